From an optimization exercise on the open Yosys and OpenROAD flow, aimed at small area; shortcuts taken in it are not production practice. At most, simulation tests tie the RTL to the original design; equivalence was not proved. The runs stand in the order in which they began. Some may have run side by side, so a run need not build on the results above it, and the first need not be the original design. Some runs may be left out. An edit can pass the tests and still lose a function that they never use. No functional check of the RTL was part of runs 5 to 9, 12, 14 to 16 and 21. The flow treats the clock pin as an ideal source, which a real chip does not have. Power is estimated from default activity; no workload was simulated.

==> flow/design.v <==
`timescale 1ns / 1ps
module mfe_led7seg_74hc595_controller (
    clk,
    rst,
    dat,
    vld,
    rdy,
    sclk,
    rclk,
    dio
    );
function integer clogb2;
   input [31:0] value;
   integer 	i;
   begin
      clogb2 = 0;
      for(i = 0; 2**i < value; i = i + 1)
	clogb2 = i + 1;
   end
endfunction
parameter   DIG_NUM       = 8;                           
parameter   SEG_NUM       = 8;                           
localparam  DAT_WIDTH_RAW = DIG_NUM + SEG_NUM;
localparam  DAT_WIDTH     = 2**clogb2(DAT_WIDTH_RAW);    
parameter   DIV_WIDTH     = 8;                           
input                     clk;
input                     rst;
input [DAT_WIDTH - 1 : 0] dat;
input                     vld;
output                    rdy;
output                    sclk;
output                    rclk;
output                    dio;
reg [DAT_WIDTH - 1 : 0] dat_reg;
reg                     start;
reg [DIV_WIDTH - 1:0]   div_cnt;
reg                     sclk_reg;
wire                    sclk_enb;
localparam CNT_WIDTH = clogb2(DAT_WIDTH);
reg [CNT_WIDTH - 1 : 0] cnt;
reg                     rclk_enb;
wire                    stop;
assign stop = rclk & (div_cnt == 0);
localparam MISS_BIT = DAT_WIDTH - DAT_WIDTH_RAW;
always @(posedge clk) begin
    if (rst) begin
        dat_reg <= {DAT_WIDTH{1'b0}};
    end
    else if (vld) begin
        dat_reg <= {dat[DAT_WIDTH_RAW - 1 -: DAT_WIDTH>>1],
                    {MISS_BIT{1'b0}}, dat[0 +: ((DAT_WIDTH>>1) - MISS_BIT)]};
    end
    else if (sclk_enb) begin
        dat_reg <= dat_reg << 1;
    end
end
always @(posedge clk) begin
    if (rst) begin
        start <= 1'b0;
    end
    else if (vld) begin
        start <= 1'b1;
    end
    else if (stop) begin
        start <= 1'b0;
    end
end
assign rdy = ~start;
assign dio = dat_reg[DAT_WIDTH - 1];
always @(posedge clk) begin
    if (rst) begin
        div_cnt <= {DIV_WIDTH{1'b0}};
    end
    else begin
        div_cnt <= div_cnt + 1'b1;
    end
end
assign sclk_enb = (div_cnt == 'd1) & sclk_reg;
always @(posedge clk) begin
    if (rst) begin
        sclk_reg <= 1'b0;
    end
    else if (start) begin
        if (div_cnt == 0) sclk_reg <= ~sclk_reg;
    end
end
assign sclk = sclk_reg & start;
always @(posedge clk) begin
    if (rst) begin
        cnt <= {CNT_WIDTH{1'b0}};
    end
    else if (start & sclk_enb) begin
        cnt <= cnt + 1'b1;
    end
end
always @(posedge clk) begin
    if (rst) begin
        rclk_enb <= 1'b0;
    end
    else if (vld) begin
        rclk_enb <= 1'b0;
    end
    else if (sclk_enb) begin
        rclk_enb <= 1'b1;
    end
end
assign rclk = (cnt == 'd0) & ~sclk & rclk_enb;
endmodule
`timescale 1ns / 1ps
module mfe_led7seg_74hc595_controller_wrapper (
    clk,
    rst,
    dat,
    vld,
    sclk,
    rclk,
    dio
    );
parameter   DIG_NUM       = 8;                       
parameter   SEG_NUM       = 8;                       
localparam  CHA_WIDTH     = DIG_NUM + SEG_NUM;       
localparam  DAT_WIDTH     = SEG_NUM * DIG_NUM;       
parameter   DIV_WIDTH     = 8;                       
function integer clogb2;
   input [31:0] value;
   integer 	i;
   begin
      clogb2 = 0;
      for(i = 0; 2**i < value; i = i + 1)
	clogb2 = i + 1;
   end
endfunction
input                     clk;
input                     rst;
input [DAT_WIDTH - 1 : 0] dat;
input                     vld;
output                    sclk;
output                    rclk;
output                    dio;
reg  [DAT_WIDTH - 1 : 0] dat_reg;
wire [CHA_WIDTH - 1 : 0] char_pos [DIG_NUM - 1 : 0];
always @(posedge clk) begin
    if (rst) begin
        dat_reg <= {DAT_WIDTH{1'b0}};
    end
    else if (vld) begin
        dat_reg <= dat;
    end
end
genvar i;
generate
    for (i = 0; i < DIG_NUM; i = i + 1) begin
        assign char_pos[i] = dat_reg[SEG_NUM * (i + 1) - 1 : SEG_NUM * i];
    end
endgenerate
localparam CNT_WIDTH = clogb2(DIG_NUM);
reg [CHA_WIDTH - 1 : 0] char;
reg [CNT_WIDTH - 1 : 0] cnt;
reg [  DIG_NUM - 1 : 0] pos;
wire                    char_vld;
wire                    ready;
assign char_vld = ready;
always @(posedge clk) begin
    if (rst) cnt <= 0;
    else if (char_vld) begin
        cnt <= cnt + 1'b1; 
    end
end
always @(posedge clk) begin
    if (rst) begin
        pos  <= {{{DIG_NUM - 1}{1'b0}}, 1'b1};
    end
    else if (char_vld) begin
        pos  <= {pos[DIG_NUM - 2 : 0], pos[DIG_NUM - 1]};
    end
end
always @(posedge clk) begin
    if (rst) begin
        char <= {CHA_WIDTH{1'b0}};
    end
    else begin
        char <= {char_pos[cnt], pos};
    end
end
mfe_led7seg_74hc595_controller
    #(
    .DIG_NUM    (DIG_NUM),
    .SEG_NUM    (SEG_NUM),
    .DIV_WIDTH  (DIV_WIDTH)
    )
led7seg_74hc595_ctrl
    (
    .clk        (clk),
    .rst        (rst),
    .dat        (char),
    .vld        (char_vld),
    .rdy        (ready),
    .sclk       (sclk),
    .rclk       (rclk),
    .dio        (dio)
    );
endmodule
==> flow/run.sh <==
#!/bin/bash
# synth_recipe.tcl (not shown) runs the flow's synth.tcl, then flattens the netlist and writes it again
# the make line also repeats each setting of config.mk as NAME=value (left out here)
make -C /OpenROAD-flow-scripts/flow DESIGN_CONFIG=/design/flow/config.mk WORK_HOME=/design/flow/orfs CLKGATE_MAP_FILE= SYNTH_SCRIPT=/design/flow/synth_recipe.tcl finish
==> flow/config.mk <==
export PLATFORM = sky130hd
export DESIGN_NAME = mfe_led7seg_74hc595_controller_wrapper
export DESIGN_NICKNAME = mfe_led7seg_74hc595_controller_wrapper
export VERILOG_FILES = /design/flow/design.v
export SDC_FILE = /design/flow/constraint.sdc
export NUM_CORES = 4
export LEC_CHECK = 0
export CAP_MARGIN = 20
export CORE_MARGIN = 2
export CORE_UTILIZATION = 40
export SLEW_MARGIN = 20
==> flow/constraint.sdc <==
create_clock -name core_clock -period 5.0 [get_ports {clk}]
set_input_delay 1.0000 -clock core_clock [delete_from_list [all_inputs] [get_ports {clk}]]
set_output_delay 1.0000 -clock core_clock [all_outputs]
set_load 0.01 [all_outputs]
==> results of run 1 <==
## metal layers
metal / global-route usage / up-vias
met3: 0.0591 / 18
met1: 0.234 / 1866
met4: 0.0685 / 0
met5: 0 / -
met2: 0.274 / 90
li1: - / 1995
## cell usage after synthesis (3+ instances only)
cell type	number
sky130_fd_sc_hd__a21oi_1	9
sky130_fd_sc_hd__o31ai_1	3
sky130_fd_sc_hd__nor2b_1	12
sky130_fd_sc_hd__buf_1	5
sky130_fd_sc_hd__a22o_1	7
sky130_fd_sc_hd__nand4_1	20
sky130_fd_sc_hd__nand3_1	19
sky130_fd_sc_hd__nor3_1	9
sky130_fd_sc_hd__buf_2	8
sky130_fd_sc_hd__nand2_1	26
sky130_fd_sc_hd__clkbuf_1	30
sky130_fd_sc_hd__or3_1	3
sky130_fd_sc_hd__inv_1	9
sky130_fd_sc_hd__xor2_1	3
sky130_fd_sc_hd__mux2_2	15
sky130_fd_sc_hd__mux2i_1	72
sky130_fd_sc_hd__dfxtp_1	122
sky130_fd_sc_hd__and3b_1	16
sky130_fd_sc_hd__o21ai_1	6
sky130_fd_sc_hd__a311oi_1	7
sky130_fd_sc_hd__ha_1	11
sky130_fd_sc_hd__o21ai_0	12
sky130_fd_sc_hd__nor2_1	82
sky130_fd_sc_hd__buf_6	3
sky130_fd_sc_hd__a221oi_1	8
## kinds of logic after synthesis
group | Yosys count | synth area share
flip-flops | 122 | 0.471
AO/OA/AOI/OAI | 59 | 0.0797
AND/OR/NAND/NOR | 201 | 0.195
buffers and inverters | 55 | 0.0461
multiplexers | 88 | 0.174
adder cells (fa/ha/maj) | 11 | 0.0266
XOR/XNOR | 4 | 0.00676
## cell usage in the layout, fill, tap and decap left out, types with 2 or more instances in the layout
cell type                         count
sky130_fd_sc_hd__nand3_1             19
sky130_fd_sc_hd__inv_1                9
sky130_fd_sc_hd__clkinv_2             3
sky130_fd_sc_hd__a22o_1               7
sky130_fd_sc_hd__nor2_1              82
sky130_fd_sc_hd__mux2i_1             72
sky130_fd_sc_hd__and3b_1             16
sky130_fd_sc_hd__a21oi_1              9
sky130_fd_sc_hd__dfxtp_1            122
sky130_fd_sc_hd__nand4_1             20
sky130_fd_sc_hd__bufinv_16            4
sky130_fd_sc_hd__buf_4                7
sky130_fd_sc_hd__or4_1                2
sky130_fd_sc_hd__clkdlybuf4s50_1     67
sky130_fd_sc_hd__xor2_1               3
sky130_fd_sc_hd__nor2b_1             12
sky130_fd_sc_hd__nand2_1             26
sky130_fd_sc_hd__a221oi_1             8
sky130_fd_sc_hd__mux2_2              15
sky130_fd_sc_hd__clkbuf_16           17
sky130_fd_sc_hd__clkbuf_8             6
sky130_fd_sc_hd__ha_1                11
sky130_fd_sc_hd__or3_1                3
sky130_fd_sc_hd__o21ai_0             12
sky130_fd_sc_hd__nor3_1               9
sky130_fd_sc_hd__a311oi_1             7
sky130_fd_sc_hd__o21ai_1              6
sky130_fd_sc_hd__o31ai_1              3
## through the flow
step	utilization	instance area, µm²	hold WS (ns)
6_report	0.521	6570	0.423
5_1_grt	0.521	6570	0.448
4_1_cts	0.521	6570	0.428
3_5_place_dp	0.469	5920	0.415
3_3_place_gp	0.469	5920	0.414
2_1_floorplan	-	5180	0.402
## critical path: stages, from the launching register on
cell and delay (ns):
sky130_fd_sc_hd__dfxtp_1 0.29, sky130_fd_sc_hd__buf_4 0.24, sky130_fd_sc_hd__nand2_1 0.14, sky130_fd_sc_hd__inv_1 0.10
sky130_fd_sc_hd__nor4_1 0.39, sky130_fd_sc_hd__clkdlybuf4s50_1 0.62
## area by class of cell
type | instances | area share
Timing Repair Buffer | 74 | 0.110
Tap cell | 172 | 0.0327
Clock buffer | 24 | 0.0779
Clock inverter | 7 | 0.0206
Multi-Input combinational cell | 363 | 0.382
Inverter | 9 | 0.00514
Sequential cell | 122 | 0.372
## where the power goes
part           total [mW]  switching, mW  internal (mW)
Sequential           1.06         0.0293           1.03
Combinational       0.231          0.113          0.119
Clock                1.32          0.411          0.907
## final timing paths
| kind | start | endpoint | slack (ns) |
|---|---|---|---|
| setup / recovery | led7seg_74hc595_ctrl.start | rclk | 1.81 |
| hold / removal | char[6] | led7seg_74hc595_ctrl.dat_reg[6] | 0.42 |
| hold reg to reg | char[6] | led7seg_74hc595_ctrl.dat_reg[6] | 0.42 |
| setup reg to reg | cnt[0] | char[13] | 2.60 |
==> PnR_summary.wiki, run 1 <==
{| class="wikitable"
! Metric !! Value
|-
| Result of the run || complete, no violations
|-
| Cts repair resizes || 0
|-
| Post-synthesis sequential area ratio || 0.471
|-
| Hold Buf Count CTS || 0
|-
| Row Count || 41
|-
| Initial antenna violation count || 0
|-
| Gpl congestion || ~0.75
|-
| Mapped Nets || between 600 and 700
|-
| Post-route non-filler standard cell count || 771
|-
| Final worst path period share || 0.639
|-
| Number of violations of the max-capacitance limit || 0
|-
| WP data arrival || about 2.2 ns
|-
| Total track usage || 0.179
|-
| Vias in the first global route || about 4000
|-
| Number of detailed-routing iterations run before antenna repair || 4
|-
| Unrepaired setup endpoints after global routing || false
|-
| Filler cells || around 1200
|-
| Crit Path Max Fanout || 36
|-
| Number of diodes || 0
|-
| Ys flop type || sky130_fd_sc_hd__dfxtp_1
|-
| Timing-limited maximum frequency || approximately 310 MHz
|-
| Wire length of the first global-routing pass || about 20000 µm
|-
| Mapped Avg Cell Area || ~9.6 µm²
|-
| Slew Limit Fails || 0
|-
| Nets@finish || around 670
|-
| Die boundary width || roughly 120 µm
|-
| Worst slack at placement || ~2.2 ns
|-
| Leak Pwr || ~2.8 nW
|-
| Total number of vias || about 4000
|-
| DRT met1 WL || ~5600 µm
|-
| Hold/Removal Path Class || register to register
|-
| Worst ir drop on vdd || approximately 0.28 mV
|-
| Required time at the worst-slack endpoint || ~4.0 ns
|-
| Largest buffer count on any clock path || 2
|-
| Total wirelength of the detailed-routed design || ~12000 µm
|-
| Vias per cell || 5.15
|-
| Clk sink count || approximately 120
|-
| Full die area || about 14000 µm²
|-
| Final setup slack of the worst path || between 1.5 and 2 ns
|-
| Setup Fix Bufs, Post-CTS || 0
|-
| Kind of launch point of the worst setup path || register
|-
| Synth cell types || 45
|-
| Final setup vio count || 0
|-
| Least-Margin Pin Slew || 1.07 ns
|-
| Hold violation total from the final report || 0
|-
| Register Area || ~2400 µm²
|-
| Wire length on met3 || about 580 µm
|-
| Number of flip-flops under the largest register name || 64
|-
| Yosys synthesis warning count || 2
|-
| Max transition margin || 0.289
|-
| Number of DRC violations after detailed-routing iteration 0 || approximately 310
|-
| Synth Cell Area || 5180 µm²
|-
| Final min period || between 3 and 4 ns
|-
| Y dimension of the die || around 120 µm
|-
| Grt ovf || 0
|-
| Total power consumption of the routed design || approximately 2.6 mW
|-
| Cell area power density || 397 nW/µm²
|-
| Floorplan core area || between 10000 and 15000 µm²
|-
| Fraction of final layout cells with drive strength greater than 1 || 0.0968
|-
| Final worst clock skew || ~0.0070 ns
|-
| Count of flip-flops with a built-in enable after synthesis || 0
|-
| Initial core utilization || 0.410
|-
| Highest metal layer with signal wires || met4
|-
| Setup TNS || 0 ns
|-
| Clock tree root buffer cell || sky130_fd_sc_hd__clkbuf_16
|-
| Remaining design rule violation count || 0
|-
| Wire length per cell after detailed routing || 15.2 µm
|-
| Met2 Wirelength || 5430 µm
|-
| Count of mapped cells out of synthesis || 540
|-
| Worst R2R Path Depth || 5
|-
| Pin count of the biggest net entering global routing || 85
|-
| TritonCTS clock tree || yes
|-
| Depth of the worst hold-timing path || 2
|-
| Synthesized flop and latch total || approximately 120
|-
| Largest cells by area after synthesis || sky130_fd_sc_hd__dfxtp_1 (47%), sky130_fd_sc_hd__mux2i_1 (14%), sky130_fd_sc_hd__nor2_1 (5.9%)
|-
| Worst Setup Path Type || register to output pin
|-
| Input/output buffers || between 60 and 70
|-
| Layout overhead on the synthesized area || 26.9%
|-
| CTS buffer count || 17
|-
| Half-perimeter wire length after placement || between 7000 and 8000 µm
|-
| Async set-or-reset flop fraction in the synthesized netlist || 0
|-
| Number of top-level design ports || 70
|-
| H-tree depth || 4
|-
| Source-to-sink clock delay at the later pin of the worst-skew pair || 0.42 ns
|-
| Library cell with the largest summed area after synthesis || sky130_fd_sc_hd__dfxtp_1
|-
| Proportion of netlist area held by the largest area contributor || 0.471
|-
| Post-route ant nets || 0
|-
| Area of the multi-input gates || 2510 µm²
|-
| Clock-pin slew of the registers on the worst-case setup and hold paths || ~0.05 ns
|-
| Cell count after placement || 740
|-
| Element type at the critical path end || output pin
|}
==> run 2: changes to the inputs <==
==> flow/design.v (replaced) <==
module mfe_led7seg_74hc595_controller (
    clk,
    rst,
    seg,
    dig,
    sclk,
    rclk,
    dio
    );
input           clk;
input           rst;
input  [7 : 0]  seg;      
output [2 : 0]  dig;      
output          sclk;
output          rclk;
output          dio;
reg  [7 : 0] div;
reg  [5 : 0] slot;
reg          first;       
reg  [2 : 0] dig;
reg  [7 : 0] seg_reg;     
wire div0 = (div == 8'd0);
wire div1 = (div == 8'd1);
wire last = (slot == 6'd33);
always @(posedge clk) begin
    if (rst) begin
        div <= 8'd0;
    end
    else begin
        div <= div + 1'b1;
    end
end
always @(posedge clk) begin
    if (rst) begin
        slot <= 6'd0;
    end
    else if (div0) begin
        slot <= last ? 6'd0 : slot + 1'b1;
    end
end
always @(posedge clk) begin
    if (rst) begin
        first <= 1'b1;
    end
    else if (div0 & last) begin
        first <= 1'b0;
    end
end
always @(posedge clk) begin
    if (rst) begin
        dig <= 3'd0;
    end
    else if (div0 & (slot == 6'd32)) begin
        dig <= dig + 1'b1;
    end
end
always @(posedge clk) begin
    if (rst) begin
        seg_reg <= 8'd0;
    end
    else if (div0 & last) begin
        seg_reg <= seg;
    end
end
assign sclk = ((slot[0] == 1'b0) & (slot != 6'd0) & (slot <= 6'd32))
            | ((slot == 6'd0) & ~first & ~div1);
assign rclk = last | ((slot == 6'd0) & div1 & ~first);
wire [5 : 0] bslot = div1 ? slot - 1'b1 : slot;
wire [3 : 0] k     = bslot[4 : 1];
wire [2 : 0] b     = ~k[2 : 0];
wire         pbit  = ~first & (dig == b);
assign dio = ~bslot[5] & (k[3] ? pbit : seg_reg[b]);
endmodule
module mfe_led7seg_74hc595_controller_wrapper (
    clk,
    rst,
    dat,
    vld,
    sclk,
    rclk,
    dio
    );
input           clk;
input           rst;
input  [63 : 0] dat;
input           vld;
output          sclk;
output          rclk;
output          dio;
reg  [63 : 0] dat_reg;
always @(posedge clk) begin
    if (rst) begin
        dat_reg <= 64'd0;
    end
    else if (vld) begin
        dat_reg <= dat;
    end
end
wire [2 : 0] dig;
wire [7 : 0] seg = dat_reg[8 * dig +: 8];
mfe_led7seg_74hc595_controller led7seg_74hc595_ctrl (
    .clk  (clk),
    .rst  (rst),
    .seg  (seg),
    .dig  (dig),
    .sclk (sclk),
    .rclk (rclk),
    .dio  (dio)
    );
endmodule
==> PnR_summary.wiki, run 2 <==
{| class="wikitable"
! Metric !! Value
|-
| Result of the run || complete, no violations
|-
| Largest cells by area after synthesis || sky130_fd_sc_hd__dfxtp_1 (44%), sky130_fd_sc_hd__mux2i_1 (16%), sky130_fd_sc_hd__mux4_2 (8.7%)
|-
| TritonCTS clock tree || yes
|-
| Clock-pin slew of the registers on the worst-case setup and hold paths || 0.09 ns (+0.04 ns)
|-
| Number of flip-flops under the largest register name || 64 (unchanged)
|-
| WP data arrival || 3.14 ns (+0.95 ns)
|-
| Wire length per cell after detailed routing || 14.8 µm (-3.0%)
|-
| Mapped Avg Cell Area || 9.97 µm² (+4.0%)
|-
| Total number of vias || 3067 (-23%)
|-
| Initial antenna violation count || 0 (unchanged)
|-
| Clk network pwr share || 0.342 (-0.164)
|-
| Reg power frac || 0.502 (+0.097)
|-
| Row Count || 37 (-9.8%)
|-
| Element type at the critical path end || output pin
|-
| Largest incremental delay on the critical path || 0.54 ns (-0.08 ns)
|-
| Count of flip-flops with a built-in enable after synthesis || 0 (unchanged)
|-
| Final min period || 4.14 ns (+0.950 ns)
|-
| Hold Buf Count CTS || 0 (unchanged)
|-
| Critical path buffer and inverter count || 1 (-2)
|-
| Wire length of the first global-routing pass || 15000 µm (-24%)
|-
| Largest buffer count on any clock path || 2 (unchanged)
|-
| Post-route ant nets || 0 (unchanged)
|-
| Final non-filler cell area || 5100 µm² (-22%)
|-
| Reg2Reg Setup Slack || 2.50 ns (-0.10 ns)
|-
| Full die area || 11200 µm² (-19%)
|-
| Clock tree root buffer cell || sky130_fd_sc_hd__clkbuf_8
|-
| Worst R2R Path Depth || 5 (unchanged)
|-
| Fraction of final layout cells with drive strength greater than 1 || 0.0930 (-0.00380)
|-
| Worst ir drop on vdd || 0.167 mV (-41%)
|-
| Number of diodes || 0 (unchanged)
|-
| Initial core utilization || 0.406 (-0.00408)
|-
| Most frequent cells after synthesis || sky130_fd_sc_hd__nor2_1 (93), sky130_fd_sc_hd__dfxtp_1 (90), sky130_fd_sc_hd__mux2i_1 (66)
|-
| Post-synthesis sequential area ratio || 0.435 (-0.0362)
|-
| Layout overhead on the synthesized area || 23.2%
|-
| Crit Path Max Fanout || 8 (-78%)
|-
| Unrepaired setup endpoints after global routing || false
|-
| Final worst clock skew || 0.00807 ns (+0.00103 ns)
|-
| Total track usage || 0.168 (-0.0114)
|-
| Cts repair resizes || 0 (unchanged)
|-
| Source-to-sink clock delay at the later pin of the worst-skew pair || 0.34 ns (-0.08 ns)
|-
| Slew Limit Fails || 0 (unchanged)
|-
| Yosys synthesis warning count || 2 (unchanged)
|-
| Power Internal || 1.16 mW (-43%)
|-
| R2R Path End || led7seg_74hc595_ctrl.slot[2]
|-
| Worst hold path endpoint || dat_reg[45]
|-
| Timing-limited maximum frequency || 241 MHz (-23%)
|-
| Count of mapped cells out of synthesis || 415 (-23%)
|-
| Kind of launch point of the worst setup path || register
|-
| Register Area || 1800 µm² (-26%)
|-
| Grt ovf || 0 (unchanged)
|-
| Most common library cell in the layout ignoring fill and taps || sky130_fd_sc_hd__nor2_1
|-
| Half-perimeter wire length after placement || 6170 µm (-20%)
|-
| Depth of the worst hold-timing path || 2 (unchanged)
|-
| Hold/Removal Path Class || register to register
|-
| Final setup vio count || 0 (unchanged)
|-
| Library cell with the largest summed area after synthesis || sky130_fd_sc_hd__dfxtp_1
|-
| Filler cells || 975 (-18%)
|-
| Setup TNS || 0 ns (unchanged)
|-
| Critical R2R Launch || led7seg_74hc595_ctrl.div[2]
|-
| Max transition margin || 0.286 (-0.00370)
|-
| Cell family with most CP delay || compound AO/OA/AOI/OAI gates
|-
| Top library cells by usage in the layout, fill and taps aside || sky130_fd_sc_hd__nor2_1 (93), sky130_fd_sc_hd__dfxtp_1 (90), sky130_fd_sc_hd__clkdlybuf4s50_1 (67), sky130_fd_sc_hd__mux2i_1 (66), sky130_fd_sc_hd__nand2_1 (24)
|-
| Gpl congestion || 0.861 (+15%)
|-
| Cell with the most instances after synthesis || sky130_fd_sc_hd__nor2_1
|-
| Number of detailed-routing iterations run before antenna repair || 4 (unchanged)
|-
| Clk sink count || 90 (-26%)
|-
| Leak Pwr || 2.07 nW (-26%)
|-
| Total wirelength of the detailed-routed design || 9000 µm (-23%)
|-
| Mapped Nets || 490 (-21%)
|-
| Synth Cell Area || 4140 µm² (-20%)
|-
| Area post-placement || 4890 µm² (-17%)
|-
| Y dimension of the die || 106 µm (-10%)
|-
| Logic gate share of total power || 0.155 (+0.066)
|-
| Net switching power || 0.384 mW (-31%)
|-
| H-tree depth || 3 (-1)
|-
| Vias per cell || 5.04 (-2.2%)
|-
| Cells along the critical path || ha_1 -> nor3b_2 -> nand4_1 -> xnor2_1 -> o211ai_1 -> a2111oi_0 -> a211o_1 -> clkdlybuf4s50_1
|-
| Number of top-level design ports || 70 (unchanged)
|-
| Vias in the first global route || 3145 (-20%)
|-
| CTS buffer count || 9 (-8)
|-
| Cell with the biggest individual delay on the critical path || sky130_fd_sc_hd__clkdlybuf4s50_1
|-
| Nets@finish || 544 (-18%)
|-
| Required time at the worst-slack endpoint || 4.00 ns (about the same)
|-
| Input/output buffers || 69 (unchanged)
|-
| Area of the multi-input gates || 2180 µm² (-13%)
|-
| Synthesized flop and latch total || 90 (-26%)
|-
| Ys flop type || sky130_fd_sc_hd__dfxtp_1
|-
| Synth cell types || 44 (-2.2%)
|-
| Setup Fix Bufs, Post-CTS || 0 (unchanged)
|-
| Least-Margin Pin Slew || 1.07 ns (+0.00555 ns)
|-
| Hold violation total from the final report || 0 (unchanged)
|-
| Remaining design rule violation count || 0 (unchanged)
|-
| Die boundary width || 106 µm (-10%)
|-
| Floorplan core area || 10200 µm² (-19%)
|-
| Proportion of netlist area held by the largest area contributor || 0.435 (-0.0362)
|-
| Startpoint of the most critical hold path || dat_reg[45]
|-
| Startpoint of the worst setup timing path || led7seg_74hc595_ctrl.div[0]
|-
| Number of DRC violations after detailed-routing iteration 0 || 128 (-58%)
|-
| Sw Share || 0.248 (+0.0363)
|-
| Cell area power density || 303 nW/µm² (-24%)
|-
| Total stage count of the critical path || 8 (+3)
|-
| Async set-or-reset flop fraction in the synthesized netlist || 0 (unchanged)
|-
| Pin count of the biggest net entering global routing || 85 (unchanged)
|-
| Worst Setup Path Type || register to output pin
|-
| Number of violations of the max-capacitance limit || 0 (unchanged)
|-
| Final worst path period share || 0.829 (+0.190)
|}
-- run 2: cell types whose count changed after synthesis, sizes merged, moves of 8 or more --
| cell | before | now |
|---|---|---|
| mux2 | 16 | 0 |
| clkbuf | 30 | 15 |
| and3b | 16 | 0 |
| xnor2 | 1 | 9 |
| nand3 | 19 | 8 |
| nand4 | 20 | 9 |
| nor2 | 82 | 93 |
| o21ai | 18 | 1 |
| mux4 | 0 | 16 |
| dfxtp | 122 | 90 |
| nor2b | 12 | 2 |
-- run 2: logic make-up (layout without fill, tap and decap cells) --
| group | Yosys count | in the layout | share of synthesized area |
|---|---|---|---|
| simple gates | 155 | 155 | 0.171 |
| flops | 90 | 90 | 0.435 |
| mux | 82 | 82 | 0.247 |
| buf+inv | 38 | 96 | 0.0384 |
| compound gates | 23 | 23 | 0.0444 |
| xor+xnor | 19 | 19 | 0.0402 |
| fa+ha+maj | 8 | 8 | 0.0242 |
-- run 2: how the worst max path moves through the flow --
| stage | end | slack (ns) |
|---|---|---|
| after CTS | dio | 0.90 |
| after global placement | dio | 1.37 |
| after floorplan | dio | 1.96 |
| after global routing | dio | 0.70 |
| final | dio | 0.86 |
| after detailed placement | dio | 1.28 |
-- run 2: metrics by stage --
| step | instances | hold WS, ns | power (mW) | setup WS (ns) | util |
|---|---|---|---|---|---|
| 6_report | 609 | 0.494 | 1.55 | 0.856 | 0.500 |
| 4_1_cts | 609 | 0.498 | 1.56 | 0.902 | 0.500 |
| 2_1_floorplan | 415 | 0.441 | 0.939 | 1.96 | - |
| 3_3_place_gp | 594 | 0.461 | 1.03 | 1.37 | 0.480 |
| 3_5_place_dp | 594 | 0.478 | 1.03 | 1.28 | 0.480 |
| 5_1_grt | 609 | 0.511 | 1.61 | 0.699 | 0.500 |
-- run 2: final cells by class --
type | count | share of cell area
clock buffer | 10 | 0.0250
clock inverter | 5 | 0.0157
inverter | 9 | 0.00663
multi-input combinational | 287 | 0.427
sequential | 90 | 0.353
tap | 136 | 0.0334
timing repair buffer | 72 | 0.138
-- run 2: worst reg2reg max path, cell delays in order, from the launching register on --
cell	delay [ns]
sky130_fd_sc_hd__dfxtp_1	0.38
sky130_fd_sc_hd__nor4_4	0.55
sky130_fd_sc_hd__and3_1	0.42
sky130_fd_sc_hd__and4_1	0.66
sky130_fd_sc_hd__or2_1	0.31
sky130_fd_sc_hd__nor2_1	0.08
-- run 2: layer usage --
layer	vias to the layer above	GRT usage	routed length, µm
li1	1544	-	-
met1	1457	0.218	4260
met2	51	0.278	4290
met3	15	0.0334	327
met4	0	0.0564	123
met5	-	0	0
-- run 2: power groups by stage --
| stage | Sequential, mW | Clock [mW] | Combinational [mW] |
|---|---|---|---|
| 5_1_grt | 0.782 | 0.570 | 0.262 |
| 6_report | 0.777 | 0.530 | 0.240 |
| 2_1_floorplan | 0.785 | 0 | 0.153 |
| 3_5_place_dp | 0.793 | 0 | 0.240 |
| 3_3_place_gp | 0.791 | 0 | 0.236 |
| 4_1_cts | 0.777 | 0.540 | 0.241 |
==> run 3: changes to the inputs <==
==> flow/flow/run.sh (new file) <==
#!/bin/bash
# Standard ORFS layout, with the port buffers made from the smallest buffer
# cell instead of the one buffer_ports picks by default.
set -euo pipefail
export BUFFER_PORTS_ARGS="-buffer_cell sky130_fd_sc_hd__buf_1"
bash standard.sh > standard.log 2>&1
==> flow/standard.sh (new file) <==
#!/bin/bash
# synth_recipe.tcl (not shown) runs the flow's synth.tcl, then flattens the netlist and writes it again
# the make line also repeats each setting of config.mk as NAME=value (left out here)
make -C /OpenROAD-flow-scripts/flow DESIGN_CONFIG=/design/flow/config.mk WORK_HOME=/design/flow/orfs CLKGATE_MAP_FILE= SYNTH_SCRIPT=/design/flow/synth_recipe.tcl "${@:-finish}"
removed: flow/run.sh
==> PnR_summary.wiki, run 3 <==
{| class="wikitable"
! Metric !! Value
|-
| Wire length of the first global-routing pass || 14800 µm (-1.1%)
|-
| Startpoint of the most critical hold path || led7seg_74hc595_ctrl.div[0]
|-
| Slew Limit Fails || 0 (unchanged)
|-
| Largest buffer count on any clock path || 2 (unchanged)
|-
| Leak Pwr || 1.88 nW (-9.2%)
|-
| Remaining design rule violation count || 0 (unchanged)
|-
| Number of diodes || 0 (unchanged)
|-
| Total track usage || 0.166 (-0.00166)
|-
| Fraction of final layout cells with drive strength greater than 1 || 0.0930 (unchanged)
|-
| Setup TNS || 0 ns (unchanged)
|-
| Required time at the worst-slack endpoint || 4.00 ns (about the same)
|-
| Number of flip-flops under the largest register name || 64 (unchanged)
|-
| Cell area power density || 320 nW/µm² (+5.3%)
|-
| Synth Cell Area || 4140 µm² (unchanged)
|-
| Setup Fix Bufs, Post-CTS || 0 (unchanged)
|-
| Y dimension of the die || 106 µm (unchanged)
|-
| Result of the run || complete, no violations
|-
| Gpl congestion || 0.869 (+0.93%)
|-
| Final setup vio count || 0 (unchanged)
|-
| Vias in the first global route || 3069 (-2.4%)
|-
| Max transition margin || 0.264 (-0.0214)
|-
| Unrepaired setup endpoints after global routing || false
|-
| Proportion of netlist area held by the largest area contributor || 0.435 (unchanged)
|-
| Total wirelength of the detailed-routed design || 8780 µm (-2.4%)
|-
| Full die area || 11200 µm² (unchanged)
|-
| Vias per cell || 5.05 (+0.29%)
|-
| TritonCTS clock tree || yes
|-
| Largest cells by area after synthesis || sky130_fd_sc_hd__dfxtp_1 (44%), sky130_fd_sc_hd__mux2i_1 (16%), sky130_fd_sc_hd__mux4_2 (8.7%)
|-
| Crit Path Max Fanout || 7 (-1)
|-
| Mapped Avg Cell Area || 9.97 µm² (unchanged)
|-
| Initial core utilization || 0.406 (unchanged)
|-
| Count of flip-flops with a built-in enable after synthesis || 0 (unchanged)
|-
| Timing-limited maximum frequency || 265 MHz (+9.7%)
|-
| Register Area || 1800 µm² (unchanged)
|-
| Clock-pin slew of the registers on the worst-case setup and hold paths || 0.09 ns (about the same)
|-
| Yosys synthesis warning count || 2 (unchanged)
|-
| Hold violation total from the final report || 0 (unchanged)
|-
| H-tree depth || 3 (unchanged)
|-
| Kind of launch point of the worst setup path || register
|-
| Number of top-level design ports || 70 (unchanged)
|-
| Element type at the critical path end || output pin
|-
| Cts repair resizes || 0 (unchanged)
|-
| Input/output buffers || 69 (unchanged)
|-
| Synth cell types || 44 (unchanged)
|-
| Source-to-sink clock delay at the later pin of the worst-skew pair || 0.36 ns (+0.02 ns)
|-
| Library cell with the largest summed area after synthesis || sky130_fd_sc_hd__dfxtp_1
|-
| Final worst hold slack || 0.483 ns (-0.0106 ns)
|-
| Die boundary width || 106 µm (unchanged)
|-
| Total number of vias || 3076 (+0.29%)
|-
| Clock tree root buffer cell || sky130_fd_sc_hd__clkbuf_8
|-
| Number of DRC violations after detailed-routing iteration 0 || 86 (-33%)
|-
| Nets@finish || 543 (-0.18%)
|-
| Synthesized flop and latch total || 90 (unchanged)
|-
| CTS buffer count || 9 (unchanged)
|-
| Area of the multi-input gates || 2180 µm² (unchanged)
|-
| Cell with the biggest individual delay on the critical path || sky130_fd_sc_hd__dfxtp_1
|-
| Final worst clock skew || 0.0111 ns (+0.00306 ns)
|-
| Least-Margin Pin Slew || 1.10 ns (+0.0322 ns)
|-
| Final min period || 3.78 ns (-0.366 ns)
|-
| Worst Setup Path Type || register to output pin
|-
| Hold Buf Count CTS || 0 (unchanged)
|-
| Top library cells by usage in the layout, fill and taps aside || sky130_fd_sc_hd__nor2_1 (93), sky130_fd_sc_hd__dfxtp_1 (90), sky130_fd_sc_hd__buf_1 (67), sky130_fd_sc_hd__mux2i_1 (66), sky130_fd_sc_hd__nand2_1 (24)
|-
| Ys flop type || sky130_fd_sc_hd__dfxtp_1
|-
| Row Count || 37 (unchanged)
|-
| Post-synthesis sequential area ratio || 0.435 (unchanged)
|-
| Pin count of the biggest net entering global routing || 70 (-18%)
|-
| Clk sink count || 90 (unchanged)
|-
| Async set-or-reset flop fraction in the synthesized netlist || 0 (unchanged)
|-
| Half-perimeter wire length after placement || 6150 µm (-0.45%)
|-
| Most frequent cells after synthesis || sky130_fd_sc_hd__nor2_1 (93), sky130_fd_sc_hd__dfxtp_1 (90), sky130_fd_sc_hd__mux2i_1 (66)
|-
| Cells along the critical path || inv_1 -> ha_1 -> nand4_2 -> and2_4 -> a2111o_1 -> and4b_1 -> a211o_1 -> buf_1
|-
| Filler cells || 1029 (+5.5%)
|-
| Post-route ant nets || 0 (unchanged)
|-
| Initial antenna violation count || 0 (unchanged)
|-
| Critical R2R Launch || led7seg_74hc595_ctrl.div[2]
|-
| Floorplan core area || 10200 µm² (unchanged)
|-
| Wire length per cell after detailed routing || 14.4 µm (-2.4%)
|-
| Number of detailed-routing iterations run before antenna repair || 4 (unchanged)
|-
| Number of violations of the max-capacitance limit || 0 (unchanged)
|-
| Startpoint of the worst setup timing path || led7seg_74hc595_ctrl.slot[1]
|-
| Cell with the most instances after synthesis || sky130_fd_sc_hd__nor2_1
|-
| Worst ir drop on vdd || 0.145 mV (-13%)
|-
| Layout overhead on the synthesized area || 12.8%
|-
| Mapped Nets || 490 (unchanged)
|-
| Largest incremental delay on the critical path || 0.47 ns (-0.07 ns)
|-
| WP data arrival || 2.78 ns (-0.36 ns)
|-
| Final worst path period share || 0.755 (-0.0732)
|-
| Grt ovf || 0 (unchanged)
|-
| Hold/Removal Path Class || register to register
|-
| Most common library cell in the layout ignoring fill and taps || sky130_fd_sc_hd__nor2_1
|-
| Count of mapped cells out of synthesis || 415 (unchanged)
|}
[run 3: changes by cell type in the layout (fill, tap and decap cells not counted)]
cell                              delta
sky130_fd_sc_hd__buf_1              +67
sky130_fd_sc_hd__buf_2               -1
sky130_fd_sc_hd__buf_4               -1
sky130_fd_sc_hd__bufinv_16           -1
sky130_fd_sc_hd__clkbuf_2            +1
sky130_fd_sc_hd__clkbuf_8            +1
sky130_fd_sc_hd__clkdlybuf4s50_1    -67
sky130_fd_sc_hd__clkinv_2            -1
sky130_fd_sc_hd__clkinv_4            +1
sky130_fd_sc_hd__inv_6               +1
[run 3: power breakdown]
| part | total, mW | leakage, nW | internal [mW] | switching, mW |
|---|---|---|---|---|
| registers | 0.777 | 0.739 | 0.752 | 0.0245 |
| logic | 0.202 | 1.04 | 0.0942 | 0.108 |
| clock network | 0.512 | 0.0962 | 0.248 | 0.264 |
[run 3: cell type report]
type,instances,share of cell area
clock buffers,11,0.0303
well taps,136,0.0365
multi-input cells,287,0.467
clock inverters,5,0.0134
inverters,9,0.00724
repair buffers,71,0.0598
flip-flops and latches,90,0.386
[run 3: final timing paths]
check        depth (start not counted)  slack [ns]                      endpoint
max                                  8        1.22                           dio
min                                  1        0.48   led7seg_74hc595_ctrl.div[0]
min reg2reg                          1        0.48   led7seg_74hc595_ctrl.div[0]
max reg2reg                          5        2.51  led7seg_74hc595_ctrl.slot[3]
[run 3: critical path: cells and delay by family (launching register included)]
kind	cells	cell delay, ns
buf+inv	2	0.31
fa+ha+maj	1	0.41
simple gates	3	0.59
compound gates	2	0.65
flops	1	0.47
[run 3: cell families after synthesis]
logic type      count (synthesis)  share of synthesized area
simple gates                  155                      0.171
fa+ha+maj                       8                     0.0242
mux                            82                      0.247
buf+inv                        38                     0.0384
xor+xnor                       19                     0.0402
compound gates                 23                     0.0444
flops                          90                      0.435
[run 3: metrics by stage]
step / util / power [mW] / worst slack [ns] / instance area, µm² / instances
2_1_floorplan: - / 0.939 / 1.96 / 4140 / 415
3_3_place_gp: 0.438 / 0.988 / 1.70 / 4460 / 593
3_5_place_dp: 0.438 / 0.997 / 1.63 / 4460 / 593
4_1_cts: 0.458 / 1.51 / 1.24 / 4670 / 609
5_1_grt: 0.458 / 1.57 / 0.982 / 4670 / 609
6_report: 0.458 / 1.49 / 1.22 / 4670 / 609
[run 3: metal layers]
layer | GRT usage | part of all wire
met4 | 0.0479 | 0.011
met2 | 0.271 | 0.47
met1 | 0.217 | 0.48
met5 | 0 | 0
met3 | 0.0421 | 0.042
==> run 4: changes to the inputs <==
==> flow/design.v (replaced) <==
module mfe_led7seg_74hc595_controller (
    clk,
    rst,
    seg,
    sel,
    sclk,
    rclk,
    dio
    );
input           clk;
input           rst;
input  [7 : 0]  seg;      
output [7 : 0]  sel;      
output          sclk;
output          rclk;
output          dio;
reg  [7 : 0] div;
reg  [5 : 0] slot;
reg          first;       
reg  [2 : 0] dig;
reg  [7 : 0] seg_reg;     
wire div0 = (div == 8'd0);
wire div1 = (div == 8'd1);
wire s32  = slot[5] & ~slot[0];
wire s33  = slot[5] &  slot[0];
always @(posedge clk) begin
    if (rst) begin
        div <= 8'd0;
    end
    else begin
        div <= div + 1'b1;
    end
end
always @(posedge clk) begin
    if (rst) begin
        slot <= 6'd0;
    end
    else if (div1) begin
        slot <= s33 ? 6'd0 : slot + 1'b1;
    end
end
always @(posedge clk) begin
    if (rst) begin
        first <= 1'b1;
    end
    else if (div0 & s33) begin
        first <= 1'b0;
    end
end
always @(posedge clk) begin
    if (rst) begin
        dig <= 3'd0;
    end
    else if (div1 & s32) begin
        dig <= dig + 1'b1;
    end
end
always @(posedge clk) begin
    if (rst) begin
        seg_reg <= 8'd0;
    end
    else if (div0 & s33) begin
        seg_reg <= seg;
    end
end
assign sel = 8'd1 << dig;
assign sclk = div1 ? (slot[0] & ~slot[5])
                   : (~slot[0] & (slot[5] | (slot[4 : 1] != 4'd0) | ~first));
assign rclk = slot[5] & (div1 | slot[0]);
wire [2 : 0] b    = ~slot[3 : 1];
wire         pbit = ~first & (dig == b);
assign dio = ~slot[5] & (slot[4] ? pbit : seg_reg[b]);
endmodule
module mfe_led7seg_74hc595_controller_wrapper (
    clk,
    rst,
    dat,
    vld,
    sclk,
    rclk,
    dio
    );
input           clk;
input           rst;
input  [63 : 0] dat;
input           vld;
output          sclk;
output          rclk;
output          dio;
wire [63 : 0] dat_reg;
mfe_led7seg_74hc595_store store (
    .clk  (clk),
    .ld   (vld & ~rst),
    .hd   (~vld & ~rst),
    .dat  (dat),
    .q    (dat_reg)
    );
wire [7 : 0] sel;     
reg  [7 : 0] seg;
integer      i;
always @(*) begin
    seg = 8'd0;
    for (i = 0; i < 8; i = i + 1) begin
        seg = seg | ({8{sel[i]}} & dat_reg[8 * i +: 8]);
    end
end
mfe_led7seg_74hc595_controller led7seg_74hc595_ctrl (
    .clk  (clk),
    .rst  (rst),
    .seg  (seg),
    .sel  (sel),
    .sclk (sclk),
    .rclk (rclk),
    .dio  (dio)
    );
endmodule
module mfe_led7seg_74hc595_store (
    clk,
    ld,
    hd,
    dat,
    q
    );
input             clk;
input             ld;
input             hd;
input  [63 : 0]   dat;
output [63 : 0]   q;
reg    [63 : 0]   q;
always @(posedge clk) begin
    q <= ({64{ld}} & dat) | ({64{hd}} & q);
end
endmodule
--- a/flow/config.mk
+++ b/flow/config.mk
@@ -10,2 +10,3 @@
 export CORE_UTILIZATION = 40
 export SLEW_MARGIN = 20
+export SYNTH_HIERARCHICAL = 1
==> PnR_summary.wiki, run 4 <==
{| class="wikitable"
! Metric !! Value
|-
| Result of the run || complete, no violations
|-
| Cell area power density || 325 nW/µm² (+1.8%)
|-
| Final min period || 3.05 ns (-0.726 ns)
|-
| Depth of the worst hold-timing path || 2 (+1)
|-
| Y dimension of the die || 103 µm (-2.2%)
|-
| Unrepaired setup endpoints after global routing || false
|-
| CTS buffer count || 9 (unchanged)
|-
| Largest incremental delay on the critical path || 0.48 ns (about the same)
|-
| Post-route ant nets || 0 (unchanged)
|-
| Worst R2R Path Depth || 3 (-2)
|-
| Synthesized flop and latch total || 90 (unchanged)
|-
| Critical R2R Launch || led7seg_74hc595_ctrl.div[4]
|-
| Async set-or-reset flop fraction in the synthesized netlist || 0 (unchanged)
|-
| Library cell with the largest summed area after synthesis || sky130_fd_sc_hd__dfxtp_1
|-
| TritonCTS clock tree || yes
|-
| Cell with the biggest individual delay on the critical path || sky130_fd_sc_hd__or3b_2
|-
| Pin count of the biggest net entering global routing || 46 (-34%)
|-
| Worst hold path endpoint || led7seg_74hc595_ctrl.seg_reg[2]
|-
| Most frequent cells after synthesis || sky130_fd_sc_hd__dfxtp_1 (90), sky130_fd_sc_hd__a22o_1 (61), sky130_fd_sc_hd__a22oi_1 (29)
|-
| Wire length per cell after detailed routing || 16.0 µm (+11%)
|-
| Least-Margin Pin Slew || 1.00 ns (-0.104 ns)
|-
| Number of DRC violations after detailed-routing iteration 0 || 104 (+21%)
|-
| Count of mapped cells out of synthesis || 361 (-13%)
|-
| Wire length of the first global-routing pass || 14000 µm (-5.5%)
|-
| Element type at the critical path end || output pin
|-
| Clock-pin slew of the registers on the worst-case setup and hold paths || 0.09 ns (about the same)
|-
| Vias in the first global route || 2719 (-11%)
|-
| Top library cells by usage in the layout, fill and taps aside || sky130_fd_sc_hd__dfxtp_1 (90), sky130_fd_sc_hd__buf_1 (69), sky130_fd_sc_hd__a22o_1 (61), sky130_fd_sc_hd__a22oi_1 (29), sky130_fd_sc_hd__nand2b_1 (18)
|-
| Reg2Reg Setup Slack || 2.94 ns (+0.43 ns)
|-
| Yosys synthesis warning count || 9 (+7)
|-
| Nets@finish || 487 (-10%)
|-
| R2R Path End || led7seg_74hc595_ctrl.seg_reg[6]
|-
| Clk sink count || 90 (unchanged)
|-
| Layout overhead on the synthesized area || 8.52%
|-
| Mapped Avg Cell Area || 10.9 µm² (+9.7%)
|-
| Final worst clock skew || 0.0150 ns (+0.00385 ns)
|-
| Worst ir drop on vdd || 0.158 mV (+9.1%)
|-
| Synth Cell Area || 3950 µm² (-4.6%)
|-
| Number of flip-flops under the largest register name || 64 (unchanged)
|-
| Setup TNS || 0 ns (unchanged)
|-
| Simple-gate share of the synthesized area || 0.121 (-0.0498)
|-
| Source-to-sink clock delay at the later pin of the worst-skew pair || 0.36 ns (about the same)
|-
| Arithmetic-cell share of the synthesized area counting full adders, half adders and majority gates || 0.0317 (+0.00749)
|-
| Die boundary width || 103 µm (-2.2%)
|-
| Compound-gate portion of the synthesized area || 0.247 (+0.203)
|-
| Kind of launch point of the worst setup path || register
|-
| Full die area || 10700 µm² (-4.4%)
|-
| Final worst hold slack || 0.479 ns (-0.00408 ns)
|-
| Row Count || 36 (-2.7%)
|-
| Remaining design rule violation count || 0 (unchanged)
|-
| Number of diodes || 0 (unchanged)
|-
| Post-synthesis share of cell area spent on xor and xnor gates || 0.0133 (-0.0269)
|-
| Cell with the most instances after synthesis || sky130_fd_sc_hd__dfxtp_1
|-
| Number of violations of the max-capacitance limit || 0 (unchanged)
|-
| Number of top-level design ports || 70 (unchanged)
|-
| Worst Setup Path Type || register to output pin
|-
| Post-synthesis mux area share || 0.0371 (-0.210)
|-
| Cts repair resizes || 0 (unchanged)
|-
| Hold/Removal Path Class || register to register
|-
| H-tree depth || 3 (unchanged)
|-
| Vias per cell || 5.27 (+4.4%)
|-
| Final worst path period share || 0.610 (-0.145)
|-
| Number of detailed-routing iterations run before antenna repair || 4 (unchanged)
|-
| Half-perimeter wire length after placement || 6280 µm (+2.2%)
|-
| Post-synthesis sequential area ratio || 0.456 (+0.0208)
|-
| Largest cells by area after synthesis || sky130_fd_sc_hd__dfxtp_1 (46%), sky130_fd_sc_hd__a22o_1 (14%), sky130_fd_sc_hd__buf_6 (7.4%)
|-
| Gpl congestion || 0.747 (-14%)
|-
| Count of flip-flops with a built-in enable after synthesis || 0 (unchanged)
|-
| Fraction of final layout cells with drive strength greater than 1 || 0.0819 (-0.0111)
|-
| Cells along the critical path || ha_1 -> or3b_2 -> o21ai_0 -> and2_1 -> buf_1
|-
| Synth cell types || 43 (-2.3%)
|-
| Initial antenna violation count || 0 (unchanged)
|-
| Final setup vio count || 0 (unchanged)
|-
| WP data arrival || 2.05 ns (-0.73 ns)
|-
| Setup Fix Bufs, Post-CTS || 0 (unchanged)
|-
| Total track usage || 0.171 (+0.00558)
|-
| Initial core utilization || 0.408 (+0.00149)
|-
| Startpoint of the most critical hold path || led7seg_74hc595_ctrl.seg_reg[2]
|-
| Grt ovf || 0 (unchanged)
|-
| Filler cells || 956 (-7.1%)
|-
| Max transition margin || 0.332 (+0.0679)
|-
| Proportion of netlist area held by the largest area contributor || 0.456 (+0.0208)
|-
| Total wirelength of the detailed-routed design || 8740 µm (-0.48%)
|-
| Crit Path Max Fanout || 7 (unchanged)
|-
| Hold violation total from the final report || 0 (unchanged)
|-
| Clock tree root buffer cell || sky130_fd_sc_hd__clkbuf_8
|-
| Largest buffer count on any clock path || 2 (unchanged)
|-
| Dominant combinational cell family by area after synthesis || compound AO/OA/AOI/OAI gates
|-
| Ys flop type || sky130_fd_sc_hd__dfxtp_1
|-
| Floorplan core area || 9680 µm² (-4.9%)
|-
| Most common library cell in the layout ignoring fill and taps || sky130_fd_sc_hd__dfxtp_1
|-
| Timing-limited maximum frequency || 328 MHz (+24%)
|-
| Input/output buffers || 69 (unchanged)
|-
| Required time at the worst-slack endpoint || 4.00 ns (about the same)
|-
| Slew Limit Fails || 0 (unchanged)
|-
| Hold Buf Count CTS || 0 (unchanged)
|-
| Leak Pwr || 1.54 nW (-18%)
|-
| Mapped Nets || 438 (-11%)
|-
| Total number of vias || 2890 (-6.0%)
|}
==> run 4: changes by cell type after synthesis, moves of 7 or more <==
| cell | previous run | this run |
|---|---|---|
| sky130_fd_sc_hd__a22oi_1 | 0 | 29 |
| sky130_fd_sc_hd__o21ai_0 | 1 | 8 |
| sky130_fd_sc_hd__nand2_1 | 24 | 3 |
| sky130_fd_sc_hd__buf_1 | 8 | 0 |
| sky130_fd_sc_hd__clkbuf_1 | 15 | 2 |
| sky130_fd_sc_hd__nor2_1 | 93 | 9 |
| sky130_fd_sc_hd__mux2i_1 | 66 | 9 |
| sky130_fd_sc_hd__a311oi_1 | 9 | 0 |
| sky130_fd_sc_hd__nand2b_1 | 1 | 18 |
| sky130_fd_sc_hd__buf_6 | 1 | 26 |
| sky130_fd_sc_hd__xnor2_1 | 9 | 1 |
| sky130_fd_sc_hd__mux4_2 | 16 | 1 |
| sky130_fd_sc_hd__a22o_1 | 0 | 61 |
==> run 4: layout make-up <==
cell class	instances	area, µm²	area share
inverters	9	33.8	0.00788
well taps	133	166	0.0388
clock inverters	7	85.1	0.0198
repair buffers	72	282	0.0657
clock buffers	9	124	0.0289
flip-flops and latches	90	1800	0.420
multi-input cells	228	1790	0.419
==> run 4: routing by layer <==
| layer | track usage | vias up | wire [µm] |
|---|---|---|---|
| li1 | - | 1462 | - |
| met1 | 0.239 | 1365 | 4320 |
| met2 | 0.267 | 55 | 4000 |
| met3 | 0.0397 | 8 | 334 |
| met4 | 0.0476 | 0 | 84 |
| met5 | 0 | - | 0 |
==> run 4: how the worst max path moves through the flow <==
stage | start | to | slack [ns] | cells past startpoint
6_report | led7seg_74hc595_ctrl.div[0] | rclk | 1.95 | 5
5_1_grt | led7seg_74hc595_ctrl.div[0] | rclk | 1.81 | 5
4_1_cts | led7seg_74hc595_ctrl.div[0] | rclk | 1.93 | 5
3_5_place_dp | rst | store.q[34] | 2.24 | 5
3_3_place_gp | rst | store.q[1] | 2.28 | 5
2_1_floorplan | led7seg_74hc595_ctrl.div[0] | rclk | 2.55 | 4
==> run 4: kinds of logic after synthesis <==
group / count (synthesis)
compound gates: 122
flops: 90
simple gates: 77
buf+inv: 43
mux: 13
fa+ha+maj: 10
xor+xnor: 6
==> run 4: critical path: cells and delay by family, from the launching register on <==
family | cells | cell delay (ns)
simple gates | 2 | 0.64
buf+inv | 1 | 0.15
flops | 1 | 0.45
compound gates | 1 | 0.21
fa+ha+maj | 1 | 0.25
==> run 4: power by group <==
| part | internal (mW) | switching, mW |
|---|---|---|
| clock | 0.242 | 0.279 |
| sequential | 0.750 | 0.0224 |
| combinational | 0.0513 | 0.0506 |
| total | 1.04 | 0.352 |
==> run 4: Yosys stat by module (local to each module, per instance) <==
module / cells inside / area (µm²) / times used / flip-flops and latches
mfe_led7seg_74hc595_controller_wrapper: 50 / 389 / 1 / 0
mfe_led7seg_74hc595_controller: 169 / 1560 / 1 / 26
mfe_led7seg_74hc595_store: 142 / 2000 / 1 / 64
==> run 4: through the flow <==
stage	cells	util	setup WS, ns	instance area [µm²]	power, mW
after global routing	548	0.443	1.81	4290	1.45
after CTS	548	0.443	1.93	4290	1.41
after floorplan	361	-	2.55	3950	0.863
after global placement	532	0.421	2.28	4080	0.889
final	548	0.443	1.95	4290	1.39
after detailed placement	532	0.421	2.24	4080	0.891
==> run 5: changes to the inputs <==
--- a/flow/design.v
+++ b/flow/design.v
@@ -16,12 +16,8 @@
 output          dio;
 reg  [7 : 0] div;
-reg  [5 : 0] slot;
-reg          first;       
-reg  [2 : 0] dig;
-reg  [7 : 0] seg_reg;     
-wire div0 = (div == 8'd0);
-wire div1 = (div == 8'd1);
-wire s32  = slot[5] & ~slot[0];
-wire s33  = slot[5] &  slot[0];
+wire         z61  = ~|div[6 : 1];
+wire         z    = z61 & ~div[0];
+wire         div0 = z & ~div[7];
+wire         div1 = z61 & div[0] & ~div[7];
 always @(posedge clk) begin
     if (rst) begin
@@ -29,7 +25,20 @@
     end
     else begin
-        div <= div + 1'b1;
+        div <= {div[6 : 0], div[7] ^ div[5] ^ div[4] ^ div[3] ^ z};
     end
 end
+reg  [5 : 0] slot;
+reg          first;       
+reg  [2 : 0] dig;
+reg  [7 : 0] seg_reg;     
+wire s32  = slot[5] & ~slot[0];
+wire s33  = slot[5] &  slot[0];
+wire [5 : 0] tgl;
+assign tgl[0] = 1'b1;
+assign tgl[1] = slot[0] & ~slot[5];
+assign tgl[2] = slot[0] & slot[1];
+assign tgl[3] = tgl[2] & slot[2];
+assign tgl[4] = tgl[3] & slot[3];
+assign tgl[5] = (tgl[4] & slot[4]) | s33;
 always @(posedge clk) begin
     if (rst) begin
@@ -37,5 +46,5 @@
     end
     else if (div1) begin
-        slot <= s33 ? 6'd0 : slot + 1'b1;
+        slot <= slot ^ tgl;
     end
 end
==> PnR_summary.wiki, run 5 <==
{| class="wikitable"
! Metric !! Value
|-
| Result of the run || complete, no violations
|-
| Post-synthesis sequential area ratio || 0.489 (+0.0333)
|-
| Proportion of netlist area held by the largest area contributor || 0.489 (+0.0333)
|-
| Vias in the first global route || 2617 (-3.8%)
|-
| Timing-limited maximum frequency || 356 MHz (+8.5%)
|-
| Final setup slack of the worst path || 2.19 ns (+0.239 ns)
|-
| Most common library cell in the layout ignoring fill and taps || sky130_fd_sc_hd__dfxtp_1
|-
| Final min period || 2.81 ns (-0.239 ns)
|-
| Post-synthesis mux area share || 0.0364 (-0.000691)
|-
| Max transition margin || 0.460 (+0.128)
|-
| Kind of launch point of the worst setup path || register
|-
| H-tree depth || 3 (unchanged)
|-
| Async set-or-reset flop fraction in the synthesized netlist || 0 (unchanged)
|-
| Critical R2R Launch || led7seg_74hc595_ctrl.dig[0]
|-
| Input/output buffers || 69 (unchanged)
|-
| Worst Setup Path Type || register to output pin
|-
| Nets@finish || 456 (-6.4%)
|-
| Worst ir drop on vdd || 0.157 mV (-0.18%)
|-
| Reg2Reg Setup Slack || 3.11 ns (+0.17 ns)
|-
| Yosys synthesis warning count || 9 (unchanged)
|-
| Cell area power density || 357 nW/µm² (+9.8%)
|-
| Hold violation total from the final report || 0 (unchanged)
|-
| Library cell with the largest summed area after synthesis || sky130_fd_sc_hd__dfxtp_1
|-
| Largest cells by area after synthesis || sky130_fd_sc_hd__dfxtp_1 (49%), sky130_fd_sc_hd__a22o_1 (15%), sky130_fd_sc_hd__a22oi_1 (5.9%)
|-
| Arithmetic-cell share of the synthesized area counting full adders, half adders and majority gates || 0.0306 (-0.00108)
|-
| Half-perimeter wire length after placement || 5620 µm (-11%)
|-
| Slew Limit Fails || 0 (unchanged)
|-
| Source-to-sink clock delay at the later pin of the worst-skew pair || 0.36 ns (about the same)
|-
| Startpoint of the most critical hold path || store.q[12]
|-
| TritonCTS clock tree || yes
|-
| Number of top-level design ports || 70 (unchanged)
|-
| Gpl congestion || 0.773 (+3.4%)
|-
| Largest buffer count on any clock path || 2 (unchanged)
|-
| Compound-gate portion of the synthesized area || 0.240 (-0.00741)
|-
| Least-Margin Pin Slew || 0.808 ns (-0.192 ns)
|-
| Count of flip-flops with a built-in enable after synthesis || 0 (unchanged)
|-
| WP data arrival || 1.81 ns (-0.24 ns)
|-
| Clock tree root buffer cell || sky130_fd_sc_hd__clkbuf_8
|-
| Y dimension of the die || 99.9 µm (-3.3%)
|-
| Crit Path Max Fanout || 7 (unchanged)
|-
| Initial antenna violation count || 0 (unchanged)
|-
| Floorplan core area || 9060 µm² (-6.4%)
|-
| Final non-filler cell area || 4090 µm² (-4.7%)
|-
| Synth Cell Area || 3680 µm² (-6.8%)
|-
| Mapped Avg Cell Area || 11.3 µm² (+3.5%)
|-
| Area post-placement || 3860 µm² (-5.3%)
|-
| Setup TNS || 0 ns (unchanged)
|-
| Top library cells by usage in the layout, fill and taps aside || sky130_fd_sc_hd__dfxtp_1 (90), sky130_fd_sc_hd__buf_1 (69), sky130_fd_sc_hd__a22o_1 (61), sky130_fd_sc_hd__a22oi_1 (29), sky130_fd_sc_hd__nor2_1 (15)
|-
| Worst slack at placement || 2.47 ns (+0.229 ns)
|-
| Total number of vias || 2680 (-7.3%)
|-
| Most frequent cells after synthesis || sky130_fd_sc_hd__dfxtp_1 (90), sky130_fd_sc_hd__a22o_1 (61), sky130_fd_sc_hd__a22oi_1 (29)
|-
| Initial core utilization || 0.406 (-0.00181)
|-
| Remaining design rule violation count || 0 (unchanged)
|-
| R2R Path End || led7seg_74hc595_ctrl.seg_reg[4]
|-
| Element type at the critical path end || output pin
|-
| Post-route ant nets || 0 (unchanged)
|-
| Number of violations of the max-capacitance limit || 0 (unchanged)
|-
| Number of diodes || 0 (unchanged)
|-
| Pin count of the biggest net entering global routing || 65 (+41%)
|-
| Hold/Removal Path Class || register to register
|-
| Post-synthesis share of cell area spent on xor and xnor gates || 0.0238 (+0.0105)
|-
| Synth cell types || 36 (-16%)
|-
| Worst hold path endpoint || store.q[12]
|-
| CTS buffer count || 9 (unchanged)
|-
| Layout overhead on the synthesized area || 11.0%
|-
| Final worst clock skew || 0.00800 ns (-0.00698 ns)
|-
| Row Count || 35 (-2.8%)
|-
| Worst R2R Path Depth || 7 (+4)
|-
| Final worst path period share || 0.562 (-0.0478)
|-
| Final setup vio count || 0 (unchanged)
|-
| Wire length of the first global-routing pass || 13100 µm (-6.6%)
|-
| Simple-gate share of the synthesized area || 0.105 (-0.0156)
|-
| Cts repair resizes || 0 (unchanged)
|-
| Synthesized flop and latch total || 90 (unchanged)
|-
| Unrepaired setup endpoints after global routing || false
|-
| Ys flop type || sky130_fd_sc_hd__dfxtp_1
|-
| Dominant combinational cell family by area after synthesis || compound AO/OA/AOI/OAI gates
|-
| Cell with the most instances after synthesis || sky130_fd_sc_hd__dfxtp_1
|-
| Number of detailed-routing iterations run before antenna repair || 4 (unchanged)
|-
| Number of DRC violations after detailed-routing iteration 0 || 120 (+15%)
|-
| Depth of the worst hold-timing path || 1 (-1)
|-
| Total track usage || 0.168 (-0.00315)
|-
| Leak Pwr || 1.59 nW (+3.1%)
|-
| Clock-pin slew of the registers on the worst-case setup and hold paths || 0.09 ns (about the same)
|-
| Setup Fix Bufs, Post-CTS || 0 (unchanged)
|-
| Total wirelength of the detailed-routed design || 8040 µm (-8.0%)
|-
| Vias per cell || 5.40 (+2.5%)
|-
| Count of mapped cells out of synthesis || 325 (-10%)
|-
| Mapped Nets || 401 (-8.4%)
|-
| Number of flip-flops under the largest register name || 64 (unchanged)
|-
| Hold Buf Count CTS || 0 (unchanged)
|-
| Required time at the worst-slack endpoint || 4.00 ns (about the same)
|-
| Wire length per cell after detailed routing || 16.2 µm (+1.6%)
|-
| Grt ovf || 0 (unchanged)
|-
| Full die area || 9990 µm² (-6.6%)
|-
| Fraction of final layout cells with drive strength greater than 1 || 0.0883 (+0.00638)
|-
| Die boundary width || 99.9 µm (-3.3%)
|-
| Clk sink count || 90 (unchanged)
|}
## run 5: worst max path at each step
stage | startpoint | endpoint | slack, ns | depth (start not counted)
floorplan | led7seg_74hc595_ctrl.slot[3] | dio | 2.69 | 4
global placement | rst | store.q[3] | 2.48 | 5
detailed placement | rst | store.q[29] | 2.47 | 5
CTS | led7seg_74hc595_ctrl.slot[3] | dio | 2.12 | 4
global route | led7seg_74hc595_ctrl.slot[3] | dio | 2.03 | 4
finish | led7seg_74hc595_ctrl.slot[3] | dio | 2.19 | 4
## run 5: cell type report
| class | count | area [µm²] |
|---|---|---|
| Clock buffer | 9 | 124 |
| Multi-Input combinational cell | 203 | 1620 |
| Inverter | 3 | 11.3 |
| Fill cell | 886 | 4980 |
| Sequential cell | 90 | 1800 |
| Clock inverter | 7 | 101 |
| Tap cell | 111 | 139 |
| Timing Repair Buffer | 73 | 289 |
## run 5: worst max-delay path, cell delays in order (launching register included)
cell,delay [ns]
sky130_fd_sc_hd__dfxtp_1,0.51
sky130_fd_sc_hd__mux2_2,0.37
sky130_fd_sc_hd__o311ai_0,0.28
sky130_fd_sc_hd__o21ai_0,0.15
sky130_fd_sc_hd__buf_1,0.14
## run 5: kinds of logic (layout without fill, tap and decap cells)
kind of cell / after synthesis / after routing
xor gates and xnor gates: 10 / 10
muxes: 12 / 12
and+or+nand+nor: 65 / 65
AOI/OAI and AO/OA: 107 / 107
DFF: 90 / 90
adders and majority gates: 9 / 9
buffers and inverters: 32 / 92
## run 5: per-stage QoR
step	power (mW)	cells	hold slack (ns)	utilization
global placement	0.921	480	0.455	0.426
detailed placement	0.923	480	0.456	0.426
finish	1.46	496	0.477	0.451
global route	1.53	496	0.497	0.451
CTS	1.48	496	0.482	0.451
floorplan	0.889	325	0.440	-
## run 5: Yosys stat by module, one instance, submodules excluded
module / cells inside / cell area [µm²] / times used / flip-flops and latches
mfe_led7seg_74hc595_store: 142 / 2000 / 1 / 64
mfe_led7seg_74hc595_controller_wrapper: 50 / 389 / 1 / 0
mfe_led7seg_74hc595_controller: 133 / 1290 / 1 / 26
## run 5: report_power, final
group	switching [mW]	internal (mW)	total, mW
combinational	0.0610	0.0635	0.124
sequential	0.0274	0.754	0.782
clock	0.268	0.287	0.554
total	0.356	1.10	1.46
## run 5: routing by layer
layer  GRT usage  vias to the layer above  share of wire
met1       0.241                     1274           0.50
met4      0.0558                        0          0.012
li1            -                     1323              -
met3      0.0501                        6          0.053
met5           0                        -              0
met2       0.242                       77           0.44
==> run 6: changes to the inputs <==
==> flow/flow/run.sh (replaced) <==
#!/bin/bash
# Standard ORFS layout, with the port buffers made from the smallest buffer
# cell, and a clock tree of a few leaf clusters without dummy loads.
set -euo pipefail
export BUFFER_PORTS_ARGS="-buffer_cell sky130_fd_sc_hd__buf_1"
export CTS_ARGS="-sink_clustering_enable -repair_clock_nets -dont_use_dummy_load -buf_list sky130_fd_sc_hd__clkbuf_8 -sink_clustering_size 30 -sink_clustering_max_diameter 200"
bash standard.sh > standard.log 2>&1
==> PnR_summary.wiki, run 6 <==
{| class="wikitable"
! Metric !! Value
|-
| Result of the run || complete, no violations
|-
| Remaining design rule violation count || 0 (unchanged)
|-
| Full die area || 9990 µm² (unchanged)
|-
| Mapped Nets || 401 (unchanged)
|-
| Hold violation total from the final report || 0 (unchanged)
|-
| Clk network pwr share || 0.297 (-0.082)
|-
| Layout overhead on the synthesized area || 8.26%
|-
| Final min period || 2.79 ns (-0.0274 ns)
|-
| Clock tree root buffer cell || sky130_fd_sc_hd__clkbuf_8
|-
| Unrepaired setup endpoints after global routing || false
|-
| Mapped Avg Cell Area || 11.3 µm² (unchanged)
|-
| Total track usage || 0.166 (-0.00260)
|-
| Vias per cell || 5.42 (+0.22%)
|-
| Crit Path Max Fanout || 7 (unchanged)
|-
| Y dimension of the die || 99.9 µm (unchanged)
|-
| Kind of launch point of the worst setup path || register
|-
| Final worst hold slack || 0.477 ns (-0.0000150 ns)
|-
| Total wirelength of the detailed-routed design || 7940 µm (-1.3%)
|-
| Synth Cell Area || 3680 µm² (unchanged)
|-
| Pin count of the biggest net entering global routing || 65 (unchanged)
|-
| Vias in the first global route || 2573 (-1.7%)
|-
| Initial core utilization || 0.406 (unchanged)
|-
| Grt ovf || 0 (unchanged)
|-
| Startpoint of the most critical hold path || store.q[12]
|-
| Critical R2R Launch || led7seg_74hc595_ctrl.dig[0]
|-
| Async set-or-reset flop fraction in the synthesized netlist || 0 (unchanged)
|-
| Setup TNS || 0 ns (unchanged)
|-
| Number of detailed-routing iterations run before antenna repair || 4 (unchanged)
|-
| Count of mapped cells out of synthesis || 325 (unchanged)
|-
| Number of diodes || 0 (unchanged)
|-
| Leak Pwr || 1.54 nW (-3.0%)
|-
| Logic gate share of total power || 0.096 (+0.011)
|-
| Final worst clock skew || 0.0301 ns (+0.0221 ns)
|-
| Timing-limited maximum frequency || 359 MHz (+0.98%)
|-
| Fraction of final layout cells with drive strength greater than 1 || 0.0714 (-0.0169)
|-
| Cell area power density || 323 nW/µm² (-9.6%)
|-
| Most frequent cells after synthesis || sky130_fd_sc_hd__dfxtp_1 (90), sky130_fd_sc_hd__a22o_1 (61), sky130_fd_sc_hd__a22oi_1 (29)
|-
| Setup Fix Bufs, Post-CTS || 0 (unchanged)
|-
| Synth cell types || 36 (unchanged)
|-
| Number of flip-flops under the largest register name || 64 (unchanged)
|-
| Total number of vias || 2648 (-1.2%)
|-
| Wire length per cell after detailed routing || 16.2 µm (+0.12%)
|-
| Proportion of netlist area held by the largest area contributor || 0.489 (unchanged)
|-
| Number of violations of the max-capacitance limit || 0 (unchanged)
|-
| Die boundary width || 99.9 µm (unchanged)
|-
| Gpl congestion || 0.773 (unchanged)
|-
| WP data arrival || 1.79 ns (-0.02 ns)
|-
| Nets@finish || 456 (unchanged)
|-
| Post-route ant nets || 0 (unchanged)
|-
| Count of flip-flops with a built-in enable after synthesis || 0 (unchanged)
|-
| Half-perimeter wire length after placement || 5620 µm (unchanged)
|-
| Number of top-level design ports || 70 (unchanged)
|-
| Row Count || 35 (unchanged)
|-
| TritonCTS clock tree || yes
|-
| Element type at the critical path end || output pin
|-
| Hold Buf Count CTS || 0 (unchanged)
|-
| Wire length of the first global-routing pass || 12900 µm (-1.5%)
|-
| Reg power frac || 0.607 (+0.072)
|-
| H-tree depth || 3 (unchanged)
|-
| Clock-pin slew of the registers on the worst-case setup and hold paths || 0.08 ns (about the same)
|-
| Final setup vio count || 0 (unchanged)
|-
| Worst ir drop on vdd || 0.148 mV (-5.7%)
|-
| Max transition margin || 0.463 (+0.00206)
|-
| Least-Margin Pin Slew || 0.804 ns (-0.00308 ns)
|-
| Net switching power || 0.308 mW (-13%)
|-
| Ys flop type || sky130_fd_sc_hd__dfxtp_1
|-
| Power Internal || 0.980 mW (-11%)
|-
| Initial antenna violation count || 0 (unchanged)
|-
| Source-to-sink clock delay at the later pin of the worst-skew pair || 0.36 ns (about the same)
|-
| Startpoint of the worst setup timing path || led7seg_74hc595_ctrl.slot[3]
|-
| Floorplan core area || 9060 µm² (unchanged)
|-
| Most common library cell in the layout ignoring fill and taps || sky130_fd_sc_hd__dfxtp_1
|-
| Top library cells by usage in the layout, fill and taps aside || sky130_fd_sc_hd__dfxtp_1 (90), sky130_fd_sc_hd__buf_1 (69), sky130_fd_sc_hd__a22o_1 (61), sky130_fd_sc_hd__a22oi_1 (29), sky130_fd_sc_hd__nor2_1 (15)
|-
| Largest buffer count on any clock path || 2 (unchanged)
|-
| Required time at the worst-slack endpoint || 4.00 ns (about the same)
|-
| Library cell with the largest summed area after synthesis || sky130_fd_sc_hd__dfxtp_1
|-
| CTS buffer count || 9 (unchanged)
|-
| Post-synthesis sequential area ratio || 0.489 (unchanged)
|-
| Largest cells by area after synthesis || sky130_fd_sc_hd__dfxtp_1 (49%), sky130_fd_sc_hd__a22o_1 (15%), sky130_fd_sc_hd__a22oi_1 (5.9%)
|-
| Clk sink count || 90 (unchanged)
|-
| Cell with the most instances after synthesis || sky130_fd_sc_hd__dfxtp_1
|-
| Slew Limit Fails || 0 (unchanged)
|-
| Number of DRC violations after detailed-routing iteration 0 || 133 (+11%)
|-
| Final worst path period share || 0.557 (-0.00548)
|-
| Sw Share || 0.239 (-0.00428)
|-
| Filler cells || 892 (+0.68%)
|-
| Worst Setup Path Type || register to output pin
|-
| Yosys synthesis warning count || 9 (unchanged)
|-
| Cts repair resizes || 0 (unchanged)
|-
| Input/output buffers || 69 (unchanged)
|-
| Synthesized flop and latch total || 90 (unchanged)
|-
| Hold/Removal Path Class || register to register
|}
==> run 6: cell count changes in the layout (fill, tap and decap cells not counted) <==
cell,delta
sky130_fd_sc_hd__clkinv_4,-1
sky130_fd_sc_hd__bufinv_16,-2
sky130_fd_sc_hd__clkinvlp_4,-1
sky130_fd_sc_hd__inv_6,-1
sky130_fd_sc_hd__inv_8,-1
sky130_fd_sc_hd__clkinv_2,-1
==> run 6: cells by family (layout without fill, tap and decap cells) <==
family                     after synthesis  in the layout  share of synthesized area
AOI/OAI and AO/OA                      107            107                      0.240
DFF                                     90             90                      0.489
and+or+nand+nor                         65             65                      0.105
buffers and inverters                   32             85                     0.0744
muxes                                   12             12                     0.0364
xor gates and xnor gates                10             10                     0.0238
adders and majority gates                9              9                     0.0306
==> run 6: metrics by stage <==
stage	worst slack [ns]	cell area, µm²	utilization	power (mW)	cells
6_report	2.21	3990	0.440	1.29	489
2_1_floorplan	2.69	3680	-	0.889	325
3_3_place_gp	2.48	3860	0.426	0.921	480
4_1_cts	2.16	3990	0.440	1.30	489
3_5_place_dp	2.47	3860	0.426	0.923	480
5_1_grt	2.07	3990	0.440	1.35	489
==> run 6: power by group through the flow <==
| stage | Clock (mW) | Combinational, mW | Sequential [mW] |
|---|---|---|---|
| after floorplan | 0 | 0.101 | 0.788 |
| after global placement | 0 | 0.123 | 0.798 |
| after detailed placement | 0 | 0.125 | 0.798 |
| after CTS | 0.396 | 0.126 | 0.782 |
| after global routing | 0.428 | 0.138 | 0.787 |
| final | 0.382 | 0.124 | 0.782 |
==> run 6: worst max-delay path, cell delays in order, from the launching register on <==
cell and delay, ns:
sky130_fd_sc_hd__dfxtp_1 0.50, sky130_fd_sc_hd__mux2_2 0.37, sky130_fd_sc_hd__o311ai_0 0.28, sky130_fd_sc_hd__o21ai_0 0.15
sky130_fd_sc_hd__buf_1 0.14
==> run 6: layout make-up <==
cell class | count | area [µm²] | area share
Clock buffer | 9 | 124 | 0.0311
Inverter | 3 | 11.3 | 0.00283
Multi-Input combinational cell | 203 | 1620 | 0.407
Sequential cell | 90 | 1800 | 0.452
Tap cell | 111 | 139 | 0.0349
Timing Repair Buffer | 73 | 289 | 0.0725
==> run 6: worst paths after layout <==
kind	to	slack (ns)	cells past startpoint
min reg2reg	store.q[12]	0.48	1
max	dio	2.21	4
max reg2reg	led7seg_74hc595_ctrl.seg_reg[2]	3.11	7
min	store.q[12]	0.48	1
==> run 6: metal layers <==
metal / wire (µm) / track usage / vias up
li1: - / - / 1317
met1: 4000 / 0.242 / 1257
met2: 3380 / 0.236 / 69
met3: 468 / 0.0501 / 5
met4: 82 / 0.0474 / 0
met5: 0 / 0 / -
==> run 6: Yosys stat by module (local to each module, per instance) <==
module,flops+latches,cells inside
mfe_led7seg_74hc595_store,64,142
mfe_led7seg_74hc595_controller,26,133
mfe_led7seg_74hc595_controller_wrapper,0,50
==> run 7: changes to the inputs <==
==> flow/flow/run.sh (replaced) <==
#!/bin/bash
# Standard ORFS layout, with the port buffers made from the smallest buffer
# cell, and a clock tree of a few leaf clusters without dummy loads.
set -euo pipefail
export BUFFER_PORTS_ARGS="-buffer_cell sky130_fd_sc_hd__buf_1"
export CTS_ARGS="-sink_clustering_enable -repair_clock_nets -dont_use_dummy_load -buf_list sky130_fd_sc_hd__clkbuf_16 -sink_clustering_size 50 -sink_clustering_max_diameter 200"
bash standard.sh > standard.log 2>&1
==> PnR_summary.wiki, run 7 <==
{| class="wikitable"
! Metric !! Value
|-
| Vias in the first global route || 2574 (+0.039%)
|-
| Final worst clock skew || 0.0200 ns (-0.0101 ns)
|-
| Final worst path period share || 0.553 (-0.00355)
|-
| Top library cells by usage in the layout, fill and taps aside || sky130_fd_sc_hd__dfxtp_1 (90), sky130_fd_sc_hd__buf_1 (69), sky130_fd_sc_hd__a22o_1 (61), sky130_fd_sc_hd__a22oi_1 (29), sky130_fd_sc_hd__nor2_1 (15)
|-
| Hold/Removal Path Class || register to register
|-
| Clock tree root buffer cell || sky130_fd_sc_hd__clkbuf_16
|-
| Unrepaired setup endpoints after global routing || false
|-
| Grt ovf || 0 (unchanged)
|-
| Setup Fix Bufs, Post-CTS || 0 (unchanged)
|-
| Cells along the critical path || mux2_2 -> o311ai_0 -> o21ai_0 -> buf_1
|-
| Timing-limited maximum frequency || 361 MHz (+0.64%)
|-
| Least-Margin Pin Slew || 0.817 ns (+0.0122 ns)
|-
| Critical R2R Launch || led7seg_74hc595_ctrl.dig[0]
|-
| Row Count || 35 (unchanged)
|-
| Yosys synthesis warning count || 9 (unchanged)
|-
| Nets@finish || 456 (unchanged)
|-
| Cell area power density || 358 nW/µm² (+11%)
|-
| TritonCTS clock tree || yes
|-
| Register Area || 1800 µm² (unchanged)
|-
| Startpoint of the most critical hold path || store.q[40]
|-
| Clk sink count || 90 (unchanged)
|-
| Worst slack at placement || 2.47 ns (unchanged)
|-
| Total wirelength of the detailed-routed design || 7980 µm (+0.58%)
|-
| Logic gate share of total power || 0.085 (-0.011)
|-
| Vias per cell || 5.39 (-0.42%)
|-
| WP data arrival || 1.77 ns (-0.02 ns)
|-
| Total power consumption of the routed design || 1.46 mW (+14%)
|-
| Async set-or-reset flop fraction in the synthesized netlist || 0 (unchanged)
|-
| Largest cells by area after synthesis || sky130_fd_sc_hd__dfxtp_1 (49%), sky130_fd_sc_hd__a22o_1 (15%), sky130_fd_sc_hd__a22oi_1 (5.9%)
|-
| H-tree depth || 3 (unchanged)
|-
| Filler cells || 874 (-2.0%)
|-
| Wire length of the first global-routing pass || 12900 µm (+0.48%)
|-
| R2R Path End || led7seg_74hc595_ctrl.seg_reg[2]
|-
| Proportion of netlist area held by the largest area contributor || 0.489 (unchanged)
|-
| Number of flip-flops under the largest register name || 64 (unchanged)
|-
| Net switching power || 0.329 mW (+6.7%)
|-
| Half-perimeter wire length after placement || 5620 µm (unchanged)
|-
| Total track usage || 0.166 (+0.000221)
|-
| Floorplan core area || 9060 µm² (unchanged)
|-
| Post-synthesis sequential area ratio || 0.489 (unchanged)
|-
| Sw Share || 0.225 (-0.0148)
|-
| Number of violations of the max-capacitance limit || 0 (unchanged)
|-
| Setup TNS || 0 ns (unchanged)
|-
| Final min period || 2.77 ns (-0.0177 ns)
|-
| Fraction of the core area covered by cells at the end of the flow || 0.451 (+0.0112)
|-
| Leak Pwr || 1.59 nW (+3.0%)
|-
| Clk network pwr share || 0.381 (+0.084)
|-
| Total number of vias || 2637 (-0.42%)
|-
| Most common library cell in the layout ignoring fill and taps || sky130_fd_sc_hd__dfxtp_1
|-
| Layout overhead on the synthesized area || 11.0%
|-
| Cell count after placement || 480 (unchanged)
|-
| Result of the run || complete, no violations
|-
| Element type at the critical path end || output pin
|-
| Final worst hold slack || 0.473 ns (-0.00422 ns)
|-
| Wire length per cell after detailed routing || 16.3 µm (+0.58%)
|-
| Cell with the biggest individual delay on the critical path || sky130_fd_sc_hd__dfxtp_1
|-
| Pin count of the biggest net entering global routing || 65 (unchanged)
|-
| Library cell with the largest summed area after synthesis || sky130_fd_sc_hd__dfxtp_1
|-
| Count of flip-flops with a built-in enable after synthesis || 0 (unchanged)
|-
| Synthesized flop and latch total || 90 (unchanged)
|-
| Most frequent cells after synthesis || sky130_fd_sc_hd__dfxtp_1 (90), sky130_fd_sc_hd__a22o_1 (61), sky130_fd_sc_hd__a22oi_1 (29)
|-
| Kind of launch point of the worst setup path || register
|-
| Mapped Nets || 401 (unchanged)
|-
| Gpl congestion || 0.773 (unchanged)
|-
| Crit Path Max Fanout || 7 (unchanged)
|-
| Synth Cell Area || 3680 µm² (unchanged)
|-
| Ys flop type || sky130_fd_sc_hd__dfxtp_1
|-
| Worst ir drop on vdd || 0.194 mV (+30%)
|-
| Post-route ant nets || 0 (unchanged)
|-
| Largest buffer count on any clock path || 2 (unchanged)
|-
| Mapped Avg Cell Area || 11.3 µm² (unchanged)
|-
| Die boundary width || 99.9 µm (unchanged)
|-
| Number of detailed-routing iterations run before antenna repair || 4 (unchanged)
|-
| Initial core utilization || 0.406 (unchanged)
|-
| Number of DRC violations after detailed-routing iteration 0 || 112 (-16%)
|-
| Reg2Reg Setup Slack || 3.12 ns (about the same)
|-
| Synth cell types || 36 (unchanged)
|-
| Power Internal || 1.14 mW (+16%)
|-
| Full die area || 9990 µm² (unchanged)
|-
| Clock-pin slew of the registers on the worst-case setup and hold paths || 0.07 ns (about the same)
|-
| Hold violation total from the final report || 0 (unchanged)
|-
| Fraction of final layout cells with drive strength greater than 1 || 0.0714 (unchanged)
|-
| Number of diodes || 0 (unchanged)
|-
| Slew Limit Fails || 0 (unchanged)
|-
| Cts repair resizes || 0 (unchanged)
|-
| Worst R2R Path Depth || 7 (unchanged)
|-
| Count of mapped cells out of synthesis || 325 (unchanged)
|-
| CTS buffer count || 9 (unchanged)
|-
| Source-to-sink clock delay at the later pin of the worst-skew pair || 0.34 ns (-0.02 ns)
|-
| Worst hold path endpoint || store.q[40]
|-
| Cell family with most CP delay || flip-flops
|-
| Hold Buf Count CTS || 0 (unchanged)
|-
| Depth of the worst hold-timing path || 1 (unchanged)
|-
| Final setup vio count || 0 (unchanged)
|-
| Input/output buffers || 69 (unchanged)
|-
| Area of the multi-input gates || 1620 µm² (unchanged)
|-
| Area post-placement || 3860 µm² (unchanged)
|-
| Max transition margin || 0.454 (-0.00812)
|-
| Largest incremental delay on the critical path || 0.50 ns (about the same)
|-
| Final setup slack of the worst path || 2.23 ns (+0.0177 ns)
|-
| Required time at the worst-slack endpoint || 4.00 ns (about the same)
|-
| Remaining design rule violation count || 0 (unchanged)
|-
| Y dimension of the die || 99.9 µm (unchanged)
|-
| Critical path buffer and inverter count || 1 (unchanged)
|-
| Number of top-level design ports || 70 (unchanged)
|-
| Post-route non-filler standard cell count || 489 (unchanged)
|-
| Final non-filler cell area || 4090 µm² (+2.5%)
|-
| Initial antenna violation count || 0 (unchanged)
|-
| Cell with the most instances after synthesis || sky130_fd_sc_hd__dfxtp_1
|-
| Worst Setup Path Type || register to output pin
|-
| Reg power frac || 0.534 (-0.073)
|}
[run 7: cell counts after synthesis]
Identical to the previous run, type by type.
[run 7: cell type report]
cell class	count	area share
Multi-Input combinational cell	203	0.397
Tap cell	111	0.0340
Sequential cell	90	0.441
Clock buffer	9	0.0551
Inverter	3	0.00276
Timing Repair Buffer	73	0.0707
[run 7: worst register-to-register path, cell delays in order (launching register included)]
cell and delay [ns]:
sky130_fd_sc_hd__dfxtp_1 0.35, sky130_fd_sc_hd__inv_1 0.13, sky130_fd_sc_hd__ha_1 0.17, sky130_fd_sc_hd__nor2b_1 0.56
sky130_fd_sc_hd__a22oi_1 0.27, sky130_fd_sc_hd__nand4_1 0.16, sky130_fd_sc_hd__mux2i_1 0.08, sky130_fd_sc_hd__nor2_1 0.09
[run 7: per-module statistics from Yosys (local to each module, per instance)]
| module | area [µm²] | times used |
|---|---|---|
| mfe_led7seg_74hc595_store | 2000 | 1 |
| mfe_led7seg_74hc595_controller_wrapper | 389 | 1 |
| mfe_led7seg_74hc595_controller | 1290 | 1 |
[run 7: layer usage]
layer / track usage / wire (µm)
met1: 0.240 / 4160
met5: 0 / 0
met4: 0.0537 / 110
met2: 0.241 / 3360
met3: 0.0439 / 349
[run 7: power by group through the flow]
stage / clock network (mW) / registers [mW] / logic (mW)
finish: 0.558 / 0.783 / 0.124
global route: 0.602 / 0.787 / 0.138
CTS: 0.571 / 0.783 / 0.126
detailed placement: 0 / 0.798 / 0.125
global placement: 0 / 0.798 / 0.123
floorplan: 0 / 0.788 / 0.101
[run 7: cells by family (layout without fill, tap and decap cells)]
group | after synthesis | count (layout) | share of synthesized area
muxes | 12 | 12 | 0.0364
xor gates and xnor gates | 10 | 10 | 0.0238
buffers and inverters | 32 | 85 | 0.0744
AOI/OAI and AO/OA | 107 | 107 | 0.240
and+or+nand+nor | 65 | 65 | 0.105
adders and majority gates | 9 | 9 | 0.0306
DFF | 90 | 90 | 0.489
[run 7: how the worst max path moves through the flow]
stage,start,to,slack [ns],depth (start not counted)
2_1_floorplan,led7seg_74hc595_ctrl.slot[3],dio,2.69,4
4_1_cts,led7seg_74hc595_ctrl.slot[3],dio,2.18,4
6_report,led7seg_74hc595_ctrl.slot[3],dio,2.23,4
3_5_place_dp,rst,store.q[29],2.47,5
5_1_grt,led7seg_74hc595_ctrl.slot[3],dio,2.10,4
3_3_place_gp,rst,store.q[3],2.48,5
==> run 8: changes to the inputs <==
==> flow/flow/run.sh (replaced) <==
#!/bin/bash
# Standard ORFS layout, with the port buffers made from the smallest buffer
# cell, and a clock tree of a few leaf clusters without dummy loads.
set -euo pipefail
export BUFFER_PORTS_ARGS="-buffer_cell sky130_fd_sc_hd__buf_1"
export CTS_ARGS="-repair_clock_nets -dont_use_dummy_load -buf_list sky130_fd_sc_hd__clkbuf_8"
bash standard.sh > standard.log 2>&1
==> PnR_summary.wiki, run 8 <==
{| class="wikitable"
! Metric !! Value
|-
| Result of the run || complete, no violations
|-
| Initial core utilization || 0.406 (unchanged)
|-
| Library cell with the largest summed area after synthesis || sky130_fd_sc_hd__dfxtp_1
|-
| Final worst path period share || 0.557 (+0.00355)
|-
| Worst ir drop on vdd || 0.148 mV (-23%)
|-
| Number of DRC violations after detailed-routing iteration 0 || 133 (+19%)
|-
| Number of detailed-routing iterations run before antenna repair || 4 (unchanged)
|-
| Async set-or-reset flop fraction in the synthesized netlist || 0 (unchanged)
|-
| Source-to-sink clock delay at the later pin of the worst-skew pair || 0.36 ns (+0.02 ns)
|-
| Final non-filler cell area || 3990 µm² (-2.5%)
|-
| Total power consumption of the routed design || 1.29 mW (-12%)
|-
| Least-Margin Pin Slew || 0.804 ns (-0.0122 ns)
|-
| Post-route ant nets || 0 (unchanged)
|-
| Largest incremental delay on the critical path || 0.50 ns (about the same)
|-
| Number of top-level design ports || 70 (unchanged)
|-
| Count of flip-flops with a built-in enable after synthesis || 0 (unchanged)
|-
| Cell with the most instances after synthesis || sky130_fd_sc_hd__dfxtp_1
|-
| Y dimension of the die || 99.9 µm (unchanged)
|-
| Hold violation total from the final report || 0 (unchanged)
|-
| Total number of vias || 2648 (+0.42%)
|-
| Element type at the critical path end || output pin
|-
| Number of violations of the max-capacitance limit || 0 (unchanged)
|-
| Kind of launch point of the worst setup path || register
|-
| Floorplan core area || 9060 µm² (unchanged)
|-
| Cell area power density || 323 nW/µm² (-9.8%)
|-
| Worst hold path endpoint || store.q[12]
|-
| Total wirelength of the detailed-routed design || 7940 µm (-0.58%)
|-
| Synthesized flop and latch total || 90 (unchanged)
|-
| Hold/Removal Path Class || register to register
|-
| Clk sink count || 90 (unchanged)
|-
| Synth Cell Area || 3680 µm² (unchanged)
|-
| Full die area || 9990 µm² (unchanged)
|-
| WP data arrival || 1.79 ns (+0.02 ns)
|-
| Vias per cell || 5.42 (+0.42%)
|-
| Total track usage || 0.166 (-0.000221)
|-
| Fraction of the core area covered by cells at the end of the flow || 0.440 (-0.0112)
|-
| Wire length per cell after detailed routing || 16.2 µm (-0.58%)
|-
| Area post-placement || 3860 µm² (unchanged)
|-
| Setup Fix Bufs, Post-CTS || 0 (unchanged)
|-
| Area of the multi-input gates || 1620 µm² (unchanged)
|-
| Worst Setup Path Type || register to output pin
|-
| TritonCTS clock tree || yes
|-
| H-tree depth || 3 (unchanged)
|-
| Yosys synthesis warning count || 9 (unchanged)
|-
| Cell with the biggest individual delay on the critical path || sky130_fd_sc_hd__dfxtp_1
|-
| Proportion of netlist area held by the largest area contributor || 0.489 (unchanged)
|-
| Final setup vio count || 0 (unchanged)
|-
| Largest buffer count on any clock path || 2 (unchanged)
|-
| Final worst hold slack || 0.477 ns (+0.00422 ns)
|-
| Count of mapped cells out of synthesis || 325 (unchanged)
|-
| Setup TNS || 0 ns (unchanged)
|-
| Grt ovf || 0 (unchanged)
|-
| Slew Limit Fails || 0 (unchanged)
|-
| Die boundary width || 99.9 µm (unchanged)
|-
| Clock-pin slew of the registers on the worst-case setup and hold paths || 0.08 ns (about the same)
|-
| Synth cell types || 36 (unchanged)
|-
| Mapped Avg Cell Area || 11.3 µm² (unchanged)
|-
| Fraction of final layout cells with drive strength greater than 1 || 0.0714 (unchanged)
|-
| Post-synthesis sequential area ratio || 0.489 (unchanged)
|-
| Nets@finish || 456 (unchanged)
|-
| Vias in the first global route || 2573 (-0.039%)
|-
| Startpoint of the most critical hold path || store.q[12]
|-
| Required time at the worst-slack endpoint || 4.00 ns (about the same)
|-
| Ys flop type || sky130_fd_sc_hd__dfxtp_1
|-
| Crit Path Max Fanout || 7 (unchanged)
|-
| Cts repair resizes || 0 (unchanged)
|-
| Remaining design rule violation count || 0 (unchanged)
|-
| Initial antenna violation count || 0 (unchanged)
|-
| Most common library cell in the layout ignoring fill and taps || sky130_fd_sc_hd__dfxtp_1
|-
| Worst slack at placement || 2.47 ns (unchanged)
|-
| R2R Path End || led7seg_74hc595_ctrl.seg_reg[2]
|-
| Cells along the critical path || mux2_2 -> o311ai_0 -> o21ai_0 -> buf_1
|-
| Row Count || 35 (unchanged)
|-
| Final setup slack of the worst path || 2.21 ns (-0.0177 ns)
|-
| Worst R2R Path Depth || 7 (unchanged)
|-
| Gpl congestion || 0.773 (unchanged)
|-
| Max transition margin || 0.463 (+0.00812)
|-
| Most frequent cells after synthesis || sky130_fd_sc_hd__dfxtp_1 (90), sky130_fd_sc_hd__a22o_1 (61), sky130_fd_sc_hd__a22oi_1 (29)
|-
| Timing-limited maximum frequency || 359 MHz (-0.64%)
|-
| Layout overhead on the synthesized area || 8.26%
|-
| Reg2Reg Setup Slack || 3.11 ns (about the same)
|-
| Depth of the worst hold-timing path || 1 (unchanged)
|-
| CTS buffer count || 9 (unchanged)
|-
| Number of diodes || 0 (unchanged)
|-
| Half-perimeter wire length after placement || 5620 µm (unchanged)
|-
| Cell count after placement || 480 (unchanged)
|-
| Number of flip-flops under the largest register name || 64 (unchanged)
|-
| Leak Pwr || 1.54 nW (-2.9%)
|-
| Pin count of the biggest net entering global routing || 65 (unchanged)
|-
| Unrepaired setup endpoints after global routing || false
|-
| Filler cells || 892 (+2.1%)
|-
| Input/output buffers || 69 (unchanged)
|-
| Wire length of the first global-routing pass || 12900 µm (-0.48%)
|-
| Post-route non-filler standard cell count || 489 (unchanged)
|-
| Final min period || 2.79 ns (+0.0177 ns)
|-
| Hold Buf Count CTS || 0 (unchanged)
|-
| Mapped Nets || 401 (unchanged)
|-
| Register Area || 1800 µm² (unchanged)
|-
| Top library cells by usage in the layout, fill and taps aside || sky130_fd_sc_hd__dfxtp_1 (90), sky130_fd_sc_hd__buf_1 (69), sky130_fd_sc_hd__a22o_1 (61), sky130_fd_sc_hd__a22oi_1 (29), sky130_fd_sc_hd__nor2_1 (15)
|-
| Largest cells by area after synthesis || sky130_fd_sc_hd__dfxtp_1 (49%), sky130_fd_sc_hd__a22o_1 (15%), sky130_fd_sc_hd__a22oi_1 (5.9%)
|-
| Critical R2R Launch || led7seg_74hc595_ctrl.dig[0]
|-
| Clock tree root buffer cell || sky130_fd_sc_hd__clkbuf_8
|-
| Final worst clock skew || 0.0301 ns (+0.0101 ns)
|-
| Startpoint of the worst setup timing path || led7seg_74hc595_ctrl.slot[3]
|}
## run 8: changes by cell type in the layout (fill, tap and decap cells not counted)
cell / change
sky130_fd_sc_hd__clkbuf_16: -9
sky130_fd_sc_hd__clkbuf_8: +9
## run 8: worst max path at each step
stage / end
after floorplan: dio
after CTS: dio
after detailed placement: store.q[29]
after global placement: store.q[3]
after global routing: dio
final: dio
## run 8: cell families (layout without fill, tap and decap cells)
group                      count (synthesis)  after routing  synth area share
DFF                                       90             90             0.489
buffers and inverters                     32             85            0.0744
adders and majority gates                  9              9            0.0306
and+or+nand+nor                           65             65             0.105
xor gates and xnor gates                  10             10            0.0238
muxes                                     12             12            0.0364
AOI/OAI and AO/OA                        107            107             0.240
## run 8: routing by layer
layer	track usage	share of wire	vias to the layer above	wire, µm
li1	-	-	1317	-
met3	0.0501	0.059	5	468
met4	0.0474	0.010	0	82
met1	0.242	0.50	1257	4000
met2	0.236	0.43	69	3380
met5	0	0	-	0
## run 8: power by group
group	internal [mW]	switching [mW]	total, mW	leakage (nW)
registers	0.755	0.0271	0.782	0.738
logic	0.0635	0.0606	0.124	0.739
clock network	0.162	0.221	0.382	0.0647
total	0.980	0.308	1.29	1.54
## run 8: worst max-delay path, delay by kind of cell, from the launching register on
family	cells	cell delay, ns
buf+inv	1	0.14
mux	1	0.37
compound gates	2	0.43
flops	1	0.50
## run 8: cell type report
cell class	instances	area share
flip-flops and latches	90	0.452
multi-input cells	203	0.407
repair buffers	73	0.0725
well taps	111	0.0349
clock buffers	9	0.0311
inverters	3	0.00283
## run 8: modules after synthesis (local to each module, per instance)
module                                  area (µm²)  cells inside  flip-flops and latches  times used
mfe_led7seg_74hc595_controller                1290           133                      26           1
mfe_led7seg_74hc595_controller_wrapper         389            50                       0           1
mfe_led7seg_74hc595_store                     2000           142                      64           1
==> run 9: changes to the inputs <==
==> flow/flow/run.sh (replaced) <==
#!/bin/bash
# Standard ORFS layout, with the port buffers made from the smallest buffer
# cell, and a clock tree of a few leaf clusters without dummy loads.
set -euo pipefail
export BUFFER_PORTS_ARGS="-buffer_cell sky130_fd_sc_hd__buf_1"
export CTS_ARGS="-sink_clustering_enable -sink_clustering_levels 1 -repair_clock_nets -dont_use_dummy_load -buf_list sky130_fd_sc_hd__clkbuf_8 -sink_clustering_size 30 -sink_clustering_max_diameter 300"
bash standard.sh > standard.log 2>&1
==> PnR_summary.wiki, run 9 <==
{| class="wikitable"
! Metric !! Value
|-
| Hold/Removal Path Class || register to register
|-
| Arithmetic-cell share of the synthesized area counting full adders, half adders and majority gates || 0.0306 (unchanged)
|-
| Hold violation total from the final report || 0 (unchanged)
|-
| Pin count of the biggest net entering global routing || 65 (unchanged)
|-
| Element type at the critical path end || output pin
|-
| Kind of launch point of the worst setup path || register
|-
| Number of flip-flops under the largest register name || 64 (unchanged)
|-
| Number of detailed-routing iterations run before antenna repair || 4 (unchanged)
|-
| Cell area power density || 323 nW/µm² (unchanged)
|-
| Crit Path Max Fanout || 7 (unchanged)
|-
| Mapped Nets || 401 (unchanged)
|-
| Grt ovf || 0 (unchanged)
|-
| Total number of vias || 2648 (unchanged)
|-
| Die boundary width || 99.9 µm (unchanged)
|-
| Unrepaired setup endpoints after global routing || false
|-
| Gpl congestion || 0.773 (unchanged)
|-
| Setup Fix Bufs, Post-CTS || 0 (unchanged)
|-
| Post-synthesis mux area share || 0.0364 (unchanged)
|-
| Fraction of final layout cells with drive strength greater than 1 || 0.0714 (unchanged)
|-
| Clock-pin slew of the registers on the worst-case setup and hold paths || 0.08 ns (about the same)
|-
| WP data arrival || 1.79 ns (about the same)
|-
| Filler cells || 892 (unchanged)
|-
| Ys flop type || sky130_fd_sc_hd__dfxtp_1
|-
| Least-Margin Pin Slew || 0.804 ns (unchanged)
|-
| Worst Setup EP || dio
|-
| Compound-gate portion of the synthesized area || 0.240 (unchanged)
|-
| Count of flip-flops with a built-in enable after synthesis || 0 (unchanged)
|-
| Number of DRC violations after detailed-routing iteration 0 || 133 (unchanged)
|-
| Worst R2R Path Depth || 7 (unchanged)
|-
| Most frequent cells after synthesis || sky130_fd_sc_hd__dfxtp_1 (90), sky130_fd_sc_hd__a22o_1 (61), sky130_fd_sc_hd__a22oi_1 (29)
|-
| TritonCTS clock tree || yes
|-
| Vias in the first global route || 2573 (unchanged)
|-
| Total wirelength of the detailed-routed design || 7940 µm (unchanged)
|-
| Count of mapped cells out of synthesis || 325 (unchanged)
|-
| Max transition margin || 0.463 (unchanged)
|-
| Vias per cell || 5.42 (unchanged)
|-
| Total track usage || 0.166 (unchanged)
|-
| Cts repair resizes || 0 (unchanged)
|-
| Worst ir drop on vdd || 0.148 mV (unchanged)
|-
| Source-to-sink clock delay at the later pin of the worst-skew pair || 0.36 ns (about the same)
|-
| Final setup vio count || 0 (unchanged)
|-
| Layout overhead on the synthesized area || 8.26% (unchanged)
|-
| Fraction of the core area covered by cells at the end of the flow || 0.440 (unchanged)
|-
| Slew Limit Fails || 0 (unchanged)
|-
| Clock tree root buffer cell || sky130_fd_sc_hd__clkbuf_8
|-
| Yosys synthesis warning count || 9 (unchanged)
|-
| Async set-or-reset flop fraction in the synthesized netlist || 0 (unchanged)
|-
| CTS buffer count || 9 (unchanged)
|-
| Y dimension of the die || 99.9 µm (unchanged)
|-
| Final worst path period share || 0.557 (unchanged)
|-
| Hold Buf Count CTS || 0 (unchanged)
|-
| Dominant combinational cell family by area after synthesis || compound AO/OA/AOI/OAI gates
|-
| Leak Pwr || 1.54 nW (unchanged)
|-
| Total power consumption of the routed design || 1.29 mW (unchanged)
|-
| Simple-gate share of the synthesized area || 0.105 (unchanged)
|-
| Nets@finish || 456 (unchanged)
|-
| Half-perimeter wire length after placement || 5620 µm (unchanged)
|-
| Final worst clock skew || 0.0301 ns (unchanged)
|-
| Post-synthesis sequential area ratio || 0.489 (unchanged)
|-
| Required time at the worst-slack endpoint || 4.00 ns (about the same)
|-
| Synth Cell Area || 3680 µm² (unchanged)
|-
| Synth cell types || 36 (unchanged)
|-
| Largest buffer count on any clock path || 2 (unchanged)
|-
| Synthesized flop and latch total || 90 (unchanged)
|-
| Full die area || 9990 µm² (unchanged)
|-
| Row Count || 35 (unchanged)
|-
| Register Area || 1800 µm² (unchanged)
|-
| Input/output buffers || 69 (unchanged)
|-
| Proportion of netlist area held by the largest area contributor || 0.489 (unchanged)
|-
| Startpoint of the worst setup timing path || led7seg_74hc595_ctrl.slot[3]
|-
| Post-route ant nets || 0 (unchanged)
|-
| Number of top-level design ports || 70 (unchanged)
|-
| Floorplan core area || 9060 µm² (unchanged)
|-
| Library cell with the largest summed area after synthesis || sky130_fd_sc_hd__dfxtp_1
|-
| Most common library cell in the layout ignoring fill and taps || sky130_fd_sc_hd__dfxtp_1
|-
| Final min period || 2.79 ns (unchanged)
|-
| Worst Setup Path Type || register to output pin
|-
| Wire length of the first global-routing pass || 12900 µm (unchanged)
|-
| Area of the multi-input gates || 1620 µm² (unchanged)
|-
| H-tree depth || 3 (unchanged)
|-
| Initial antenna violation count || 0 (unchanged)
|-
| Top library cells by usage in the layout, fill and taps aside || sky130_fd_sc_hd__dfxtp_1 (90), sky130_fd_sc_hd__buf_1 (69), sky130_fd_sc_hd__a22o_1 (61), sky130_fd_sc_hd__a22oi_1 (29), sky130_fd_sc_hd__nor2_1 (15)
|-
| Cell with the most instances after synthesis || sky130_fd_sc_hd__dfxtp_1
|-
| Post-synthesis share of cell area spent on xor and xnor gates || 0.0238 (unchanged)
|-
| Critical R2R Launch || led7seg_74hc595_ctrl.dig[0]
|-
| R2R Path End || led7seg_74hc595_ctrl.seg_reg[2]
|-
| Clk sink count || 90 (unchanged)
|-
| Largest cells by area after synthesis || sky130_fd_sc_hd__dfxtp_1 (49%), sky130_fd_sc_hd__a22o_1 (15%), sky130_fd_sc_hd__a22oi_1 (5.9%)
|-
| Number of violations of the max-capacitance limit || 0 (unchanged)
|-
| Initial core utilization || 0.406 (unchanged)
|-
| Timing-limited maximum frequency || 359 MHz (unchanged)
|-
| Result of the run || complete, no violations
|-
| Setup TNS || 0 ns (unchanged)
|-
| Wire length per cell after detailed routing || 16.2 µm (unchanged)
|-
| Mapped Avg Cell Area || 11.3 µm² (unchanged)
|-
| Remaining design rule violation count || 0 (unchanged)
|-
| Reg2Reg Setup Slack || 3.11 ns (about the same)
|-
| Number of diodes || 0 (unchanged)
|}
-- run 9: cell counts in the layout (fill, tap and decap cells not counted) --
No cell type changed its count.
-- run 9: metrics by stage --
stage,instance area (µm²),std cells,worst slack (ns),hold WS (ns)
after floorplan,3680,325,2.69,0.440
after global placement,3860,480,2.48,0.455
after detailed placement,3860,480,2.47,0.456
after CTS,3990,489,2.16,0.478
after global routing,3990,489,2.07,0.496
final,3990,489,2.21,0.477
-- run 9: routing by layer --
metal	global-route usage	share of wire	vias up
met5	0	0	-
met3	0.0501	0.059	5
met2	0.236	0.43	69
li1	-	-	1317
met4	0.0474	0.010	0
met1	0.242	0.50	1257
-- run 9: layout make-up --
cell class                      instances  area share
Multi-Input combinational cell        203       0.407
Inverter                                3     0.00283
Timing Repair Buffer                   73      0.0725
Clock buffer                            9      0.0311
Tap cell                              111      0.0349
Sequential cell                        90       0.452
-- run 9: worst max-delay path: stages (launching register included) --
cell and delay, ns:
sky130_fd_sc_hd__dfxtp_1 0.50, sky130_fd_sc_hd__mux2_2 0.37, sky130_fd_sc_hd__o311ai_0 0.28, sky130_fd_sc_hd__o21ai_0 0.15, sky130_fd_sc_hd__buf_1 0.14
-- run 9: per-module statistics from Yosys (local to each module, per instance) --
module                                  flip-flops and latches  cell area [µm²]
mfe_led7seg_74hc595_controller                              26             1290
mfe_led7seg_74hc595_controller_wrapper                       0              389
mfe_led7seg_74hc595_store                                   64             2000
-- run 9: cell families after synthesis --
logic type,count (synthesis)
xor+xnor,10
compound gates,107
simple gates,65
buf+inv,32
fa+ha+maj,9
mux,12
flops,90
-- run 9: worst min path at each step --
| stage | start | endpoint | slack [ns] | depth (start not counted) |
|---|---|---|---|---|
| 2_1_floorplan | store.q[22] | store.q[22] | 0.44 | 1 |
| 3_3_place_gp | store.q[9] | store.q[9] | 0.45 | 1 |
| 3_5_place_dp | store.q[47] | store.q[47] | 0.46 | 1 |
| 4_1_cts | store.q[8] | store.q[8] | 0.48 | 1 |
| 5_1_grt | store.q[21] | store.q[21] | 0.50 | 1 |
| 6_report | store.q[12] | store.q[12] | 0.48 | 1 |
-- run 9: power by group --
part,internal (mW),total (mW),switching (mW)
combinational,0.0635,0.124,0.0606
sequential,0.755,0.782,0.0271
clock,0.162,0.382,0.221
==> run 10: changes to the inputs <==
--- a/flow/design.v
+++ b/flow/design.v
@@ -2,6 +2,5 @@
     clk,
     rst,
-    seg,
-    sel,
+    dat,
     sclk,
     rclk,
@@ -10,6 +9,5 @@
 input           clk;
 input           rst;
-input  [7 : 0]  seg;      
-output [7 : 0]  sel;      
+input  [63 : 0] dat;      
 output          sclk;
 output          rclk;
@@ -31,5 +29,4 @@
 reg          first;       
 reg  [2 : 0] dig;
-reg  [7 : 0] seg_reg;     
 wire s32  = slot[5] & ~slot[0];
 wire s33  = slot[5] &  slot[0];
@@ -49,4 +46,5 @@
     end
 end
+wire cap = div0 & s33 & ~rst;
 always @(posedge clk) begin
     if (rst) begin
@@ -65,13 +63,12 @@
     end
 end
-always @(posedge clk) begin
-    if (rst) begin
-        seg_reg <= 8'd0;
-    end
-    else if (div0 & s33) begin
-        seg_reg <= seg;
-    end
-end
-assign sel = 8'd1 << dig;
+wire [7 : 0] seg_reg;
+mfe_led7seg_74hc595_snap snap (
+    .clk  (clk),
+    .sel  ({8{cap}} & (8'd1 << dig)),
+    .hd   (~cap & ~rst),
+    .dat  (dat),
+    .q    (seg_reg)
+    );
 assign sclk = div1 ? (slot[0] & ~slot[5])
                    : (~slot[0] & (slot[5] | (slot[4 : 1] != 4'd0) | ~first));
@@ -98,25 +95,15 @@
 output          dio;
 wire [63 : 0] dat_reg;
-mfe_led7seg_74hc595_store store (
+mfe_led7seg_74hc595_store #(.W(64)) store (
     .clk  (clk),
     .ld   (vld & ~rst),
     .hd   (~vld & ~rst),
-    .dat  (dat),
+    .d    (dat),
     .q    (dat_reg)
     );
-wire [7 : 0] sel;     
-reg  [7 : 0] seg;
-integer      i;
-always @(*) begin
-    seg = 8'd0;
-    for (i = 0; i < 8; i = i + 1) begin
-        seg = seg | ({8{sel[i]}} & dat_reg[8 * i +: 8]);
-    end
-end
 mfe_led7seg_74hc595_controller led7seg_74hc595_ctrl (
     .clk  (clk),
     .rst  (rst),
-    .seg  (seg),
-    .sel  (sel),
+    .dat  (dat_reg),
     .sclk (sclk),
     .rclk (rclk),
@@ -124,7 +111,26 @@
     );
 endmodule
-module mfe_led7seg_74hc595_store (
+module mfe_led7seg_74hc595_store #(
+    parameter W = 64
+    ) (
     clk,
     ld,
+    hd,
+    d,
+    q
+    );
+input             clk;
+input             ld;
+input             hd;
+input  [W - 1 : 0] d;
+output [W - 1 : 0] q;
+reg    [W - 1 : 0] q;
+always @(posedge clk) begin
+    q <= ({W{ld}} & d) | ({W{hd}} & q);
+end
+endmodule
+module mfe_led7seg_74hc595_snap (
+    clk,
+    sel,
     hd,
     dat,
@@ -132,11 +138,57 @@
     );
 input             clk;
-input             ld;
+input  [7 : 0]    sel;
 input             hd;
 input  [63 : 0]   dat;
-output [63 : 0]   q;
-reg    [63 : 0]   q;
+output [7 : 0]    q;
+reg    [7 : 0]    q;
+wire   [7 : 0]    t0;
+wire   [7 : 0]    t1;
+wire   [7 : 0]    t2;
+wire   [7 : 0]    nxt;
+genvar i;
+generate
+    for (i = 0; i < 8; i = i + 1) begin : bit_g
+        mfe_led7seg_74hc595_aoi222 g0 (
+            .a1 (sel[0]), .a2 (dat[i]),
+            .b1 (sel[1]), .b2 (dat[8 + i]),
+            .c1 (sel[2]), .c2 (dat[16 + i]),
+            .y  (t0[i])
+            );
+        mfe_led7seg_74hc595_aoi222 g1 (
+            .a1 (sel[3]), .a2 (dat[24 + i]),
+            .b1 (sel[4]), .b2 (dat[32 + i]),
+            .c1 (sel[5]), .c2 (dat[40 + i]),
+            .y  (t1[i])
+            );
+        mfe_led7seg_74hc595_aoi222 g2 (
+            .a1 (sel[6]), .a2 (dat[48 + i]),
+            .b1 (sel[7]), .b2 (dat[56 + i]),
+            .c1 (hd),     .c2 (q[i]),
+            .y  (t2[i])
+            );
+        assign nxt[i] = ~(t0[i] & t1[i] & t2[i]);
+    end
+endgenerate
 always @(posedge clk) begin
-    q <= ({64{ld}} & dat) | ({64{hd}} & q);
+    q <= nxt;
 end
 endmodule
+module mfe_led7seg_74hc595_aoi222 (
+    a1,
+    a2,
+    b1,
+    b2,
+    c1,
+    c2,
+    y
+    );
+input  a1;
+input  a2;
+input  b1;
+input  b2;
+input  c1;
+input  c2;
+output y;
+assign y = ~((a1 & a2) | (b1 & b2) | (c1 & c2));
+endmodule
==> flow/flow/run.sh (replaced) <==
#!/bin/bash
# Standard ORFS layout, with the port buffers made from the smallest buffer
# cell, and a clock tree of a few leaf clusters without dummy loads.
set -euo pipefail
export BUFFER_PORTS_ARGS="-buffer_cell sky130_fd_sc_hd__buf_1"
export CTS_ARGS="-sink_clustering_enable -repair_clock_nets -dont_use_dummy_load -buf_list sky130_fd_sc_hd__clkbuf_8 -sink_clustering_size 30 -sink_clustering_max_diameter 200"
bash standard.sh > standard.log 2>&1
==> PnR_summary.wiki, run 10 <==
{| class="wikitable"
! Metric !! Value
|-
| Total power consumption of the routed design || 1.28 mW (-0.71%)
|-
| Gpl congestion || 0.790 (+2.3%)
|-
| Largest cells by area after synthesis || sky130_fd_sc_hd__dfxtp_1 (52%), sky130_fd_sc_hd__a22o_1 (15%), sky130_fd_sc_hd__a222oi_1 (6.9%)
|-
| Critical R2R Launch || led7seg_74hc595_ctrl.div[2]
|-
| Crit Path Max Fanout || 6 (-1)
|-
| Async set-or-reset flop fraction in the synthesized netlist || 0 (unchanged)
|-
| Clock tree root buffer cell || sky130_fd_sc_hd__clkbuf_8
|-
| Final worst clock skew || 0.0148 ns (-0.0153 ns)
|-
| Hold Buf Count CTS || 0 (unchanged)
|-
| Synth cell types || 38 (+5.6%)
|-
| Nets@finish || 430 (-5.7%)
|-
| Final setup vio count || 0 (unchanged)
|-
| Filler cells || 849 (-4.8%)
|-
| Worst Setup EP || dio
|-
| Setup Fix Bufs, Post-CTS || 0 (unchanged)
|-
| Post-route ant nets || 0 (unchanged)
|-
| Number of diodes || 0 (unchanged)
|-
| Reg2Reg Setup Slack || 2.78 ns (-0.33 ns)
|-
| H-tree depth || 3 (unchanged)
|-
| Grt ovf || 0 (unchanged)
|-
| Fraction of final layout cells with drive strength greater than 1 || 0.0682 (-0.00325)
|-
| Hold/Removal Path Class || register to register
|-
| Input/output buffers || 69 (unchanged)
|-
| Die boundary width || 97.5 µm (-2.4%)
|-
| Cts repair resizes || 0 (unchanged)
|-
| Row Count || 34 (-2.9%)
|-
| Number of violations of the max-capacitance limit || 0 (unchanged)
|-
| Final min period || 3.05 ns (+0.268 ns)
|-
| Slew Limit Fails || 0 (unchanged)
|-
| WP data arrival || 2.05 ns (+0.26 ns)
|-
| Wire length of the first global-routing pass || 13200 µm (+2.4%)
|-
| Full die area || 9510 µm² (-4.8%)
|-
| Pin count of the biggest net entering global routing || 37 (-43%)
|-
| TritonCTS clock tree || yes
|-
| Highest metal layer with signal wires || met4
|-
| Largest buffer count on any clock path || 2 (unchanged)
|-
| Unrepaired setup endpoints after global routing || false
|-
| Leak Pwr || 1.47 nW (-4.8%)
|-
| Worst Setup Path Type || register to output pin
|-
| Vias in the first global route || 2472 (-3.9%)
|-
| Most common library cell in the layout ignoring fill and taps || sky130_fd_sc_hd__dfxtp_1
|-
| R2R Path End || led7seg_74hc595_ctrl.snap.q[2]
|-
| Floorplan core area || 8590 µm² (-5.2%)
|-
| Vias per cell || 5.70 (+5.3%)
|-
| Library cell with the largest summed area after synthesis || sky130_fd_sc_hd__dfxtp_1
|-
| Setup TNS || 0 ns (unchanged)
|-
| Clock-pin slew of the registers on the worst-case setup and hold paths || 0.07 ns (about the same)
|-
| Number of DRC violations after detailed-routing iteration 0 || 173 (+30%)
|-
| Initial core utilization || 0.407 (+0.00103)
|-
| Clk sink count || 90 (unchanged)
|-
| Half-perimeter wire length after placement || 5700 µm (+1.5%)
|-
| Number of top-level design ports || 70 (unchanged)
|-
| Yosys synthesis warning count || 9 (unchanged)
|-
| Met2 Wirelength || 3750 µm (+11%)
|-
| Area post-placement || 3750 µm² (-3.0%)
|-
| Post-synthesis sequential area ratio || 0.515 (+0.0256)
|-
| Worst ir drop on vdd || 0.172 mV (+16%)
|-
| Least-Margin Pin Slew || 0.799 ns (-0.00564 ns)
|-
| Source-to-sink clock delay at the later pin of the worst-skew pair || 0.35 ns (about the same)
|-
| Element type at the critical path end || output pin
|-
| Initial antenna violation count || 0 (unchanged)
|-
| Top library cells by usage in the layout, fill and taps aside || sky130_fd_sc_hd__dfxtp_1 (90), sky130_fd_sc_hd__buf_1 (69), sky130_fd_sc_hd__a22o_1 (61), sky130_fd_sc_hd__a222oi_1 (24), sky130_fd_sc_hd__nand3_1 (12)
|-
| Result of the run || complete, no violations
|-
| Number of detailed-routing iterations run before antenna repair || 5 (+1)
|-
| Worst R2R Path Depth || 6 (-1)
|-
| Wire length on met3 || 344 µm (-26%)
|-
| Ys flop type || sky130_fd_sc_hd__dfxtp_1
|-
| Kind of launch point of the worst setup path || register
|-
| Count of flip-flops with a built-in enable after synthesis || 0 (unchanged)
|-
| Number of flip-flops under the largest register name || 64 (unchanged)
|-
| Synth Cell Area || 3500 µm² (-5.0%)
|-
| Total track usage || 0.173 (+0.00711)
|-
| Proportion of netlist area held by the largest area contributor || 0.515 (+0.0256)
|-
| CTS buffer count || 9 (unchanged)
|-
| Mapped Avg Cell Area || 12.1 µm² (+6.9%)
|-
| Y dimension of the die || 97.5 µm (-2.4%)
|-
| Synthesized flop and latch total || 90 (unchanged)
|-
| DRT met1 WL || 3880 µm (-3.1%)
|-
| Hold violation total from the final report || 0 (unchanged)
|-
| Max transition margin || 0.466 (+0.00363)
|-
| Mapped Nets || 365 (-9.0%)
|-
| Final non-filler cell area || 3870 µm² (-2.9%)
|-
| Timing-limited maximum frequency || 328 MHz (-8.8%)
|-
| Total wirelength of the detailed-routed design || 8040 µm (+1.3%)
|-
| Remaining design rule violation count || 0 (unchanged)
|-
| Most frequent cells after synthesis || sky130_fd_sc_hd__dfxtp_1 (90), sky130_fd_sc_hd__a22o_1 (61), sky130_fd_sc_hd__a222oi_1 (24)
|-
| Required time at the worst-slack endpoint || 4.00 ns (about the same)
|-
| Startpoint of the worst setup timing path || led7seg_74hc595_ctrl.slot[1]
|-
| Final worst path period share || 0.611 (+0.0535)
|-
| Cell area power density || 330 nW/µm² (+2.2%)
|-
| Wire length per cell after detailed routing || 17.5 µm (+7.6%)
|-
| Layout overhead on the synthesized area || 10.6%
|-
| Total number of vias || 2623 (-0.94%)
|-
| Cell with the most instances after synthesis || sky130_fd_sc_hd__dfxtp_1
|-
| Depth of the worst hold-timing path || 1 (unchanged)
|-
| Count of mapped cells out of synthesis || 289 (-11%)
|}
-- run 10: metal layers --
layer | track usage | vias up
met4 | 0.0481 | 0
li1 | - | 1274
met5 | 0 | -
met1 | 0.247 | 1275
met2 | 0.259 | 68
met3 | 0.0446 | 6
-- run 10: layout make-up --
cell class / count / area [µm²] / area share
Inverter: 4 / 15.0 / 0.00388
Sequential cell: 90 / 1800 / 0.466
Multi-Input combinational cell: 177 / 1510 / 0.391
Tap cell: 108 / 135 / 0.0349
Clock buffer: 9 / 124 / 0.0320
Timing Repair Buffer: 72 / 282 / 0.0727
-- run 10: cells by family (layout without fill, tap and decap cells) --
| group | after synthesis | in the layout | share of synthesized area |
|---|---|---|---|
| flip-flops | 90 | 90 | 0.515 |
| buffers and inverters | 22 | 85 | 0.0561 |
| AO/OA/AOI/OAI | 97 | 97 | 0.245 |
| XOR/XNOR | 10 | 10 | 0.0250 |
| multiplexers | 5 | 5 | 0.0240 |
| adder cells (fa/ha/maj) | 9 | 9 | 0.0322 |
| AND/OR/NAND/NOR | 56 | 56 | 0.102 |
-- run 10: modules after synthesis, one instance, submodules excluded, excerpt --
module,times used,cells
mfe_led7seg_74hc595_aoi222,24,1
mfe_led7seg_74hc595_controller,1,105
mfe_led7seg_74hc595_controller_wrapper,1,2
mfe_led7seg_74hc595_snap,1,16
-- run 10: how the worst min path moves through the flow --
stage / from / to / slack (ns)
5_1_grt: store.q[29] / store.q[29] / 0.49
3_3_place_gp: store.q[25] / store.q[25] / 0.45
2_1_floorplan: store.q[24] / store.q[24] / 0.44
4_1_cts: store.q[6] / store.q[6] / 0.48
3_5_place_dp: store.q[44] / store.q[44] / 0.46
6_report: store.q[6] / store.q[6] / 0.47
-- run 10: critical path, cell delays in order (launching register included) --
cell and delay [ns]:
sky130_fd_sc_hd__dfxtp_1 0.51, sky130_fd_sc_hd__mux4_1 0.59, sky130_fd_sc_hd__mux2_2 0.28, sky130_fd_sc_hd__o21ai_1 0.17
sky130_fd_sc_hd__nor2_1 0.06, sky130_fd_sc_hd__buf_1 0.13
-- run 10: through the flow --
stage,utilization,hold WS (ns),setup slack [ns],instances
finish,0.450,0.470,1.95,460
global route,0.450,0.488,1.84,460
global placement,0.436,0.451,2.31,451
floorplan,-,0.438,2.62,289
detailed placement,0.436,0.457,2.30,451
CTS,0.450,0.476,1.93,460
-- run 10: power breakdown --
group	internal, mW	switching (mW)
combinational	0.0578	0.0578
sequential	0.755	0.0297
clock	0.161	0.217
total	0.974	0.305
==> run 11: changes to the inputs <==
--- a/flow/flow/run.sh
+++ b/flow/flow/run.sh
@@ -4,4 +4,5 @@
 set -euo pipefail
 export BUFFER_PORTS_ARGS="-buffer_cell sky130_fd_sc_hd__buf_1"
+export RECOVER_POWER=100
 export CTS_ARGS="-sink_clustering_enable -repair_clock_nets -dont_use_dummy_load -buf_list sky130_fd_sc_hd__clkbuf_8 -sink_clustering_size 30 -sink_clustering_max_diameter 200"
 bash standard.sh > standard.log 2>&1
==> PnR_summary.wiki, run 11 <==
{| class="wikitable"
! Metric !! Value
|-
| CTS buffer count || 9 (unchanged)
|-
| Full die area || 9510 µm² (unchanged)
|-
| Y dimension of the die || 97.5 µm (unchanged)
|-
| Total wirelength of the detailed-routed design || 8060 µm (+0.31%)
|-
| Final setup slack of the worst path || 1.39 ns (-0.553 ns)
|-
| Die boundary width || 97.5 µm (unchanged)
|-
| Hold violation total from the final report || 0 (unchanged)
|-
| Ys flop type || sky130_fd_sc_hd__dfxtp_1
|-
| Clock tree root buffer cell || sky130_fd_sc_hd__clkbuf_8
|-
| Cell count after placement || 451 (unchanged)
|-
| Gpl congestion || 0.790 (unchanged)
|-
| Number of DRC violations after detailed-routing iteration 0 || 168 (-2.9%)
|-
| Initial core utilization || 0.407 (unchanged)
|-
| Vias in the first global route || 2472 (unchanged)
|-
| Wire length per cell after detailed routing || 17.5 µm (+0.31%)
|-
| Cell with the most instances after synthesis || sky130_fd_sc_hd__dfxtp_1
|-
| Grt ovf || 0 (unchanged)
|-
| Worst Setup Path Type || register to output pin
|-
| Layout overhead on the synthesized area || 9.91%
|-
| Final min period || 3.61 ns (+0.553 ns)
|-
| Largest buffer count on any clock path || 2 (unchanged)
|-
| Worst ir drop on vdd || 0.172 mV (about the same)
|-
| Source-to-sink clock delay at the later pin of the worst-skew pair || 0.35 ns (about the same)
|-
| Mapped Avg Cell Area || 12.1 µm² (unchanged)
|-
| Mapped Nets || 365 (unchanged)
|-
| Final worst path period share || 0.721 (+0.111)
|-
| Vias per cell || 5.72 (+0.27%)
|-
| Proportion of netlist area held by the largest area contributor || 0.515 (unchanged)
|-
| Number of violations of the max-capacitance limit || 0 (unchanged)
|-
| Most frequent cells after synthesis || sky130_fd_sc_hd__dfxtp_1 (90), sky130_fd_sc_hd__a22o_1 (61), sky130_fd_sc_hd__a222oi_1 (24)
|-
| Nets@finish || 430 (unchanged)
|-
| Hold Buf Count CTS || 0 (unchanged)
|-
| Row Count || 34 (unchanged)
|-
| Fraction of the core area covered by cells at the end of the flow || 0.447 (-0.00291)
|-
| H-tree depth || 3 (unchanged)
|-
| Cts repair resizes || 0 (unchanged)
|-
| Final setup vio count || 0 (unchanged)
|-
| Synthesized flop and latch total || 90 (unchanged)
|-
| WP data arrival || 2.61 ns (+0.56 ns)
|-
| Library cell with the largest summed area after synthesis || sky130_fd_sc_hd__dfxtp_1
|-
| Number of flip-flops under the largest register name || 64 (unchanged)
|-
| Post-route non-filler standard cell count || 460 (unchanged)
|-
| Synth cell types || 38 (unchanged)
|-
| Element type at the critical path end || output pin
|-
| Number of detailed-routing iterations run before antenna repair || 5 (unchanged)
|-
| Unrepaired setup endpoints after global routing || false
|-
| Setup TNS || 0 ns (unchanged)
|-
| Leak Pwr || 1.45 nW (-0.98%)
|-
| Crit Path Max Fanout || 9 (+3)
|-
| Count of flip-flops with a built-in enable after synthesis || 0 (unchanged)
|-
| Synth Cell Area || 3500 µm² (unchanged)
|-
| Largest cells by area after synthesis || sky130_fd_sc_hd__dfxtp_1 (52%), sky130_fd_sc_hd__a22o_1 (15%), sky130_fd_sc_hd__a222oi_1 (6.9%)
|-
| Floorplan core area || 8590 µm² (unchanged)
|-
| Cell area power density || 332 nW/µm² (+0.40%)
|-
| Async set-or-reset flop fraction in the synthesized netlist || 0 (unchanged)
|-
| Top library cells by usage in the layout, fill and taps aside || sky130_fd_sc_hd__dfxtp_1 (90), sky130_fd_sc_hd__buf_1 (69), sky130_fd_sc_hd__a22o_1 (61), sky130_fd_sc_hd__a222oi_1 (24), sky130_fd_sc_hd__nand3_1 (12)
|-
| Final worst clock skew || 0.0150 ns (+0.000137 ns)
|-
| Initial antenna violation count || 0 (unchanged)
|-
| Number of diodes || 0 (unchanged)
|-
| Count of mapped cells out of synthesis || 289 (unchanged)
|-
| Wire length of the first global-routing pass || 13200 µm (unchanged)
|-
| Filler cells || 851 (+0.24%)
|-
| Slew Limit Fails || 0 (unchanged)
|-
| Required time at the worst-slack endpoint || 4.00 ns (about the same)
|-
| Most common library cell in the layout ignoring fill and taps || sky130_fd_sc_hd__dfxtp_1
|-
| Number of top-level design ports || 70 (unchanged)
|-
| Max transition margin || 0.125 (-0.341)
|-
| Worst slack at placement || 2.30 ns (unchanged)
|-
| Input/output buffers || 69 (unchanged)
|-
| Remaining design rule violation count || 0 (unchanged)
|-
| Yosys synthesis warning count || 9 (unchanged)
|-
| Total track usage || 0.173 (unchanged)
|-
| Fraction of final layout cells with drive strength greater than 1 || 0.0568 (-0.0114)
|-
| Clock-pin slew of the registers on the worst-case setup and hold paths || 0.08 ns (about the same)
|-
| Least-Margin Pin Slew || 1.30 ns (+0.502 ns)
|-
| Result of the run || complete, no violations
|-
| Post-synthesis sequential area ratio || 0.515 (unchanged)
|-
| Pin count of the biggest net entering global routing || 37 (unchanged)
|-
| Total number of vias || 2630 (+0.27%)
|-
| Setup Fix Bufs, Post-CTS || 0 (unchanged)
|-
| Kind of launch point of the worst setup path || register
|-
| Half-perimeter wire length after placement || 5700 µm (unchanged)
|-
| Timing-limited maximum frequency || 277 MHz (-15%)
|-
| Final worst hold slack || 0.454 ns (-0.0160 ns)
|-
| Hold/Removal Path Class || register to register
|-
| Clk sink count || 90 (unchanged)
|-
| Post-route ant nets || 0 (unchanged)
|-
| TritonCTS clock tree || yes
|}
[run 11: critical path, cell delays in order (launching register included)]
cell and delay, ns:
sky130_fd_sc_hd__dfxtp_1 0.31, sky130_fd_sc_hd__nor4_1 1.08, sky130_fd_sc_hd__nand2_1 0.44, sky130_fd_sc_hd__a21boi_0 0.28, sky130_fd_sc_hd__buf_1 0.17
[run 11: metal layers]
metal  wire [µm]  track usage
met5           0            0
met4          49       0.0481
met3         366       0.0446
met2        3770        0.259
met1        3880        0.247
[run 11: power breakdown]
part / internal (mW) / total (mW) / switching (mW) / leakage [nW]
clock: 0.161 / 0.379 / 0.218 / 0.0647
sequential: 0.755 / 0.784 / 0.0289 / 0.738
combinational: 0.0552 / 0.113 / 0.0575 / 0.650
total: 0.971 / 1.28 / 0.304 / 1.45
[run 11: modules after synthesis, one instance, submodules excluded, excerpt]
module	cells inside	times used	flip-flops and latches	cell area, µm²
mfe_led7seg_74hc595_aoi222	1	24	0	10.0
mfe_led7seg_74hc595_controller	105	1	18	1040
mfe_led7seg_74hc595_controller_wrapper	2	1	0	12.5
mfe_led7seg_74hc595_snap	16	1	8	200
[run 11: kinds of logic (layout without fill, tap and decap cells)]
family          count (synthesis)  count (layout)  share of synthesized area
compound gates                 97              97                      0.245
flops                          90              90                      0.515
simple gates                   56              56                      0.102
buf+inv                        22              85                     0.0561
xor+xnor                       10              10                     0.0250
fa+ha+maj                       9               9                     0.0322
mux                             5               5                     0.0240
[run 11: worst paths after layout]
check,startpoint,endpoint,slack [ns],depth (start not counted)
worst max register to register,led7seg_74hc595_ctrl.div[2],led7seg_74hc595_ctrl.snap.q[2],1.84,6
worst min-delay path,led7seg_74hc595_ctrl.div[2],led7seg_74hc595_ctrl.div[3],0.45,1
worst min register to register,led7seg_74hc595_ctrl.div[2],led7seg_74hc595_ctrl.div[3],0.45,1
worst max-delay path,led7seg_74hc595_ctrl.div[2],rclk,1.39,4
[run 11: area by class of cell]
cell class / instances / area, µm² / share of cell area
flip-flops and latches: 90 / 1800 / 0.469
multi-input cells: 177 / 1500 / 0.389
repair buffers: 72 / 274 / 0.0713
well taps: 108 / 135 / 0.0351
clock buffers: 9 / 124 / 0.0322
inverters: 4 / 15.0 / 0.00390
[run 11: per-stage QoR]
step / area (µm²) / total power, mW
floorplan: 3500 / 0.881
global placement: 3750 / 0.915
detailed placement: 3750 / 0.917
CTS: 3870 / 1.29
global route: 3840 / 1.34
finish: 3840 / 1.28
==> run 12: changes to the inputs <==
--- a/flow/design.v
+++ b/flow/design.v
@@ -13,43 +13,140 @@
 output          rclk;
 output          dio;
-reg  [7 : 0] div;
-wire         z61  = ~|div[6 : 1];
-wire         z    = z61 & ~div[0];
-wire         div0 = z & ~div[7];
-wire         div1 = z61 & div[0] & ~div[7];
+wire         div0;        
+wire         div1;        
+wire [5 : 0] slot;
+wire         first;       
+wire [2 : 0] dig;         
+wire [7 : 0] sel;         
+wire         hd;          
+wire [7 : 0] seg_reg;     
+mfe_led7seg_74hc595_div div (
+    .clk  (clk),
+    .rst  (rst),
+    .div0 (div0),
+    .div1 (div1)
+    );
+mfe_led7seg_74hc595_slot slot_cnt (
+    .clk  (clk),
+    .rst  (rst),
+    .en   (div1),
+    .slot (slot)
+    );
+mfe_led7seg_74hc595_digit digit (
+    .clk   (clk),
+    .rst   (rst),
+    .div0  (div0),
+    .div1  (div1),
+    .s5    (slot[5]),
+    .s0    (slot[0]),
+    .first (first),
+    .dig   (dig),
+    .sel   (sel),
+    .hd    (hd)
+    );
+mfe_led7seg_74hc595_snap snap (
+    .clk  (clk),
+    .sel  (sel),
+    .hd   (hd),
+    .dat  (dat),
+    .q    (seg_reg)
+    );
+mfe_led7seg_74hc595_out out (
+    .div1  (div1),
+    .slot  (slot),
+    .first (first),
+    .dig   (dig),
+    .seg   (seg_reg),
+    .sclk  (sclk),
+    .rclk  (rclk),
+    .dio   (dio)
+    );
+endmodule
+module mfe_led7seg_74hc595_div (
+    clk,
+    rst,
+    div0,
+    div1
+    );
+input        clk;
+input        rst;
+output       div0;
+output       div1;
+reg  [7 : 0] q;
+wire         z61 = ~|q[6 : 1];
+wire         z   = z61 & ~q[0];
+assign div0 = z & ~q[7];
+assign div1 = z61 & q[0] & ~q[7];
 always @(posedge clk) begin
     if (rst) begin
-        div <= 8'd0;
+        q <= 8'd0;
     end
     else begin
-        div <= {div[6 : 0], div[7] ^ div[5] ^ div[4] ^ div[3] ^ z};
-    end
-end
+        q <= {q[6 : 0], q[7] ^ q[5] ^ q[4] ^ q[3] ^ z};
+    end
+end
+endmodule
+module mfe_led7seg_74hc595_slot (
+    clk,
+    rst,
+    en,
+    slot
+    );
+input        clk;
+input        rst;
+input        en;
+output [5 : 0] slot;
 reg  [5 : 0] slot;
-reg          first;       
-reg  [2 : 0] dig;
-wire s32  = slot[5] & ~slot[0];
-wire s33  = slot[5] &  slot[0];
 wire [5 : 0] tgl;
-assign tgl[0] = 1'b1;
-assign tgl[1] = slot[0] & ~slot[5];
-assign tgl[2] = slot[0] & slot[1];
+wire         a = en & slot[0];
+assign tgl[0] = en;
+assign tgl[1] = a & ~slot[5];
+assign tgl[2] = a & slot[1];
 assign tgl[3] = tgl[2] & slot[2];
 assign tgl[4] = tgl[3] & slot[3];
-assign tgl[5] = (tgl[4] & slot[4]) | s33;
+assign tgl[5] = (tgl[4] & slot[4]) | (a & slot[5]);
 always @(posedge clk) begin
     if (rst) begin
         slot <= 6'd0;
     end
-    else if (div1) begin
+    else begin
         slot <= slot ^ tgl;
     end
 end
-wire cap = div0 & s33 & ~rst;
+endmodule
+module mfe_led7seg_74hc595_digit (
+    clk,
+    rst,
+    div0,
+    div1,
+    s5,
+    s0,
+    first,
+    dig,
+    sel,
+    hd
+    );
+input          clk;
+input          rst;
+input          div0;
+input          div1;
+input          s5;
+input          s0;
+output         first;
+output [2 : 0] dig;
+output [7 : 0] sel;
+output         hd;
+reg            first;
+reg    [2 : 0] dig;
+wire           end0 = div0 & s5 & s0;
+wire           cap  = end0 & ~rst;
+wire           inc  = div1 & s5 & ~s0;
+assign sel = {8{cap}} & (8'd1 << dig);
+assign hd  = ~end0 & ~rst;
 always @(posedge clk) begin
     if (rst) begin
         first <= 1'b1;
     end
-    else if (div0 & s33) begin
+    else if (end0) begin
         first <= 1'b0;
     end
@@ -59,22 +156,33 @@
         dig <= 3'd0;
     end
-    else if (div1 & s32) begin
+    else if (inc) begin
         dig <= dig + 1'b1;
     end
 end
-wire [7 : 0] seg_reg;
-mfe_led7seg_74hc595_snap snap (
-    .clk  (clk),
-    .sel  ({8{cap}} & (8'd1 << dig)),
-    .hd   (~cap & ~rst),
-    .dat  (dat),
-    .q    (seg_reg)
-    );
+endmodule
+module mfe_led7seg_74hc595_out (
+    div1,
+    slot,
+    first,
+    dig,
+    seg,
+    sclk,
+    rclk,
+    dio
+    );
+input          div1;
+input  [5 : 0] slot;
+input          first;
+input  [2 : 0] dig;
+input  [7 : 0] seg;
+output         sclk;
+output         rclk;
+output         dio;
+wire   [2 : 0] b    = ~slot[3 : 1];
+wire           pbit = ~first & (dig == b);
 assign sclk = div1 ? (slot[0] & ~slot[5])
                    : (~slot[0] & (slot[5] | (slot[4 : 1] != 4'd0) | ~first));
 assign rclk = slot[5] & (div1 | slot[0]);
-wire [2 : 0] b    = ~slot[3 : 1];
-wire         pbit = ~first & (dig == b);
-assign dio = ~slot[5] & (slot[4] ? pbit : seg_reg[b]);
+assign dio  = ~slot[5] & (slot[4] ? pbit : seg[b]);
 endmodule
 module mfe_led7seg_74hc595_controller_wrapper (
==> PnR_summary.wiki, run 12 <==
{| class="wikitable"
! Metric !! Value
|-
| SO Faults || capacitance limit, slew limit
|-
| Element type at the critical path end || register
|-
| Required time at the worst-slack endpoint || 5.27 ns (+1.27 ns)
|-
| Floorplan core area || 8680 µm² (+0.99%)
|-
| Initial antenna violation count || 0 (unchanged)
|-
| Y dimension of the die || 98.2 µm (+0.67%)
|-
| Hold Buf Count CTS || 0 (unchanged)
|-
| Cell with the most instances after synthesis || sky130_fd_sc_hd__dfxtp_1
|-
| Result of the run || failed layout checks
|-
| Half-perimeter wire length after placement || 5880 µm (+3.1%)
|-
| Mapped Avg Cell Area || 12.1 µm² (-0.33%)
|-
| Full die area || 9640 µm² (+1.3%)
|-
| Final worst path period share || 0.675 (-0.0459)
|-
| Initial core utilization || 0.409 (+0.00163)
|-
| Die boundary width || 98.2 µm (+0.67%)
|-
| Fraction of final layout cells with drive strength greater than 1 || 0.0557 (-0.00111)
|-
| Unrepaired setup endpoints after global routing || false
|-
| Synth cell types || 44 (+16%)
|-
| Max transition margin || -0.222 (-0.347)
|-
| Clk sink count || 90 (unchanged)
|-
| Kind of launch point of the worst setup path || input port
|-
| Fraction of the core area covered by cells at the end of the flow || 0.450 (+0.00225)
|-
| Ys flop type || sky130_fd_sc_hd__dfxtp_1
|-
| Number of flip-flops under the largest register name || 64 (unchanged)
|-
| Startpoint of the worst setup timing path || rst
|-
| Crit Path Max Fanout || 38 (+29)
|-
| H-tree depth || 3 (unchanged)
|-
| Leak Pwr || 1.48 nW (+1.5%)
|-
| Async set-or-reset flop fraction in the synthesized netlist || 0 (unchanged)
|-
| Setup Fix Bufs, Post-CTS || 0 (unchanged)
|-
| DRT met1 WL || 3690 µm (-4.8%)
|-
| Mapped Nets || 371 (+1.6%)
|-
| Highest metal layer with signal wires || met4
|-
| Timing-limited maximum frequency || 296 MHz (+6.8%)
|-
| Source-to-sink clock delay at the later pin of the worst-skew pair || 0.35 ns (about the same)
|-
| Largest buffer count on any clock path || 2 (unchanged)
|-
| Number of violations of the max-capacitance limit || 1 (+1)
|-
| Wire length per cell after detailed routing || 17.2 µm (-1.6%)
|-
| Clock-pin slew of the registers on the worst-case setup and hold paths || 0.09 ns (about the same)
|-
| Yosys synthesis warning count || 11 (+2)
|-
| Total wirelength of the detailed-routed design || 8050 µm (about the same)
|-
| Slew Limit Fails || 28 (+28)
|-
| Wire length on met3 || 395 µm (+7.9%)
|-
| Count of mapped cells out of synthesis || 294 (+1.7%)
|-
| Count of flip-flops with a built-in enable after synthesis || 0 (unchanged)
|-
| Met2 Wirelength || 3820 µm (+1.2%)
|-
| CTS buffer count || 9 (unchanged)
|-
| Largest cells by area after synthesis || sky130_fd_sc_hd__dfxtp_1 (51%), sky130_fd_sc_hd__a22o_1 (15%), sky130_fd_sc_hd__a222oi_1 (6.8%)
|-
| Vias per cell || 5.64 (-1.3%)
|-
| Number of DRC violations after detailed-routing iteration 0 || 186 (+11%)
|-
| Wire length of the first global-routing pass || 13100 µm (-0.31%)
|-
| Gpl congestion || 0.754 (-4.6%)
|-
| Setup TNS || 0 ns (unchanged)
|-
| Most frequent cells after synthesis || sky130_fd_sc_hd__dfxtp_1 (90), sky130_fd_sc_hd__a22o_1 (61), sky130_fd_sc_hd__a222oi_1 (24)
|-
| Worst Setup Path Type || input port to register
|-
| Pin count of the biggest net entering global routing || 39 (+5.4%)
|-
| Row Count || 34 (unchanged)
|-
| Layout overhead on the synthesized area || 10.0%
|-
| Hold/Removal Path Class || register to register
|-
| Total track usage || 0.172 (-0.000909)
|-
| Vias in the first global route || 2603 (+5.3%)
|-
| Critical R2R Launch || led7seg_74hc595_ctrl.div.q[4]
|-
| Most common library cell in the layout ignoring fill and taps || sky130_fd_sc_hd__dfxtp_1
|-
| Total number of vias || 2635 (+0.19%)
|-
| Number of detailed-routing iterations run before antenna repair || 5 (unchanged)
|-
| Post-route ant nets || 0 (unchanged)
|-
| Cts repair resizes || 0 (unchanged)
|-
| Synth Cell Area || 3550 µm² (+1.4%)
|-
| WP data arrival || 3.65 ns (+1.04 ns)
|-
| Least-Margin Pin Slew || 1.83 ns (+0.529 ns)
|-
| Final setup vio count || 0 (unchanged)
|-
| Filler cells || 854 (+0.35%)
|-
| Library cell with the largest summed area after synthesis || sky130_fd_sc_hd__dfxtp_1
|-
| Input/output buffers || 69 (unchanged)
|-
| Clock tree root buffer cell || sky130_fd_sc_hd__clkbuf_8
|-
| TritonCTS clock tree || yes
|-
| Hold violation total from the final report || 0 (unchanged)
|-
| Grt ovf || 0 (unchanged)
|-
| Nets@finish || 438 (+1.9%)
|-
| Area of the multi-input gates || 1550 µm² (+3.6%)
|-
| Cell area power density || 322 nW/µm² (-2.9%)
|-
| Startpoint of the most critical hold path || led7seg_74hc595_ctrl.div.q[6]
|-
| Proportion of netlist area held by the largest area contributor || 0.508 (-0.00708)
|-
| Number of top-level design ports || 70 (unchanged)
|-
| Register Area || 1800 µm² (unchanged)
|-
| Final min period || 3.38 ns (-0.229 ns)
|-
| Number of diodes || 0 (unchanged)
|-
| Worst ir drop on vdd || 0.169 mV (-1.7%)
|-
| Synthesized flop and latch total || 90 (unchanged)
|-
| Final worst clock skew || 0.0272 ns (+0.0123 ns)
|-
| Post-synthesis sequential area ratio || 0.508 (-0.00708)
|-
| Remaining design rule violation count || 0 (unchanged)
|-
| Top library cells by usage in the layout, fill and taps aside || sky130_fd_sc_hd__dfxtp_1 (90), sky130_fd_sc_hd__buf_1 (68), sky130_fd_sc_hd__a22o_1 (61), sky130_fd_sc_hd__a222oi_1 (24), sky130_fd_sc_hd__nor2b_1 (11)
|}
[run 12: power by group]
part | internal, mW | leakage (nW) | switching, mW
combinational | 0.0491 | 0.672 | 0.0492
clock | 0.161 | 0.0647 | 0.216
sequential | 0.753 | 0.738 | 0.0290
total | 0.964 | 1.48 | 0.294
[run 12: cell type report]
type	instances	share of cell area
Clock buffer	9	0.0317
Inverter	4	0.00385
Multi-Input combinational cell	184	0.397
Sequential cell	90	0.462
Tap cell	108	0.0346
Timing Repair Buffer	72	0.0712
[run 12: worst paths after layout]
check,cells past startpoint,endpoint,slack [ns]
setup / recovery,4,store.q[4],1.62
hold / removal,1,led7seg_74hc595_ctrl.div.q[7],0.44
setup reg to reg,7,led7seg_74hc595_ctrl.snap.q[3],2.21
hold reg to reg,1,led7seg_74hc595_ctrl.div.q[7],0.44
[run 12: worst max-delay path, cell delays in order]
cell and delay (ns):
sky130_fd_sc_hd__clkbuf_1 0.36, sky130_fd_sc_hd__nor2b_1 1.50, sky130_fd_sc_hd__buf_4 0.55, sky130_fd_sc_hd__a22o_1 0.20
[run 12: kinds of logic (layout without fill, tap and decap cells)]
logic type,Yosys count,in the layout,synth area share
buffers and inverters,20,85,0.0511
XOR/XNOR,4,4,0.00988
AND/OR/NAND/NOR,65,65,0.115
adder cells (fa/ha/maj),10,10,0.0353
AO/OA/AOI/OAI,97,97,0.246
multiplexers,8,8,0.0349
flip-flops,90,90,0.508
[run 12: stage by stage]
stage | worst slack [ns] | instances | hold WS (ns) | power (mW) | area [µm²]
floorplan | 2.59 | 294 | 0.438 | 0.863 | 3550
global placement | 1.82 | 458 | 0.451 | 0.900 | 3800
detailed placement | 1.74 | 458 | 0.457 | 0.900 | 3800
CTS | 1.99 | 467 | 0.450 | 1.27 | 3930
global route | 1.33 | 467 | 0.461 | 1.32 | 3900
finish | 1.62 | 467 | 0.444 | 1.26 | 3900
[run 12: per-module statistics from Yosys, one instance, submodules excluded, a selection]
module | cell area [µm²] | cells inside
mfe_led7seg_74hc595_digit | 362 | 42
mfe_led7seg_74hc595_aoi222 | 10.0 | 1
mfe_led7seg_74hc595_snap | 200 | 16
mfe_led7seg_74hc595_slot | 254 | 22
mfe_led7seg_74hc595_div | 327 | 32
mfe_led7seg_74hc595_out | 144 | 14
mfe_led7seg_74hc595_controller_wrapper | 17.5 | 2
[run 12: per-layer routing]
metal | global-route usage | vias up
li1 | - | 1303
met1 | 0.233 | 1249
met2 | 0.266 | 72
met3 | 0.0494 | 11
met4 | 0.0548 | 0
met5 | 0 | -
==> run 13: changes to the inputs <==
==> flow/design.v: back to that of run 10 <==
--- a/flow/config.mk
+++ b/flow/config.mk
@@ -8,5 +8,6 @@
 export CAP_MARGIN = 20
 export CORE_MARGIN = 2
-export CORE_UTILIZATION = 40
+export CORE_UTILIZATION = 65
+export PLACE_DENSITY = 0.75
 export SLEW_MARGIN = 20
 export SYNTH_HIERARCHICAL = 1
==> PnR_summary.wiki, run 13 <==
{| class="wikitable"
! Metric !! Value
|-
| Number of violations of the max-capacitance limit || 0 (-1)
|-
| Slew Limit Fails || 0 (-100%)
|-
| Max transition margin || 0.197 (+0.420)
|-
| TritonCTS clock tree || yes
|-
| Setup Fix Bufs, Post-CTS || 0 (unchanged)
|-
| Post-route ant nets || 0 (unchanged)
|-
| Synth Cell Area || 3500 µm² (-1.4%)
|-
| Largest incremental delay on the critical path || 1.00 ns (-0.50 ns)
|-
| Row Count || 26 (-24%)
|-
| Total wirelength of the detailed-routed design || 7270 µm (-9.7%)
|-
| Count of flip-flops with a built-in enable after synthesis || 0 (unchanged)
|-
| Grt ovf || 0 (unchanged)
|-
| Post-synthesis sequential area ratio || 0.515 (+0.00708)
|-
| Mapped Avg Cell Area || 12.1 µm² (+0.33%)
|-
| Final min period || 3.56 ns (+0.187 ns)
|-
| Floorplan core area || 5140 µm² (-41%)
|-
| Proportion of netlist area held by the largest area contributor || 0.515 (+0.00708)
|-
| Largest buffer count on any clock path || 2 (unchanged)
|-
| Source-to-sink clock delay at the later pin of the worst-skew pair || 0.35 ns (about the same)
|-
| Final setup slack of the worst path || 1.44 ns (-0.187 ns)
|-
| Input/output buffers || 69 (unchanged)
|-
| Cells along the critical path || nor4_1 -> nand2_1 -> a21boi_0 -> buf_1
|-
| Synth cell types || 38 (-14%)
|-
| Final worst clock skew || 0.0168 ns (-0.0104 ns)
|-
| Critical path buffer and inverter count || 1 (-1)
|-
| Most frequent cells after synthesis || sky130_fd_sc_hd__dfxtp_1 (90), sky130_fd_sc_hd__a22o_1 (61), sky130_fd_sc_hd__a222oi_1 (24)
|-
| Number of detailed-routing iterations run before antenna repair || 5 (unchanged)
|-
| Clock-pin slew of the registers on the worst-case setup and hold paths || 0.07 ns (-0.02 ns)
|-
| Clock tree root buffer cell || sky130_fd_sc_hd__clkbuf_8
|-
| Least-Margin Pin Slew || 1.19 ns (-0.637 ns)
|-
| Fraction of final layout cells with drive strength greater than 1 || 0.0595 (+0.00378)
|-
| Die boundary width || 77.4 µm (-21%)
|-
| Number of top-level design ports || 70 (unchanged)
|-
| Initial antenna violation count || 0 (unchanged)
|-
| Largest cells by area after synthesis || sky130_fd_sc_hd__dfxtp_1 (52%), sky130_fd_sc_hd__a22o_1 (15%), sky130_fd_sc_hd__a222oi_1 (6.9%)
|-
| Clk sink count || 90 (unchanged)
|-
| Wire length of the first global-routing pass || 12200 µm (-7.0%)
|-
| Synthesized flop and latch total || 90 (unchanged)
|-
| Ys flop type || sky130_fd_sc_hd__dfxtp_1
|-
| Worst R2R Path Depth || 6 (-1)
|-
| Most common library cell in the layout ignoring fill and taps || sky130_fd_sc_hd__dfxtp_1
|-
| Cell area power density || 332 nW/µm² (+2.9%)
|-
| Worst Setup Path Type || register to output pin
|-
| Total stage count of the critical path || 4 (unchanged)
|-
| R2R Path End || led7seg_74hc595_ctrl.snap.q[4]
|-
| Total track usage || 0.258 (+0.0859)
|-
| Vias per cell || 6.26 (+11%)
|-
| Hold Buf Count CTS || 0 (unchanged)
|-
| Remaining design rule violation count || 0 (unchanged)
|-
| Crit Path Max Fanout || 9 (-76%)
|-
| Vias in the first global route || 2458 (-5.6%)
|-
| Cell with the most instances after synthesis || sky130_fd_sc_hd__dfxtp_1
|-
| Leak Pwr || 1.46 nW (-0.80%)
|-
| Layout overhead on the synthesized area || 9.12%
|-
| H-tree depth || 3 (unchanged)
|-
| Total number of vias || 2650 (+0.57%)
|-
| Reg2Reg Setup Slack || 2.17 ns (-0.04 ns)
|-
| Mapped Nets || 365 (-1.6%)
|-
| Hold/Removal Path Class || register to register
|-
| Hold violation total from the final report || 0 (unchanged)
|-
| Cts repair resizes || 0 (unchanged)
|-
| Count of mapped cells out of synthesis || 289 (-1.7%)
|-
| Result of the run || complete, no violations
|-
| Worst Setup EP || rclk
|-
| Number of flip-flops under the largest register name || 64 (unchanged)
|-
| Top library cells by usage in the layout, fill and taps aside || sky130_fd_sc_hd__dfxtp_1 (90), sky130_fd_sc_hd__buf_1 (69), sky130_fd_sc_hd__a22o_1 (61), sky130_fd_sc_hd__a222oi_1 (24), sky130_fd_sc_hd__nand3_1 (12)
|-
| Worst ir drop on vdd || 0.276 mV (+63%)
|-
| Y dimension of the die || 77.4 µm (-21%)
|-
| Initial core utilization || 0.681 (+0.272)
|-
| Cell with the biggest individual delay on the critical path || sky130_fd_sc_hd__nor4_1
|-
| Yosys synthesis warning count || 9 (-2)
|-
| WP data arrival || 2.56 ns (-1.09 ns)
|-
| Final setup vio count || 0 (unchanged)
|-
| Timing-limited maximum frequency || 281 MHz (-5.2%)
|-
| Unrepaired setup endpoints after global routing || false
|-
| Number of diodes || 0 (unchanged)
|-
| Critical R2R Launch || led7seg_74hc595_ctrl.div[2]
|-
| Library cell with the largest summed area after synthesis || sky130_fd_sc_hd__dfxtp_1
|-
| Element type at the critical path end || output pin
|-
| Required time at the worst-slack endpoint || 4.00 ns (-1.27 ns)
|-
| Number of DRC violations after detailed-routing iteration 0 || 286 (+54%)
|-
| Startpoint of the worst setup timing path || led7seg_74hc595_ctrl.div[2]
|-
| Worst slack at placement || 2.25 ns (+0.502 ns)
|-
| Half-perimeter wire length after placement || 5120 µm (-13%)
|-
| Full die area || 5980 µm² (-38%)
|-
| Setup TNS || 0 ns (unchanged)
|-
| Nets@finish || 431 (-1.6%)
|-
| Wire length per cell after detailed routing || 17.2 µm (-0.32%)
|-
| Async set-or-reset flop fraction in the synthesized netlist || 0 (unchanged)
|-
| Final worst path period share || 0.713 (+0.0374)
|-
| Cell family with most CP delay || simple AND/OR/NAND/NOR gates
|-
| Pin count of the biggest net entering global routing || 54 (+38%)
|-
| Gpl congestion || 0.808 (+7.2%)
|-
| CTS buffer count || 9 (unchanged)
|-
| Kind of launch point of the worst setup path || register
|}
==> run 13: changes by cell type after synthesis, sizes merged, moves of 3 or more <==
cell    before  now
a21oi        1    4
and2b        4    0
and3         2    6
nand2b       5    0
xnor2        3    9
==> run 13: modules after synthesis (local to each module, per instance), a selection <==
| module | cell area [µm²] | cells |
|---|---|---|
| mfe_led7seg_74hc595_aoi222 | 10.0 | 1 |
| mfe_led7seg_74hc595_controller | 1040 | 105 |
| mfe_led7seg_74hc595_controller_wrapper | 12.5 | 2 |
| mfe_led7seg_74hc595_snap | 200 | 16 |
==> run 13: metrics by stage <==
step / hold WS, ns / util / area (µm²) / std cells / total power, mW
after floorplan: 0.438 / - / 3500 / 289 / 0.881
after global placement: 0.452 / 0.720 / 3700 / 413 / 0.910
after detailed placement: 0.456 / 0.720 / 3700 / 413 / 0.913
after CTS: 0.476 / 0.744 / 3820 / 422 / 1.27
after global routing: 0.475 / 0.743 / 3820 / 423 / 1.32
final: 0.468 / 0.743 / 3820 / 423 / 1.27
==> run 13: worst min path at each step <==
stage	depth (start not counted)	startpoint	end	slack (ns)
final	1	led7seg_74hc595_ctrl.div[1]	led7seg_74hc595_ctrl.div[2]	0.47
after global routing	1	led7seg_74hc595_ctrl.div[1]	led7seg_74hc595_ctrl.div[2]	0.47
after CTS	1	store.q[15]	store.q[15]	0.48
after detailed placement	1	store.q[12]	store.q[12]	0.46
after global placement	1	store.q[17]	store.q[17]	0.45
after floorplan	1	store.q[24]	store.q[24]	0.44
==> run 13: layout make-up <==
| cell class | count | area, µm² |
|---|---|---|
| clock buffers | 9 | 124 |
| fillers | 396 | 1320 |
| flip-flops and latches | 90 | 1800 |
| well taps | 70 | 87.6 |
| inverters | 4 | 15.0 |
| repair buffers | 73 | 294 |
| multi-input cells | 177 | 1500 |
==> run 13: worst register-to-register path, stage by stage (launching register included) <==
cell	delay, ns
sky130_fd_sc_hd__dfxtp_1	0.31
sky130_fd_sc_hd__nor4_1	1.00
sky130_fd_sc_hd__nand4b_1	0.31
sky130_fd_sc_hd__nor2_1	0.39
sky130_fd_sc_hd__and3_1	0.40
sky130_fd_sc_hd__a222oi_1	0.24
sky130_fd_sc_hd__nand3_1	0.12
==> run 13: logic make-up after synthesis <==
| group | count (synthesis) | share of synthesized area |
|---|---|---|
| multiplexers | 5 | 0.0240 |
| adder cells (fa/ha/maj) | 9 | 0.0322 |
| XOR/XNOR | 10 | 0.0250 |
| flip-flops | 90 | 0.515 |
| AND/OR/NAND/NOR | 56 | 0.102 |
| AO/OA/AOI/OAI | 97 | 0.245 |
| buffers and inverters | 22 | 0.0561 |
==> run 13: power breakdown <==
part	switching [mW]	total [mW]	leakage (nW)	internal [mW]
Sequential	0.0283	0.783	0.738	0.755
Combinational	0.0565	0.113	0.660	0.0568
Clock	0.208	0.369	0.0647	0.161
Total	0.293	1.27	1.46	0.973
==> run 13: layer usage <==
layer | share of wire | vias to the layer above | track usage
li1 | - | 1269 | -
met3 | 0.058 | 7 | 0.0709
met2 | 0.45 | 99 | 0.376
met4 | 0.0083 | 0 | 0.0625
met5 | 0 | - | 0
met1 | 0.49 | 1275 | 0.382
==> run 14: changes to the inputs <==
--- a/flow/design.v
+++ b/flow/design.v
@@ -13,68 +13,180 @@
 output          rclk;
 output          dio;
-reg  [7 : 0] div;
-wire         z61  = ~|div[6 : 1];
-wire         z    = z61 & ~div[0];
-wire         div0 = z & ~div[7];
-wire         div1 = z61 & div[0] & ~div[7];
+reg  [7 : 0] div;         
+reg  [5 : 0] slot;        
+reg          first;       
+reg  [2 : 0] dig;         
+wire [7 : 0] seg_reg;     
+wire [7 : 0] div_d;
+wire [5 : 0] slot_d;
+wire         first_d;
+wire [2 : 0] dig_d;
 always @(posedge clk) begin
-    if (rst) begin
-        div <= 8'd0;
+    div   <= div_d;
+    slot  <= slot_d;
+    first <= first_d;
+    dig   <= dig_d;
+end
+wire n64, n31, z61n, div0, div1, z, x75, x43, x, xn;
+mfe_led7seg_74hc595_g_nor3  u_n64  (.a(div[6]), .b(div[5]), .c(div[4]), .y(n64));
+mfe_led7seg_74hc595_g_nor3  u_n31  (.a(div[3]), .b(div[2]), .c(div[1]), .y(n31));
+mfe_led7seg_74hc595_g_nand2 u_z61n (.a(n64), .b(n31), .y(z61n));
+mfe_led7seg_74hc595_g_nor3  u_div0 (.a(z61n), .b(div[0]), .c(div[7]), .y(div0));
+mfe_led7seg_74hc595_g_nor2n u_div1 (.a(z61n), .b(div[7]), .c(div[0]), .y(div1));
+mfe_led7seg_74hc595_g_nor2  u_z    (.a(z61n), .b(div[0]), .y(z));
+mfe_led7seg_74hc595_g_xor2  u_x75  (.a(div[7]), .b(div[5]), .y(x75));
+mfe_led7seg_74hc595_g_xor2  u_x43  (.a(div[4]), .b(div[3]), .y(x43));
+mfe_led7seg_74hc595_g_xor2  u_x    (.a(x75), .b(x43), .y(x));
+mfe_led7seg_74hc595_g_xnor2 u_xn   (.a(x), .b(z), .y(xn));
+mfe_led7seg_74hc595_g_nor2  u_d0   (.a(rst), .b(xn), .y(div_d[0]));
+genvar i;
+generate
+    for (i = 1; i < 8; i = i + 1) begin : div_g
+        mfe_led7seg_74hc595_g_andn u_d (.a(rst), .b(div[i - 1]), .y(div_d[i]));
     end
-    else begin
-        div <= {div[6 : 0], div[7] ^ div[5] ^ div[4] ^ div[3] ^ z};
+endgenerate
+wire [5 : 0] tgl;
+wire         a;
+assign tgl[0] = div1;
+mfe_led7seg_74hc595_g_and2 u_a  (.a(div1), .b(slot[0]), .y(a));
+mfe_led7seg_74hc595_g_andn u_t1 (.a(slot[5]), .b(a), .y(tgl[1]));
+mfe_led7seg_74hc595_g_and2 u_t2 (.a(a), .b(slot[1]), .y(tgl[2]));
+mfe_led7seg_74hc595_g_and2 u_t3 (.a(tgl[2]), .b(slot[2]), .y(tgl[3]));
+mfe_led7seg_74hc595_g_and2 u_t4 (.a(tgl[3]), .b(slot[3]), .y(tgl[4]));
+mfe_led7seg_74hc595_g_a22o u_t5 (.a1(tgl[4]), .a2(slot[4]), .b1(a), .b2(slot[5]), .y(tgl[5]));
+generate
+    for (i = 0; i < 6; i = i + 1) begin : slot_g
+        mfe_led7seg_74hc595_g_tbit u_s (.rst(rst), .q(slot[i]), .t(tgl[i]), .y(slot_d[i]));
     end
-end
-reg  [5 : 0] slot;
-reg          first;       
-reg  [2 : 0] dig;
-wire s32  = slot[5] & ~slot[0];
-wire s33  = slot[5] &  slot[0];
-wire [5 : 0] tgl;
-assign tgl[0] = 1'b1;
-assign tgl[1] = slot[0] & ~slot[5];
-assign tgl[2] = slot[0] & slot[1];
-assign tgl[3] = tgl[2] & slot[2];
-assign tgl[4] = tgl[3] & slot[3];
-assign tgl[5] = (tgl[4] & slot[4]) | s33;
-always @(posedge clk) begin
-    if (rst) begin
-        slot <= 6'd0;
-    end
-    else if (div1) begin
-        slot <= slot ^ tgl;
-    end
-end
-wire cap = div0 & s33 & ~rst;
-always @(posedge clk) begin
-    if (rst) begin
-        first <= 1'b1;
-    end
-    else if (div0 & s33) begin
-        first <= 1'b0;
-    end
-end
-always @(posedge clk) begin
-    if (rst) begin
-        dig <= 3'd0;
-    end
-    else if (div1 & s32) begin
-        dig <= dig + 1'b1;
-    end
-end
-wire [7 : 0] seg_reg;
+endgenerate
+wire inc, i1, i2, end0n, hd, cap, c0, c1;
+wire [7 : 0] sel;
+mfe_led7seg_74hc595_g_and3n u_inc (.a(slot[0]), .b(div1), .c(slot[5]), .y(inc));
+mfe_led7seg_74hc595_g_and2  u_i1  (.a(inc), .b(dig[0]), .y(i1));
+mfe_led7seg_74hc595_g_and2  u_i2  (.a(i1), .b(dig[1]), .y(i2));
+mfe_led7seg_74hc595_g_tbit  u_g0  (.rst(rst), .q(dig[0]), .t(inc), .y(dig_d[0]));
+mfe_led7seg_74hc595_g_tbit  u_g1  (.rst(rst), .q(dig[1]), .t(i1), .y(dig_d[1]));
+mfe_led7seg_74hc595_g_tbit  u_g2  (.rst(rst), .q(dig[2]), .t(i2), .y(dig_d[2]));
+mfe_led7seg_74hc595_g_nand3 u_end (.a(div0), .b(slot[5]), .c(slot[0]), .y(end0n));
+mfe_led7seg_74hc595_g_a21o  u_f   (.a1(first), .a2(end0n), .b1(rst), .y(first_d));
+mfe_led7seg_74hc595_g_andn  u_hd  (.a(rst), .b(end0n), .y(hd));
+mfe_led7seg_74hc595_g_nor2  u_cap (.a(rst), .b(end0n), .y(cap));
+mfe_led7seg_74hc595_g_andn  u_c0  (.a(dig[2]), .b(cap), .y(c0));
+mfe_led7seg_74hc595_g_and2  u_c1  (.a(dig[2]), .b(cap), .y(c1));
+mfe_led7seg_74hc595_g_nor2n u_s0  (.a(dig[1]), .b(dig[0]), .c(c0), .y(sel[0]));
+mfe_led7seg_74hc595_g_and3n u_s1  (.a(dig[1]), .b(c0), .c(dig[0]), .y(sel[1]));
+mfe_led7seg_74hc595_g_and3n u_s2  (.a(dig[0]), .b(c0), .c(dig[1]), .y(sel[2]));
+mfe_led7seg_74hc595_g_and3  u_s3  (.a(c0), .b(dig[1]), .c(dig[0]), .y(sel[3]));
+mfe_led7seg_74hc595_g_nor2n u_s4  (.a(dig[1]), .b(dig[0]), .c(c1), .y(sel[4]));
+mfe_led7seg_74hc595_g_and3n u_s5  (.a(dig[1]), .b(c1), .c(dig[0]), .y(sel[5]));
+mfe_led7seg_74hc595_g_and3n u_s6  (.a(dig[0]), .b(c1), .c(dig[1]), .y(sel[6]));
+mfe_led7seg_74hc595_g_and3  u_s7  (.a(c1), .b(dig[1]), .c(dig[0]), .y(sel[7]));
 mfe_led7seg_74hc595_snap snap (
     .clk  (clk),
-    .sel  ({8{cap}} & (8'd1 << dig)),
-    .hd   (~cap & ~rst),
+    .sel  (sel),
+    .hd   (hd),
     .dat  (dat),
     .q    (seg_reg)
     );
-assign sclk = div1 ? (slot[0] & ~slot[5])
-                   : (~slot[0] & (slot[5] | (slot[4 : 1] != 4'd0) | ~first));
-assign rclk = slot[5] & (div1 | slot[0]);
-wire [2 : 0] b    = ~slot[3 : 1];
-wire         pbit = ~first & (dig == b);
-assign dio = ~slot[5] & (slot[4] ? pbit : seg_reg[b]);
+wire v, nz, w, u, m_hi, m_lo, m_s, e0, e1, e2, pbit, ms;
+mfe_led7seg_74hc595_g_o21a  u_rclk (.a1(div1), .a2(slot[0]), .b1(slot[5]), .y(rclk));
+mfe_led7seg_74hc595_g_andn  u_v    (.a(slot[5]), .b(slot[0]), .y(v));
+mfe_led7seg_74hc595_g_or4   u_nz   (.a(slot[4]), .b(slot[3]), .c(slot[2]), .d(slot[1]), .y(nz));
+mfe_led7seg_74hc595_g_or3n  u_w    (.a(slot[5]), .b(nz), .c(first), .y(w));
+mfe_led7seg_74hc595_g_andn  u_u    (.a(slot[0]), .b(w), .y(u));
+mfe_led7seg_74hc595_g_mux2  u_sclk (.a0(u), .a1(v), .s(div1), .y(sclk));
+mfe_led7seg_74hc595_g_mux4  u_mhi  (.a0(seg_reg[7]), .a1(seg_reg[6]), .a2(seg_reg[5]), .a3(seg_reg[4]),
+                                    .s0(slot[1]), .s1(slot[2]), .y(m_hi));
+mfe_led7seg_74hc595_g_mux4  u_mlo  (.a0(seg_reg[3]), .a1(seg_reg[2]), .a2(seg_reg[1]), .a3(seg_reg[0]),
+                                    .s0(slot[1]), .s1(slot[2]), .y(m_lo));
+mfe_led7seg_74hc595_g_mux2  u_ms   (.a0(m_hi), .a1(m_lo), .s(slot[3]), .y(m_s));
+mfe_led7seg_74hc595_g_xor2  u_e0   (.a(dig[0]), .b(slot[1]), .y(e0));
+mfe_led7seg_74hc595_g_xor2  u_e1   (.a(dig[1]), .b(slot[2]), .y(e1));
+mfe_led7seg_74hc595_g_xor2  u_e2   (.a(dig[2]), .b(slot[3]), .y(e2));
+mfe_led7seg_74hc595_g_and4n u_pbit (.a(first), .b(e0), .c(e1), .d(e2), .y(pbit));
+mfe_led7seg_74hc595_g_andn  u_mss  (.a(slot[5]), .b(m_s), .y(ms));
+mfe_led7seg_74hc595_g_mux2  u_dio  (.a0(ms), .a1(pbit), .s(slot[4]), .y(dio));
+endmodule
+module mfe_led7seg_74hc595_g_nor2 (a, b, y);
+input a, b; output y;
+assign y = ~(a | b);
+endmodule
+module mfe_led7seg_74hc595_g_nor3 (a, b, c, y);
+input a, b, c; output y;
+assign y = ~(a | b | c);
+endmodule
+module mfe_led7seg_74hc595_g_nor2n (a, b, c, y);
+input a, b, c; output y;
+assign y = ~(a | b) & c;
+endmodule
+module mfe_led7seg_74hc595_g_nand2 (a, b, y);
+input a, b; output y;
+assign y = ~(a & b);
+endmodule
+module mfe_led7seg_74hc595_g_nand3 (a, b, c, y);
+input a, b, c; output y;
+assign y = ~(a & b & c);
+endmodule
+module mfe_led7seg_74hc595_g_and2 (a, b, y);
+input a, b; output y;
+assign y = a & b;
+endmodule
+module mfe_led7seg_74hc595_g_and3 (a, b, c, y);
+input a, b, c; output y;
+assign y = a & b & c;
+endmodule
+module mfe_led7seg_74hc595_g_andn (a, b, y);
+input a, b; output y;
+assign y = ~a & b;
+endmodule
+module mfe_led7seg_74hc595_g_and3n (a, b, c, y);
+input a, b, c; output y;
+assign y = ~a & b & c;
+endmodule
+module mfe_led7seg_74hc595_g_and4n (a, b, c, d, y);
+input a, b, c, d; output y;
+assign y = ~a & b & c & d;
+endmodule
+module mfe_led7seg_74hc595_g_or4 (a, b, c, d, y);
+input a, b, c, d; output y;
+assign y = a | b | c | d;
+endmodule
+module mfe_led7seg_74hc595_g_or3n (a, b, c, y);
+input a, b, c; output y;
+assign y = a | b | ~c;
+endmodule
+module mfe_led7seg_74hc595_g_xor2 (a, b, y);
+input a, b; output y;
+assign y = a ^ b;
+endmodule
+module mfe_led7seg_74hc595_g_xnor2 (a, b, y);
+input a, b; output y;
+assign y = ~(a ^ b);
+endmodule
+module mfe_led7seg_74hc595_g_a21o (a1, a2, b1, y);
+input a1, a2, b1; output y;
+assign y = (a1 & a2) | b1;
+endmodule
+module mfe_led7seg_74hc595_g_o21a (a1, a2, b1, y);
+input a1, a2, b1; output y;
+assign y = (a1 | a2) & b1;
+endmodule
+module mfe_led7seg_74hc595_g_a22o (a1, a2, b1, b2, y);
+input a1, a2, b1, b2; output y;
+assign y = (a1 & a2) | (b1 & b2);
+endmodule
+module mfe_led7seg_74hc595_g_mux2 (a0, a1, s, y);
+input a0, a1, s; output y;
+assign y = s ? a1 : a0;
+endmodule
+module mfe_led7seg_74hc595_g_mux4 (a0, a1, a2, a3, s0, s1, y);
+input a0, a1, a2, a3, s0, s1; output y;
+assign y = s1 ? (s0 ? a3 : a2) : (s0 ? a1 : a0);
+endmodule
+module mfe_led7seg_74hc595_g_tbit (rst, q, t, y);
+input rst, q, t; output y;
+wire xn;
+mfe_led7seg_74hc595_g_xnor2 u_xn (.a(q), .b(t), .y(xn));
+mfe_led7seg_74hc595_g_nor2  u_y  (.a(rst), .b(xn), .y(y));
 endmodule
 module mfe_led7seg_74hc595_controller_wrapper (
--- a/flow/config.mk
+++ b/flow/config.mk
@@ -8,6 +8,5 @@
 export CAP_MARGIN = 20
 export CORE_MARGIN = 2
-export CORE_UTILIZATION = 65
-export PLACE_DENSITY = 0.75
+export CORE_UTILIZATION = 40
 export SLEW_MARGIN = 20
 export SYNTH_HIERARCHICAL = 1
==> PnR_summary.wiki, run 14 <==
{| class="wikitable"
! Metric !! Value
|-
| Highest metal layer with signal wires || met4
|-
| Final worst clock skew || 0.0166 ns (-0.000188 ns)
|-
| Fraction of final layout cells with drive strength greater than 1 || 0.102 (+0.0428)
|-
| WP data arrival || 3.95 ns (+1.39 ns)
|-
| Wire length on met3 || 402 µm (-4.5%)
|-
| Library cell with the largest summed area after synthesis || sky130_fd_sc_hd__dfxtp_1
|-
| Row Count || 34 (+31%)
|-
| Wire length of the first global-routing pass || 12600 µm (+3.3%)
|-
| DRT met1 WL || 3510 µm (-0.88%)
|-
| Cts repair resizes || 0 (unchanged)
|-
| Gpl congestion || 0.776 (-3.9%)
|-
| Input/output buffers || 69 (unchanged)
|-
| Mapped Avg Cell Area || 12.7 µm² (+4.8%)
|-
| Number of diodes || 0 (unchanged)
|-
| Max transition margin || -0.131 (-0.329)
|-
| Number of DRC violations after detailed-routing iteration 0 || 207 (-28%)
|-
| Startpoint of the worst setup timing path || rst
|-
| Number of violations of the max-capacitance limit || 2 (+2)
|-
| Count of flip-flops with a built-in enable after synthesis || 0 (unchanged)
|-
| Hold Buf Count CTS || 0 (unchanged)
|-
| Largest incremental delay on the critical path || 1.18 ns (+0.18 ns)
|-
| Layout overhead on the synthesized area || 10.2%
|-
| Clock-pin slew of the registers on the worst-case setup and hold paths || 0.08 ns (about the same)
|-
| Initial core utilization || 0.408 (-0.273)
|-
| Half-perimeter wire length after placement || 5570 µm (+8.7%)
|-
| Post-route ant nets || 0 (unchanged)
|-
| Full die area || 9520 µm² (+59%)
|-
| Worst ir drop on vdd || 0.187 mV (-32%)
|-
| Yosys synthesis warning count || 9 (unchanged)
|-
| Setup Fix Bufs, Post-CTS || 0 (unchanged)
|-
| Vias per cell || 5.59 (-11%)
|-
| Synthesized flop and latch total || 90 (unchanged)
|-
| Grt ovf || 0 (unchanged)
|-
| Largest buffer count on any clock path || 2 (unchanged)
|-
| Total number of vias || 2517 (-5.0%)
|-
| Cell area power density || 331 nW/µm² (about the same)
|-
| Number of detailed-routing iterations run before antenna repair || 6 (+1)
|-
| Post-synthesis sequential area ratio || 0.514 (-0.000552)
|-
| Crit Path Max Fanout || 34 (+25)
|-
| Kind of launch point of the worst setup path || input port
|-
| Required time at the worst-slack endpoint || 5.28 ns (+1.28 ns)
|-
| Met2 Wirelength || 3610 µm (+11%)
|-
| Y dimension of the die || 97.6 µm (+26%)
|-
| Hold/Removal Path Class || register to register
|-
| Floorplan core area || 8590 µm² (+67%)
|-
| Total track usage || 0.167 (-0.0906)
|-
| Async set-or-reset flop fraction in the synthesized netlist || 0 (unchanged)
|-
| Vias in the first global route || 2518 (+2.4%)
|-
| Synth Cell Area || 3500 µm² (+0.11%)
|-
| Most common library cell in the layout ignoring fill and taps || sky130_fd_sc_hd__dfxtp_1
|-
| Slew Limit Fails || 58 (+58)
|-
| SO Faults || capacitance limit, slew limit
|-
| CTS buffer count || 9 (unchanged)
|-
| Startpoint of the most critical hold path || led7seg_74hc595_ctrl.div[6]
|-
| Critical R2R Launch || led7seg_74hc595_ctrl.div[5]
|-
| Top library cells by usage in the layout, fill and taps aside || sky130_fd_sc_hd__dfxtp_1 (90), sky130_fd_sc_hd__buf_1 (68), sky130_fd_sc_hd__a22o_1 (62), sky130_fd_sc_hd__a222oi_1 (24), sky130_fd_sc_hd__nor2b_4 (13)
|-
| Cell with the most instances after synthesis || sky130_fd_sc_hd__dfxtp_1
|-
| Wire length per cell after detailed routing || 17.1 µm (-0.42%)
|-
| Unrepaired setup endpoints after global routing || false
|-
| Total power consumption of the routed design || 1.28 mW (+1.1%)
|-
| Total wirelength of the detailed-routed design || 7700 µm (+5.9%)
|-
| Worst Setup Path Type || input port to register
|-
| Die boundary width || 97.6 µm (+26%)
|-
| Number of flip-flops under the largest register name || 64 (unchanged)
|-
| Final setup vio count || 0 (unchanged)
|-
| Final min period || 3.68 ns (+0.114 ns)
|-
| Clock tree root buffer cell || sky130_fd_sc_hd__clkbuf_8
|-
| Most frequent cells after synthesis || sky130_fd_sc_hd__dfxtp_1 (90), sky130_fd_sc_hd__a22o_1 (62), sky130_fd_sc_hd__a222oi_1 (24)
|-
| Clk sink count || 90 (unchanged)
|-
| Result of the run || failed layout checks
|-
| H-tree depth || 3 (unchanged)
|-
| Mapped Nets || 343 (-6.0%)
|-
| Cells along the critical path || clkbuf_1 -> nor2b_4 -> clkbuf_1 -> a22o_1
|-
| Leak Pwr || 1.48 nW (+0.88%)
|-
| Nets@finish || 411 (-4.6%)
|-
| Remaining design rule violation count || 0 (unchanged)
|-
| Pin count of the biggest net entering global routing || 35 (-35%)
|-
| Largest cells by area after synthesis || sky130_fd_sc_hd__dfxtp_1 (51%), sky130_fd_sc_hd__a22o_1 (16%), sky130_fd_sc_hd__a222oi_1 (6.9%)
|-
| Number of top-level design ports || 70 (unchanged)
|-
| Setup TNS || 0 ns (unchanged)
|-
| Count of mapped cells out of synthesis || 276 (-4.5%)
|-
| Timing-limited maximum frequency || 272 MHz (-3.1%)
|-
| Least-Margin Pin Slew || 1.70 ns (+0.504 ns)
|-
| TritonCTS clock tree || yes
|-
| Ys flop type || sky130_fd_sc_hd__dfxtp_1
|-
| Source-to-sink clock delay at the later pin of the worst-skew pair || 0.35 ns (about the same)
|-
| Final worst path period share || 0.735 (+0.0228)
|-
| Cell with the biggest individual delay on the critical path || sky130_fd_sc_hd__clkbuf_1
|-
| Proportion of netlist area held by the largest area contributor || 0.514 (-0.000552)
|-
| Element type at the critical path end || register
|-
| Most repeated library cell on the critical path || sky130_fd_sc_hd__clkbuf_1
|-
| Hold violation total from the final report || 0 (unchanged)
|-
| Synth cell types || 23 (-39%)
|-
| Initial antenna violation count || 0 (unchanged)
|}
==> run 14: worst paths after layout <==
| check | to | slack (ns) | cells after the start |
|---|---|---|---|
| hold / removal | led7seg_74hc595_ctrl.div[7] | 0.47 | 1 |
| setup / recovery | store.q[10] | 1.32 | 4 |
| setup reg to reg | led7seg_74hc595_ctrl.slot[5] | 2.52 | 10 |
| hold reg to reg | led7seg_74hc595_ctrl.div[7] | 0.47 | 1 |
==> run 14: logic make-up (layout without fill, tap and decap cells) <==
logic type | after synthesis | count (layout) | synth area share
muxes | 5 | 5 | 0.0257
DFF | 90 | 90 | 0.514
and+or+nand+nor | 60 | 60 | 0.138
buffers and inverters | 14 | 80 | 0.0450
xor gates and xnor gates | 16 | 16 | 0.0400
AOI/OAI and AO/OA | 91 | 91 | 0.237
==> run 14: metrics by stage <==
step	util	setup WS, ns	hold slack, ns	instance area, µm²	cells
3_3_place_gp	0.438	2.07	0.451	3760	441
6_report	0.449	1.32	0.474	3860	450
2_1_floorplan	-	2.39	0.436	3500	276
4_1_cts	0.452	1.78	0.477	3890	450
3_5_place_dp	0.438	2.05	0.458	3760	441
5_1_grt	0.449	1.11	0.490	3860	450
==> run 14: modules after synthesis, one instance, submodules excluded, excerpt <==
module	times used	flops+latches
mfe_led7seg_74hc595_g_a22o	1	0
mfe_led7seg_74hc595_g_and4n	1	0
mfe_led7seg_74hc595_g_nand2	1	0
mfe_led7seg_74hc595_g_nor3	3	0
mfe_led7seg_74hc595_g_o21a	1	0
mfe_led7seg_74hc595_g_or3n	1	0
==> run 14: cell type report <==
type / count / area, µm²
fillers: 849 / 4730
flip-flops and latches: 90 / 1800
multi-input cells: 172 / 1530
repair buffers: 71 / 270
well taps: 108 / 135
clock buffers: 9 / 124
==> run 14: critical path, delay by kind of cell <==
kind / cells / cell delay (ns)
and+or+nand+nor: 1 / 0.82
AOI/OAI and AO/OA: 1 / 0.32
buffers and inverters: 2 / 1.80
==> run 14: metal layers <==
metal  up-vias  track usage
met4         0       0.0716
met5         -            0
met1      1205        0.213
li1       1225            -
met2        72        0.266
met3        15       0.0468
==> run 14: power breakdown <==
part,switching (mW),internal [mW]
Clock,0.219,0.161
Sequential,0.0297,0.755
Combinational,0.0516,0.0631
Total,0.300,0.979
==> run 15: changes to the inputs <==
--- a/flow/flow/run.sh
+++ b/flow/flow/run.sh
@@ -4,5 +4,4 @@
 set -euo pipefail
 export BUFFER_PORTS_ARGS="-buffer_cell sky130_fd_sc_hd__buf_1"
-export RECOVER_POWER=100
 export CTS_ARGS="-sink_clustering_enable -repair_clock_nets -dont_use_dummy_load -buf_list sky130_fd_sc_hd__clkbuf_8 -sink_clustering_size 30 -sink_clustering_max_diameter 200"
 bash standard.sh > standard.log 2>&1
==> PnR_summary.wiki, run 15 <==
{| class="wikitable"
! Metric !! Value
|-
| Count of mapped cells out of synthesis || 276 (unchanged)
|-
| Number of top-level design ports || 70 (unchanged)
|-
| Final worst path period share || 0.637 (-0.0989)
|-
| Kind of launch point of the worst setup path || register
|-
| Cells along the critical path || mux4_2 -> mux2_4 -> nor2b_4 -> mux2_4 -> buf_1
|-
| Most frequent cells after synthesis || sky130_fd_sc_hd__dfxtp_1 (90), sky130_fd_sc_hd__a22o_1 (62), sky130_fd_sc_hd__a222oi_1 (24)
|-
| Pin count of the biggest net entering global routing || 35 (unchanged)
|-
| Proportion of netlist area held by the largest area contributor || 0.514 (unchanged)
|-
| Required time at the worst-slack endpoint || 4.00 ns (-1.28 ns)
|-
| Grt ovf || 0 (unchanged)
|-
| Hold violation total from the final report || 0 (unchanged)
|-
| Register Area || 1800 µm² (unchanged)
|-
| Cts repair resizes || 0 (unchanged)
|-
| Fraction of final layout cells with drive strength greater than 1 || 0.120 (+0.0175)
|-
| Worst Setup Path Type || register to output pin
|-
| Layout overhead on the synthesized area || 11.0%
|-
| Mapped Nets || 343 (unchanged)
|-
| Full die area || 9520 µm² (unchanged)
|-
| Most repeated library cell on the critical path || sky130_fd_sc_hd__mux2_4
|-
| TritonCTS clock tree || yes
|-
| Filler cells || 846 (-0.35%)
|-
| Final min period || 3.18 ns (-0.495 ns)
|-
| Count of flip-flops with a built-in enable after synthesis || 0 (unchanged)
|-
| Clock-pin slew of the registers on the worst-case setup and hold paths || 0.09 ns (about the same)
|-
| Area post-placement || 3760 µm² (unchanged)
|-
| Hold Buf Count CTS || 0 (unchanged)
|-
| Row Count || 34 (unchanged)
|-
| Vias in the first global route || 2518 (unchanged)
|-
| Most common library cell in the layout ignoring fill and taps || sky130_fd_sc_hd__dfxtp_1
|-
| Cell with the biggest individual delay on the critical path || sky130_fd_sc_hd__mux4_2
|-
| Gpl congestion || 0.776 (unchanged)
|-
| Initial core utilization || 0.408 (unchanged)
|-
| Result of the run || complete, no violations
|-
| Unrepaired setup endpoints after global routing || false
|-
| Element type at the critical path end || output pin
|-
| Max transition margin || 0.475 (+0.607)
|-
| Library cell with the largest summed area after synthesis || sky130_fd_sc_hd__dfxtp_1
|-
| Die boundary width || 97.6 µm (unchanged)
|-
| Final setup slack of the worst path || 1.82 ns (+0.495 ns)
|-
| Post-route ant nets || 0 (unchanged)
|-
| Source-to-sink clock delay at the later pin of the worst-skew pair || 0.35 ns (about the same)
|-
| Initial antenna violation count || 0 (unchanged)
|-
| Worst hold path endpoint || store.q[33]
|-
| Yosys synthesis warning count || 9 (unchanged)
|-
| Number of detailed-routing iterations run before antenna repair || 6 (unchanged)
|-
| Number of violations of the max-capacitance limit || 0 (-2)
|-
| Wire length of the first global-routing pass || 12600 µm (unchanged)
|-
| Setup Fix Bufs, Post-CTS || 0 (unchanged)
|-
| Hold/Removal Path Class || register to register
|-
| Final non-filler cell area || 3890 µm² (+0.68%)
|-
| Setup TNS || 0 ns (unchanged)
|-
| Startpoint of the worst setup timing path || led7seg_74hc595_ctrl.slot[1]
|-
| Input/output buffers || 69 (unchanged)
|-
| Vias per cell || 5.60 (+0.20%)
|-
| Timing-limited maximum frequency || 314 MHz (+16%)
|-
| WP data arrival || 2.18 ns (-1.77 ns)
|-
| Clock tree root buffer cell || sky130_fd_sc_hd__clkbuf_8
|-
| Crit Path Max Fanout || 6 (-82%)
|-
| Post-route non-filler standard cell count || 450 (unchanged)
|-
| Floorplan core area || 8590 µm² (unchanged)
|-
| Worst slack at placement || 2.05 ns (unchanged)
|-
| H-tree depth || 3 (unchanged)
|-
| Least-Margin Pin Slew || 0.787 ns (-0.910 ns)
|-
| Number of flip-flops under the largest register name || 64 (unchanged)
|-
| Synth Cell Area || 3500 µm² (unchanged)
|-
| Number of diodes || 0 (unchanged)
|-
| Total track usage || 0.167 (unchanged)
|-
| Startpoint of the most critical hold path || store.q[33]
|-
| Clk sink count || 90 (unchanged)
|-
| Async set-or-reset flop fraction in the synthesized netlist || 0 (unchanged)
|-
| Cell with the most instances after synthesis || sky130_fd_sc_hd__dfxtp_1
|-
| R2R Path End || led7seg_74hc595_ctrl.slot[5]
|-
| Y dimension of the die || 97.6 µm (unchanged)
|-
| Worst ir drop on vdd || 0.187 mV (about the same)
|-
| Final worst clock skew || 0.0172 ns (+0.000548 ns)
|-
| Worst R2R Path Depth || 10 (unchanged)
|-
| Reg2Reg Setup Slack || 2.81 ns (+0.29 ns)
|-
| Total number of vias || 2522 (+0.20%)
|-
| Largest cells by area after synthesis || sky130_fd_sc_hd__dfxtp_1 (51%), sky130_fd_sc_hd__a22o_1 (16%), sky130_fd_sc_hd__a222oi_1 (6.9%)
|-
| Synth cell types || 23 (unchanged)
|-
| Half-perimeter wire length after placement || 5570 µm (unchanged)
|-
| Largest incremental delay on the critical path || 0.54 ns (-0.64 ns)
|-
| Wire length per cell after detailed routing || 17.2 µm (+0.61%)
|-
| Final setup vio count || 0 (unchanged)
|-
| Slew Limit Fails || 0 (-100%)
|-
| Total wirelength of the detailed-routed design || 7750 µm (+0.61%)
|-
| Cell count after placement || 441 (unchanged)
|-
| Largest buffer count on any clock path || 2 (unchanged)
|-
| Area of the multi-input gates || 1550 µm² (+1.4%)
|-
| Top library cells by usage in the layout, fill and taps aside || sky130_fd_sc_hd__dfxtp_1 (90), sky130_fd_sc_hd__buf_1 (68), sky130_fd_sc_hd__a22o_1 (62), sky130_fd_sc_hd__a222oi_1 (24), sky130_fd_sc_hd__nor2b_4 (14)
|-
| Nets@finish || 411 (unchanged)
|-
| Critical R2R Launch || led7seg_74hc595_ctrl.div[5]
|-
| Mapped Avg Cell Area || 12.7 µm² (unchanged)
|-
| Ys flop type || sky130_fd_sc_hd__dfxtp_1
|-
| Post-synthesis sequential area ratio || 0.514 (unchanged)
|-
| CTS buffer count || 9 (unchanged)
|-
| Remaining design rule violation count || 0 (unchanged)
|-
| Synthesized flop and latch total || 90 (unchanged)
|-
| Leak Pwr || 1.49 nW (+0.91%)
|-
| Number of DRC violations after detailed-routing iteration 0 || 215 (+3.9%)
|-
| Cell area power density || 330 nW/µm² (-0.40%)
|-
| Depth of the worst hold-timing path || 1 (unchanged)
|}
run 15: kinds of logic (layout without fill, tap and decap cells):
family	Yosys count	count (layout)	share of synthesized area
AOI/OAI and AO/OA	91	91	0.237
DFF	90	90	0.514
and+or+nand+nor	60	60	0.138
xor gates and xnor gates	16	16	0.0400
buffers and inverters	14	80	0.0450
muxes	5	5	0.0257
run 15: Yosys stat by module, one instance, submodules excluded, a selection:
module	cells	flip-flops and latches	copies in the design	area, µm²
mfe_led7seg_74hc595_g_and3	1	0	2	6.26
mfe_led7seg_74hc595_controller	18	18	1	360
mfe_led7seg_74hc595_g_xor2	1	0	6	8.76
mfe_led7seg_74hc595_controller_wrapper	2	0	1	17.5
mfe_led7seg_74hc595_g_nand3	1	0	1	5.00
mfe_led7seg_74hc595_g_nor2n	1	0	3	12.5
mfe_led7seg_74hc595_g_mux4	1	0	2	22.5
mfe_led7seg_74hc595_g_a22o	1	0	1	8.76
mfe_led7seg_74hc595_g_a21o	1	0	1	7.51
mfe_led7seg_74hc595_g_nor2	1	0	12	3.75
run 15: worst max-delay path by stage:
stage | depth (start not counted) | to | slack [ns]
after detailed placement | 6 | led7seg_74hc595_ctrl.snap.q[4] | 2.05
final | 5 | dio | 1.82
after CTS | 5 | dio | 1.78
after floorplan | 4 | dio | 2.39
after global placement | 6 | led7seg_74hc595_ctrl.snap.q[4] | 2.07
after global routing | 5 | dio | 1.70
run 15: critical path, delay by kind of cell, from the launching register on:
family	cells	cell delay (ns)
buffers and inverters	1	0.13
muxes	3	1.09
and+or+nand+nor	1	0.12
DFF	1	0.49
run 15: final cells by class:
cell class                      count  area share
Multi-Input combinational cell    172       0.399
Timing Repair Buffer               71      0.0708
Tap cell                          108      0.0348
Sequential cell                    90       0.464
Clock buffer                        9      0.0319
run 15: metrics by stage:
step | power [mW] | hold WS [ns] | utilization
after floorplan | 0.882 | 0.436 | -
after global placement | 0.919 | 0.451 | 0.438
after detailed placement | 0.920 | 0.458 | 0.438
after CTS | 1.30 | 0.477 | 0.452
after global routing | 1.34 | 0.490 | 0.452
final | 1.28 | 0.476 | 0.452
run 15: report_power, final:
group / internal [mW] / total [mW] / switching [mW]
Sequential: 0.755 / 0.786 / 0.0311
Combinational: 0.0646 / 0.116 / 0.0518
Clock: 0.161 / 0.380 / 0.219
run 15: routing by layer:
metal	vias to the layer above	GRT usage	part of all wire
met3	15	0.0468	0.058
met2	87	0.266	0.47
met4	0	0.0716	0.023
met1	1196	0.213	0.45
met5	-	0	0
li1	1224	-	-
==> run 16: changes to the inputs <==
--- a/flow/design.v
+++ b/flow/design.v
@@ -28,20 +28,23 @@
     dig   <= dig_d;
 end
-wire n64, n31, z61n, div0, div1, z, x75, x43, x, xn;
-mfe_led7seg_74hc595_g_nor3  u_n64  (.a(div[6]), .b(div[5]), .c(div[4]), .y(n64));
-mfe_led7seg_74hc595_g_nor3  u_n31  (.a(div[3]), .b(div[2]), .c(div[1]), .y(n31));
-mfe_led7seg_74hc595_g_nand2 u_z61n (.a(n64), .b(n31), .y(z61n));
-mfe_led7seg_74hc595_g_nor3  u_div0 (.a(z61n), .b(div[0]), .c(div[7]), .y(div0));
-mfe_led7seg_74hc595_g_nor2n u_div1 (.a(z61n), .b(div[7]), .c(div[0]), .y(div1));
-mfe_led7seg_74hc595_g_nor2  u_z    (.a(z61n), .b(div[0]), .y(z));
+genvar i;
+wire o7, o3, h7, h3, div0, div1, o6, n5, z, x75, x43, x, xz;
+mfe_led7seg_74hc595_g_or4   u_o7   (.a(div[7]), .b(div[6]), .c(div[5]), .d(div[4]), .y(o7));
+mfe_led7seg_74hc595_g_or4   u_o3   (.a(div[3]), .b(div[2]), .c(div[1]), .d(div[0]), .y(o3));
+mfe_led7seg_74hc595_g_nor2  u_div0 (.a(o7), .b(o3), .y(div0));
+mfe_led7seg_74hc595_g_nand4 u_h7   (.a(div[7]), .b(div[6]), .c(div[5]), .d(div[4]), .y(h7));
+mfe_led7seg_74hc595_g_nand4 u_h3   (.a(div[3]), .b(div[2]), .c(div[1]), .d(div[0]), .y(h3));
+mfe_led7seg_74hc595_g_nor2  u_div1 (.a(h7), .b(h3), .y(div1));
+mfe_led7seg_74hc595_g_or4   u_o6   (.a(div[6]), .b(div[4]), .c(div[2]), .d(div[0]), .y(o6));
+mfe_led7seg_74hc595_g_nand3 u_n5   (.a(div[5]), .b(div[3]), .c(div[1]), .y(n5));
+mfe_led7seg_74hc595_g_nor2  u_z    (.a(o6), .b(n5), .y(z));
 mfe_led7seg_74hc595_g_xor2  u_x75  (.a(div[7]), .b(div[5]), .y(x75));
 mfe_led7seg_74hc595_g_xor2  u_x43  (.a(div[4]), .b(div[3]), .y(x43));
 mfe_led7seg_74hc595_g_xor2  u_x    (.a(x75), .b(x43), .y(x));
-mfe_led7seg_74hc595_g_xnor2 u_xn   (.a(x), .b(z), .y(xn));
-mfe_led7seg_74hc595_g_nor2  u_d0   (.a(rst), .b(xn), .y(div_d[0]));
-genvar i;
+mfe_led7seg_74hc595_g_xor2  u_xz   (.a(x), .b(z), .y(xz));
+mfe_led7seg_74hc595_g_nor2  u_d0   (.a(rst), .b(xz), .y(div_d[0]));
 generate
     for (i = 1; i < 8; i = i + 1) begin : div_g
-        mfe_led7seg_74hc595_g_andn u_d (.a(rst), .b(div[i - 1]), .y(div_d[i]));
+        mfe_led7seg_74hc595_g_nor2 u_d (.a(rst), .b(div[i - 1]), .y(div_d[i]));
     end
 endgenerate
@@ -49,10 +52,10 @@
 wire         a;
 assign tgl[0] = div1;
-mfe_led7seg_74hc595_g_and2 u_a  (.a(div1), .b(slot[0]), .y(a));
-mfe_led7seg_74hc595_g_andn u_t1 (.a(slot[5]), .b(a), .y(tgl[1]));
-mfe_led7seg_74hc595_g_and2 u_t2 (.a(a), .b(slot[1]), .y(tgl[2]));
-mfe_led7seg_74hc595_g_and2 u_t3 (.a(tgl[2]), .b(slot[2]), .y(tgl[3]));
-mfe_led7seg_74hc595_g_and2 u_t4 (.a(tgl[3]), .b(slot[3]), .y(tgl[4]));
-mfe_led7seg_74hc595_g_a22o u_t5 (.a1(tgl[4]), .a2(slot[4]), .b1(a), .b2(slot[5]), .y(tgl[5]));
+mfe_led7seg_74hc595_g_and2  u_a  (.a(div1), .b(slot[0]), .y(a));
+mfe_led7seg_74hc595_g_and3n u_t1 (.a(slot[5]), .b(div1), .c(slot[0]), .y(tgl[1]));
+mfe_led7seg_74hc595_g_and2  u_t2 (.a(a), .b(slot[1]), .y(tgl[2]));
+mfe_led7seg_74hc595_g_and2  u_t3 (.a(tgl[2]), .b(slot[2]), .y(tgl[3]));
+mfe_led7seg_74hc595_g_and2  u_t4 (.a(tgl[3]), .b(slot[3]), .y(tgl[4]));
+mfe_led7seg_74hc595_g_a22o  u_t5 (.a1(tgl[4]), .a2(slot[4]), .b1(a), .b2(slot[5]), .y(tgl[5]));
 generate
     for (i = 0; i < 6; i = i + 1) begin : slot_g
@@ -60,5 +63,5 @@
     end
 endgenerate
-wire inc, i1, i2, end0n, hd, cap, c0, c1;
+wire inc, i1, i2, end0, end0n, hd, cap, capn, c0, c0n, c1, c1n, g00n;
 wire [7 : 0] sel;
 mfe_led7seg_74hc595_g_and3n u_inc (.a(slot[0]), .b(div1), .c(slot[5]), .y(inc));
@@ -68,18 +71,23 @@
 mfe_led7seg_74hc595_g_tbit  u_g1  (.rst(rst), .q(dig[1]), .t(i1), .y(dig_d[1]));
 mfe_led7seg_74hc595_g_tbit  u_g2  (.rst(rst), .q(dig[2]), .t(i2), .y(dig_d[2]));
-mfe_led7seg_74hc595_g_nand3 u_end (.a(div0), .b(slot[5]), .c(slot[0]), .y(end0n));
-mfe_led7seg_74hc595_g_a21o  u_f   (.a1(first), .a2(end0n), .b1(rst), .y(first_d));
-mfe_led7seg_74hc595_g_andn  u_hd  (.a(rst), .b(end0n), .y(hd));
-mfe_led7seg_74hc595_g_nor2  u_cap (.a(rst), .b(end0n), .y(cap));
-mfe_led7seg_74hc595_g_andn  u_c0  (.a(dig[2]), .b(cap), .y(c0));
-mfe_led7seg_74hc595_g_and2  u_c1  (.a(dig[2]), .b(cap), .y(c1));
-mfe_led7seg_74hc595_g_nor2n u_s0  (.a(dig[1]), .b(dig[0]), .c(c0), .y(sel[0]));
-mfe_led7seg_74hc595_g_and3n u_s1  (.a(dig[1]), .b(c0), .c(dig[0]), .y(sel[1]));
-mfe_led7seg_74hc595_g_and3n u_s2  (.a(dig[0]), .b(c0), .c(dig[1]), .y(sel[2]));
-mfe_led7seg_74hc595_g_and3  u_s3  (.a(c0), .b(dig[1]), .c(dig[0]), .y(sel[3]));
-mfe_led7seg_74hc595_g_nor2n u_s4  (.a(dig[1]), .b(dig[0]), .c(c1), .y(sel[4]));
-mfe_led7seg_74hc595_g_and3n u_s5  (.a(dig[1]), .b(c1), .c(dig[0]), .y(sel[5]));
-mfe_led7seg_74hc595_g_and3n u_s6  (.a(dig[0]), .b(c1), .c(dig[1]), .y(sel[6]));
-mfe_led7seg_74hc595_g_and3  u_s7  (.a(c1), .b(dig[1]), .c(dig[0]), .y(sel[7]));
+mfe_led7seg_74hc595_g_and3  u_end  (.a(div0), .b(slot[5]), .c(slot[0]), .y(end0));
+mfe_led7seg_74hc595_g_nand3 u_endn (.a(div0), .b(slot[5]), .c(slot[0]), .y(end0n));
+mfe_led7seg_74hc595_g_a21o  u_f    (.a1(first), .a2(end0n), .b1(rst), .y(first_d));
+mfe_led7seg_74hc595_g_nor2  u_hd   (.a(rst), .b(end0), .y(hd));
+mfe_led7seg_74hc595_g_nor2  u_cap  (.a(rst), .b(end0n), .y(cap));
+mfe_led7seg_74hc595_g_or2   u_capn (.a(rst), .b(end0n), .y(capn));
+mfe_led7seg_74hc595_g_nor2  u_c0   (.a(dig[2]), .b(capn), .y(c0));
+mfe_led7seg_74hc595_g_or2   u_c0n  (.a(dig[2]), .b(capn), .y(c0n));
+mfe_led7seg_74hc595_g_and2  u_c1   (.a(dig[2]), .b(cap), .y(c1));
+mfe_led7seg_74hc595_g_nand2 u_c1n  (.a(dig[2]), .b(cap), .y(c1n));
+mfe_led7seg_74hc595_g_or2   u_g00n (.a(dig[1]), .b(dig[0]), .y(g00n));
+mfe_led7seg_74hc595_g_nor2  u_s0   (.a(g00n), .b(c0n), .y(sel[0]));
+mfe_led7seg_74hc595_g_and3n u_s1   (.a(dig[1]), .b(c0), .c(dig[0]), .y(sel[1]));
+mfe_led7seg_74hc595_g_and3n u_s2   (.a(dig[0]), .b(c0), .c(dig[1]), .y(sel[2]));
+mfe_led7seg_74hc595_g_and3  u_s3   (.a(c0), .b(dig[1]), .c(dig[0]), .y(sel[3]));
+mfe_led7seg_74hc595_g_nor2  u_s4   (.a(g00n), .b(c1n), .y(sel[4]));
+mfe_led7seg_74hc595_g_and3n u_s5   (.a(dig[1]), .b(c1), .c(dig[0]), .y(sel[5]));
+mfe_led7seg_74hc595_g_and3n u_s6   (.a(dig[0]), .b(c1), .c(dig[1]), .y(sel[6]));
+mfe_led7seg_74hc595_g_and3  u_s7   (.a(c1), .b(dig[1]), .c(dig[0]), .y(sel[7]));
 mfe_led7seg_74hc595_snap snap (
     .clk  (clk),
@@ -89,22 +97,26 @@
     .q    (seg_reg)
     );
-wire v, nz, w, u, m_hi, m_lo, m_s, e0, e1, e2, pbit, ms;
+wire nz, w, n01, m_hi, m_lo, e0, e1, e2, pbit, m, s5n;
 mfe_led7seg_74hc595_g_o21a  u_rclk (.a1(div1), .a2(slot[0]), .b1(slot[5]), .y(rclk));
-mfe_led7seg_74hc595_g_andn  u_v    (.a(slot[5]), .b(slot[0]), .y(v));
 mfe_led7seg_74hc595_g_or4   u_nz   (.a(slot[4]), .b(slot[3]), .c(slot[2]), .d(slot[1]), .y(nz));
 mfe_led7seg_74hc595_g_or3n  u_w    (.a(slot[5]), .b(nz), .c(first), .y(w));
-mfe_led7seg_74hc595_g_andn  u_u    (.a(slot[0]), .b(w), .y(u));
-mfe_led7seg_74hc595_g_mux2  u_sclk (.a0(u), .a1(v), .s(div1), .y(sclk));
+mfe_led7seg_74hc595_g_nor2  u_n01  (.a(div1), .b(slot[0]), .y(n01));
+mfe_led7seg_74hc595_g_a21o  u_sclk (.a1(n01), .a2(w), .b1(tgl[1]), .y(sclk));
 mfe_led7seg_74hc595_g_mux4  u_mhi  (.a0(seg_reg[7]), .a1(seg_reg[6]), .a2(seg_reg[5]), .a3(seg_reg[4]),
                                     .s0(slot[1]), .s1(slot[2]), .y(m_hi));
 mfe_led7seg_74hc595_g_mux4  u_mlo  (.a0(seg_reg[3]), .a1(seg_reg[2]), .a2(seg_reg[1]), .a3(seg_reg[0]),
                                     .s0(slot[1]), .s1(slot[2]), .y(m_lo));
-mfe_led7seg_74hc595_g_mux2  u_ms   (.a0(m_hi), .a1(m_lo), .s(slot[3]), .y(m_s));
 mfe_led7seg_74hc595_g_xor2  u_e0   (.a(dig[0]), .b(slot[1]), .y(e0));
 mfe_led7seg_74hc595_g_xor2  u_e1   (.a(dig[1]), .b(slot[2]), .y(e1));
 mfe_led7seg_74hc595_g_xor2  u_e2   (.a(dig[2]), .b(slot[3]), .y(e2));
 mfe_led7seg_74hc595_g_and4n u_pbit (.a(first), .b(e0), .c(e1), .d(e2), .y(pbit));
-mfe_led7seg_74hc595_g_andn  u_mss  (.a(slot[5]), .b(m_s), .y(ms));
-mfe_led7seg_74hc595_g_mux2  u_dio  (.a0(ms), .a1(pbit), .s(slot[4]), .y(dio));
+mfe_led7seg_74hc595_g_mux4  u_m    (.a0(m_hi), .a1(m_lo), .a2(pbit), .a3(pbit),
+                                    .s0(slot[3]), .s1(slot[4]), .y(m));
+mfe_led7seg_74hc595_g_inv   u_s5n  (.a(slot[5]), .y(s5n));
+mfe_led7seg_74hc595_g_and2  u_dio  (.a(m), .b(s5n), .y(dio));
+endmodule
+module mfe_led7seg_74hc595_g_inv (a, y);
+input a; output y;
+assign y = ~a;
 endmodule
 module mfe_led7seg_74hc595_g_nor2 (a, b, y);
@@ -112,12 +124,4 @@
 assign y = ~(a | b);
 endmodule
-module mfe_led7seg_74hc595_g_nor3 (a, b, c, y);
-input a, b, c; output y;
-assign y = ~(a | b | c);
-endmodule
-module mfe_led7seg_74hc595_g_nor2n (a, b, c, y);
-input a, b, c; output y;
-assign y = ~(a | b) & c;
-endmodule
 module mfe_led7seg_74hc595_g_nand2 (a, b, y);
 input a, b; output y;
@@ -128,4 +132,8 @@
 assign y = ~(a & b & c);
 endmodule
+module mfe_led7seg_74hc595_g_nand4 (a, b, c, d, y);
+input a, b, c, d; output y;
+assign y = ~(a & b & c & d);
+endmodule
 module mfe_led7seg_74hc595_g_and2 (a, b, y);
 input a, b; output y;
@@ -136,8 +144,4 @@
 assign y = a & b & c;
 endmodule
-module mfe_led7seg_74hc595_g_andn (a, b, y);
-input a, b; output y;
-assign y = ~a & b;
-endmodule
 module mfe_led7seg_74hc595_g_and3n (a, b, c, y);
 input a, b, c; output y;
@@ -148,4 +152,8 @@
 assign y = ~a & b & c & d;
 endmodule
+module mfe_led7seg_74hc595_g_or2 (a, b, y);
+input a, b; output y;
+assign y = a | b;
+endmodule
 module mfe_led7seg_74hc595_g_or4 (a, b, c, d, y);
 input a, b, c, d; output y;
@@ -176,8 +184,4 @@
 assign y = (a1 & a2) | (b1 & b2);
 endmodule
-module mfe_led7seg_74hc595_g_mux2 (a0, a1, s, y);
-input a0, a1, s; output y;
-assign y = s ? a1 : a0;
-endmodule
 module mfe_led7seg_74hc595_g_mux4 (a0, a1, a2, a3, s0, s1, y);
 input a0, a1, a2, a3, s0, s1; output y;
@@ -207,8 +211,11 @@
 output          dio;
 wire [63 : 0] dat_reg;
+wire          vld_n = ~vld;
+wire          ld    = ~(rst | vld_n);
+wire          hd    = ~(rst | vld);
 mfe_led7seg_74hc595_store #(.W(64)) store (
     .clk  (clk),
-    .ld   (vld & ~rst),
-    .hd   (~vld & ~rst),
+    .ld   (ld),
+    .hd   (hd),
     .d    (dat),
     .q    (dat_reg)
==> PnR_summary.wiki, run 16 <==
{| class="wikitable"
! Metric !! Value
|-
| Result of the run || complete, no violations
|-
| Wire length on met3 || 456 µm (+1.6%)
|-
| Crit Path Max Fanout || 6 (unchanged)
|-
| Cell area power density || 328 nW/µm² (-0.62%)
|-
| Highest metal layer with signal wires || met4
|-
| Final worst clock skew || 0.0214 ns (+0.00419 ns)
|-
| Half-perimeter wire length after placement || 5530 µm (-0.77%)
|-
| Total track usage || 0.175 (+0.00769)
|-
| Gpl congestion || 0.785 (+1.1%)
|-
| Post-route ant nets || 0 (unchanged)
|-
| Library cell with the largest summed area after synthesis || sky130_fd_sc_hd__dfxtp_1
|-
| Layout overhead on the synthesized area || 11.4%
|-
| Worst ir drop on vdd || 0.150 mV (-20%)
|-
| Unrepaired setup endpoints after global routing || false
|-
| Clock-pin slew of the registers on the worst-case setup and hold paths || 0.09 ns (about the same)
|-
| Most common library cell in the layout ignoring fill and taps || sky130_fd_sc_hd__dfxtp_1
|-
| Setup Fix Bufs, Post-CTS || 0 (unchanged)
|-
| Vias per cell || 5.55 (-0.90%)
|-
| Mapped Avg Cell Area || 11.9 µm² (-6.0%)
|-
| Remaining design rule violation count || 0 (unchanged)
|-
| Number of violations of the max-capacitance limit || 0 (unchanged)
|-
| Clk sink count || 90 (unchanged)
|-
| Timing-limited maximum frequency || 320 MHz (+1.8%)
|-
| Met2 Wirelength || 3490 µm (-4.6%)
|-
| Cell with the biggest individual delay on the critical path || sky130_fd_sc_hd__mux4_2
|-
| Mapped Nets || 350 (+2.0%)
|-
| Count of mapped cells out of synthesis || 283 (+2.5%)
|-
| Element type at the critical path end || output pin
|-
| Hold/Removal Path Class || register to register
|-
| Register Area || 1800 µm² (unchanged)
|-
| Initial antenna violation count || 0 (unchanged)
|-
| Yosys synthesis warning count || 9 (unchanged)
|-
| Largest buffer count on any clock path || 2 (unchanged)
|-
| Final worst path period share || 0.625 (-0.0111)
|-
| Final min period || 3.13 ns (-0.0554 ns)
|-
| Row Count || 33 (-2.9%)
|-
| Largest incremental delay on the critical path || 0.55 ns (about the same)
|-
| Worst Setup Path Type || register to output pin
|-
| H-tree depth || 3 (unchanged)
|-
| Area post-placement || 3640 µm² (-3.3%)
|-
| Final setup slack of the worst path || 1.87 ns (+0.0554 ns)
|-
| Total wirelength of the detailed-routed design || 7810 µm (+0.74%)
|-
| Vias in the first global route || 2428 (-3.6%)
|-
| Synth Cell Area || 3380 µm² (-3.6%)
|-
| Worst slack at placement || 2.24 ns (+0.196 ns)
|-
| Filler cells || 780 (-7.8%)
|-
| Largest cells by area after synthesis || sky130_fd_sc_hd__dfxtp_1 (53%), sky130_fd_sc_hd__a22o_1 (16%), sky130_fd_sc_hd__a222oi_1 (7.1%)
|-
| Nets@finish || 419 (+1.9%)
|-
| Initial core utilization || 0.411 (+0.00345)
|-
| Y dimension of the die || 95.9 µm (-1.7%)
|-
| Input/output buffers || 69 (unchanged)
|-
| Required time at the worst-slack endpoint || 4.00 ns (about the same)
|-
| Clock tree root buffer cell || sky130_fd_sc_hd__clkbuf_8
|-
| Kind of launch point of the worst setup path || register
|-
| Number of top-level design ports || 70 (unchanged)
|-
| Source-to-sink clock delay at the later pin of the worst-skew pair || 0.34 ns (about the same)
|-
| Full die area || 9190 µm² (-3.4%)
|-
| Slew Limit Fails || 0 (unchanged)
|-
| Async set-or-reset flop fraction in the synthesized netlist || 0 (unchanged)
|-
| Most repeated library cell on the critical path || sky130_fd_sc_hd__mux4_2
|-
| Floorplan core area || 8220 µm² (-4.4%)
|-
| Least-Margin Pin Slew || 0.676 ns (-0.110 ns)
|-
| Hold violation total from the final report || 0 (unchanged)
|-
| Fraction of final layout cells with drive strength greater than 1 || 0.0571 (-0.0627)
|-
| Area of the multi-input gates || 1420 µm² (-8.3%)
|-
| Reg2Reg Setup Slack || 2.43 ns (-0.38 ns)
|-
| Top library cells by usage in the layout, fill and taps aside || sky130_fd_sc_hd__dfxtp_1 (90), sky130_fd_sc_hd__buf_1 (69), sky130_fd_sc_hd__a22o_1 (62), sky130_fd_sc_hd__nor2_1 (26), sky130_fd_sc_hd__a222oi_1 (24)
|-
| Synthesized flop and latch total || 90 (unchanged)
|-
| Cts repair resizes || 0 (unchanged)
|-
| Number of diodes || 0 (unchanged)
|-
| WP data arrival || 2.13 ns (-0.05 ns)
|-
| Final worst hold slack || 0.458 ns (-0.0187 ns)
|-
| Wire length of the first global-routing pass || 12200 µm (-3.4%)
|-
| Grt ovf || 0 (unchanged)
|-
| Ys flop type || sky130_fd_sc_hd__dfxtp_1
|-
| Number of DRC violations after detailed-routing iteration 0 || 205 (-4.7%)
|-
| Pin count of the biggest net entering global routing || 39 (+11%)
|-
| Number of flip-flops under the largest register name || 64 (unchanged)
|-
| Total number of vias || 2527 (+0.20%)
|-
| Cell with the most instances after synthesis || sky130_fd_sc_hd__dfxtp_1
|-
| Post-synthesis sequential area ratio || 0.534 (+0.0191)
|-
| Wire length per cell after detailed routing || 17.2 µm (-0.37%)
|-
| Total power consumption of the routed design || 1.23 mW (-3.8%)
|-
| Leak Pwr || 1.45 nW (-2.6%)
|-
| Synth cell types || 23 (unchanged)
|-
| Cells along the critical path || mux4_2 -> mux4_2 -> and2_1 -> buf_1
|-
| Most frequent cells after synthesis || sky130_fd_sc_hd__dfxtp_1 (90), sky130_fd_sc_hd__a22o_1 (62), sky130_fd_sc_hd__nor2_1 (27)
|-
| DRT met1 WL || 3800 µm (+9.8%)
|-
| Setup TNS || 0 ns (unchanged)
|-
| Number of detailed-routing iterations run before antenna repair || 5 (-1)
|-
| Hold Buf Count CTS || 0 (unchanged)
|-
| TritonCTS clock tree || yes
|-
| Die boundary width || 95.9 µm (-1.7%)
|-
| Final setup vio count || 0 (unchanged)
|-
| Proportion of netlist area held by the largest area contributor || 0.534 (+0.0191)
|-
| Final non-filler cell area || 3760 µm² (-3.2%)
|-
| CTS buffer count || 9 (unchanged)
|-
| Count of flip-flops with a built-in enable after synthesis || 0 (unchanged)
|-
| Max transition margin || 0.547 (+0.0720)
|}
## run 16: cell count changes in the layout (fill, tap and decap cells not counted), moves of 2 or more
cell                      previous run  this run
sky130_fd_sc_hd__nor2b_4            14         1
sky130_fd_sc_hd__nor2_1             12        26
sky130_fd_sc_hd__nand4_1             0         2
sky130_fd_sc_hd__mux2_4              3         0
sky130_fd_sc_hd__nor3b_2             3         0
sky130_fd_sc_hd__or2_1               0         3
sky130_fd_sc_hd__nor3_2              3         0
sky130_fd_sc_hd__or4_1               1         4
## run 16: path summary, 6_finish.rpt
path                                      from  cells after the start                              to
hold reg to reg    led7seg_74hc595_ctrl.div[2]                      1     led7seg_74hc595_ctrl.div[3]
setup reg to reg   led7seg_74hc595_ctrl.div[3]                      8  led7seg_74hc595_ctrl.snap.q[2]
setup / recovery  led7seg_74hc595_ctrl.slot[1]                      4                             dio
hold / removal     led7seg_74hc595_ctrl.div[2]                      1     led7seg_74hc595_ctrl.div[3]
## run 16: worst max-delay path, delay by kind of cell, from the launching register on
| family | cells | cell delay, ns |
|---|---|---|
| buffers and inverters | 1 | 0.12 |
| DFF | 1 | 0.48 |
| muxes | 2 | 1.02 |
| and+or+nand+nor | 1 | 0.17 |
## run 16: report_power, final
group          total, mW  switching (mW)  internal, mW
Sequential         0.778          0.0245         0.754
Combinational     0.0838          0.0412        0.0426
Clock              0.372           0.211         0.161
Total               1.23           0.277         0.958
## run 16: area by class of cell
cell class / count / share of cell area
timing repair buffer: 72 / 0.0748
multi-input combinational: 178 / 0.378
clock buffer: 9 / 0.0329
sequential: 90 / 0.479
tap: 105 / 0.0349
inverter: 1 / 0.000997
## run 16: per-module statistics from Yosys (local to each module, per instance), a selection
module	cells inside	area [µm²]	times used
mfe_led7seg_74hc595_g_nand2	1	3.75	1
mfe_led7seg_74hc595_g_a22o	1	8.76	1
mfe_led7seg_74hc595_g_or4	1	7.51	4
mfe_led7seg_74hc595_snap	16	200	1
mfe_led7seg_74hc595_g_a21o	1	7.51	2
mfe_led7seg_74hc595_g_nand4	1	6.26	2
mfe_led7seg_74hc595_g_and4n	1	10.0	1
mfe_led7seg_74hc595_g_mux4	1	22.5	3
mfe_led7seg_74hc595_g_and3n	1	8.76	6
mfe_led7seg_74hc595_g_xnor2	1	8.76	9
## run 16: cell families after synthesis
| family | share of synthesized area |
|---|---|
| buffers and inverters | 0.0478 |
| DFF | 0.534 |
| AOI/OAI and AO/OA | 0.247 |
| muxes | 0.0200 |
| xor gates and xnor gates | 0.0415 |
| and+or+nand+nor | 0.110 |
## run 16: per-stage QoR
step | util | std cells
floorplan | - | 283
global placement | 0.443 | 446
detailed placement | 0.443 | 446
CTS | 0.458 | 455
global route | 0.458 | 455
finish | 0.458 | 455
## run 16: per-layer routing
metal | GRT usage | vias up
met5 | 0 | -
met4 | 0.0476 | 0
met3 | 0.0501 | 7
met2 | 0.266 | 72
met1 | 0.244 | 1197
li1 | - | 1251
==> run 17: changes to the inputs <==
--- a/flow/design.v
+++ b/flow/design.v
@@ -211,7 +211,10 @@
 output          dio;
 wire [63 : 0] dat_reg;
-wire          vld_n = ~vld;
-wire          ld    = ~(rst | vld_n);
-wire          hd    = ~(rst | vld);
+wire          vld_n;
+wire          ld;
+wire          hd;
+mfe_led7seg_74hc595_g_inv  u_vld_n (.a(vld), .y(vld_n));
+mfe_led7seg_74hc595_g_nor2 u_ld    (.a(rst), .b(vld_n), .y(ld));
+mfe_led7seg_74hc595_g_nor2 u_hd    (.a(rst), .b(vld), .y(hd));
 mfe_led7seg_74hc595_store #(.W(64)) store (
     .clk  (clk),
@@ -245,6 +248,13 @@
 output [W - 1 : 0] q;
 reg    [W - 1 : 0] q;
+wire   [W - 1 : 0] nxt;
+genvar i;
+generate
+    for (i = 0; i < W; i = i + 1) begin : bit_g
+        mfe_led7seg_74hc595_g_a22o u_n (.a1(ld), .a2(d[i]), .b1(hd), .b2(q[i]), .y(nxt[i]));
+    end
+endgenerate
 always @(posedge clk) begin
-    q <= ({W{ld}} & d) | ({W{hd}} & q);
+    q <= nxt;
 end
 endmodule
==> PnR_summary.wiki, run 17 <==
{| class="wikitable"
! Metric !! Value
|-
| Leak Pwr || 1.45 nW (about the same)
|-
| Synth cell types || 20 (-13%)
|-
| Number of detailed-routing iterations run before antenna repair || 4 (-1)
|-
| Worst Setup Path Type || register to output pin
|-
| Nets@finish || 420 (+0.24%)
|-
| Total number of vias || 2559 (+1.3%)
|-
| Result of the run || complete, no violations
|-
| Filler cells || 751 (-3.7%)
|-
| Initial antenna violation count || 0 (unchanged)
|-
| Proportion of netlist area held by the largest area contributor || 0.561 (+0.0279)
|-
| Post-route ant nets || 0 (unchanged)
|-
| Pin count of the biggest net entering global routing || 35 (-10%)
|-
| Number of flip-flops under the largest register name || 64 (unchanged)
|-
| Post-route non-filler standard cell count || 453 (-0.44%)
|-
| Grt ovf || 0 (unchanged)
|-
| CTS buffer count || 9 (unchanged)
|-
| Cell with the most instances after synthesis || sky130_fd_sc_hd__dfxtp_1
|-
| Count of flip-flops with a built-in enable after synthesis || 0 (unchanged)
|-
| Final setup slack of the worst path || 1.89 ns (+0.0150 ns)
|-
| Hold/Removal Path Class || register to register
|-
| Slew Limit Fails || 0 (unchanged)
|-
| Area post-placement || 3630 µm² (-0.17%)
|-
| Critical path buffer and inverter count || 1 (unchanged)
|-
| WP data arrival || 2.11 ns (-0.02 ns)
|-
| Top library cells by usage in the layout, fill and taps aside || sky130_fd_sc_hd__dfxtp_1 (90), sky130_fd_sc_hd__buf_1 (69), sky130_fd_sc_hd__a22o_1 (65), sky130_fd_sc_hd__nor2_1 (26), sky130_fd_sc_hd__a222oi_1 (24)
|-
| Startpoint of the most critical hold path || led7seg_74hc595_ctrl.div[6]
|-
| Reg2Reg Setup Slack || 2.40 ns (-0.03 ns)
|-
| Final worst path period share || 0.622 (-0.00299)
|-
| Largest incremental delay on the critical path || 0.55 ns (about the same)
|-
| Total track usage || 0.182 (+0.00704)
|-
| Mapped Nets || 337 (-3.7%)
|-
| Yosys synthesis warning count || 9 (unchanged)
|-
| Worst slack at placement || 2.24 ns (-0.00424 ns)
|-
| Depth of the worst hold-timing path || 1 (unchanged)
|-
| Mapped Avg Cell Area || 11.9 µm² (-0.39%)
|-
| Unrepaired setup endpoints after global routing || false
|-
| Cell area power density || 330 nW/µm² (+0.49%)
|-
| Half-perimeter wire length after placement || 5140 µm (-7.0%)
|-
| Count of mapped cells out of synthesis || 270 (-4.6%)
|-
| Cell with the biggest individual delay on the critical path || sky130_fd_sc_hd__mux4_2
|-
| Wire length per cell after detailed routing || 16.7 µm (-2.7%)
|-
| Largest cells by area after synthesis || sky130_fd_sc_hd__dfxtp_1 (56%), sky130_fd_sc_hd__a22o_1 (18%), sky130_fd_sc_hd__a222oi_1 (7.5%)
|-
| Number of diodes || 0 (unchanged)
|-
| Vias in the first global route || 2392 (-1.5%)
|-
| Total wirelength of the detailed-routed design || 7570 µm (-3.1%)
|-
| Vias per cell || 5.65 (+1.7%)
|-
| Setup TNS || 0 ns (unchanged)
|-
| Crit Path Max Fanout || 6 (unchanged)
|-
| Most common library cell in the layout ignoring fill and taps || sky130_fd_sc_hd__dfxtp_1
|-
| Worst ir drop on vdd || 0.174 mV (+16%)
|-
| Final setup vio count || 0 (unchanged)
|-
| Hold Buf Count CTS || 0 (unchanged)
|-
| Y dimension of the die || 93.6 µm (-2.4%)
|-
| Setup Fix Bufs, Post-CTS || 0 (unchanged)
|-
| Number of top-level design ports || 70 (unchanged)
|-
| Critical R2R Launch || led7seg_74hc595_ctrl.div[3]
|-
| Final worst hold slack || 0.450 ns (-0.00786 ns)
|-
| Final worst clock skew || 0.0161 ns (-0.00524 ns)
|-
| Synthesized flop and latch total || 90 (unchanged)
|-
| Floorplan core area || 7770 µm² (-5.5%)
|-
| Fraction of final layout cells with drive strength greater than 1 || 0.0484 (-0.00871)
|-
| Full die area || 8760 µm² (-4.8%)
|-
| Gpl congestion || 0.761 (-3.0%)
|-
| Source-to-sink clock delay at the later pin of the worst-skew pair || 0.35 ns (about the same)
|-
| Number of violations of the max-capacitance limit || 0 (unchanged)
|-
| Clk sink count || 90 (unchanged)
|-
| Final min period || 3.11 ns (-0.0150 ns)
|-
| Max transition margin || 0.492 (-0.0553)
|-
| Final non-filler cell area || 3760 µm² (-0.17%)
|-
| Wire length of the first global-routing pass || 12200 µm (-0.17%)
|-
| Input/output buffers || 69 (unchanged)
|-
| Cell family with most CP delay || multiplexers
|-
| Die boundary width || 93.6 µm (-2.4%)
|-
| Async set-or-reset flop fraction in the synthesized netlist || 0 (unchanged)
|-
| Cells along the critical path || mux4_2 -> mux4_2 -> and2_1 -> buf_1
|-
| Initial core utilization || 0.413 (+0.00218)
|-
| Worst R2R Path Depth || 8 (unchanged)
|-
| Post-synthesis sequential area ratio || 0.561 (+0.0279)
|-
| Synth Cell Area || 3210 µm² (-5.0%)
|-
| Kind of launch point of the worst setup path || register
|-
| Fraction of the core area covered by cells at the end of the flow || 0.484 (+0.0257)
|-
| Element type at the critical path end || output pin
|-
| Layout overhead on the synthesized area || 17.1%
|-
| Largest buffer count on any clock path || 2 (unchanged)
|-
| R2R Path End || led7seg_74hc595_ctrl.snap.q[0]
|-
| H-tree depth || 3 (unchanged)
|-
| Worst hold path endpoint || led7seg_74hc595_ctrl.div[7]
|-
| Cell count after placement || 444 (-0.45%)
|-
| Hold violation total from the final report || 0 (unchanged)
|-
| Number of DRC violations after detailed-routing iteration 0 || 247 (+20%)
|-
| Least-Margin Pin Slew || 0.760 ns (+0.0836 ns)
|-
| Row Count || 32 (-3.0%)
|-
| TritonCTS clock tree || yes
|-
| Total power consumption of the routed design || 1.24 mW (+0.32%)
|-
| Timing-limited maximum frequency || 321 MHz (+0.48%)
|-
| Cts repair resizes || 0 (unchanged)
|-
| Most frequent cells after synthesis || sky130_fd_sc_hd__dfxtp_1 (90), sky130_fd_sc_hd__a22o_1 (65), sky130_fd_sc_hd__nor2_1 (28)
|-
| Remaining design rule violation count || 0 (unchanged)
|-
| Ys flop type || sky130_fd_sc_hd__dfxtp_1
|-
| Library cell with the largest summed area after synthesis || sky130_fd_sc_hd__dfxtp_1
|-
| Required time at the worst-slack endpoint || 4.00 ns (about the same)
|-
| Clock-pin slew of the registers on the worst-case setup and hold paths || 0.07 ns (-0.02 ns)
|-
| Most repeated library cell on the critical path || sky130_fd_sc_hd__mux4_2
|-
| Clock tree root buffer cell || sky130_fd_sc_hd__clkbuf_8
|}
-- run 17: metal layers --
metal  up-vias  share of wire  global-route usage
met2        63           0.46               0.269
li1       1258              -                   -
met1      1226           0.48               0.260
met5         -              0                   0
met3        12          0.046              0.0379
met4         0          0.017              0.0725
-- run 17: cell families (layout without fill, tap and decap cells) --
logic type      after synthesis  in the layout  share of synthesized area
xor+xnor                     16             16                     0.0437
buf+inv                       2             83                    0.00234
compound gates               92             92                      0.259
flops                        90             90                      0.561
mux                           3              3                     0.0211
simple gates                 67             67                      0.112
-- run 17: worst max path at each step --
stage | startpoint | endpoint | slack (ns) | cells past startpoint
after detailed placement | led7seg_74hc595_ctrl.slot[1] | dio | 2.24 | 4
after global placement | led7seg_74hc595_ctrl.slot[1] | dio | 2.29 | 4
after CTS | led7seg_74hc595_ctrl.slot[1] | dio | 1.86 | 4
final | led7seg_74hc595_ctrl.slot[1] | dio | 1.89 | 4
after global routing | led7seg_74hc595_ctrl.slot[1] | dio | 1.76 | 4
after floorplan | vld | store.q[0] | 1.56 | 3
-- run 17: where the power goes --
group | internal, mW | switching, mW | total (mW)
Sequential | 0.754 | 0.0235 | 0.777
Combinational | 0.0426 | 0.0406 | 0.0833
Clock | 0.161 | 0.217 | 0.378
Total | 0.958 | 0.281 | 1.24
-- run 17: final cells by class --
type | instances | area, µm² | area share
multi-input combinational | 178 | 1420 | 0.377
timing repair buffer | 72 | 282 | 0.0749
clock buffer | 9 | 124 | 0.0330
sequential | 90 | 1800 | 0.480
inverter | 2 | 7.51 | 0.00200
tap | 102 | 128 | 0.0340
-- run 17: worst register-to-register path, cell delays in order, from the launching register on --
cell and delay (ns):
sky130_fd_sc_hd__dfxtp_1 0.36, sky130_fd_sc_hd__or4_1 0.52, sky130_fd_sc_hd__nor2_1 0.15, sky130_fd_sc_hd__nand3_1 0.14
sky130_fd_sc_hd__or2_1 0.27, sky130_fd_sc_hd__or2_1 0.22, sky130_fd_sc_hd__nor2_1 0.50, sky130_fd_sc_hd__a222oi_1 0.26
sky130_fd_sc_hd__nand3_1 0.13
-- run 17: per-module statistics from Yosys (local to each module, per instance), a selection --
module	flops+latches	cells inside	cell area, µm²	times used
mfe_led7seg_74hc595_g_nor2	0	1	3.75	28
mfe_led7seg_74hc595_g_xor2	0	1	8.76	7
mfe_led7seg_74hc595_aoi222	0	1	10.0	24
mfe_led7seg_74hc595_g_nand4	0	1	6.26	2
mfe_led7seg_74hc595_g_mux4	0	1	22.5	3
mfe_led7seg_74hc595_g_a22o	0	1	8.76	65
mfe_led7seg_74hc595_g_a21o	0	1	7.51	2
mfe_led7seg_74hc595_g_and4n	0	1	10.0	1
mfe_led7seg_74hc595_g_or3n	0	1	8.76	1
mfe_led7seg_74hc595_g_o21a	0	1	7.51	1
mfe_led7seg_74hc595_g_and3n	0	1	8.76	6
mfe_led7seg_74hc595_g_nand2	0	1	3.75	1
==> run 18: changes to the inputs <==
==> flow/flow/run.sh (replaced) <==
#!/bin/bash
# Standard ORFS layout with three changes:
#  - the port buffers are made from the smallest buffer cell;
#  - the clock tree is built by flow/cts_tree.tcl before CTS runs (one root
#    buffer on the clock port driving six leaf buffers, each driving the
#    registers nearest to it), and CTS leaves it alone;
#  - no dummy loads on the clock tree.
set -euo pipefail
export BUFFER_PORTS_ARGS="-buffer_cell sky130_fd_sc_hd__buf_1"
export PRE_CTS_TCL="$PWD/flow/cts_tree.tcl"
export CTS_ARGS="-sink_clustering_enable -repair_clock_nets -dont_use_dummy_load -buf_list sky130_fd_sc_hd__clkbuf_8"
bash standard.sh > standard.log 2>&1
==> flow/flow/cts_tree.tcl (new file) <==
# Clock tree made by hand, run before clock_tree_synthesis (PRE_CTS_TCL).
# The registers are split into groups by position (k-means on their
# locations, with a cap on group size); each group is driven by a leaf clock
# buffer placed at its centre, and the leaves are driven by one root buffer
# on the clock port. TritonCTS is then told to leave these nets alone.
proc mfe_clock_tree { nleaf leaf_cell root_cell } {
  set block [ord::get_db_block]
  set db [ord::get_db]
  set clk_net [$block findNet clk]
  set sinks {}
  foreach it [$clk_net getITerms] {
    set inst [$it getInst]
    if { [[$inst getMaster] isSequential] } {
      set box [$inst getBBox]
      set x [expr {([$box xMin] + [$box xMax]) / 2}]
      set y [expr {([$box yMin] + [$box yMax]) / 2}]
      lappend sinks [list $x $y $it]
    }
  }
  set n [llength $sinks]
  # initial centres: spread along a snake over the bounding box
  set sorted [lsort -integer -index 0 $sinks]
  set cx {}
  set cy {}
  for {set g 0} {$g < $nleaf} {incr g} {
    set s [lindex $sorted [expr {int(($g + 0.5) * $n / $nleaf)}]]
    lappend cx [lindex $s 0]
    lappend cy [lindex $s 1]
  }
  set cap [expr {int(ceil(double($n) / $nleaf)) + 1}]
  for {set iter 0} {$iter < 40} {incr iter} {
    set pairs {}
    set i 0
    foreach s $sinks {
      for {set g 0} {$g < $nleaf} {incr g} {
        set dx [expr {[lindex $s 0] - [lindex $cx $g]}]
        set dy [expr {[lindex $s 1] - [lindex $cy $g]}]
        lappend pairs [list [expr {$dx * $dx + $dy * $dy}] $i $g]
      }
      incr i
    }
    set pairs [lsort -integer -index 0 $pairs]
    set assign [lrepeat $n -1]
    set count [lrepeat $nleaf 0]
    foreach p $pairs {
      lassign $p d i g
      if { [lindex $assign $i] >= 0 || [lindex $count $g] >= $cap } { continue }
      lset assign $i $g
      lset count $g [expr {[lindex $count $g] + 1}]
    }
    set sx [lrepeat $nleaf 0]
    set sy [lrepeat $nleaf 0]
    set i 0
    foreach s $sinks {
      set g [lindex $assign $i]
      lset sx $g [expr {[lindex $sx $g] + [lindex $s 0]}]
      lset sy $g [expr {[lindex $sy $g] + [lindex $s 1]}]
      incr i
    }
    for {set g 0} {$g < $nleaf} {incr g} {
      set c [lindex $count $g]
      if { $c > 0 } {
        lset cx $g [expr {[lindex $sx $g] / $c}]
        lset cy $g [expr {[lindex $sy $g] / $c}]
      }
    }
  }
  # root buffer on the clock port, at the centre of the leaves
  set root_net [odb::dbNet_create $block "clknet_mfe_root"]
  $root_net setSigType CLOCK
  set root [odb::dbInst_create $block [$db findMaster $root_cell] "clkbuf_mfe_root"]
  [$root findITerm A] connect $clk_net
  [$root findITerm X] connect $root_net
  set rx 0
  set ry 0
  set nets [list clk clknet_mfe_root]
  for {set g 0} {$g < $nleaf} {incr g} {
    set net [odb::dbNet_create $block "clknet_mfe_$g"]
    $net setSigType CLOCK
    lappend nets "clknet_mfe_$g"
    set buf [odb::dbInst_create $block [$db findMaster $leaf_cell] "clkbuf_mfe_$g"]
    [$buf findITerm A] connect $root_net
    [$buf findITerm X] connect $net
    set i 0
    foreach s $sinks {
      if { [lindex $assign $i] == $g } {
        set it [lindex $s 2]
        $it disconnect
        $it connect $net
      }
      incr i
    }
    $buf setLocation [lindex $cx $g] [lindex $cy $g]
    $buf setPlacementStatus PLACED
    incr rx [lindex $cx $g]
    incr ry [lindex $cy $g]
    puts "clkbuf_mfe_$g drives [lindex $count $g] registers"
  }
  $root setLocation [expr {$rx / $nleaf}] [expr {$ry / $nleaf}]
  $root setPlacementStatus PLACED
  set_cts_config -skip_nets $nets
}

# Six leaf buffers of about 15 registers each, under one small root buffer
mfe_clock_tree 6 sky130_fd_sc_hd__clkbuf_8 sky130_fd_sc_hd__clkbuf_2
set_propagated_clock [all_clocks]
==> PnR_summary.wiki, run 18 <==
{| class="wikitable"
! Metric !! Value
|-
| Library cell with the largest summed area after synthesis || sky130_fd_sc_hd__dfxtp_1
|-
| Pin count of the biggest net entering global routing || 35 (unchanged)
|-
| Synth cell types || 20 (unchanged)
|-
| Area post-placement || 3630 µm² (unchanged)
|-
| Reg2Reg Setup Slack || 2.42 ns (+0.02 ns)
|-
| Total track usage || 0.170 (-0.0121)
|-
| Wire length of the first global-routing pass || 12100 µm (-0.57%)
|-
| Full die area || 8760 µm² (unchanged)
|-
| WP data arrival || 2.28 ns (+0.17 ns)
|-
| Total power consumption of the routed design || 1.18 mW (-4.7%)
|-
| Final worst path period share || 0.655 (+0.0328)
|-
| Number of violations of the max-capacitance limit || 0 (unchanged)
|-
| Vias in the first global route || 2365 (-1.1%)
|-
| Number of detailed-routing iterations run before antenna repair || 5 (+1)
|-
| Worst ir drop on vdd || 0.167 mV (-3.6%)
|-
| Unrepaired setup endpoints after global routing || false
|-
| Hold/Removal Path Class || register to register
|-
| Largest cells by area after synthesis || sky130_fd_sc_hd__dfxtp_1 (56%), sky130_fd_sc_hd__a22o_1 (18%), sky130_fd_sc_hd__a222oi_1 (7.5%)
|-
| Initial core utilization || 0.413 (unchanged)
|-
| Final non-filler cell area || 3720 µm² (-0.97%)
|-
| Max transition margin || 0.501 (+0.00856)
|-
| Async set-or-reset flop fraction in the synthesized netlist || 0 (unchanged)
|-
| Input/output buffers || 69 (unchanged)
|-
| Worst slack at placement || 2.24 ns (unchanged)
|-
| Final min period || 3.28 ns (+0.164 ns)
|-
| Kind of launch point of the worst setup path || register
|-
| Total wirelength of the detailed-routed design || 7530 µm (-0.44%)
|-
| Critical R2R Launch || led7seg_74hc595_ctrl.div[3]
|-
| Final setup vio count || 0 (unchanged)
|-
| Remaining design rule violation count || 0 (unchanged)
|-
| Final worst clock skew || 0.0103 ns (-0.00582 ns)
|-
| Startpoint of the worst setup timing path || led7seg_74hc595_ctrl.slot[1]
|-
| Number of top-level design ports || 70 (unchanged)
|-
| Setup Fix Bufs, Post-CTS || 0 (unchanged)
|-
| Gpl congestion || 0.761 (unchanged)
|-
| Element type at the critical path end || output pin
|-
| Most frequent cells after synthesis || sky130_fd_sc_hd__dfxtp_1 (90), sky130_fd_sc_hd__a22o_1 (65), sky130_fd_sc_hd__nor2_1 (28)
|-
| Area of the multi-input gates || 1420 µm² (unchanged)
|-
| Floorplan core area || 7770 µm² (unchanged)
|-
| Number of DRC violations after detailed-routing iteration 0 || 203 (-18%)
|-
| Result of the run || complete, no violations
|-
| Most common library cell in the layout ignoring fill and taps || sky130_fd_sc_hd__dfxtp_1
|-
| Proportion of netlist area held by the largest area contributor || 0.561 (unchanged)
|-
| Cell area power density || 317 nW/µm² (-3.8%)
|-
| Layout overhead on the synthesized area || 15.9%
|-
| Least-Margin Pin Slew || 0.747 ns (-0.0128 ns)
|-
| Number of flip-flops under the largest register name || 64 (unchanged)
|-
| Hold Buf Count CTS || 0 (unchanged)
|-
| Cell count after placement || 444 (unchanged)
|-
| Top library cells by usage in the layout, fill and taps aside || sky130_fd_sc_hd__dfxtp_1 (90), sky130_fd_sc_hd__buf_1 (69), sky130_fd_sc_hd__a22o_1 (65), sky130_fd_sc_hd__nor2_1 (26), sky130_fd_sc_hd__a222oi_1 (24)
|-
| Post-synthesis sequential area ratio || 0.561 (unchanged)
|-
| Total number of vias || 2490 (-2.7%)
|-
| Timing-limited maximum frequency || 305 MHz (-5.0%)
|-
| Initial antenna violation count || 0 (unchanged)
|-
| Worst R2R Path Depth || 8 (unchanged)
|-
| Final setup slack of the worst path || 1.72 ns (-0.164 ns)
|-
| Yosys synthesis warning count || 9 (unchanged)
|-
| Mapped Avg Cell Area || 11.9 µm² (unchanged)
|-
| Row Count || 32 (unchanged)
|-
| Source-to-sink clock delay at the later pin of the worst-skew pair || 0.50 ns (+0.15 ns)
|-
| Ys flop type || sky130_fd_sc_hd__dfxtp_1
|-
| Filler cells || 743 (-1.1%)
|-
| Count of flip-flops with a built-in enable after synthesis || 0 (unchanged)
|-
| Register Area || 1800 µm² (unchanged)
|-
| Die boundary width || 93.6 µm (unchanged)
|-
| Worst Setup Path Type || register to output pin
|-
| Synthesized flop and latch total || 90 (unchanged)
|-
| Final worst hold slack || 0.453 ns (+0.00337 ns)
|-
| Worst Setup EP || dio
|-
| Mapped Nets || 337 (unchanged)
|-
| Nets@finish || 418 (-0.48%)
|-
| Grt ovf || 0 (unchanged)
|-
| Half-perimeter wire length after placement || 5140 µm (unchanged)
|-
| Slew Limit Fails || 0 (unchanged)
|-
| Clock-pin slew of the registers on the worst-case setup and hold paths || 0.10 ns (+0.03 ns)
|-
| Setup TNS || 0 ns (unchanged)
|-
| Synth Cell Area || 3210 µm² (unchanged)
|-
| Required time at the worst-slack endpoint || 4.00 ns (about the same)
|-
| Fraction of final layout cells with drive strength greater than 1 || 0.0430 (-0.00545)
|-
| Number of diodes || 0 (unchanged)
|-
| Leak Pwr || 1.43 nW (-1.2%)
|-
| Cell with the most instances after synthesis || sky130_fd_sc_hd__dfxtp_1
|-
| Post-route non-filler standard cell count || 451 (-0.44%)
|-
| Post-route ant nets || 0 (unchanged)
|-
| Vias per cell || 5.52 (-2.3%)
|-
| Hold violation total from the final report || 0 (unchanged)
|-
| Count of mapped cells out of synthesis || 270 (unchanged)
|-
| Crit Path Max Fanout || 6 (unchanged)
|-
| Cts repair resizes || 0 (unchanged)
|-
| Y dimension of the die || 93.6 µm (unchanged)
|-
| Fraction of the core area covered by cells at the end of the flow || 0.479 (-0.00467)
|-
| Wire length per cell after detailed routing || 16.7 µm (about the same)
|-
| R2R Path End || led7seg_74hc595_ctrl.snap.q[0]
|}
[run 18: changes by cell type in the layout (fill, tap and decap cells not counted), sizes merged]
cell and change:
clkbuf -2
[run 18: critical path: stages (launching register included)]
cell                      delay (ns)
sky130_fd_sc_hd__dfxtp_1        0.48
sky130_fd_sc_hd__mux4_2         0.55
sky130_fd_sc_hd__mux4_2         0.47
sky130_fd_sc_hd__and2_1         0.17
sky130_fd_sc_hd__buf_1          0.12
[run 18: cells by family (layout without fill, tap and decap cells)]
kind of cell / after synthesis / in the layout / synth area share
flops: 90 / 90 / 0.561
buf+inv: 2 / 81 / 0.00234
simple gates: 67 / 67 / 0.112
mux: 3 / 3 / 0.0211
compound gates: 92 / 92 / 0.259
xor+xnor: 16 / 16 / 0.0437
[run 18: per-layer routing]
metal	wire length (µm)	track usage	part of all wire	vias up
li1	-	-	-	1255
met1	3640	0.258	0.48	1168
met2	3430	0.267	0.46	58
met3	353	0.0193	0.047	9
met4	108	0.0242	0.014	0
met5	0	0	0	-
[run 18: modules after synthesis, one instance, submodules excluded, a selection]
module                       area (µm²)  flops+latches
mfe_led7seg_74hc595_g_a21o         7.51              0
mfe_led7seg_74hc595_g_a22o         8.76              0
mfe_led7seg_74hc595_g_and3         6.26              0
mfe_led7seg_74hc595_g_and3n        8.76              0
mfe_led7seg_74hc595_g_mux4         22.5              0
mfe_led7seg_74hc595_g_nand3        5.00              0
mfe_led7seg_74hc595_g_o21a         7.51              0
mfe_led7seg_74hc595_g_or2          6.26              0
mfe_led7seg_74hc595_g_or3n         8.76              0
mfe_led7seg_74hc595_g_or4          7.51              0
mfe_led7seg_74hc595_snap            200              8
[run 18: report_power, final]
part	internal, mW	switching [mW]	leakage [nW]
Combinational	0.0426	0.0406	0.645
Sequential	0.753	0.0237	0.740
Clock	0.111	0.208	0.0473
Total	0.907	0.273	1.43
[run 18: how the worst min path moves through the flow]
stage | start | endpoint | slack (ns) | depth (start not counted)
floorplan | led7seg_74hc595_ctrl.div[2] | led7seg_74hc595_ctrl.div[3] | 0.41 | 1
global placement | led7seg_74hc595_ctrl.div[2] | led7seg_74hc595_ctrl.div[3] | 0.42 | 1
detailed placement | led7seg_74hc595_ctrl.div[2] | led7seg_74hc595_ctrl.div[3] | 0.43 | 1
CTS | led7seg_74hc595_ctrl.div[2] | led7seg_74hc595_ctrl.div[3] | 0.46 | 1
global route | led7seg_74hc595_ctrl.div[6] | led7seg_74hc595_ctrl.div[7] | 0.49 | 1
finish | led7seg_74hc595_ctrl.div[6] | led7seg_74hc595_ctrl.div[7] | 0.45 | 1
[run 18: layout make-up]
cell class / count / share of cell area
Buffer: 7 / 0.0235
Multi-Input combinational cell: 178 / 0.380
Inverter: 2 / 0.00202
Timing Repair Buffer: 72 / 0.0757
Tap cell: 102 / 0.0343
Sequential cell: 90 / 0.484
==> run 19: changes to the inputs <==
--- a/flow/flow/cts_tree.tcl
+++ b/flow/flow/cts_tree.tcl
@@ -102,5 +102,5 @@
 }
 
-# Six leaf buffers of about 15 registers each, under one small root buffer
-mfe_clock_tree 6 sky130_fd_sc_hd__clkbuf_8 sky130_fd_sc_hd__clkbuf_2
+# Five leaf buffers of about 18 registers each, under one small root buffer
+mfe_clock_tree 5 sky130_fd_sc_hd__clkbuf_8 sky130_fd_sc_hd__clkbuf_2
 set_propagated_clock [all_clocks]
==> PnR_summary.wiki, run 19 <==
{| class="wikitable"
! Metric !! Value
|-
| Total number of vias || 2507 (+0.68%)
|-
| Timing-limited maximum frequency || 306 MHz (+0.23%)
|-
| Die boundary width || 93.6 µm (unchanged)
|-
| Worst Setup Path Type || register to output pin
|-
| Hold/Removal Path Class || register to register
|-
| Vias per cell || 5.57 (+0.91%)
|-
| Most common library cell in the layout ignoring fill and taps || sky130_fd_sc_hd__dfxtp_1
|-
| Kind of launch point of the worst setup path || register
|-
| Fraction of final layout cells with drive strength greater than 1 || 0.0402 (-0.00275)
|-
| Final setup slack of the worst path || 1.73 ns (+0.00749 ns)
|-
| Dominant combinational cell family by area after synthesis || compound AO/OA/AOI/OAI gates
|-
| Y dimension of the die || 93.6 µm (unchanged)
|-
| Startpoint of the worst setup timing path || led7seg_74hc595_ctrl.slot[1]
|-
| Hold Buf Count CTS || 0 (unchanged)
|-
| Post-synthesis share of cell area spent on xor and xnor gates || 0.0437 (unchanged)
|-
| Grt ovf || 0 (unchanged)
|-
| Number of DRC violations after detailed-routing iteration 0 || 207 (+2.0%)
|-
| Fraction of the core area covered by cells at the end of the flow || 0.477 (-0.00177)
|-
| Number of flip-flops under the largest register name || 64 (unchanged)
|-
| Filler cells || 747 (+0.54%)
|-
| Unrepaired setup endpoints after global routing || false
|-
| Number of diodes || 0 (unchanged)
|-
| Simple-gate share of the synthesized area || 0.112 (unchanged)
|-
| Half-perimeter wire length after placement || 5140 µm (unchanged)
|-
| Post-synthesis mux area share || 0.0211 (unchanged)
|-
| Final min period || 3.27 ns (-0.00749 ns)
|-
| Max transition margin || 0.501 (+0.000551)
|-
| Setup TNS || 0 ns (unchanged)
|-
| Wire length per cell after detailed routing || 16.8 µm (+0.58%)
|-
| Yosys synthesis warning count || 9 (unchanged)
|-
| Initial core utilization || 0.413 (unchanged)
|-
| Result of the run || complete, no violations
|-
| Number of violations of the max-capacitance limit || 0 (unchanged)
|-
| Remaining design rule violation count || 0 (unchanged)
|-
| Worst ir drop on vdd || 0.176 mV (+5.3%)
|-
| Setup Fix Bufs, Post-CTS || 0 (unchanged)
|-
| Pin count of the biggest net entering global routing || 35 (unchanged)
|-
| Floorplan core area || 7770 µm² (unchanged)
|-
| Cell area power density || 312 nW/µm² (-1.5%)
|-
| Crit Path Max Fanout || 6 (unchanged)
|-
| Largest cells by area after synthesis || sky130_fd_sc_hd__dfxtp_1 (56%), sky130_fd_sc_hd__a22o_1 (18%), sky130_fd_sc_hd__a222oi_1 (7.5%)
|-
| Leak Pwr || 1.43 nW (-0.50%)
|-
| Total track usage || 0.170 (+0.000512)
|-
| Gpl congestion || 0.761 (unchanged)
|-
| Mapped Avg Cell Area || 11.9 µm² (unchanged)
|-
| Worst Setup EP || dio
|-
| Critical R2R Launch || led7seg_74hc595_ctrl.div[3]
|-
| Input/output buffers || 69 (unchanged)
|-
| Final worst hold slack || 0.456 ns (+0.00334 ns)
|-
| Worst slack at placement || 2.24 ns (unchanged)
|-
| Top library cells by usage in the layout, fill and taps aside || sky130_fd_sc_hd__dfxtp_1 (90), sky130_fd_sc_hd__buf_1 (69), sky130_fd_sc_hd__a22o_1 (65), sky130_fd_sc_hd__nor2_1 (26), sky130_fd_sc_hd__a222oi_1 (24)
|-
| Ys flop type || sky130_fd_sc_hd__dfxtp_1
|-
| Reg2Reg Setup Slack || 2.41 ns (about the same)
|-
| Synth Cell Area || 3210 µm² (unchanged)
|-
| Least-Margin Pin Slew || 0.746 ns (-0.000824 ns)
|-
| Synth cell types || 20 (unchanged)
|-
| Hold violation total from the final report || 0 (unchanged)
|-
| Slew Limit Fails || 0 (unchanged)
|-
| Compound-gate portion of the synthesized area || 0.259 (unchanged)
|-
| Final setup vio count || 0 (unchanged)
|-
| Worst R2R Path Depth || 8 (unchanged)
|-
| Clock-pin slew of the registers on the worst-case setup and hold paths || 0.11 ns (about the same)
|-
| Required time at the worst-slack endpoint || 4.00 ns (about the same)
|-
| Post-synthesis sequential area ratio || 0.561 (unchanged)
|-
| Post-route ant nets || 0 (unchanged)
|-
| Final worst path period share || 0.654 (-0.00150)
|-
| Number of top-level design ports || 70 (unchanged)
|-
| Synthesized flop and latch total || 90 (unchanged)
|-
| Proportion of netlist area held by the largest area contributor || 0.561 (unchanged)
|-
| Async set-or-reset flop fraction in the synthesized netlist || 0 (unchanged)
|-
| Layout overhead on the synthesized area || 15.5%
|-
| Vias in the first global route || 2356 (-0.38%)
|-
| Library cell with the largest summed area after synthesis || sky130_fd_sc_hd__dfxtp_1
|-
| WP data arrival || 2.27 ns (about the same)
|-
| Total wirelength of the detailed-routed design || 7560 µm (+0.36%)
|-
| Initial antenna violation count || 0 (unchanged)
|-
| Arithmetic-cell share of the synthesized area counting full adders, half adders and majority gates || 0 (unchanged)
|-
| Mapped Nets || 337 (unchanged)
|-
| Most frequent cells after synthesis || sky130_fd_sc_hd__dfxtp_1 (90), sky130_fd_sc_hd__a22o_1 (65), sky130_fd_sc_hd__nor2_1 (28)
|-
| Row Count || 32 (unchanged)
|-
| Final worst clock skew || 0.0115 ns (+0.00121 ns)
|-
| Cts repair resizes || 0 (unchanged)
|-
| Full die area || 8760 µm² (unchanged)
|-
| Count of mapped cells out of synthesis || 270 (unchanged)
|-
| Element type at the critical path end || output pin
|-
| Number of detailed-routing iterations run before antenna repair || 6 (+1)
|-
| Wire length of the first global-routing pass || 12200 µm (+0.34%)
|-
| R2R Path End || led7seg_74hc595_ctrl.snap.q[6]
|-
| Source-to-sink clock delay at the later pin of the worst-skew pair || 0.48 ns (-0.02 ns)
|-
| Nets@finish || 417 (-0.24%)
|-
| Count of flip-flops with a built-in enable after synthesis || 0 (unchanged)
|-
| Cell with the most instances after synthesis || sky130_fd_sc_hd__dfxtp_1
|}
## run 19: per-layer routing
metal	track usage	wire (µm)
met5	0	0
met4	0.0181	98
met3	0.0201	408
met2	0.268	3480
met1	0.260	3570
## run 19: layout make-up
type,count,area [µm²],area share
timing repair buffer,72,282,0.0759
sequential,90,1800,0.486
multi-input combinational,178,1420,0.382
buffer,6,73.8,0.0199
inverter,2,7.51,0.00202
tap,102,128,0.0344
## run 19: worst max-delay path: stages (launching register included)
cell and delay, ns:
sky130_fd_sc_hd__dfxtp_1 0.49, sky130_fd_sc_hd__mux4_2 0.55, sky130_fd_sc_hd__mux4_2 0.47, sky130_fd_sc_hd__and2_1 0.17
sky130_fd_sc_hd__buf_1 0.12
## run 19: cell families (layout without fill, tap and decap cells)
group | count (synthesis) | in the layout
AOI/OAI and AO/OA | 92 | 92
DFF | 90 | 90
and+or+nand+nor | 67 | 67
xor gates and xnor gates | 16 | 16
muxes | 3 | 3
buffers and inverters | 2 | 80
## run 19: stage by stage
step / power (mW) / cells / area [µm²]
6_report: 1.16 / 450 / 3710
5_1_grt: 1.22 / 450 / 3710
2_1_floorplan: 0.834 / 270 / 3210
3_3_place_gp: 0.876 / 444 / 3630
4_1_cts: 1.17 / 450 / 3710
3_5_place_dp: 0.877 / 444 / 3630
## run 19: how the worst min path moves through the flow
stage	from	to	slack, ns	cells past startpoint
floorplan	led7seg_74hc595_ctrl.div[2]	led7seg_74hc595_ctrl.div[3]	0.41	1
global placement	led7seg_74hc595_ctrl.div[2]	led7seg_74hc595_ctrl.div[3]	0.42	1
detailed placement	led7seg_74hc595_ctrl.div[2]	led7seg_74hc595_ctrl.div[3]	0.43	1
CTS	led7seg_74hc595_ctrl.div[2]	led7seg_74hc595_ctrl.div[3]	0.46	1
global route	led7seg_74hc595_ctrl.div[6]	led7seg_74hc595_ctrl.div[7]	0.49	1
finish	led7seg_74hc595_ctrl.div[2]	led7seg_74hc595_ctrl.div[3]	0.46	1
## run 19: modules after synthesis, one instance, submodules excluded, a selection
| module | copies in the design | area, µm² | flops+latches |
|---|---|---|---|
| mfe_led7seg_74hc595_controller | 1 | 360 | 18 |
| mfe_led7seg_74hc595_snap | 1 | 200 | 8 |
| mfe_led7seg_74hc595_g_mux4 | 3 | 22.5 | 0 |
| mfe_led7seg_74hc595_g_and4n | 1 | 10.0 | 0 |
| mfe_led7seg_74hc595_g_xnor2 | 9 | 8.76 | 0 |
| mfe_led7seg_74hc595_g_xor2 | 7 | 8.76 | 0 |
| mfe_led7seg_74hc595_g_or3n | 1 | 8.76 | 0 |
| mfe_led7seg_74hc595_g_o21a | 1 | 7.51 | 0 |
| mfe_led7seg_74hc595_g_and3 | 3 | 6.26 | 0 |
| mfe_led7seg_74hc595_g_nand4 | 2 | 6.26 | 0 |
| mfe_led7seg_74hc595_g_nand3 | 2 | 5.00 | 0 |
| mfe_led7seg_74hc595_g_nor2 | 28 | 3.75 | 0 |
| mfe_led7seg_74hc595_g_nand2 | 1 | 3.75 | 0 |
| mfe_led7seg_74hc595_g_inv | 2 | 3.75 | 0 |
## run 19: power by group
part	switching, mW	total (mW)	internal, mW
sequential	0.0236	0.777	0.754
combinational	0.0407	0.0834	0.0426
clock	0.203	0.298	0.0944
==> run 20: changes to the inputs <==
--- a/flow/flow/run.sh
+++ b/flow/flow/run.sh
@@ -3,5 +3,5 @@
 #  - the port buffers are made from the smallest buffer cell;
 #  - the clock tree is built by flow/cts_tree.tcl before CTS runs (one root
-#    buffer on the clock port driving six leaf buffers, each driving the
+#    buffer on the clock port driving five leaf buffers, each driving the
 #    registers nearest to it), and CTS leaves it alone;
 #  - no dummy loads on the clock tree.
==> PnR_summary.wiki, run 20 <==
{| class="wikitable"
! Metric !! Value
|-
| Result of the run || complete, no violations
|-
| Clk network pwr share || 0.257 (about the same)
|-
| Gpl congestion || 0.761 (unchanged)
|-
| Vias per cell || 5.57 (unchanged)
|-
| Worst Setup Path Type || register to output pin
|-
| Total power consumption of the routed design || 1.16 mW (unchanged)
|-
| Die boundary width || 93.6 µm (unchanged)
|-
| Wire length of the first global-routing pass || 12200 µm (unchanged)
|-
| Floorplan core area || 7770 µm² (unchanged)
|-
| Half-perimeter wire length after placement || 5140 µm (unchanged)
|-
| Final non-filler cell area || 3710 µm² (unchanged)
|-
| Worst slack at placement || 2.24 ns (unchanged)
|-
| Layout overhead on the synthesized area || 15.5% (unchanged)
|-
| Logic gate share of total power || 0.072 (about the same)
|-
| Final setup vio count || 0 (unchanged)
|-
| Synth Cell Area || 3210 µm² (unchanged)
|-
| Kind of launch point of the worst setup path || register
|-
| Count of flip-flops with a built-in enable after synthesis || 0 (unchanged)
|-
| Wire length per cell after detailed routing || 16.8 µm (unchanged)
|-
| Vias in the first global route || 2356 (unchanged)
|-
| Sw Share || 0.231 (unchanged)
|-
| Final setup slack of the worst path || 1.73 ns (unchanged)
|-
| Ys flop type || sky130_fd_sc_hd__dfxtp_1
|-
| Proportion of netlist area held by the largest area contributor || 0.561 (unchanged)
|-
| Post-route ant nets || 0 (unchanged)
|-
| Reg power frac || 0.671 (about the same)
|-
| Final worst hold slack || 0.456 ns (unchanged)
|-
| R2R Path End || led7seg_74hc595_ctrl.snap.q[6]
|-
| Initial antenna violation count || 0 (unchanged)
|-
| Top library cells by usage in the layout, fill and taps aside || sky130_fd_sc_hd__dfxtp_1 (90), sky130_fd_sc_hd__buf_1 (69), sky130_fd_sc_hd__a22o_1 (65), sky130_fd_sc_hd__nor2_1 (26), sky130_fd_sc_hd__a222oi_1 (24)
|-
| Required time at the worst-slack endpoint || 4.00 ns (about the same)
|-
| Clock-pin slew of the registers on the worst-case setup and hold paths || 0.11 ns (about the same)
|-
| Full die area || 8760 µm² (unchanged)
|-
| Cell with the most instances after synthesis || sky130_fd_sc_hd__dfxtp_1
|-
| Setup TNS || 0 ns (unchanged)
|-
| Yosys synthesis warning count || 9 (unchanged)
|-
| Timing-limited maximum frequency || 306 MHz (unchanged)
|-
| Input/output buffers || 69 (unchanged)
|-
| Y dimension of the die || 93.6 µm (unchanged)
|-
| Source-to-sink clock delay at the later pin of the worst-skew pair || 0.48 ns (about the same)
|-
| Total track usage || 0.170 (unchanged)
|-
| Number of diodes || 0 (unchanged)
|-
| Max transition margin || 0.501 (unchanged)
|-
| Number of violations of the max-capacitance limit || 0 (unchanged)
|-
| Fraction of final layout cells with drive strength greater than 1 || 0.0402 (unchanged)
|-
| Area post-placement || 3630 µm² (unchanged)
|-
| Mapped Avg Cell Area || 11.9 µm² (unchanged)
|-
| Element type at the critical path end || output pin
|-
| Least-Margin Pin Slew || 0.746 ns (unchanged)
|-
| Mapped Nets || 337 (unchanged)
|-
| Largest cells by area after synthesis || sky130_fd_sc_hd__dfxtp_1 (56%), sky130_fd_sc_hd__a22o_1 (18%), sky130_fd_sc_hd__a222oi_1 (7.5%)
|-
| Total number of vias || 2507 (unchanged)
|-
| Reg2Reg Setup Slack || 2.41 ns (about the same)
|-
| Setup Fix Bufs, Post-CTS || 0 (unchanged)
|-
| Synthesized flop and latch total || 90 (unchanged)
|-
| Hold/Removal Path Class || register to register
|-
| Leak Pwr || 1.43 nW (unchanged)
|-
| Worst ir drop on vdd || 0.176 mV (unchanged)
|-
| Cell area power density || 312 nW/µm² (unchanged)
|-
| Startpoint of the worst setup timing path || led7seg_74hc595_ctrl.slot[1]
|-
| Final worst clock skew || 0.0115 ns (unchanged)
|-
| Slew Limit Fails || 0 (unchanged)
|-
| Initial core utilization || 0.413 (unchanged)
|-
| Net switching power || 0.268 mW (unchanged)
|-
| Row Count || 32 (unchanged)
|-
| Nets@finish || 417 (unchanged)
|-
| Total wirelength of the detailed-routed design || 7560 µm (unchanged)
|-
| Library cell with the largest summed area after synthesis || sky130_fd_sc_hd__dfxtp_1
|-
| Synth cell types || 20 (unchanged)
|-
| Post-synthesis sequential area ratio || 0.561 (unchanged)
|-
| Number of detailed-routing iterations run before antenna repair || 6 (unchanged)
|-
| Post-route non-filler standard cell count || 450 (unchanged)
|-
| Critical R2R Launch || led7seg_74hc595_ctrl.div[3]
|-
| WP data arrival || 2.27 ns (about the same)
|-
| Most common library cell in the layout ignoring fill and taps || sky130_fd_sc_hd__dfxtp_1
|-
| Unrepaired setup endpoints after global routing || false
|-
| Grt ovf || 0 (unchanged)
|-
| Worst Setup EP || dio
|-
| Remaining design rule violation count || 0 (unchanged)
|-
| Hold violation total from the final report || 0 (unchanged)
|-
| Hold Buf Count CTS || 0 (unchanged)
|-
| Number of flip-flops under the largest register name || 64 (unchanged)
|-
| Number of top-level design ports || 70 (unchanged)
|-
| Power Internal || 0.891 mW (unchanged)
|-
| Cts repair resizes || 0 (unchanged)
|-
| Cell count after placement || 444 (unchanged)
|-
| Fraction of the core area covered by cells at the end of the flow || 0.477 (unchanged)
|-
| Crit Path Max Fanout || 6 (unchanged)
|-
| Count of mapped cells out of synthesis || 270 (unchanged)
|-
| Async set-or-reset flop fraction in the synthesized netlist || 0 (unchanged)
|-
| Number of DRC violations after detailed-routing iteration 0 || 207 (unchanged)
|-
| Final worst path period share || 0.654 (unchanged)
|-
| Pin count of the biggest net entering global routing || 35 (unchanged)
|-
| Worst R2R Path Depth || 8 (unchanged)
|-
| Final min period || 3.27 ns (unchanged)
|-
| Most frequent cells after synthesis || sky130_fd_sc_hd__dfxtp_1 (90), sky130_fd_sc_hd__a22o_1 (65), sky130_fd_sc_hd__nor2_1 (28)
|}
==> run 20: kinds of logic after synthesis <==
family / Yosys count / share of synthesized area
buffers and inverters: 2 / 0.00234
AO/OA/AOI/OAI: 92 / 0.259
multiplexers: 3 / 0.0211
XOR/XNOR: 16 / 0.0437
flip-flops: 90 / 0.561
AND/OR/NAND/NOR: 67 / 0.112
==> run 20: how the worst min path moves through the flow <==
stage / from / endpoint / slack, ns / depth (start not counted)
after floorplan: led7seg_74hc595_ctrl.div[2] / led7seg_74hc595_ctrl.div[3] / 0.41 / 1
after global placement: led7seg_74hc595_ctrl.div[2] / led7seg_74hc595_ctrl.div[3] / 0.42 / 1
after detailed placement: led7seg_74hc595_ctrl.div[2] / led7seg_74hc595_ctrl.div[3] / 0.43 / 1
after CTS: led7seg_74hc595_ctrl.div[2] / led7seg_74hc595_ctrl.div[3] / 0.46 / 1
after global routing: led7seg_74hc595_ctrl.div[6] / led7seg_74hc595_ctrl.div[7] / 0.49 / 1
final: led7seg_74hc595_ctrl.div[2] / led7seg_74hc595_ctrl.div[3] / 0.46 / 1
==> run 20: critical path, cell delays in order, from the launching register on <==
cell and delay (ns):
sky130_fd_sc_hd__dfxtp_1 0.49, sky130_fd_sc_hd__mux4_2 0.55, sky130_fd_sc_hd__mux4_2 0.47, sky130_fd_sc_hd__and2_1 0.17
sky130_fd_sc_hd__buf_1 0.12
==> run 20: layer usage <==
| layer | vias to the layer above | wire, µm | track usage |
|---|---|---|---|
| met5 | - | 0 | 0 |
| met4 | 0 | 98 | 0.0181 |
| met3 | 8 | 408 | 0.0201 |
| met2 | 69 | 3480 | 0.268 |
| met1 | 1178 | 3570 | 0.260 |
| li1 | 1252 | - | - |
==> run 20: power groups by stage <==
| stage | clock network [mW] | logic (mW) | registers [mW] |
|---|---|---|---|
| floorplan | 0 | 0.0486 | 0.786 |
| global placement | 0 | 0.0823 | 0.793 |
| detailed placement | 0 | 0.0836 | 0.793 |
| CTS | 0.311 | 0.0839 | 0.777 |
| global route | 0.341 | 0.0929 | 0.782 |
| finish | 0.298 | 0.0834 | 0.777 |
==> run 20: per-module statistics from Yosys (local to each module, per instance), a selection <==
| module | cells | times used |
|---|---|---|
| mfe_led7seg_74hc595_g_and2 | 1 | 8 |
| mfe_led7seg_74hc595_g_and3 | 1 | 3 |
| mfe_led7seg_74hc595_g_nand4 | 1 | 2 |
| mfe_led7seg_74hc595_g_and3n | 1 | 6 |
| mfe_led7seg_74hc595_g_xnor2 | 1 | 9 |
| mfe_led7seg_74hc595_g_a21o | 1 | 2 |
| mfe_led7seg_74hc595_aoi222 | 1 | 24 |
==> run 20: layout make-up <==
cell class                 count  area [µm²]
multi-input combinational    178        1420
inverter                       2        7.51
buffer                         6        73.8
sequential                    90        1800
timing repair buffer          72         282
tap                          102         128
fill                         747        4060
==> run 21: changes to the inputs <==
--- a/flow/design.v
+++ b/flow/design.v
@@ -212,16 +212,21 @@
 wire [63 : 0] dat_reg;
 wire          vld_n;
-wire          ld;
-wire          hd;
-mfe_led7seg_74hc595_g_inv  u_vld_n (.a(vld), .y(vld_n));
-mfe_led7seg_74hc595_g_nor2 u_ld    (.a(rst), .b(vld_n), .y(ld));
-mfe_led7seg_74hc595_g_nor2 u_hd    (.a(rst), .b(vld), .y(hd));
-mfe_led7seg_74hc595_store #(.W(64)) store (
-    .clk  (clk),
-    .ld   (ld),
-    .hd   (hd),
-    .d    (dat),
-    .q    (dat_reg)
-    );
+mfe_led7seg_74hc595_g_inv u_vld_n (.a(vld), .y(vld_n));
+genvar i;
+generate
+    for (i = 0; i < 4; i = i + 1) begin : quarter_g
+        wire ld;
+        wire hd;
+        mfe_led7seg_74hc595_g_nor2 u_ld (.a(rst), .b(vld_n), .y(ld));
+        mfe_led7seg_74hc595_g_nor2 u_hd (.a(rst), .b(vld), .y(hd));
+        mfe_led7seg_74hc595_store #(.W(16)) store (
+            .clk  (clk),
+            .ld   (ld),
+            .hd   (hd),
+            .d    (dat[16 * i +: 16]),
+            .q    (dat_reg[16 * i +: 16])
+            );
+    end
+endgenerate
 mfe_led7seg_74hc595_controller led7seg_74hc595_ctrl (
     .clk  (clk),
@@ -234,5 +239,5 @@
 endmodule
 module mfe_led7seg_74hc595_store #(
-    parameter W = 64
+    parameter W = 16
     ) (
     clk,
==> PnR_summary.wiki, run 21 <==
{| class="wikitable"
! Metric !! Value
|-
| Result of the run || complete, no violations
|-
| Worst Setup Path Type || register to output pin
|-
| Setup TNS || 0 ns (unchanged)
|-
| Cts repair resizes || 0 (unchanged)
|-
| Unrepaired setup endpoints after global routing || false
|-
| Ys flop type || sky130_fd_sc_hd__dfxtp_1
|-
| Vias in the first global route || 2438 (+3.5%)
|-
| Async set-or-reset flop fraction in the synthesized netlist || 0 (unchanged)
|-
| Final worst path period share || 0.653 (about the same)
|-
| Hold violation total from the final report || 0 (unchanged)
|-
| Synth Cell Area || 3230 µm² (+0.70%)
|-
| Global Route met1 Usage || 0.265 (+0.00523)
|-
| Initial antenna violation count || 0 (unchanged)
|-
| Clock-pin slew of the registers on the worst-case setup and hold paths || 0.11 ns (about the same)
|-
| Kind of launch point of the worst setup path || register
|-
| Proportion of netlist area held by the largest area contributor || 0.557 (-0.00391)
|-
| Half-perimeter wire length after placement || 5620 µm (+9.3%)
|-
| Yosys synthesis warning count || 9 (unchanged)
|-
| Post-synthesis sequential area ratio || 0.557 (-0.00391)
|-
| Total wirelength of the detailed-routed design || 8080 µm (+6.9%)
|-
| Number of diodes || 0 (unchanged)
|-
| Input/output buffers || 69 (unchanged)
|-
| Vias per cell || 5.67 (+1.8%)
|-
| Cell with the most instances after synthesis || sky130_fd_sc_hd__dfxtp_1
|-
| Floorplan core area || 7770 µm² (unchanged)
|-
| Mapped Nets || 343 (+1.8%)
|-
| Remaining design rule violation count || 0 (unchanged)
|-
| Met2 routing resource usage after global routing || 0.289 (+0.0207)
|-
| Number of top-level design ports || 70 (unchanged)
|-
| Wire length per cell after detailed routing || 17.8 µm (+6.0%)
|-
| Least-Margin Pin Slew || 0.773 ns (+0.0270 ns)
|-
| Count of flip-flops with a built-in enable after synthesis || 0 (unchanged)
|-
| Initial core utilization || 0.416 (+0.00290)
|-
| Source-to-sink clock delay at the later pin of the worst-skew pair || 0.48 ns (about the same)
|-
| Gpl congestion || 0.799 (+4.9%)
|-
| Number of violations of the max-capacitance limit || 0 (unchanged)
|-
| WP data arrival || 2.27 ns (about the same)
|-
| Slew Limit Fails || 0 (unchanged)
|-
| Total number of vias || 2574 (+2.7%)
|-
| Required time at the worst-slack endpoint || 4.00 ns (about the same)
|-
| Full die area || 8810 µm² (+0.67%)
|-
| Timing-limited maximum frequency || 306 MHz (about the same)
|-
| Number of flip-flops under the largest register name || 64 (unchanged)
|-
| Y dimension of the die || 93.9 µm (+0.34%)
|-
| Worst ir drop on vdd || 0.158 mV (-10%)
|-
| Met3 track demand over resource in global routing || 0.0257 (+0.00554)
|-
| Final worst clock skew || 0.00474 ns (-0.00678 ns)
|-
| Most common library cell in the layout ignoring fill and taps || sky130_fd_sc_hd__dfxtp_1
|-
| Post-route ant nets || 0 (unchanged)
|-
| Count of mapped cells out of synthesis || 276 (+2.2%)
|-
| Pin count of the biggest net entering global routing || 30 (-14%)
|-
| Row Count || 32 (unchanged)
|-
| Total track usage || 0.180 (+0.00980)
|-
| Fraction of final layout cells with drive strength greater than 1 || 0.0511 (+0.0109)
|-
| Mapped Avg Cell Area || 11.7 µm² (-1.5%)
|-
| Synthesized flop and latch total || 90 (unchanged)
|-
| Library cell with the largest summed area after synthesis || sky130_fd_sc_hd__dfxtp_1
|-
| Die boundary width || 93.9 µm (+0.34%)
|-
| Synth cell types || 20 (unchanged)
|-
| Fraction of the core area covered by cells at the end of the flow || 0.479 (+0.00161)
|-
| Final min period || 3.27 ns (-0.00292 ns)
|-
| Setup Fix Bufs, Post-CTS || 0 (unchanged)
|-
| Hold Buf Count CTS || 0 (unchanged)
|-
| Wire length of the first global-routing pass || 13000 µm (+6.8%)
|-
| Cell area power density || 314 nW/µm² (+0.48%)
|-
| Final setup vio count || 0 (unchanged)
|-
| Layout overhead on the synthesized area || 15.1%
|-
| Most crowded layer after global routing || met2
|-
| Hold/Removal Path Class || register to register
|-
| Filler cells || 781 (+4.6%)
|-
| Element type at the critical path end || output pin
|-
| Nets@finish || 421 (+0.96%)
|-
| Grt ovf || 0 (unchanged)
|-
| Number of DRC violations after detailed-routing iteration 0 || 206 (-0.48%)
|-
| Crit Path Max Fanout || 6 (unchanged)
|-
| Most frequent cells after synthesis || sky130_fd_sc_hd__dfxtp_1 (90), sky130_fd_sc_hd__a22o_1 (65), sky130_fd_sc_hd__nor2_1 (34)
|-
| Leak Pwr || 1.42 nW (about the same)
|-
| Max transition margin || 0.484 (-0.0173)
|-
| Largest cells by area after synthesis || sky130_fd_sc_hd__dfxtp_1 (56%), sky130_fd_sc_hd__a22o_1 (18%), sky130_fd_sc_hd__a222oi_1 (7.4%)
|-
| Number of detailed-routing iterations run before antenna repair || 4 (-2)
|-
| Top library cells by usage in the layout, fill and taps aside || sky130_fd_sc_hd__dfxtp_1 (90), sky130_fd_sc_hd__buf_1 (69), sky130_fd_sc_hd__a22o_1 (65), sky130_fd_sc_hd__nor2_1 (26), sky130_fd_sc_hd__a222oi_1 (24)
|}
[run 21: changes by cell type after synthesis]
cell | previous run | this run
sky130_fd_sc_hd__nor2_1 | 28 | 34
[run 21: modules after synthesis, one instance, submodules excluded, a selection]
module	flip-flops and latches	area, µm²	cells
mfe_led7seg_74hc595_g_inv	0	3.75	1
mfe_led7seg_74hc595_g_and4n	0	10.0	1
mfe_led7seg_74hc595_g_nand4	0	6.26	1
mfe_led7seg_74hc595_g_and3n	0	8.76	1
mfe_led7seg_74hc595_g_or2	0	6.26	1
mfe_led7seg_74hc595_controller	18	360	18
mfe_led7seg_74hc595_g_o21a	0	7.51	1
mfe_led7seg_74hc595_g_mux4	0	22.5	1
mfe_led7seg_74hc595_g_a22o	0	8.76	1
mfe_led7seg_74hc595_g_xor2	0	8.76	1
mfe_led7seg_74hc595_g_and3	0	6.26	1
[run 21: worst paths after layout]
check | end | cells past startpoint | slack [ns] | from
worst max-delay path | dio | 4 | 1.73 | led7seg_74hc595_ctrl.slot[1]
worst min-delay path | led7seg_74hc595_ctrl.div[3] | 1 | 0.47 | led7seg_74hc595_ctrl.div[2]
worst max register to register | led7seg_74hc595_ctrl.snap.q[2] | 8 | 2.41 | led7seg_74hc595_ctrl.div[3]
worst min register to register | led7seg_74hc595_ctrl.div[3] | 1 | 0.47 | led7seg_74hc595_ctrl.div[2]
[run 21: worst max-delay path, cell delays in order, from the launching register on]
cell,delay [ns]
sky130_fd_sc_hd__dfxtp_1,0.49
sky130_fd_sc_hd__mux4_2,0.55
sky130_fd_sc_hd__mux4_2,0.45
sky130_fd_sc_hd__and2_1,0.16
sky130_fd_sc_hd__buf_1,0.12
[run 21: cell type report]
| class | count | area [µm²] | share of cell area |
|---|---|---|---|
| plain buffers | 6 | 73.8 | 0.0198 |
| inverters | 2 | 7.51 | 0.00202 |
| repair buffers | 70 | 267 | 0.0716 |
| flip-flops and latches | 90 | 1800 | 0.484 |
| multi-input cells | 184 | 1440 | 0.388 |
| well taps | 102 | 128 | 0.0343 |
[run 21: metrics by stage]
stage	power (mW)	setup slack (ns)	area, µm²	cells	hold slack, ns
3_3_place_gp	0.878	2.29	3630	448	0.431
3_5_place_dp	0.879	2.24	3630	448	0.442
6_report	1.17	1.73	3720	454	0.467
2_1_floorplan	0.835	2.43	3230	276	0.414
5_1_grt	1.22	1.61	3720	454	0.492
4_1_cts	1.18	1.68	3700	454	0.467
[run 21: power breakdown]
group	switching, mW	total (mW)	internal, mW
clock	0.209	0.304	0.0946
combinational	0.0433	0.0857	0.0424
sequential	0.0248	0.778	0.754
total	0.277	1.17	0.891
[run 21: cells by family after synthesis]
family          synth area share
flops                      0.557
mux                       0.0209
compound gates             0.257
buf+inv                  0.00232
simple gates               0.118
xor+xnor                  0.0434
[run 21: routing by layer]
layer | wire, µm | part of all wire
met1 | 3760 | 0.47
met2 | 3760 | 0.47
met3 | 441 | 0.055
met4 | 115 | 0.014
met5 | 0 | 0
==> run 22: changes to the inputs <==
--- a/flow/design.v
+++ b/flow/design.v
@@ -63,5 +63,5 @@
     end
 endgenerate
-wire inc, i1, i2, end0, end0n, hd, cap, capn, c0, c0n, c1, c1n, g00n;
+wire inc, i1, i2, end0, end0n, lo, sh, hs, hd, cap, capn, c0, c0n, c1, c1n, g00n;
 wire [7 : 0] sel;
 mfe_led7seg_74hc595_g_and3n u_inc (.a(slot[0]), .b(div1), .c(slot[5]), .y(inc));
@@ -74,5 +74,8 @@
 mfe_led7seg_74hc595_g_nand3 u_endn (.a(div0), .b(slot[5]), .c(slot[0]), .y(end0n));
 mfe_led7seg_74hc595_g_a21o  u_f    (.a1(first), .a2(end0n), .b1(rst), .y(first_d));
-mfe_led7seg_74hc595_g_nor2  u_hd   (.a(rst), .b(end0), .y(hd));
+mfe_led7seg_74hc595_g_nor2  u_lo   (.a(slot[4]), .b(slot[5]), .y(lo));
+mfe_led7seg_74hc595_g_and3n u_sh   (.a(rst), .b(a), .c(lo), .y(sh));
+mfe_led7seg_74hc595_g_or2   u_hs   (.a(end0), .b(sh), .y(hs));
+mfe_led7seg_74hc595_g_nor2  u_hd   (.a(rst), .b(hs), .y(hd));
 mfe_led7seg_74hc595_g_nor2  u_cap  (.a(rst), .b(end0n), .y(cap));
 mfe_led7seg_74hc595_g_or2   u_capn (.a(rst), .b(end0n), .y(capn));
@@ -93,9 +96,10 @@
     .clk  (clk),
     .sel  (sel),
+    .sh   (sh),
     .hd   (hd),
     .dat  (dat),
     .q    (seg_reg)
     );
-wire nz, w, n01, m_hi, m_lo, e0, e1, e2, pbit, m, s5n;
+wire nz, w, n01, e0, e1, e2, pbit;
 mfe_led7seg_74hc595_g_o21a  u_rclk (.a1(div1), .a2(slot[0]), .b1(slot[5]), .y(rclk));
 mfe_led7seg_74hc595_g_or4   u_nz   (.a(slot[4]), .b(slot[3]), .c(slot[2]), .d(slot[1]), .y(nz));
@@ -103,16 +107,9 @@
 mfe_led7seg_74hc595_g_nor2  u_n01  (.a(div1), .b(slot[0]), .y(n01));
 mfe_led7seg_74hc595_g_a21o  u_sclk (.a1(n01), .a2(w), .b1(tgl[1]), .y(sclk));
-mfe_led7seg_74hc595_g_mux4  u_mhi  (.a0(seg_reg[7]), .a1(seg_reg[6]), .a2(seg_reg[5]), .a3(seg_reg[4]),
-                                    .s0(slot[1]), .s1(slot[2]), .y(m_hi));
-mfe_led7seg_74hc595_g_mux4  u_mlo  (.a0(seg_reg[3]), .a1(seg_reg[2]), .a2(seg_reg[1]), .a3(seg_reg[0]),
-                                    .s0(slot[1]), .s1(slot[2]), .y(m_lo));
 mfe_led7seg_74hc595_g_xor2  u_e0   (.a(dig[0]), .b(slot[1]), .y(e0));
 mfe_led7seg_74hc595_g_xor2  u_e1   (.a(dig[1]), .b(slot[2]), .y(e1));
 mfe_led7seg_74hc595_g_xor2  u_e2   (.a(dig[2]), .b(slot[3]), .y(e2));
 mfe_led7seg_74hc595_g_and4n u_pbit (.a(first), .b(e0), .c(e1), .d(e2), .y(pbit));
-mfe_led7seg_74hc595_g_mux4  u_m    (.a0(m_hi), .a1(m_lo), .a2(pbit), .a3(pbit),
-                                    .s0(slot[3]), .s1(slot[4]), .y(m));
-mfe_led7seg_74hc595_g_inv   u_s5n  (.a(slot[5]), .y(s5n));
-mfe_led7seg_74hc595_g_and2  u_dio  (.a(m), .b(s5n), .y(dio));
+mfe_led7seg_74hc595_g_a22o  u_dio  (.a1(slot[4]), .a2(pbit), .b1(lo), .b2(seg_reg[7]), .y(dio));
 endmodule
 module mfe_led7seg_74hc595_g_inv (a, y);
@@ -212,21 +209,16 @@
 wire [63 : 0] dat_reg;
 wire          vld_n;
-mfe_led7seg_74hc595_g_inv u_vld_n (.a(vld), .y(vld_n));
-genvar i;
-generate
-    for (i = 0; i < 4; i = i + 1) begin : quarter_g
-        wire ld;
-        wire hd;
-        mfe_led7seg_74hc595_g_nor2 u_ld (.a(rst), .b(vld_n), .y(ld));
-        mfe_led7seg_74hc595_g_nor2 u_hd (.a(rst), .b(vld), .y(hd));
-        mfe_led7seg_74hc595_store #(.W(16)) store (
-            .clk  (clk),
-            .ld   (ld),
-            .hd   (hd),
-            .d    (dat[16 * i +: 16]),
-            .q    (dat_reg[16 * i +: 16])
-            );
-    end
-endgenerate
+wire          ld;
+wire          hd;
+mfe_led7seg_74hc595_g_inv  u_vld_n (.a(vld), .y(vld_n));
+mfe_led7seg_74hc595_g_nor2 u_ld    (.a(rst), .b(vld_n), .y(ld));
+mfe_led7seg_74hc595_g_nor2 u_hd    (.a(rst), .b(vld), .y(hd));
+mfe_led7seg_74hc595_store #(.W(64)) store (
+    .clk  (clk),
+    .ld   (ld),
+    .hd   (hd),
+    .d    (dat),
+    .q    (dat_reg)
+    );
 mfe_led7seg_74hc595_controller led7seg_74hc595_ctrl (
     .clk  (clk),
@@ -239,5 +231,5 @@
 endmodule
 module mfe_led7seg_74hc595_store #(
-    parameter W = 16
+    parameter W = 64
     ) (
     clk,
@@ -267,4 +259,5 @@
     clk,
     sel,
+    sh,
     hd,
     dat,
@@ -273,4 +266,5 @@
 input             clk;
 input  [7 : 0]    sel;
+input             sh;
 input             hd;
 input  [63 : 0]   dat;
@@ -280,4 +274,5 @@
 wire   [7 : 0]    t1;
 wire   [7 : 0]    t2;
+wire   [7 : 0]    t3;
 wire   [7 : 0]    nxt;
 genvar i;
@@ -296,11 +291,24 @@
             .y  (t1[i])
             );
-        mfe_led7seg_74hc595_aoi222 g2 (
-            .a1 (sel[6]), .a2 (dat[48 + i]),
-            .b1 (sel[7]), .b2 (dat[56 + i]),
-            .c1 (hd),     .c2 (q[i]),
-            .y  (t2[i])
-            );
-        assign nxt[i] = ~(t0[i] & t1[i] & t2[i]);
+        if (i == 0) begin : lsb_g
+            mfe_led7seg_74hc595_aoi222 g2 (
+                .a1 (sel[6]), .a2 (dat[48 + i]),
+                .b1 (sel[7]), .b2 (dat[56 + i]),
+                .c1 (hd),     .c2 (q[i]),
+                .y  (t2[i])
+                );
+            assign t3[i] = 1'b1;
+            mfe_led7seg_74hc595_g_nand3 g4 (.a(t0[i]), .b(t1[i]), .c(t2[i]), .y(nxt[i]));
+        end
+        else begin : up_g
+            mfe_led7seg_74hc595_aoi222 g2 (
+                .a1 (sel[6]), .a2 (dat[48 + i]),
+                .b1 (sel[7]), .b2 (dat[56 + i]),
+                .c1 (sh),     .c2 (q[i - 1]),
+                .y  (t2[i])
+                );
+            mfe_led7seg_74hc595_g_nand2 g3 (.a(hd), .b(q[i]), .y(t3[i]));
+            mfe_led7seg_74hc595_g_nand4 g4 (.a(t0[i]), .b(t1[i]), .c(t2[i]), .d(t3[i]), .y(nxt[i]));
+        end
     end
 endgenerate
==> PnR_summary.wiki, run 22 <==
{| class="wikitable"
! Metric !! Value
|-
| Count of flip-flops with a built-in enable after synthesis || 0 (unchanged)
|-
| Simple-gate share of the synthesized area || 0.128 (+0.00923)
|-
| Filler cells || 755 (-3.3%)
|-
| Slew Limit Fails || 0 (unchanged)
|-
| Mapped Avg Cell Area || 11.6 µm² (-1.2%)
|-
| Proportion of netlist area held by the largest area contributor || 0.564 (+0.00655)
|-
| Cell count after placement || 450 (+0.45%)
|-
| Vias in the first global route || 2408 (-1.2%)
|-
| Wire length per cell after detailed routing || 16.7 µm (-6.4%)
|-
| Final worst path period share || 0.613 (-0.0403)
|-
| Unrepaired setup endpoints after global routing || false
|-
| Kind of launch point of the worst setup path || register
|-
| Nets@finish || 423 (+0.48%)
|-
| Leak Pwr || 1.42 nW (-0.53%)
|-
| Worst Setup Path Type || register to output pin
|-
| Number of top-level design ports || 70 (unchanged)
|-
| Area of the multi-input gates || 1400 µm² (-2.7%)
|-
| Fraction of final layout cells with drive strength greater than 1 || 0.0311 (-0.0201)
|-
| Dominant combinational cell family by area after synthesis || compound AO/OA/AOI/OAI gates
|-
| Cts repair resizes || 0 (unchanged)
|-
| Register Area || 1800 µm² (unchanged)
|-
| Startpoint of the worst setup timing path || led7seg_74hc595_ctrl.slot[3]
|-
| Hold violation total from the final report || 0 (unchanged)
|-
| Result of the run || complete, no violations
|-
| Initial antenna violation count || 0 (unchanged)
|-
| Final worst clock skew || 0.0180 ns (+0.0133 ns)
|-
| Pin count of the biggest net entering global routing || 42 (+40%)
|-
| Async set-or-reset flop fraction in the synthesized netlist || 0 (unchanged)
|-
| Net switching power || 0.277 mW (-0.11%)
|-
| Hold/Removal Path Class || register to register
|-
| Power Internal || 0.891 mW (about the same)
|-
| Wire length of the first global-routing pass || 12400 µm (-4.4%)
|-
| Ys flop type || sky130_fd_sc_hd__dfxtp_1
|-
| WP data arrival || 2.06 ns (-0.21 ns)
|-
| Crit Path Max Fanout || 4 (-2)
|-
| Post-route ant nets || 0 (unchanged)
|-
| Most frequent cells after synthesis || sky130_fd_sc_hd__dfxtp_1 (90), sky130_fd_sc_hd__a22o_1 (66), sky130_fd_sc_hd__nor2_1 (29)
|-
| Y dimension of the die || 93.4 µm (-0.55%)
|-
| Input/output buffers || 69 (unchanged)
|-
| Total wirelength of the detailed-routed design || 7600 µm (-6.0%)
|-
| Cell area power density || 316 nW/µm² (+0.76%)
|-
| Die boundary width || 93.4 µm (-0.55%)
|-
| Synth cell types || 19 (-5.0%)
|-
| Reg power frac || 0.667 (about the same)
|-
| Grt ovf || 0 (unchanged)
|-
| Synth Cell Area || 3190 µm² (-1.2%)
|-
| Number of DRC violations after detailed-routing iteration 0 || 177 (-14%)
|-
| Synthesized flop and latch total || 90 (unchanged)
|-
| Vias per cell || 5.61 (-1.1%)
|-
| Half-perimeter wire length after placement || 5330 µm (-5.2%)
|-
| Post-synthesis sequential area ratio || 0.564 (+0.00655)
|-
| Required time at the worst-slack endpoint || 4.00 ns (about the same)
|-
| Logic gate share of total power || 0.072 (about the same)
|-
| Clock-pin slew of the registers on the worst-case setup and hold paths || 0.12 ns (about the same)
|-
| Number of detailed-routing iterations run before antenna repair || 5 (+1)
|-
| Hold Buf Count CTS || 0 (unchanged)
|-
| Initial core utilization || 0.413 (-0.00270)
|-
| Number of flip-flops under the largest register name || 64 (unchanged)
|-
| Critical R2R Launch || led7seg_74hc595_ctrl.div[3]
|-
| Compound-gate portion of the synthesized area || 0.263 (+0.00577)
|-
| Arithmetic-cell share of the synthesized area counting full adders, half adders and majority gates || 0 (unchanged)
|-
| Largest cells by area after synthesis || sky130_fd_sc_hd__dfxtp_1 (56%), sky130_fd_sc_hd__a22o_1 (18%), sky130_fd_sc_hd__a222oi_1 (7.5%)
|-
| Setup Fix Bufs, Post-CTS || 0 (unchanged)
|-
| Total track usage || 0.172 (-0.00858)
|-
| Most common library cell in the layout ignoring fill and taps || sky130_fd_sc_hd__dfxtp_1
|-
| Layout overhead on the synthesized area || 15.6%
|-
| Least-Margin Pin Slew || 0.905 ns (+0.131 ns)
|-
| Number of diodes || 0 (unchanged)
|-
| Gpl congestion || 0.761 (-4.7%)
|-
| Post-synthesis share of cell area spent on xor and xnor gates || 0.0439 (+0.000510)
|-
| Library cell with the largest summed area after synthesis || sky130_fd_sc_hd__dfxtp_1
|-
| Number of violations of the max-capacitance limit || 0 (unchanged)
|-
| Full die area || 8720 µm² (-1.1%)
|-
| Yosys synthesis warning count || 9 (unchanged)
|-
| Cell with the most instances after synthesis || sky130_fd_sc_hd__dfxtp_1
|-
| Top library cells by usage in the layout, fill and taps aside || sky130_fd_sc_hd__dfxtp_1 (90), sky130_fd_sc_hd__buf_1 (69), sky130_fd_sc_hd__a22o_1 (66), sky130_fd_sc_hd__nor2_1 (27), sky130_fd_sc_hd__a222oi_1 (24)
|-
| Total number of vias || 2557 (-0.66%)
|-
| Worst ir drop on vdd || 0.142 mV (-11%)
|-
| Floorplan core area || 7730 µm² (-0.52%)
|-
| Final setup vio count || 0 (unchanged)
|-
| Final min period || 3.06 ns (-0.201 ns)
|-
| Remaining design rule violation count || 0 (unchanged)
|-
| Row Count || 32 (unchanged)
|-
| Startpoint of the most critical hold path || led7seg_74hc595_ctrl.div[1]
|-
| Max transition margin || 0.396 (-0.0884)
|-
| Element type at the critical path end || output pin
|-
| Source-to-sink clock delay at the later pin of the worst-skew pair || 0.49 ns (about the same)
|-
| Timing-limited maximum frequency || 326 MHz (+6.6%)
|-
| Post-synthesis mux area share || 0 (-0.0209)
|-
| Count of mapped cells out of synthesis || 276 (unchanged)
|-
| Mapped Nets || 343 (unchanged)
|-
| Sw Share || 0.237 (-0.000276)
|-
| Clk network pwr share || 0.262 (+0.002)
|-
| Post-route non-filler standard cell count || 456 (+0.44%)
|-
| Setup TNS || 0 ns (unchanged)
|}
==> run 22: worst paths after layout <==
check	to	slack, ns	depth (start not counted)
max	sclk	1.94	4
min	led7seg_74hc595_ctrl.div[2]	0.47	1
max reg2reg	led7seg_74hc595_ctrl.snap.q[2]	2.50	8
min reg2reg	led7seg_74hc595_ctrl.div[2]	0.47	1
==> run 22: layer usage <==
metal | global-route usage | vias to the layer above | part of all wire | wire, µm
met5 | 0 | - | 0 | 0
met4 | 0.0184 | 0 | 0.013 | 97
li1 | - | 1270 | - | -
met3 | 0.0193 | 8 | 0.063 | 475
met1 | 0.276 | 1201 | 0.51 | 3880
met2 | 0.254 | 78 | 0.41 | 3150
==> run 22: through the flow <==
stage | area, µm² | worst slack, ns | power (mW) | hold WS [ns] | utilization
finish | 3690 | 1.94 | 1.17 | 0.471 | 0.478
global route | 3690 | 1.86 | 1.22 | 0.501 | 0.478
CTS | 3690 | 1.91 | 1.18 | 0.478 | 0.478
detailed placement | 3620 | 2.28 | 0.879 | 0.442 | 0.468
global placement | 3620 | 2.28 | 0.876 | 0.436 | 0.468
floorplan | 3190 | 1.56 | 0.835 | 0.414 | -
==> run 22: logic make-up after synthesis <==
logic type	Yosys count
flops	90
buf+inv	1
xor+xnor	16
simple gates	76
compound gates	93
==> run 22: per-module statistics from Yosys (local to each module, per instance), a selection <==
module	flops+latches	area (µm²)	cells
mfe_led7seg_74hc595_g_a22o	0	8.76	1
mfe_led7seg_74hc595_g_nand4	0	6.26	1
mfe_led7seg_74hc595_g_and3n	0	8.76	1
mfe_led7seg_74hc595_g_nor2	0	3.75	1
mfe_led7seg_74hc595_snap	8	160	8
mfe_led7seg_74hc595_aoi222	0	10.0	1
mfe_led7seg_74hc595_g_xnor2	0	8.76	1
mfe_led7seg_74hc595_g_a21o	0	7.51	1
mfe_led7seg_74hc595_g_nand3	0	5.00	1
mfe_led7seg_74hc595_controller	18	360	18
mfe_led7seg_74hc595_g_nand2	0	3.75	1
==> run 22: final cells by class <==
type	instances	share of cell area
buffer	6	0.0200
inverter	1	0.00102
multi-input combinational	185	0.380
sequential	90	0.488
tap	102	0.0346
timing repair buffer	72	0.0762
==> run 22: power by group through the flow <==
| stage | logic, mW | clock network, mW | registers [mW] |
|---|---|---|---|
| after global routing | 0.0944 | 0.341 | 0.784 |
| after CTS | 0.0852 | 0.313 | 0.779 |
| after global placement | 0.0824 | 0 | 0.794 |
| final | 0.0838 | 0.305 | 0.779 |
| after detailed placement | 0.0847 | 0 | 0.794 |
| after floorplan | 0.0487 | 0 | 0.786 |
==> run 22: critical path, cell delays in order (launching register included) <==
cell and delay (ns):
sky130_fd_sc_hd__dfxtp_1 0.37, sky130_fd_sc_hd__or4_1 0.53, sky130_fd_sc_hd__or3b_1 0.39, sky130_fd_sc_hd__a21o_1 0.16, sky130_fd_sc_hd__buf_1 0.12
==> run 23: changes to the inputs <==
--- a/flow/config.mk
+++ b/flow/config.mk
@@ -6,7 +6,7 @@
 export NUM_CORES = 4
 export LEC_CHECK = 0
-export CAP_MARGIN = 20
+export CAP_MARGIN = 5
 export CORE_MARGIN = 2
 export CORE_UTILIZATION = 40
-export SLEW_MARGIN = 20
+export SLEW_MARGIN = 5
 export SYNTH_HIERARCHICAL = 1
==> PnR_summary.wiki, run 23 <==
{| class="wikitable"
! Metric !! Value
|-
| Number of diodes || 0 (unchanged)
|-
| R2R Path End || led7seg_74hc595_ctrl.snap.q[2]
|-
| Reg2Reg Setup Slack || 2.50 ns (about the same)
|-
| Layout overhead on the synthesized area || 15.6% (unchanged)
|-
| Most common library cell in the layout ignoring fill and taps || sky130_fd_sc_hd__dfxtp_1
|-
| Source-to-sink clock delay at the later pin of the worst-skew pair || 0.49 ns (about the same)
|-
| Floorplan core area || 7730 µm² (unchanged)
|-
| Total power consumption of the routed design || 1.17 mW (unchanged)
|-
| Post-synthesis sequential area ratio || 0.564 (unchanged)
|-
| Depth of the worst hold-timing path || 1 (unchanged)
|-
| Setup TNS || 0 ns (unchanged)
|-
| Wire length of the first global-routing pass || 12400 µm (unchanged)
|-
| Post-route ant nets || 0 (unchanged)
|-
| Worst ir drop on vdd || 0.142 mV (unchanged)
|-
| Final min period || 3.06 ns (unchanged)
|-
| Largest cells by area after synthesis || sky130_fd_sc_hd__dfxtp_1 (56%), sky130_fd_sc_hd__a22o_1 (18%), sky130_fd_sc_hd__a222oi_1 (7.5%)
|-
| Critical R2R Launch || led7seg_74hc595_ctrl.div[3]
|-
| Startpoint of the most critical hold path || led7seg_74hc595_ctrl.div[1]
|-
| Synth Cell Area || 3190 µm² (unchanged)
|-
| Least-Margin Pin Slew || 0.905 ns (unchanged)
|-
| Setup Fix Bufs, Post-CTS || 0 (unchanged)
|-
| Gpl congestion || 0.761 (unchanged)
|-
| Most frequent cells after synthesis || sky130_fd_sc_hd__dfxtp_1 (90), sky130_fd_sc_hd__a22o_1 (66), sky130_fd_sc_hd__nor2_1 (29)
|-
| Required time at the worst-slack endpoint || 4.00 ns (about the same)
|-
| Unrepaired setup endpoints after global routing || false
|-
| Total track usage || 0.172 (unchanged)
|-
| Hold Buf Count CTS || 0 (unchanged)
|-
| Final worst path period share || 0.613 (unchanged)
|-
| Total number of vias || 2557 (unchanged)
|-
| Leak Pwr || 1.42 nW (unchanged)
|-
| Worst hold path endpoint || led7seg_74hc595_ctrl.div[2]
|-
| Nets@finish || 423 (unchanged)
|-
| Y dimension of the die || 93.4 µm (unchanged)
|-
| Slew Limit Fails || 0 (unchanged)
|-
| Synthesized flop and latch total || 90 (unchanged)
|-
| Hold/Removal Path Class || register to register
|-
| Number of top-level design ports || 70 (unchanged)
|-
| Final setup vio count || 0 (unchanged)
|-
| Remaining design rule violation count || 0 (unchanged)
|-
| Worst Setup Path Type || register to output pin
|-
| Clock-pin slew of the registers on the worst-case setup and hold paths || 0.12 ns (about the same)
|-
| Initial antenna violation count || 0 (unchanged)
|-
| Grt ovf || 0 (unchanged)
|-
| Worst R2R Path Depth || 8 (unchanged)
|-
| Row Count || 32 (unchanged)
|-
| Vias per cell || 5.61 (unchanged)
|-
| Yosys synthesis warning count || 9 (unchanged)
|-
| Fraction of final layout cells with drive strength greater than 1 || 0.0311 (unchanged)
|-
| Wire length per cell after detailed routing || 16.7 µm (unchanged)
|-
| Number of detailed-routing iterations run before antenna repair || 5 (unchanged)
|-
| Kind of launch point of the worst setup path || register
|-
| Number of violations of the max-capacitance limit || 0 (unchanged)
|-
| Mapped Nets || 343 (unchanged)
|-
| Input/output buffers || 69 (unchanged)
|-
| Element type at the critical path end || output pin
|-
| Async set-or-reset flop fraction in the synthesized netlist || 0 (unchanged)
|-
| Total wirelength of the detailed-routed design || 7600 µm (unchanged)
|-
| Full die area || 8720 µm² (unchanged)
|-
| Max transition margin || 0.396 (unchanged)
|-
| Proportion of netlist area held by the largest area contributor || 0.564 (unchanged)
|-
| Timing-limited maximum frequency || 326 MHz (unchanged)
|-
| Final worst clock skew || 0.0180 ns (unchanged)
|-
| Ys flop type || sky130_fd_sc_hd__dfxtp_1
|-
| Cell with the most instances after synthesis || sky130_fd_sc_hd__dfxtp_1
|-
| Number of flip-flops under the largest register name || 64 (unchanged)
|-
| Synth cell types || 19 (unchanged)
|-
| Result of the run || complete, no violations
|-
| Crit Path Max Fanout || 4 (unchanged)
|-
| Initial core utilization || 0.413 (unchanged)
|-
| WP data arrival || 2.06 ns (about the same)
|-
| Hold violation total from the final report || 0 (unchanged)
|-
| Vias in the first global route || 2408 (unchanged)
|-
| Number of DRC violations after detailed-routing iteration 0 || 177 (unchanged)
|-
| Half-perimeter wire length after placement || 5330 µm (unchanged)
|-
| Die boundary width || 93.4 µm (unchanged)
|-
| Mapped Avg Cell Area || 11.6 µm² (unchanged)
|-
| Cts repair resizes || 0 (unchanged)
|-
| Count of mapped cells out of synthesis || 276 (unchanged)
|-
| Pin count of the biggest net entering global routing || 42 (unchanged)
|-
| Count of flip-flops with a built-in enable after synthesis || 0 (unchanged)
|-
| Library cell with the largest summed area after synthesis || sky130_fd_sc_hd__dfxtp_1
|-
| Top library cells by usage in the layout, fill and taps aside || sky130_fd_sc_hd__dfxtp_1 (90), sky130_fd_sc_hd__buf_1 (69), sky130_fd_sc_hd__a22o_1 (66), sky130_fd_sc_hd__nor2_1 (27), sky130_fd_sc_hd__a222oi_1 (24)
|-
| Filler cells || 755 (unchanged)
|-
| Cell area power density || 316 nW/µm² (unchanged)
|}
[run 23: cell counts after synthesis]
No cell type changed its count.
[run 23: modules after synthesis, one instance, submodules excluded, a selection]
module | area [µm²] | cells inside | flops+latches | times used
mfe_led7seg_74hc595_g_or3n | 8.76 | 1 | 0 | 1
mfe_led7seg_74hc595_g_and3n | 8.76 | 1 | 0 | 7
mfe_led7seg_74hc595_g_inv | 3.75 | 1 | 0 | 1
mfe_led7seg_74hc595_g_or4 | 7.51 | 1 | 0 | 4
mfe_led7seg_74hc595_g_a22o | 8.76 | 1 | 0 | 66
mfe_led7seg_74hc595_snap | 160 | 8 | 8 | 1
mfe_led7seg_74hc595_aoi222 | 10.0 | 1 | 0 | 24
mfe_led7seg_74hc595_g_a21o | 7.51 | 1 | 0 | 2
mfe_led7seg_74hc595_g_and4n | 10.0 | 1 | 0 | 1
mfe_led7seg_74hc595_g_o21a | 7.51 | 1 | 0 | 1
mfe_led7seg_74hc595_g_nand2 | 3.75 | 1 | 0 | 8
mfe_led7seg_74hc595_g_nor2 | 3.75 | 1 | 0 | 29
mfe_led7seg_74hc595_g_xnor2 | 8.76 | 1 | 0 | 9
mfe_led7seg_74hc595_g_and3 | 6.26 | 1 | 0 | 3
[run 23: metal layers]
metal,vias up,share of wire,global-route usage
met5,-,0,0
met4,0,0.013,0.0184
li1,1270,-,-
met1,1201,0.51,0.276
met2,78,0.41,0.254
met3,8,0.063,0.0193
[run 23: final cells by class]
type	instances	area, µm²	area share
Timing Repair Buffer	72	282	0.0762
Sequential cell	90	1800	0.488
Buffer	6	73.8	0.0200
Inverter	1	3.75	0.00102
Multi-Input combinational cell	185	1400	0.380
Tap cell	102	128	0.0346
[run 23: worst max-delay path by stage]
| stage | start | end | cells after the start | slack (ns) |
|---|---|---|---|---|
| after detailed placement | rst | led7seg_74hc595_ctrl.snap.q[0] | 7 | 2.28 |
| after global routing | led7seg_74hc595_ctrl.slot[3] | sclk | 4 | 1.86 |
| after CTS | led7seg_74hc595_ctrl.slot[3] | sclk | 4 | 1.91 |
| after global placement | rst | led7seg_74hc595_ctrl.snap.q[0] | 7 | 2.28 |
| after floorplan | vld | store.q[0] | 3 | 1.56 |
| final | led7seg_74hc595_ctrl.slot[3] | sclk | 4 | 1.94 |
[run 23: cells by family after synthesis]
group | Yosys count | synth area share
AO/OA/AOI/OAI | 93 | 0.263
flip-flops | 90 | 0.564
AND/OR/NAND/NOR | 76 | 0.128
XOR/XNOR | 16 | 0.0439
buffers and inverters | 1 | 0.00117
[run 23: worst max-delay path, cell delays in order (launching register included)]
cell	delay, ns
sky130_fd_sc_hd__dfxtp_1	0.37
sky130_fd_sc_hd__or4_1	0.53
sky130_fd_sc_hd__or3b_1	0.39
sky130_fd_sc_hd__a21o_1	0.16
sky130_fd_sc_hd__buf_1	0.12
[run 23: report_power, final]
part           total [mW]  internal (mW)  switching (mW)
registers           0.779          0.754          0.0249
logic              0.0838         0.0428          0.0410
clock network       0.305         0.0946           0.211
total                1.17          0.891           0.277
[run 23: through the flow]
stage | std cells | setup slack (ns) | utilization | cell area, µm² | hold WS, ns
after detailed placement | 450 | 2.28 | 0.468 | 3620 | 0.442
after global routing | 456 | 1.86 | 0.478 | 3690 | 0.501
after global placement | 450 | 2.28 | 0.468 | 3620 | 0.436
final | 456 | 1.94 | 0.478 | 3690 | 0.471
after CTS | 456 | 1.91 | 0.478 | 3690 | 0.478
after floorplan | 276 | 1.56 | - | 3190 | 0.414

static timing again, ports no longer ideal:
How much do the figures lean on ideal ports? The routed layouts below were timed once more, with nothing changed but the port constraints. Step 1 assumes that a clkbuf_16 drives the clock port and a buf_2 every other input. Step 2 moves the port delays by t, midway between the first and last clock arrival at a register: inputs arrive t later, outputs are due t later. That takes back most of the time a late clock gives input paths. Slacks: ideal / step 1 / step 2; pairs: ideal / step 1.
run | t (ns) | setup WS [ns] | worst hold slack (ns) | worst slew at a driven data input, ns
run 1 | 0.452 | 1.806 / 1.768 / 2.219 | 0.423 / 0.423 / 0.423 | 0.06
run 2 | 0.372 | 0.856 / 0.823 / 1.195 | 0.494 / 0.494 / 0.494 | 0.04
run 3 | 0.385 | 1.223 / 1.189 / 1.574 | 0.483 / 0.483 / 0.483 | 0.04
run 4 | 0.385 | 1.948 / 1.917 / 2.221 | 0.479 / 0.479 / 0.479 | 0.04
run 5 | 0.383 | 2.188 / 2.156 / 2.416 | 0.477 / 0.477 / 0.477 | 0.04
run 6 | 0.374 | 2.215 / 2.183 / 2.425 | 0.477 / 0.477 / 0.477 | 0.04
run 7 | 0.364 | 2.233 / 2.195 / 2.409 | 0.473 / 0.473 / 0.473 | 0.04
run 8 | 0.374 | 2.215 / 2.183 / 2.425 | 0.477 / 0.477 / 0.477 | 0.04
run 9 | 0.374 | 2.215 / 2.183 / 2.425 | 0.477 / 0.477 / 0.477 | 0.04
run 10 | 0.369 | 1.947 / 1.918 / 2.287 | 0.470 / 0.470 / 0.470 | 0.04
run 11 | 0.369 | 1.394 / 1.365 / 1.367 | 0.454 / 0.454 / 0.454 | 0.04
run 12 | 0.369 | 1.623 / 1.633 / 1.264 | 0.444 / 0.444 / 0.444 | 0.04
run 13 | 0.365 | 1.437 / 1.406 / 1.521 | 0.468 / 0.468 / 0.468 | 0.04
run 14 | 0.377 | 1.323 / 1.335 / 0.959 | 0.474 / 0.474 / 0.474 | 0.04
run 15 | 0.376 | 1.817 / 1.785 / 2.050 | 0.476 / 0.476 / 0.476 | 0.04
run 16 | 0.366 | 1.873 / 1.841 / 2.207 | 0.458 / 0.458 / 0.458 | 0.04
run 17 | 0.371 | 1.888 / 1.858 / 2.229 | 0.450 / 0.450 / 0.450 | 0.04
run 18 | 0.520 | 1.723 / 1.693 / 2.214 | 0.453 / 0.453 / 0.453 | 0.04
run 19 | 0.510 | 1.731 / 1.700 / 2.210 | 0.456 / 0.456 / 0.456 | 0.04
run 20 | 0.510 | 1.731 / 1.700 / 2.210 | 0.456 / 0.456 / 0.456 | 0.04
run 21 | 0.508 | 1.734 / 1.705 / 2.212 | 0.467 / 0.467 / 0.467 | 0.05
run 22 | 0.511 | 1.935 / 1.906 / 2.290 | 0.471 / 0.471 / 0.471 | 0.04
run 23 | 0.511 | 1.935 / 1.906 / 2.290 | 0.471 / 0.471 / 0.471 | 0.04
The setup slack of run 14, which loses most, moves by +0.012 ns with the drivers and by -0.364 ns with both steps.
